What follows belongs to an exercise in optimizing a design on an open flow for small area, a short achievable clock period and few clock cycles per item; a production flow would make more cautious choices. At most, simulation tests tie the RTL to the original design; equivalence was not proved. Order is by start time. A run may have started before the one above it ended, and the first run may already hold edits. Some runs may be left out. An edit can pass the tests and still lose a function that they never use. Function not checked in runs 3 to 13, 19 to 21, 23, 28, 29, 33 and 40: the RTL went through the layout flow alone.

--- design.v ---
`timescale 1ns/1ps
  module sbox(
    input [63:0] x0, x1, x2, x3, x4,
    output [63:0] sl0, sl1, sl2, sl3, sl4
    );
            assign sl0 = (x4 & x1) ^ x3 ^ (x2 & x1) ^ x2 ^ (x1 & x0) ^ x1 ^ x0;      
            assign sl1 = x4 ^ (x3 & x2) ^ (x3 & x1) ^ x3 ^ x2 ^ x1 ^ x0 ^ (x2 & x1);
            assign sl2 = (x4 & x3) ^ x4 ^ x2 ^ x1 ^ 64'hffffffffffffffff;               
            assign sl3 = (x4 & x0) ^ (x3 & x0) ^ x4 ^ x3 ^ x2 ^x1 ^ x0;                 
            assign sl4 = (x4 & x1) ^ x4 ^ x3 ^ (x1 & x0) ^ x1;                          
        endmodule
`timescale 1ns / 1ps
module linear_sub(
        input [63:0] x0, x1, x2, x3, x4,
    output [63:0] o0, o1, o2, o3, o4
    );
    assign o0 = x0 ^ ((x0 >> 19) | ((x0 & (1<<19)-1) << (64-19))) ^ ((x0 >> 28) | ((x0 & (1<<28)-1) << (64-28)));
    assign o1 = x1 ^ ((x1 >> 61) | ((x1 & (1<<61)-1) << (64-61))) ^ ((x1 >> 39) | ((x1 & (1<<39)-1) << (64-39)));
    assign o2 = x2 ^ ((x2 >> 1)  | ((x2 & (1<<1)-1) << (64-1)))   ^ ((x2 >> 6)  | ((x2 & (1<<6)-1)  << (64-6)));
    assign o3 = x3 ^ ((x3 >> 10) | ((x3 & (1<<10)-1) << (64-10))) ^ ((x3 >> 17) | ((x3 & (1<<17)-1) << (64-17)));
    assign o4 = x4 ^ ((x4 >> 7)  | ((x4 & (1<<7)-1) << (64-7)))   ^ ((x4 >> 41) | ((x4 & (1<<41)-1) << (64-41)));
endmodule
module RND_Const(
    input  [63:0] x2_in,
    input  [3:0]  rnd,
    input [3:0] rnds,
    output [63:0] x2_out
);
reg [63:0] out_buf;
reg [7:0] rc;
assign x2_out = out_buf;
always @(*) begin
    if(rnds==6)
        rc = 8'h96 - rnd*8'h0F;
    else if(rnds==8)
        rc = 8'hB4 - rnd*8'h0F;
    else
        rc = 8'hF0 - rnd*8'h0F;
    out_buf = x2_in ^ {56'd0, rc};
end
endmodule
`timescale 1ns / 1ps
module Perm(
    input clk,
    input [319:0] S,
    input start,
    input [3:0]rnd_type,
    output reg finish,
    output reg [319:0] S_out
    );
    wire [63:0] x0,x1,x2,x3,x4;
    reg [63:0] x0_t,x1_t,x2_t,x3_t,x4_t;
    reg [3:0] rnd_total,rnd_no;
    always@(posedge clk)begin
    if(start==1)begin
    {x0_t,x1_t,x2_t,x3_t,x4_t}<=S;
    rnd_total<=rnd_type;
    rnd_no<=0;
    finish<=0;
    end
    else if(start!=1 && rnd_no<rnd_total) begin
    x0_t <= x0;
    x1_t <= x1;
    x2_t <= x2;
    x3_t <= x3;
    x4_t <= x4;
    rnd_no<=rnd_no+1;
    end
    else if(rnd_no==rnd_total)begin
    finish<=1;
    S_out<={x0_t,x1_t,x2_t,x3_t,x4_t};
    end
    end
    wire [63:0]a1;
    RND_Const  L1(.rnds(rnd_total),.x2_in(x2_t),.rnd(rnd_no),.x2_out(a1));
    wire [63:0] b0,b1,b2,b3,b4;
    sbox L2(.x0(x0_t),.x1(x1_t),.x2(a1),.x3(x3_t),.x4(x4_t),
            .sl0(b0),.sl1(b1),.sl2(b2),.sl3(b3),.sl4(b4));
    linear_sub L3(.x0(b0),.x1(b1),.x2(b2),.x3(b3),.x4(b4),
            .o0(x0),.o1(x1),.o2(x2),.o3(x3),.o4(x4));
 endmodule           
`timescale 1ns / 1ps
module initialization(
    input [127:0]key,
    input [127:0]nonce,
    input clk,
    input rst,
    input start,
    output reg finish,
    output reg [319:0] state
 );
   reg [319:0]S;
   wire[319:0] perm_out;
   reg [2:0]layer;
   reg perm_start;
   wire perm_done;
   localparam [63:0] IV= 64'h00001000808c0001;
   localparam [3:0] rnd= 4'd12;
   localparam Idle=2'd0;
   localparam Permu=2'd1;
   localparam key_xor =2'd2;
   localparam done =2'd3;
   always@(posedge clk)begin
   if(rst) begin
   layer<= Idle;
   perm_start<=0;
   finish<=0;
   end
   else begin
   case(layer)
       Idle: begin
       if(start) begin
       finish<=0;
       S<={IV,key,nonce};
       perm_start <=1'b1;
       layer<=Permu;
       end
       end
       Permu: begin
       perm_start<=0;
       if(perm_done && !perm_start)begin
       layer<=key_xor;
       S<=perm_out;
       end
       end
       key_xor:begin
       S<=S^{192'b0,key};
       layer<=done;
       end
       done: begin
       state<=S;
       finish<=1;
       layer<=Idle;
       end
       endcase
       end
       end
       Perm P(.clk(clk),.S(S),.start(perm_start),.rnd_type(rnd),.finish(perm_done),.S_out(perm_out));
endmodule
--- run.sh ---
#!/bin/bash
# synth_recipe.tcl (not shown) runs the flow's synth.tcl, then flattens the netlist and writes it again
# the make line also repeats each setting of config.mk as NAME=value (left out here)
make -C /OpenROAD-flow-scripts/flow DESIGN_CONFIG=/design/flow/config.mk WORK_HOME=/design/flow/orfs CLKGATE_MAP_FILE= SYNTH_SCRIPT=/design/flow/synth_recipe.tcl finish
--- config.mk ---
export PLATFORM = sky130hd
export DESIGN_NAME = initialization
export DESIGN_NICKNAME = initialization
export VERILOG_FILES = /design/flow/design.v
export SDC_FILE = /design/flow/constraint.sdc
export NUM_CORES = 4
export LEC_CHECK = 0
export CAP_MARGIN = 20
export CORE_MARGIN = 2
export CORE_UTILIZATION = 35
export SLEW_MARGIN = 20
--- constraint.sdc ---
create_clock -name core_clock -period 5.0 [get_ports {clk}]
set_input_delay 1.0000 -clock core_clock [delete_from_list [all_inputs] [get_ports {clk}]]
set_output_delay 1.0000 -clock core_clock [all_outputs]
set_load 0.01 [all_outputs]
==> results of run 1 <==
-- cell usage after synthesis (3+ instances only) --
library cell / n
xnor2_2: 3
o21ai_0: 349
inv_1: 143
a21o_1: 9
xnor3_1: 5
nor3_1: 117
edfxtp_1: 1280
and2_1: 7
nor2b_1: 111
nor2_1: 210
a211oi_1: 4
buf_1: 14
mux2_2: 216
nand2_1: 365
nand2b_1: 11
clkbuf_1: 144
a21oi_1: 133
xnor2_1: 936
mux2i_1: 8
xor2_1: 353
fa_1: 4
and3_1: 118
o21ai_1: 13
ha_1: 23
a22oi_1: 128
dfxtp_1: 9
-- per-layer routing --
layer / GRT usage, % / part of all wire, % / vias to the layer above
li1: - / - / 18100
met1: 34.4 / 41 / 21200
met2: 41.5 / 47 / 1931
met3: 4.68 / 7.6 / 423
met4: 11.5 / 4.9 / 26
met5: 0 / 0.072 / -
-- registers in the layout, summed over array words and instances, names as in the netlist --
signal      cells
P.S_out       320
P.finish        1
P.rnd_no        4
P.x0_t         64
P.x1_t         64
P.x2_t         64
P.x3_t         64
P.x4_t         64
S             320
finish          1
layer           2
perm_start      1
state         320
-- metrics by stage --
step | utilization [%] | setup TNS (ns)
global route | 43.4 | 0
detailed placement | 40.6 | 0
finish | 43.4 | 0
floorplan | - | -4647.77
CTS | 43.3 | 0
global placement | 40.6 | 0
-- kinds of logic (layout without fill, tap and decap cells) --
kind of cell / count (synthesis) / count (layout)
other cells: 0 / 5
fa+ha+maj: 27 / 27
compound gates: 644 / 644
mux: 225 / 225
simple gates: 950 / 950
xor+xnor: 1302 / 1302
buf+inv: 302 / 1105
flops: 1289 / 1289
-- worst reg2reg max path, cell delays in order, from the launching register on --
cell and delay, ns:
dfxtp_1 0.51, inv_1 0.20, fa_1 0.50, ha_1 0.29, inv_1 0.04, ha_1 0.31, fa_1 0.51, xor2_1 0.53
xnor2_1 0.22, xnor2_1 0.60, xnor2_1 0.21, xnor2_1 0.13, o21ai_0 0.08
-- final cells by class --
cell class                      instances  share of cell area (%)
Tap cell                             2340                    3.83
Timing Repair Buffer                  699                    9.05
Multi-Input combinational cell       3148                    29.7
Clock inverter                         89                    1.24
Clock buffer                          174                    4.96
Inverter                              143                   0.702
Sequential cell                      1289                    50.5
Antenna cell                            5                  0.0164
-- worst paths after layout --
check                            startpoint    endpoint  slack, ns  cells past startpoint
worst min-delay path                 S[159]  state[159]       0.44                      0
worst max register to register  P.rnd_no[2]   P.x2_t[3]       0.58                     12
worst max-delay path            P.rnd_no[2]   P.x2_t[3]       0.58                     12
worst min register to register       S[159]  state[159]       0.44                      0
==> reports/qor.csv, run 1 <==
stage;metric;value;unit
clock_tree;total CTS buffers;145;
cells_and_area;fill count;16300;
timing;Fin. Hold Viols;0;
job;max cap viols;0;
drt;initial DRC count;5022;
drt;DRC errors left;0;
worst_setup_path;CP endpoint kind;register;
global_routing;vias in the first global route;39700;
timing;Worst-Margin Slew;1.30;ns
logic_synthesis;syn nets;5025;
drt;TritonRoute pass-1 iters;5;
clock_tree;Reg clk slew, reported paths;0.06;ns
cells_and_area;non-filler instance count after layout;7887;
timing;Slew Limit Fails;0;
logic_synthesis;count of state elements after synthesis;1289;
clock_tree;post_cts resized;0;
clock_tree;clk buf depth;3;
die;I/O pin count;580;
die;Die H;426;µm
drt;total wire length;241000;µm
logic_synthesis;synth unique cells;48;
timing;clk_skew;0.0528;ns
worst_setup_path;Worst EP arrival;4.97;ns
worst_setup_path;startpoint types;register;
cells_and_area;commonest non-fill, non-tap cell in the layout;edfxtp_1;
clock_tree;CTS Hold Buffers Added;0;
cells_and_area;FF/Latch Area;38600;µm²
die;core area;176000;µm²
worst_setup_path;CP peak stage delay;0.60;ns
placed_design;GP Congestion;1.02;
logic_synthesis;post-synth top area share;61.8;%
cells_and_area;fin nets;5712;
logic_synthesis;Post-synth ARST share;0;%
clock_tree;Post-CTS Setup Bufs;0;
worst_setup_path;cell mode on critical path;xnor2_1;
timing;slew margin rel.;12.7;%
logic_synthesis;Syn Inst Count;4739;
placed_design;I/O Buffers;579;
logic_synthesis;syn_area_per_cell;13.1;µm²
timing;RSZ-0062 raised after global routing;false;
global_routing;initial antenna violation count;24;
logic_synthesis;number of flops mapped to enable cells by yosys;1280;
logic_synthesis;fraction of synthesized area in multiplexers;4.07;%
worst_setup_path;critical path class;register to register;
worst_setup_path;Req. time, crit path;5.54;ns
drt;antenna viol nets, final;0;
placed_design;Placed Area;71700;µm²
logic_synthesis;Ys Warns;3;
outcome;status;finished clean;
logic_synthesis;Simple-Gate Fraction of Synth Area;7.03;%
logic_synthesis;Synth area leaders;edfxtp_1 62%, xnor2_1 13%, xor2_1 5.0%;
cells_and_area;most frequent cells in the layout;1280 x edfxtp_1, 922 x xnor2_1, 579 x clkdlybuf4s50_1, 364 x nand2_1, 353 x xor2_1;
logic_synthesis;ys flop type;edfxtp_1;
worst_setup_path;crit-path max FO;7;
timing;FMAX;226;MHz
logic_synthesis;post-synthesis adder-cell area fraction;0.591;%
worst_setup_path;WP buf/inv;2;
clock_tree;clock root buffer;clkbuf_16;
placed_design;dpl cells;7619;
drt;Avg WL per Cell;30.5;µm
die;die area;181000;µm²
timing;Setup WS post-layout;0.579;ns
cells_and_area;layout cell share with drive strength beyond 1;10.7;%
cells_and_area;Area growth syn-to-layout;22.9;%
worst_setup_path;cell family with most CP delay;XOR/XNOR gates;
logic_synthesis;post-synthesis xor/xnor area fraction;18.6;%
logic_synthesis;Synth area leader;edfxtp_1;
die;starting density of the core;35.3;%
die;chip width;426;µm
clock_tree;H-tree Lvls;4;
timing;min Tclk post-route;4.42;ns
logic_synthesis;Synth Cell Area;62200;µm²
global_routing;first-pass GRT wire length;325000;µm
timing;Period Utilization, post-route;88.4;%
global_routing;GRT Total Usage;26.0;%
placed_design;Post-Place Setup Slack;0.616;ns
clock_tree;CTS Sinks;1289;
worst_hold_path;HP Class;register to register;
logic_synthesis;sequential-to-total area share from yosys stat;62.1;%
logic_synthesis;largest family of logic cells by synthesized area;XOR/XNOR gates;
die;Site Rows;154;
worst_setup_path;Cell Chain, Critical Path;inv_1 > fa_1 > ha_1 > inv_1 > ha_1 > fa_1 > xor2_1 > xnor2_1 > xnor2_1 > xnor2_1 > xnor2_1 > o21ai_0;
drt;total vias in the final route;41600;
placed_design;Post-DP HPWL;185000;µm
drt;Avg Vias per Cell;5.28;
cells_and_area;footprint of the multi-input gates;22700;µm²
timing;endpoints failing setup;0;
global_routing;gr ovfl total;0;
global_routing;largest net degree at the start of global routing;146;
worst_setup_path;CP max-delay cell;xnor2_1;
timing;worst hold slack;0.444;ns
logic_synthesis;post-synthesis compound-gate area fraction;5.82;%
clock_tree;CTS tree;built;
cells_and_area;Final Instance Area;76400;µm²
clock_tree;Clk Latency, worst-skew pair;0.83;ns
Testbench counts, summed over its fixed seeds: cycles 6,920, items 384.
Power of run 1 is left out: the tool's default activity adds up to more than one toggle a clock period on the data nets, which glitch-free logic cannot reach.
==> inputs of run 2 (changes only) <==
==> design.v (replaced) <==
`timescale 1ns/1ps
module sbox(
    input  [63:0] x0, x1, x2, x3, x4,
    output [63:0] sl0, sl1, sl2, sl3, sl4
    );
    wire [63:0] a0 = x0 ^ x4;
    wire [63:0] a4 = x4 ^ x3;
    wire [63:0] a2 = x2 ^ x1;
    wire [63:0] b0 = a0 ^ (~x1 & a2);
    wire [63:0] b1 = x1 ^ (~a2 & x3);
    wire [63:0] b2 = a2 ^ (~x3 & a4);
    wire [63:0] b3 = x3 ^ (~a4 & a0);
    wire [63:0] b4 = a4 ^ (~a0 & x1);
    assign sl0 = b0 ^ b4;
    assign sl1 = b1 ^ b0;
    assign sl2 = ~b2;
    assign sl3 = b3 ^ b2;
    assign sl4 = b4;
endmodule
`timescale 1ns / 1ps
module linear_sub(
    input  [63:0] x0, x1, x2, x3, x4,
    input  [63:0] k3, k4,
    output [63:0] o0, o1, o2, o3, o4
    );
    function [63:0] ror(input [63:0] x, input integer n);
        ror = (x >> n) | (x << (64 - n));
    endfunction
    assign o0 = (x0 ^ ror(x0, 19)) ^ ror(x0, 28);
    assign o1 = (x1 ^ ror(x1, 61)) ^ ror(x1, 39);
    assign o2 = (x2 ^ ror(x2, 1))  ^ ror(x2, 6);
    assign o3 = (x3 ^ ror(x3, 10)) ^ (ror(x3, 17) ^ k3);
    assign o4 = (x4 ^ ror(x4, 7))  ^ (ror(x4, 41) ^ k4);
endmodule
`timescale 1ns / 1ps
module RND_Const(
    input  [63:0] x2_in,
    input  [3:0]  rnd,
    output [63:0] x2_out
);
    wire [3:0] hi = 4'd15 - rnd;
    assign x2_out = x2_in ^ {56'd0, hi, rnd};
endmodule
`timescale 1ns / 1ps
module Perm(
    input  [319:0] S,
    input  [3:0]   rnd,
    input  [63:0]  k3, k4,
    output [319:0] S_out
    );
    wire [63:0] x0, x1, x2, x3, x4;
    assign {x0, x1, x2, x3, x4} = S;
    wire [63:0] c2;
    RND_Const L1(.x2_in(x2), .rnd(rnd), .x2_out(c2));
    wire [63:0] b0, b1, b2, b3, b4;
    sbox L2(.x0(x0), .x1(x1), .x2(c2), .x3(x3), .x4(x4),
            .sl0(b0), .sl1(b1), .sl2(b2), .sl3(b3), .sl4(b4));
    linear_sub L3(.x0(b0), .x1(b1), .x2(b2), .x3(b3), .x4(b4), .k3(k3), .k4(k4),
            .o0(S_out[319:256]), .o1(S_out[255:192]), .o2(S_out[191:128]),
            .o3(S_out[127:64]), .o4(S_out[63:0]));
endmodule
`timescale 1ns / 1ps
module initialization(
    input [127:0] key,
    input [127:0] nonce,
    input clk,
    input rst,
    input start,
    output reg finish,
    output reg [319:0] state
 );
   localparam [63:0] IV = 64'h00001000808c0001;
   reg        busy;
   reg [3:0]  rnd;
   wire       last = (rnd == 4'd11);
   wire [127:0] kx = last ? key : 128'd0;
   wire [319:0] nxt;
   Perm P(.S(state), .rnd(rnd), .k3(kx[127:64]), .k4(kx[63:0]), .S_out(nxt));
   always @(posedge clk) begin
      if (rst) begin
         busy   <= 1'b0;
         finish <= 1'b0;
      end else if (start && !busy) begin
         busy   <= 1'b1;
         finish <= 1'b0;
      end else if (busy && last) begin
         busy   <= 1'b0;
         finish <= 1'b1;
      end
   end
   always @(posedge clk) begin
      if (start && !busy) begin
         state <= {IV, key, nonce};
         rnd   <= 4'd0;
      end else if (busy) begin
         state <= nxt;
         rnd   <= rnd + 4'd1;
      end
   end
endmodule
==> run 2 against run 1 <==
  * Still clean
  * Worst setup slack improved by 1.2 ns
  * Die area decreased by 49%
  * Non-clock buffer count decreased by 42
  * Critical path type unchanged
  * Largest cell class is now multi-input gates
==> reports/qor.csv, run 2 <==
stage;metric;value;unit
die;Die H;305;µm
cells_and_area;FF/Latch Area;9090;µm²
logic_synthesis;syn nets;3156;
logic_synthesis;most common cell in the netlist;xnor2_1;
global_routing;gr ovfl total;0;
worst_setup_path;critical path class;register to register;
worst_setup_path;FF-to-FF path depth;8;
placed_design;GP Congestion;1.06;
drt;Avg Vias per Cell;5.42;
clock_tree;Post-CTS Setup Bufs;0;
job;max cap viols;0;
cells_and_area;footprint of the multi-input gates;21600;µm²
logic_synthesis;syn_area_per_cell;11.4;µm²
timing;FMAX;306;MHz
global_routing;GRT Total Usage;33.7;%
placed_design;Post-DP HPWL;134000;µm
clock_tree;H-tree Lvls;2;
cells_and_area;Largest Register;state;
drt;total wire length;160000;µm
global_routing;vias in the first global route;23900;
cells_and_area;fill count;8478;
placed_design;I/O Buffers;579;
timing;Fin. Hold Viols;0;
die;core area;89700;µm²
logic_synthesis;Synth Cell Area;31600;µm²
worst_setup_path;crit-path max FO;35;
clock_tree;CTS tree;built;
timing;RSZ-0062 raised after global routing;false;
global_routing;first-pass GRT wire length;211000;µm
cells_and_area;Largest regs;state: 320 flops, rnd: 4 flops;
clock_tree;CTS Sinks;326;
die;chip width;305;µm
clock_tree;post_cts resized;0;
clock_tree;clk buf depth;3;
drt;DRC errors left;0;
drt;total vias in the final route;24900;
outcome;status;finished clean;
cells_and_area;layout cell share with drive strength beyond 1;6.53;%
drt;Avg WL per Cell;34.8;µm
timing;Worst-Margin Slew;1.31;ns
logic_synthesis;commonest cells in the netlist;420 x xnor2_1, 283 x nand2_1, 256 x edfxtp_1;
logic_synthesis;sequential-to-total area share from yosys stat;28.7;%
worst_hold_path;WHS Path Cells;2;
logic_synthesis;Post-synth ARST share;0;%
worst_setup_path;startpoint types;register;
cells_and_area;Area growth syn-to-layout;29.1;%
worst_setup_path;CP endpoint kind;register;
drt;antenna viol nets, final;0;
logic_synthesis;number of flops mapped to enable cells by yosys;256;
clock_tree;Reg clk slew, reported paths;0.06;ns
timing;clk_skew;0.0219;ns
die;die area;92800;µm²
timing;Period Utilization, post-route;65.4;%
cells_and_area;commonest non-fill, non-tap cell in the layout;clkdlybuf4s50_1;
logic_synthesis;Ys Warns;2;
timing;Setup Total Neg Slack;0;ns
logic_synthesis;Syn Inst Count;2768;
cells_and_area;fin nets;3771;
die;Site Rows;110;
global_routing;largest net degree at the start of global routing;100;
timing;min Tclk post-route;3.27;ns
worst_hold_path;HP Class;register to register;
drt;initial DRC count;3465;
cells_and_area;most frequent cells in the layout;579 x clkdlybuf4s50_1, 409 x xnor2_1, 282 x nand2_1, 256 x edfxtp_1, 250 x xnor3_1;
logic_synthesis;post-synth top area share;24.3;%
logic_synthesis;Synth area leaders;edfxtp_1 24%, xnor3_1 18%, xnor2_1 12%;
clock_tree;Clk Latency, worst-skew pair;0.60;ns
global_routing;initial antenna violation count;8;
worst_setup_path;Worst EP arrival;3.61;ns
logic_synthesis;ys flop type;edfxtp_1;
timing;Slew Limit Fails;0;
worst_setup_path;Req. time, crit path;5.34;ns
drt;TritonRoute pass-1 iters;5;
clock_tree;total CTS buffers;45;
timing;endpoints failing setup;0;
die;I/O pin count;580;
clock_tree;CTS Hold Buffers Added;0;
clock_tree;clock root buffer;clkbuf_16;
die;starting density of the core;35.2;%
timing;slew margin rel.;12.3;%
logic_synthesis;Synth area leader;edfxtp_1;
logic_synthesis;count of state elements after synthesis;326;
cells_and_area;max reg flops;320;
logic_synthesis;synth unique cells;35;
## run 2: cell types whose count changed in the layout (fill, tap and decap cells not counted), sizes merged, moves of 82 or more
cell    previous run  this run
ha                23       129
a22oi            129         0
nor3             118         6
xnor2            940       431
xor3               3       142
xor2             354       184
clkbuf           174        62
nor2b            112         0
o21ai            362       131
edfxtp          1280       256
xnor3              5       250
and3             118        32
nand2            365       283
mux2             216        42
## run 2: worst max-delay path, stage by stage (launching register included)
cell	delay, ns
dfxtp_1	0.45
ha_1	0.24
and3b_4	0.61
buf_4	0.40
buf_4	0.41
nand2_1	0.14
xnor3_1	0.25
xnor3_1	0.21
mux2_2	0.28
## run 2: metrics by stage
| step | cells | instance area, µm² | worst slack, ns | utilization [%] | hold slack, ns |
|---|---|---|---|---|---|
| floorplan | 2768 | 31700 | -0.705 | - | 0.484 |
| global placement | 4512 | 39300 | 1.55 | 43.8 | 0.486 |
| detailed placement | 4512 | 39300 | 1.48 | 43.8 | 0.489 |
| CTS | 4593 | 40800 | 1.79 | 45.5 | 0.496 |
| global route | 4594 | 40800 | 1.64 | 45.5 | 0.529 |
| finish | 4598 | 40800 | 1.73 | 45.5 | 0.497 |
## run 2: final timing paths
| path | from | slack (ns) | endpoint |
|---|---|---|---|
| worst max register to register | rnd[0] | 1.73 | state[20] |
| worst max-delay path | rnd[0] | 1.73 | state[20] |
| worst min-delay path | finish | 0.50 | finish |
| worst min register to register | finish | 0.50 | finish |
## run 2: cells by family after synthesis
group | share of synthesized area [%]
adder cells (fa/ha/maj) | 7.13
multiplexers | 1.88
AO/OA/AOI/OAI | 5.89
buffers and inverters | 3.46
flip-flops | 28.7
AND/OR/NAND/NOR | 7.11
XOR/XNOR | 45.8
## run 2: final cells by class
class,instances,area share [%]
multi-input combinational,2158,52.8
sequential,326,22.3
timing repair buffer,657,16.0
tap,1176,3.60
clock buffer,62,3.06
inverter,195,1.80
clock inverter,19,0.484
antenna,5,0.0306
## run 2: metal layers
metal	track usage (%)	part of all wire, %	up-vias
met5	0	0.024	-
met4	19.0	6.8	6
met3	8.55	11	305
met2	52.5	44	1583
met1	42.6	38	12400
li1	-	-	10700
Testbench counts for the RTL of run 2, summed over its fixed seeds: cycles 5,000, items 384.
Power of run 2 is left out for the same reason.
==> inputs of run 3 (changes only) <==
--- a/design.v
+++ b/design.v
@@ -73,5 +73,5 @@
    reg        busy;
    reg [3:0]  rnd;
-   wire       last = (rnd == 4'd11);
+   reg        last;    
    wire [127:0] kx = last ? key : 128'd0;
    wire [319:0] nxt;
@@ -93,7 +93,9 @@
          state <= {IV, key, nonce};
          rnd   <= 4'd0;
+         last  <= 1'b0;
       end else if (busy) begin
          state <= nxt;
          rnd   <= rnd + 4'd1;
+         last  <= (rnd == 4'd10);
       end
    end
--- a/config.mk
+++ b/config.mk
@@ -6,4 +6,5 @@
 export NUM_CORES = 4
 export LEC_CHECK = 0
+export ABC_AREA = 1
 export CAP_MARGIN = 20
 export CORE_MARGIN = 2
==> run 3 against run 2 <==
  * Cell area is 8.3% higher
  * Via count rose by 68%
  * Non-clock buffer count fell by 37
  * Worst setup slack worse by 0.10 ns
  * Flip-flop and latch count is 1 higher
  * Clock skew grew 0.015 ns
  * First-iteration DRC count up 60%
  * Die area is 11% higher
  * Count of clock-buffer cells in the layout fell by 5
  * Highest routed layer unchanged
  * Register-to-register slack worse by 0.10 ns
  * Routed wire length increased by 47%
  * Largest cell class unchanged
  * Synthesized area is 11% higher
  * Still clean on timing, DRC and antenna
==> reports/qor.csv, run 3 <==
stage;metric;value;unit
outcome;status;finished clean;
logic_synthesis;Syn Inst Count;5783;
clock_tree;Reg clk slew, reported paths;0.06;ns
logic_synthesis;number of flops mapped to enable cells by yosys;256;
worst_setup_path;critical path class;register to register;
drt;Avg Vias per Cell;5.44;
cells_and_area;most frequent cells in the layout;2976 x nand2_1, 695 x inv_1, 616 x nand3_1, 579 x clkdlybuf4s50_1, 256 x edfxtp_1;
die;core area;99900;µm²
cells_and_area;fill count;10500;
logic_synthesis;sequential-to-total area share from yosys stat;25.9;%
logic_synthesis;Synth area leaders;nand2_1 32%, edfxtp_1 22%, nand3_1 8.8%;
logic_synthesis;synth unique cells;37;
worst_setup_path;WP buf/inv;1;
timing;Slew Limit Fails;0;
clock_tree;Post-CTS Setup Bufs;0;
placed_design;I/O Buffers;579;
job;max cap viols;0;
drt;total wire length;235000;µm
cells_and_area;fin nets;6751;
die;Die H;321;µm
global_routing;GRT Total Usage;44.1;%
logic_synthesis;Synth Cell Area;35200;µm²
die;I/O pin count;580;
drt;DRC errors left;0;
cells_and_area;layout cell share with drive strength beyond 1;4.80;%
worst_hold_path;HP Class;register to register;
cells_and_area;Area growth syn-to-layout;25.5;%
timing;clk_skew;0.0370;ns
timing;Worst-Margin Slew;1.27;ns
global_routing;initial antenna violation count;25;
logic_synthesis;ys flop type;edfxtp_1;
die;Site Rows;116;
worst_setup_path;Worst EP arrival;3.78;ns
drt;initial DRC count;5547;
placed_design;Post-DP HPWL;200000;µm
worst_setup_path;CP peak stage delay;0.91;ns
logic_synthesis;Synth area leader;nand2_1;
die;starting density of the core;35.3;%
cells_and_area;Largest Register;state;
timing;Period Utilization, post-route;67.4;%
clock_tree;CTS Sinks;327;
clock_tree;clk buf depth;3;
logic_synthesis;commonest cells in the netlist;2976 x nand2_1, 697 x inv_1, 616 x nand3_1;
drt;total vias in the final route;41900;
timing;slew margin rel.;15.0;%
cells_and_area;FF/Latch Area;9110;µm²
drt;TritonRoute pass-1 iters;9;
drt;antenna viol nets, final;0;
timing;FMAX;297;MHz
cells_and_area;commonest non-fill, non-tap cell in the layout;nand2_1;
logic_synthesis;count of state elements after synthesis;327;
clock_tree;CTS tree;built;
worst_setup_path;cell mode on critical path;nand2_1;
drt;Avg WL per Cell;30.5;µm
global_routing;largest net degree at the start of global routing;168;
worst_setup_path;CP endpoint kind;register;
worst_setup_path;startpoint types;register;
cells_and_area;Largest regs;state: 320 flops, rnd: 4 flops;
timing;min Tclk post-route;3.37;ns
worst_setup_path;cell family with most CP delay;XOR/XNOR gates;
worst_setup_path;Req. time, crit path;5.41;ns
timing;Fin. Hold Viols;0;
clock_tree;H-tree Lvls;2;
logic_synthesis;post-synth top area share;31.7;%
cells_and_area;footprint of the multi-input gates;23000;µm²
clock_tree;Clk Latency, worst-skew pair;0.66;ns
worst_setup_path;CP max-delay cell;xor2_1;
clock_tree;clock root buffer;clkbuf_16;
placed_design;GP Congestion;1.10;
clock_tree;post_cts resized;0;
logic_synthesis;Post-synth ARST share;0;%
timing;endpoints failing setup;0;
timing;Setup WS post-layout;1.63;ns
logic_synthesis;most common cell in the netlist;nand2_1;
logic_synthesis;Ys Warns;2;
die;chip width;321;µm
worst_setup_path;Cell Chain, Critical Path;inv_1 > ha_1 > xnor2_2 > xor2_1 > nand2_1 > nand2_1 > nand3_1 > nand3_1 > nand2_1;
cells_and_area;max reg flops;320;
placed_design;Post-Place Setup Slack;1.70;ns
global_routing;first-pass GRT wire length;308000;µm
global_routing;gr ovfl total;0;
clock_tree;total CTS buffers;45;
die;die area;103000;µm²
clock_tree;CTS Hold Buffers Added;0;
logic_synthesis;syn nets;6172;
global_routing;vias in the first global route;36900;
timing;RSZ-0062 raised after global routing;false;
worst_setup_path;crit-path max FO;5;
logic_synthesis;syn_area_per_cell;6.09;µm²
==> run 3: logic make-up after synthesis <==
kind of cell               synth area share, %
DFF                                       25.9
AOI/OAI and AO/OA                         3.39
xor gates and xnor gates                  12.9
adders and majority gates                 4.62
buffers and inverters                     9.02
and+or+nand+nor                           44.2
==> run 3: path summary, 6_finish.rpt <==
path               from    endpoint  slack [ns]  cells after the start
min reg2reg  state[318]  state[318]        0.48                      2
max          state[252]  state[107]        1.63                      9
max reg2reg  state[252]  state[107]        1.63                      9
min          state[318]  state[318]        0.48                      2
==> run 3: per-stage QoR <==
stage,hold slack [ns],util (%),cell area [µm²],setup TNS (ns),instances
final,0.483,44.3,44200,0,7703
after global routing,0.508,44.3,44200,0,7697
after CTS,0.490,44.2,44200,0,7697
after detailed placement,0.482,42.7,42600,0,7613
after global placement,0.473,42.7,42600,0,7613
after floorplan,0.500,-,35200,-119.58,5783
==> run 3: cell type report <==
cell class / instances / area share, %
diodes: 6 / 0.0340
clock buffers: 57 / 2.84
clock inverters: 27 / 0.617
inverters: 724 / 6.17
multi-input cells: 4644 / 52.0
flip-flops and latches: 327 / 20.6
well taps: 1298 / 3.67
repair buffers: 620 / 14.0
==> run 3: routing by layer <==
layer | vias to the layer above | GRT usage [%] | wire length (µm)
met2 | 2456 | 66.2 | 99100
met4 | 36 | 27.0 | 16800
met1 | 19800 | 56.8 | 93600
li1 | 19100 | - | -
met5 | - | 0 | 241
met3 | 501 | 10.8 | 25200
==> run 3: tightest hold or removal path: stages, from the launching register on <==
cell     delay (ns)
dfxtp_1        0.33
nand2_1        0.07
nand2_1        0.04
Power of run 3 is left out for the same reason.
==> inputs of run 4 (changes only) <==
--- a/config.mk
+++ b/config.mk
@@ -6,5 +6,4 @@
 export NUM_CORES = 4
 export LEC_CHECK = 0
-export ABC_AREA = 1
 export CAP_MARGIN = 20
 export CORE_MARGIN = 2
==> run 4 against run 3 <==
  * Synthesized area shrank 9.8%
  * Register-to-register slack gained 0.25 ns
  * Critical endpoint is now state[124]
  * Clock skew shrank 0.019 ns
  * Critical path depth shrank 2
  * Count of clock-buffer cells in the layout grew 4
==> reports/qor.csv, run 4 <==
stage;metric;value;unit
timing;Setup Total Neg Slack;0;ns
timing;min Tclk post-route;3.12;ns
global_routing;met3 Resource Use GR;10.4;%
clock_tree;clock root buffer;clkbuf_16;
timing;endpoints failing setup;0;
timing;Period Utilization, post-route;62.4;%
worst_setup_path;CP endpoint kind;register;
global_routing;first-pass GRT wire length;211000;µm
drt;Avg WL per Cell;35.3;µm
worst_hold_path;HP Class;register to register;
cells_and_area;most frequent cells in the layout;578 x clkdlybuf4s50_1, 407 x xnor2_1, 258 x xnor3_1, 257 x nor2_1, 256 x edfxtp_1;
placed_design;Post-DP HPWL;135000;µm
logic_synthesis;sequential-to-total area share from yosys stat;28.7;%
logic_synthesis;ys flop type;edfxtp_1;
die;die area;93200;µm²
cells_and_area;Area growth syn-to-layout;28.3;%
clock_tree;CTS Hold Buffers Added;0;
logic_synthesis;synth unique cells;40;
global_routing;largest net degree at the start of global routing;150;
worst_setup_path;crit-path max FO;6;
cells_and_area;Largest regs;state: 320 flops, rnd: 4 flops;
clock_tree;CTS tree;built;
cells_and_area;layout cell share with drive strength beyond 1;6.44;%
outcome;status;finished clean;
die;core area;90000;µm²
clock_tree;H-tree Lvls;2;
timing;slew margin rel.;7.76;%
timing;Slew Limit Fails;0;
global_routing;vias in the first global route;23700;
die;Site Rows;110;
logic_synthesis;syn_area_per_cell;11.4;µm²
drt;Avg Vias per Cell;5.44;
placed_design;GP Congestion;1.00;
global_routing;gr busiest metal;met2;
cells_and_area;Largest Register;state;
job;max cap viols;0;
die;Die H;305;µm
die;I/O pin count;580;
placed_design;I/O Buffers;579;
cells_and_area;commonest non-fill, non-tap cell in the layout;clkdlybuf4s50_1;
logic_synthesis;number of flops mapped to enable cells by yosys;256;
logic_synthesis;Synth area leader;edfxtp_1;
clock_tree;Reg clk slew, reported paths;0.06;ns
clock_tree;total CTS buffers;44;
drt;initial DRC count;3070;
worst_setup_path;Worst EP arrival;3.47;ns
cells_and_area;fill count;8479;
logic_synthesis;most common cell in the netlist;xnor2_1;
logic_synthesis;post-synth top area share;24.2;%
cells_and_area;max reg flops;320;
die;chip width;305;µm
worst_setup_path;startpoint types;register;
worst_setup_path;Req. time, crit path;5.35;ns
clock_tree;CTS Sinks;327;
cells_and_area;fin nets;3756;
worst_setup_path;critical path class;register to register;
global_routing;GRT Total Usage;33.9;%
die;starting density of the core;35.3;%
drt;antenna viol nets, final;0;
clock_tree;post_cts resized;0;
clock_tree;clk buf depth;3;
global_routing;met1 global-route usage;41.3;%
drt;DRC errors left;0;
logic_synthesis;Syn Inst Count;2779;
drt;total vias in the final route;24900;
logic_synthesis;Ys Warns;2;
clock_tree;Post-CTS Setup Bufs;0;
global_routing;initial antenna violation count;17;
logic_synthesis;Synth area leaders;edfxtp_1 24%, xnor3_1 18%, xnor2_1 11%;
logic_synthesis;commonest cells in the netlist;416 x xnor2_1, 258 x nor2_1, 258 x xnor3_1;
timing;FMAX;320;MHz
clock_tree;Clk Latency, worst-skew pair;0.60;ns
global_routing;gr ovfl total;0;
drt;TritonRoute pass-1 iters;6;
timing;clk_skew;0.0178;ns
global_routing;GR met2 Demand/Resource;53.0;%
logic_synthesis;Post-synth ARST share;0;%
timing;Worst-Margin Slew;1.37;ns
logic_synthesis;count of state elements after synthesis;327;
logic_synthesis;syn nets;3168;
drt;total wire length;162000;µm
timing;RSZ-0062 raised after global routing;false;
logic_synthesis;Synth Cell Area;31800;µm²
timing;Fin. Hold Viols;0;
run 4: cell count changes in the layout (fill, tap and decap cells not counted), moves of 73 or more:
| cell | delta |
|---|---|
| nand2_1 | -2722 |
| xor3_1 | +130 |
| a21oi_1 | +159 |
| xor2_1 | -73 |
| inv_1 | -498 |
| nor2_1 | +175 |
| xnor3_1 | +258 |
| nand3_1 | -615 |
| xnor2_1 | +261 |
run 4: final cells by class:
cell class	count	area, µm²	share of cell area (%)
multi-input cells	2162	21700	53.2
clock buffers	61	1250	3.06
flip-flops and latches	327	9120	22.4
diodes	8	20.0	0.0491
clock inverters	19	244	0.599
inverters	199	754	1.85
well taps	1176	1470	3.61
repair buffers	633	6230	15.3
run 4: kinds of logic after synthesis:
family                   synth area share, %
adder cells (fa/ha/maj)                 7.15
AND/OR/NAND/NOR                         7.02
multiplexers                            1.97
AO/OA/AOI/OAI                           5.72
XOR/XNOR                                46.0
flip-flops                              28.7
buffers and inverters                   3.44
run 4: worst max-delay path: stages, from the launching register on:
cell and delay (ns):
dfxtp_1 0.59, xnor2_1 0.20, ha_1 0.27, xnor2_1 0.75
xnor2_2 0.19, buf_4 0.20, xnor3_1 0.41, mux2_2 0.26
run 4: final timing paths:
path	start	end	slack, ns	cells past startpoint
worst min register to register	finish	finish	0.54	2
worst max-delay path	rnd[2]	state[124]	1.88	7
worst max register to register	rnd[2]	state[124]	1.88	7
worst min-delay path	finish	finish	0.54	2
run 4: per-layer routing:
metal | vias up | share of wire [%]
met5 | - | 0.048
met2 | 1561 | 45
li1 | 10600 | -
met3 | 334 | 11
met1 | 12400 | 37
met4 | 12 | 7.0
run 4: through the flow:
stage	util (%)	cells	setup slack, ns	hold WS [ns]	instance area (µm²)
4_1_cts	45.2	4577	1.92	0.517	40700
2_1_floorplan	-	2779	1.35	0.497	31800
3_5_place_dp	43.6	4497	1.67	0.507	39200
6_report	45.3	4585	1.88	0.535	40800
3_3_place_gp	43.5	4497	1.70	0.504	39200
5_1_grt	45.3	4579	1.79	0.554	40700
Power of run 4 is left out for the same reason.
==> inputs of run 5 (changes only) <==
==> flow/run.sh (new file) <==
#!/bin/bash
set -euo pipefail
export BUFFER_PORTS_ARGS="-buffer_cell sky130_fd_sc_hd__buf_2"
bash standard.sh > standard.log 2>&1
==> standard.sh (new file) <==
#!/bin/bash
# synth_recipe.tcl (not shown) runs the flow's synth.tcl, then flattens the netlist and writes it again
# the make line also repeats each setting of config.mk as NAME=value (left out here)
make -C /OpenROAD-flow-scripts/flow DESIGN_CONFIG=/design/flow/config.mk WORK_HOME=/design/flow/orfs CLKGATE_MAP_FILE= SYNTH_SCRIPT=/design/flow/synth_recipe.tcl "${@:-finish}"
removed: run.sh
==> run 5 against run 4 <==
  * Register-to-register slack worse by 0.38 ns
  * Worst hold slack worse by 0.0053 ns
  * Synthesized area unchanged
  * Worst setup slack worse by 0.38 ns
  * Maximum frequency down 11%
  * Critical path type unchanged
  * Critical endpoint is now state[125]
  * Highest routed layer unchanged
==> reports/qor.csv, run 5 <==
stage;metric;value;unit
timing;Setup Total Neg Slack;0;ns
clock_tree;Post-CTS Setup Bufs;0;
die;core area;90000;µm²
cells_and_area;Largest regs;state: 320 flops, rnd: 4 flops;
timing;Slew Limit Fails;0;
drt;Avg Vias per Cell;5.49;
cells_and_area;footprint of the multi-input gates;21600;µm²
clock_tree;CTS tree;built;
global_routing;GRT Total Usage;33.1;%
timing;slew margin rel.;11.6;%
drt;antenna viol nets, final;0;
cells_and_area;commonest non-fill, non-tap cell in the layout;buf_2;
timing;FMAX;286;MHz
worst_setup_path;CP endpoint kind;register;
worst_setup_path;CP max-delay cell;xnor2_1;
clock_tree;total CTS buffers;46;
cells_and_area;Area growth syn-to-layout;19.3;%
logic_synthesis;Synth Cell Area;31800;µm²
drt;total vias in the final route;25200;
die;Die H;305;µm
cells_and_area;fin nets;3758;
worst_setup_path;worst r2r src;state[135];
global_routing;gr ovfl total;0;
logic_synthesis;post-synth top area share;24.2;%
logic_synthesis;count of state elements after synthesis;327;
worst_setup_path;Req. time, crit path;5.35;ns
worst_setup_path;cell mode on critical path;xnor2_1;
worst_setup_path;Worst EP arrival;3.85;ns
logic_synthesis;syn nets;3168;
timing;Worst-Margin Slew;1.32;ns
die;I/O pin count;580;
logic_synthesis;commonest cells in the netlist;416 x xnor2_1, 258 x nor2_1, 258 x xnor3_1;
drt;TritonRoute pass-1 iters;5;
timing;endpoints failing setup;0;
worst_setup_path;cell family with most CP delay;XOR/XNOR gates;
clock_tree;CTS Sinks;327;
cells_and_area;layout cell share with drive strength beyond 1;23.3;%
placed_design;Post-DP HPWL;133000;µm
worst_setup_path;FF-to-FF path depth;6;
timing;worst hold slack;0.530;ns
clock_tree;CTS Hold Buffers Added;0;
cells_and_area;max reg flops;320;
die;die area;93200;µm²
cells_and_area;FF/Latch Area;9120;µm²
worst_hold_path;HP Class;register to register;
logic_synthesis;most common cell in the netlist;xnor2_1;
timing;Period Utilization, post-route;70.0;%
worst_setup_path;Reg-to-Reg End;state[125];
clock_tree;H-tree Lvls;2;
placed_design;GP Congestion;1.02;
worst_hold_path;Hold Startpoint;finish;
drt;initial DRC count;3310;
worst_setup_path;Cell Chain, Critical Path;xnor2_1 > ha_1 > xnor2_1 > xnor2_1 > xor3_1 > mux2_2;
timing;clk_skew;0.0243;ns
logic_synthesis;Synth area leaders;edfxtp_1 24%, xnor3_1 18%, xnor2_1 11%;
cells_and_area;most frequent cells in the layout;579 x buf_2, 409 x xnor2_1, 258 x xnor3_1, 257 x nor2_1, 256 x edfxtp_1;
logic_synthesis;synth unique cells;40;
clock_tree;Reg clk slew, reported paths;0.06;ns
worst_hold_path;WHS Path Cells;2;
global_routing;vias in the first global route;24000;
timing;min Tclk post-route;3.50;ns
die;starting density of the core;35.3;%
worst_hold_path;Hold Path Sink;finish;
job;max cap viols;0;
timing;Fin. Hold Viols;0;
logic_synthesis;Ys Warns;2;
worst_setup_path;WP buf/inv;0;
worst_setup_path;critical path class;register to register;
logic_synthesis;Post-synth ARST share;0;%
clock_tree;clk buf depth;3;
outcome;status;finished clean;
drt;total wire length;159000;µm
cells_and_area;Largest Register;state;
logic_synthesis;Synth area leader;edfxtp_1;
logic_synthesis;syn_area_per_cell;11.4;µm²
die;chip width;305;µm
worst_setup_path;Reg2Reg Setup Slack;1.50;ns
die;Site Rows;110;
clock_tree;clock root buffer;clkbuf_16;
clock_tree;Clk Latency, worst-skew pair;0.61;ns
logic_synthesis;ys flop type;edfxtp_1;
placed_design;I/O Buffers;579;
logic_synthesis;sequential-to-total area share from yosys stat;28.7;%
worst_setup_path;startpoint types;register;
logic_synthesis;Syn Inst Count;2779;
timing;RSZ-0062 raised after global routing;false;
worst_setup_path;CP peak stage delay;1.04;ns
global_routing;first-pass GRT wire length;207000;µm
logic_synthesis;number of flops mapped to enable cells by yosys;256;
cells_and_area;fill count;8808;
clock_tree;post_cts resized;0;
global_routing;initial antenna violation count;28;
global_routing;largest net degree at the start of global routing;120;
drt;DRC errors left;0;
placed_design;dpl cells;4497;
drt;Avg WL per Cell;34.5;µm
worst_setup_path;crit-path max FO;4;
cells_and_area;non-filler instance count after layout;4592;
==> run 5: cell counts after synthesis <==
No cell type changed its count.
==> run 5: worst max-delay path by stage <==
stage               cells after the start       start          to  slack [ns]
floorplan                               3       start    state[0]        1.35
global placement                        4       start  state[197]        1.46
detailed placement                      7       start  state[100]        1.44
CTS                                     6  state[135]  state[125]        1.58
global route                            6      rnd[0]  state[111]        1.51
finish                                  6  state[135]  state[125]        1.50
==> run 5: kinds of logic after synthesis <==
logic type | Yosys count | share of synthesized area, %
AO/OA/AOI/OAI | 335 | 5.72
flip-flops | 327 | 28.7
AND/OR/NAND/NOR | 563 | 7.02
buffers and inverters | 290 | 3.44
adder cells (fa/ha/maj) | 194 | 7.15
multiplexers | 57 | 1.97
XOR/XNOR | 1013 | 46.0
==> run 5: metal layers <==
layer  vias to the layer above  GRT usage (%)  wire length, µm
met5                         -              0              197
met4                        28           19.5            11200
met3                       378           9.98            19000
met2                      1707           52.4            71400
met1                     12500           39.7            56800
li1                      10600              -                -
==> run 5: tightest hold or removal path, cell delays in order, from the launching register on <==
cell and delay, ns:
dfxtp_1 0.34, nand2b_1 0.08, a21oi_1 0.06
==> run 5: stage by stage <==
stage	cell area [µm²]	setup WS, ns	util (%)
2_1_floorplan	31800	1.35	-
3_3_place_gp	36300	1.46	40.4
3_5_place_dp	36300	1.44	40.4
4_1_cts	37800	1.58	42.0
5_1_grt	37900	1.51	42.1
6_report	37900	1.50	42.1
==> run 5: layout make-up <==
| class | instances | area share [%] |
|---|---|---|
| multi-input cells | 2162 | 57.1 |
| flip-flops and latches | 327 | 24.1 |
| repair buffers | 633 | 8.98 |
| well taps | 1176 | 3.88 |
| clock buffers | 65 | 3.50 |
| inverters | 199 | 1.99 |
| clock inverters | 21 | 0.433 |
| diodes | 9 | 0.0594 |
Power of run 5 is left out for the same reason.
==> inputs of run 6 (changes only) <==
==> run.sh (new file) <==
#!/bin/bash
# synth_recipe.tcl (not shown) runs the flow's synth.tcl, then flattens the netlist and writes it again
# the make line also repeats each setting of config.mk as NAME=value (left out here)
make -C /OpenROAD-flow-scripts/flow DESIGN_CONFIG=/design/flow/config.mk WORK_HOME=/design/flow/orfs CLKGATE_MAP_FILE= SYNTH_SCRIPT=/design/flow/synth_recipe.tcl finish
--- a/config.mk
+++ b/config.mk
@@ -9,3 +9,4 @@
 export CORE_MARGIN = 2
 export CORE_UTILIZATION = 35
+export SETUP_SLACK_MARGIN = 2.5
 export SLEW_MARGIN = 20
removed: flow/run.sh
removed: standard.sh
==> run 6 against run 5 <==
  * Non-clock buffer count rose by 236
  * Sequential share of layout area fell by 3.6 points
  * Count of clock-buffer cells in the layout is 3 lower
  * Synthesized area did not move
  * Register-to-register slack better by 0.92 ns
  * Clock skew rose by 0.0033 ns
  * Worst setup slack better by 0.92 ns
  * Critical path depth unchanged
  * Synthesized cell count stayed put
  * First-iteration DRC count rose by 7.6%
  * Cell area is 19% higher
==> reports/qor.csv, run 6 <==
stage;metric;value;unit
logic_synthesis;Synth Cell Area;31800;µm²
timing;Worst-Margin Slew;0.930;ns
die;Site Rows;110;
global_routing;initial antenna violation count;19;
logic_synthesis;syn_area_per_cell;11.4;µm²
cells_and_area;most frequent cells in the layout;302 x dlygate4sd2_1, 269 x buf_4, 261 x clkdlybuf4s50_1, 256 x edfxtp_1, 254 x nand2_1;
worst_hold_path;HP Class;register to register;
timing;RSZ-0062 raised after global routing;true;
clock_tree;Reg clk slew, reported paths;0.06;ns
timing;Slew Limit Fails;0;
die;chip width;305;µm
cells_and_area;Largest regs;state: 320 flops, rnd: 4 flops;
worst_setup_path;Req. time, crit path;5.34;ns
clock_tree;clk buf depth;3;
placed_design;Post-DP HPWL;137000;µm
logic_synthesis;Synth area leader;edfxtp_1;
logic_synthesis;Syn Inst Count;2779;
timing;min Tclk post-route;2.58;ns
logic_synthesis;post-synth top area share;24.2;%
drt;DRC errors left;0;
clock_tree;H-tree Lvls;2;
timing;Setup Total Neg Slack;0;ns
outcome;status;finished clean;
global_routing;largest net degree at the start of global routing;84;
clock_tree;CTS tree;built;
worst_setup_path;crit-path max FO;3;
drt;initial DRC count;3563;
worst_setup_path;critical path class;register to register;
die;Die H;305;µm
drt;antenna viol nets, final;0;
clock_tree;total CTS buffers;44;
global_routing;GRT Total Usage;34.7;%
worst_setup_path;startpoint types;register;
logic_synthesis;syn nets;3168;
timing;clk_skew;0.0275;ns
cells_and_area;max reg flops;320;
cells_and_area;layout cell share with drive strength beyond 1;19.9;%
timing;worst hold slack;0.539;ns
clock_tree;Clk Latency, worst-skew pair;0.60;ns
timing;Fin. Hold Viols;0;
logic_synthesis;count of state elements after synthesis;327;
die;I/O pin count;580;
worst_setup_path;CP endpoint kind;register;
die;die area;93200;µm²
logic_synthesis;Ys Warns;2;
drt;Avg WL per Cell;34.6;µm
placed_design;GP Congestion;1.03;
drt;total wire length;167000;µm
logic_synthesis;synth unique cells;40;
cells_and_area;fin nets;3994;
drt;total vias in the final route;26700;
logic_synthesis;Post-synth ARST share;0;%
drt;Avg Vias per Cell;5.53;
logic_synthesis;ys flop type;edfxtp_1;
clock_tree;clock root buffer;clkbuf_16;
job;max cap viols;0;
timing;endpoints failing setup;0;
worst_setup_path;Worst EP arrival;2.93;ns
logic_synthesis;sequential-to-total area share from yosys stat;28.7;%
die;core area;90000;µm²
logic_synthesis;number of flops mapped to enable cells by yosys;256;
global_routing;first-pass GRT wire length;217000;µm
clock_tree;CTS Sinks;327;
timing;slew margin rel.;37.6;%
timing;Period Utilization, post-route;51.7;%
timing;FMAX;387;MHz
cells_and_area;Largest Register;state;
global_routing;gr ovfl total;0;
die;starting density of the core;35.3;%
logic_synthesis;Synth area leaders;edfxtp_1 24%, xnor3_1 18%, xnor2_1 11%;
drt;TritonRoute pass-1 iters;6;
cells_and_area;commonest non-fill, non-tap cell in the layout;dlygate4sd2_1;
cells_and_area;Area growth syn-to-layout;41.7;%
logic_synthesis;commonest cells in the netlist;416 x xnor2_1, 258 x nor2_1, 258 x xnor3_1;
placed_design;I/O Buffers;579;
global_routing;vias in the first global route;25600;
logic_synthesis;most common cell in the netlist;xnor2_1;
-- run 6: cell count changes in the layout (fill, tap and decap cells not counted), moves of 11 or more --
| cell | change |
|---|---|
| xor2_4 | +15 |
| xnor2_2 | +82 |
| xnor2_4 | +81 |
| xor2_1 | -28 |
| dfxtp_4 | +12 |
| dlygate4sd2_1 | +302 |
| xnor2_1 | -163 |
| clkdlybuf4s50_1 | +261 |
| xor2_2 | +13 |
| buf_12 | +11 |
| buf_4 | +223 |
| dfxtp_2 | +34 |
| dfxtp_1 | -46 |
| buf_2 | -578 |
-- run 6: cell families after synthesis --
family | share of synthesized area [%]
xor gates and xnor gates | 46.0
and+or+nand+nor | 7.02
DFF | 28.7
AOI/OAI and AO/OA | 5.72
buffers and inverters | 3.44
muxes | 1.97
adders and majority gates | 7.15
-- run 6: cell type report --
class | instances | area, µm²
Timing Repair Buffer | 869 | 7850
Multi-Input combinational cell | 2163 | 24200
Sequential cell | 327 | 9200
Clock buffer | 62 | 1240
Clock inverter | 18 | 196
Timing Repair inverter | 1 | 8.76
Tap cell | 1176 | 1470
Fill cell | 8270 | 45000
Antenna cell | 11 | 27.5
Inverter | 199 | 773
-- run 6: critical path, stage by stage, from the launching register on --
cell,delay (ns)
edfxtp_1,0.43
buf_4,0.18
xor2_1,0.18
nor2_2,0.53
xnor2_1,0.31
xnor3_1,0.42
mux2_2,0.27
-- run 6: timing repair --
item | 4_1_cts | 5_1_grt
hold buffers | 0 | 0
resized for setup | 586 | 129
pin swaps | 17 | 39
gates cloned | 2 | 0
buffers inserted | 146 | 76
setup endpoints to repair | 680 | 175
-- run 6: final timing paths --
path	from	slack [ns]	depth (start not counted)	to
setup / recovery	state[11]	2.42	6	state[4]
hold / removal	rnd[1]	0.54	2	rnd[1]
setup reg to reg	state[11]	2.42	6	state[4]
hold reg to reg	rnd[1]	0.54	2	rnd[1]
-- run 6: per-layer routing --
layer | vias to the layer above | GRT usage [%] | routed length [µm]
met5 | - | 0 | 103
met4 | 14 | 21.6 | 12900
met3 | 434 | 9.60 | 19800
met2 | 1882 | 54.6 | 74600
met1 | 13200 | 42.2 | 59600
li1 | 11100 | - | -
-- run 6: metrics by stage --
step / worst slack (ns) / instance area, µm² / cells / utilization, %
after floorplan: 2.54 / 31800 / 2779 / -
after global placement: 1.64 / 39300 / 4511 / 43.7
after detailed placement: 1.61 / 39400 / 4511 / 43.7
after CTS: 2.38 / 43400 / 4739 / 48.2
after global routing: 2.42 / 45000 / 4817 / 50.0
final: 2.42 / 45000 / 4826 / 50.0
Power of run 6 is left out for the same reason.
==> inputs of run 7 (changes only) <==
--- a/design.v
+++ b/design.v
@@ -72,31 +72,37 @@
    localparam [63:0] IV = 64'h00001000808c0001;
    reg        busy;
-   reg [3:0]  rnd;
+   reg [3:0]  rnd;     
    reg        last;    
+   wire       go = start && !busy;
    wire [127:0] kx = last ? key : 128'd0;
+   wire [319:0] src = busy ? state : {IV, key, nonce};
    wire [319:0] nxt;
-   Perm P(.S(state), .rnd(rnd), .k3(kx[127:64]), .k4(kx[63:0]), .S_out(nxt));
+   Perm P(.S(src), .rnd(rnd), .k3(kx[127:64]), .k4(kx[63:0]), .S_out(nxt));
    always @(posedge clk) begin
       if (rst) begin
          busy   <= 1'b0;
          finish <= 1'b0;
-      end else if (start && !busy) begin
+         rnd    <= 4'd0;
+         last   <= 1'b0;
+      end else if (go) begin
          busy   <= 1'b1;
          finish <= 1'b0;
-      end else if (busy && last) begin
-         busy   <= 1'b0;
-         finish <= 1'b1;
+         rnd    <= 4'd1;
+         last   <= 1'b0;
+      end else if (busy) begin
+         if (last) begin
+            busy   <= 1'b0;
+            finish <= 1'b1;
+            rnd    <= 4'd0;
+            last   <= 1'b0;
+         end else begin
+            rnd    <= rnd + 4'd1;
+            last   <= (rnd == 4'd10);
+         end
       end
    end
    always @(posedge clk) begin
-      if (start && !busy) begin
-         state <= {IV, key, nonce};
-         rnd   <= 4'd0;
-         last  <= 1'b0;
-      end else if (busy) begin
+      if (go || busy)
          state <= nxt;
-         rnd   <= rnd + 4'd1;
-         last  <= (rnd == 4'd10);
-      end
    end
 endmodule
==> flow/run.sh (new file) <==
#!/bin/bash
set -euo pipefail
export BUFFER_PORTS_ARGS="-buffer_cell sky130_fd_sc_hd__buf_2"
bash standard.sh > standard.log 2>&1
==> standard.sh (new file) <==
#!/bin/bash
# synth_recipe.tcl (not shown) runs the flow's synth.tcl, then flattens the netlist and writes it again
# the make line also repeats each setting of config.mk as NAME=value (left out here)
make -C /OpenROAD-flow-scripts/flow DESIGN_CONFIG=/design/flow/config.mk WORK_HOME=/design/flow/orfs CLKGATE_MAP_FILE= SYNTH_SCRIPT=/design/flow/synth_recipe.tcl "${@:-finish}"
removed: run.sh
==> run 7 against run 6 <==
  * Clock skew increased by 0.0011 ns
  * Non-clock buffer count increased by 717
  * Die area increased by 0.51%
  * Count of clock-buffer cells in the layout decreased by 6
  * Worst hold slack got worse by 0.044 ns
  * Still clean
  * Synthesized cell count decreased by 1.7%
  * Global-route usage increased by 3.2 points
  * Largest cell class unchanged
==> reports/qor.csv, run 7 <==
stage;metric;value;unit
placed_design;Placed Area;37500;µm²
drt;total wire length;198000;µm
clock_tree;CTS tree;built;
drt;Avg WL per Cell;36.0;µm
clock_tree;total CTS buffers;44;
timing;Period Utilization, post-route;63.3;%
timing;Worst-Margin Slew;0.784;ns
global_routing;GRT Total Usage;37.9;%
die;chip width;306;µm
timing;Setup WS post-layout;1.84;ns
logic_synthesis;Synth area leaders;edfxtp_1 30%, xnor2_1 20%, xor2_1 10%;
logic_synthesis;Ys Warns;2;
clock_tree;CTS Sinks;327;
cells_and_area;Area growth syn-to-layout;92.7;%
worst_hold_path;HP Class;register to register;
clock_tree;Reg clk slew, reported paths;0.06;ns
logic_synthesis;count of state elements after synthesis;327;
placed_design;I/O Buffers;579;
logic_synthesis;commonest cells in the netlist;715 x xnor2_1, 373 x xor2_1, 320 x edfxtp_1;
timing;RSZ-0062 raised after global routing;true;
logic_synthesis;most common cell in the netlist;xnor2_1;
logic_synthesis;post-synth top area share;30.1;%
placed_design;dpl cells;4540;
worst_setup_path;Req. time, crit path;5.36;ns
logic_synthesis;synth unique cells;57;
cells_and_area;max reg flops;320;
worst_setup_path;CP endpoint kind;register;
cells_and_area;Final Instance Area;61500;µm²
timing;Fin. Hold Viols;0;
worst_setup_path;Worst EP arrival;3.52;ns
timing;slew margin rel.;47.8;%
die;I/O pin count;580;
clock_tree;clk buf depth;3;
clock_tree;H-tree Lvls;2;
placed_design;Post-Place Setup Slack;0.735;ns
die;die area;93600;µm²
global_routing;gr ovfl total;0;
cells_and_area;commonest non-fill, non-tap cell in the layout;buf_2;
drt;DRC errors left;0;
cells_and_area;Largest regs;state: 320 flops, rnd: 4 flops;
die;Die H;306;µm
cells_and_area;fin nets;4672;
outcome;status;finished clean;
clock_tree;Clk Latency, worst-skew pair;0.62;ns
cells_and_area;non-filler instance count after layout;5510;
worst_setup_path;startpoint types;register;
logic_synthesis;Synth area leader;edfxtp_1;
logic_synthesis;Post-synth ARST share;0;%
drt;TritonRoute pass-1 iters;5;
clock_tree;clock root buffer;clkbuf_16;
global_routing;largest net degree at the start of global routing;75;
worst_setup_path;crit-path max FO;7;
global_routing;first-pass GRT wire length;245000;µm
timing;endpoints failing setup;0;
logic_synthesis;number of flops mapped to enable cells by yosys;320;
global_routing;initial antenna violation count;30;
worst_setup_path;CP startpoint;busy;
timing;FMAX;316;MHz
placed_design;GP Congestion;1.02;
drt;Avg Vias per Cell;5.80;
timing;clk_skew;0.0287;ns
worst_hold_path;Hold Startpoint;finish;
cells_and_area;Largest Register;state;
drt;total vias in the final route;32000;
drt;antenna viol nets, final;0;
timing;min Tclk post-route;3.16;ns
die;core area;90100;µm²
worst_setup_path;critical path class;register to register;
timing;Slew Limit Fails;0;
logic_synthesis;syn_area_per_cell;11.7;µm²
logic_synthesis;Syn Inst Count;2733;
logic_synthesis;sequential-to-total area share from yosys stat;30.5;%
placed_design;Post-DP HPWL;130000;µm
logic_synthesis;Synth Cell Area;31900;µm²
job;max cap viols;0;
die;starting density of the core;35.4;%
timing;Setup Total Neg Slack;0;ns
logic_synthesis;syn nets;3122;
die;Site Rows;110;
drt;initial DRC count;4043;
cells_and_area;most frequent cells in the layout;579 x buf_2, 439 x buf_4, 325 x buf_6, 320 x edfxtp_1, 291 x xnor2_2;
cells_and_area;layout cell share with drive strength beyond 1;70.6;%
worst_setup_path;worst r2r src;busy;
logic_synthesis;ys flop type;edfxtp_1;
global_routing;vias in the first global route;30200;
-- run 7: changes by cell type after synthesis, moves of 107 or more --
| cell | previous run | this run |
|---|---|---|
| xor3_1 | 130 | 7 |
| nor2_1 | 258 | 19 |
| a21oi_1 | 185 | 71 |
| nand2_1 | 255 | 148 |
| inv_1 | 198 | 60 |
| xor2_1 | 182 | 373 |
| xnor3_1 | 258 | 118 |
| xnor2_1 | 416 | 715 |
-- run 7: cells by family (layout without fill, tap and decap cells) --
kind of cell | Yosys count | count (layout) | share of synthesized area [%]
xor gates and xnor gates | 1246 | 1246 | 40.4
DFF | 327 | 327 | 30.5
and+or+nand+nor | 318 | 320 | 4.92
AOI/OAI and AO/OA | 310 | 310 | 6.91
muxes | 239 | 239 | 9.00
buffers and inverters | 155 | 1736 | 2.85
adders and majority gates | 138 | 138 | 5.35
other | 0 | 18 | 0
-- run 7: cell type report --
cell class	count	area, µm²
clock inverters	23	260
repair buffers	1586	14800
clock buffers	56	1170
flip-flops and latches	327	9760
diodes	18	45.0
inverters	71	364
well taps	1176	1470
multi-input cells	2253	33600
fillers	5556	28600
-- run 7: timing repair --
item / 4_1_cts / 5_1_grt
pin swaps: 488 / 486
buffers inserted: 576 / 258
cloned: 37 / 2
gates resized for setup: 1595 / 601
endpoints found under the setup margin: 599 / 369
hold buffers: 0 / 0
-- run 7: worst paths after layout --
check               to  slack [ns]  depth (start not counted)
max reg2reg  state[89]        1.84                         13
max          state[89]        1.84                         13
min reg2reg     finish        0.50                          2
min             finish        0.50                          2
-- run 7: metal layers --
layer / up-vias / wire, µm / track usage [%]
met1: 16000 / 65300 / 45.4
met5: - / 128 / 0
li1: 12500 / - / -
met4: 18 / 20400 / 26.0
met3: 837 / 25700 / 11.5
met2: 2681 / 86600 / 58.5
-- run 7: critical path: stages (launching register included) --
cell,delay (ns)
dfxtp_4,0.38
buf_12,0.15
buf_12,0.15
buf_6,0.12
buf_16,0.14
mux2_4,0.34
inv_4,0.08
ha_4,0.21
xnor2_4,0.12
xor2_1,0.17
xnor2_1,0.26
buf_4,0.29
xnor3_1,0.36
xnor2_1,0.14
-- run 7: stage by stage --
step           hold WS (ns)  utilization [%]
2_1_floorplan         0.496                -
3_3_place_gp          0.469             41.6
3_5_place_dp          0.484             41.6
4_1_cts               0.495             61.4
5_1_grt               0.524             68.2
6_report              0.495             68.3
Power of run 7 is not shown: the default activity estimate is doubtful for this run.
==> inputs of run 8 (changes only) <==
--- a/design.v
+++ b/design.v
@@ -72,37 +72,31 @@
    localparam [63:0] IV = 64'h00001000808c0001;
    reg        busy;
-   reg [3:0]  rnd;     
+   reg [3:0]  rnd;
    reg        last;    
-   wire       go = start && !busy;
    wire [127:0] kx = last ? key : 128'd0;
-   wire [319:0] src = busy ? state : {IV, key, nonce};
    wire [319:0] nxt;
-   Perm P(.S(src), .rnd(rnd), .k3(kx[127:64]), .k4(kx[63:0]), .S_out(nxt));
+   Perm P(.S(state), .rnd(rnd), .k3(kx[127:64]), .k4(kx[63:0]), .S_out(nxt));
    always @(posedge clk) begin
       if (rst) begin
          busy   <= 1'b0;
          finish <= 1'b0;
-         rnd    <= 4'd0;
-         last   <= 1'b0;
-      end else if (go) begin
+      end else if (start && !busy) begin
          busy   <= 1'b1;
          finish <= 1'b0;
-         rnd    <= 4'd1;
-         last   <= 1'b0;
-      end else if (busy) begin
-         if (last) begin
-            busy   <= 1'b0;
-            finish <= 1'b1;
-            rnd    <= 4'd0;
-            last   <= 1'b0;
-         end else begin
-            rnd    <= rnd + 4'd1;
-            last   <= (rnd == 4'd10);
-         end
+      end else if (busy && last) begin
+         busy   <= 1'b0;
+         finish <= 1'b1;
       end
    end
    always @(posedge clk) begin
-      if (go || busy)
+      if (start && !busy) begin
+         state <= {IV, key, nonce};
+         rnd   <= 4'd0;
+         last  <= 1'b0;
+      end else if (busy) begin
          state <= nxt;
+         rnd   <= rnd + 4'd1;
+         last  <= (rnd == 4'd10);
+      end
    end
 endmodule
==> run 8 against run 7 <==
  * Synthesized cell count up 1.7%
  * Die area fell by 0.50%
  * Critical path depth is 7 lower
  * Utilization fell by 23 points
  * Critical path type unchanged
  * Highest routed layer unchanged
==> reports/qor.csv, run 8 <==
stage;metric;value;unit
outcome;status;finished clean;
worst_setup_path;Reg2Reg Setup Slack;2.35;ns
logic_synthesis;Syn Inst Count;2779;
die;Die H;305;µm
worst_setup_path;CP startpoint;rnd[0];
worst_setup_path;cell family with most CP delay;XOR/XNOR gates;
drt;total vias in the final route;25700;
logic_synthesis;synth unique cells;40;
drt;initial DRC count;3241;
worst_setup_path;cell mode on critical path;xnor2_4;
cells_and_area;fill count;8589;
timing;slew margin rel.;27.3;%
global_routing;initial antenna violation count;35;
timing;Slew Limit Fails;0;
logic_synthesis;Synth Cell Area;31800;µm²
worst_setup_path;worst r2r src;rnd[0];
timing;min Tclk post-route;2.65;ns
worst_setup_path;Reg-to-Reg End;state[111];
clock_tree;clock root buffer;clkbuf_16;
timing;endpoints failing setup;0;
logic_synthesis;sequential-to-total area share from yosys stat;28.7;%
die;chip width;305;µm
logic_synthesis;commonest cells in the netlist;416 x xnor2_1, 258 x nor2_1, 258 x xnor3_1;
timing;Setup Total Neg Slack;0;ns
placed_design;Post-DP HPWL;133000;µm
die;die area;93200;µm²
clock_tree;total CTS buffers;44;
logic_synthesis;number of flops mapped to enable cells by yosys;256;
worst_setup_path;startpoint types;register;
drt;TritonRoute pass-1 iters;8;
drt;Avg Vias per Cell;5.47;
cells_and_area;footprint of the multi-input gates;23900;µm²
drt;DRC errors left;0;
logic_synthesis;syn_area_per_cell;11.4;µm²
job;max cap viols;0;
worst_setup_path;WP buf/inv;0;
clock_tree;CTS Sinks;327;
worst_setup_path;CP endpoint kind;register;
global_routing;gr ovfl total;0;
global_routing;vias in the first global route;24400;
cells_and_area;most frequent cells in the layout;578 x buf_2, 257 x xnor2_1, 256 x edfxtp_1, 254 x nand2_1, 254 x nor2_1;
worst_hold_path;Hold Startpoint;finish;
cells_and_area;FF/Latch Area;9120;µm²
worst_setup_path;CP max-delay cell;xnor3_1;
cells_and_area;max reg flops;320;
die;I/O pin count;580;
placed_design;I/O Buffers;579;
logic_synthesis;Ys Warns;2;
global_routing;largest net degree at the start of global routing;118;
worst_hold_path;HP Class;register to register;
cells_and_area;commonest non-fill, non-tap cell in the layout;buf_2;
clock_tree;CTS tree;built;
global_routing;GRT Total Usage;33.5;%
logic_synthesis;most common cell in the netlist;xnor2_1;
timing;worst hold slack;0.518;ns
cells_and_area;Area growth syn-to-layout;28.9;%
die;core area;90000;µm²
worst_setup_path;Cell Chain, Critical Path;xor2_1 > ha_1 > xnor2_4 > xnor2_4 > xnor3_1 > mux2_2;
timing;FMAX;378;MHz
worst_setup_path;CP peak stage delay;0.49;ns
timing;RSZ-0062 raised after global routing;true;
logic_synthesis;count of state elements after synthesis;327;
clock_tree;Reg clk slew, reported paths;0.06;ns
clock_tree;H-tree Lvls;2;
clock_tree;Clk Latency, worst-skew pair;0.60;ns
timing;clk_skew;0.0154;ns
worst_setup_path;FF-to-FF path depth;6;
logic_synthesis;syn nets;3168;
worst_setup_path;Worst EP arrival;3.00;ns
cells_and_area;fin nets;3855;
cells_and_area;Largest Register;state;
worst_setup_path;Req. time, crit path;5.35;ns
cells_and_area;Largest regs;state: 320 flops, rnd: 4 flops;
die;starting density of the core;35.3;%
logic_synthesis;post-synth top area share;24.2;%
drt;total wire length;162000;µm
die;Site Rows;110;
timing;Worst-Margin Slew;1.09;ns
worst_setup_path;critical path class;register to register;
drt;antenna viol nets, final;0;
logic_synthesis;Synth area leader;edfxtp_1;
placed_design;GP Congestion;1.05;
timing;Fin. Hold Viols;0;
logic_synthesis;Synth area leaders;edfxtp_1 24%, xnor3_1 18%, xnor2_1 11%;
drt;Avg WL per Cell;34.5;µm
global_routing;first-pass GRT wire length;210000;µm
cells_and_area;layout cell share with drive strength beyond 1;31.1;%
worst_setup_path;crit-path max FO;6;
timing;Period Utilization, post-route;53.0;%
logic_synthesis;ys flop type;edfxtp_1;
clock_tree;clk buf depth;3;
logic_synthesis;Post-synth ARST share;0;%
worst_hold_path;Hold Path Sink;finish;
worst_hold_path;WHS Path Cells;2;
run 8: cell count changes after synthesis, moves of 79 or more:
cell      change
a211oi_1    -104
a21oi_1     +114
inv_1       +138
mux2_2       -86
nand2_1     +107
nor2_1      +239
nor2b_1      -82
o21ai_0      +79
xnor2_1     -299
xnor3_1     +140
xor2_1      -191
xor3_1      +123
run 8: cell families (layout without fill, tap and decap cells):
| group | after synthesis | count (layout) | synth area share (%) |
|---|---|---|---|
| xor+xnor | 1013 | 1013 | 46.0 |
| simple gates | 563 | 565 | 7.02 |
| buf+inv | 290 | 1009 | 3.44 |
| fa+ha+maj | 194 | 194 | 7.15 |
| mux | 57 | 57 | 1.97 |
| compound gates | 335 | 335 | 5.72 |
| other cells | 0 | 23 | 0 |
| flops | 327 | 327 | 28.7 |
run 8: worst max path at each step:
stage | endpoint | slack (ns) | cells after the start
finish | state[111] | 2.35 | 6
global route | state[111] | 2.34 | 6
CTS | state[111] | 2.31 | 6
detailed placement | state[10] | 1.38 | 4
global placement | state[10] | 1.43 | 4
floorplan | state[111] | 2.54 | 6
run 8: final cells by class:
cell class,instances,area share (%)
diodes,23,0.141
clock buffers,55,2.94
clock inverters,25,0.519
inverters,199,1.85
multi-input cells,2164,58.4
flip-flops and latches,327,22.3
well taps,1176,3.59
repair buffers,730,10.3
run 8: what timing repair did:
action	CTS	global route
hold buffers	0	0
setup buffers	23	62
setup endpoints to repair	464	207
pin swaps	20	30
resized for setup	219	70
cloned	0	2
run 8: per-stage QoR:
step / utilization, % / setup slack, ns / instances / cell area (µm²)
floorplan: - / 2.54 / 2779 / 31800
CTS: 44.3 / 2.31 / 4612 / 39900
global route: 45.5 / 2.34 / 4683 / 40900
finish: 45.5 / 2.35 / 4699 / 41000
detailed placement: 40.4 / 1.38 / 4509 / 36400
global placement: 40.4 / 1.43 / 4509 / 36400
run 8: layer usage:
metal | wire length (µm) | GRT usage [%]
met2 | 72100 | 52.1
met3 | 19700 | 10.3
met1 | 57400 | 40.4
met5 | 170 | 0
met4 | 12600 | 21.4
run 8: worst reg2reg max path: cells and delay by family (launching register included):
family / cells / cell delay [ns]
XOR/XNOR: 4 / 1.31
multiplexers: 1 / 0.27
adder cells (fa/ha/maj): 1 / 0.35
flip-flops: 1 / 0.47
Power of run 8 is left out: the tool's default activity adds up to more than one toggle a clock period on the data nets, which glitch-free logic cannot reach.
==> inputs of run 9 (changes only) <==
--- a/config.mk
+++ b/config.mk
@@ -8,5 +8,5 @@
 export CAP_MARGIN = 20
 export CORE_MARGIN = 2
-export CORE_UTILIZATION = 35
+export CORE_UTILIZATION = 55
 export SETUP_SLACK_MARGIN = 2.5
 export SLEW_MARGIN = 20
==> run 9 against run 8 <==
  * Critical path depth down 1
  * Count of clock-buffer cells in the layout is 10 higher
  * First-iteration DRC count up 16%
  * Critical endpoint is now state[124]
==> reports/qor.csv, run 9 <==
stage;metric;value;unit
logic_synthesis;count of state elements after synthesis;327;
cells_and_area;most frequent cells in the layout;578 x buf_2, 261 x xnor2_1, 256 x edfxtp_1, 254 x nand2_1, 254 x nor2_1;
drt;Avg WL per Cell;35.2;µm
drt;total wire length;149000;µm
worst_setup_path;crit-path max FO;4;
logic_synthesis;Post-synth ARST share;0;%
logic_synthesis;Ys Warns;2;
global_routing;GRT Total Usage;48.9;%
logic_synthesis;ys flop type;edfxtp_1;
global_routing;gr ovfl total;0;
worst_setup_path;Worst EP arrival;3.01;ns
timing;endpoints failing setup;0;
global_routing;vias in the first global route;24900;
die;starting density of the core;55.4;%
clock_tree;Reg clk slew, reported paths;0.07;ns
logic_synthesis;commonest cells in the netlist;416 x xnor2_1, 258 x nor2_1, 258 x xnor3_1;
worst_hold_path;HP Class;register to register;
clock_tree;CTS tree;built;
timing;clk_skew;0.0247;ns
logic_synthesis;Synth area leaders;edfxtp_1 24%, xnor3_1 18%, xnor2_1 11%;
timing;Slew Limit Fails;0;
clock_tree;clock root buffer;clkbuf_16;
clock_tree;total CTS buffers;43;
drt;antenna viol nets, final;0;
clock_tree;CTS Sinks;327;
timing;slew margin rel.;37.2;%
drt;initial DRC count;3771;
timing;RSZ-0062 raised after global routing;true;
placed_design;I/O Buffers;579;
placed_design;Post-DP HPWL;120000;µm
clock_tree;Clk Latency, worst-skew pair;0.60;ns
logic_synthesis;post-synth top area share;24.2;%
cells_and_area;Largest regs;state: 320 flops, rnd: 4 flops;
timing;Setup Total Neg Slack;0;ns
cells_and_area;commonest non-fill, non-tap cell in the layout;buf_2;
worst_setup_path;Req. time, crit path;5.35;ns
die;Site Rows;88;
cells_and_area;final core occ;70.5;%
logic_synthesis;sequential-to-total area share from yosys stat;28.7;%
cells_and_area;fin nets;3823;
placed_design;Post-Place Setup Slack;1.44;ns
placed_design;GP Congestion;1.05;
logic_synthesis;synth unique cells;40;
worst_setup_path;startpoint types;register;
outcome;status;finished clean;
job;max cap viols;0;
logic_synthesis;Synth Cell Area;31800;µm²
cells_and_area;FF/Latch Area;9130;µm²
die;die area;59700;µm²
timing;Fin. Hold Viols;0;
worst_setup_path;critical path class;register to register;
timing;Setup WS post-layout;2.34;ns
cells_and_area;layout cell share with drive strength beyond 1;30.3;%
logic_synthesis;most common cell in the netlist;xnor2_1;
timing;min Tclk post-route;2.66;ns
timing;Period Utilization, post-route;53.1;%
logic_synthesis;number of flops mapped to enable cells by yosys;256;
cells_and_area;fill count;4172;
logic_synthesis;syn_area_per_cell;11.4;µm²
global_routing;first-pass GRT wire length;196000;µm
die;core area;57400;µm²
die;chip width;244;µm
logic_synthesis;Syn Inst Count;2779;
timing;Worst-Margin Slew;0.935;ns
clock_tree;H-tree Lvls;2;
die;Die H;244;µm
cells_and_area;footprint of the multi-input gates;24100;µm²
timing;worst hold slack;0.493;ns
drt;TritonRoute pass-1 iters;5;
cells_and_area;Area growth syn-to-layout;27.3;%
drt;DRC errors left;0;
logic_synthesis;Synth area leader;edfxtp_1;
timing;FMAX;376;MHz
clock_tree;clk buf depth;3;
drt;Avg Vias per Cell;6.25;
cells_and_area;Largest Register;state;
drt;total vias in the final route;26500;
die;I/O pin count;580;
cells_and_area;max reg flops;320;
global_routing;initial antenna violation count;14;
logic_synthesis;syn nets;3168;
global_routing;largest net degree at the start of global routing;106;
worst_setup_path;CP endpoint kind;register;
clock_tree;CTS Hold Buffers Added;0;
run 9: cell types whose count changed in the layout (fill, tap and decap cells not counted), sizes merged:
cell	change
buf	-30
bufinv	+1
clkbuf	+10
clkinv	-6
clkinvlp	-5
diode	-15
nand2	-1
nor2b	-1
run 9: final timing paths:
| kind | start | cells past startpoint | slack (ns) | end |
|---|---|---|---|---|
| worst max register to register | state[141] | 5 | 2.34 | state[124] |
| worst max-delay path | state[141] | 5 | 2.34 | state[124] |
| worst min register to register | finish | 2 | 0.49 | finish |
| worst min-delay path | finish | 2 | 0.49 | finish |
run 9: what timing repair did:
action,4_1_cts,5_1_grt
gates resized for setup,227,85
setup endpoints to repair,446,124
cloned,0,1
pin swaps,22,18
setup buffers,33,31
run 9: worst max-delay path: stages (launching register included):
cell and delay [ns]:
edfxtp_1 0.46, ha_1 0.41, xnor2_4 0.23, xnor2_2 0.58
xnor3_1 0.46, mux2_2 0.27
run 9: layer usage:
layer | wire [µm] | GRT usage, % | vias up
li1 | - | - | 10800
met3 | 21700 | 16.7 | 572
met1 | 49400 | 59.0 | 12900
met5 | 93 | 0 | -
met4 | 13300 | 33.5 | 14
met2 | 64700 | 73.9 | 2258
run 9: area by class of cell:
cell class              count  share of cell area [%]
inverters                 199                    1.91
flip-flops and latches    327                    22.6
clock inverters            14                   0.343
clock buffers              65                    3.12
well taps                 765                    2.37
repair buffers            700                    9.98
multi-input cells        2162                    59.6
diodes                      8                  0.0495
repair inverters            1                  0.0217
run 9: kinds of logic after synthesis:
kind of cell             share of synthesized area [%]
adder cells (fa/ha/maj)                           7.15
AND/OR/NAND/NOR                                   7.02
XOR/XNOR                                          46.0
AO/OA/AOI/OAI                                     5.72
multiplexers                                      1.97
buffers and inverters                             3.44
flip-flops                                        28.7
run 9: stage by stage:
stage / cell area (µm²) / cells
2_1_floorplan: 31800 / 2779
3_3_place_gp: 35900 / 4089
3_5_place_dp: 35900 / 4089
4_1_cts: 39500 / 4201
5_1_grt: 40400 / 4233
6_report: 40400 / 4241
Power of run 9 is left out for the same reason.
==> inputs of run 10 (changes only) <==
--- a/design.v
+++ b/design.v
@@ -90,12 +90,12 @@
    end
    always @(posedge clk) begin
-      if (start && !busy) begin
+      if (busy) begin
+         state <= nxt;
+         rnd   <= rnd + 4'd1;
+         last  <= (rnd == 4'd10);
+      end else if (start) begin
          state <= {IV, key, nonce};
          rnd   <= 4'd0;
          last  <= 1'b0;
-      end else if (busy) begin
-         state <= nxt;
-         rnd   <= rnd + 4'd1;
-         last  <= (rnd == 4'd10);
       end
    end
--- a/config.mk
+++ b/config.mk
@@ -8,5 +8,5 @@
 export CAP_MARGIN = 20
 export CORE_MARGIN = 2
-export CORE_UTILIZATION = 55
+export CORE_UTILIZATION = 35
 export SETUP_SLACK_MARGIN = 2.5
 export SLEW_MARGIN = 20
==> run 10 against run 9 <==
  * Flip-flop and latch count unchanged
  * Non-clock buffer count up 52
  * Maximum frequency up 3.4%
  * Register-to-register slack better by 0.09 ns
  * First-iteration DRC count down 15%
  * Cell area up 4.6%
  * Die area up 57%
  * Routed wire length up 8.2%
  * Utilization down 24 points
  * Largest cell class unchanged
  * Highest routed layer unchanged
==> reports/qor.csv, run 10 <==
stage;metric;value;unit
timing;endpoints failing setup;0;
clock_tree;total CTS buffers;45;
worst_hold_path;HP Class;register to register;
die;starting density of the core;35.4;%
worst_setup_path;CP peak stage delay;0.59;ns
clock_tree;clk buf depth;3;
timing;RSZ-0062 raised after global routing;true;
die;die area;93700;µm²
global_routing;gr busiest metal;met2;
logic_synthesis;post-synthesis adder-cell area fraction;7.07;%
drt;total wire length;162000;µm
worst_setup_path;Cell Chain, Critical Path;inv_1 > ha_1 > xnor3_2 > xnor2_2 > mux2i_4;
logic_synthesis;most common cell in the netlist;xnor2_1;
worst_setup_path;worst r2r src;state[79];
timing;Worst-Margin Slew;0.948;ns
timing;slew margin rel.;36.5;%
drt;antenna viol nets, final;0;
logic_synthesis;ys flop type;edfxtp_1;
cells_and_area;most frequent cells in the layout;579 x buf_2, 325 x edfxtp_1, 249 x xnor3_1, 223 x nor2_1, 213 x a21oi_1;
clock_tree;CTS Hold Buffers Added;0;
logic_synthesis;synth unique cells;31;
clock_tree;clock root buffer;clkbuf_16;
placed_design;Post-DP HPWL;133000;µm
logic_synthesis;Simple-Gate Fraction of Synth Area;6.39;%
drt;total vias in the final route;25200;
die;chip width;306;µm
cells_and_area;Largest Register;state;
global_routing;GRT Total Usage;33.6;%
worst_setup_path;Worst EP arrival;2.96;ns
outcome;status;finished clean;
worst_hold_path;WHS Path Cells;2;
logic_synthesis;largest family of logic cells by synthesized area;XOR/XNOR gates;
worst_hold_path;Hold Startpoint;finish;
timing;FMAX;389;MHz
worst_setup_path;Reg2Reg Setup Slack;2.43;ns
clock_tree;CTS Sinks;327;
die;I/O pin count;580;
cells_and_area;max reg flops;320;
logic_synthesis;commonest cells in the netlist;335 x xnor2_1, 325 x edfxtp_1, 275 x xnor3_1;
cells_and_area;Area growth syn-to-layout;32.5;%
logic_synthesis;post-synth top area share;30.6;%
worst_setup_path;CP max-delay cell;xnor3_2;
clock_tree;Reg clk slew, reported paths;0.06;ns
worst_setup_path;Reg-to-Reg End;state[316];
logic_synthesis;post-synthesis xor/xnor area fraction;44.2;%
logic_synthesis;Synth area leaders;edfxtp_1 31%, xnor3_1 19%, xnor2_1 9.2%;
die;Site Rows;110;
placed_design;I/O Buffers;579;
logic_synthesis;Synth Cell Area;31900;µm²
worst_setup_path;critical path class;register to register;
worst_hold_path;Hold Path Sink;finish;
die;core area;90300;µm²
worst_setup_path;startpoint types;register;
timing;clk_skew;0.0201;ns
timing;Fin. Hold Viols;0;
logic_synthesis;syn_area_per_cell;12.2;µm²
drt;Avg WL per Cell;35.3;µm
logic_synthesis;fraction of synthesized area in multiplexers;4.70;%
die;Die H;306;µm
logic_synthesis;Post-synth ARST share;0;%
cells_and_area;commonest non-fill, non-tap cell in the layout;buf_2;
global_routing;GR met2 Demand/Resource;52.1;%
worst_setup_path;crit-path max FO;5;
logic_synthesis;syn nets;3016;
timing;min Tclk post-route;2.57;ns
placed_design;GP Congestion;1.05;
global_routing;initial antenna violation count;32;
logic_synthesis;post-synthesis compound-gate area fraction;3.76;%
timing;Period Utilization, post-route;51.4;%
drt;Avg Vias per Cell;5.52;
cells_and_area;layout cell share with drive strength beyond 1;37.4;%
cells_and_area;Largest regs;state: 320 flops, rnd: 4 flops;
worst_setup_path;Req. time, crit path;5.39;ns
global_routing;met1 global-route usage;42.2;%
logic_synthesis;number of flops mapped to enable cells by yosys;325;
drt;initial DRC count;3213;
clock_tree;Clk Latency, worst-skew pair;0.62;ns
drt;TritonRoute pass-1 iters;7;
cells_and_area;fin nets;3733;
global_routing;met3 Resource Use GR;8.81;%
worst_setup_path;CP endpoint kind;register;
logic_synthesis;Syn Inst Count;2627;
global_routing;largest net degree at the start of global routing;91;
timing;Slew Limit Fails;0;
worst_setup_path;FF-to-FF path depth;5;
clock_tree;H-tree Lvls;2;
logic_synthesis;Synth area leader;edfxtp_1;
logic_synthesis;count of state elements after synthesis;327;
drt;DRC errors left;0;
global_routing;first-pass GRT wire length;210000;µm
job;max cap viols;0;
logic_synthesis;Ys Warns;2;
logic_synthesis;sequential-to-total area share from yosys stat;30.7;%
global_routing;gr ovfl total;0;
global_routing;vias in the first global route;23900;
timing;Setup Total Neg Slack;0;ns
clock_tree;CTS tree;built;
[run 10: cell count changes after synthesis, sizes merged, moves of 23 or more]
cell,before,now
and2,3,42
o21ai,88,27
xnor2,437,355
xor2,184,208
edfxtp,256,325
dfxtp,71,2
nor3,23,0
a21o,33,0
mux2i,12,65
nor2,258,223
a21oi,185,213
nand2,255,203
mux2,45,75
[run 10: kinds of logic after synthesis]
group / Yosys count
multiplexers: 140
AND/OR/NAND/NOR: 496
flip-flops: 327
AO/OA/AOI/OAI: 240
XOR/XNOR: 955
adder cells (fa/ha/maj): 193
buffers and inverters: 276
[run 10: worst max path at each step]
stage / slack (ns) / end / from / cells past startpoint
2_1_floorplan: 1.20 / last / start / 1
4_1_cts: 2.35 / state[218] / state[23] / 5
6_report: 2.43 / state[316] / state[79] / 5
3_3_place_gp: 1.79 / state[79] / state[143] / 5
3_5_place_dp: 1.85 / state[79] / state[143] / 5
5_1_grt: 2.44 / state[281] / state[300] / 5
[run 10: through the flow]
step                      util, %  hold slack, ns  setup slack [ns]  cell area (µm²)  instances
after CTS                    45.1           0.487              2.35            40700       4483
after detailed placement     40.4           0.476              1.85            36500       4346
final                        46.9           0.479              2.43            42300       4574
after floorplan                 -           0.496              1.20            31900       2627
after global placement       40.4           0.472              1.79            36500       4346
after global routing         46.8           0.522              2.44            42300       4560
[run 10: layout make-up]
cell class | count | area [µm²]
sequential | 327 | 9800
antenna | 24 | 60.1
multi-input combinational | 2024 | 24400
inverter | 194 | 728
clock inverter | 20 | 160
clock buffer | 57 | 1170
fill | 8338 | 48000
tap | 1176 | 1470
timing repair buffer | 752 | 4490
[run 10: critical path: cells and delay by family (launching register included)]
kind | cells | cell delay [ns]
mux | 1 | 0.41
xor+xnor | 2 | 0.86
flops | 1 | 0.48
buf+inv | 1 | 0.09
fa+ha+maj | 1 | 0.50
[run 10: per-layer routing]
layer	share of wire, %	up-vias	wire length [µm]
met5	0.043	-	69
met4	7.5	12	12100
met3	12	396	19100
met2	45	1795	72200
met1	36	12600	58100
li1	-	10400	-
[run 10: what timing repair did]
item,CTS,global route
gates resized for setup,318,139
endpoints found under the setup margin,236,138
endpoints found under the hold margin,0,0
setup buffers,60,67
pin swaps,41,47
Power of run 10 is left out for the same reason.
==> inputs of run 11 (changes only) <==
--- a/config.mk
+++ b/config.mk
@@ -9,4 +9,4 @@
 export CORE_MARGIN = 2
 export CORE_UTILIZATION = 35
-export SETUP_SLACK_MARGIN = 2.5
+export SETUP_SLACK_MARGIN = 3.0
 export SLEW_MARGIN = 20
==> run 11 against run 10 <==
  * Non-clock buffer count rose by 787
  * Utilization increased by 18 points
  * Global-route usage increased by 3.3 points
  * Register-to-register slack improved by 0.03 ns
  * Synthesized cell count unchanged
  * Highest routed layer unchanged
  * Die area unchanged
  * Cell area rose by 39%
  * First-iteration DRC count increased by 15%
  * Flip-flop and latch count unchanged
==> reports/qor.csv, run 11 <==
stage;metric;value;unit
logic_synthesis;ys flop type;edfxtp_1;
die;core area;90300;µm²
worst_setup_path;Req. time, crit path;5.37;ns
logic_synthesis;most common cell in the netlist;xnor2_1;
cells_and_area;max reg flops;320;
timing;Setup Total Neg Slack;0;ns
die;die area;93700;µm²
clock_tree;CTS Hold Buffers Added;0;
timing;Fin. Hold Viols;0;
drt;initial DRC count;3696;
clock_tree;CTS tree;built;
cells_and_area;Largest regs;state: 320 flops, rnd: 4 flops;
die;Die H;306;µm
logic_synthesis;Post-synth ARST share;0;%
logic_synthesis;count of state elements after synthesis;327;
timing;RSZ-0062 raised after global routing;true;
clock_tree;CTS Sinks;327;
global_routing;vias in the first global route;28500;
clock_tree;total CTS buffers;44;
worst_setup_path;startpoint types;register;
timing;Period Utilization, post-route;50.8;%
worst_hold_path;HP Class;register to register;
job;max cap viols;0;
worst_setup_path;CP peak stage delay;0.52;ns
logic_synthesis;Synth area leader;edfxtp_1;
logic_synthesis;syn_area_per_cell;12.2;µm²
worst_setup_path;CP max-delay cell;edfxtp_1;
logic_synthesis;Synth area leaders;edfxtp_1 31%, xnor3_1 19%, xnor2_1 9.2%;
logic_synthesis;sequential-to-total area share from yosys stat;30.7;%
timing;endpoints failing setup;0;
placed_design;Post-DP HPWL;132000;µm
cells_and_area;layout cell share with drive strength beyond 1;66.3;%
global_routing;gr ovfl total;0;
logic_synthesis;post-synthesis compound-gate area fraction;3.76;%
timing;clk_skew;0.0233;ns
worst_setup_path;CP endpoint kind;register;
clock_tree;clk buf depth;3;
drt;DRC errors left;0;
die;Site Rows;110;
cells_and_area;commonest non-fill, non-tap cell in the layout;buf_6;
logic_synthesis;Simple-Gate Fraction of Synth Area;6.39;%
timing;min Tclk post-route;2.54;ns
cells_and_area;most frequent cells in the layout;513 x buf_6, 505 x buf_4, 368 x buf_2, 325 x edfxtp_1, 220 x nor2_1;
clock_tree;Clk Latency, worst-skew pair;0.61;ns
outcome;status;finished clean;
die;starting density of the core;35.4;%
logic_synthesis;Ys Warns;2;
drt;Avg Vias per Cell;5.55;
worst_setup_path;critical path class;register to register;
drt;Avg WL per Cell;34.8;µm
drt;TritonRoute pass-1 iters;5;
logic_synthesis;Syn Inst Count;2627;
cells_and_area;Largest Register;state;
worst_setup_path;crit-path max FO;4;
global_routing;largest net degree at the start of global routing;170;
drt;total wire length;186000;µm
timing;Slew Limit Fails;0;
timing;Worst-Margin Slew;1.18;ns
clock_tree;H-tree Lvls;2;
logic_synthesis;synth unique cells;31;
die;I/O pin count;580;
placed_design;I/O Buffers;579;
logic_synthesis;syn nets;3016;
die;chip width;306;µm
global_routing;GRT Total Usage;36.9;%
logic_synthesis;largest family of logic cells by synthesized area;XOR/XNOR gates;
logic_synthesis;post-synthesis xor/xnor area fraction;44.2;%
worst_setup_path;Cell Chain, Critical Path;xnor2_2 > buf_4 > xor2_4 > xor3_2 > buf_4 > xnor2_2 > mux2i_4;
logic_synthesis;post-synth top area share;30.6;%
drt;total vias in the final route;29700;
global_routing;first-pass GRT wire length;234000;µm
drt;antenna viol nets, final;0;
logic_synthesis;post-synthesis adder-cell area fraction;7.07;%
timing;FMAX;394;MHz
logic_synthesis;fraction of synthesized area in multiplexers;4.70;%
logic_synthesis;commonest cells in the netlist;335 x xnor2_1, 325 x edfxtp_1, 275 x xnor3_1;
cells_and_area;Area growth syn-to-layout;83.6;%
placed_design;GP Congestion;1.06;
clock_tree;clock root buffer;clkbuf_16;
global_routing;initial antenna violation count;31;
logic_synthesis;number of flops mapped to enable cells by yosys;325;
logic_synthesis;Synth Cell Area;31900;µm²
worst_setup_path;Worst EP arrival;2.91;ns
cells_and_area;fin nets;4519;
clock_tree;Reg clk slew, reported paths;0.06;ns
timing;slew margin rel.;21.3;%
run 11: cell count changes in the layout (fill, tap and decap cells not counted), sizes merged:
cell	change
buf	+787
bufinv	-2
diode	-6
clkinv	+2
run 11: logic make-up after synthesis:
family,Yosys count
adders and majority gates,193
muxes,140
buffers and inverters,276
AOI/OAI and AO/OA,240
DFF,327
xor gates and xnor gates,955
and+or+nand+nor,496
run 11: timing repair:
| item | in CTS | in global routing |
|---|---|---|
| gates resized for setup | 1495 | 498 |
| pin swaps | 505 | 415 |
| endpoints found under the setup margin | 620 | 637 |
| gates cloned | 9 | 0 |
| setup buffers | 651 | 271 |
run 11: area by class of cell:
type	count	area, µm²
Clock inverter	20	113
Sequential cell	327	9800
Fill cell	6037	31600
Clock buffer	57	1170
Antenna cell	18	45.0
Timing Repair Buffer	1539	14400
Multi-Input combinational cell	2024	30900
Inverter	194	728
Tap cell	1176	1470
run 11: worst paths after layout:
kind / startpoint / end / slack (ns) / cells after the start
setup / recovery: state[35] / state[291] / 2.46 / 7
hold / removal: finish / finish / 0.48 / 2
setup reg to reg: state[35] / state[291] / 2.46 / 7
hold reg to reg: finish / finish / 0.48 / 2
run 11: per-stage QoR:
stage | instances | hold slack (ns) | instance area (µm²) | worst slack, ns | utilization (%)
floorplan | 2627 | 0.496 | 34400 | 1.20 | -
global placement | 4329 | 0.467 | 38700 | 1.95 | 42.9
detailed placement | 4329 | 0.473 | 38700 | 1.93 | 42.9
CTS | 5066 | 0.481 | 53900 | 2.57 | 59.7
global route | 5343 | 0.510 | 58600 | 2.48 | 64.9
finish | 5355 | 0.481 | 58700 | 2.46 | 65.0
run 11: worst max-delay path, delay by kind of cell (launching register included):
family | cells | cell delay [ns]
mux | 1 | 0.46
flops | 1 | 0.52
buf+inv | 2 | 0.34
xor+xnor | 4 | 0.99
run 11: metal layers:
layer / part of all wire [%] / track usage, % / wire [µm]
met5: 0.088 / 0.362 / 164
met4: 11 / 28.8 / 20300
met3: 13 / 11.6 / 24000
met2: 44 / 56.8 / 81200
met1: 33 / 42.8 / 60600
Power of run 11 is left out for the same reason.
==> inputs of run 12 (changes only) <==
--- a/config.mk
+++ b/config.mk
@@ -9,4 +9,4 @@
 export CORE_MARGIN = 2
 export CORE_UTILIZATION = 35
-export SETUP_SLACK_MARGIN = 3.0
+export SETUP_SLACK_MARGIN = 2.0
 export SLEW_MARGIN = 20
==> run 12 against run 11 <==
  * Die area unchanged
  * Critical path type unchanged
  * Sequential share of layout area increased by 9.1 points
  * Cell area decreased by 35%
  * First-iteration DRC count decreased by 15%
  * Cell count decreased by 17%
  * Still clean on timing, DRC and antenna
  * Non-clock buffer count shrank 914
  * Via count shrank 18%
  * Register-to-register slack worse by 0.51 ns
  * Critical path depth shrank 2
==> reports/qor.csv, run 12 <==
stage;metric;value;unit
logic_synthesis;Post-synth ARST share;0;%
logic_synthesis;syn nets;3016;
timing;endpoints failing setup;0;
worst_setup_path;CP peak stage delay;0.83;ns
drt;Avg WL per Cell;35.5;µm
outcome;status;finished clean;
worst_setup_path;CP endpoint kind;register;
logic_synthesis;Ys Warns;2;
logic_synthesis;syn_area_per_cell;12.2;µm²
placed_design;I/O Buffers;579;
global_routing;gr ovfl total;0;
die;starting density of the core;35.4;%
drt;total vias in the final route;24300;
cells_and_area;fill count;8759;
clock_tree;CTS tree;built;
timing;Slew Limit Fails;0;
worst_setup_path;startpoint types;register;
clock_tree;clock root buffer;clkbuf_16;
timing;clk_skew;0.0140;ns
timing;Period Utilization, post-route;60.9;%
logic_synthesis;post-synth top area share;30.6;%
logic_synthesis;sequential-to-total area share from yosys stat;30.7;%
worst_setup_path;CP max-delay cell;xor2_1;
cells_and_area;fin nets;3606;
worst_setup_path;FF-to-FF path depth;5;
timing;Worst-Margin Slew;1.30;ns
cells_and_area;Largest regs;state: 320 flops, rnd: 4 flops;
drt;initial DRC count;3159;
cells_and_area;Area growth syn-to-layout;19.0;%
worst_setup_path;crit-path max FO;3;
logic_synthesis;synth unique cells;31;
die;Die H;306;µm
global_routing;first-pass GRT wire length;206000;µm
worst_setup_path;Worst EP arrival;3.40;ns
global_routing;initial antenna violation count;34;
cells_and_area;max reg flops;320;
cells_and_area;layout cell share with drive strength beyond 1;25.3;%
die;Site Rows;110;
logic_synthesis;commonest cells in the netlist;335 x xnor2_1, 325 x edfxtp_1, 275 x xnor3_1;
worst_setup_path;Reg-to-Reg End;state[200];
placed_design;GP Congestion;1.05;
timing;min Tclk post-route;3.05;ns
clock_tree;H-tree Lvls;2;
worst_hold_path;WHS Path Cells;2;
global_routing;vias in the first global route;23200;
clock_tree;CTS Sinks;327;
clock_tree;CTS Hold Buffers Added;0;
drt;DRC errors left;0;
clock_tree;Clk Latency, worst-skew pair;0.61;ns
timing;RSZ-0062 raised after global routing;false;
placed_design;Post-DP HPWL;133000;µm
clock_tree;clk buf depth;3;
cells_and_area;commonest non-fill, non-tap cell in the layout;buf_2;
worst_setup_path;cell mode on critical path;xor2_1;
worst_setup_path;Req. time, crit path;5.36;ns
drt;antenna viol nets, final;0;
logic_synthesis;count of state elements after synthesis;327;
logic_synthesis;Synth Cell Area;31900;µm²
die;I/O pin count;580;
drt;TritonRoute pass-1 iters;5;
worst_hold_path;Hold Path Sink;finish;
logic_synthesis;most common cell in the netlist;xnor2_1;
die;die area;93700;µm²
logic_synthesis;Synth area leaders;edfxtp_1 31%, xnor3_1 19%, xnor2_1 9.2%;
worst_setup_path;Cell Chain, Critical Path;xnor2_1 > xor2_1 > xor2_1 > xnor3_1 > mux2_2;
global_routing;GRT Total Usage;32.9;%
clock_tree;Reg clk slew, reported paths;0.06;ns
timing;slew margin rel.;12.6;%
drt;total wire length;158000;µm
logic_synthesis;number of flops mapped to enable cells by yosys;325;
worst_hold_path;HP Class;register to register;
timing;Fin. Hold Viols;0;
logic_synthesis;Synth area leader;edfxtp_1;
worst_setup_path;worst r2r src;state[303];
timing;Setup Total Neg Slack;0;ns
logic_synthesis;ys flop type;edfxtp_1;
worst_hold_path;Hold Startpoint;finish;
die;chip width;306;µm
cells_and_area;most frequent cells in the layout;579 x buf_2, 325 x edfxtp_1, 323 x xnor2_1, 275 x xnor3_1, 223 x nor2_1;
timing;FMAX;328;MHz
drt;Avg Vias per Cell;5.47;
job;max cap viols;0;
timing;worst hold slack;0.480;ns
die;core area;90300;µm²
clock_tree;total CTS buffers;45;
logic_synthesis;Syn Inst Count;2627;
worst_setup_path;critical path class;register to register;
worst_setup_path;Reg2Reg Setup Slack;1.95;ns
global_routing;largest net degree at the start of global routing;91;
cells_and_area;Largest Register;state;
cells_and_area;FF/Latch Area;9800;µm²
cells_and_area;footprint of the multi-input gates;21300;µm²
[run 12: changes by cell type in the layout (fill, tap and decap cells not counted), sizes merged]
| cell | previous run | this run |
|---|---|---|
| bufinv | 1 | 3 |
| buf | 1539 | 625 |
| diode | 18 | 21 |
| clkinv | 19 | 17 |
[run 12: final cells by class]
| type | instances | area share [%] |
|---|---|---|
| multi-input cells | 2024 | 56.0 |
| flip-flops and latches | 327 | 25.8 |
| repair buffers | 625 | 8.76 |
| well taps | 1176 | 3.87 |
| clock buffers | 57 | 3.08 |
| inverters | 194 | 1.92 |
| clock inverters | 20 | 0.421 |
| diodes | 21 | 0.138 |
[run 12: through the flow]
| stage | cells | worst slack [ns] | area [µm²] | util (%) |
|---|---|---|---|---|
| finish | 4444 | 1.95 | 38000 | 42.1 |
| global route | 4431 | 2.01 | 38000 | 42.1 |
| CTS | 4423 | 2.01 | 37900 | 41.9 |
| detailed placement | 4346 | 1.85 | 36500 | 40.4 |
| global placement | 4346 | 1.79 | 36500 | 40.4 |
| floorplan | 2627 | 1.20 | 31900 | - |
[run 12: critical path, delay by kind of cell (launching register included)]
kind / cells / cell delay, ns
muxes: 1 / 0.27
xor gates and xnor gates: 4 / 1.97
DFF: 1 / 0.53
[run 12: worst max path at each step]
stage                from    endpoint  cells after the start
6_report       state[303]  state[200]                      5
5_1_grt        state[303]  state[200]                      5
4_1_cts        state[144]   state[80]                      5
3_5_place_dp   state[143]   state[79]                      5
3_3_place_gp   state[143]   state[79]                      5
2_1_floorplan       start        last                      1
[run 12: layer usage]
metal  routed length [µm]  global-route usage, %
met5                  155                      0
met4                11100                   19.5
met3                17400                   9.03
met2                70100                   51.0
met1                59000                   41.2
[run 12: kinds of logic after synthesis]
family                     after synthesis  synth area share, %
xor gates and xnor gates               955                 44.2
and+or+nand+nor                        496                 6.39
buffers and inverters                  276                 3.24
adders and majority gates              193                 7.07
muxes                                  140                 4.70
AOI/OAI and AO/OA                      240                 3.76
DFF                                    327                 30.7
[run 12: timing repair]
| action | in CTS | in global routing |
|---|---|---|
| resized for setup | 6 | 12 |
| endpoints found under the setup margin | 10 | 14 |
| buffers inserted | 0 | 0 |
Power of run 12 is left out for the same reason.
==> inputs of run 13 (changes only) <==
--- a/design.v
+++ b/design.v
@@ -1,21 +1,13 @@
 `timescale 1ns/1ps
-module sbox(
-    input  [63:0] x0, x1, x2, x3, x4,
+  module sbox(
+    input [63:0] x0, x1, x2, x3, x4,
     output [63:0] sl0, sl1, sl2, sl3, sl4
     );
-    wire [63:0] a0 = x0 ^ x4;
-    wire [63:0] a4 = x4 ^ x3;
-    wire [63:0] a2 = x2 ^ x1;
-    wire [63:0] b0 = a0 ^ (~x1 & a2);
-    wire [63:0] b1 = x1 ^ (~a2 & x3);
-    wire [63:0] b2 = a2 ^ (~x3 & a4);
-    wire [63:0] b3 = x3 ^ (~a4 & a0);
-    wire [63:0] b4 = a4 ^ (~a0 & x1);
-    assign sl0 = b0 ^ b4;
-    assign sl1 = b1 ^ b0;
-    assign sl2 = ~b2;
-    assign sl3 = b3 ^ b2;
-    assign sl4 = b4;
-endmodule
+            assign sl0 = (x4 & x1) ^ x3 ^ (x2 & x1) ^ x2 ^ (x1 & x0) ^ x1 ^ x0;      
+            assign sl1 = x4 ^ (x3 & x2) ^ (x3 & x1) ^ x3 ^ x2 ^ x1 ^ x0 ^ (x2 & x1);
+            assign sl2 = (x4 & x3) ^ x4 ^ x2 ^ x1 ^ 64'hffffffffffffffff;               
+            assign sl3 = (x4 & x0) ^ (x3 & x0) ^ x4 ^ x3 ^ x2 ^x1 ^ x0;                 
+            assign sl4 = (x4 & x1) ^ x4 ^ x3 ^ (x1 & x0) ^ x1;                          
+        endmodule
 `timescale 1ns / 1ps
 module linear_sub(
--- a/config.mk
+++ b/config.mk
@@ -9,4 +9,4 @@
 export CORE_MARGIN = 2
 export CORE_UTILIZATION = 35
-export SETUP_SLACK_MARGIN = 2.0
+export SETUP_SLACK_MARGIN = 2.5
 export SLEW_MARGIN = 20
==> run 13 against run 12 <==
  * Non-clock buffer count increased by 83
  * Synthesized area increased by 1.3%
  * Register-to-register slack improved by 0.49 ns
  * Via count increased by 4.6%
  * Count of clock-buffer cells in the layout decreased by 6
  * Worst setup slack improved by 0.49 ns
  * Still clean
  * Clock skew increased by 0.019 ns
  * Highest routed layer unchanged
  * Worst hold slack improved by 0.0039 ns
  * Routed wire length increased by 4.4%
==> reports/qor.csv, run 13 <==
stage;metric;value;unit
outcome;status;finished clean;
drt;Avg WL per Cell;36.4;µm
drt;total wire length;165000;µm
timing;worst hold slack;0.484;ns
die;I/O pin count;580;
drt;antenna viol nets, final;0;
global_routing;GRT Total Usage;33.7;%
timing;FMAX;392;MHz
worst_setup_path;CP startpoint;last;
timing;Worst-Margin Slew;1.11;ns
placed_design;GP Congestion;1.05;
timing;clk_skew;0.0329;ns
global_routing;largest net degree at the start of global routing;131;
clock_tree;Reg clk slew, reported paths;0.06;ns
drt;initial DRC count;3485;
logic_synthesis;Ys Warns;2;
die;chip width;308;µm
clock_tree;CTS tree;built;
die;core area;91700;µm²
global_routing;first-pass GRT wire length;212000;µm
timing;Setup Total Neg Slack;0;ns
clock_tree;clock root buffer;clkbuf_16;
clock_tree;H-tree Lvls;2;
timing;slew margin rel.;25.5;%
logic_synthesis;Synth Cell Area;32400;µm²
placed_design;Post-DP HPWL;136000;µm
placed_design;I/O Buffers;579;
timing;Slew Limit Fails;0;
cells_and_area;fin nets;3569;
worst_setup_path;Req. time, crit path;5.35;ns
logic_synthesis;syn_area_per_cell;12.2;µm²
cells_and_area;Largest Register;state;
timing;Fin. Hold Viols;0;
clock_tree;Clk Latency, worst-skew pair;0.62;ns
die;Site Rows;111;
clock_tree;CTS Sinks;327;
logic_synthesis;synth unique cells;36;
global_routing;initial antenna violation count;20;
job;max cap viols;0;
cells_and_area;layout cell share with drive strength beyond 1;34.8;%
logic_synthesis;ys flop type;edfxtp_1;
logic_synthesis;number of flops mapped to enable cells by yosys;325;
worst_setup_path;FF-to-FF path depth;7;
cells_and_area;final core occ;44.1;%
global_routing;gr ovfl total;0;
clock_tree;CTS Hold Buffers Added;0;
logic_synthesis;Synth area leaders;edfxtp_1 30%, xnor3_1 17%, xor3_1 11%;
timing;RSZ-0062 raised after global routing;true;
worst_setup_path;Reg-to-Reg End;state[23];
worst_setup_path;Worst EP arrival;2.90;ns
die;die area;94900;µm²
worst_setup_path;worst setup path end;state[23];
worst_setup_path;crit-path max FO;17;
logic_synthesis;most common cell in the netlist;edfxtp_1;
cells_and_area;fill count;8709;
timing;Period Utilization, post-route;51.1;%
cells_and_area;most frequent cells in the layout;579 x buf_2, 325 x edfxtp_1, 238 x xnor3_1, 238 x nand2_1, 225 x xnor2_1;
timing;endpoints failing setup;0;
clock_tree;total CTS buffers;45;
logic_synthesis;count of state elements after synthesis;327;
worst_setup_path;startpoint types;register;
logic_synthesis;Syn Inst Count;2645;
logic_synthesis;Synth area leader;edfxtp_1;
logic_synthesis;commonest cells in the netlist;325 x edfxtp_1, 323 x xnor2_1, 247 x xor2_1;
worst_setup_path;critical path class;register to register;
timing;Setup WS post-layout;2.45;ns
die;Die H;308;µm
placed_design;Post-Place Setup Slack;1.86;ns
logic_synthesis;Post-synth ARST share;0;%
logic_synthesis;syn nets;2906;
cells_and_area;Area growth syn-to-layout;24.8;%
clock_tree;clk buf depth;3;
cells_and_area;Largest regs;state: 320 flops, rnd: 4 flops;
logic_synthesis;sequential-to-total area share from yosys stat;30.3;%
drt;Avg Vias per Cell;5.62;
drt;total vias in the final route;25400;
drt;DRC errors left;0;
logic_synthesis;post-synth top area share;30.1;%
cells_and_area;commonest non-fill, non-tap cell in the layout;buf_2;
die;starting density of the core;35.3;%
cells_and_area;max reg flops;320;
global_routing;vias in the first global route;23300;
worst_setup_path;Reg2Reg Setup Slack;2.45;ns
worst_setup_path;worst r2r src;last;
timing;min Tclk post-route;2.55;ns
drt;TritonRoute pass-1 iters;5;
worst_setup_path;CP endpoint kind;register;
worst_hold_path;HP Class;register to register;
worst_hold_path;WHS Path Cells;2;
==> run 13: logic make-up (layout without fill, tap and decap cells) <==
group	count (synthesis)	after routing	share of synthesized area [%]
AND/OR/NAND/NOR	775	775	12.0
other	0	4	0
XOR/XNOR	1015	1015	46.1
adder cells (fa/ha/maj)	2	2	0.0773
multiplexers	195	195	6.61
flip-flops	327	327	30.3
AO/OA/AOI/OAI	200	200	3.14
buffers and inverters	131	827	1.74
==> run 13: layer usage <==
metal  wire length [µm]  track usage [%]
met1              59400             41.7
met2              72500             51.2
met3              20800             11.0
met4              11800             20.3
met5                238                0
==> run 13: cell type report <==
cell class                      instances  area, µm²  share of cell area (%)
Multi-Input combinational cell       2187      23400                    57.8
Sequential cell                       327       9800                    24.3
Tap cell                             1186       1480                    3.67
Timing Repair Buffer                  708       4130                    10.2
Antenna cell                            4       10.0                  0.0248
Clock inverter                         29        273                   0.675
Clock buffer                           51       1190                    2.95
Inverter                               39        146                   0.362
==> run 13: what timing repair did <==
| item | 4_1_cts | 5_1_grt |
|---|---|---|
| gates resized for setup | 122 | 44 |
| setup buffers | 58 | 28 |
| endpoints found under the setup margin | 218 | 74 |
| pin swaps | 11 | 8 |
==> run 13: through the flow <==
step | area, µm² | cells
finish | 40400 | 4531
global route | 40400 | 4527
global placement | 36800 | 4361
detailed placement | 36800 | 4361
floorplan | 32400 | 2645
CTS | 39900 | 4499
==> run 13: critical path, cell delays in order (launching register included) <==
cell      delay (ns)
edfxtp_1        0.39
buf_12          0.18
buf_4           0.18
buf_4           0.27
nand2_1         0.13
xor3_1          0.44
xnor3_1         0.38
mux2_2          0.30
==> run 13: worst min-delay path by stage <==
stage,to,start
floorplan,finish,finish
global placement,finish,finish
detailed placement,finish,finish
CTS,finish,finish
global route,finish,finish
finish,finish,finish
Power of run 13 is left out for the same reason.
==> inputs of run 14 (changes only) <==
--- a/design.v
+++ b/design.v
@@ -1,16 +1,23 @@
 `timescale 1ns/1ps
-  module sbox(
-    input [63:0] x0, x1, x2, x3, x4,
-    output [63:0] sl0, sl1, sl2, sl3, sl4
+module sbox(
+    input  [63:0] x0, x1, x2, x3, x4,
+    output [63:0] n0, n1, n2, n3, n4,
+    output [63:0] l0, l1, l2, l3, l4
     );
-            assign sl0 = (x4 & x1) ^ x3 ^ (x2 & x1) ^ x2 ^ (x1 & x0) ^ x1 ^ x0;      
-            assign sl1 = x4 ^ (x3 & x2) ^ (x3 & x1) ^ x3 ^ x2 ^ x1 ^ x0 ^ (x2 & x1);
-            assign sl2 = (x4 & x3) ^ x4 ^ x2 ^ x1 ^ 64'hffffffffffffffff;               
-            assign sl3 = (x4 & x0) ^ (x3 & x0) ^ x4 ^ x3 ^ x2 ^x1 ^ x0;                 
-            assign sl4 = (x4 & x1) ^ x4 ^ x3 ^ (x1 & x0) ^ x1;                          
-        endmodule
+    assign n0 = x1 & ~(x4 ^ x2 ^ x0);
+    assign l0 = x3 ^ x2 ^ x0;
+    assign n1 = (x1 | x2 | x3) & ~(x1 & x2 & x3);
+    assign l1 = x4 ^ x0;
+    assign n2 = x4 & ~x3;
+    assign l2 = ~(x2 ^ x1);
+    assign n3 = (x4 ^ x3) & ~x0;
+    assign l3 = x2 ^ x1 ^ x0;
+    assign n4 = x1 & ~(x4 ^ x0);
+    assign l4 = x4 ^ x3;
+endmodule
 `timescale 1ns / 1ps
 module linear_sub(
-    input  [63:0] x0, x1, x2, x3, x4,
+    input  [63:0] n0, n1, n2, n3, n4,
+    input  [63:0] l0, l1, l2, l3, l4,
     input  [63:0] k3, k4,
     output [63:0] o0, o1, o2, o3, o4
@@ -19,9 +26,12 @@
         ror = (x >> n) | (x << (64 - n));
     endfunction
-    assign o0 = (x0 ^ ror(x0, 19)) ^ ror(x0, 28);
-    assign o1 = (x1 ^ ror(x1, 61)) ^ ror(x1, 39);
-    assign o2 = (x2 ^ ror(x2, 1))  ^ ror(x2, 6);
-    assign o3 = (x3 ^ ror(x3, 10)) ^ (ror(x3, 17) ^ k3);
-    assign o4 = (x4 ^ ror(x4, 7))  ^ (ror(x4, 41) ^ k4);
+    function [63:0] sig(input [63:0] x, input integer a, input integer b);
+        sig = x ^ ror(x, a) ^ ror(x, b);
+    endfunction
+    assign o0 = sig(n0, 19, 28) ^ sig(l0, 19, 28);
+    assign o1 = sig(n1, 61, 39) ^ sig(l1, 61, 39);
+    assign o2 = sig(n2, 1, 6)   ^ sig(l2, 1, 6);
+    assign o3 = sig(n3, 10, 17) ^ (sig(l3, 10, 17) ^ k3);
+    assign o4 = sig(n4, 7, 41)  ^ (sig(l4, 7, 41) ^ k4);
 endmodule
 `timescale 1ns / 1ps
@@ -45,8 +55,10 @@
     wire [63:0] c2;
     RND_Const L1(.x2_in(x2), .rnd(rnd), .x2_out(c2));
-    wire [63:0] b0, b1, b2, b3, b4;
+    wire [63:0] n0, n1, n2, n3, n4, l0, l1, l2, l3, l4;
     sbox L2(.x0(x0), .x1(x1), .x2(c2), .x3(x3), .x4(x4),
-            .sl0(b0), .sl1(b1), .sl2(b2), .sl3(b3), .sl4(b4));
-    linear_sub L3(.x0(b0), .x1(b1), .x2(b2), .x3(b3), .x4(b4), .k3(k3), .k4(k4),
+            .n0(n0), .n1(n1), .n2(n2), .n3(n3), .n4(n4),
+            .l0(l0), .l1(l1), .l2(l2), .l3(l3), .l4(l4));
+    linear_sub L3(.n0(n0), .n1(n1), .n2(n2), .n3(n3), .n4(n4),
+            .l0(l0), .l1(l1), .l2(l2), .l3(l3), .l4(l4), .k3(k3), .k4(k4),
             .o0(S_out[319:256]), .o1(S_out[255:192]), .o2(S_out[191:128]),
             .o3(S_out[127:64]), .o4(S_out[63:0]));
==> run 14 against run 13 <==
  * Via count fell by 3.2%
  * Count of clock-buffer cells in the layout rose by 2
  * Maximum frequency fell by 4.0%
  * Cell count rose by 2.5%
  * Global-route usage fell by 0.87 points
  * Worst hold slack improved by 0.015 ns
  * Routed wire length fell by 6.8%
  * Flip-flop and latch count did not move
  * Non-clock buffer count fell by 39
  * First-iteration DRC count fell by 20%
  * Clock skew fell by 0.0055 ns
  * Synthesized area fell by 4.3%
  * Largest cell class unchanged
  * Highest routed layer unchanged
==> reports/qor.csv, run 14 <==
stage;metric;value;unit
timing;Setup Total Neg Slack;0;ns
timing;min Tclk post-route;2.66;ns
logic_synthesis;synth unique cells;34;
logic_synthesis;Syn Inst Count;2800;
clock_tree;CTS Sinks;327;
placed_design;Post-DP HPWL;128000;µm
drt;initial DRC count;2802;
cells_and_area;FF/Latch Area;9800;µm²
timing;Slew Limit Fails;0;
cells_and_area;Final Instance Area;39000;µm²
drt;antenna viol nets, final;0;
die;core area;88100;µm²
worst_hold_path;Hold Startpoint;finish;
cells_and_area;Largest Register;state;
cells_and_area;commonest non-fill, non-tap cell in the layout;buf_2;
timing;Fin. Hold Viols;0;
worst_setup_path;Reg-to-Reg End;state[201];
global_routing;vias in the first global route;23200;
drt;Avg WL per Cell;33.1;µm
cells_and_area;fin nets;3890;
timing;Worst-Margin Slew;1.25;ns
timing;RSZ-0062 raised after global routing;true;
logic_synthesis;syn nets;3250;
clock_tree;Clk Latency, worst-skew pair;0.60;ns
timing;Setup WS post-layout;2.34;ns
worst_setup_path;critical path class;register to register;
cells_and_area;Area growth syn-to-layout;25.9;%
logic_synthesis;sequential-to-total area share from yosys stat;31.6;%
clock_tree;CTS Hold Buffers Added;0;
global_routing;gr ovfl total;0;
drt;Avg Vias per Cell;5.31;
cells_and_area;most frequent cells in the layout;579 x buf_2, 536 x xnor2_1, 325 x edfxtp_1, 234 x nand2_1, 193 x inv_1;
clock_tree;H-tree Lvls;2;
worst_hold_path;WHS Path Cells;2;
logic_synthesis;ys flop type;edfxtp_1;
drt;total vias in the final route;24600;
clock_tree;total CTS buffers;45;
drt;total wire length;154000;µm
logic_synthesis;count of state elements after synthesis;327;
timing;endpoints failing setup;0;
logic_synthesis;Synth area leader;edfxtp_1;
worst_hold_path;Hold Path Sink;finish;
worst_setup_path;Worst EP arrival;3.00;ns
worst_setup_path;crit-path max FO;6;
die;I/O pin count;580;
worst_setup_path;worst r2r src;state[240];
cells_and_area;footprint of the multi-input gates;21900;µm²
die;Die H;301;µm
logic_synthesis;syn_area_per_cell;11.1;µm²
timing;slew margin rel.;16.8;%
worst_setup_path;CP startpoint;state[240];
worst_setup_path;CP peak stage delay;0.59;ns
clock_tree;clock root buffer;clkbuf_16;
cells_and_area;final core occ;44.3;%
global_routing;first-pass GRT wire length;201000;µm
clock_tree;Reg clk slew, reported paths;0.06;ns
global_routing;largest net degree at the start of global routing;189;
global_routing;initial antenna violation count;18;
logic_synthesis;commonest cells in the netlist;675 x xnor2_1, 325 x edfxtp_1, 234 x nand2_1;
cells_and_area;layout cell share with drive strength beyond 1;31.8;%
timing;Period Utilization, post-route;53.2;%
worst_setup_path;WP buf/inv;1;
worst_setup_path;Cell Chain, Critical Path;inv_1 > ha_1 > mux2i_1 > xor2_2 > xnor2_1 > xnor2_1 > mux2_2;
cells_and_area;max reg flops;320;
logic_synthesis;Synth Cell Area;31000;µm²
logic_synthesis;post-synth top area share;31.5;%
logic_synthesis;number of flops mapped to enable cells by yosys;325;
worst_setup_path;FF-to-FF path depth;7;
worst_setup_path;cell family with most CP delay;XOR/XNOR gates;
worst_setup_path;startpoint types;register;
drt;TritonRoute pass-1 iters;5;
clock_tree;clk buf depth;3;
logic_synthesis;Synth area leaders;edfxtp_1 32%, xnor2_1 19%, ha_1 7.7%;
placed_design;GP Congestion;1.07;
worst_setup_path;cell mode on critical path;xnor2_1;
die;chip width;301;µm
job;max cap viols;0;
timing;clk_skew;0.0275;ns
outcome;status;finished clean;
worst_setup_path;CP max-delay cell;xor2_2;
logic_synthesis;Post-synth ARST share;0;%
global_routing;GRT Total Usage;32.8;%
cells_and_area;fill count;8614;
die;Site Rows;109;
timing;FMAX;376;MHz
die;die area;90900;µm²
logic_synthesis;most common cell in the netlist;xnor2_1;
placed_design;Placed Area;35500;µm²
cells_and_area;Largest regs;state: 320 flops, rnd: 4 flops;
placed_design;I/O Buffers;579;
placed_design;Post-Place Setup Slack;1.89;ns
worst_setup_path;Req. time, crit path;5.34;ns
logic_synthesis;Ys Warns;2;
worst_setup_path;CP endpoint kind;register;
drt;DRC errors left;0;
worst_setup_path;Reg2Reg Setup Slack;2.34;ns
clock_tree;CTS tree;built;
worst_hold_path;HP Class;register to register;
die;starting density of the core;35.2;%
-- run 14: changes by cell type after synthesis, moves of 75 or more --
| cell | change |
|---|---|
| xnor2_1 | +352 |
| ha_1 | +189 |
| inv_1 | +154 |
| xnor3_1 | -139 |
| nor2b_1 | -109 |
| xor3_1 | -100 |
| nor3_1 | -83 |
| mux2i_1 | +75 |
-- run 14: per-stage QoR --
stage	std cells	hold WS, ns
final	4645	0.499
after global routing	4641	0.511
after CTS	4611	0.489
after detailed placement	4510	0.480
after global placement	4508	0.474
after floorplan	2800	0.496
-- run 14: area by class of cell --
type                    instances  share of cell area, %
repair buffers                669                   9.49
flip-flops and latches        327                   25.1
inverters                     193                   1.86
clock buffers                  53                   2.96
clock inverters                27                  0.603
multi-input cells            2204                   56.2
well taps                    1165                   3.74
diodes                          7                 0.0449
-- run 14: layer usage --
metal | vias up | GRT usage, % | wire, µm
met2 | 1465 | 52.0 | 69700
met5 | - | 0 | 84
met1 | 12300 | 41.4 | 58200
li1 | 10500 | - | -
met3 | 316 | 7.71 | 15500
met4 | 14 | 17.8 | 10100
-- run 14: kinds of logic (layout without fill, tap and decap cells) --
family | count (synthesis) | count (layout) | share of synthesized area, %
other | 0 | 7 | 0
buffers and inverters | 269 | 942 | 3.36
xor gates and xnor gates | 1087 | 1087 | 38.7
DFF | 327 | 327 | 31.6
muxes | 256 | 256 | 8.84
AOI/OAI and AO/OA | 175 | 175 | 2.85
adders and majority gates | 191 | 191 | 7.71
and+or+nand+nor | 495 | 495 | 6.88
-- run 14: worst min-delay path, delay by kind of cell (launching register included) --
kind,cells,cell delay [ns]
and+or+nand+nor,1,0.07
AOI/OAI and AO/OA,1,0.06
DFF,1,0.32
-- run 14: what timing repair did --
action,4_1_cts,5_1_grt
setup buffers,21,27
setup endpoints to repair,182,89
pin swaps,3,9
resized for setup,139,79
endpoints found under the hold margin,0,0
-- run 14: how the worst max path moves through the flow --
stage	endpoint	slack (ns)	cells past startpoint
2_1_floorplan	last	1.20	1
3_3_place_gp	state[231]	1.72	6
3_5_place_dp	state[196]	1.89	8
4_1_cts	state[56]	2.34	5
5_1_grt	state[201]	2.35	7
6_report	state[201]	2.34	7
Testbench counts for the RTL of run 14, summed over its fixed seeds: cycles 5,000, items 384.
Power of run 14 is left out for the same reason.
==> inputs of run 15 (changes only) <==
--- a/config.mk
+++ b/config.mk
@@ -9,4 +9,5 @@
 export CORE_MARGIN = 2
 export CORE_UTILIZATION = 35
-export SETUP_SLACK_MARGIN = 2.5
+export SETUP_SLACK_MARGIN = 2.7
 export SLEW_MARGIN = 20
+export TNS_END_PERCENT = 5
==> run 15 against run 14 <==
  * Still clean
  * Cell area up 2.3%
  * Highest routed layer unchanged
  * Worst setup slack better by 0.079 ns
  * Via count up 1.1%
==> reports/qor.csv, run 15 <==
stage;metric;value;unit
outcome;status;finished clean;
cells_and_area;Area growth syn-to-layout;28.8;%
clock_tree;CTS tree;built;
clock_tree;Reg clk slew, reported paths;0.06;ns
die;I/O pin count;580;
job;max cap viols;0;
cells_and_area;commonest non-fill, non-tap cell in the layout;buf_2;
logic_synthesis;syn nets;3250;
die;die area;90900;µm²
clock_tree;H-tree Lvls;2;
timing;slew margin rel.;24.4;%
cells_and_area;most frequent cells in the layout;579 x buf_2, 533 x xnor2_1, 325 x edfxtp_1, 233 x nand2_1, 191 x inv_1;
global_routing;first-pass GRT wire length;201000;µm
global_routing;vias in the first global route;23300;
drt;TritonRoute pass-1 iters;7;
timing;RSZ-0062 raised after global routing;true;
cells_and_area;fin nets;3936;
clock_tree;total CTS buffers;45;
die;chip width;301;µm
worst_setup_path;Worst EP arrival;2.89;ns
global_routing;GRT Total Usage;32.9;%
die;Die H;301;µm
clock_tree;clk buf depth;3;
logic_synthesis;post-synth top area share;31.5;%
worst_setup_path;crit-path max FO;4;
worst_setup_path;CP max-delay cell;xnor2_1;
timing;Setup Total Neg Slack;0;ns
drt;DRC errors left;0;
logic_synthesis;Ys Warns;2;
timing;clk_skew;0.0303;ns
global_routing;met3 Resource Use GR;7.38;%
logic_synthesis;count of state elements after synthesis;327;
clock_tree;Clk Latency, worst-skew pair;0.60;ns
logic_synthesis;syn_area_per_cell;11.1;µm²
placed_design;Post-DP HPWL;128000;µm
global_routing;GR met2 Demand/Resource;51.8;%
logic_synthesis;Synth Cell Area;31000;µm²
clock_tree;CTS Sinks;327;
logic_synthesis;Synth area leaders;edfxtp_1 32%, xnor2_1 19%, ha_1 7.7%;
placed_design;GP Congestion;1.07;
cells_and_area;Largest Register;state;
global_routing;largest net degree at the start of global routing;189;
drt;initial DRC count;2881;
cells_and_area;layout cell share with drive strength beyond 1;33.7;%
clock_tree;clock root buffer;clkbuf_16;
worst_setup_path;Cell Chain, Critical Path;xnor2_1 > mux2i_1 > xnor2_1 > xor2_1 > mux2i_1;
worst_setup_path;critical path class;register to register;
drt;Avg WL per Cell;32.9;µm
timing;min Tclk post-route;2.58;ns
drt;total vias in the final route;24900;
drt;total wire length;154000;µm
timing;Worst-Margin Slew;1.13;ns
die;core area;88100;µm²
logic_synthesis;most common cell in the netlist;xnor2_1;
logic_synthesis;commonest cells in the netlist;675 x xnor2_1, 325 x edfxtp_1, 234 x nand2_1;
worst_hold_path;HP Class;register to register;
placed_design;I/O Buffers;579;
timing;Period Utilization, post-route;51.6;%
die;starting density of the core;35.2;%
timing;FMAX;387;MHz
logic_synthesis;Post-synth ARST share;0;%
timing;endpoints failing setup;0;
drt;Avg Vias per Cell;5.32;
cells_and_area;Largest regs;state: 320 flops, rnd: 4 flops;
global_routing;met1 global-route usage;41.6;%
logic_synthesis;sequential-to-total area share from yosys stat;31.6;%
global_routing;gr ovfl total;0;
cells_and_area;max reg flops;320;
logic_synthesis;number of flops mapped to enable cells by yosys;325;
timing;Fin. Hold Viols;0;
logic_synthesis;synth unique cells;34;
worst_setup_path;startpoint types;register;
global_routing;initial antenna violation count;11;
logic_synthesis;ys flop type;edfxtp_1;
worst_setup_path;cell family with most CP delay;XOR/XNOR gates;
global_routing;gr busiest metal;met2;
cells_and_area;fill count;8520;
logic_synthesis;Synth area leader;edfxtp_1;
logic_synthesis;Syn Inst Count;2800;
worst_setup_path;Req. time, crit path;5.31;ns
timing;Slew Limit Fails;0;
worst_setup_path;WP buf/inv;0;
worst_setup_path;CP endpoint kind;register;
drt;antenna viol nets, final;0;
die;Site Rows;109;
worst_setup_path;CP peak stage delay;0.54;ns
-- run 15: cells by family (layout without fill, tap and decap cells) --
logic type | Yosys count | count (layout) | share of synthesized area, %
xor+xnor | 1087 | 1087 | 38.7
simple gates | 495 | 495 | 6.88
flops | 327 | 327 | 31.6
buf+inv | 269 | 988 | 3.36
mux | 256 | 256 | 8.84
fa+ha+maj | 191 | 191 | 7.71
compound gates | 175 | 175 | 2.85
other cells | 0 | 3 | 0
-- run 15: layout make-up --
class / instances / area [µm²] / share of cell area (%)
inverter: 193 / 724 / 1.82
clock buffer: 53 / 1160 / 2.90
sequential: 327 / 9800 / 24.6
timing repair buffer: 715 / 4190 / 10.5
multi-input combinational: 2204 / 22300 / 55.9
clock inverter: 27 / 235 / 0.590
tap: 1165 / 1460 / 3.65
antenna: 3 / 7.51 / 0.0188
-- run 15: tightest hold or removal path, stage by stage, from the launching register on --
cell,delay (ns)
dfxtp_1,0.32
nand2b_1,0.07
a21oi_1,0.06
-- run 15: repair_timing --
item | CTS | global route
hold buffers | 0 | 0
pin swaps | 19 | 30
gates cloned | 0 | 0
buffers inserted | 42 | 52
gates resized for setup | 156 | 128
endpoints found under the setup margin | 353 | 386
-- run 15: per-stage QoR --
stage / setup slack, ns / area (µm²) / hold slack [ns] / util [%] / std cells
6_report: 2.42 / 39900 / 0.489 / 45.3 / 4687
5_1_grt: 2.47 / 39900 / 0.511 / 45.3 / 4685
4_1_cts: 2.40 / 38400 / 0.489 / 43.6 / 4632
3_5_place_dp: 1.89 / 35500 / 0.480 / 40.3 / 4510
3_3_place_gp: 1.72 / 35400 / 0.474 / 40.2 / 4508
2_1_floorplan: 1.20 / 31000 / 0.496 / - / 2800
-- run 15: metal layers --
metal,wire length (µm),up-vias
met3,15900,358
met4,11300,8
met5,47,-
met1,57900,12400
li1,-,10600
met2,69000,1517
-- run 15: worst paths after layout --
check	startpoint	endpoint	slack [ns]	cells after the start
worst min-delay path	finish	finish	0.49	2
worst min register to register	finish	finish	0.49	2
worst max-delay path	state[279]	state[260]	2.42	5
worst max register to register	state[279]	state[260]	2.42	5
Power of run 15 is left out for the same reason.
==> inputs of run 16 (changes only) <==
--- a/config.mk
+++ b/config.mk
@@ -9,5 +9,5 @@
 export CORE_MARGIN = 2
 export CORE_UTILIZATION = 35
-export SETUP_SLACK_MARGIN = 2.7
+export SETUP_SLACK_MARGIN = 2.5
 export SLEW_MARGIN = 20
 export TNS_END_PERCENT = 5
==> run 16 against run 15 <==
  * Worst hold slack gained 0.0094 ns
  * Worst setup slack worse by 0.29 ns
  * Cell count is 1.4% lower
  * Synthesized area is the same
  * Flip-flop and latch count is the same
  * Maximum frequency decreased by 10%
  * Non-clock buffer count down 71
  * Register-to-register slack worse by 0.29 ns
  * Clock skew is 0.0077 ns lower
  * Count of clock-buffer cells in the layout unchanged
  * Utilization is 2.7 points lower
  * First-iteration DRC count down 5.9%
  * Critical endpoint is now state[26]
==> reports/qor.csv, run 16 <==
stage;metric;value;unit
global_routing;vias in the first global route;23100;
global_routing;first-pass GRT wire length;200000;µm
timing;Setup Total Neg Slack;0;ns
logic_synthesis;synth unique cells;34;
clock_tree;CTS Sinks;327;
logic_synthesis;Simple-Gate Fraction of Synth Area;6.88;%
worst_setup_path;Req. time, crit path;5.43;ns
timing;slew margin rel.;16.8;%
die;starting density of the core;35.2;%
clock_tree;H-tree Lvls;2;
logic_synthesis;Synth area leaders;edfxtp_1 32%, xnor2_1 19%, ha_1 7.7%;
worst_setup_path;Cell Chain, Critical Path;xor2_1 > or2_1 > xor2_1 > xnor3_1 > a21oi_1;
worst_setup_path;startpoint types;register;
timing;Slew Limit Fails;0;
clock_tree;total CTS buffers;45;
cells_and_area;fin nets;3865;
drt;Avg WL per Cell;33.0;µm
outcome;status;finished clean;
placed_design;I/O Buffers;579;
worst_setup_path;cell mode on critical path;xor2_1;
worst_setup_path;FF-to-FF path depth;5;
logic_synthesis;Post-synth ARST share;0;%
drt;initial DRC count;2712;
timing;Fin. Hold Viols;0;
worst_setup_path;CP peak stage delay;0.71;ns
drt;DRC errors left;0;
logic_synthesis;syn_area_per_cell;11.1;µm²
die;chip width;301;µm
die;core area;88100;µm²
drt;TritonRoute pass-1 iters;5;
logic_synthesis;post-synthesis compound-gate area fraction;2.85;%
global_routing;initial antenna violation count;15;
worst_setup_path;worst setup path end;state[26];
timing;RSZ-0062 raised after global routing;true;
global_routing;gr ovfl total;0;
worst_setup_path;CP max-delay cell;xor2_1;
timing;min Tclk post-route;2.88;ns
placed_design;Post-Place Setup Slack;1.89;ns
timing;FMAX;348;MHz
timing;clk_skew;0.0226;ns
timing;endpoints failing setup;0;
global_routing;largest net degree at the start of global routing;189;
worst_hold_path;HP Class;register to register;
worst_setup_path;CP startpoint;state[259];
logic_synthesis;Synth area leader;edfxtp_1;
die;Die H;301;µm
logic_synthesis;Synth Cell Area;31000;µm²
worst_setup_path;crit-path max FO;4;
worst_setup_path;critical path class;register to register;
logic_synthesis;post-synthesis xor/xnor area fraction;38.7;%
placed_design;Post-DP HPWL;128000;µm
cells_and_area;most frequent cells in the layout;637 x xnor2_1, 579 x buf_2, 325 x edfxtp_1, 234 x nand2_1, 207 x xor2_1;
worst_setup_path;Reg2Reg Setup Slack;2.12;ns
timing;Worst-Margin Slew;1.24;ns
logic_synthesis;largest family of logic cells by synthesized area;XOR/XNOR gates;
logic_synthesis;ys flop type;edfxtp_1;
drt;total wire length;153000;µm
logic_synthesis;count of state elements after synthesis;327;
cells_and_area;Largest regs;state: 320 flops, rnd: 4 flops;
logic_synthesis;sequential-to-total area share from yosys stat;31.6;%
clock_tree;CTS tree;built;
job;max cap viols;0;
clock_tree;Reg clk slew, reported paths;0.06;ns
cells_and_area;Area growth syn-to-layout;21.1;%
timing;Period Utilization, post-route;57.5;%
logic_synthesis;post-synth top area share;31.5;%
clock_tree;CTS Hold Buffers Added;0;
logic_synthesis;post-synthesis adder-cell area fraction;7.71;%
worst_setup_path;Reg-to-Reg End;state[26];
worst_setup_path;worst r2r src;state[259];
global_routing;GRT Total Usage;32.6;%
drt;total vias in the final route;24500;
logic_synthesis;most common cell in the netlist;xnor2_1;
clock_tree;Clk Latency, worst-skew pair;0.60;ns
logic_synthesis;Syn Inst Count;2800;
worst_setup_path;Worst EP arrival;3.31;ns
logic_synthesis;syn nets;3250;
cells_and_area;commonest non-fill, non-tap cell in the layout;xnor2_1;
clock_tree;clock root buffer;clkbuf_16;
cells_and_area;layout cell share with drive strength beyond 1;27.4;%
drt;Avg Vias per Cell;5.30;
logic_synthesis;fraction of synthesized area in multiplexers;8.84;%
die;Site Rows;109;
placed_design;GP Congestion;1.07;
logic_synthesis;Ys Warns;2;
timing;Setup WS post-layout;2.12;ns
die;die area;90900;µm²
logic_synthesis;commonest cells in the netlist;675 x xnor2_1, 325 x edfxtp_1, 234 x nand2_1;
die;I/O pin count;580;
logic_synthesis;number of flops mapped to enable cells by yosys;325;
drt;antenna viol nets, final;0;
cells_and_area;Largest Register;state;
clock_tree;clk buf depth;3;
worst_setup_path;CP endpoint kind;register;
cells_and_area;max reg flops;320;
==> run 16: changes by cell type in the layout (fill, tap and decap cells not counted), sizes merged <==
cell   before  now
diode       3    8
buf       715  644
==> run 16: cell type report <==
cell class                 count  area [µm²]
tap                         1165        1460
sequential                   327        9800
antenna                        8        20.0
inverter                     193         724
fill                        8778       50600
clock inverter                27         235
timing repair buffer         644        3490
multi-input combinational   2204       20600
clock buffer                  53        1160
==> run 16: critical path, delay by kind of cell (launching register included) <==
family                    cells  cell delay [ns]
AOI/OAI and AO/OA             1             0.16
xor gates and xnor gates      3             1.74
DFF                           1             0.55
and+or+nand+nor               1             0.26
==> run 16: how the worst min path moves through the flow <==
stage               endpoint  startpoint  cells past startpoint  slack, ns
detailed placement    finish      finish                      2       0.48
global route          finish      finish                      2       0.51
floorplan             finish      finish                      2       0.50
CTS                   finish      finish                      2       0.49
global placement      finish      finish                      2       0.47
finish                finish      finish                      2       0.50
==> run 16: stage by stage <==
| step | cell area (µm²) | cells | utilization [%] | hold slack (ns) |
|---|---|---|---|---|
| 2_1_floorplan | 31000 | 2800 | - | 0.496 |
| 6_report | 37500 | 4621 | 42.6 | 0.499 |
| 3_3_place_gp | 35400 | 4508 | 40.2 | 0.474 |
| 5_1_grt | 37500 | 4614 | 42.6 | 0.510 |
| 3_5_place_dp | 35500 | 4510 | 40.3 | 0.480 |
| 4_1_cts | 37100 | 4604 | 42.1 | 0.489 |
==> run 16: cell families after synthesis <==
| family | Yosys count |
|---|---|
| XOR/XNOR | 1087 |
| AND/OR/NAND/NOR | 495 |
| flip-flops | 327 |
| buffers and inverters | 269 |
| multiplexers | 256 |
| adder cells (fa/ha/maj) | 191 |
| AO/OA/AOI/OAI | 175 |
==> run 16: repair_timing <==
action / CTS / global route
setup buffers: 14 / 9
endpoints found under the setup margin: 182 / 205
resized for setup: 18 / 38
pin swaps: 2 / 5
==> run 16: per-layer routing <==
metal  routed length [µm]  up-vias  share of wire, %  GRT usage, %
met4                 9840       12               6.4          17.0
met2                69100     1406                45          52.0
met1                57900    12300                38          40.6
met3                15700      322                10          8.61
met5                   87        -             0.057             0
li1                     -    10500                 -             -
Power of run 16 is left out for the same reason.
==> inputs of run 17 (changes only) <==
--- a/config.mk
+++ b/config.mk
@@ -9,5 +9,5 @@
 export CORE_MARGIN = 2
 export CORE_UTILIZATION = 35
+export PLACE_DENSITY = 0.8
 export SETUP_SLACK_MARGIN = 2.5
 export SLEW_MARGIN = 20
-export TNS_END_PERCENT = 5
==> run 17 against run 16 <==
  * Still clean
  * Synthesized area did not move
  * Clock skew barely moved
  * First-iteration DRC count rose by 31%
  * Cell count rose by 0.15%
  * Critical endpoint is now state[54]
  * Largest cell class unchanged
==> reports/qor.csv, run 17 <==
stage;metric;value;unit
timing;Setup Total Neg Slack;0;ns
logic_synthesis;post-synthesis adder-cell area fraction;7.71;%
logic_synthesis;count of state elements after synthesis;327;
worst_setup_path;startpoint types;register;
timing;Slew Limit Fails;0;
logic_synthesis;fraction of synthesized area in multiplexers;8.84;%
drt;antenna viol nets, final;0;
logic_synthesis;syn nets;3250;
worst_setup_path;crit-path max FO;4;
clock_tree;CTS Hold Buffers Added;0;
logic_synthesis;ys flop type;edfxtp_1;
global_routing;vias in the first global route;24000;
clock_tree;Reg clk slew, reported paths;0.06;ns
die;Site Rows;109;
clock_tree;total CTS buffers;42;
logic_synthesis;Synth area leader;edfxtp_1;
worst_setup_path;Req. time, crit path;5.31;ns
timing;clk_skew;0.0223;ns
global_routing;GRT Total Usage;32.7;%
worst_hold_path;Hold Startpoint;finish;
logic_synthesis;syn_area_per_cell;11.1;µm²
logic_synthesis;Ys Warns;2;
global_routing;gr ovfl total;0;
die;I/O pin count;580;
logic_synthesis;Synth Cell Area;31000;µm²
drt;total vias in the final route;25400;
logic_synthesis;number of flops mapped to enable cells by yosys;325;
cells_and_area;layout cell share with drive strength beyond 1;30.4;%
timing;min Tclk post-route;2.70;ns
timing;endpoints failing setup;0;
drt;DRC errors left;0;
timing;Worst-Margin Slew;1.13;ns
logic_synthesis;post-synth top area share;31.5;%
logic_synthesis;commonest cells in the netlist;675 x xnor2_1, 325 x edfxtp_1, 234 x nand2_1;
drt;Avg WL per Cell;33.4;µm
clock_tree;Clk Latency, worst-skew pair;0.59;ns
die;core area;88100;µm²
logic_synthesis;Post-synth ARST share;0;%
cells_and_area;max reg flops;320;
logic_synthesis;Synth area leaders;edfxtp_1 32%, xnor2_1 19%, ha_1 7.7%;
worst_setup_path;CP peak stage delay;0.67;ns
worst_setup_path;cell family with most CP delay;XOR/XNOR gates;
worst_setup_path;critical path class;register to register;
cells_and_area;Largest Register;state;
clock_tree;clock root buffer;clkbuf_16;
global_routing;first-pass GRT wire length;201000;µm
timing;slew margin rel.;23.8;%
die;Die H;301;µm
placed_design;I/O Buffers;579;
timing;Period Utilization, post-route;54.0;%
cells_and_area;Largest regs;state: 320 flops, rnd: 4 flops;
logic_synthesis;sequential-to-total area share from yosys stat;31.6;%
drt;initial DRC count;3545;
worst_setup_path;CP endpoint kind;register;
clock_tree;H-tree Lvls;2;
worst_setup_path;CP max-delay cell;xnor2_1;
outcome;status;finished clean;
drt;total wire length;155000;µm
worst_setup_path;Reg2Reg Setup Slack;2.30;ns
cells_and_area;fill count;8435;
logic_synthesis;post-synthesis compound-gate area fraction;2.85;%
timing;worst hold slack;0.485;ns
worst_setup_path;worst r2r src;state[310];
drt;TritonRoute pass-1 iters;6;
placed_design;Post-DP HPWL;128000;µm
worst_setup_path;FF-to-FF path depth;5;
worst_setup_path;WP buf/inv;0;
worst_setup_path;cell mode on critical path;xnor2_1;
job;max cap viols;0;
logic_synthesis;Syn Inst Count;2800;
logic_synthesis;most common cell in the netlist;xnor2_1;
logic_synthesis;largest family of logic cells by synthesized area;XOR/XNOR gates;
worst_setup_path;Reg-to-Reg End;state[54];
cells_and_area;fin nets;3862;
worst_setup_path;Worst EP arrival;3.01;ns
logic_synthesis;synth unique cells;34;
cells_and_area;Area growth syn-to-layout;24.5;%
die;die area;90900;µm²
worst_hold_path;Hold Path Sink;finish;
global_routing;initial antenna violation count;36;
placed_design;GP Congestion;1.10;
global_routing;largest net degree at the start of global routing;168;
worst_hold_path;HP Class;register to register;
clock_tree;CTS Sinks;327;
worst_hold_path;WHS Path Cells;2;
logic_synthesis;post-synthesis xor/xnor area fraction;38.7;%
drt;Avg Vias per Cell;5.48;
cells_and_area;commonest non-fill, non-tap cell in the layout;buf_2;
clock_tree;CTS tree;built;
worst_setup_path;Cell Chain, Critical Path;xnor2_1 > nand2_1 > xnor2_1 > xnor3_1 > a21oi_1;
timing;FMAX;370;MHz
cells_and_area;most frequent cells in the layout;579 x buf_2, 562 x xnor2_1, 325 x edfxtp_1, 234 x nand2_1, 193 x inv_1;
timing;Fin. Hold Viols;0;
die;starting density of the core;35.2;%
clock_tree;clk buf depth;3;
die;chip width;301;µm
timing;RSZ-0062 raised after global routing;true;
logic_synthesis;Simple-Gate Fraction of Synth Area;6.88;%
run 17: cell types whose count changed in the layout (fill, tap and decap cells not counted), sizes merged:
cell,previous run,this run
buf,644,641
bufbuf,0,1
bufinv,4,6
clkinv,20,15
clkinvlp,3,4
diode,8,18
or2,16,17
run 17: layer usage:
metal / wire (µm) / global-route usage, %
met4: 13500 / 23.1
met3: 20200 / 11.1
met2: 67800 / 50.3
met1: 52900 / 38.2
met5: 207 / 0
run 17: through the flow:
step / setup WS (ns) / cell area (µm²) / utilization, % / std cells
global placement: 2.09 / 35400 / 40.1 / 4501
floorplan: 1.20 / 31000 / - / 2800
detailed placement: 2.04 / 35400 / 40.2 / 4501
finish: 2.30 / 38600 / 43.8 / 4628
global route: 2.36 / 38600 / 43.8 / 4618
CTS: 2.28 / 37800 / 42.9 / 4587
run 17: how the worst max path moves through the flow:
stage	start	end	slack, ns	cells past startpoint
6_report	state[310]	state[54]	2.30	5
5_1_grt	state[239]	state[200]	2.36	6
4_1_cts	last	state[60]	2.28	5
3_5_place_dp	state[316]	state[60]	2.04	5
3_3_place_gp	state[316]	state[60]	2.09	5
2_1_floorplan	start	last	1.20	1
run 17: timing repair:
action / CTS / global route
buffers inserted: 8 / 21
cloned: 1 / 2
gates resized for setup: 118 / 62
pin swaps: 1 / 5
setup endpoints to repair: 168 / 228
run 17: worst min-delay path: stages (launching register included):
cell and delay, ns:
dfxtp_1 0.32, nand2b_1 0.07, a21oi_1 0.05
run 17: cells by family after synthesis:
| kind of cell | after synthesis |
|---|---|
| XOR/XNOR | 1087 |
| AND/OR/NAND/NOR | 495 |
| flip-flops | 327 |
| buffers and inverters | 269 |
| multiplexers | 256 |
| adder cells (fa/ha/maj) | 191 |
| AO/OA/AOI/OAI | 175 |
run 17: cell type report:
cell class	instances	area [µm²]	share of cell area, %
sequential	327	9800	25.4
clock inverter	25	277	0.717
timing repair buffer	643	3550	9.20
multi-input combinational	2205	21600	55.9
antenna	18	45.0	0.117
inverter	193	724	1.88
tap	1165	1460	3.78
clock buffer	52	1150	2.99
Power of run 17 is left out for the same reason.
==> inputs of run 18 (changes only) <==
--- a/config.mk
+++ b/config.mk
@@ -9,5 +9,6 @@
 export CORE_MARGIN = 2
 export CORE_UTILIZATION = 35
-export PLACE_DENSITY = 0.8
+export CTS_CLUSTER_DIAMETER = 80
+export CTS_CLUSTER_SIZE = 40
 export SETUP_SLACK_MARGIN = 2.5
 export SLEW_MARGIN = 20
==> run 18 against run 17 <==
  * Cell count decreased by 0.11%
  * First-iteration DRC count down 23%
  * Count of clock-buffer cells in the layout is 13 lower
  * Non-clock buffer count grew 21
  * Die area is the same
  * Critical path type unchanged
==> reports/qor.csv, run 18 <==
stage;metric;value;unit
logic_synthesis;syn nets;3250;
die;I/O pin count;580;
timing;slew margin rel.;11.3;%
die;starting density of the core;35.2;%
logic_synthesis;most common cell in the netlist;xnor2_1;
drt;Avg Vias per Cell;5.33;
logic_synthesis;number of flops mapped to enable cells by yosys;325;
logic_synthesis;Synth area leader;edfxtp_1;
drt;total vias in the final route;24600;
clock_tree;total CTS buffers;34;
global_routing;gr ovfl total;0;
cells_and_area;Largest regs;state: 320 flops, rnd: 4 flops;
timing;Setup Total Neg Slack;0;ns
worst_setup_path;startpoint types;register;
timing;clk_skew;0.0247;ns
logic_synthesis;Synth Cell Area;31000;µm²
global_routing;largest net degree at the start of global routing;189;
clock_tree;CTS Sinks;327;
worst_hold_path;HP Class;register to register;
logic_synthesis;syn_area_per_cell;11.1;µm²
timing;Slew Limit Fails;0;
timing;Fin. Hold Viols;0;
logic_synthesis;synth unique cells;34;
logic_synthesis;Syn Inst Count;2800;
logic_synthesis;commonest cells in the netlist;675 x xnor2_1, 325 x edfxtp_1, 234 x nand2_1;
timing;min Tclk post-route;2.66;ns
logic_synthesis;Ys Warns;2;
drt;initial DRC count;2745;
cells_and_area;Area growth syn-to-layout;25.2;%
timing;Worst-Margin Slew;1.33;ns
worst_setup_path;crit-path max FO;3;
cells_and_area;fin nets;3874;
logic_synthesis;sequential-to-total area share from yosys stat;31.6;%
clock_tree;H-tree Lvls;2;
global_routing;initial antenna violation count;17;
die;core area;88100;µm²
die;Die H;301;µm
die;Site Rows;109;
timing;Period Utilization, post-route;53.2;%
logic_synthesis;Post-synth ARST share;0;%
logic_synthesis;post-synth top area share;31.5;%
global_routing;first-pass GRT wire length;201000;µm
die;die area;90900;µm²
drt;TritonRoute pass-1 iters;6;
job;max cap viols;0;
logic_synthesis;Synth area leaders;edfxtp_1 32%, xnor2_1 19%, ha_1 7.7%;
worst_setup_path;critical path class;register to register;
placed_design;GP Congestion;1.07;
drt;antenna viol nets, final;0;
clock_tree;clock root buffer;clkbuf_16;
global_routing;vias in the first global route;23100;
worst_setup_path;Worst EP arrival;2.95;ns
placed_design;Post-DP HPWL;128000;µm
drt;DRC errors left;0;
cells_and_area;most frequent cells in the layout;579 x buf_2, 538 x xnor2_1, 325 x edfxtp_1, 234 x nand2_1, 193 x inv_1;
placed_design;I/O Buffers;579;
timing;RSZ-0062 raised after global routing;true;
clock_tree;Clk Latency, worst-skew pair;0.60;ns
worst_setup_path;CP endpoint kind;register;
drt;Avg WL per Cell;33.2;µm
clock_tree;clk buf depth;3;
timing;endpoints failing setup;0;
worst_setup_path;Req. time, crit path;5.29;ns
clock_tree;Reg clk slew, reported paths;0.08;ns
cells_and_area;commonest non-fill, non-tap cell in the layout;buf_2;
outcome;status;finished clean;
die;chip width;301;µm
cells_and_area;layout cell share with drive strength beyond 1;31.7;%
timing;FMAX;376;MHz
logic_synthesis;count of state elements after synthesis;327;
clock_tree;CTS tree;built;
cells_and_area;max reg flops;320;
drt;total wire length;153000;µm
global_routing;GRT Total Usage;32.8;%
logic_synthesis;ys flop type;edfxtp_1;
cells_and_area;Largest Register;state;
## run 18: routing by layer
| layer | wire length, µm | vias to the layer above | track usage [%] |
|---|---|---|---|
| met5 | 77 | - | 0 |
| met4 | 10100 | 12 | 17.7 |
| met3 | 16500 | 332 | 8.39 |
| met2 | 69500 | 1474 | 51.8 |
| met1 | 57200 | 12300 | 41.1 |
| li1 | - | 10500 | - |
## run 18: cell families (layout without fill, tap and decap cells)
| logic type | count (synthesis) | after routing | synth area share [%] |
|---|---|---|---|
| xor gates and xnor gates | 1087 | 1087 | 38.7 |
| AOI/OAI and AO/OA | 175 | 175 | 2.85 |
| and+or+nand+nor | 495 | 495 | 6.88 |
| other | 0 | 9 | 0 |
| adders and majority gates | 191 | 191 | 7.71 |
| muxes | 256 | 256 | 8.84 |
| DFF | 327 | 327 | 31.6 |
| buffers and inverters | 269 | 918 | 3.36 |
## run 18: worst paths after layout
kind         startpoint   endpoint  slack, ns  cells after the start
min reg2reg      finish     finish       0.49                      2
min              finish     finish       0.49                      2
max          state[112]  state[95]       2.34                      7
max reg2reg  state[112]  state[95]       2.34                      7
## run 18: stage by stage
stage	hold slack (ns)	instance area (µm²)	util (%)	setup WS [ns]	instances
2_1_floorplan	0.496	31000	-	1.20	2800
3_3_place_gp	0.474	35400	40.2	1.72	4508
3_5_place_dp	0.480	35500	40.3	1.89	4510
4_1_cts	0.491	37900	43.0	2.34	4590
5_1_grt	0.513	38800	44.0	2.36	4615
6_report	0.492	38800	44.0	2.34	4623
## run 18: critical path: stages (launching register included)
cell	delay (ns)
edfxtp_1	0.44
inv_1	0.14
ha_1	0.27
nor2b_1	0.18
xnor2_2	0.54
xor2_1	0.17
xnor2_1	0.47
a21oi_1	0.14
## run 18: repair_timing
item	in CTS	in global routing
setup buffers	19	24
hold buffers	0	0
pin swaps	3	7
resized for setup	138	75
endpoints found under the setup margin	182	99
## run 18: area by class of cell
| type | instances | area (µm²) |
|---|---|---|
| antenna | 9 | 22.5 |
| clock buffer | 39 | 933 |
| clock inverter | 22 | 273 |
| fill | 8616 | 49300 |
| inverter | 193 | 724 |
| multi-input combinational | 2204 | 21900 |
| sequential | 327 | 9800 |
| tap | 1165 | 1460 |
| timing repair buffer | 664 | 3710 |
Power of run 18 is left out for the same reason.
==> inputs of run 19 (changes only) <==
--- a/design.v
+++ b/design.v
@@ -76,31 +76,37 @@
    localparam [63:0] IV = 64'h00001000808c0001;
    reg        busy;
-   reg [3:0]  rnd;
+   reg [3:0]  rnd;     
    reg        last;    
+   wire       go = start && !busy;
    wire [127:0] kx = last ? key : 128'd0;
+   wire [319:0] src = busy ? state : {IV, key, nonce};
    wire [319:0] nxt;
-   Perm P(.S(state), .rnd(rnd), .k3(kx[127:64]), .k4(kx[63:0]), .S_out(nxt));
+   Perm P(.S(src), .rnd(rnd), .k3(kx[127:64]), .k4(kx[63:0]), .S_out(nxt));
    always @(posedge clk) begin
       if (rst) begin
          busy   <= 1'b0;
          finish <= 1'b0;
-      end else if (start && !busy) begin
+         rnd    <= 4'd0;
+         last   <= 1'b0;
+      end else if (go) begin
          busy   <= 1'b1;
          finish <= 1'b0;
-      end else if (busy && last) begin
-         busy   <= 1'b0;
-         finish <= 1'b1;
+         rnd    <= 4'd1;
+         last   <= 1'b0;
+      end else if (busy) begin
+         if (last) begin
+            busy   <= 1'b0;
+            finish <= 1'b1;
+            rnd    <= 4'd0;
+            last   <= 1'b0;
+         end else begin
+            rnd    <= rnd + 4'd1;
+            last   <= (rnd == 4'd10);
+         end
       end
    end
    always @(posedge clk) begin
-      if (busy) begin
+      if (go || busy)
          state <= nxt;
-         rnd   <= rnd + 4'd1;
-         last  <= (rnd == 4'd10);
-      end else if (start) begin
-         state <= {IV, key, nonce};
-         rnd   <= 4'd0;
-         last  <= 1'b0;
-      end
    end
 endmodule
--- a/config.mk
+++ b/config.mk
@@ -9,6 +9,4 @@
 export CORE_MARGIN = 2
 export CORE_UTILIZATION = 35
-export CTS_CLUSTER_DIAMETER = 80
-export CTS_CLUSTER_SIZE = 40
-export SETUP_SLACK_MARGIN = 2.5
+export SETUP_SLACK_MARGIN = 2.2
 export SLEW_MARGIN = 20
==> run 19 against run 18 <==
  * Cell area is 7.4% higher
  * Synthesized cell count fell by 2.0%
  * Worst hold slack got worse by 0.0077 ns
  * First-iteration DRC count shrank 5.4%
  * Die area increased by 2.1%
  * Register-to-register slack got worse by 0.25 ns
  * Critical path depth up 1
  * Worst setup slack got worse by 0.25 ns
  * Critical endpoint is now state[278]
  * Largest cell class unchanged
  * Still clean
  * Maximum frequency fell by 8.4%
  * Count of clock-buffer cells in the layout rose by 18
==> reports/qor.csv, run 19 <==
stage;metric;value;unit
logic_synthesis;Synth area leaders;edfxtp_1 30%, xnor2_1 18%, xor2_1 11%;
logic_synthesis;syn nets;3189;
cells_and_area;Area growth syn-to-layout;31.7;%
die;Site Rows;110;
clock_tree;Clk Latency, worst-skew pair;0.60;ns
timing;Setup Total Neg Slack;0;ns
worst_setup_path;startpoint types;register;
clock_tree;Reg clk slew, reported paths;0.06;ns
worst_setup_path;FF-to-FF path depth;8;
drt;initial DRC count;2598;
worst_setup_path;critical path class;register to register;
timing;clk_skew;0.0168;ns
global_routing;initial antenna violation count;24;
worst_setup_path;Reg-to-Reg End;state[278];
placed_design;I/O Buffers;579;
cells_and_area;non-filler instance count after layout;4682;
worst_setup_path;Worst EP arrival;3.20;ns
worst_setup_path;Req. time, crit path;5.30;ns
logic_synthesis;sequential-to-total area share from yosys stat;30.8;%
drt;Avg Vias per Cell;5.32;
logic_synthesis;number of flops mapped to enable cells by yosys;320;
clock_tree;total CTS buffers;43;
worst_setup_path;crit-path max FO;39;
timing;Worst-Margin Slew;0.766;ns
timing;RSZ-0062 raised after global routing;true;
logic_synthesis;Syn Inst Count;2744;
drt;TritonRoute pass-1 iters;7;
logic_synthesis;Synth Cell Area;31600;µm²
worst_setup_path;worst setup path end;state[278];
worst_hold_path;WHS Path Cells;2;
logic_synthesis;Post-synth ARST share;0;%
placed_design;Post-Place Setup Slack;1.12;ns
cells_and_area;commonest non-fill, non-tap cell in the layout;buf_2;
cells_and_area;most frequent cells in the layout;579 x buf_2, 481 x xnor2_1, 320 x edfxtp_1, 312 x xor2_1, 267 x nand2_1;
global_routing;first-pass GRT wire length;199000;µm
die;core area;89700;µm²
worst_hold_path;Hold Startpoint;finish;
clock_tree;CTS tree;built;
drt;Avg WL per Cell;32.2;µm
drt;DRC errors left;0;
cells_and_area;layout cell share with drive strength beyond 1;36.5;%
cells_and_area;Largest regs;state: 320 flops, rnd: 4 flops;
drt;total wire length;151000;µm
logic_synthesis;Synth area leader;edfxtp_1;
die;I/O pin count;580;
die;starting density of the core;35.2;%
placed_design;dpl cells;4520;
logic_synthesis;Ys Warns;2;
timing;FMAX;344;MHz
die;die area;92800;µm²
logic_synthesis;most common cell in the netlist;xnor2_1;
logic_synthesis;commonest cells in the netlist;633 x xnor2_1, 398 x xor2_1, 320 x edfxtp_1;
clock_tree;CTS Sinks;327;
timing;endpoints failing setup;0;
timing;Fin. Hold Viols;0;
logic_synthesis;ys flop type;edfxtp_1;
global_routing;vias in the first global route;24100;
cells_and_area;Largest Register;state;
timing;Period Utilization, post-route;58.1;%
cells_and_area;fin nets;3913;
job;max cap viols;0;
worst_setup_path;CP startpoint;busy;
logic_synthesis;count of state elements after synthesis;327;
drt;antenna viol nets, final;0;
global_routing;largest net degree at the start of global routing;115;
die;Die H;305;µm
timing;slew margin rel.;48.6;%
die;chip width;305;µm
timing;min Tclk post-route;2.90;ns
logic_synthesis;syn_area_per_cell;11.5;µm²
placed_design;GP Congestion;0.979;
timing;Setup WS post-layout;2.10;ns
global_routing;GRT Total Usage;31.2;%
clock_tree;H-tree Lvls;2;
worst_setup_path;Reg2Reg Setup Slack;2.10;ns
placed_design;Post-DP HPWL;124000;µm
global_routing;gr ovfl total;0;
outcome;status;finished clean;
timing;Slew Limit Fails;0;
logic_synthesis;synth unique cells;48;
cells_and_area;max reg flops;320;
drt;total vias in the final route;24900;
worst_setup_path;worst r2r src;busy;
logic_synthesis;post-synth top area share;30.4;%
clock_tree;clk buf depth;3;
worst_hold_path;HP Class;register to register;
clock_tree;clock root buffer;clkbuf_16;
worst_setup_path;CP endpoint kind;register;
==> run 19: cell count changes after synthesis, sizes merged, moves of 24 or more <==
cell	before	now
mux2i	121	265
a21oi	125	57
xor2	233	404
xnor2	698	664
nand2	234	268
a211oi	0	52
nor2	156	16
mux2	135	58
inv	193	119
xor3	56	12
o21ai	47	7
clkbuf	47	23
buf	29	55
a21o	0	56
==> run 19: cells by family (layout without fill, tap and decap cells) <==
kind of cell    after synthesis  count (layout)  synth area share [%]
xor+xnor                   1157            1157                  36.8
simple gates                362             362                  4.91
flops                       327             327                  30.8
mux                         323             323                  12.4
buf+inv                     197             955                  3.43
compound gates              192             192                  4.26
fa+ha+maj                   186             186                  7.36
other cells                   0               4                     0
==> run 19: stage by stage <==
stage | utilization [%] | hold slack (ns) | area, µm²
4_1_cts | 44.7 | 0.487 | 40100
6_report | 46.4 | 0.484 | 41600
3_5_place_dp | 40.8 | 0.478 | 36600
2_1_floorplan | - | 0.496 | 32100
5_1_grt | 46.4 | 0.519 | 41600
3_3_place_gp | 40.8 | 0.468 | 36600
==> run 19: worst max-delay path, stage by stage, from the launching register on <==
cell	delay [ns]
dfxtp_4	0.38
buf_12	0.22
buf_12	0.29
mux2i_1	0.34
inv_1	0.13
mux2i_1	0.15
xnor2_1	0.24
buf_4	0.22
xor3_1	0.55
==> run 19: metal layers <==
metal / GRT usage [%] / share of wire, % / vias up
li1: - / - / 10700
met1: 38.6 / 37 / 12500
met2: 50.3 / 46 / 1368
met3: 8.37 / 10 / 335
met4: 15.1 / 5.9 / 26
met5: 0 / 0.11 / -
==> run 19: worst min-delay path by stage <==
stage / slack (ns) / end
after floorplan: 0.50 / finish
after global placement: 0.47 / finish
after detailed placement: 0.48 / finish
after CTS: 0.49 / finish
after global routing: 0.52 / finish
final: 0.48 / finish
==> run 19: timing repair <==
action,4_1_cts,5_1_grt
gates resized for setup,197,135
endpoints found under the setup margin,565,217
pin swaps,15,16
setup buffers,29,42
hold buffers,0,0
gates cloned,2,6
==> run 19: cell type report <==
| type | count | area, µm² |
|---|---|---|
| Clock buffer | 57 | 1200 |
| Sequential cell | 327 | 9760 |
| Antenna cell | 4 | 10.0 |
| Clock inverter | 22 | 312 |
| Timing Repair Buffer | 757 | 4840 |
| Tap cell | 1176 | 1470 |
| Inverter | 119 | 447 |
| Multi-Input combinational cell | 2220 | 23600 |
| Fill cell | 8338 | 48100 |
Power of run 19 is not shown: the default activity estimate is doubtful for this run.
==> inputs of run 20 (changes only) <==
--- a/design.v
+++ b/design.v
@@ -80,5 +80,11 @@
    wire       go = start && !busy;
    wire [127:0] kx = last ? key : 128'd0;
-   wire [319:0] src = busy ? state : {IV, key, nonce};
+   reg  [7:0]   sel;
+   wire [319:0] init = {IV, key, nonce};
+   reg  [319:0] src;
+   integer g;
+   always @(*)
+      for (g = 0; g < 8; g = g + 1)
+         src[g*40 +: 40] = sel[g] ? state[g*40 +: 40] : init[g*40 +: 40];
    wire [319:0] nxt;
    Perm P(.S(src), .rnd(rnd), .k3(kx[127:64]), .k4(kx[63:0]), .S_out(nxt));
@@ -106,4 +112,7 @@
       end
    end
+   always @(posedge clk)
+      for (g = 0; g < 8; g = g + 1)
+         sel[g] <= !rst && (go || (sel[g] && !last));
    always @(posedge clk) begin
       if (go || busy)
==> run 20 against run 19 <==
  * Cell area decreased by 0.77%
  * Worst hold slack improved by 0.0022 ns
  * Sequential share of layout area up 0.62 points
  * Flip-flop and latch count is 8 higher
  * Die area rose by 2.4%
  * Critical path depth down 1
  * Non-clock buffer count shrank 26
  * First-iteration DRC count up 6.7%
  * Cell count rose by 0.21%
  * Highest routed layer unchanged
==> reports/qor.csv, run 20 <==
stage;metric;value;unit
worst_setup_path;cell mode on critical path;xnor2_1;
cells_and_area;most frequent cells in the layout;579 x buf_2, 480 x xnor2_1, 444 x xor2_1, 320 x edfxtp_1, 253 x nand2_1;
timing;endpoints failing setup;0;
global_routing;vias in the first global route;23800;
timing;slew margin rel.;37.8;%
global_routing;GRT Total Usage;32.7;%
cells_and_area;Largest regs;state: 320 flops, sel: 8 flops, rnd: 4 flops;
worst_setup_path;Reg-to-Reg End;state[184];
placed_design;I/O Buffers;579;
global_routing;GR met2 Demand/Resource;51.3;%
global_routing;gr ovfl total;0;
die;core area;91700;µm²
logic_synthesis;Post-synth ARST share;0;%
timing;Period Utilization, post-route;57.1;%
timing;clk_skew;0.0359;ns
cells_and_area;Largest Register;state;
die;I/O pin count;580;
die;starting density of the core;35.3;%
worst_setup_path;WP buf/inv;2;
worst_setup_path;FF-to-FF path depth;7;
die;Site Rows;111;
timing;min Tclk post-route;2.85;ns
global_routing;first-pass GRT wire length;207000;µm
drt;DRC errors left;0;
worst_setup_path;Cell Chain, Critical Path;buf_4 > buf_4 > mux2i_4 > ha_1 > xnor2_1 > xnor2_1 > xnor2_1;
logic_synthesis;Ys Warns;2;
logic_synthesis;commonest cells in the netlist;542 x xnor2_1, 520 x xor2_1, 320 x edfxtp_1;
logic_synthesis;ys flop type;edfxtp_1;
drt;Avg Vias per Cell;5.20;
logic_synthesis;count of state elements after synthesis;335;
timing;Setup Total Neg Slack;0;ns
clock_tree;clk buf depth;3;
cells_and_area;fin nets;3912;
worst_hold_path;WHS Path Cells;2;
drt;Avg WL per Cell;34.2;µm
worst_hold_path;Hold Startpoint;finish;
logic_synthesis;most common cell in the netlist;xnor2_1;
placed_design;Placed Area;36900;µm²
worst_setup_path;critical path class;register to register;
drt;initial DRC count;2773;
cells_and_area;commonest non-fill, non-tap cell in the layout;buf_2;
placed_design;Post-DP HPWL;133000;µm
clock_tree;Reg clk slew, reported paths;0.07;ns
logic_synthesis;sequential-to-total area share from yosys stat;30.6;%
die;Die H;308;µm
worst_setup_path;CP peak stage delay;0.66;ns
clock_tree;total CTS buffers;44;
clock_tree;CTS Sinks;335;
drt;TritonRoute pass-1 iters;5;
cells_and_area;layout cell share with drive strength beyond 1;37.4;%
placed_design;GP Congestion;1.07;
clock_tree;clock root buffer;clkbuf_16;
timing;Worst-Margin Slew;0.930;ns
drt;antenna viol nets, final;0;
clock_tree;CTS tree;built;
worst_setup_path;Worst EP arrival;3.21;ns
logic_synthesis;Synth Cell Area;32400;µm²
timing;FMAX;350;MHz
logic_synthesis;number of flops mapped to enable cells by yosys;320;
drt;total vias in the final route;24400;
timing;RSZ-0062 raised after global routing;true;
global_routing;met3 Resource Use GR;8.41;%
worst_setup_path;cell family with most CP delay;XOR/XNOR gates;
global_routing;gr busiest metal;met2;
worst_setup_path;Reg2Reg Setup Slack;2.15;ns
cells_and_area;Final Instance Area;41300;µm²
logic_synthesis;Syn Inst Count;2747;
global_routing;initial antenna violation count;12;
worst_setup_path;CP endpoint kind;register;
drt;total wire length;160000;µm
job;max cap viols;0;
worst_hold_path;Hold Path Sink;finish;
worst_hold_path;HP Class;register to register;
logic_synthesis;Synth area leaders;edfxtp_1 30%, xnor2_1 15%, xor2_1 14%;
worst_setup_path;worst r2r src;sel[4];
global_routing;met1 global-route usage;40.3;%
logic_synthesis;post-synth top area share;29.7;%
cells_and_area;fill count;8695;
worst_setup_path;startpoint types;register;
clock_tree;Clk Latency, worst-skew pair;0.62;ns
timing;Fin. Hold Viols;0;
worst_setup_path;crit-path max FO;7;
global_routing;largest net degree at the start of global routing;89;
cells_and_area;Area growth syn-to-layout;27.6;%
timing;Slew Limit Fails;0;
worst_setup_path;CP max-delay cell;xnor2_1;
die;die area;95000;µm²
logic_synthesis;synth unique cells;36;
logic_synthesis;Synth area leader;edfxtp_1;
die;chip width;308;µm
logic_synthesis;syn nets;3192;
worst_setup_path;Req. time, crit path;5.36;ns
logic_synthesis;syn_area_per_cell;11.8;µm²
outcome;status;finished clean;
clock_tree;H-tree Lvls;2;
cells_and_area;max reg flops;320;
-- run 20: cell types whose count changed after synthesis, sizes merged, moves of 14 or more --
cell	delta
a21oi	-45
xor2	+135
inv	+74
nor2b	-57
nand2	-14
a211oi	-52
mux2i	+110
buf	-18
nor2	+60
xnor3	-77
a21o	-56
xnor2	+24
mux2	-54
-- run 20: worst reg2reg max path: cells and delay by family, from the launching register on --
| kind | cells | cell delay, ns |
|---|---|---|
| fa+ha+maj | 1 | 0.32 |
| buf+inv | 2 | 0.46 |
| flops | 1 | 0.45 |
| mux | 1 | 0.32 |
| xor+xnor | 3 | 1.05 |
-- run 20: worst max path at each step --
stage	start	end	slack [ns]	cells past startpoint
after floorplan	start	state[0]	1.25	1
after global routing	sel[4]	state[272]	2.09	7
after detailed placement	sel[3]	state[226]	1.15	8
after global placement	sel[3]	state[226]	1.15	8
final	sel[4]	state[184]	2.15	7
after CTS	sel[0]	state[71]	2.04	9
-- run 20: cell families (layout without fill, tap and decap cells) --
| group | count (synthesis) | in the layout | synth area share [%] |
|---|---|---|---|
| xor gates and xnor gates | 1227 | 1227 | 37.0 |
| muxes | 379 | 379 | 16.7 |
| and+or+nand+nor | 350 | 350 | 4.23 |
| DFF | 335 | 335 | 30.6 |
| buffers and inverters | 250 | 1005 | 3.84 |
| adders and majority gates | 186 | 186 | 7.19 |
| AOI/OAI and AO/OA | 20 | 20 | 0.402 |
| other | 0 | 4 | 0 |
-- run 20: per-layer routing --
metal / wire length, µm / part of all wire, % / up-vias
li1: - / - / 10400
met1: 59800 / 37 / 12000
met2: 71400 / 45 / 1562
met3: 16700 / 10 / 401
met4: 12300 / 7.7 / 14
met5: 81 / 0.051 / -
-- run 20: metrics by stage --
| stage | cells | utilization [%] | setup slack (ns) | hold WS, ns |
|---|---|---|---|---|
| floorplan | 2747 | - | 1.25 | 0.496 |
| global placement | 4516 | 40.2 | 1.15 | 0.471 |
| detailed placement | 4516 | 40.2 | 1.15 | 0.476 |
| CTS | 4643 | 43.7 | 2.04 | 0.486 |
| global route | 4689 | 45.1 | 2.09 | 0.506 |
| finish | 4692 | 45.1 | 2.15 | 0.486 |
-- run 20: layout make-up --
cell class	count	area [µm²]	area share, %
multi-input cells	2162	23300	56.3
flip-flops and latches	335	9940	24.1
repair buffers	731	4540	11.0
well taps	1186	1480	3.59
clock buffers	52	1150	2.79
inverters	193	724	1.75
clock inverters	29	208	0.503
diodes	4	10.0	0.0242
-- run 20: what timing repair did --
| action | 4_1_cts | 5_1_grt |
|---|---|---|
| setup endpoints to repair | 300 | 138 |
| resized for setup | 167 | 81 |
| setup buffers | 46 | 43 |
| hold buffers | 0 | 0 |
| gates cloned | 0 | 2 |
| pin swaps | 8 | 16 |
Power of run 20 is not shown: the default activity estimate is doubtful for this run.
==> inputs of run 21 (changes only) <==
--- a/config.mk
+++ b/config.mk
@@ -9,4 +9,4 @@
 export CORE_MARGIN = 2
 export CORE_UTILIZATION = 35
-export SETUP_SLACK_MARGIN = 2.2
+export SETUP_SLACK_MARGIN = 2.4
 export SLEW_MARGIN = 20
==> run 21 against run 20 <==
  * Still clean on timing, DRC and antenna
  * Routed wire length is 2.7% higher
  * Count of clock-buffer cells in the layout up 4
  * Flip-flop and latch count did not move
  * Synthesized area unchanged
  * Critical endpoint is now state[268]
  * Largest cell class unchanged
  * Highest routed layer unchanged
==> reports/qor.csv, run 21 <==
stage;metric;value;unit
outcome;status;finished clean;
logic_synthesis;Synth area leader;edfxtp_1;
clock_tree;Clk Latency, worst-skew pair;0.62;ns
die;chip width;308;µm
global_routing;first-pass GRT wire length;212000;µm
drt;total wire length;165000;µm
cells_and_area;commonest non-fill, non-tap cell in the layout;buf_2;
logic_synthesis;commonest cells in the netlist;542 x xnor2_1, 520 x xor2_1, 320 x edfxtp_1;
drt;initial DRC count;2723;
clock_tree;CTS Sinks;335;
logic_synthesis;fraction of synthesized area in multiplexers;16.7;%
logic_synthesis;Post-synth ARST share;0;%
placed_design;GP Congestion;1.02;
worst_setup_path;CP startpoint;sel[5];
logic_synthesis;Syn Inst Count;2747;
worst_hold_path;Hold Startpoint;finish;
timing;endpoints failing setup;0;
global_routing;largest net degree at the start of global routing;81;
timing;Worst-Margin Slew;0.797;ns
cells_and_area;Area growth syn-to-layout;45.0;%
logic_synthesis;post-synthesis adder-cell area fraction;7.19;%
clock_tree;H-tree Lvls;2;
logic_synthesis;ys flop type;edfxtp_1;
logic_synthesis;count of state elements after synthesis;335;
timing;Setup WS post-layout;2.31;ns
die;starting density of the core;35.3;%
global_routing;gr ovfl total;0;
cells_and_area;layout cell share with drive strength beyond 1;48.6;%
timing;clk_skew;0.0302;ns
logic_synthesis;syn nets;3192;
timing;Setup Total Neg Slack;0;ns
logic_synthesis;synth unique cells;36;
cells_and_area;Largest regs;state: 320 flops, sel: 8 flops, rnd: 4 flops;
worst_setup_path;startpoint types;register;
drt;antenna viol nets, final;0;
logic_synthesis;most common cell in the netlist;xnor2_1;
worst_hold_path;HP Class;register to register;
die;die area;95000;µm²
clock_tree;clk buf depth;3;
drt;Avg Vias per Cell;5.24;
clock_tree;total CTS buffers;45;
cells_and_area;max reg flops;320;
global_routing;vias in the first global route;24600;
cells_and_area;fin nets;4113;
timing;Period Utilization, post-route;53.8;%
placed_design;Post-DP HPWL;133000;µm
cells_and_area;most frequent cells in the layout;579 x buf_2, 427 x xnor2_1, 347 x xor2_1, 320 x edfxtp_1, 230 x nand2_1;
drt;TritonRoute pass-1 iters;5;
logic_synthesis;largest family of logic cells by synthesized area;XOR/XNOR gates;
clock_tree;CTS tree;built;
global_routing;initial antenna violation count;15;
timing;Slew Limit Fails;0;
clock_tree;Reg clk slew, reported paths;0.06;ns
drt;DRC errors left;0;
worst_setup_path;crit-path max FO;19;
logic_synthesis;post-synthesis compound-gate area fraction;0.402;%
logic_synthesis;Synth Cell Area;32400;µm²
worst_setup_path;worst r2r src;sel[5];
logic_synthesis;Ys Warns;2;
placed_design;Post-Place Setup Slack;1.40;ns
logic_synthesis;post-synthesis xor/xnor area fraction;37.0;%
worst_setup_path;Req. time, crit path;5.37;ns
logic_synthesis;syn_area_per_cell;11.8;µm²
die;core area;91700;µm²
clock_tree;clock root buffer;clkbuf_16;
drt;total vias in the final route;25700;
die;Die H;308;µm
job;max cap viols;0;
global_routing;GRT Total Usage;33.4;%
worst_setup_path;critical path class;register to register;
logic_synthesis;post-synth top area share;29.7;%
logic_synthesis;number of flops mapped to enable cells by yosys;320;
worst_setup_path;Worst EP arrival;3.06;ns
logic_synthesis;Synth area leaders;edfxtp_1 30%, xnor2_1 15%, xor2_1 14%;
timing;slew margin rel.;46.9;%
timing;RSZ-0062 raised after global routing;true;
die;Site Rows;111;
logic_synthesis;sequential-to-total area share from yosys stat;30.6;%
timing;min Tclk post-route;2.69;ns
logic_synthesis;Simple-Gate Fraction of Synth Area;4.23;%
timing;Fin. Hold Viols;0;
cells_and_area;Largest Register;state;
timing;FMAX;372;MHz
drt;Avg WL per Cell;33.6;µm
die;I/O pin count;580;
worst_setup_path;CP endpoint kind;register;
placed_design;I/O Buffers;579;
run 21: cell counts after synthesis:
Identical to the previous run, type by type.
run 21: layout make-up:
class | instances | area, µm²
fill | 7993 | 44700
antenna | 4 | 10.0
timing repair buffer | 931 | 7020
clock buffer | 56 | 1180
inverter | 193 | 724
clock inverter | 27 | 285
tap | 1186 | 1480
sequential | 335 | 9940
multi-input combinational | 2162 | 26300
run 21: logic make-up after synthesis:
logic type	count (synthesis)
and+or+nand+nor	350
xor gates and xnor gates	1227
AOI/OAI and AO/OA	20
muxes	379
DFF	335
buffers and inverters	250
adders and majority gates	186
run 21: path summary, 6_finish.rpt:
kind,end,slack [ns],cells after the start
min reg2reg,finish,0.49,2
max,state[268],2.31,8
max reg2reg,state[268],2.31,8
min,finish,0.49,2
run 21: what timing repair did:
action	CTS	global route
gates resized for setup	402	291
hold buffers	0	0
gates cloned	1	1
buffers inserted	171	106
pin swaps	69	64
setup endpoints to repair	320	227
endpoints found under the hold margin	0	0
run 21: critical path, stage by stage (launching register included):
cell     delay [ns]
dfxtp_4        0.46
buf_16         0.26
buf_4          0.20
mux2i_4        0.28
mux2i_1        0.38
xnor2_2        0.11
buf_4          0.18
xor2_1         0.16
xnor2_1        0.38
run 21: metal layers:
metal | track usage (%) | routed length (µm) | up-vias
met1 | 42.1 | 61700 | 13000
li1 | - | - | 10700
met2 | 52.1 | 74100 | 1527
met3 | 7.75 | 16600 | 393
met4 | 19.7 | 12100 | 18
met5 | 0 | 116 | -
run 21: metrics by stage:
step	area [µm²]	util (%)	std cells	hold slack (ns)
2_1_floorplan	32400	-	2747	0.496
3_3_place_gp	37000	40.4	4528	0.475
3_5_place_dp	37000	40.4	4528	0.482
4_1_cts	43900	47.9	4783	0.492
5_1_grt	47000	51.2	4891	0.528
6_report	47000	51.2	4894	0.489
Power of run 21 is not shown: the default activity estimate is doubtful for this run.
==> inputs of run 22 (changes only) <==
--- a/design.v
+++ b/design.v
@@ -76,46 +76,31 @@
    localparam [63:0] IV = 64'h00001000808c0001;
    reg        busy;
-   reg [3:0]  rnd;     
+   reg [3:0]  rnd;
    reg        last;    
-   wire       go = start && !busy;
    wire [127:0] kx = last ? key : 128'd0;
-   reg  [7:0]   sel;
-   wire [319:0] init = {IV, key, nonce};
-   reg  [319:0] src;
-   integer g;
-   always @(*)
-      for (g = 0; g < 8; g = g + 1)
-         src[g*40 +: 40] = sel[g] ? state[g*40 +: 40] : init[g*40 +: 40];
    wire [319:0] nxt;
-   Perm P(.S(src), .rnd(rnd), .k3(kx[127:64]), .k4(kx[63:0]), .S_out(nxt));
+   Perm P(.S(state), .rnd(rnd), .k3(kx[127:64]), .k4(kx[63:0]), .S_out(nxt));
    always @(posedge clk) begin
       if (rst) begin
          busy   <= 1'b0;
          finish <= 1'b0;
-         rnd    <= 4'd0;
-         last   <= 1'b0;
-      end else if (go) begin
+      end else if (start && !busy) begin
          busy   <= 1'b1;
          finish <= 1'b0;
-         rnd    <= 4'd1;
-         last   <= 1'b0;
-      end else if (busy) begin
-         if (last) begin
-            busy   <= 1'b0;
-            finish <= 1'b1;
-            rnd    <= 4'd0;
-            last   <= 1'b0;
-         end else begin
-            rnd    <= rnd + 4'd1;
-            last   <= (rnd == 4'd10);
-         end
+      end else if (busy && last) begin
+         busy   <= 1'b0;
+         finish <= 1'b1;
       end
    end
-   always @(posedge clk)
-      for (g = 0; g < 8; g = g + 1)
-         sel[g] <= !rst && (go || (sel[g] && !last));
    always @(posedge clk) begin
-      if (go || busy)
+      if (busy) begin
          state <= nxt;
+         rnd   <= rnd + 4'd1;
+         last  <= (rnd == 4'd10);
+      end else if (start) begin
+         state <= {IV, key, nonce};
+         rnd   <= 4'd0;
+         last  <= 1'b0;
+      end
    end
 endmodule
--- a/config.mk
+++ b/config.mk
@@ -9,4 +9,7 @@
 export CORE_MARGIN = 2
 export CORE_UTILIZATION = 35
-export SETUP_SLACK_MARGIN = 2.4
+export CTS_CLUSTER_DIAMETER = 80
+export CTS_CLUSTER_SIZE = 40
+export GPL_ROUTABILITY_DRIVEN = 0
+export SETUP_SLACK_MARGIN = 2.5
 export SLEW_MARGIN = 20
==> run 22 against run 21 <==
  * Worst hold slack gained 0.060 ns
  * Critical endpoint is now state[253]
  * Routed wire length shrank 7.3%
  * Non-clock buffer count is 281 lower
  * Critical path depth shrank 1
==> reports/qor.csv, run 22 <==
stage;metric;value;unit
outcome;status;finished clean;
job;max cap viols;0;
cells_and_area;Area growth syn-to-layout;24.2;%
cells_and_area;commonest non-fill, non-tap cell in the layout;buf_2;
clock_tree;total CTS buffers;29;
logic_synthesis;synth unique cells;34;
clock_tree;Clk Latency, worst-skew pair;0.63;ns
clock_tree;CTS Hold Buffers Added;0;
drt;initial DRC count;3073;
worst_setup_path;critical path class;register to register;
drt;DRC errors left;0;
worst_setup_path;worst setup path end;state[253];
cells_and_area;footprint of the multi-input gates;21900;µm²
worst_setup_path;critical path depth;7;
global_routing;GRT Total Usage;32.6;%
timing;min Tclk post-route;2.61;ns
clock_tree;clock root buffer;clkbuf_16;
worst_setup_path;FF-to-FF path depth;7;
worst_setup_path;CP peak stage delay;0.59;ns
die;core area;88100;µm²
die;Site Rows;109;
clock_tree;H-tree Lvls;1;
worst_setup_path;Reg-to-Reg End;state[253];
worst_setup_path;crit-path max FO;6;
drt;total wire length;153000;µm
cells_and_area;Final Instance Area;38500;µm²
timing;clk_skew;0.0245;ns
logic_synthesis;commonest cells in the netlist;675 x xnor2_1, 325 x edfxtp_1, 234 x nand2_1;
cells_and_area;fin nets;3855;
timing;RSZ-0062 raised after global routing;true;
worst_setup_path;Reg2Reg Setup Slack;2.39;ns
clock_tree;Reg clk slew, reported paths;0.09;ns
die;Die H;301;µm
die;I/O pin count;580;
cells_and_area;FF/Latch Area;9800;µm²
worst_setup_path;cell mode on critical path;xnor2_1;
timing;worst hold slack;0.549;ns
logic_synthesis;syn_area_per_cell;11.1;µm²
placed_design;dpl cells;4502;
worst_setup_path;WP buf/inv;1;
worst_setup_path;Cell Chain, Critical Path;inv_1 > ha_1 > mux2i_1 > xnor2_2 > xnor2_1 > xnor2_1 > mux2_2;
placed_design;Post-DP HPWL;127000;µm
clock_tree;CTS tree;built;
placed_design;I/O Buffers;579;
timing;Slew Limit Fails;0;
timing;Period Utilization, post-route;52.1;%
worst_setup_path;Worst EP arrival;3.11;ns
worst_setup_path;CP startpoint;state[253];
worst_setup_path;Req. time, crit path;5.51;ns
cells_and_area;Largest regs;state: 320 flops, rnd: 4 flops;
cells_and_area;non-filler instance count after layout;4602;
drt;total vias in the final route;24800;
die;die area;90900;µm²
logic_synthesis;number of flops mapped to enable cells by yosys;325;
logic_synthesis;Post-synth ARST share;0;%
timing;endpoints failing setup;0;
cells_and_area;most frequent cells in the layout;579 x buf_2, 545 x xnor2_1, 325 x edfxtp_1, 234 x nand2_1, 192 x inv_1;
global_routing;first-pass GRT wire length;201000;µm
global_routing;gr ovfl total;0;
global_routing;vias in the first global route;23600;
worst_hold_path;HP Class;register to register;
global_routing;initial antenna violation count;29;
worst_setup_path;CP max-delay cell;xnor2_1;
logic_synthesis;Synth area leaders;edfxtp_1 32%, xnor2_1 19%, ha_1 7.7%;
logic_synthesis;sequential-to-total area share from yosys stat;31.6;%
worst_setup_path;worst r2r src;state[253];
logic_synthesis;count of state elements after synthesis;327;
logic_synthesis;Syn Inst Count;2800;
clock_tree;clk buf depth;3;
timing;FMAX;384;MHz
logic_synthesis;most common cell in the netlist;xnor2_1;
drt;Avg Vias per Cell;5.39;
worst_setup_path;CP endpoint kind;register;
drt;TritonRoute pass-1 iters;6;
drt;Avg WL per Cell;33.2;µm
global_routing;largest net degree at the start of global routing;93;
worst_setup_path;startpoint types;register;
timing;slew margin rel.;34.6;%
drt;antenna viol nets, final;0;
worst_setup_path;cell family with most CP delay;XOR/XNOR gates;
logic_synthesis;Synth area leader;edfxtp_1;
cells_and_area;fill count;8545;
die;starting density of the core;35.2;%
cells_and_area;max reg flops;320;
timing;Worst-Margin Slew;0.973;ns
die;chip width;301;µm
timing;Setup Total Neg Slack;0;ns
placed_design;Placed Area;35400;µm²
logic_synthesis;post-synth top area share;31.5;%
cells_and_area;layout cell share with drive strength beyond 1;31.2;%
logic_synthesis;syn nets;3250;
logic_synthesis;ys flop type;edfxtp_1;
logic_synthesis;Ys Warns;2;
timing;Fin. Hold Viols;0;
logic_synthesis;Synth Cell Area;31000;µm²
cells_and_area;Largest Register;state;
clock_tree;CTS Sinks;327;
## run 22: changes by cell type in the layout (fill, tap and decap cells not counted), moves of 63 or more
| cell | change |
|---|---|
| xor2_1 | -172 |
| buf_4 | -164 |
| mux2i_4 | -157 |
| mux2_2 | +130 |
| xnor2_1 | +118 |
| a21oi_1 | +113 |
| xnor3_1 | +100 |
| nor2_1 | +97 |
| buf_12 | -90 |
| mux2i_2 | -75 |
| xor2_2 | -67 |
| xor2_4 | -67 |
| nor2b_1 | +63 |
## run 22: area by class of cell
type                    instances  area share (%)
diodes                         10          0.0650
inverters                     193            1.89
clock inverters                22           0.566
repair buffers                650            9.32
well taps                    1165            3.79
clock buffers                  31            1.91
multi-input cells            2204            57.0
flip-flops and latches        327            25.5
## run 22: through the flow
step	setup slack (ns)	utilization, %
floorplan	1.20	-
global placement	1.68	40.1
detailed placement	1.70	40.1
CTS	2.35	42.6
global route	2.39	43.7
finish	2.39	43.7
## run 22: tightest hold or removal path: cells and delay by family (launching register included)
family / cells / cell delay [ns]
DFF: 1 / 0.36
and+or+nand+nor: 1 / 0.09
AOI/OAI and AO/OA: 1 / 0.06
## run 22: cells by family after synthesis
| logic type | count (synthesis) | synth area share (%) |
|---|---|---|
| AND/OR/NAND/NOR | 495 | 6.88 |
| adder cells (fa/ha/maj) | 191 | 7.71 |
| buffers and inverters | 269 | 3.36 |
| AO/OA/AOI/OAI | 175 | 2.85 |
| flip-flops | 327 | 31.6 |
| XOR/XNOR | 1087 | 38.7 |
| multiplexers | 256 | 8.84 |
## run 22: worst min-delay path by stage
stage                      start      to  slack, ns  cells past startpoint
after floorplan           finish  finish       0.50                      2
after global placement    finish  finish       0.52                      2
after detailed placement  finish  finish       0.51                      2
after CTS                 finish  finish       0.52                      2
after global routing      finish  finish       0.56                      2
final                     finish  finish       0.55                      2
## run 22: layer usage
layer | vias to the layer above | wire, µm | part of all wire (%) | GRT usage [%]
li1 | 10500 | - | - | -
met1 | 12300 | 54000 | 35 | 39.1
met2 | 1615 | 66900 | 44 | 49.6
met3 | 407 | 18900 | 12 | 10.7
met4 | 28 | 12700 | 8.3 | 22.0
met5 | - | 157 | 0.10 | 0
## run 22: timing repair
action | 4_1_cts | 5_1_grt
pin swaps | 2 | 13
buffers inserted | 16 | 21
hold endpoints to repair | 0 | 0
setup endpoints to repair | 232 | 187
resized for setup | 146 | 84
Testbench counts for the RTL of run 22, summed over its fixed seeds: cycles 5,000, items 384.
Power of run 22 is not shown: default switching activity piles up to over one toggle a cycle in this logic, so the estimate is an artifact.
==> inputs of run 23 (changes only) <==
==> design.v: back to that of run 13 <==
==> run 23 against run 22 <==
  * Critical endpoint is now state[269]
  * Die area increased by 4.4%
  * Largest cell class unchanged
  * Synthesized cell count decreased by 5.5%
  * Register-to-register slack about the same
  * Maximum frequency decreased by 0.22%
  * Non-clock buffer count increased by 55
  * Still clean on timing, DRC and antenna
  * Cell area increased by 3.6%
==> reports/qor.csv, run 23 <==
stage;metric;value;unit
drt;total vias in the final route;25500;
logic_synthesis;post-synthesis adder-cell area fraction;0.0773;%
clock_tree;total CTS buffers;29;
die;core area;91700;µm²
timing;endpoints failing setup;0;
die;die area;94900;µm²
logic_synthesis;Simple-Gate Fraction of Synth Area;12.0;%
drt;Avg Vias per Cell;5.66;
worst_setup_path;WP buf/inv;0;
worst_setup_path;CP startpoint;state[205];
worst_setup_path;Reg2Reg Setup Slack;2.39;ns
logic_synthesis;syn nets;2906;
global_routing;initial antenna violation count;33;
cells_and_area;Area growth syn-to-layout;23.1;%
cells_and_area;most frequent cells in the layout;579 x buf_2, 325 x edfxtp_1, 238 x nand2_1, 235 x xnor3_1, 227 x xnor2_1;
clock_tree;Clk Latency, worst-skew pair;0.65;ns
clock_tree;H-tree Lvls;1;
logic_synthesis;largest family of logic cells by synthesized area;XOR/XNOR gates;
logic_synthesis;syn_area_per_cell;12.2;µm²
worst_setup_path;Worst EP arrival;3.04;ns
timing;Period Utilization, post-route;52.2;%
logic_synthesis;Synth Cell Area;32400;µm²
clock_tree;clk buf depth;3;
timing;Fin. Hold Viols;0;
cells_and_area;Largest Register;state;
global_routing;met3 Resource Use GR;12.9;%
drt;TritonRoute pass-1 iters;6;
global_routing;met1 global-route usage;39.6;%
worst_setup_path;crit-path max FO;8;
cells_and_area;footprint of the multi-input gates;23300;µm²
logic_synthesis;post-synthesis xor/xnor area fraction;46.1;%
clock_tree;clock root buffer;clkbuf_16;
cells_and_area;FF/Latch Area;9800;µm²
cells_and_area;layout cell share with drive strength beyond 1;34.5;%
worst_setup_path;cell family with most CP delay;XOR/XNOR gates;
logic_synthesis;synth unique cells;36;
logic_synthesis;Syn Inst Count;2645;
cells_and_area;fill count;8721;
worst_setup_path;critical path depth;4;
timing;Slew Limit Fails;0;
die;starting density of the core;35.3;%
logic_synthesis;commonest cells in the netlist;325 x edfxtp_1, 323 x xnor2_1, 247 x xor2_1;
die;chip width;308;µm
cells_and_area;fin nets;3552;
placed_design;Post-DP HPWL;134000;µm
worst_setup_path;worst r2r src;state[205];
placed_design;Post-Place Setup Slack;2.09;ns
timing;Setup Total Neg Slack;0;ns
clock_tree;CTS Sinks;327;
worst_setup_path;Cell Chain, Critical Path;o21ai_0 > xnor2_1 > xnor3_1 > nor2b_1;
drt;DRC errors left;0;
logic_synthesis;Synth area leaders;edfxtp_1 30%, xnor3_1 17%, xor3_1 11%;
drt;antenna viol nets, final;0;
timing;Setup WS post-layout;2.39;ns
global_routing;first-pass GRT wire length;210000;µm
die;Site Rows;111;
logic_synthesis;Post-synth ARST share;0;%
logic_synthesis;Ys Warns;2;
timing;min Tclk post-route;2.61;ns
global_routing;GRT Total Usage;33.3;%
logic_synthesis;ys flop type;edfxtp_1;
logic_synthesis;Synth area leader;edfxtp_1;
worst_setup_path;worst setup path end;state[269];
timing;clk_skew;0.0352;ns
clock_tree;CTS Hold Buffers Added;0;
clock_tree;Reg clk slew, reported paths;0.10;ns
worst_setup_path;critical path class;register to register;
drt;total wire length;163000;µm
logic_synthesis;sequential-to-total area share from yosys stat;30.3;%
worst_setup_path;CP peak stage delay;0.76;ns
die;I/O pin count;580;
worst_hold_path;HP Class;register to register;
drt;Avg WL per Cell;36.2;µm
timing;Worst-Margin Slew;1.13;ns
worst_setup_path;Req. time, crit path;5.43;ns
logic_synthesis;number of flops mapped to enable cells by yosys;325;
cells_and_area;max reg flops;320;
outcome;status;finished clean;
placed_design;I/O Buffers;579;
worst_setup_path;CP endpoint kind;register;
global_routing;gr ovfl total;0;
logic_synthesis;fraction of synthesized area in multiplexers;6.61;%
logic_synthesis;most common cell in the netlist;edfxtp_1;
logic_synthesis;post-synth top area share;30.1;%
worst_setup_path;CP max-delay cell;xnor2_1;
cells_and_area;Largest regs;state: 320 flops, rnd: 4 flops;
worst_setup_path;Reg-to-Reg End;state[269];
worst_setup_path;FF-to-FF path depth;4;
drt;initial DRC count;3562;
global_routing;largest net degree at the start of global routing;155;
die;Die H;308;µm
timing;slew margin rel.;24.4;%
logic_synthesis;count of state elements after synthesis;327;
timing;FMAX;383;MHz
timing;RSZ-0062 raised after global routing;true;
cells_and_area;commonest non-fill, non-tap cell in the layout;buf_2;
job;max cap viols;0;
clock_tree;CTS tree;built;
global_routing;vias in the first global route;23300;
worst_setup_path;startpoint types;register;
global_routing;gr busiest metal;met2;
logic_synthesis;post-synthesis compound-gate area fraction;3.14;%
global_routing;GR met2 Demand/Resource;49.5;%
-- run 23: changes by cell type after synthesis, sizes merged, moves of 16 or more --
cell / change
mux2i: -75
ha: -189
nor3: +119
xor2: +44
and3: +56
xnor2: -359
inv: -154
nor2b: +109
xor3: +100
buf: +16
xnor3: +143
o21ai: +59
a21oi: -31
-- run 23: per-stage QoR --
stage | cell area (µm²) | cells | hold slack (ns) | utilization (%)
floorplan | 32400 | 2645 | 0.496 | -
global placement | 36700 | 4352 | 0.463 | 40.0
detailed placement | 36800 | 4352 | 0.472 | 40.1
CTS | 39000 | 4458 | 0.486 | 42.5
global route | 39800 | 4504 | 0.527 | 43.5
finish | 39900 | 4511 | 0.483 | 43.5
-- run 23: what timing repair did --
item / CTS / global route
cloned: 2 / 0
gates resized for setup: 102 / 67
buffers inserted: 51 / 41
pin swaps: 4 / 12
endpoints found under the setup margin: 310 / 96
endpoints found under the hold margin: 0 / 0
-- run 23: logic make-up (layout without fill, tap and decap cells) --
family,after synthesis,in the layout
buf+inv,131,797
simple gates,775,777
mux,195,195
xor+xnor,1015,1015
fa+ha+maj,2,2
other cells,0,12
compound gates,200,200
flops,327,327
-- run 23: layer usage --
layer	share of wire (%)	wire length [µm]
met5	0.085	139
met4	8.6	14100
met3	14	22700
met2	43	69400
met1	35	56800
-- run 23: cell type report --
type | count | area share, %
well taps | 1186 | 3.72
inverters | 39 | 0.367
clock inverters | 24 | 0.706
clock buffers | 29 | 1.82
repair buffers | 705 | 10.2
flip-flops and latches | 327 | 24.6
multi-input cells | 2189 | 58.6
diodes | 12 | 0.0753
-- run 23: how the worst min path moves through the flow --
stage | start | to | slack [ns] | cells after the start
3_3_place_gp | finish | finish | 0.46 | 2
6_report | finish | finish | 0.48 | 2
2_1_floorplan | finish | finish | 0.50 | 2
3_5_place_dp | finish | finish | 0.47 | 2
4_1_cts | finish | finish | 0.49 | 2
5_1_grt | finish | finish | 0.53 | 2
-- run 23: worst register-to-register path: cells and delay by family (launching register included) --
kind,cells,cell delay [ns]
simple gates,1,0.25
compound gates,1,0.23
flops,1,0.62
xor+xnor,2,1.32
Power of run 23 is left out for the same reason.
==> inputs of run 24 (changes only) <==
==> design.v: back to that of run 14 <==
==> flow/run.sh (replaced) <==
#!/bin/bash
set -euo pipefail
here=$(cd "$(dirname "$0")" && pwd)
export BUFFER_PORTS_ARGS="-buffer_cell sky130_fd_sc_hd__buf_2"
export PRE_GLOBAL_ROUTE_TCL="$here/pre_grt.tcl"
export RECOVER_POWER=100
bash standard.sh > standard.log 2>&1
==> flow/pre_grt.tcl (new file) <==
# Sourced before global routing. ORFS's recover_power_helper downsizes gates on
# paths with positive slack; run it against a setup uncertainty equal to the
# design's current setup slack, so that only gates off the critical paths are
# downsized and the worst slack at the design's clock is kept.
rename recover_power_helper my_orig_recover_power_helper
proc recover_power_helper { } {
  set ws [worst_slack -max]
  if { $ws <= 0 } { return }
  puts "recover_power_helper: setup uncertainty $ws ns while downsizing"
  set_clock_uncertainty -setup $ws [all_clocks]
  my_orig_recover_power_helper
  unset_clock_uncertainty -setup [all_clocks]
  puts "recover_power_helper: worst slack after downsizing [worst_slack -max]"
}
==> run 24 against run 23 <==
  * Cell area fell by 4.5%
  * Die area fell by 4.3%
  * Flip-flop and latch count stayed put
  * Worst hold slack improved by 0.074 ns
  * Largest cell class unchanged
==> reports/qor.csv, run 24 <==
stage;metric;value;unit
global_routing;gr ovfl total;0;
die;Die H;301;µm
worst_setup_path;Cell Chain, Critical Path;xor2_1 > nor2_1 > xnor2_2 > xor3_1 > a21oi_1;
die;die area;90900;µm²
global_routing;first-pass GRT wire length;201000;µm
cells_and_area;footprint of the multi-input gates;21800;µm²
drt;Avg Vias per Cell;5.38;
cells_and_area;Largest regs;state: 320 flops, rnd: 4 flops;
logic_synthesis;number of flops mapped to enable cells by yosys;325;
cells_and_area;Largest Register;state;
drt;met3 wire len;19400;µm
drt;metal2 WL;66500;µm
cells_and_area;Area growth syn-to-layout;22.8;%
placed_design;I/O Buffers;579;
cells_and_area;layout cell share with drive strength beyond 1;25.1;%
worst_setup_path;startpoint types;register;
timing;Period Utilization, post-route;53.0;%
clock_tree;H-tree Lvls;1;
logic_synthesis;Synth area leaders;edfxtp_1 32%, xnor2_1 19%, ha_1 7.7%;
placed_design;Placed Area;35400;µm²
global_routing;GRT Total Usage;32.6;%
global_routing;initial antenna violation count;29;
cells_and_area;commonest non-fill, non-tap cell in the layout;xnor2_1;
clock_tree;CTS Sinks;327;
global_routing;largest net degree at the start of global routing;93;
cells_and_area;Final Instance Area;38100;µm²
drt;total wire length;153000;µm
drt;total vias in the final route;24700;
logic_synthesis;ys flop type;edfxtp_1;
global_routing;vias in the first global route;23600;
logic_synthesis;commonest cells in the netlist;675 x xnor2_1, 325 x edfxtp_1, 234 x nand2_1;
drt;DRC errors left;0;
cells_and_area;max reg flops;320;
drt;Top Metal Used;met5;
worst_setup_path;WP buf/inv;0;
worst_setup_path;CP startpoint;state[286];
cells_and_area;most frequent cells in the layout;551 x xnor2_1, 380 x buf_2, 325 x edfxtp_1, 234 x nand2_1, 203 x clkbuf_1;
worst_setup_path;critical path class;register to register;
timing;RSZ-0062 raised after global routing;true;
timing;Fin. Hold Viols;0;
worst_setup_path;critical path depth;5;
die;chip width;301;µm
clock_tree;clk buf depth;3;
worst_setup_path;Req. time, crit path;5.35;ns
timing;slew margin rel.;24.5;%
worst_setup_path;FF-to-FF path depth;5;
timing;clk_skew;0.0249;ns
timing;min Tclk post-route;2.65;ns
clock_tree;Reg clk slew, reported paths;0.08;ns
drt;TritonRoute pass-1 iters;6;
timing;Slew Limit Fails;0;
cells_and_area;fill count;8647;
timing;Worst-Margin Slew;1.13;ns
logic_synthesis;Synth area leader;edfxtp_1;
cells_and_area;fin nets;3855;
die;core area;88100;µm²
logic_synthesis;Ys Warns;2;
timing;endpoints failing setup;0;
die;starting density of the core;35.2;%
logic_synthesis;syn_area_per_cell;11.1;µm²
worst_setup_path;crit-path max FO;4;
job;max cap viols;0;
clock_tree;total CTS buffers;29;
worst_hold_path;HP Class;register to register;
worst_setup_path;worst r2r src;state[286];
cells_and_area;final core occ;43.2;%
worst_setup_path;Reg2Reg Setup Slack;2.35;ns
timing;Setup Total Neg Slack;0;ns
worst_setup_path;worst setup path end;state[30];
worst_setup_path;Reg-to-Reg End;state[30];
logic_synthesis;syn nets;3250;
logic_synthesis;Synth Cell Area;31000;µm²
placed_design;Post-DP HPWL;127000;µm
logic_synthesis;synth unique cells;34;
cells_and_area;FF/Latch Area;9800;µm²
clock_tree;clock root buffer;clkbuf_16;
logic_synthesis;count of state elements after synthesis;327;
outcome;status;finished clean;
logic_synthesis;Post-synth ARST share;0;%
drt;Avg WL per Cell;33.1;µm
logic_synthesis;Syn Inst Count;2800;
timing;Setup WS post-layout;2.35;ns
worst_setup_path;Worst EP arrival;3.00;ns
clock_tree;CTS tree;built;
timing;FMAX;377;MHz
clock_tree;Clk Latency, worst-skew pair;0.63;ns
die;Site Rows;109;
worst_setup_path;cell family with most CP delay;XOR/XNOR gates;
worst_setup_path;CP max-delay cell;xnor2_2;
placed_design;Post-Place Setup Slack;1.70;ns
logic_synthesis;most common cell in the netlist;xnor2_1;
logic_synthesis;sequential-to-total area share from yosys stat;31.6;%
die;I/O pin count;580;
drt;antenna viol nets, final;0;
drt;met1 WL;53600;µm
drt;initial DRC count;2998;
worst_setup_path;CP endpoint kind;register;
clock_tree;CTS Hold Buffers Added;0;
worst_hold_path;WHS Path Cells;2;
worst_setup_path;CP peak stage delay;0.65;ns
logic_synthesis;post-synth top area share;31.5;%
run 24: cell types whose count changed in the layout (fill, tap and decap cells not counted), moves of 135 or more:
cell | before | now
buf_2 | 579 | 380
clkbuf_1 | 0 | 203
ha_1 | 2 | 190
inv_1 | 39 | 192
xnor2_1 | 227 | 551
xnor3_1 | 235 | 100
run 24: kinds of logic after synthesis:
family          after synthesis  share of synthesized area [%]
flops                       327                           31.6
mux                         256                           8.84
fa+ha+maj                   191                           7.71
simple gates                495                           6.88
buf+inv                     269                           3.36
xor+xnor                   1087                           38.7
compound gates              175                           2.85
run 24: timing repair:
item / CTS / global route
setup buffers: 16 / 21
pin swaps: 2 / 13
gates cloned: 0 / 0
resized for setup: 146 / 84
endpoints found under the setup margin: 232 / 187
run 24: cell type report:
cell class	instances	share of cell area, %
Inverter	193	1.91
Tap cell	1165	3.83
Antenna cell	11	0.0723
Sequential cell	327	25.8
Multi-Input combinational cell	2204	57.3
Clock buffer	31	1.93
Timing Repair Buffer	650	8.62
Clock inverter	22	0.572
run 24: worst reg2reg max path, delay by kind of cell, from the launching register on:
kind	cells	cell delay [ns]
AOI/OAI and AO/OA	1	0.12
xor gates and xnor gates	3	1.58
DFF	1	0.56
and+or+nand+nor	1	0.12
run 24: how the worst min path moves through the flow:
stage | startpoint | end | slack (ns)
after floorplan | finish | finish | 0.50
after global placement | finish | finish | 0.52
after detailed placement | finish | finish | 0.51
after CTS | finish | finish | 0.52
after global routing | finish | finish | 0.56
final | finish | finish | 0.56
run 24: routing by layer:
metal	vias up	track usage, %
met5	-	0
met3	416	10.7
met2	1611	49.6
met4	26	22.0
li1	10500	-
met1	12200	39.1
run 24: through the flow:
step | instances | hold slack [ns]
6_report | 4603 | 0.557
5_1_grt | 4595 | 0.562
4_1_cts | 4571 | 0.524
3_5_place_dp | 4502 | 0.511
3_3_place_gp | 4501 | 0.520
2_1_floorplan | 2800 | 0.496
Testbench counts for the RTL of run 24, summed over its fixed seeds: cycles 5,000, items 384.
Power of run 24 is left out for the same reason.
==> inputs of run 25 (changes only) <==
--- a/config.mk
+++ b/config.mk
@@ -12,4 +12,4 @@
 export CTS_CLUSTER_SIZE = 40
 export GPL_ROUTABILITY_DRIVEN = 0
-export SETUP_SLACK_MARGIN = 2.5
+export SETUP_SLACK_MARGIN = 2.6
 export SLEW_MARGIN = 20
==> run 25 against run 24 <==
  * Flip-flop and latch count is the same
  * Register-to-register slack lost 0.02 ns
  * Sequential share of layout area shrank 0.79 points
  * First-iteration DRC count shrank 3.1%
  * Count of clock-buffer cells in the layout is the same
  * Worst hold slack lost 0.024 ns
  * Critical path depth grew 1
  * Utilization grew 1.4 points
  * Still clean on timing, DRC and antenna
  * Synthesized cell count is the same
  * Non-clock buffer count grew 76
  * Maximum frequency shrank 0.87%
==> reports/qor.csv, run 25 <==
stage;metric;value;unit
outcome;status;finished clean;
cells_and_area;max reg flops;320;
drt;antenna viol nets, final;0;
global_routing;met1 global-route usage;39.1;%
timing;Setup Total Neg Slack;0;ns
logic_synthesis;Post-synth ARST share;0;%
cells_and_area;FF/Latch Area;9800;µm²
worst_setup_path;FF-to-FF path depth;6;
logic_synthesis;sequential-to-total area share from yosys stat;31.6;%
global_routing;largest net degree at the start of global routing;93;
worst_hold_path;HP Class;register to register;
clock_tree;CTS tree;built;
cells_and_area;Largest Register;state;
die;Site Rows;109;
logic_synthesis;count of state elements after synthesis;327;
global_routing;GR met2 Demand/Resource;50.0;%
timing;clk_skew;0.0226;ns
clock_tree;Reg clk slew, reported paths;0.09;ns
timing;slew margin rel.;33.8;%
drt;total vias in the final route;25100;
logic_synthesis;Ys Warns;2;
die;starting density of the core;35.2;%
drt;TritonRoute pass-1 iters;6;
worst_hold_path;WHS Path Cells;2;
placed_design;Placed Area;35400;µm²
worst_hold_path;Hold Path Sink;finish;
clock_tree;clock root buffer;clkbuf_16;
logic_synthesis;syn_area_per_cell;11.1;µm²
global_routing;gr busiest metal;met2;
timing;endpoints failing setup;0;
drt;Avg Vias per Cell;5.36;
worst_setup_path;crit-path max FO;3;
cells_and_area;fill count;8545;
cells_and_area;final core occ;44.6;%
logic_synthesis;commonest cells in the netlist;675 x xnor2_1, 325 x edfxtp_1, 234 x nand2_1;
cells_and_area;Final Instance Area;39300;µm²
cells_and_area;fin nets;3931;
worst_setup_path;Reg2Reg Setup Slack;2.33;ns
cells_and_area;Area growth syn-to-layout;26.7;%
clock_tree;clk buf depth;3;
job;max cap viols;0;
worst_setup_path;worst r2r src;rnd[0];
placed_design;Post-DP HPWL;127000;µm
global_routing;vias in the first global route;23900;
worst_setup_path;Worst EP arrival;3.04;ns
clock_tree;total CTS buffers;29;
logic_synthesis;post-synth top area share;31.5;%
die;chip width;301;µm
worst_setup_path;Reg-to-Reg End;state[260];
timing;Setup WS post-layout;2.33;ns
timing;Worst-Margin Slew;0.985;ns
die;I/O pin count;580;
global_routing;first-pass GRT wire length;202000;µm
global_routing;met3 Resource Use GR;10.8;%
logic_synthesis;ys flop type;edfxtp_1;
cells_and_area;most frequent cells in the layout;506 x xnor2_1, 325 x edfxtp_1, 320 x clkbuf_1, 263 x buf_2, 234 x nand2_1;
timing;Period Utilization, post-route;53.5;%
timing;Fin. Hold Viols;0;
drt;total wire length;154000;µm
cells_and_area;layout cell share with drive strength beyond 1;25.3;%
worst_hold_path;Hold Startpoint;finish;
logic_synthesis;syn nets;3250;
logic_synthesis;Synth Cell Area;31000;µm²
logic_synthesis;Syn Inst Count;2800;
timing;min Tclk post-route;2.67;ns
global_routing;initial antenna violation count;33;
clock_tree;Clk Latency, worst-skew pair;0.62;ns
drt;DRC errors left;0;
cells_and_area;footprint of the multi-input gates;22500;µm²
timing;RSZ-0062 raised after global routing;true;
worst_setup_path;Req. time, crit path;5.37;ns
die;die area;90900;µm²
placed_design;Post-Place Setup Slack;1.70;ns
die;core area;88100;µm²
logic_synthesis;Synth area leader;edfxtp_1;
worst_setup_path;CP endpoint kind;register;
global_routing;GRT Total Usage;32.8;%
logic_synthesis;Synth area leaders;edfxtp_1 32%, xnor2_1 19%, ha_1 7.7%;
timing;Slew Limit Fails;0;
clock_tree;CTS Sinks;327;
cells_and_area;Largest regs;state: 320 flops, rnd: 4 flops;
drt;Avg WL per Cell;32.9;µm
placed_design;I/O Buffers;579;
cells_and_area;commonest non-fill, non-tap cell in the layout;xnor2_1;
die;Die H;301;µm
logic_synthesis;synth unique cells;34;
logic_synthesis;number of flops mapped to enable cells by yosys;325;
clock_tree;H-tree Lvls;1;
global_routing;gr ovfl total;0;
worst_setup_path;critical path class;register to register;
logic_synthesis;most common cell in the netlist;xnor2_1;
drt;initial DRC count;2905;
timing;FMAX;374;MHz
worst_setup_path;startpoint types;register;
[run 25: cell counts after synthesis]
Identical to the previous run, type by type.
[run 25: worst max-delay path by stage]
stage | from | endpoint | slack [ns] | cells after the start
CTS | state[180] | state[289] | 2.42 | 5
global placement | rnd[1] | state[196] | 1.68 | 8
detailed placement | rnd[1] | state[196] | 1.70 | 8
finish | rnd[0] | state[260] | 2.33 | 6
global route | rnd[0] | state[260] | 2.40 | 6
floorplan | start | last | 1.20 | 1
[run 25: cells by family (layout without fill, tap and decap cells)]
logic type	Yosys count	count (layout)	synth area share, %
other	0	14	0
adder cells (fa/ha/maj)	191	191	7.71
AO/OA/AOI/OAI	175	175	2.85
buffers and inverters	269	972	3.36
XOR/XNOR	1087	1087	38.7
AND/OR/NAND/NOR	495	495	6.88
multiplexers	256	256	8.84
flip-flops	327	327	31.6
[run 25: final cells by class]
type	count	area share, %
antenna	14	0.0892
clock buffer	31	1.87
clock inverter	22	0.555
inverter	193	1.85
multi-input combinational	2204	57.2
sequential	327	25.0
tap	1165	3.71
timing repair buffer	726	9.76
[run 25: timing repair]
action | 4_1_cts | 5_1_grt
setup endpoints to repair | 330 | 237
pin swaps | 12 | 45
hold buffers | 0 | 0
gates resized for setup | 227 | 131
setup buffers | 45 | 68
[run 25: metal layers]
layer,up-vias,share of wire [%]
li1,10600,-
met1,12400,35
met2,1600,44
met3,432,12
met4,32,8.7
met5,-,0.14
[run 25: per-stage QoR]
| stage | hold slack (ns) | cells |
|---|---|---|
| after detailed placement | 0.511 | 4502 |
| final | 0.533 | 4682 |
| after floorplan | 0.496 | 2800 |
| after CTS | 0.524 | 4600 |
| after global placement | 0.520 | 4501 |
| after global routing | 0.562 | 4672 |
[run 25: worst max-delay path: stages, from the launching register on]
cell and delay (ns):
edfxtp_1 0.44, clkbuf_1 0.18, xor3_1 0.39, mux2i_1 0.09, xnor2_1 0.68, nand2_1 0.22
mux2i_1 0.43
Power of run 25 is left out for the same reason.
==> inputs of run 26 (changes only) <==
--- a/config.mk
+++ b/config.mk
@@ -12,4 +12,4 @@
 export CTS_CLUSTER_SIZE = 40
 export GPL_ROUTABILITY_DRIVEN = 0
-export SETUP_SLACK_MARGIN = 2.6
+export SETUP_SLACK_MARGIN = 2.7
 export SLEW_MARGIN = 20
==> run 26 against run 25 <==
  * Cell area increased by 17%
  * Sequential share of layout area decreased by 3.7 points
  * Critical path type unchanged
  * Worst hold slack about the same
  * Cell count increased by 8.3%
  * Utilization increased by 7.7 points
  * Clock skew increased by 0.0031 ns
  * Flip-flop and latch count unchanged
  * Synthesized cell count unchanged
  * Routed wire length increased by 6.4%
  * Count of clock-buffer cells in the layout unchanged
  * Synthesized area unchanged
  * Highest routed layer unchanged
==> reports/qor.csv, run 26 <==
stage;metric;value;unit
outcome;status;finished clean;
logic_synthesis;sequential-to-total area share from yosys stat;31.6;%
global_routing;largest net degree at the start of global routing;93;
logic_synthesis;count of state elements after synthesis;327;
clock_tree;CTS Hold Buffers Added;0;
timing;Slew Limit Fails;0;
cells_and_area;fill count;7664;
worst_setup_path;CP endpoint kind;register;
drt;total vias in the final route;27500;
timing;slew margin rel.;30.6;%
logic_synthesis;synth unique cells;34;
die;chip width;301;µm
global_routing;vias in the first global route;25200;
worst_setup_path;Req. time, crit path;5.44;ns
drt;Avg WL per Cell;32.3;µm
logic_synthesis;commonest cells in the netlist;675 x xnor2_1, 325 x edfxtp_1, 234 x nand2_1;
logic_synthesis;Syn Inst Count;2800;
worst_setup_path;Cell Chain, Critical Path;buf_4 > xor3_1 > mux2i_1 > xnor2_1 > nand2_1 > mux2i_4;
cells_and_area;Largest regs;state: 320 flops, rnd: 4 flops;
logic_synthesis;syn_area_per_cell;11.1;µm²
logic_synthesis;syn nets;3250;
worst_setup_path;CP max-delay cell;xnor2_1;
logic_synthesis;Post-synth ARST share;0;%
timing;clk_skew;0.0257;ns
worst_setup_path;Worst EP arrival;3.12;ns
clock_tree;total CTS buffers;29;
worst_setup_path;CP peak stage delay;0.82;ns
timing;endpoints failing setup;0;
logic_synthesis;Synth area leaders;edfxtp_1 32%, xnor2_1 19%, ha_1 7.7%;
timing;Period Utilization, post-route;53.7;%
timing;Fin. Hold Viols;0;
timing;FMAX;372;MHz
job;max cap viols;0;
placed_design;I/O Buffers;579;
cells_and_area;commonest non-fill, non-tap cell in the layout;buf_2;
global_routing;first-pass GRT wire length;208000;µm
die;I/O pin count;580;
cells_and_area;max reg flops;320;
logic_synthesis;most common cell in the netlist;xnor2_1;
global_routing;GRT Total Usage;33.5;%
clock_tree;clock root buffer;clkbuf_16;
drt;DRC errors left;0;
timing;RSZ-0062 raised after global routing;true;
drt;antenna viol nets, final;0;
cells_and_area;Area growth syn-to-layout;48.6;%
logic_synthesis;Synth area leader;edfxtp_1;
timing;Setup Total Neg Slack;0;ns
die;Site Rows;109;
clock_tree;H-tree Lvls;1;
clock_tree;Clk Latency, worst-skew pair;0.63;ns
logic_synthesis;Ys Warns;2;
drt;initial DRC count;3467;
die;Die H;301;µm
cells_and_area;fin nets;4318;
worst_hold_path;HP Class;register to register;
die;starting density of the core;35.2;%
placed_design;Post-DP HPWL;127000;µm
logic_synthesis;number of flops mapped to enable cells by yosys;325;
clock_tree;CTS Sinks;327;
cells_and_area;Largest Register;state;
cells_and_area;most frequent cells in the layout;504 x buf_2, 436 x buf_4, 411 x xnor2_1, 325 x edfxtp_1, 224 x nand2_1;
worst_setup_path;crit-path max FO;3;
timing;Worst-Margin Slew;1.03;ns
clock_tree;clk buf depth;3;
die;die area;90900;µm²
worst_setup_path;critical path class;register to register;
timing;min Tclk post-route;2.69;ns
drt;TritonRoute pass-1 iters;6;
worst_setup_path;startpoint types;register;
clock_tree;Reg clk slew, reported paths;0.09;ns
global_routing;initial antenna violation count;25;
clock_tree;CTS tree;built;
cells_and_area;layout cell share with drive strength beyond 1;47.5;%
logic_synthesis;post-synth top area share;31.5;%
drt;Avg Vias per Cell;5.42;
logic_synthesis;ys flop type;edfxtp_1;
global_routing;gr ovfl total;0;
drt;total wire length;164000;µm
logic_synthesis;Synth Cell Area;31000;µm²
die;core area;88100;µm²
## run 26: final cells by class
| class | instances | area, µm² | area share, % |
|---|---|---|---|
| well taps | 1165 | 1460 | 3.17 |
| clock inverters | 22 | 218 | 0.473 |
| repair buffers | 1113 | 8340 | 18.1 |
| inverters | 193 | 728 | 1.58 |
| clock buffers | 31 | 733 | 1.59 |
| multi-input cells | 2204 | 24700 | 53.7 |
| diodes | 17 | 42.5 | 0.0924 |
| flip-flops and latches | 327 | 9800 | 21.3 |
## run 26: cells by family after synthesis
| group | synth area share [%] |
|---|---|
| flops | 31.6 |
| mux | 8.84 |
| xor+xnor | 38.7 |
| simple gates | 6.88 |
| buf+inv | 3.36 |
| compound gates | 2.85 |
| fa+ha+maj | 7.71 |
## run 26: final timing paths
kind                            startpoint    endpoint  slack (ns)  cells past startpoint
worst min-delay path                finish      finish        0.53                      2
worst min register to register      finish      finish        0.53                      2
worst max register to register      rnd[0]  state[260]        2.31                      6
worst max-delay path                rnd[0]  state[260]        2.31                      6
## run 26: worst max-delay path, delay by kind of cell (launching register included)
kind	cells	cell delay (ns)
AND/OR/NAND/NOR	1	0.28
multiplexers	2	0.41
XOR/XNOR	2	1.18
buffers and inverters	1	0.19
flip-flops	1	0.44
## run 26: metrics by stage
| step | setup WS (ns) | hold WS, ns | cells | area [µm²] | util, % |
|---|---|---|---|---|---|
| 6_report | 2.31 | 0.533 | 5072 | 46000 | 52.3 |
| 5_1_grt | 2.37 | 0.560 | 5059 | 46000 | 52.2 |
| 4_1_cts | 2.50 | 0.524 | 4802 | 41400 | 46.9 |
| 3_5_place_dp | 1.70 | 0.511 | 4502 | 35400 | 40.1 |
| 3_3_place_gp | 1.68 | 0.520 | 4501 | 35300 | 40.1 |
| 2_1_floorplan | 1.20 | 0.496 | 2800 | 31000 | - |
## run 26: per-layer routing
layer	track usage, %	vias up	part of all wire, %
li1	-	11400	-
met1	39.0	13600	34
met2	50.7	1897	43
met3	12.4	567	14
met4	24.3	20	9.6
met5	0	-	0.071
## run 26: timing repair
item | in CTS | in global routing
pin swaps | 56 | 104
resized for setup | 416 | 424
buffers inserted | 247 | 249
setup endpoints to repair | 525 | 539
cloned | 0 | 4
Power of run 26 is left out for the same reason.
==> inputs of run 27 (changes only) <==
==> flow/run.sh (replaced) <==
#!/bin/bash
set -euo pipefail
export BUFFER_PORTS_ARGS="-buffer_cell sky130_fd_sc_hd__buf_2"
bash standard.sh > standard.log 2>&1
--- a/config.mk
+++ b/config.mk
@@ -12,4 +12,4 @@
 export CTS_CLUSTER_SIZE = 40
 export GPL_ROUTABILITY_DRIVEN = 0
-export SETUP_SLACK_MARGIN = 2.7
+export SETUP_SLACK_MARGIN = 2.6
 export SLEW_MARGIN = 20
removed: flow/pre_grt.tcl
==> run 27 against run 26 <==
  * Cell area down 13%
  * Count of clock-buffer cells in the layout is the same
  * Synthesized area stayed put
  * Routed wire length fell by 6.0%
  * Sequential share of layout area grew 3.1 points
==> reports/qor.csv, run 27 <==
stage;metric;value;unit
timing;slew margin rel.;33.9;%
clock_tree;H-tree Lvls;1;
global_routing;vias in the first global route;23900;
cells_and_area;max reg flops;320;
cells_and_area;Area growth syn-to-layout;29.6;%
worst_setup_path;CP peak stage delay;0.65;ns
drt;Avg WL per Cell;32.9;µm
timing;endpoints failing setup;0;
clock_tree;CTS Hold Buffers Added;0;
logic_synthesis;post-synthesis adder-cell area fraction;7.71;%
timing;RSZ-0062 raised after global routing;true;
global_routing;GRT Total Usage;32.8;%
clock_tree;Clk Latency, worst-skew pair;0.63;ns
timing;min Tclk post-route;2.51;ns
timing;Setup WS post-layout;2.49;ns
cells_and_area;final core occ;45.6;%
die;Die H;301;µm
logic_synthesis;commonest cells in the netlist;675 x xnor2_1, 325 x edfxtp_1, 234 x nand2_1;
logic_synthesis;post-synth top area share;31.5;%
timing;clk_skew;0.0248;ns
die;starting density of the core;35.2;%
worst_setup_path;startpoint types;register;
clock_tree;CTS Sinks;327;
drt;total vias in the final route;25300;
logic_synthesis;Synth Cell Area;31000;µm²
worst_setup_path;CP endpoint kind;register;
timing;Period Utilization, post-route;50.3;%
placed_design;I/O Buffers;579;
global_routing;initial antenna violation count;33;
cells_and_area;footprint of the multi-input gates;22800;µm²
timing;Setup Total Neg Slack;0;ns
logic_synthesis;most common cell in the netlist;xnor2_1;
logic_synthesis;synth unique cells;34;
clock_tree;clock root buffer;clkbuf_16;
outcome;status;finished clean;
logic_synthesis;count of state elements after synthesis;327;
logic_synthesis;ys flop type;edfxtp_1;
job;max cap viols;0;
logic_synthesis;Ys Warns;2;
die;chip width;301;µm
logic_synthesis;fraction of synthesized area in multiplexers;8.84;%
timing;Slew Limit Fails;0;
global_routing;largest net degree at the start of global routing;93;
die;core area;88100;µm²
die;I/O pin count;580;
logic_synthesis;Syn Inst Count;2800;
drt;total wire length;154000;µm
logic_synthesis;number of flops mapped to enable cells by yosys;325;
timing;Worst-Margin Slew;0.984;ns
cells_and_area;layout cell share with drive strength beyond 1;35.2;%
worst_hold_path;HP Class;register to register;
worst_setup_path;Cell Chain, Critical Path;buf_4 > xor3_1 > mux2i_1 > xnor2_1 > nand2_1 > mux2i_2;
logic_synthesis;post-synthesis compound-gate area fraction;2.85;%
logic_synthesis;Synth area leaders;edfxtp_1 32%, xnor2_1 19%, ha_1 7.7%;
worst_setup_path;Worst EP arrival;2.92;ns
placed_design;Post-DP HPWL;127000;µm
cells_and_area;Largest Register;state;
logic_synthesis;largest family of logic cells by synthesized area;XOR/XNOR gates;
logic_synthesis;syn nets;3250;
clock_tree;clk buf depth;3;
cells_and_area;Largest regs;state: 320 flops, rnd: 4 flops;
clock_tree;total CTS buffers;29;
cells_and_area;most frequent cells in the layout;575 x buf_2, 499 x xnor2_1, 325 x edfxtp_1, 234 x nand2_1, 192 x inv_1;
worst_setup_path;CP max-delay cell;xnor2_1;
cells_and_area;fin nets;3931;
worst_setup_path;crit-path max FO;3;
global_routing;first-pass GRT wire length;202000;µm
timing;FMAX;398;MHz
logic_synthesis;Post-synth ARST share;0;%
logic_synthesis;sequential-to-total area share from yosys stat;31.6;%
die;Site Rows;109;
drt;antenna viol nets, final;0;
cells_and_area;commonest non-fill, non-tap cell in the layout;buf_2;
cells_and_area;fill count;8327;
timing;Fin. Hold Viols;0;
logic_synthesis;Synth area leader;edfxtp_1;
clock_tree;CTS tree;built;
drt;initial DRC count;3017;
drt;DRC errors left;0;
drt;TritonRoute pass-1 iters;5;
logic_synthesis;post-synthesis xor/xnor area fraction;38.7;%
logic_synthesis;syn_area_per_cell;11.1;µm²
drt;Avg Vias per Cell;5.39;
cells_and_area;FF/Latch Area;9800;µm²
global_routing;gr ovfl total;0;
die;die area;90900;µm²
placed_design;Post-Place Setup Slack;1.70;ns
worst_setup_path;critical path class;register to register;
worst_setup_path;Req. time, crit path;5.41;ns
clock_tree;Reg clk slew, reported paths;0.09;ns
logic_synthesis;Simple-Gate Fraction of Synth Area;6.88;%
## run 27: cell counts after synthesis
Identical to the previous run, type by type.
## run 27: timing repair
item / in CTS / in global routing
resized for setup: 227 / 131
endpoints found under the hold margin: 0 / 0
buffers inserted: 45 / 68
setup endpoints to repair: 330 / 237
pin swaps: 12 / 45
## run 27: metal layers
layer / up-vias / share of wire (%) / GRT usage (%)
met1: 12600 / 35 / 39.1
met3: 413 / 13 / 10.8
li1: 10600 / - / -
met2: 1626 / 44 / 50.0
met5: - / 0.14 / 0.212
met4: 32 / 8.6 / 22.2
## run 27: through the flow
step           hold WS [ns]  instance area (µm²)  cells
6_report              0.530                40100   4683
5_1_grt               0.561                40100   4672
4_1_cts               0.524                38500   4600
3_5_place_dp          0.511                35400   4502
3_3_place_gp          0.520                35300   4501
2_1_floorplan         0.496                31000   2800
## run 27: path summary, 6_finish.rpt
| check | slack, ns | startpoint | to | depth (start not counted) |
|---|---|---|---|---|
| max reg2reg | 2.49 | rnd[0] | state[260] | 6 |
| min reg2reg | 0.53 | finish | finish | 2 |
| min | 0.53 | finish | finish | 2 |
| max | 2.49 | rnd[0] | state[260] | 6 |
## run 27: final cells by class
cell class / count / area share, %
multi-input cells: 2204 / 56.8
flip-flops and latches: 327 / 24.4
repair buffers: 726 / 10.9
well taps: 1165 / 3.63
clock buffers: 31 / 1.83
inverters: 193 / 1.81
clock inverters: 22 / 0.542
diodes: 15 / 0.0935
## run 27: logic make-up after synthesis
| group | Yosys count |
|---|---|
| xor gates and xnor gates | 1087 |
| DFF | 327 |
| adders and majority gates | 191 |
| and+or+nand+nor | 495 |
| AOI/OAI and AO/OA | 175 |
| buffers and inverters | 269 |
| muxes | 256 |
## run 27: critical path, delay by kind of cell, from the launching register on
kind | cells | cell delay (ns)
AND/OR/NAND/NOR | 1 | 0.23
buffers and inverters | 1 | 0.18
XOR/XNOR | 2 | 1.01
multiplexers | 2 | 0.44
flip-flops | 1 | 0.44
Power of run 27 is left out for the same reason.
==> inputs of run 28 (changes only) <==
--- a/design.v
+++ b/design.v
@@ -2,22 +2,15 @@
 module sbox(
     input  [63:0] x0, x1, x2, x3, x4,
-    output [63:0] n0, n1, n2, n3, n4,
-    output [63:0] l0, l1, l2, l3, l4
+    output [63:0] sl0, sl1, sl2, sl3, sl4
     );
-    assign n0 = x1 & ~(x4 ^ x2 ^ x0);
-    assign l0 = x3 ^ x2 ^ x0;
-    assign n1 = (x1 | x2 | x3) & ~(x1 & x2 & x3);
-    assign l1 = x4 ^ x0;
-    assign n2 = x4 & ~x3;
-    assign l2 = ~(x2 ^ x1);
-    assign n3 = (x4 ^ x3) & ~x0;
-    assign l3 = x2 ^ x1 ^ x0;
-    assign n4 = x1 & ~(x4 ^ x0);
-    assign l4 = x4 ^ x3;
+    assign sl0 = (x1 & ~(x4 ^ x2 ^ x0)) ^ x3 ^ x2 ^ x0;
+    assign sl1 = ((x1 | x2 | x3) & ~(x1 & x2 & x3)) ^ x4 ^ x0;
+    assign sl2 = ~((x4 & ~x3) ^ x2 ^ x1);
+    assign sl3 = ((x4 ^ x3) & ~x0) ^ x2 ^ x1 ^ x0;
+    assign sl4 = (x1 & ~(x4 ^ x0)) ^ x4 ^ x3;
 endmodule
 `timescale 1ns / 1ps
 module linear_sub(
-    input  [63:0] n0, n1, n2, n3, n4,
-    input  [63:0] l0, l1, l2, l3, l4,
+    input  [63:0] x0, x1, x2, x3, x4,
     input  [63:0] k3, k4,
     output [63:0] o0, o1, o2, o3, o4
@@ -26,12 +19,9 @@
         ror = (x >> n) | (x << (64 - n));
     endfunction
-    function [63:0] sig(input [63:0] x, input integer a, input integer b);
-        sig = x ^ ror(x, a) ^ ror(x, b);
-    endfunction
-    assign o0 = sig(n0, 19, 28) ^ sig(l0, 19, 28);
-    assign o1 = sig(n1, 61, 39) ^ sig(l1, 61, 39);
-    assign o2 = sig(n2, 1, 6)   ^ sig(l2, 1, 6);
-    assign o3 = sig(n3, 10, 17) ^ (sig(l3, 10, 17) ^ k3);
-    assign o4 = sig(n4, 7, 41)  ^ (sig(l4, 7, 41) ^ k4);
+    assign o0 = (x0 ^ ror(x0, 19)) ^ ror(x0, 28);
+    assign o1 = (x1 ^ ror(x1, 61)) ^ ror(x1, 39);
+    assign o2 = (x2 ^ ror(x2, 1))  ^ ror(x2, 6);
+    assign o3 = (x3 ^ ror(x3, 10)) ^ (ror(x3, 17) ^ k3);
+    assign o4 = (x4 ^ ror(x4, 7))  ^ (ror(x4, 41) ^ k4);
 endmodule
 `timescale 1ns / 1ps
@@ -55,10 +45,8 @@
     wire [63:0] c2;
     RND_Const L1(.x2_in(x2), .rnd(rnd), .x2_out(c2));
-    wire [63:0] n0, n1, n2, n3, n4, l0, l1, l2, l3, l4;
+    wire [63:0] b0, b1, b2, b3, b4;
     sbox L2(.x0(x0), .x1(x1), .x2(c2), .x3(x3), .x4(x4),
-            .n0(n0), .n1(n1), .n2(n2), .n3(n3), .n4(n4),
-            .l0(l0), .l1(l1), .l2(l2), .l3(l3), .l4(l4));
-    linear_sub L3(.n0(n0), .n1(n1), .n2(n2), .n3(n3), .n4(n4),
-            .l0(l0), .l1(l1), .l2(l2), .l3(l3), .l4(l4), .k3(k3), .k4(k4),
+            .sl0(b0), .sl1(b1), .sl2(b2), .sl3(b3), .sl4(b4));
+    linear_sub L3(.x0(b0), .x1(b1), .x2(b2), .x3(b3), .x4(b4), .k3(k3), .k4(k4),
             .o0(S_out[319:256]), .o1(S_out[255:192]), .o2(S_out[191:128]),
             .o3(S_out[127:64]), .o4(S_out[63:0]));
==> run 28 against run 27 <==
  * Critical path depth is the same
  * Worst hold slack worse by 0.033 ns
  * Highest routed layer unchanged
  * Non-clock buffer count increased by 149
  * Critical path type unchanged
  * Register-to-register slack got worse by 0.08 ns
  * Still clean on timing, DRC and antenna
  * Clock skew is 0.00087 ns higher
==> reports/qor.csv, run 28 <==
stage;metric;value;unit
outcome;status;finished clean;
clock_tree;H-tree Lvls;1;
timing;slew margin rel.;32.1;%
drt;antenna viol nets, final;0;
drt;total wire length;161000;µm
drt;TritonRoute pass-1 iters;6;
worst_setup_path;worst r2r src;rnd[2];
cells_and_area;most frequent cells in the layout;570 x buf_2, 334 x xnor2_1, 325 x edfxtp_1, 263 x buf_4, 254 x xnor3_1;
logic_synthesis;ys flop type;edfxtp_1;
cells_and_area;fill count;8322;
worst_hold_path;WHS Path Cells;2;
logic_synthesis;most common cell in the netlist;xnor2_1;
logic_synthesis;Syn Inst Count;2683;
worst_setup_path;Worst EP arrival;3.01;ns
worst_hold_path;Hold Startpoint;finish;
worst_hold_path;Hold Path Sink;finish;
worst_setup_path;CP peak stage delay;0.53;ns
clock_tree;CTS Hold Buffers Added;0;
clock_tree;Reg clk slew, reported paths;0.09;ns
die;I/O pin count;580;
logic_synthesis;syn nets;3008;
global_routing;initial antenna violation count;33;
clock_tree;CTS tree;built;
drt;DRC errors left;0;
clock_tree;CTS Sinks;327;
cells_and_area;Largest Register;state;
global_routing;first-pass GRT wire length;207000;µm
logic_synthesis;Post-synth ARST share;0;%
die;core area;88400;µm²
logic_synthesis;count of state elements after synthesis;327;
global_routing;GRT Total Usage;33.7;%
cells_and_area;layout cell share with drive strength beyond 1;37.8;%
global_routing;vias in the first global route;23700;
die;Die H;303;µm
die;starting density of the core;35.3;%
logic_synthesis;sequential-to-total area share from yosys stat;31.4;%
worst_setup_path;cell mode on critical path;xnor3_1;
logic_synthesis;commonest cells in the netlist;508 x xnor2_1, 325 x edfxtp_1, 268 x xnor3_1;
timing;Setup Total Neg Slack;0;ns
logic_synthesis;Ys Warns;2;
timing;Worst-Margin Slew;1.02;ns
placed_design;dpl cells;4401;
global_routing;gr ovfl total;0;
logic_synthesis;post-synth top area share;31.3;%
job;max cap viols;0;
logic_synthesis;synth unique cells;32;
worst_setup_path;Reg2Reg Setup Slack;2.40;ns
drt;initial DRC count;3512;
worst_setup_path;startpoint types;register;
timing;Fin. Hold Viols;0;
die;die area;91600;µm²
worst_setup_path;crit-path max FO;5;
timing;FMAX;385;MHz
worst_hold_path;HP Class;register to register;
cells_and_area;max reg flops;320;
logic_synthesis;syn_area_per_cell;11.6;µm²
global_routing;largest net degree at the start of global routing;153;
drt;total vias in the final route;25900;
timing;endpoints failing setup;0;
worst_setup_path;Reg-to-Reg End;state[262];
timing;RSZ-0062 raised after global routing;true;
logic_synthesis;Synth Cell Area;31200;µm²
cells_and_area;Largest regs;state: 320 flops, rnd: 4 flops;
clock_tree;total CTS buffers;30;
worst_setup_path;FF-to-FF path depth;6;
worst_setup_path;Cell Chain, Critical Path;buf_4 > xnor3_1 > o21ai_1 > xnor2_2 > xnor3_1 > nor2b_1;
timing;Slew Limit Fails;0;
cells_and_area;fin nets;3848;
logic_synthesis;Synth area leader;edfxtp_1;
die;Site Rows;109;
worst_setup_path;CP endpoint kind;register;
placed_design;Post-DP HPWL;128000;µm
timing;clk_skew;0.0257;ns
clock_tree;Clk Latency, worst-skew pair;0.65;ns
placed_design;I/O Buffers;579;
logic_synthesis;number of flops mapped to enable cells by yosys;325;
worst_setup_path;CP startpoint;rnd[2];
cells_and_area;Area growth syn-to-layout;31.7;%
drt;Avg WL per Cell;34.1;µm
timing;min Tclk post-route;2.60;ns
cells_and_area;commonest non-fill, non-tap cell in the layout;buf_2;
clock_tree;clock root buffer;clkbuf_16;
worst_setup_path;CP max-delay cell;xnor2_2;
logic_synthesis;Synth area leaders;edfxtp_1 31%, xnor3_1 19%, xnor2_1 14%;
timing;Period Utilization, post-route;51.9;%
worst_setup_path;Req. time, crit path;5.41;ns
clock_tree;clk buf depth;3;
worst_setup_path;critical path class;register to register;
die;chip width;303;µm
drt;Avg Vias per Cell;5.50;
cells_and_area;non-filler instance count after layout;4719;
## run 28: cell count changes after synthesis, sizes merged, moves of 36 or more
cell	before	now
xnor2	698	526
mux2i	121	81
xor3	56	20
xnor3	100	274
and3	0	56
inv	193	138
ha	191	66
nor3	1	56
## run 28: kinds of logic (layout without fill, tap and decap cells)
logic type	Yosys count	in the layout	share of synthesized area [%]
fa+ha+maj	66	66	2.65
flops	327	327	31.4
xor+xnor	1067	1067	43.7
other cells	0	9	0
simple gates	623	623	9.29
buf+inv	205	1067	2.59
compound gates	176	176	2.82
mux	219	219	7.58
## run 28: through the flow
step	hold WS (ns)	setup slack, ns	area [µm²]	util (%)
floorplan	0.496	1.20	31200	-
global placement	0.482	1.94	35700	40.4
detailed placement	0.480	2.04	35700	40.4
CTS	0.496	2.34	39000	44.1
global route	0.542	2.45	41100	46.5
finish	0.497	2.40	41100	46.5
## run 28: worst max path at each step
stage	endpoint	cells past startpoint
after global placement	state[230]	5
after detailed placement	state[230]	5
after global routing	state[230]	5
final	state[262]	6
after CTS	state[230]	4
after floorplan	last	1
## run 28: critical path, delay by kind of cell (launching register included)
family / cells / cell delay [ns]
compound gates: 1 / 0.11
flops: 1 / 0.49
simple gates: 1 / 0.35
buf+inv: 1 / 0.19
xor+xnor: 3 / 1.23
## run 28: metal layers
layer	routed length, µm	vias up	track usage (%)
li1	-	10800	-
met3	23300	480	13.5
met5	308	-	0
met1	54500	12700	39.8
met2	70300	1873	52.1
met4	12400	44	19.2
## run 28: what timing repair did
item                                    in CTS  in global routing
endpoints found under the hold margin        0                  0
setup buffers                               87                165
gates resized for setup                    198                124
endpoints found under the setup margin     252                182
gates cloned                                 2                  1
pin swaps                                   13                 66
## run 28: final cells by class
cell class / instances / area (µm²) / area share [%]
antenna: 9 / 22.5 / 0.0548
clock buffer: 32 / 779 / 1.90
clock inverter: 22 / 244 / 0.594
inverter: 138 / 518 / 1.26
multi-input combinational: 2151 / 22800 / 55.4
sequential: 327 / 9800 / 23.9
tap: 1165 / 1460 / 3.55
timing repair buffer: 875 / 5510 / 13.4
Power of run 28 is left out for the same reason.
==> inputs of run 29 (changes only) <==
--- a/design.v
+++ b/design.v
@@ -2,15 +2,22 @@
 module sbox(
     input  [63:0] x0, x1, x2, x3, x4,
-    output [63:0] sl0, sl1, sl2, sl3, sl4
+    output [63:0] n0, n1, n2, n3, n4,
+    output [63:0] l0, l1, l2, l3, l4
     );
-    assign sl0 = (x1 & ~(x4 ^ x2 ^ x0)) ^ x3 ^ x2 ^ x0;
-    assign sl1 = ((x1 | x2 | x3) & ~(x1 & x2 & x3)) ^ x4 ^ x0;
-    assign sl2 = ~((x4 & ~x3) ^ x2 ^ x1);
-    assign sl3 = ((x4 ^ x3) & ~x0) ^ x2 ^ x1 ^ x0;
-    assign sl4 = (x1 & ~(x4 ^ x0)) ^ x4 ^ x3;
+    assign n0 = x1 & ~(x4 ^ x2 ^ x0);
+    assign l0 = x3 ^ x2 ^ x0;
+    assign n1 = (x1 ^ x2) | (x2 ^ x3);
+    assign l1 = x4 ^ x0;
+    assign n2 = x4 & ~x3;
+    assign l2 = ~(x2 ^ x1);
+    assign n3 = (x4 ^ x3) & ~x0;
+    assign l3 = x2 ^ x1 ^ x0;
+    assign n4 = x1 & ~(x4 ^ x0);
+    assign l4 = x4 ^ x3;
 endmodule
 `timescale 1ns / 1ps
 module linear_sub(
-    input  [63:0] x0, x1, x2, x3, x4,
+    input  [63:0] n0, n1, n2, n3, n4,
+    input  [63:0] l0, l1, l2, l3, l4,
     input  [63:0] k3, k4,
     output [63:0] o0, o1, o2, o3, o4
@@ -19,9 +26,12 @@
         ror = (x >> n) | (x << (64 - n));
     endfunction
-    assign o0 = (x0 ^ ror(x0, 19)) ^ ror(x0, 28);
-    assign o1 = (x1 ^ ror(x1, 61)) ^ ror(x1, 39);
-    assign o2 = (x2 ^ ror(x2, 1))  ^ ror(x2, 6);
-    assign o3 = (x3 ^ ror(x3, 10)) ^ (ror(x3, 17) ^ k3);
-    assign o4 = (x4 ^ ror(x4, 7))  ^ (ror(x4, 41) ^ k4);
+    function [63:0] sig(input [63:0] x, input integer a, input integer b);
+        sig = x ^ ror(x, a) ^ ror(x, b);
+    endfunction
+    assign o0 = sig(n0, 19, 28) ^ sig(l0, 19, 28);
+    assign o1 = sig(n1, 61, 39) ^ sig(l1, 61, 39);
+    assign o2 = sig(n2, 1, 6)   ^ sig(l2, 1, 6);
+    assign o3 = sig(n3, 10, 17) ^ (sig(l3, 10, 17) ^ k3);
+    assign o4 = sig(n4, 7, 41)  ^ (sig(l4, 7, 41) ^ k4);
 endmodule
 `timescale 1ns / 1ps
@@ -45,8 +55,10 @@
     wire [63:0] c2;
     RND_Const L1(.x2_in(x2), .rnd(rnd), .x2_out(c2));
-    wire [63:0] b0, b1, b2, b3, b4;
+    wire [63:0] n0, n1, n2, n3, n4, l0, l1, l2, l3, l4;
     sbox L2(.x0(x0), .x1(x1), .x2(c2), .x3(x3), .x4(x4),
-            .sl0(b0), .sl1(b1), .sl2(b2), .sl3(b3), .sl4(b4));
-    linear_sub L3(.x0(b0), .x1(b1), .x2(b2), .x3(b3), .x4(b4), .k3(k3), .k4(k4),
+            .n0(n0), .n1(n1), .n2(n2), .n3(n3), .n4(n4),
+            .l0(l0), .l1(l1), .l2(l2), .l3(l3), .l4(l4));
+    linear_sub L3(.n0(n0), .n1(n1), .n2(n2), .n3(n3), .n4(n4),
+            .l0(l0), .l1(l1), .l2(l2), .l3(l3), .l4(l4), .k3(k3), .k4(k4),
             .o0(S_out[319:256]), .o1(S_out[255:192]), .o2(S_out[191:128]),
             .o3(S_out[127:64]), .o4(S_out[63:0]));
==> run 29 against run 28 <==
  * Still clean
  * Worst hold slack improved by 0.021 ns
  * Cell count down 2.0%
  * Synthesized area shrank 1.4%
  * Flip-flop and latch count unchanged
  * Count of clock-buffer cells in the layout decreased by 1
  * Register-to-register slack improved by 0.05 ns
  * Worst setup slack improved by 0.053 ns
  * Via count is 2.8% lower
  * Synthesized cell count did not move
  * Utilization fell by 0.063 points
  * Routed wire length decreased by 2.3%
  * Critical endpoint is now state[244]
==> reports/qor.csv, run 29 <==
stage;metric;value;unit
drt;DRC errors left;0;
die;chip width;301;µm
timing;FMAX;393;MHz
worst_setup_path;Worst EP arrival;2.94;ns
worst_setup_path;Req. time, crit path;5.40;ns
drt;Avg WL per Cell;34.0;µm
drt;total vias in the final route;25200;
worst_setup_path;CP endpoint kind;register;
global_routing;largest net degree at the start of global routing;167;
logic_synthesis;post-synth top area share;31.7;%
worst_setup_path;CP peak stage delay;0.65;ns
worst_setup_path;FF-to-FF path depth;5;
worst_setup_path;CP startpoint;state[244];
cells_and_area;most frequent cells in the layout;572 x buf_2, 325 x edfxtp_1, 308 x xnor2_1, 242 x xor2_1, 227 x nand2_1;
clock_tree;total CTS buffers;31;
cells_and_area;non-filler instance count after layout;4623;
global_routing;GRT Total Usage;33.3;%
worst_setup_path;WP buf/inv;0;
logic_synthesis;Synth area leader;edfxtp_1;
worst_setup_path;CP max-delay cell;xnor3_2;
logic_synthesis;syn nets;3008;
timing;Fin. Hold Viols;0;
clock_tree;Reg clk slew, reported paths;0.09;ns
worst_setup_path;worst r2r src;state[244];
logic_synthesis;synth unique cells;33;
die;core area;87000;µm²
worst_setup_path;startpoint types;register;
cells_and_area;commonest non-fill, non-tap cell in the layout;buf_2;
die;starting density of the core;35.4;%
logic_synthesis;number of flops mapped to enable cells by yosys;325;
logic_synthesis;sequential-to-total area share from yosys stat;31.8;%
clock_tree;CTS tree;built;
timing;endpoints failing setup;0;
cells_and_area;Area growth syn-to-layout;31.3;%
global_routing;first-pass GRT wire length;202000;µm
worst_hold_path;WHS Path Cells;2;
clock_tree;CTS Sinks;327;
global_routing;vias in the first global route;23300;
timing;min Tclk post-route;2.54;ns
timing;Slew Limit Fails;0;
worst_setup_path;cell family with most CP delay;XOR/XNOR gates;
placed_design;I/O Buffers;579;
worst_hold_path;HP Class;primary input to register;
cells_and_area;Largest regs;state: 320 flops, rnd: 4 flops;
timing;Period Utilization, post-route;50.9;%
cells_and_area;fin nets;3748;
drt;initial DRC count;3436;
timing;slew margin rel.;24.6;%
die;I/O pin count;580;
logic_synthesis;count of state elements after synthesis;327;
logic_synthesis;ys flop type;edfxtp_1;
cells_and_area;layout cell share with drive strength beyond 1;37.6;%
logic_synthesis;commonest cells in the netlist;485 x xnor2_1, 325 x edfxtp_1, 275 x xor2_1;
timing;Setup Total Neg Slack;0;ns
outcome;status;finished clean;
placed_design;dpl cells;4370;
cells_and_area;max reg flops;320;
logic_synthesis;Synth Cell Area;30800;µm²
logic_synthesis;most common cell in the netlist;xnor2_1;
timing;RSZ-0062 raised after global routing;true;
worst_setup_path;critical path depth;5;
timing;worst hold slack;0.519;ns
drt;total wire length;157000;µm
die;Die H;301;µm
clock_tree;Clk Latency, worst-skew pair;0.65;ns
drt;TritonRoute pass-1 iters;5;
worst_setup_path;critical path class;register to register;
global_routing;gr ovfl total;0;
worst_setup_path;crit-path max FO;7;
logic_synthesis;Post-synth ARST share;0;%
worst_hold_path;Hold Startpoint;rst;
timing;Worst-Margin Slew;1.12;ns
job;max cap viols;0;
drt;antenna viol nets, final;0;
placed_design;Post-DP HPWL;126000;µm
die;die area;90300;µm²
logic_synthesis;Synth area leaders;edfxtp_1 32%, xnor3_1 16%, xnor2_1 14%;
clock_tree;H-tree Lvls;1;
logic_synthesis;syn_area_per_cell;11.5;µm²
worst_setup_path;Cell Chain, Critical Path;or3_1 > nand2_1 > xnor2_4 > xnor3_2 > mux2_2;
clock_tree;CTS Hold Buffers Added;0;
timing;clk_skew;0.0294;ns
die;Site Rows;108;
logic_synthesis;Ys Warns;2;
cells_and_area;Largest Register;state;
clock_tree;clk buf depth;3;
logic_synthesis;Syn Inst Count;2683;
clock_tree;clock root buffer;clkbuf_16;
global_routing;initial antenna violation count;35;
drt;Avg Vias per Cell;5.45;
run 29: cell count changes after synthesis, moves of 29 or more:
| cell | previous run | this run |
|---|---|---|
| inv_1 | 138 | 105 |
| mux2i_1 | 81 | 9 |
| nor2_1 | 168 | 197 |
| xnor3_1 | 268 | 215 |
| xor2_1 | 244 | 275 |
| xor3_1 | 20 | 75 |
run 29: what timing repair did:
item / 4_1_cts / 5_1_grt
pin swaps: 31 / 52
gates cloned: 2 / 0
endpoints found under the setup margin: 496 / 166
buffers inserted: 73 / 100
resized for setup: 211 / 165
endpoints found under the hold margin: 0 / 0
run 29: final cells by class:
cell class                 instances  area (µm²)
fill                            8119       46600
clock buffer                      31         776
inverter                         105         394
tap                             1155        1450
multi-input combinational       2172       22700
timing repair buffer             786        4850
sequential                       327        9800
clock inverter                    27         358
antenna                           20        50.0
run 29: stage by stage:
stage	worst slack [ns]	utilization [%]	area, µm²
finish	2.46	46.4	40400
detailed placement	2.07	40.5	35200
floorplan	1.20	-	30800
global route	2.41	46.4	40400
global placement	1.98	40.4	35200
CTS	2.47	44.2	38500
run 29: final timing paths:
kind                 to  slack, ns
max reg2reg  state[244]       2.46
min reg2reg      finish       0.55
max          state[244]       2.46
min                busy       0.52
run 29: cell families after synthesis:
kind of cell,Yosys count,share of synthesized area (%)
xor+xnor,1069,44.4
simple gates,705,10.7
flops,327,31.8
compound gates,194,3.15
buf+inv,185,2.33
mux,137,4.98
fa+ha+maj,66,2.68
run 29: per-layer routing:
layer	track usage, %	vias up	part of all wire, %
li1	-	10600	-
met1	38.9	12400	34
met2	50.9	1808	44
met3	12.2	429	14
met4	23.1	24	8.7
met5	0	-	0.11
Power of run 29 is left out for the same reason.
==> inputs of run 30 (changes only) <==
--- a/design.v
+++ b/design.v
@@ -7,5 +7,5 @@
     assign n0 = x1 & ~(x4 ^ x2 ^ x0);
     assign l0 = x3 ^ x2 ^ x0;
-    assign n1 = (x1 ^ x2) | (x2 ^ x3);
+    assign n1 = (x1 | x2 | x3) & ~(x1 & x2 & x3);
     assign l1 = x4 ^ x0;
     assign n2 = x4 & ~x3;
--- a/config.mk
+++ b/config.mk
@@ -12,4 +12,4 @@
 export CTS_CLUSTER_SIZE = 40
 export GPL_ROUTABILITY_DRIVEN = 0
-export SETUP_SLACK_MARGIN = 2.6
+export SETUP_SLACK_MARGIN = 2.65
 export SLEW_MARGIN = 20
==> run 30 against run 29 <==
  * Via count up 1.9%
  * Routed wire length decreased by 0.77%
  * First-iteration DRC count fell by 16%
  * Register-to-register slack lost 0.03 ns
  * Cell area increased by 3.7%
  * Worst setup slack got worse by 0.033 ns
  * Largest cell class unchanged
==> reports/qor.csv, run 30 <==
stage;metric;value;unit
drt;Avg WL per Cell;32.5;µm
cells_and_area;Largest Register;state;
timing;Setup Total Neg Slack;0;ns
logic_synthesis;count of state elements after synthesis;327;
logic_synthesis;fraction of synthesized area in multiplexers;8.84;%
logic_synthesis;post-synthesis compound-gate area fraction;2.85;%
global_routing;GRT Total Usage;32.9;%
timing;endpoints failing setup;0;
die;chip width;301;µm
clock_tree;Reg clk slew, reported paths;0.09;ns
die;Site Rows;109;
cells_and_area;Largest regs;state: 320 flops, rnd: 4 flops;
timing;clk_skew;0.0234;ns
clock_tree;clk buf depth;3;
timing;slew margin rel.;32.8;%
drt;Avg Vias per Cell;5.36;
die;die area;90900;µm²
cells_and_area;layout cell share with drive strength beyond 1;39.3;%
logic_synthesis;syn nets;3250;
logic_synthesis;largest family of logic cells by synthesized area;XOR/XNOR gates;
worst_setup_path;Worst EP arrival;3.08;ns
worst_setup_path;Req. time, crit path;5.50;ns
drt;total wire length;156000;µm
logic_synthesis;syn_area_per_cell;11.1;µm²
cells_and_area;Area growth syn-to-layout;35.3;%
drt;antenna viol nets, final;0;
logic_synthesis;most common cell in the netlist;xnor2_1;
die;starting density of the core;35.2;%
die;I/O pin count;580;
logic_synthesis;Simple-Gate Fraction of Synth Area;6.88;%
logic_synthesis;commonest cells in the netlist;675 x xnor2_1, 325 x edfxtp_1, 234 x nand2_1;
worst_setup_path;critical path class;register to register;
clock_tree;CTS tree;built;
drt;total vias in the final route;25700;
placed_design;Post-DP HPWL;127000;µm
logic_synthesis;Synth Cell Area;31000;µm²
worst_setup_path;crit-path max FO;4;
cells_and_area;fill count;8155;
worst_hold_path;HP Class;register to register;
logic_synthesis;post-synthesis adder-cell area fraction;7.71;%
clock_tree;total CTS buffers;29;
logic_synthesis;synth unique cells;34;
drt;met3 wire len;19600;µm
die;Die H;301;µm
cells_and_area;FF/Latch Area;9800;µm²
clock_tree;H-tree Lvls;1;
logic_synthesis;Post-synth ARST share;0;%
logic_synthesis;number of flops mapped to enable cells by yosys;325;
timing;FMAX;388;MHz
global_routing;first-pass GRT wire length;203000;µm
drt;met1 WL;54000;µm
drt;DRC errors left;0;
drt;initial DRC count;2885;
worst_setup_path;CP endpoint kind;register;
worst_setup_path;cell mode on critical path;xnor2_1;
logic_synthesis;Synth area leader;edfxtp_1;
global_routing;vias in the first global route;24100;
timing;Fin. Hold Viols;0;
worst_setup_path;startpoint types;register;
global_routing;gr ovfl total;0;
drt;TritonRoute pass-1 iters;6;
logic_synthesis;Synth area leaders;edfxtp_1 32%, xnor2_1 19%, ha_1 7.7%;
timing;min Tclk post-route;2.58;ns
worst_setup_path;CP max-delay cell;xnor2_2;
timing;Period Utilization, post-route;51.6;%
logic_synthesis;Syn Inst Count;2800;
drt;Top Metal Used;met5;
drt;metal2 WL;68100;µm
clock_tree;CTS Sinks;327;
outcome;status;finished clean;
job;max cap viols;0;
timing;RSZ-0062 raised after global routing;true;
cells_and_area;commonest non-fill, non-tap cell in the layout;buf_2;
logic_synthesis;Ys Warns;2;
timing;Worst-Margin Slew;1.00;ns
cells_and_area;footprint of the multi-input gates;23400;µm²
timing;Slew Limit Fails;0;
worst_setup_path;Cell Chain, Critical Path;inv_1 > ha_1 > mux2i_1 > xnor2_2 > xnor2_1 > xnor2_1 > mux2_2;
clock_tree;Clk Latency, worst-skew pair;0.63;ns
global_routing;largest net degree at the start of global routing;93;
cells_and_area;max reg flops;320;
logic_synthesis;post-synthesis xor/xnor area fraction;38.7;%
logic_synthesis;post-synth top area share;31.5;%
placed_design;I/O Buffers;579;
global_routing;initial antenna violation count;29;
cells_and_area;most frequent cells in the layout;564 x buf_2, 465 x xnor2_1, 325 x edfxtp_1, 231 x nand2_1, 202 x buf_4;
clock_tree;CTS Hold Buffers Added;0;
cells_and_area;fin nets;4043;
logic_synthesis;sequential-to-total area share from yosys stat;31.6;%
logic_synthesis;ys flop type;edfxtp_1;
die;core area;88100;µm²
worst_setup_path;CP peak stage delay;0.60;ns
clock_tree;clock root buffer;clkbuf_16;
## run 30: cell count changes in the layout (fill, tap and decap cells not counted), sizes merged, moves of 19 or more
cell / delta
and2: -21
and3: -38
buf: +54
ha: +125
inv: +86
mux2i: +112
nor2: -41
nor2b: -30
nor3: -37
xnor2: +201
xnor3: -119
xor2: -45
xor3: -19
## run 30: kinds of logic after synthesis
logic type | Yosys count
buffers and inverters | 269
adders and majority gates | 191
muxes | 256
AOI/OAI and AO/OA | 175
xor gates and xnor gates | 1087
and+or+nand+nor | 495
DFF | 327
## run 30: critical path: cells and delay by family, from the launching register on
kind | cells | cell delay, ns
XOR/XNOR | 3 | 1.36
adder cells (fa/ha/maj) | 1 | 0.14
buffers and inverters | 1 | 0.09
flip-flops | 1 | 0.47
multiplexers | 2 | 0.38
## run 30: final timing paths
| check | from | endpoint | slack, ns | depth (start not counted) |
|---|---|---|---|---|
| setup / recovery | state[189] | state[253] | 2.42 | 7 |
| hold / removal | finish | finish | 0.54 | 2 |
| setup reg to reg | state[189] | state[253] | 2.42 | 7 |
| hold reg to reg | finish | finish | 0.54 | 2 |
## run 30: per-layer routing
layer  vias to the layer above  global-route usage (%)
li1                      10800                       -
met2                      1703                    50.2
met3                       475                    9.74
met5                         -                   0.952
met4                        30                    22.8
met1                     12700                    39.7
## run 30: layout make-up
cell class                 instances  share of cell area, %
antenna                           13                 0.0776
clock inverter                    22                  0.519
multi-input combinational       2204                   55.9
inverter                         193                   1.74
timing repair buffer             838                   13.2
clock buffer                      31                   1.75
tap                             1165                   3.48
sequential                       327                   23.4
## run 30: timing repair
item	CTS	global route
endpoints found under the setup margin	377	309
pin swaps	30	67
gates resized for setup	275	213
setup buffers	86	139
## run 30: per-stage QoR
| step | cell area (µm²) | cells | hold WS [ns] | util, % | setup slack (ns) |
|---|---|---|---|---|---|
| finish | 41900 | 4793 | 0.538 | 47.6 | 2.42 |
| global route | 41900 | 4784 | 0.561 | 47.6 | 2.46 |
| CTS | 39200 | 4641 | 0.524 | 44.5 | 2.38 |
| detailed placement | 35400 | 4502 | 0.511 | 40.1 | 1.70 |
| global placement | 35300 | 4501 | 0.520 | 40.1 | 1.68 |
| floorplan | 31000 | 2800 | 0.496 | - | 1.20 |
Testbench counts for the RTL of run 30, summed over its fixed seeds: cycles 5,000, items 384.
Power of run 30 is left out for the same reason.
==> inputs of run 31 (changes only) <==
--- a/config.mk
+++ b/config.mk
@@ -12,4 +12,4 @@
 export CTS_CLUSTER_SIZE = 40
 export GPL_ROUTABILITY_DRIVEN = 0
-export SETUP_SLACK_MARGIN = 2.65
+export SETUP_SLACK_MARGIN = 2.55
 export SLEW_MARGIN = 20
==> run 31 against run 30 <==
  * Maximum frequency down 1.3%
  * Flip-flop and latch count unchanged
  * Synthesized area unchanged
  * First-iteration DRC count increased by 4.3%
  * Critical path depth shrank 2
  * Worst setup slack lost 0.035 ns
  * Worst hold slack gained 0.0010 ns
  * Utilization down 3.0 points
  * Global-route usage decreased by 0.17 points
  * Cell count down 3.3%
  * Die area stayed put
==> reports/qor.csv, run 31 <==
stage;metric;value;unit
logic_synthesis;Post-synth ARST share;0;%
logic_synthesis;number of flops mapped to enable cells by yosys;325;
cells_and_area;most frequent cells in the layout;579 x buf_2, 519 x xnor2_1, 325 x edfxtp_1, 234 x nand2_1, 192 x inv_1;
worst_setup_path;startpoint types;register;
clock_tree;Reg clk slew, reported paths;0.09;ns
timing;Slew Limit Fails;0;
cells_and_area;fin nets;3888;
placed_design;Post-Place Setup Slack;1.70;ns
die;Die H;301;µm
logic_synthesis;commonest cells in the netlist;675 x xnor2_1, 325 x edfxtp_1, 234 x nand2_1;
clock_tree;Clk Latency, worst-skew pair;0.63;ns
placed_design;dpl cells;4502;
timing;slew margin rel.;35.8;%
logic_synthesis;synth unique cells;34;
timing;clk_skew;0.0207;ns
logic_synthesis;Syn Inst Count;2800;
die;die area;90900;µm²
die;I/O pin count;580;
global_routing;GRT Total Usage;32.7;%
worst_hold_path;WHS Path Cells;2;
outcome;status;finished clean;
drt;Avg Vias per Cell;5.35;
worst_setup_path;FF-to-FF path depth;5;
worst_setup_path;critical path class;register to register;
global_routing;vias in the first global route;23700;
cells_and_area;non-filler instance count after layout;4637;
timing;endpoints failing setup;0;
logic_synthesis;ys flop type;edfxtp_1;
cells_and_area;fill count;8459;
drt;Avg WL per Cell;33.0;µm
logic_synthesis;most common cell in the netlist;xnor2_1;
global_routing;gr ovfl total;0;
die;Site Rows;109;
global_routing;largest net degree at the start of global routing;93;
clock_tree;CTS Sinks;327;
cells_and_area;max reg flops;320;
die;chip width;301;µm
logic_synthesis;Synth area leader;edfxtp_1;
drt;total vias in the final route;24800;
worst_setup_path;Reg2Reg Setup Slack;2.39;ns
logic_synthesis;Synth area leaders;edfxtp_1 32%, xnor2_1 19%, ha_1 7.7%;
timing;Setup Total Neg Slack;0;ns
timing;RSZ-0062 raised after global routing;true;
clock_tree;CTS tree;built;
cells_and_area;commonest non-fill, non-tap cell in the layout;buf_2;
global_routing;first-pass GRT wire length;201000;µm
worst_hold_path;Hold Path Sink;finish;
cells_and_area;Largest Register;state;
drt;TritonRoute pass-1 iters;6;
worst_setup_path;worst r2r src;rnd[0];
die;starting density of the core;35.2;%
clock_tree;total CTS buffers;29;
timing;Worst-Margin Slew;0.956;ns
drt;DRC errors left;0;
timing;Setup WS post-layout;2.39;ns
timing;min Tclk post-route;2.61;ns
logic_synthesis;Ys Warns;2;
cells_and_area;Largest regs;state: 320 flops, rnd: 4 flops;
logic_synthesis;count of state elements after synthesis;327;
global_routing;initial antenna violation count;27;
drt;initial DRC count;3009;
drt;total wire length;153000;µm
worst_setup_path;CP endpoint kind;register;
timing;Period Utilization, post-route;52.3;%
placed_design;Post-DP HPWL;127000;µm
worst_setup_path;Worst EP arrival;3.01;ns
clock_tree;clk buf depth;3;
job;max cap viols;0;
logic_synthesis;sequential-to-total area share from yosys stat;31.6;%
logic_synthesis;syn nets;3250;
clock_tree;clock root buffer;clkbuf_16;
worst_setup_path;Req. time, crit path;5.39;ns
timing;FMAX;383;MHz
worst_hold_path;Hold Startpoint;finish;
worst_hold_path;HP Class;register to register;
worst_setup_path;Reg-to-Reg End;state[260];
timing;Fin. Hold Viols;0;
cells_and_area;Area growth syn-to-layout;26.8;%
logic_synthesis;syn_area_per_cell;11.1;µm²
clock_tree;H-tree Lvls;1;
placed_design;I/O Buffers;579;
drt;antenna viol nets, final;0;
cells_and_area;layout cell share with drive strength beyond 1;33.2;%
worst_setup_path;crit-path max FO;5;
logic_synthesis;post-synth top area share;31.5;%
die;core area;88100;µm²
logic_synthesis;Synth Cell Area;31000;µm²
-- run 31: cell counts after synthesis --
Identical to the previous run, type by type.
-- run 31: worst max-delay path by stage --
| stage | from | end | slack [ns] | depth (start not counted) |
|---|---|---|---|---|
| 6_report | rnd[0] | state[260] | 2.39 | 5 |
| 3_5_place_dp | rnd[1] | state[196] | 1.70 | 8 |
| 2_1_floorplan | start | last | 1.20 | 1 |
| 5_1_grt | state[213] | state[213] | 2.38 | 6 |
| 4_1_cts | state[237] | state[198] | 2.48 | 6 |
| 3_3_place_gp | rnd[1] | state[196] | 1.68 | 8 |
-- run 31: area by class of cell --
type / count / area [µm²] / area share, %
multi-input cells: 2204 / 22400 / 57.0
flip-flops and latches: 327 / 9800 / 25.0
repair buffers: 683 / 3900 / 9.94
well taps: 1165 / 1460 / 3.71
clock buffers: 31 / 733 / 1.87
inverters: 193 / 728 / 1.85
clock inverters: 22 / 218 / 0.554
diodes: 12 / 30.0 / 0.0765
-- run 31: what timing repair did --
action                                 4_1_cts  5_1_grt
endpoints found under the hold margin        0        0
setup buffers                               24       46
setup endpoints to repair                  253      214
hold buffers                                 0        0
pin swaps                                    5       26
gates resized for setup                    190      103
-- run 31: critical path: stages (launching register included) --
cell and delay, ns:
edfxtp_1 0.50, xor3_1 0.42, mux2i_1 0.08, xnor2_1 0.72, nand2_1 0.25, mux2i_2 0.41
-- run 31: cells by family after synthesis --
logic type	synth area share, %
XOR/XNOR	38.7
AND/OR/NAND/NOR	6.88
flip-flops	31.6
buffers and inverters	3.36
multiplexers	8.84
adder cells (fa/ha/maj)	7.71
AO/OA/AOI/OAI	2.85
-- run 31: through the flow --
stage / instance area (µm²) / hold slack (ns) / util, %
4_1_cts: 38000 / 0.524 / 43.1
2_1_floorplan: 31000 / 0.496 / -
3_3_place_gp: 35300 / 0.520 / 40.1
5_1_grt: 39200 / 0.560 / 44.5
6_report: 39300 / 0.539 / 44.6
3_5_place_dp: 35400 / 0.511 / 40.1
-- run 31: layer usage --
metal  wire (µm)  up-vias  share of wire, %  global-route usage, %
met3       18900      388                12                   10.6
met2       66600     1561                43                   49.4
met1       54200    12300                35                   39.3
li1            -    10500                 -                      -
met4       13400       20               8.7                   23.1
met5         109        -             0.071                      0
Power of run 31 is left out for the same reason.
==> inputs of run 32 (changes only) <==
--- a/config.mk
+++ b/config.mk
@@ -8,5 +8,5 @@
 export CAP_MARGIN = 20
 export CORE_MARGIN = 2
-export CORE_UTILIZATION = 35
+export CORE_UTILIZATION = 45
 export CTS_CLUSTER_DIAMETER = 80
 export CTS_CLUSTER_SIZE = 40
==> run 32 against run 31 <==
  * Still clean on timing, DRC and antenna
  * Via count rose by 2.0%
  * Clock skew is 0.0037 ns higher
  * Global-route usage up 7.4 points
  * Synthesized cell count stayed put
  * Critical path depth is the same
  * Die area down 22%
  * Utilization is 12 points higher
  * Count of clock-buffer cells in the layout down 1
  * Maximum frequency is 2.5% higher
  * Routed wire length is 4.6% lower
  * Critical endpoint is now state[272]
==> reports/qor.csv, run 32 <==
stage;metric;value;unit
cells_and_area;fin nets;3876;
die;starting density of the core;45.3;%
placed_design;I/O Buffers;579;
clock_tree;clock root buffer;clkbuf_16;
timing;Worst-Margin Slew;0.990;ns
drt;total vias in the final route;25300;
worst_setup_path;FF-to-FF path depth;5;
worst_setup_path;Req. time, crit path;5.36;ns
clock_tree;CTS Sinks;327;
global_routing;largest net degree at the start of global routing;101;
drt;Avg Vias per Cell;5.84;
clock_tree;Reg clk slew, reported paths;0.09;ns
logic_synthesis;count of state elements after synthesis;327;
logic_synthesis;Ys Warns;2;
worst_setup_path;CP startpoint;state[300];
timing;clk_skew;0.0244;ns
logic_synthesis;commonest cells in the netlist;675 x xnor2_1, 325 x edfxtp_1, 234 x nand2_1;
logic_synthesis;post-synth top area share;31.5;%
worst_setup_path;crit-path max FO;4;
cells_and_area;layout cell share with drive strength beyond 1;32.9;%
die;Site Rows;96;
logic_synthesis;sequential-to-total area share from yosys stat;31.6;%
logic_synthesis;ys flop type;edfxtp_1;
clock_tree;CTS tree;built;
logic_synthesis;syn nets;3250;
cells_and_area;Largest Register;state;
worst_setup_path;critical path class;register to register;
timing;Fin. Hold Viols;0;
global_routing;GR met2 Demand/Resource;60.3;%
drt;Avg WL per Cell;33.7;µm
worst_hold_path;Hold Path Sink;finish;
global_routing;first-pass GRT wire length;194000;µm
logic_synthesis;synth unique cells;34;
logic_synthesis;number of flops mapped to enable cells by yosys;325;
timing;Period Utilization, post-route;51.0;%
worst_hold_path;Hold Startpoint;finish;
drt;antenna viol nets, final;0;
timing;Slew Limit Fails;0;
worst_hold_path;HP Class;register to register;
die;Die H;266;µm
timing;min Tclk post-route;2.55;ns
worst_setup_path;CP max-delay cell;edfxtp_1;
outcome;status;finished clean;
worst_setup_path;worst r2r src;state[300];
logic_synthesis;Synth Cell Area;31000;µm²
timing;Setup Total Neg Slack;0;ns
die;core area;68300;µm²
cells_and_area;commonest non-fill, non-tap cell in the layout;buf_2;
timing;slew margin rel.;33.5;%
clock_tree;total CTS buffers;29;
global_routing;met3 Resource Use GR;9.57;%
timing;endpoints failing setup;0;
worst_setup_path;Cell Chain, Critical Path;xor2_1 > o21ai_0 > xnor2_2 > xnor3_1 > nor2_1;
worst_hold_path;WHS Path Cells;2;
clock_tree;clk buf depth;3;
global_routing;gr ovfl total;0;
global_routing;gr busiest metal;met2;
worst_setup_path;startpoint types;register;
global_routing;vias in the first global route;24500;
clock_tree;Clk Latency, worst-skew pair;0.64;ns
global_routing;initial antenna violation count;8;
logic_synthesis;Synth area leader;edfxtp_1;
logic_synthesis;syn_area_per_cell;11.1;µm²
cells_and_area;Largest regs;state: 320 flops, rnd: 4 flops;
cells_and_area;most frequent cells in the layout;579 x buf_2, 522 x xnor2_1, 325 x edfxtp_1, 234 x nand2_1, 192 x inv_1;
worst_setup_path;Reg-to-Reg End;state[272];
drt;total wire length;146000;µm
global_routing;GRT Total Usage;40.1;%
timing;RSZ-0062 raised after global routing;true;
cells_and_area;final core occ;56.7;%
die;die area;71000;µm²
worst_setup_path;CP endpoint kind;register;
clock_tree;H-tree Lvls;1;
drt;DRC errors left;0;
global_routing;met1 global-route usage;50.9;%
drt;TritonRoute pass-1 iters;6;
die;I/O pin count;580;
drt;initial DRC count;3456;
placed_design;Post-DP HPWL;120000;µm
timing;FMAX;392;MHz
logic_synthesis;Post-synth ARST share;0;%
logic_synthesis;most common cell in the netlist;xnor2_1;
worst_setup_path;CP peak stage delay;0.56;ns
worst_setup_path;Reg2Reg Setup Slack;2.45;ns
worst_setup_path;Worst EP arrival;2.91;ns
logic_synthesis;Synth area leaders;edfxtp_1 32%, xnor2_1 19%, ha_1 7.7%;
job;max cap viols;0;
cells_and_area;max reg flops;320;
logic_synthesis;Syn Inst Count;2800;
cells_and_area;Area growth syn-to-layout;25.1;%
die;chip width;266;µm
-- run 32: cell counts after synthesis --
No cell type changed its count.
-- run 32: worst max path at each step --
stage                       endpoint  slack [ns]
after detailed placement  state[218]        1.98
after global placement    state[220]        1.98
final                     state[272]        2.45
after global routing      state[218]        2.44
after floorplan                 last        1.20
after CTS                 state[218]        2.46
-- run 32: cell families after synthesis --
group / Yosys count / share of synthesized area [%]
AOI/OAI and AO/OA: 175 / 2.85
xor gates and xnor gates: 1087 / 38.7
adders and majority gates: 191 / 7.71
buffers and inverters: 269 / 3.36
DFF: 327 / 31.6
muxes: 256 / 8.84
and+or+nand+nor: 495 / 6.88
-- run 32: final cells by class --
| type | instances | area [µm²] |
|---|---|---|
| clock inverter | 24 | 329 |
| inverter | 193 | 724 |
| timing repair buffer | 671 | 3770 |
| clock buffer | 30 | 729 |
| antenna | 5 | 12.5 |
| tap | 882 | 1100 |
| fill | 5884 | 29600 |
| multi-input combinational | 2204 | 22300 |
| sequential | 327 | 9800 |
-- run 32: worst max-delay path, delay by kind of cell, from the launching register on --
| kind | cells | cell delay (ns) |
|---|---|---|
| AND/OR/NAND/NOR | 1 | 0.40 |
| AO/OA/AOI/OAI | 1 | 0.17 |
| XOR/XNOR | 3 | 1.15 |
| flip-flops | 1 | 0.56 |
-- run 32: per-stage QoR --
| stage | std cells | area, µm² | setup WS, ns | hold slack [ns] |
|---|---|---|---|---|
| finish | 4336 | 38800 | 2.45 | 0.494 |
| global route | 4331 | 38800 | 2.44 | 0.533 |
| CTS | 4295 | 37700 | 2.46 | 0.490 |
| detailed placement | 4223 | 35100 | 1.98 | 0.477 |
| global placement | 4220 | 35000 | 1.98 | 0.467 |
| floorplan | 2800 | 31000 | 1.20 | 0.496 |
-- run 32: what timing repair did --
item | 4_1_cts | 5_1_grt
endpoints found under the setup margin | 235 | 139
gates cloned | 1 | 0
pin swaps | 0 | 28
hold buffers | 0 | 0
resized for setup | 188 | 97
buffers inserted | 17 | 36
-- run 32: layer usage --
| layer | wire length [µm] | share of wire [%] | up-vias |
|---|---|---|---|
| met3 | 18000 | 12 | 443 |
| met5 | 172 | 0.12 | - |
| met2 | 63100 | 43 | 1784 |
| met4 | 12300 | 8.4 | 6 |
| met1 | 52500 | 36 | 12600 |
| li1 | - | - | 10500 |
Power of run 32 is left out for the same reason.
==> inputs of run 33 (changes only) <==
--- a/design.v
+++ b/design.v
@@ -76,31 +76,46 @@
    localparam [63:0] IV = 64'h00001000808c0001;
    reg        busy;
-   reg [3:0]  rnd;
+   reg [3:0]  rnd;     
    reg        last;    
+   wire       go = start && !busy;
    wire [127:0] kx = last ? key : 128'd0;
+   reg  [31:0]  sel;
+   wire [319:0] init = {IV, key, nonce};
+   reg  [319:0] src;
+   integer g;
+   always @(*)
+      for (g = 0; g < 32; g = g + 1)
+         src[g*10 +: 10] = sel[g] ? state[g*10 +: 10] : init[g*10 +: 10];
    wire [319:0] nxt;
-   Perm P(.S(state), .rnd(rnd), .k3(kx[127:64]), .k4(kx[63:0]), .S_out(nxt));
+   Perm P(.S(src), .rnd(rnd), .k3(kx[127:64]), .k4(kx[63:0]), .S_out(nxt));
    always @(posedge clk) begin
       if (rst) begin
          busy   <= 1'b0;
          finish <= 1'b0;
-      end else if (start && !busy) begin
+         rnd    <= 4'd0;
+         last   <= 1'b0;
+      end else if (go) begin
          busy   <= 1'b1;
          finish <= 1'b0;
-      end else if (busy && last) begin
-         busy   <= 1'b0;
-         finish <= 1'b1;
+         rnd    <= 4'd1;
+         last   <= 1'b0;
+      end else if (busy) begin
+         if (last) begin
+            busy   <= 1'b0;
+            finish <= 1'b1;
+            rnd    <= 4'd0;
+            last   <= 1'b0;
+         end else begin
+            rnd    <= rnd + 4'd1;
+            last   <= (rnd == 4'd10);
+         end
       end
    end
+   always @(posedge clk)
+      for (g = 0; g < 32; g = g + 1)
+         sel[g] <= !rst && (go || (sel[g] && !last));
    always @(posedge clk) begin
-      if (busy) begin
+      if (go || busy)
          state <= nxt;
-         rnd   <= rnd + 4'd1;
-         last  <= (rnd == 4'd10);
-      end else if (start) begin
-         state <= {IV, key, nonce};
-         rnd   <= 4'd0;
-         last  <= 1'b0;
-      end
    end
 endmodule
--- a/config.mk
+++ b/config.mk
@@ -8,8 +8,8 @@
 export CAP_MARGIN = 20
 export CORE_MARGIN = 2
-export CORE_UTILIZATION = 45
+export CORE_UTILIZATION = 35
 export CTS_CLUSTER_DIAMETER = 80
 export CTS_CLUSTER_SIZE = 40
 export GPL_ROUTABILITY_DRIVEN = 0
-export SETUP_SLACK_MARGIN = 2.55
+export SETUP_SLACK_MARGIN = 2.5
 export SLEW_MARGIN = 20
==> run 33 against run 32 <==
  * Critical path depth is the same
  * Count of clock-buffer cells in the layout grew 1
  * Clock skew grew 0.0069 ns
  * Non-clock buffer count grew 125
  * Cell area grew 13%
  * Global-route usage shrank 7.5 points
  * Largest cell class unchanged
  * Register-to-register slack lost 0.09 ns
  * Utilization shrank 8.8 points
  * Still clean on timing, DRC and antenna
==> reports/qor.csv, run 33 <==
stage;metric;value;unit
drt;Avg WL per Cell;33.1;µm
drt;antenna viol nets, final;0;
clock_tree;H-tree Lvls;1;
logic_synthesis;ys flop type;edfxtp_1;
global_routing;first-pass GRT wire length;209000;µm
die;I/O pin count;580;
placed_design;I/O Buffers;579;
die;Site Rows;111;
cells_and_area;fin nets;4038;
logic_synthesis;fraction of synthesized area in multiplexers;15.1;%
die;chip width;308;µm
logic_synthesis;sequential-to-total area share from yosys stat;32.1;%
logic_synthesis;syn_area_per_cell;11.5;µm²
cells_and_area;Largest regs;state: 320 flops, sel: 32 flops, rnd: 4 flops;
global_routing;largest net degree at the start of global routing;87;
worst_setup_path;critical path class;register to register;
logic_synthesis;Synth area leaders;edfxtp_1 30%, xnor2_1 15%, xor2_1 14%;
logic_synthesis;largest family of logic cells by synthesized area;XOR/XNOR gates;
die;Die H;308;µm
cells_and_area;Area growth syn-to-layout;35.7;%
global_routing;gr ovfl total;0;
logic_synthesis;post-synthesis adder-cell area fraction;7.18;%
worst_setup_path;CP max-delay cell;xnor2_2;
logic_synthesis;synth unique cells;37;
timing;RSZ-0062 raised after global routing;true;
logic_synthesis;post-synthesis xor/xnor area fraction;36.6;%
logic_synthesis;Post-synth ARST share;0;%
logic_synthesis;post-synthesis compound-gate area fraction;0.749;%
logic_synthesis;Simple-Gate Fraction of Synth Area;4.73;%
drt;TritonRoute pass-1 iters;5;
die;starting density of the core;35.3;%
logic_synthesis;post-synth top area share;29.7;%
placed_design;Post-DP HPWL;132000;µm
worst_setup_path;Req. time, crit path;5.37;ns
cells_and_area;commonest non-fill, non-tap cell in the layout;buf_2;
timing;clk_skew;0.0313;ns
worst_setup_path;CP peak stage delay;0.56;ns
logic_synthesis;number of flops mapped to enable cells by yosys;320;
logic_synthesis;Synth area leader;edfxtp_1;
global_routing;initial antenna violation count;32;
worst_setup_path;startpoint types;register;
clock_tree;clock root buffer;clkbuf_16;
logic_synthesis;Syn Inst Count;2824;
worst_setup_path;WP buf/inv;0;
timing;endpoints failing setup;0;
timing;Setup Total Neg Slack;0;ns
clock_tree;Clk Latency, worst-skew pair;0.65;ns
timing;Fin. Hold Viols;0;
logic_synthesis;syn nets;3269;
job;max cap viols;0;
global_routing;GRT Total Usage;32.6;%
cells_and_area;layout cell share with drive strength beyond 1;42.3;%
outcome;status;finished clean;
timing;min Tclk post-route;2.64;ns
timing;Slew Limit Fails;0;
cells_and_area;most frequent cells in the layout;579 x buf_2, 446 x xnor2_1, 404 x xor2_1, 320 x edfxtp_1, 247 x nand2_1;
drt;total vias in the final route;25500;
worst_setup_path;CP endpoint kind;register;
worst_hold_path;HP Class;register to register;
drt;Avg Vias per Cell;5.30;
timing;Period Utilization, post-route;52.8;%
worst_setup_path;Cell Chain, Critical Path;mux2i_1 > mux2i_1 > xnor2_2 > xor2_1 > xnor2_1;
clock_tree;Reg clk slew, reported paths;0.08;ns
cells_and_area;Largest Register;state;
worst_setup_path;cell family with most CP delay;XOR/XNOR gates;
global_routing;vias in the first global route;24400;
worst_setup_path;cell mode on critical path;mux2i_1;
worst_setup_path;crit-path max FO;11;
timing;slew margin rel.;31.0;%
drt;total wire length;160000;µm
timing;Worst-Margin Slew;1.03;ns
logic_synthesis;count of state elements after synthesis;359;
timing;FMAX;379;MHz
clock_tree;CTS Sinks;359;
drt;DRC errors left;0;
drt;initial DRC count;2798;
cells_and_area;max reg flops;320;
die;die area;95000;µm²
logic_synthesis;Synth Cell Area;32400;µm²
logic_synthesis;most common cell in the netlist;xnor2_1;
clock_tree;clk buf depth;3;
logic_synthesis;Ys Warns;2;
clock_tree;CTS tree;built;
worst_setup_path;Worst EP arrival;3.01;ns
die;core area;91700;µm²
logic_synthesis;commonest cells in the netlist;562 x xnor2_1, 524 x xor2_1, 320 x edfxtp_1;
clock_tree;total CTS buffers;31;
-- run 33: cell types whose count changed in the layout (fill, tap and decap cells not counted), sizes merged, moves of 19 or more --
cell	delta
xor2	+305
mux2i	+252
mux2	-130
buf	+125
xnor3	-100
a21oi	-88
nor2	-79
nor2b	-61
xor3	-56
o21ai	-46
dfxtp	+37
nand2b	+32
nand2	+19
-- run 33: timing repair --
item,CTS,global route
hold buffers,0,0
pin swaps,35,33
gates resized for setup,354,183
cloned,0,1
buffers inserted,96,70
setup endpoints to repair,320,186
-- run 33: final timing paths --
| kind | startpoint | slack, ns | cells after the start | endpoint |
|---|---|---|---|---|
| worst max-delay path | sel[25] | 2.36 | 5 | state[288] |
| worst min register to register | finish | 0.50 | 2 | finish |
| worst min-delay path | finish | 0.50 | 2 | finish |
| worst max register to register | sel[25] | 2.36 | 5 | state[288] |
-- run 33: final cells by class --
type	instances	area, µm²
Clock buffer	31	776
Fill cell	8382	47700
Timing Repair Buffer	796	5290
Antenna cell	12	30.0
Sequential cell	359	10500
Tap cell	1186	1480
Clock inverter	26	333
Multi-Input combinational cell	2212	24800
Inverter	193	724
-- run 33: through the flow --
stage          instances  instance area, µm²  worst slack [ns]  utilization [%]  hold WS, ns
3_5_place_dp        4579               37100              1.44             40.5        0.486
4_1_cts             4732               41900              2.42             45.7        0.497
3_3_place_gp        4579               37100              1.39             40.5        0.473
5_1_grt             4811               44000              2.37             48.0        0.503
6_report            4815               44000              2.36             48.0        0.498
2_1_floorplan       2824               32700              1.25                -        0.502
-- run 33: kinds of logic (layout without fill, tap and decap cells) --
group,after synthesis,in the layout
xor+xnor,1228,1228
mux,378,378
simple gates,375,375
flops,359,359
buf+inv,253,1046
fa+ha+maj,186,186
compound gates,45,45
other cells,0,12
-- run 33: routing by layer --
layer / track usage (%) / vias up / part of all wire, %
met5: 0 / - / 0.11
met4: 20.2 / 26 / 7.7
met3: 7.72 / 426 / 11
li1: - / 10700 / -
met2: 51.8 / 1643 / 45
met1: 39.9 / 12700 / 36
-- run 33: worst reg2reg max path, cell delays in order, from the launching register on --
cell and delay, ns:
dfxtp_4 0.52, mux2i_1 0.44, mux2i_1 0.19, xnor2_2 0.56
xor2_1 0.19, xnor2_1 0.48
Power of run 33 is not shown: the default activity estimate is doubtful for this run.
==> inputs of run 34 (changes only) <==
--- a/design.v
+++ b/design.v
@@ -76,46 +76,31 @@
    localparam [63:0] IV = 64'h00001000808c0001;
    reg        busy;
-   reg [3:0]  rnd;     
+   reg [3:0]  rnd;
    reg        last;    
-   wire       go = start && !busy;
    wire [127:0] kx = last ? key : 128'd0;
-   reg  [31:0]  sel;
-   wire [319:0] init = {IV, key, nonce};
-   reg  [319:0] src;
-   integer g;
-   always @(*)
-      for (g = 0; g < 32; g = g + 1)
-         src[g*10 +: 10] = sel[g] ? state[g*10 +: 10] : init[g*10 +: 10];
    wire [319:0] nxt;
-   Perm P(.S(src), .rnd(rnd), .k3(kx[127:64]), .k4(kx[63:0]), .S_out(nxt));
+   Perm P(.S(state), .rnd(rnd), .k3(kx[127:64]), .k4(kx[63:0]), .S_out(nxt));
    always @(posedge clk) begin
       if (rst) begin
          busy   <= 1'b0;
          finish <= 1'b0;
-         rnd    <= 4'd0;
-         last   <= 1'b0;
-      end else if (go) begin
+      end else if (start && !busy) begin
          busy   <= 1'b1;
          finish <= 1'b0;
-         rnd    <= 4'd1;
-         last   <= 1'b0;
-      end else if (busy) begin
-         if (last) begin
-            busy   <= 1'b0;
-            finish <= 1'b1;
-            rnd    <= 4'd0;
-            last   <= 1'b0;
-         end else begin
-            rnd    <= rnd + 4'd1;
-            last   <= (rnd == 4'd10);
-         end
+      end else if (busy && last) begin
+         busy   <= 1'b0;
+         finish <= 1'b1;
       end
    end
-   always @(posedge clk)
-      for (g = 0; g < 32; g = g + 1)
-         sel[g] <= !rst && (go || (sel[g] && !last));
    always @(posedge clk) begin
-      if (go || busy)
+      if (busy) begin
          state <= nxt;
+         rnd   <= rnd + 4'd1;
+         last  <= (rnd == 4'd10);
+      end else if (start) begin
+         state <= {IV, key, nonce};
+         rnd   <= 4'd0;
+         last  <= 1'b0;
+      end
    end
 endmodule
==> flow/run.sh (replaced) <==
#!/bin/bash
set -euo pipefail
here=$(cd "$(dirname "$0")" && pwd)
export BUFFER_PORTS_ARGS="-buffer_cell sky130_fd_sc_hd__buf_2"
export POST_SYNTH_TCL="$here/post_synth.tcl"
bash standard.sh > standard.log 2>&1
==> flow/post_synth.tcl (new file) <==
# Sourced after the synthesized netlist is loaded (POST_SYNTH hook). Splits
# each 3-input XOR/XNOR cell into two 2-input cells; the input with the least
# slack goes to the second cell, so the late signal passes one gate only.
proc my_split_xor3 { } {
  set db [ord::get_db]
  set block [ord::get_db_block]
  set xor2 [$db findMaster sky130_fd_sc_hd__xor2_1]
  set xnor2 [$db findMaster sky130_fd_sc_hd__xnor2_1]
  set todo {}
  foreach cell [get_cells -hierarchical *] {
    set m [get_property $cell ref_name]
    if { ![regexp {^sky130_fd_sc_hd__x(n?)or3_[0-9]+$} $m -> isn] } { continue }
    set ins {}
    foreach p {A B C} {
      set s [get_property [get_pins -of_objects $cell -filter "lib_pin_name==$p"] slack_max]
      if { ![string is double -strict $s] } { set s 1e30 }
      lappend ins [list $p $s]
    }
    # least slack last
    set ins [lsort -real -decreasing -index 1 $ins]
    lappend todo [list [sta::sta_to_db_inst $cell] $isn [lindex $ins 0 0] [lindex $ins 1 0] [lindex $ins 2 0]]
  }
  set n 0
  foreach t $todo {
    lassign $t inst isn p1 p2 p3
    set name [$inst getName]
    set n1 [[$inst findITerm $p1] getNet]
    set n2 [[$inst findITerm $p2] getNet]
    set n3 [[$inst findITerm $p3] getNet]
    set nx [[$inst findITerm X] getNet]
    odb::dbInst_destroy $inst
    set mid [odb::dbNet_create $block "${name}_xs"]
    set i1 [odb::dbInst_create $block $xor2 "${name}_xa"]
    [$i1 findITerm A] connect $n1
    [$i1 findITerm B] connect $n2
    [$i1 findITerm X] connect $mid
    if { $isn eq "n" } {
      set i2 [odb::dbInst_create $block $xnor2 "${name}_xb"]
      [$i2 findITerm Y] connect $nx
    } else {
      set i2 [odb::dbInst_create $block $xor2 "${name}_xb"]
      [$i2 findITerm X] connect $nx
    }
    [$i2 findITerm A] connect $mid
    [$i2 findITerm B] connect $n3
    incr n
  }
  puts "my_split_xor3: split $n cells"
}
my_split_xor3
--- a/config.mk
+++ b/config.mk
@@ -12,4 +12,4 @@
 export CTS_CLUSTER_SIZE = 40
 export GPL_ROUTABILITY_DRIVEN = 0
-export SETUP_SLACK_MARGIN = 2.5
+export SETUP_SLACK_MARGIN = 2.6
 export SLEW_MARGIN = 20
==> run 34 against run 33 <==
  * Non-clock buffer count down 68
  * Cell count up 0.15%
  * Still clean
  * Via count up 0.59%
  * Clock skew down 0.0025 ns
  * Critical path depth up 2
  * Worst hold slack worse by 0.014 ns
  * Global-route usage up 0.69 points
  * Critical endpoint is now state[28]
  * Sequential share of layout area up 0.55 points
  * Count of clock-buffer cells in the layout up 10
==> reports/qor.csv, run 34 <==
stage;metric;value;unit
cells_and_area;final core occ;47.1;%
timing;Setup Total Neg Slack;0;ns
timing;Worst-Margin Slew;1.11;ns
logic_synthesis;Ys Warns;2;
drt;initial DRC count;3132;
timing;Period Utilization, post-route;50.5;%
drt;TritonRoute pass-1 iters;5;
global_routing;initial antenna violation count;19;
worst_hold_path;HP Class;register to register;
drt;total vias in the final route;25700;
placed_design;Post-Place Setup Slack;1.37;ns
global_routing;first-pass GRT wire length;203000;µm
worst_setup_path;WP buf/inv;0;
die;die area;88400;µm²
drt;antenna viol nets, final;0;
die;chip width;297;µm
drt;Avg WL per Cell;32.0;µm
clock_tree;CTS Hold Buffers Added;0;
die;Die H;297;µm
cells_and_area;max reg flops;320;
clock_tree;total CTS buffers;34;
cells_and_area;commonest non-fill, non-tap cell in the layout;buf_2;
worst_setup_path;worst r2r src;state[28];
timing;min Tclk post-route;2.52;ns
worst_setup_path;CP max-delay cell;edfxtp_1;
worst_setup_path;cell mode on critical path;xor2_4;
job;max cap viols;0;
cells_and_area;Area growth syn-to-layout;33.3;%
timing;clk_skew;0.0288;ns
cells_and_area;Largest regs;state: 320 flops, rnd: 4 flops;
clock_tree;Clk Latency, worst-skew pair;0.60;ns
global_routing;gr ovfl total;0;
global_routing;GRT Total Usage;33.3;%
clock_tree;CTS Sinks;327;
die;I/O pin count;580;
worst_setup_path;Worst EP arrival;2.84;ns
timing;Fin. Hold Viols;0;
clock_tree;H-tree Lvls;2;
cells_and_area;fin nets;4094;
placed_design;I/O Buffers;579;
worst_setup_path;Cell Chain, Critical Path;xnor2_4 > nand2_1 > xor2_1 > xnor2_2 > xor2_4 > xor2_4 > a21oi_2;
worst_setup_path;critical path class;register to register;
global_routing;vias in the first global route;24400;
worst_setup_path;CP endpoint kind;register;
clock_tree;CTS tree;built;
cells_and_area;Largest Register;state;
worst_setup_path;crit-path max FO;4;
worst_setup_path;cell family with most CP delay;XOR/XNOR gates;
worst_setup_path;CP startpoint;state[28];
global_routing;largest net degree at the start of global routing;176;
timing;Setup WS post-layout;2.48;ns
logic_synthesis;syn_area_per_cell;10.2;µm²
clock_tree;clk buf depth;3;
logic_synthesis;syn nets;3406;
cells_and_area;fill count;8040;
drt;Avg Vias per Cell;5.32;
logic_synthesis;Syn Inst Count;2956;
worst_hold_path;Hold Startpoint;finish;
placed_design;Placed Area;34500;µm²
timing;FMAX;396;MHz
outcome;status;finished clean;
worst_setup_path;CP peak stage delay;0.56;ns
placed_design;Post-DP HPWL;124000;µm
cells_and_area;most frequent cells in the layout;577 x buf_2, 566 x xnor2_1, 359 x xor2_1, 325 x edfxtp_1, 232 x nand2_1;
timing;endpoints failing setup;0;
drt;DRC errors left;0;
cells_and_area;layout cell share with drive strength beyond 1;35.5;%
clock_tree;clock root buffer;clkbuf_16;
logic_synthesis;Synth Cell Area;30100;µm²
clock_tree;Reg clk slew, reported paths;0.08;ns
drt;total wire length;154000;µm
worst_setup_path;Req. time, crit path;5.31;ns
worst_setup_path;startpoint types;register;
timing;Slew Limit Fails;0;
cells_and_area;Final Instance Area;40200;µm²
die;Site Rows;107;
die;starting density of the core;35.3;%
timing;slew margin rel.;25.8;%
timing;RSZ-0062 raised after global routing;true;
die;core area;85300;µm²
## run 34: final timing paths
check,depth (start not counted),to,slack (ns)
min reg2reg,2,finish,0.48
max reg2reg,7,state[28],2.48
min,2,finish,0.48
max,7,state[28],2.48
## run 34: layer usage
layer	track usage [%]	part of all wire [%]
met1	40.6	36
met2	51.0	44
met3	10.9	13
met4	20.0	7.5
met5	0	0.15
## run 34: layout make-up
type | count | area (µm²) | share of cell area [%]
timing repair buffer | 728 | 4470 | 11.1
clock buffer | 41 | 941 | 2.34
antenna | 8 | 20.0 | 0.0498
multi-input combinational | 2360 | 22500 | 56.1
inverter | 193 | 724 | 1.80
sequential | 327 | 9800 | 24.4
tap | 1144 | 1430 | 3.56
clock inverter | 21 | 259 | 0.645
## run 34: tightest hold or removal path, cell delays in order (launching register included)
cell and delay [ns]:
dfxtp_1 0.32, nand2b_1 0.07, a21oi_1 0.06
## run 34: metrics by stage
step / std cells / hold slack, ns
after global routing: 4815 / 0.521
after detailed placement: 4633 / 0.478
after CTS: 4742 / 0.489
after global placement: 4633 / 0.468
final: 4822 / 0.484
after floorplan: 2956 / 0.496
## run 34: repair_timing
item | in CTS | in global routing
buffers inserted | 44 | 72
cloned | 3 | 0
gates resized for setup | 243 | 191
pin swaps | 16 | 46
endpoints found under the setup margin | 215 | 186
Testbench counts for the RTL of run 34, summed over its fixed seeds: cycles 5,000, items 384.
Power of run 34 is left out: the tool's default activity adds up to more than one toggle a clock period on the data nets, which glitch-free logic cannot reach.
==> inputs of run 35 (changes only) <==
--- a/config.mk
+++ b/config.mk
@@ -12,4 +12,4 @@
 export CTS_CLUSTER_SIZE = 40
 export GPL_ROUTABILITY_DRIVEN = 0
-export SETUP_SLACK_MARGIN = 2.6
+export SETUP_SLACK_MARGIN = 2.55
 export SLEW_MARGIN = 20
==> run 35 against run 34 <==
  * Via count decreased by 0.67%
  * Worst hold slack got worse by 0.00080 ns
  * Critical path type unchanged
  * Non-clock buffer count fell by 42
  * Maximum frequency shrank 1.6%
  * Critical path depth down 1
  * Worst setup slack lost 0.042 ns
==> reports/qor.csv, run 35 <==
stage;metric;value;unit
cells_and_area;Final Instance Area;39000;µm²
die;chip width;297;µm
drt;Avg WL per Cell;31.9;µm
worst_setup_path;Worst EP arrival;2.86;ns
timing;RSZ-0062 raised after global routing;true;
timing;Slew Limit Fails;0;
timing;endpoints failing setup;0;
drt;antenna viol nets, final;0;
die;Die H;297;µm
global_routing;GRT Total Usage;33.2;%
cells_and_area;commonest non-fill, non-tap cell in the layout;xnor2_1;
drt;met3 wire len;18500;µm
global_routing;first-pass GRT wire length;202000;µm
drt;TritonRoute pass-1 iters;6;
worst_setup_path;Reg-to-Reg End;state[4];
worst_setup_path;Reg2Reg Setup Slack;2.43;ns
die;starting density of the core;35.3;%
global_routing;largest net degree at the start of global routing;176;
worst_hold_path;Hold Path Sink;finish;
cells_and_area;Largest Register;state;
job;max cap viols;0;
drt;Top Metal Used;met5;
drt;metal2 WL;67400;µm
global_routing;vias in the first global route;24100;
worst_setup_path;FF-to-FF path depth;6;
worst_setup_path;critical path class;register to register;
die;Site Rows;107;
worst_hold_path;HP Class;register to register;
timing;Fin. Hold Viols;0;
die;core area;85300;µm²
worst_setup_path;startpoint types;register;
clock_tree;Reg clk slew, reported paths;0.08;ns
drt;total vias in the final route;25500;
cells_and_area;Largest regs;state: 320 flops, rnd: 4 flops;
logic_synthesis;Syn Inst Count;2956;
logic_synthesis;syn_area_per_cell;10.2;µm²
timing;Setup Total Neg Slack;0;ns
logic_synthesis;Ys Warns;2;
placed_design;I/O Buffers;579;
global_routing;gr ovfl total;0;
drt;initial DRC count;3158;
timing;slew margin rel.;26.5;%
clock_tree;CTS tree;built;
clock_tree;Clk Latency, worst-skew pair;0.59;ns
cells_and_area;most frequent cells in the layout;595 x xnor2_1, 579 x buf_2, 373 x xor2_1, 325 x edfxtp_1, 232 x nand2_1;
drt;Avg Vias per Cell;5.33;
die;die area;88400;µm²
outcome;status;finished clean;
worst_hold_path;WHS Path Cells;2;
worst_setup_path;crit-path max FO;4;
placed_design;Post-DP HPWL;124000;µm
die;I/O pin count;580;
placed_design;Placed Area;34500;µm²
timing;Period Utilization, post-route;51.3;%
timing;min Tclk post-route;2.57;ns
timing;clk_skew;0.0332;ns
worst_setup_path;worst r2r src;state[301];
clock_tree;CTS Sinks;327;
clock_tree;total CTS buffers;34;
worst_setup_path;CP endpoint kind;register;
cells_and_area;Area growth syn-to-layout;29.5;%
cells_and_area;layout cell share with drive strength beyond 1;32.8;%
timing;Worst-Margin Slew;1.10;ns
logic_synthesis;syn nets;3406;
cells_and_area;fin nets;4052;
timing;FMAX;390;MHz
clock_tree;clk buf depth;3;
global_routing;initial antenna violation count;18;
clock_tree;clock root buffer;clkbuf_16;
cells_and_area;max reg flops;320;
drt;DRC errors left;0;
worst_setup_path;Req. time, crit path;5.30;ns
drt;total wire length;153000;µm
drt;met1 WL;56000;µm
worst_hold_path;Hold Startpoint;finish;
clock_tree;CTS Hold Buffers Added;0;
logic_synthesis;Synth Cell Area;30100;µm²
clock_tree;H-tree Lvls;2;
run 35: what timing repair did:
action / 4_1_cts / 5_1_grt
gates cloned: 2 / 0
setup endpoints to repair: 188 / 151
buffers inserted: 33 / 42
pin swaps: 10 / 32
gates resized for setup: 192 / 135
run 35: worst max path at each step:
stage	startpoint	end	slack, ns	cells after the start
floorplan	start	last	1.20	1
global placement	last	state[28]	1.31	6
detailed placement	last	state[28]	1.37	6
CTS	state[284]	state[28]	2.28	7
global route	state[92]	state[28]	2.40	7
finish	state[301]	state[4]	2.43	6
run 35: final cells by class:
type                            count  area, µm²
Fill cell                        8182      46300
Multi-Input combinational cell   2360      21900
Sequential cell                   327       9800
Timing Repair Buffer              686       3970
Tap cell                         1144       1430
Clock buffer                       41        941
Inverter                          193        724
Clock inverter                     21        259
Antenna cell                        8       20.0
run 35: worst max-delay path, cell delays in order, from the launching register on:
cell and delay (ns):
edfxtp_1 0.51, xnor2_1 0.34, nand2_1 0.15, xor2_1 0.51, xor2_1 0.22, xnor2_2 0.43
a21oi_1 0.12
run 35: routing by layer:
layer  up-vias  GRT usage (%)
li1      10800              -
met1     12600           40.9
met2      1619           51.0
met3       378           10.3
met4        20           19.1
met5         -              0
run 35: metrics by stage:
step                setup WS, ns  util [%]  instances  hold WS, ns
floorplan                   1.20         -       2956        0.496
global route                2.40      45.7       4774        0.521
detailed placement          1.37      40.4       4633        0.478
CTS                         2.28      44.0       4730        0.489
global placement            1.31      40.4       4633        0.468
finish                      2.43      45.8       4780        0.483
Power of run 35 is left out for the same reason.
==> inputs of run 36 (changes only) <==
==> flow/run.sh (replaced) <==
#!/bin/bash
set -euo pipefail
export BUFFER_PORTS_ARGS="-buffer_cell sky130_fd_sc_hd__buf_2"
bash standard.sh > standard.log 2>&1
--- a/config.mk
+++ b/config.mk
@@ -8,8 +8,9 @@
 export CAP_MARGIN = 20
 export CORE_MARGIN = 2
-export CORE_UTILIZATION = 35
+export CORE_UTILIZATION = 55
 export CTS_CLUSTER_DIAMETER = 80
 export CTS_CLUSTER_SIZE = 40
 export GPL_ROUTABILITY_DRIVEN = 0
+export PLACE_DENSITY = 0.65
 export SETUP_SLACK_MARGIN = 2.55
 export SLEW_MARGIN = 20
removed: flow/post_synth.tcl
==> run 36 against run 35 <==
  * Maximum frequency shrank 2.6%
  * Sequential share of layout area is 0.18 points higher
  * Worst setup slack got worse by 0.069 ns
  * Synthesized area up 2.8%
  * Utilization is 24 points higher
  * Routed wire length down 6.8%
  * First-iteration DRC count grew 14%
  * Global-route usage increased by 15 points
  * Flip-flop and latch count unchanged
  * Clock skew down 0.0060 ns
  * Critical path type unchanged
==> reports/qor.csv, run 36 <==
stage;metric;value;unit
global_routing;first-pass GRT wire length;188000;µm
clock_tree;H-tree Lvls;2;
die;chip width;241;µm
worst_hold_path;HP Class;register to register;
timing;Period Utilization, post-route;52.7;%
logic_synthesis;Post-synth ARST share;0;%
timing;clk_skew;0.0272;ns
drt;total wire length;142000;µm
logic_synthesis;sequential-to-total area share from yosys stat;31.6;%
job;max cap viols;0;
timing;endpoints failing setup;0;
worst_setup_path;Worst EP arrival;2.97;ns
worst_setup_path;Reg-to-Reg End;state[231];
worst_setup_path;FF-to-FF path depth;7;
outcome;status;finished clean;
cells_and_area;fin nets;3893;
logic_synthesis;most common cell in the netlist;xnor2_1;
global_routing;largest net degree at the start of global routing;156;
cells_and_area;Largest Register;state;
timing;slew margin rel.;31.0;%
cells_and_area;Area growth syn-to-layout;25.1;%
global_routing;gr ovfl total;0;
die;core area;55400;µm²
logic_synthesis;Syn Inst Count;2800;
timing;RSZ-0062 raised after global routing;true;
cells_and_area;most frequent cells in the layout;579 x buf_2, 522 x xnor2_1, 325 x edfxtp_1, 234 x nand2_1, 193 x inv_1;
timing;Setup Total Neg Slack;0;ns
logic_synthesis;Synth area leader;edfxtp_1;
cells_and_area;Largest regs;state: 320 flops, rnd: 4 flops;
worst_setup_path;CP endpoint kind;register;
logic_synthesis;Synth Cell Area;31000;µm²
clock_tree;CTS Sinks;327;
drt;antenna viol nets, final;0;
worst_setup_path;crit-path max FO;6;
clock_tree;CTS tree;built;
worst_setup_path;startpoint types;register;
placed_design;I/O Buffers;579;
cells_and_area;commonest non-fill, non-tap cell in the layout;buf_2;
logic_synthesis;ys flop type;edfxtp_1;
clock_tree;Reg clk slew, reported paths;0.07;ns
cells_and_area;layout cell share with drive strength beyond 1;32.8;%
worst_hold_path;Hold Startpoint;finish;
logic_synthesis;Ys Warns;2;
logic_synthesis;syn nets;3250;
clock_tree;clk buf depth;3;
logic_synthesis;synth unique cells;34;
global_routing;vias in the first global route;24300;
timing;FMAX;379;MHz
die;Die H;241;µm
drt;total vias in the final route;25600;
clock_tree;CTS Hold Buffers Added;0;
cells_and_area;max reg flops;320;
drt;Avg Vias per Cell;6.08;
clock_tree;total CTS buffers;34;
logic_synthesis;number of flops mapped to enable cells by yosys;325;
timing;Slew Limit Fails;0;
logic_synthesis;count of state elements after synthesis;327;
die;I/O pin count;580;
global_routing;GRT Total Usage;48.0;%
die;die area;58200;µm²
timing;min Tclk post-route;2.64;ns
clock_tree;clock root buffer;clkbuf_16;
worst_setup_path;Reg2Reg Setup Slack;2.36;ns
drt;TritonRoute pass-1 iters;12;
placed_design;Post-DP HPWL;115000;µm
worst_hold_path;Hold Path Sink;finish;
global_routing;initial antenna violation count;16;
timing;Worst-Margin Slew;1.03;ns
drt;initial DRC count;3602;
logic_synthesis;post-synth top area share;31.5;%
worst_hold_path;WHS Path Cells;2;
die;Site Rows;86;
drt;DRC errors left;0;
worst_setup_path;critical path class;register to register;
logic_synthesis;Synth area leaders;edfxtp_1 32%, xnor2_1 19%, ha_1 7.7%;
timing;Fin. Hold Viols;0;
clock_tree;Clk Latency, worst-skew pair;0.59;ns
logic_synthesis;syn_area_per_cell;11.1;µm²
worst_setup_path;Req. time, crit path;5.33;ns
worst_setup_path;worst r2r src;state[231];
drt;Avg WL per Cell;33.7;µm
die;starting density of the core;55.9;%
logic_synthesis;commonest cells in the netlist;675 x xnor2_1, 325 x edfxtp_1, 234 x nand2_1;
## run 36: changes by cell type in the layout (fill, tap and decap cells not counted), sizes merged, moves of 2 or more
cell / previous run / this run
xor2: 445 / 233
xnor2: 798 / 698
xnor3: 0 / 100
xor3: 0 / 56
clkbuf: 41 / 38
bufbuf: 2 / 0
inv: 200 / 198
## run 36: routing by layer
metal	vias to the layer above	track usage (%)	part of all wire [%]
li1	10500	-	-
met1	12500	60.0	35
met2	2068	68.9	42
met3	534	16.1	15
met4	18	36.0	9.3
met5	-	0	0.087
## run 36: logic make-up (layout without fill, tap and decap cells)
group,after synthesis,after routing,synth area share [%]
and+or+nand+nor,495,495,6.88
other,0,7,0
AOI/OAI and AO/OA,175,175,2.85
buffers and inverters,269,932,3.36
muxes,256,256,8.84
adders and majority gates,191,191,7.71
DFF,327,327,31.6
xor gates and xnor gates,1087,1087,38.7
## run 36: final cells by class
cell class / count / area [µm²]
Fill cell: 4192 / 16700
Clock buffer: 38 / 887
Tap cell: 748 / 936
Inverter: 193 / 724
Antenna cell: 7 / 17.5
Multi-Input combinational cell: 2204 / 22200
Sequential cell: 327 / 9800
Timing Repair Buffer: 683 / 3950
Clock inverter: 18 / 218
## run 36: how the worst max path moves through the flow
stage	start	end	cells after the start
6_report	state[231]	state[231]	7
5_1_grt	state[167]	state[231]	7
4_1_cts	state[131]	state[220]	8
3_5_place_dp	rnd[3]	state[220]	7
3_3_place_gp	rnd[3]	state[220]	8
2_1_floorplan	start	last	1
## run 36: repair_timing
item	4_1_cts	5_1_grt
gates resized for setup	151	113
setup endpoints to repair	179	144
cloned	0	0
buffers inserted	19	49
pin swaps	5	26
## run 36: stage by stage
stage | setup WS, ns | instances | hold slack [ns] | cell area [µm²] | util [%]
3_5_place_dp | 1.94 | 4087 | 0.544 | 34900 | 63.0
2_1_floorplan | 1.20 | 2800 | 0.496 | 31000 | -
4_1_cts | 2.39 | 4162 | 0.558 | 37400 | 67.4
5_1_grt | 2.33 | 4211 | 0.569 | 38700 | 69.9
3_3_place_gp | 1.94 | 4087 | 0.526 | 34900 | 62.9
6_report | 2.36 | 4218 | 0.541 | 38700 | 69.9
## run 36: worst max-delay path: stages, from the launching register on
cell and delay [ns]:
edfxtp_1 0.50, inv_1 0.08, ha_1 0.18, mux2i_1 0.21, xor2_2 0.67, xnor2_1 0.19
xnor2_1 0.24, mux2_2 0.31
Power of run 36 is left out for the same reason.
==> inputs of run 37 (changes only) <==
--- a/config.mk
+++ b/config.mk
@@ -8,9 +8,9 @@
 export CAP_MARGIN = 20
 export CORE_MARGIN = 2
-export CORE_UTILIZATION = 55
+export CORE_UTILIZATION = 65
 export CTS_CLUSTER_DIAMETER = 80
 export CTS_CLUSTER_SIZE = 40
 export GPL_ROUTABILITY_DRIVEN = 0
-export PLACE_DENSITY = 0.65
+export PLACE_DENSITY = 0.75
 export SETUP_SLACK_MARGIN = 2.55
 export SLEW_MARGIN = 20
==> run 37 against run 36 <==
  * Utilization grew 12 points
  * Via count is 3.3% higher
  * Highest routed layer unchanged
  * Sequential share of layout area is 0.25 points higher
  * Largest cell class unchanged
  * Count of clock-buffer cells in the layout down 5
  * Still clean on timing, DRC and antenna
==> reports/qor.csv, run 37 <==
stage;metric;value;unit
outcome;status;finished clean;
die;I/O pin count;580;
die;die area;49400;µm²
placed_design;Post-DP HPWL;108000;µm
die;Site Rows;79;
worst_setup_path;Worst EP arrival;3.01;ns
global_routing;gr ovfl total;0;
timing;slew margin rel.;23.7;%
timing;Worst-Margin Slew;1.14;ns
cells_and_area;most frequent cells in the layout;578 x buf_2, 525 x xnor2_1, 325 x edfxtp_1, 233 x nand2_1, 192 x inv_1;
logic_synthesis;number of flops mapped to enable cells by yosys;325;
logic_synthesis;Post-synth ARST share;0;%
clock_tree;CTS Sinks;327;
die;core area;46800;µm²
cells_and_area;layout cell share with drive strength beyond 1;32.9;%
logic_synthesis;post-synth top area share;31.5;%
die;starting density of the core;66.3;%
worst_setup_path;startpoint types;register;
logic_synthesis;syn_area_per_cell;11.1;µm²
global_routing;first-pass GRT wire length;184000;µm
drt;antenna viol nets, final;0;
drt;total vias in the final route;26500;
drt;Avg Vias per Cell;6.53;
cells_and_area;Largest Register;state;
logic_synthesis;ys flop type;edfxtp_1;
worst_hold_path;WHS Path Cells;2;
worst_hold_path;HP Class;register to register;
timing;Setup Total Neg Slack;0;ns
die;Die H;222;µm
timing;min Tclk post-route;2.67;ns
drt;TritonRoute pass-1 iters;8;
drt;initial DRC count;4507;
global_routing;initial antenna violation count;10;
logic_synthesis;commonest cells in the netlist;675 x xnor2_1, 325 x edfxtp_1, 234 x nand2_1;
worst_setup_path;CP endpoint kind;register;
logic_synthesis;syn nets;3250;
logic_synthesis;Ys Warns;2;
clock_tree;clock root buffer;clkbuf_16;
clock_tree;clk buf depth;3;
timing;Slew Limit Fails;0;
logic_synthesis;Synth Cell Area;31000;µm²
cells_and_area;fin nets;3870;
worst_setup_path;Reg2Reg Setup Slack;2.33;ns
timing;Period Utilization, post-route;53.4;%
logic_synthesis;Syn Inst Count;2800;
timing;FMAX;375;MHz
timing;endpoints failing setup;0;
clock_tree;Reg clk slew, reported paths;0.09;ns
cells_and_area;commonest non-fill, non-tap cell in the layout;buf_2;
clock_tree;CTS Hold Buffers Added;0;
logic_synthesis;count of state elements after synthesis;327;
placed_design;I/O Buffers;579;
drt;Avg WL per Cell;33.7;µm
die;chip width;222;µm
logic_synthesis;synth unique cells;34;
cells_and_area;max reg flops;320;
job;max cap viols;0;
logic_synthesis;Synth area leaders;edfxtp_1 32%, xnor2_1 19%, ha_1 7.7%;
logic_synthesis;most common cell in the netlist;xnor2_1;
timing;clk_skew;0.0369;ns
clock_tree;CTS tree;built;
clock_tree;H-tree Lvls;1;
timing;RSZ-0062 raised after global routing;true;
drt;DRC errors left;0;
worst_setup_path;FF-to-FF path depth;5;
clock_tree;Clk Latency, worst-skew pair;0.64;ns
cells_and_area;fill count;2756;
drt;total wire length;137000;µm
cells_and_area;Area growth syn-to-layout;23.9;%
cells_and_area;footprint of the multi-input gates;22200;µm²
logic_synthesis;Synth area leader;edfxtp_1;
worst_setup_path;critical path class;register to register;
global_routing;GRT Total Usage;53.6;%
worst_setup_path;crit-path max FO;4;
timing;Fin. Hold Viols;0;
logic_synthesis;sequential-to-total area share from yosys stat;31.6;%
cells_and_area;Largest regs;state: 320 flops, rnd: 4 flops;
global_routing;vias in the first global route;25000;
cells_and_area;FF/Latch Area;9800;µm²
global_routing;largest net degree at the start of global routing;196;
worst_setup_path;Req. time, crit path;5.34;ns
clock_tree;total CTS buffers;30;
## run 37: cell families (layout without fill, tap and decap cells)
logic type,count (synthesis),in the layout,synth area share [%]
xor+xnor,1087,1087,38.7
simple gates,495,495,6.88
flops,327,327,31.6
buf+inv,269,913,3.36
mux,256,256,8.84
fa+ha+maj,191,191,7.71
compound gates,175,175,2.85
other cells,0,8,0
## run 37: routing by layer
metal	share of wire, %	vias up	track usage [%]
met3	17	766	23.2
met1	31	12600	62.4
met2	41	2592	75.8
met4	11	14	45.4
met5	0.15	-	3.81
li1	-	10500	-
## run 37: worst paths after layout
kind / to / start
min reg2reg: finish / finish
max: state[273] / state[273]
min: finish / finish
max reg2reg: state[273] / state[273]
## run 37: layout make-up
cell class	count	share of cell area, %
diodes	8	0.0522
clock buffers	33	2.07
clock inverters	23	0.629
inverters	193	1.89
multi-input cells	2204	57.9
flip-flops and latches	327	25.5
well taps	607	1.98
repair buffers	664	9.91
## run 37: metrics by stage
stage	util, %	setup slack, ns	area (µm²)	hold slack [ns]	cells
2_1_floorplan	-	1.20	31000	0.496	2800
3_3_place_gp	74.0	1.78	34600	0.463	3938
3_5_place_dp	74.1	1.80	34600	0.490	3938
4_1_cts	79.3	2.34	37100	0.503	4014
5_1_grt	82.0	2.34	38400	0.534	4052
6_report	82.1	2.33	38400	0.497	4059
## run 37: critical path, cell delays in order, from the launching register on
cell and delay (ns):
edfxtp_1 0.52, xnor2_1 0.18, mux2i_1 0.10, xnor2_1 0.74, nand2_1 0.20, mux2i_1 0.63
## run 37: repair_timing
item / in CTS / in global routing
pin swaps: 5 / 21
endpoints found under the setup margin: 210 / 159
gates resized for setup: 159 / 123
setup buffers: 20 / 37
Power of run 37 is left out for the same reason.
==> inputs of run 38 (changes only) <==
--- a/config.mk
+++ b/config.mk
@@ -6,11 +6,10 @@
 export NUM_CORES = 4
 export LEC_CHECK = 0
-export CAP_MARGIN = 20
+export CAP_MARGIN = 0
 export CORE_MARGIN = 2
-export CORE_UTILIZATION = 65
+export CORE_UTILIZATION = 35
 export CTS_CLUSTER_DIAMETER = 80
 export CTS_CLUSTER_SIZE = 40
 export GPL_ROUTABILITY_DRIVEN = 0
-export PLACE_DENSITY = 0.75
 export SETUP_SLACK_MARGIN = 2.55
-export SLEW_MARGIN = 20
+export SLEW_MARGIN = 0
==> run 38 against run 37 <==
  * Die area up 84%
  * Sequential share of layout area down 0.60 points
  * Count of clock-buffer cells in the layout down 3
  * Global-route usage down 21 points
  * Worst hold slack better by 0.042 ns
  * Register-to-register slack better by 0.09 ns
  * Clock skew down 0.019 ns
  * Flip-flop and latch count unchanged
  * Maximum frequency up 3.7%
==> reports/qor.csv, run 38 <==
stage;metric;value;unit
logic_synthesis;Post-synth ARST share;0;%
clock_tree;clk buf depth;3;
die;die area;90900;µm²
drt;total vias in the final route;24900;
drt;Avg WL per Cell;33.0;µm
global_routing;gr ovfl total;0;
die;Die H;301;µm
clock_tree;total CTS buffers;28;
timing;Period Utilization, post-route;51.5;%
clock_tree;H-tree Lvls;1;
logic_synthesis;syn nets;3250;
timing;Fin. Hold Viols;0;
timing;Slew Limit Fails;0;
global_routing;initial antenna violation count;28;
timing;min Tclk post-route;2.57;ns
cells_and_area;max reg flops;320;
cells_and_area;non-filler instance count after layout;4639;
cells_and_area;fill count;8482;
worst_setup_path;Req. time, crit path;5.35;ns
clock_tree;Clk Latency, worst-skew pair;0.63;ns
die;starting density of the core;35.2;%
cells_and_area;most frequent cells in the layout;579 x buf_2, 517 x xnor2_1, 325 x edfxtp_1, 234 x nand2_1, 192 x inv_1;
logic_synthesis;sequential-to-total area share from yosys stat;31.6;%
logic_synthesis;Synth area leader;edfxtp_1;
logic_synthesis;Ys Warns;2;
global_routing;vias in the first global route;23800;
timing;clk_skew;0.0174;ns
logic_synthesis;post-synth top area share;31.5;%
clock_tree;CTS tree;built;
cells_and_area;fin nets;3885;
timing;endpoints failing setup;0;
global_routing;largest net degree at the start of global routing;93;
logic_synthesis;count of state elements after synthesis;327;
cells_and_area;final core occ;44.6;%
global_routing;GRT Total Usage;32.7;%
cells_and_area;layout cell share with drive strength beyond 1;33.2;%
die;chip width;301;µm
drt;DRC errors left;0;
logic_synthesis;syn_area_per_cell;11.1;µm²
job;max cap viols;0;
timing;FMAX;388;MHz
cells_and_area;Area growth syn-to-layout;26.9;%
worst_hold_path;HP Class;register to register;
cells_and_area;Largest regs;state: 320 flops, rnd: 4 flops;
die;Site Rows;109;
global_routing;first-pass GRT wire length;201000;µm
timing;RSZ-0062 raised after global routing;true;
worst_setup_path;Worst EP arrival;2.92;ns
placed_design;Post-DP HPWL;127000;µm
drt;initial DRC count;2985;
cells_and_area;Largest Register;state;
cells_and_area;footprint of the multi-input gates;22400;µm²
logic_synthesis;most common cell in the netlist;xnor2_1;
placed_design;I/O Buffers;579;
cells_and_area;commonest non-fill, non-tap cell in the layout;buf_2;
placed_design;dpl cells;4501;
clock_tree;Reg clk slew, reported paths;0.09;ns
drt;antenna viol nets, final;0;
drt;TritonRoute pass-1 iters;6;
logic_synthesis;ys flop type;edfxtp_1;
logic_synthesis;Synth Cell Area;31000;µm²
die;core area;88100;µm²
die;I/O pin count;580;
drt;total wire length;153000;µm
cells_and_area;FF/Latch Area;9800;µm²
logic_synthesis;synth unique cells;34;
worst_setup_path;critical path class;register to register;
clock_tree;CTS Hold Buffers Added;0;
logic_synthesis;commonest cells in the netlist;675 x xnor2_1, 325 x edfxtp_1, 234 x nand2_1;
clock_tree;clock root buffer;clkbuf_16;
worst_setup_path;crit-path max FO;4;
outcome;status;finished clean;
logic_synthesis;number of flops mapped to enable cells by yosys;325;
worst_setup_path;startpoint types;register;
timing;Setup Total Neg Slack;0;ns
timing;slew margin rel.;31.3;%
drt;Avg Vias per Cell;5.36;
clock_tree;CTS Sinks;327;
timing;Worst-Margin Slew;1.02;ns
logic_synthesis;Syn Inst Count;2800;
logic_synthesis;Synth area leaders;edfxtp_1 32%, xnor2_1 19%, ha_1 7.7%;
worst_setup_path;CP endpoint kind;register;
[run 38: cell counts after synthesis]
No cell type changed its count.
[run 38: worst max-delay path, stage by stage (launching register included)]
cell,delay (ns)
edfxtp_1,0.51
ha_1,0.42
nor2b_1,0.19
xnor2_2,0.54
xnor2_1,0.19
xnor2_1,0.34
a21oi_1,0.11
[run 38: final timing paths]
| kind | start | to | slack (ns) | cells past startpoint |
|---|---|---|---|---|
| min | finish | finish | 0.54 | 2 |
| max reg2reg | state[44] | state[98] | 2.43 | 6 |
| max | state[44] | state[98] | 2.43 | 6 |
| min reg2reg | finish | finish | 0.54 | 2 |
[run 38: cells by family (layout without fill, tap and decap cells)]
kind of cell               after synthesis  in the layout  synth area share, %
adders and majority gates              191            191                 7.71
xor gates and xnor gates              1087           1087                 38.7
AOI/OAI and AO/OA                      175            175                 2.85
buffers and inverters                  269            926                 3.36
muxes                                  256            256                 8.84
other                                    0             17                    0
DFF                                    327            327                 31.6
and+or+nand+nor                        495            495                 6.88
[run 38: stage by stage]
stage          instance area (µm²)  hold slack [ns]  setup slack [ns]
6_report                     39300            0.539              2.43
5_1_grt                      39300            0.565              2.40
4_1_cts                      38000            0.528              2.43
3_5_place_dp                 35300            0.516              1.70
3_3_place_gp                 35300            0.520              1.68
2_1_floorplan                31000            0.496              1.20
[run 38: layout make-up]
type / count / share of cell area, %
tap: 1165 / 3.71
multi-input combinational: 2204 / 56.9
antenna: 17 / 0.108
clock buffer: 30 / 1.86
clock inverter: 22 / 0.554
inverter: 193 / 1.85
timing repair buffer: 681 / 10.0
sequential: 327 / 24.9
[run 38: what timing repair did]
action	in CTS	in global routing
gates resized for setup	198	98
endpoints found under the setup margin	256	209
pin swaps	4	22
buffers inserted	22	47
[run 38: per-layer routing]
metal  routed length, µm  part of all wire [%]  GRT usage, %  up-vias
li1                    -                     -             -    10500
met3               19800                    13          12.0      433
met5                 213                  0.14             0        -
met1               53200                    35          38.3    12300
met2               66800                    44          50.3     1604
met4               13000                   8.5          21.7       24
Power of run 38 is left out for the same reason.
==> inputs of run 39 (changes only) <==
--- a/config.mk
+++ b/config.mk
@@ -6,5 +6,5 @@
 export NUM_CORES = 4
 export LEC_CHECK = 0
-export CAP_MARGIN = 0
+export CAP_MARGIN = 40
 export CORE_MARGIN = 2
 export CORE_UTILIZATION = 35
@@ -13,3 +13,3 @@
 export GPL_ROUTABILITY_DRIVEN = 0
 export SETUP_SLACK_MARGIN = 2.55
-export SLEW_MARGIN = 0
+export SLEW_MARGIN = 40
==> run 39 against run 38 <==
  * Highest routed layer unchanged
  * Worst setup slack better by 0.0013 ns
  * Synthesized area is the same
  * Critical path depth up 1
  * Die area is the same
  * Maximum frequency about the same
  * First-iteration DRC count is 2.8% lower
  * Synthesized cell count unchanged
  * Worst hold slack worse by 0.014 ns
  * Count of clock-buffer cells in the layout is 4 higher
==> reports/qor.csv, run 39 <==
stage;metric;value;unit
outcome;status;finished clean;
global_routing;met3 Resource Use GR;12.3;%
worst_setup_path;Req. time, crit path;5.49;ns
die;core area;88100;µm²
worst_setup_path;Cell Chain, Critical Path;inv_1 > ha_1 > mux2i_1 > xnor2_2 > xnor2_1 > xnor2_1 > mux2_2;
logic_synthesis;number of flops mapped to enable cells by yosys;325;
drt;total wire length;154000;µm
drt;total vias in the final route;24800;
global_routing;first-pass GRT wire length;202000;µm
logic_synthesis;syn_area_per_cell;11.1;µm²
timing;Setup Total Neg Slack;0;ns
clock_tree;Reg clk slew, reported paths;0.08;ns
cells_and_area;most frequent cells in the layout;580 x buf_2, 516 x xnor2_1, 325 x edfxtp_1, 234 x nand2_1, 192 x inv_1;
die;starting density of the core;35.2;%
global_routing;vias in the first global route;23900;
drt;Avg WL per Cell;33.1;µm
global_routing;GRT Total Usage;32.8;%
global_routing;GR met2 Demand/Resource;49.7;%
worst_setup_path;cell family with most CP delay;XOR/XNOR gates;
timing;Period Utilization, post-route;51.5;%
placed_design;Post-DP HPWL;128000;µm
clock_tree;clk buf depth;3;
clock_tree;clock root buffer;clkbuf_16;
drt;Avg Vias per Cell;5.35;
clock_tree;CTS tree;built;
die;die area;90900;µm²
drt;initial DRC count;2902;
clock_tree;total CTS buffers;29;
global_routing;gr busiest metal;met2;
cells_and_area;layout cell share with drive strength beyond 1;33.1;%
cells_and_area;Area growth syn-to-layout;27.0;%
cells_and_area;commonest non-fill, non-tap cell in the layout;buf_2;
worst_setup_path;critical path class;register to register;
worst_setup_path;CP max-delay cell;xnor2_2;
logic_synthesis;sequential-to-total area share from yosys stat;31.6;%
worst_setup_path;startpoint types;register;
logic_synthesis;Synth Cell Area;31000;µm²
global_routing;largest net degree at the start of global routing;93;
cells_and_area;Largest Register;state;
logic_synthesis;post-synth top area share;31.5;%
logic_synthesis;Synth area leader;edfxtp_1;
timing;endpoints failing setup;0;
timing;RSZ-0062 raised after global routing;true;
timing;Slew Limit Fails;0;
die;Site Rows;109;
timing;min Tclk post-route;2.57;ns
timing;Fin. Hold Viols;0;
die;I/O pin count;580;
cells_and_area;max reg flops;320;
logic_synthesis;Synth area leaders;edfxtp_1 32%, xnor2_1 19%, ha_1 7.7%;
drt;TritonRoute pass-1 iters;6;
timing;clk_skew;0.0278;ns
logic_synthesis;most common cell in the netlist;xnor2_1;
logic_synthesis;Post-synth ARST share;0;%
clock_tree;CTS Sinks;327;
cells_and_area;fill count;8509;
placed_design;I/O Buffers;579;
job;max cap viols;0;
logic_synthesis;commonest cells in the netlist;675 x xnor2_1, 325 x edfxtp_1, 234 x nand2_1;
worst_setup_path;crit-path max FO;6;
worst_setup_path;WP buf/inv;1;
drt;antenna viol nets, final;0;
cells_and_area;fin nets;3893;
logic_synthesis;syn nets;3250;
worst_setup_path;CP peak stage delay;0.59;ns
worst_hold_path;HP Class;register to register;
clock_tree;Clk Latency, worst-skew pair;0.63;ns
logic_synthesis;synth unique cells;34;
die;Die H;301;µm
cells_and_area;Largest regs;state: 320 flops, rnd: 4 flops;
worst_setup_path;CP endpoint kind;register;
timing;Worst-Margin Slew;0.932;ns
worst_setup_path;Worst EP arrival;3.06;ns
die;chip width;301;µm
logic_synthesis;Syn Inst Count;2800;
logic_synthesis;Ys Warns;2;
logic_synthesis;ys flop type;edfxtp_1;
clock_tree;H-tree Lvls;1;
logic_synthesis;count of state elements after synthesis;327;
timing;slew margin rel.;37.4;%
global_routing;met1 global-route usage;38.5;%
drt;DRC errors left;0;
timing;FMAX;389;MHz
global_routing;gr ovfl total;0;
worst_setup_path;cell mode on critical path;xnor2_1;
global_routing;initial antenna violation count;33;
[run 39: final timing paths]
path         cells after the start  slack (ns)    endpoint        from
min                              2        0.52      finish      finish
max                              7        2.43  state[253]  state[253]
max reg2reg                      7        2.43  state[253]  state[253]
min reg2reg                      2        0.52      finish      finish
[run 39: cells by family (layout without fill, tap and decap cells)]
group,count (synthesis),count (layout),synth area share (%)
flip-flops,327,327,31.6
adder cells (fa/ha/maj),191,191,7.71
AO/OA/AOI/OAI,175,175,2.85
other,0,13,0
multiplexers,256,256,8.84
XOR/XNOR,1087,1087,38.7
buffers and inverters,269,933,3.36
AND/OR/NAND/NOR,495,495,6.88
[run 39: stage by stage]
stage | utilization (%) | instances | cell area [µm²] | setup WS, ns | hold slack (ns)
6_report | 44.6 | 4642 | 39300 | 2.43 | 0.525
5_1_grt | 44.6 | 4634 | 39300 | 2.46 | 0.575
4_1_cts | 43.2 | 4575 | 38000 | 2.40 | 0.523
3_5_place_dp | 40.7 | 4502 | 35900 | 2.08 | 0.511
3_3_place_gp | 40.1 | 4501 | 35300 | 1.68 | 0.520
2_1_floorplan | - | 2800 | 31000 | 1.20 | 0.496
[run 39: worst reg2reg max path: stages, from the launching register on]
cell and delay [ns]:
edfxtp_1 0.47, inv_1 0.09, ha_1 0.15, mux2i_1 0.11
xnor2_2 0.59, xnor2_1 0.20, xnor2_1 0.56, mux2_2 0.28
[run 39: what timing repair did]
| item | in CTS | in global routing |
|---|---|---|
| hold buffers | 0 | 0 |
| gates resized for setup | 128 | 98 |
| setup endpoints to repair | 200 | 153 |
| pin swaps | 3 | 24 |
| buffers inserted | 21 | 54 |
[run 39: layer usage]
layer | wire, µm | part of all wire [%] | vias up
met5 | 250 | 0.16 | -
met4 | 13600 | 8.8 | 36
met3 | 19700 | 13 | 464
met2 | 66500 | 43 | 1579
met1 | 53600 | 35 | 12200
li1 | - | - | 10600
[run 39: layout make-up]
class | count | area [µm²] | share of cell area [%]
clock buffer | 34 | 744 | 1.89
timing repair buffer | 688 | 3920 | 9.98
sequential | 327 | 9800 | 24.9
inverter | 193 | 728 | 1.85
clock inverter | 18 | 208 | 0.528
tap | 1165 | 1460 | 3.71
multi-input combinational | 2204 | 22400 | 57.0
antenna | 13 | 32.5 | 0.0827
Power of run 39 is left out for the same reason.
==> inputs of run 40 (changes only) <==
==> design.v (replaced) <==
`timescale 1ns/1ps
module sbox(
    input  [63:0] a0, a1, a2, a3, a4,
    output [63:0] sl0, sl1, sl2, sl3, sl4
    );
    wire [63:0] b0 = a0 ^ (~a1 & a2);
    wire [63:0] b1 = a1 ^ (~a2 & a3);
    wire [63:0] b2 = a2 ^ (~a3 & a4);
    wire [63:0] b3 = a3 ^ (~a4 & a0);
    wire [63:0] b4 = a4 ^ (~a0 & a1);
    assign sl0 = b0 ^ b4;
    assign sl1 = b1 ^ b0;
    assign sl2 = ~b2;
    assign sl3 = b3 ^ b2;
    assign sl4 = b4;
endmodule
`timescale 1ns / 1ps
module linear_sub(
    input  [63:0] x0, x1, x2, x3, x4,
    input  [63:0] k3, k4,
    output [63:0] o0, o1, o2, o3, o4
    );
    function [63:0] ror(input [63:0] x, input integer n);
        ror = (x >> n) | (x << (64 - n));
    endfunction
    assign o0 = (x0 ^ ror(x0, 19)) ^ ror(x0, 28);
    assign o1 = (x1 ^ ror(x1, 61)) ^ ror(x1, 39);
    assign o2 = (x2 ^ ror(x2, 1))  ^ ror(x2, 6);
    assign o3 = (x3 ^ ror(x3, 10)) ^ (ror(x3, 17) ^ k3);
    assign o4 = (x4 ^ ror(x4, 7))  ^ (ror(x4, 41) ^ k4);
endmodule
`timescale 1ns / 1ps
module RND_Const(
    input  [3:0]  rnd,
    output [63:0] rc
);
    assign rc = {56'd0, ~rnd, rnd};
endmodule
`timescale 1ns / 1ps
module Perm(
    input  [319:0] S,
    input  [3:0]   rnd,
    input          sel,
    input  [63:0]  iv,
    input  [127:0] key,
    input  [127:0] nonce,
    input  [63:0]  k3, k4,
    output [319:0] S_out
    );
    wire [63:0] x0, x1, x2, x3, x4;
    assign {x0, x1, x2, x3, x4} = S;
    wire [63:0] rc;
    RND_Const L1(.rnd(rnd), .rc(rc));
    wire [63:0] s0 = x0 ^ x4;
    wire [63:0] s2 = x2 ^ rc ^ x1;
    wire [63:0] s4 = x4 ^ x3;
    wire [63:0] i0 = iv ^ nonce[63:0];
    wire [63:0] i2 = key[63:0] ^ 64'hf0 ^ key[127:64];
    wire [63:0] i4 = nonce[63:0] ^ nonce[127:64];
    wire [63:0] a0 = sel ? s0 : i0;
    wire [63:0] a1 = sel ? x1 : key[127:64];
    wire [63:0] a2 = sel ? s2 : i2;
    wire [63:0] a3 = sel ? x3 : nonce[127:64];
    wire [63:0] a4 = sel ? s4 : i4;
    wire [63:0] b0, b1, b2, b3, b4;
    sbox L2(.a0(a0), .a1(a1), .a2(a2), .a3(a3), .a4(a4),
            .sl0(b0), .sl1(b1), .sl2(b2), .sl3(b3), .sl4(b4));
    linear_sub L3(.x0(b0), .x1(b1), .x2(b2), .x3(b3), .x4(b4), .k3(k3), .k4(k4),
            .o0(S_out[319:256]), .o1(S_out[255:192]), .o2(S_out[191:128]),
            .o3(S_out[127:64]), .o4(S_out[63:0]));
endmodule
`timescale 1ns / 1ps
module initialization(
    input [127:0] key,
    input [127:0] nonce,
    input clk,
    input rst,
    input start,
    output reg finish,
    output reg [319:0] state
 );
   localparam [63:0] IV = 64'h00001000808c0001;
   reg        busy;
   reg [3:0]  rnd;     
   reg        last;    
   wire       go = start && !busy;
   wire [127:0] kx = last ? key : 128'd0;
   wire [319:0] nxt;
   Perm P(.S(state), .rnd(rnd), .sel(busy), .iv(IV), .key(key), .nonce(nonce),
          .k3(kx[127:64]), .k4(kx[63:0]), .S_out(nxt));
   always @(posedge clk) begin
      if (rst) begin
         busy   <= 1'b0;
         finish <= 1'b0;
         rnd    <= 4'd0;
         last   <= 1'b0;
      end else if (go) begin
         busy   <= 1'b1;
         finish <= 1'b0;
         rnd    <= 4'd1;
         last   <= 1'b0;
      end else if (busy) begin
         if (last) begin
            busy   <= 1'b0;
            finish <= 1'b1;
            rnd    <= 4'd0;
            last   <= 1'b0;
         end else begin
            rnd    <= rnd + 4'd1;
            last   <= (rnd == 4'd10);
         end
      end
   end
   always @(posedge clk) begin
      if (go || busy)
         state <= nxt;
   end
endmodule
--- a/config.mk
+++ b/config.mk
@@ -6,5 +6,5 @@
 export NUM_CORES = 4
 export LEC_CHECK = 0
-export CAP_MARGIN = 40
+export CAP_MARGIN = 20
 export CORE_MARGIN = 2
 export CORE_UTILIZATION = 35
@@ -12,4 +12,4 @@
 export CTS_CLUSTER_SIZE = 40
 export GPL_ROUTABILITY_DRIVEN = 0
-export SETUP_SLACK_MARGIN = 2.55
-export SLEW_MARGIN = 40
+export SETUP_SLACK_MARGIN = 2.5
+export SLEW_MARGIN = 20
==> run 40 against run 39 <==
  * Cell count is 13% higher
  * Clock skew is 0.0046 ns higher
  * Non-clock buffer count is 320 higher
  * First-iteration DRC count is 42% higher
  * Utilization is 5.3 points higher
  * Routed wire length increased by 20%
  * Critical endpoint is now state[40]
  * Still clean on timing, DRC and antenna
  * Worst setup slack better by 0.0029 ns
  * Worst hold slack worse by 0.034 ns
  * Flip-flop and latch count did not move
  * Critical path type unchanged
  * Sequential share of layout area fell by 5.1 points
==> reports/qor.csv, run 40 <==
stage;metric;value;unit
timing;Period Utilization, post-route;51.4;%
global_routing;largest net degree at the start of global routing;54;
timing;endpoints failing setup;0;
timing;Setup Total Neg Slack;0;ns
cells_and_area;commonest non-fill, non-tap cell in the layout;buf_2;
worst_setup_path;CP endpoint kind;register;
global_routing;first-pass GRT wire length;243000;µm
cells_and_area;fill count;8596;
die;Site Rows;115;
die;Die H;320;µm
logic_synthesis;ys flop type;edfxtp_1;
logic_synthesis;Post-synth ARST share;0;%
placed_design;Post-DP HPWL;138000;µm
clock_tree;CTS Sinks;327;
cells_and_area;Largest Register;state;
clock_tree;CTS tree;built;
timing;FMAX;389;MHz
placed_design;I/O Buffers;579;
logic_synthesis;syn_area_per_cell;11.7;µm²
global_routing;GRT Total Usage;34.4;%
drt;Avg Vias per Cell;5.77;
drt;TritonRoute pass-1 iters;5;
drt;total vias in the final route;30300;
clock_tree;Clk Latency, worst-skew pair;0.63;ns
die;I/O pin count;580;
cells_and_area;max reg flops;320;
timing;Fin. Hold Viols;0;
cells_and_area;Area growth syn-to-layout;40.9;%
global_routing;initial antenna violation count;42;
worst_setup_path;CP max-delay cell;dfxtp_4;
logic_synthesis;commonest cells in the netlist;613 x xnor2_1, 485 x xor2_1, 320 x edfxtp_1;
timing;clk_skew;0.0324;ns
worst_setup_path;CP peak stage delay;0.37;ns
timing;RSZ-0062 raised after global routing;true;
outcome;status;finished clean;
cells_and_area;layout cell share with drive strength beyond 1;39.5;%
clock_tree;H-tree Lvls;1;
job;max cap viols;0;
logic_synthesis;number of flops mapped to enable cells by yosys;320;
cells_and_area;most frequent cells in the layout;579 x buf_2, 522 x xnor2_1, 342 x xor2_1, 320 x edfxtp_1, 308 x buf_4;
clock_tree;CTS Hold Buffers Added;0;
timing;min Tclk post-route;2.57;ns
worst_setup_path;startpoint types;register;
cells_and_area;fin nets;4179;
die;starting density of the core;35.4;%
logic_synthesis;Syn Inst Count;2983;
logic_synthesis;Ys Warns;2;
worst_setup_path;critical path class;register to register;
logic_synthesis;synth unique cells;48;
clock_tree;clock root buffer;clkbuf_16;
logic_synthesis;sequential-to-total area share from yosys stat;27.9;%
global_routing;vias in the first global route;28900;
cells_and_area;Largest regs;state: 320 flops, rnd: 4 flops;
worst_setup_path;crit-path max FO;15;
die;core area;98700;µm²
logic_synthesis;Synth area leaders;edfxtp_1 27%, xnor2_1 15%, xor2_1 12%;
timing;Worst-Margin Slew;0.827;ns
logic_synthesis;Synth area leader;edfxtp_1;
drt;antenna viol nets, final;0;
die;chip width;320;µm
clock_tree;Reg clk slew, reported paths;0.10;ns
clock_tree;clk buf depth;3;
global_routing;gr ovfl total;0;
worst_setup_path;Req. time, crit path;5.38;ns
drt;DRC errors left;0;
logic_synthesis;most common cell in the netlist;xnor2_1;
worst_setup_path;Cell Chain, Critical Path;buf_12 > buf_12 > buf_16 > buf_16 > buf_4 > mux2i_1 > a211oi_1 > xor2_2 > buf_4 > xor2_1 > xnor2_1;
worst_setup_path;Worst EP arrival;2.95;ns
drt;Avg WL per Cell;35.1;µm
clock_tree;total CTS buffers;28;
drt;initial DRC count;4126;
logic_synthesis;Synth Cell Area;35000;µm²
drt;total wire length;184000;µm
timing;Slew Limit Fails;0;
worst_hold_path;HP Class;register to register;
die;die area;103000;µm²
logic_synthesis;post-synth top area share;27.5;%
logic_synthesis;count of state elements after synthesis;327;
timing;slew margin rel.;44.9;%
logic_synthesis;syn nets;3244;
-- run 40: cell count changes after synthesis, sizes merged, moves of 41 or more --
cell   delta
nor2b    -46
xor3     +87
mux2    -134
xnor3    +85
ha      -189
inv     -162
a32oi    +81
buf      +57
xnor2    -67
nand2    +76
xor2    +258
a21oi    -41
mux2i    +79
-- run 40: worst max-delay path: cells and delay by family, from the launching register on --
family | cells | cell delay, ns
flip-flops | 1 | 0.37
XOR/XNOR | 3 | 0.54
buffers and inverters | 6 | 0.91
AO/OA/AOI/OAI | 1 | 0.37
multiplexers | 1 | 0.12
-- run 40: layout make-up --
class	count	area (µm²)	share of cell area [%]
timing repair inverter	5	118	0.239
timing repair buffer	1008	7800	15.8
clock buffer	29	726	1.47
tap	1287	1610	3.27
clock inverter	21	220	0.447
inverter	31	143	0.289
multi-input combinational	2517	28900	58.5
antenna	28	70.1	0.142
sequential	327	9760	19.8
-- run 40: metrics by stage --
stage / utilization [%] / hold WS, ns / instances / area (µm²) / worst slack, ns
6_report: 50.0 / 0.491 / 5253 / 49300 / 2.43
5_1_grt: 49.9 / 0.524 / 5237 / 49300 / 2.39
4_1_cts: 47.6 / 0.494 / 5087 / 47000 / 2.40
3_5_place_dp: 40.2 / 0.479 / 4824 / 39700 / 1.19
3_3_place_gp: 40.2 / 0.470 / 4824 / 39700 / 1.20
2_1_floorplan: - / 0.496 / 2983 / 35100 / 1.24
-- run 40: timing repair --
action,CTS,global route
pin swaps,93,47
cloned,23,6
hold endpoints to repair,0,0
setup endpoints to repair,615,254
gates resized for setup,492,165
setup buffers,190,132
-- run 40: path summary, 6_finish.rpt --
check | end | start | slack (ns) | depth (start not counted)
worst max-delay path | state[40] | busy | 2.43 | 11
worst min register to register | finish | finish | 0.49 | 2
worst min-delay path | finish | finish | 0.49 | 2
worst max register to register | state[40] | busy | 2.43 | 11
-- run 40: logic make-up after synthesis --
family	Yosys count	synth area share, %
buf+inv	139	2.40
compound gates	312	6.33
xor+xnor	1450	50.2
flops	327	27.9
simple gates	552	6.42
mux	201	6.69
fa+ha+maj	2	0.0715
-- run 40: per-layer routing --
metal | up-vias | GRT usage [%] | routed length [µm]
li1 | 12200 | - | -
met1 | 15100 | 42.3 | 62900
met2 | 2415 | 51.8 | 79700
met3 | 588 | 10.6 | 25900
met4 | 22 | 23.3 | 15400
met5 | - | 0 | 136
Power of run 40 is not shown: the default activity estimate is doubtful for this run.

what the ideal ports hide:
No port has a modelled driver above. Below, the same layouts with a new extraction and two added sets of constraints.
Step 1: set_driving_cell puts a clkbuf_16 on clk and a buf_2 on each other input, an assumption about the parent block.
Step 2 moves the port delays by t, midway between the first and last clock arrival at a register: inputs arrive t later, outputs are due t later. That takes back most of the time a late clock gives input paths.
a / b / c = no drivers / after step 1 / after step 2; a / b = the first two.
run	t (ns)	slack for setup (ns)	hold slack, ns	worst setup path at the end	latest minus earliest clock arrival (ns)
run 1	0.900	0.579 / 0.579 / 0.579	0.444 / 0.444 / 0.444	register to register	0.058 / 0.058
run 2	0.661	1.730 / 1.730 / 1.402	0.497 / 0.497 / 0.497	input to register	0.022 / 0.023
run 3	0.717	1.628 / 1.628 / 1.563	0.483 / 0.483 / 0.483	input to register	0.038 / 0.038
run 4	0.661	1.878 / 1.878 / 1.571	0.535 / 0.535 / 0.535	input to register	0.019 / 0.019
run 5	0.665	1.499 / 1.499 / 1.293	0.530 / 0.530 / 0.530	input to register	0.025 / 0.025
run 6	0.658	2.416 / 2.416 / 1.919	0.539 / 0.539 / 0.539	input to register	0.028 / 0.028
run 7	0.677	1.837 / 1.837 / 1.622	0.495 / 0.495 / 0.495	input to register	0.030 / 0.030
run 8	0.661	2.352 / 2.352 / 1.801	0.518 / 0.518 / 0.518	input to register	0.017 / 0.017
run 9	0.655	2.344 / 2.344 / 1.912	0.493 / 0.493 / 0.493	input to register	0.025 / 0.026
run 10	0.678	2.431 / 2.431 / 2.197	0.479 / 0.479 / 0.479	input to register	0.021 / 0.021
run 11	0.672	2.462 / 2.462 / 2.386	0.481 / 0.481 / 0.481	input to register	0.024 / 0.024
run 12	0.679	1.953 / 1.953 / 1.953	0.480 / 0.480 / 0.480	register to register	0.014 / 0.014
run 13	0.675	2.446 / 2.441 / 2.106	0.484 / 0.484 / 0.484	input to register	0.033 / 0.033
run 14	0.657	2.339 / 2.339 / 2.180	0.499 / 0.499 / 0.499	input to register	0.028 / 0.028
run 15	0.657	2.418 / 2.418 / 2.192	0.489 / 0.489 / 0.489	input to register	0.031 / 0.031
run 16	0.657	2.124 / 2.124 / 2.124	0.499 / 0.499 / 0.499	register to register	0.023 / 0.023
run 17	0.652	2.299 / 2.299 / 2.282	0.485 / 0.485 / 0.485	input to register	0.023 / 0.022
run 18	0.654	2.342 / 2.342 / 2.191	0.492 / 0.492 / 0.492	input to register	0.027 / 0.026
run 19	0.661	2.097 / 2.097 / 1.886	0.484 / 0.484 / 0.484	input to register	0.018 / 0.017
run 20	0.670	2.146 / 2.146 / 1.764	0.486 / 0.486 / 0.486	input to register	0.036 / 0.037
run 21	0.674	2.311 / 2.311 / 1.910	0.489 / 0.489 / 0.489	input to register	0.030 / 0.030
run 22	0.691	2.394 / 2.394 / 2.265	0.549 / 0.536 / 0.549	input to register	0.025 / 0.026
run 23	0.703	2.388 / 2.378 / 2.240	0.483 / 0.483 / 0.483	input to register	0.036 / 0.036
run 24	0.688	2.350 / 2.350 / 2.136	0.557 / 0.545 / 0.557	input to register	0.027 / 0.026
run 25	0.681	2.326 / 2.326 / 2.203	0.533 / 0.533 / 0.533	input to register	0.024 / 0.023
run 26	0.694	2.315 / 2.315 / 2.272	0.533 / 0.533 / 0.533	input to register	0.027 / 0.026
run 27	0.683	2.486 / 2.480 / 2.334	0.530 / 0.530 / 0.530	input to register	0.025 / 0.025
run 28	0.712	2.403 / 2.403 / 2.114	0.497 / 0.483 / 0.497	input to register	0.026 / 0.026
run 29	0.708	2.456 / 2.424 / 2.271	0.519 / 0.474 / 0.550	input to register	0.030 / 0.031
run 30	0.689	2.422 / 2.422 / 2.217	0.538 / 0.538 / 0.538	input to register	0.024 / 0.024
run 31	0.685	2.387 / 2.387 / 2.266	0.539 / 0.539 / 0.539	input to register	0.021 / 0.022
run 32	0.700	2.451 / 2.440 / 2.349	0.494 / 0.476 / 0.494	input to register	0.025 / 0.026
run 33	0.712	2.362 / 2.362 / 1.782	0.498 / 0.498 / 0.498	input to register	0.032 / 0.032
run 34	0.651	2.476 / 2.472 / 2.259	0.484 / 0.484 / 0.484	input to register	0.030 / 0.030
run 35	0.651	2.434 / 2.434 / 2.211	0.483 / 0.483 / 0.483	input to register	0.033 / 0.034
run 36	0.647	2.364 / 2.364 / 2.362	0.541 / 0.541 / 0.541	input to register	0.028 / 0.028
run 37	0.689	2.331 / 2.331 / 2.059	0.497 / 0.497 / 0.497	input to register	0.037 / 0.037
run 38	0.692	2.426 / 2.426 / 2.253	0.539 / 0.539 / 0.539	input to register	0.018 / 0.018
run 39	0.686	2.427 / 2.427 / 2.278	0.525 / 0.525 / 0.525	input to register	0.029 / 0.028
run 40	0.684	2.430 / 2.388 / 2.011	0.491 / 0.491 / 0.491	input to register	0.033 / 0.032
After both steps setup and hold are still met in every run listed. For run 33, which loses most, drivers alone change the setup slack by 0.000 ns; drivers and shift together by -0.580 ns.
